From an optimization exercise on the open Yosys and OpenROAD flow, aimed at small area, a short achievable clock period and few clock cycles; shortcuts taken in it are not production practice. At most, simulation tests tie the RTL to the original design; equivalence was not proved. The runs stand in the order in which they began. Some may have run side by side, so a run need not build on the results above it, and the first need not be the original design. Not every run is shown, and edits may drop behaviour that the tests do not exercise. Only the layout flow was run in runs 4 to 13, 25 to 27, 43 and 44; the RTL was not checked for function there. In runs 39 to 63 the design's own scripts or RTL, not TritonCTS, make the clock network. The clock input has no modelled driver; a real chip could not lean on it and would need a root buffer or a full tree. Power and IR drop assume default switching activity.

===== flow/config.mk =====
export PLATFORM = sky130hd
export DESIGN_NAME = fifo_conv_top
export DESIGN_NICKNAME = fifo_conv_top
export VERILOG_FILES = /design/flow/design.v
export SDC_FILE = /design/flow/constraint.sdc
export NUM_CORES = 4
export LEC_CHECK = 0
export CAP_MARGIN = 20
export CORE_MARGIN = 2
export CORE_UTILIZATION = 40
export SLEW_MARGIN = 20

===== flow/constraint.sdc =====
create_clock -name core_clock -period 5.0 [get_ports {clk}]
set_input_delay 1.0000 -clock core_clock [delete_from_list [all_inputs] [get_ports {clk}]]
set_output_delay 1.0000 -clock core_clock [all_outputs]
set_load 0.01 [all_outputs]

===== flow/design.v =====
module fifo_conv_top(
input clk,
input rst,
input data_valid,
input [7:0] data_i,
output wire idle,
output wire done,
output wire [15:0] data_o,
output wire conv_done
);
assign idle = 1'b1;
reg [7:0] x;           
reg acc;               
reg [7:0] h0, h1;      
reg [2:0] col;         
reg [2:0] row;         
reg signed [8:0]  a0, a1, a2;
reg signed [10:0] b0, b1, b2;
reg signed [10:0] out_r;
reg vld_r, done_r;
wire signed [8:0] d = {1'b0, x} - {1'b0, h0};
wire last_col = (col == 3'd4);
wire upd = acc && (col[2] || col[1]);    
always @(posedge clk) begin
  x <= data_i;
  out_r <= b0 + d;
  if (acc) begin
    h1 <= x;
    h0 <= h1;
  end
  if (upd) begin
    a0 <= a1; a1 <= a2; a2 <= d;
    b0 <= b1; b1 <= b2; b2 <= a0 + (d <<< 1);
  end
  if (rst) begin
    acc <= 1'b0;
    col <= 3'd0;
    row <= 3'd0;
    vld_r <= 1'b0;
    done_r <= 1'b0;
  end else begin
    acc <= data_valid;
    vld_r <= upd && (row[2] || row[1]);
    if (acc) begin
      col <= last_col ? 3'd0 : col + 3'd1;
      if (last_col && !row[2]) row <= row + 3'd1;
      if (last_col && row[2]) done_r <= 1'b1;
    end
  end
end
assign data_o = {{5{out_r[10]}}, out_r};
assign conv_done = vld_r;
assign done = done_r;
endmodule

===== flow/run.sh =====
#!/bin/bash
# synth_recipe.tcl (not shown) runs the flow's synth.tcl, then flattens the netlist and writes it again
# the make line also repeats each setting of config.mk as NAME=value (left out here)
make -C /OpenROAD-flow-scripts/flow DESIGN_CONFIG=/design/flow/config.mk WORK_HOME=/design/flow/orfs CLKGATE_MAP_FILE= SYNTH_SCRIPT=/design/flow/synth_recipe.tcl finish

==> results of run 1 <==
-- sequential cells by signal, indices dropped and copies added (netlist names) --
| name | cells |
|---|---|
| a0 | 9 |
| a1 | 9 |
| a2 | 9 |
| acc | 1 |
| b0 | 11 |
| b1 | 11 |
| b2 | 11 |
| col | 3 |
| done_r | 1 |
| h0 | 8 |
| h1 | 8 |
| out_r | 11 |
| row | 3 |
| vld_r | 1 |
| x | 8 |
-- cell usage after synthesis, drive strengths merged, types with 2 or more instances --
cell type  count
fa             3
o21bai         2
dfxtp         28
nor3           4
edfxtp        76
nand2b         2
nor2b          4
xor2           7
nand2          7
nand3          2
o21a           3
buf            6
a21oi         15
o21ai         14
mux2i          2
a21o           3
nor2          25
a211oi         6
xnor2         15
inv           14
o41ai          2
ha            33
-- stage by stage --
stage | instances | setup WS (ns)
2_1_floorplan | 281 | 2.312
3_3_place_gp | 439 | 2.016
3_5_place_dp | 439 | 1.925
4_1_cts | 455 | 1.876
5_1_grt | 455 | 1.573
6_report | 455 | 1.918
-- critical path, delay by kind of cell, from the launching register on --
kind | cells | cell delay (ns)
fa+ha+maj | 2 | 0.54
flops | 1 | 0.37
simple gates | 3 | 0.41
buf+inv | 1 | 0.10
xor+xnor | 3 | 0.60
compound gates | 6 | 0.95
-- power groups by stage --
| stage | Combinational (mW) | Sequential [mW] | Clock [mW] |
|---|---|---|---|
| 2_1_floorplan | 0.175 | 1.02 | 0 |
| 3_3_place_gp | 0.276 | 1.00 | 0 |
| 3_5_place_dp | 0.281 | 1.00 | 0 |
| 4_1_cts | 0.282 | 0.985 | 0.516 |
| 5_1_grt | 0.312 | 0.989 | 0.550 |
| 6_report | 0.279 | 0.984 | 0.494 |
-- per-layer routing --
layer | vias to the layer above | routed length (um) | global-route usage
met5 | - | 0 | 0
met2 | 42 | 2487 | 0.1722
met1 | 1006 | 2582 | 0.1297
met4 | 0 | 73 | 0.04135
met3 | 6 | 235 | 0.03924
li1 | 1074 | - | -
-- worst min-delay path by stage --
stage / start / endpoint / slack, ns / cells past startpoint
3_5_place_dp: b1[4]$_DFFE_PP_ / b0[4]$_DFFE_PP_ / 0.40 / 0
6_report: a2[7]$_DFFE_PP_ / a1[7]$_DFFE_PP_ / 0.42 / 0
4_1_cts: b2[5]$_DFFE_PP_ / b1[5]$_DFFE_PP_ / 0.42 / 0
5_1_grt: a2[7]$_DFFE_PP_ / a1[7]$_DFFE_PP_ / 0.43 / 0
2_1_floorplan: a1[0]$_DFFE_PP_ / a0[0]$_DFFE_PP_ / 0.40 / 0
3_3_place_gp: b1[10]$_DFFE_PP_ / b0[10]$_DFFE_PP_ / 0.40 / 0
-- kinds of logic (layout without fill, tap and decap cells) --
family	Yosys count	after routing	synth area share
muxes	2	2	0.004791
and+or+nand+nor	47	47	0.04970
buffers and inverters	21	59	0.02425
DFF	104	104	0.6802
other	1	1	0.0008973
adders and majority gates	36	36	0.1132
AOI/OAI and AO/OA	48	48	0.08084
xor gates and xnor gates	22	22	0.04611
-- cell type report --
class,count,area (um2),area share
sequential,104,2843,0.5946
multi-input combinational,156,1236,0.2586
timing repair buffer,29,287.8,0.06019
tap,136,170.2,0.03559
clock buffer,12,166.4,0.03481
inverter,14,52.55,0.01099
clock inverter,4,25.02,0.005234
==> flow_metrics.py, run 1 <==
metrics = {
    "pwr": {
        "leakage_nw": 1.746,
        "pwr-share-comb": 0.159,
        "seqPwrFrac": 0.560,
        "irDropWorstVdd_v": 0.0001915,
        "p_int_mw": 1.339,
        "switchingPower_mw": 0.4171,
        "powerDensity_nw_per_um2": 367.4,
        "clockPowerShare": 0.281,
        "power_switching_share": 0.2375,
        "finalPower_mw": 1.757,
    },
    "layout": {
        "final_cell_mix": "edfxtp_1, ha_1, dfxtp_1, clkdlybuf4s50_1, nor2_1",
        "syn_to_final_growth_pct": 14.40,
        "final_core_util": 0.4673,
        "layout_commonest_cell": "edfxtp_1",
        "layout-drive-gt1-share": 0.08150,
        "design_area_um2": 4781,
        "fillers": 883,
        "antennaDiodeCount": 0,
        "final_nets": 361,
    },
    "yosys": {
        "syn_area_um2": 4179,
        "synthTopCellsByArea": "edfxtp_1, dfxtp_1, ha_1",
        "postSynthCellCount": 281,
        "synth.distinct_cells": 36,
        "synth.top_cell.area_share": 0.5461,
        "ys_ff_latch": 104,
        "syn_area_per_cell_um2": 14.87,
        "yosys_warnings": 1,
        "ys.flop_type": "edfxtp_1",
        "synthArstFlopShare": 0,
        "yosys.area.top_type": "edfxtp_1",
        "syn_nets": 328,
        "synth_edf_count": 76,
        "synth.yosys.seq_area_share": 0.6802,
    },
    "critical_path": {
        "critPathArrivalTime_ns": 3.33,
        "path_cells": "inv_1 > ha_1 > nor2b_1 > o21ai_0 > a21oi_1 > nor4_1 > a21oi_1 > xor2_1 > ha_1 > a21oi_1 > nor2_1 > a211oi_4 > o31ai_2 > xnor2_1 > xnor2_1",
        "r2r_end": "out_r[10]$_DFF_P_",
        "regToRegSetupSlack_ns": 1.92,
        "cp-endpoint": "out_r[10]$_DFF_P_",
        "path_common_cell": "a21oi_1",
        "start_kind": "flop",
        "crit_fanout": 4,
        "worstSetupPathType": "flop to flop",
        "critPathSlowestCell": "edfxtp_1",
        "crit_path_end_kind": "flop",
        "rr_startpoint": "h0[1]$_DFFE_PP_",
        "critPathLaunch": "h0[1]$_DFFE_PP_",
        "max_stage_delay_ns": 0.37,
        "reg2regPathDepth": 15,
        "required_ns": 5.25,
    },
    "die": {
        "io_pins": 30,
        "coreArea_um2": 10230,
        "dieHeight_um": 106.2,
        "std_cell_rows": 37,
        "die_w_um": 106.2,
        "floorplan.initialDensity": 0.4085,
        "dieArea_um2": 11280,
    },
    "drt": {
        "drc_errors": 0,
        "antenna_left": 0,
        "routed_via_density": 4.677,
        "first_iter_violations": 36,
        "detail_route.wl_per_cell_um": 11.82,
        "dr.pass1.iters": 4,
        "num_vias": 2128,
        "drt_wl_total_um": 5378,
    },
    "global_routing": {
        "grt_max_degree": 49,
        "gr-total-overflow": 0,
        "track_usage": 0.1065,
        "grt_pass1_vias": 2119,
        "antenna_found_initial": 0,
        "grt_pass1_wl_um": 9301,
    },
    "sta": {
        "setup_viol": 0,
        "hold_slack_ns": 0.4160,
        "tightest_slew_ns": 0.9043,
        "fmax_mhz": 324.5,
        "finClkSkew_ns": 0.01756,
        "min_period_ns": 3.082,
        "finalSetupTns_ns": 0,
        "drv_slew": 0,
        "rsz0062_at_grt": "no",
        "min_period_over_period": 0.6164,
        "slew_headroom": 0.3963,
        "hold_violations": 0,
    },
    "clock_tree": {
        "post_cts_resize_count": 0,
        "post_cts_buffers": 0,
        "htree_num_levels": 3,
        "cts-buffers-inserted": 9,
        "cts-root-buf": "clkbuf_8",
        "cts.sinks": 104,
        "hold_buffers": 0,
        "worstSkewPairLatency_ns": 0.36,
        "path_clk_slew_ns": 0.10,
        "cts_tree": "yes",
        "cts_buffer_depth": 2,
    },
    "hold_path": {
        "holdCritPathClass": "flop to flop",
    },
    "placement": {
        "place_area_um2": 4589,
        "dp_hpwl_um": 3683,
        "io_buffers": 28,
        "gp_congestion": 0.7523,
    },
    "run_status": {
        "status": "timing/DRC/antenna clean",
    },
    "run": {
        "max-cap-violations": 0,
    },
}
Testbench counts, summed over its fixed seeds: cycles 1,616.
==> run 2: changes to the inputs <==
--- a/flow/config.mk
+++ b/flow/config.mk
@@ -7,2 +7,3 @@
 export LEC_CHECK = 0
+export ABC_CLOCK_PERIOD_IN_PS = 1500
 export CAP_MARGIN = 20
@@ -10,2 +11,3 @@
 export CORE_UTILIZATION = 40
+export SETUP_SLACK_MARGIN = 3.5
 export SLEW_MARGIN = 20
==> run 2 against run 1 <==
- wire length up 23%
- critical endpoint unchanged
- die area unchanged
- worst hold slack worse by 0.0018 ns
- first-iteration DRC count up 120%
==> flow_metrics.py, run 2 <==
metrics = {
    "run_status": {
        "status": "timing/DRC/antenna clean",
    },
    "yosys": {
        "synth_edf_count": 76,
        "synth.top_cells.by_count": "edfxtp_1, ha_1, dfxtp_1",
        "synthArstFlopShare": 0,
        "synthTopCellsByArea": "edfxtp_1, dfxtp_1, ha_1",
        "synth.most_common_cell": "edfxtp_1",
        "syn_area_um2": 4179,
        "synth.yosys.seq_area_share": 0.6802,
        "synth.top_cell.area_share": 0.5461,
        "ys_ff_latch": 104,
        "ys.flop_type": "edfxtp_1",
        "synth.distinct_cells": 36,
        "postSynthCellCount": 281,
    },
    "layout": {
        "final_nets": 388,
        "layout_commonest_cell": "edfxtp_1",
        "syn_to_final_growth_pct": 32.13,
        "design_area_um2": 5522,
        "final_cell_count_no_fill": 482,
        "final_cell_mix": "edfxtp_1, dfxtp_1, nor2_1, buf_4, ha_4",
        "final_core_util": 0.5397,
        "fillers": 817,
        "antennaDiodeCount": 0,
        "layout-drive-gt1-share": 0.3960,
    },
    "critical_path": {
        "required_ns": 5.29,
        "crit_path_end_kind": "flop",
        "critPathLaunch": "x[0]$_DFF_P_",
        "critPathArrivalTime_ns": 3.09,
        "rr_startpoint": "x[0]$_DFF_P_",
        "critPathSlowestCell": "dfxtp_2",
        "crit_fanout": 4,
    },
    "clock_tree": {
        "path_clk_slew_ns": 0.10,
        "cts_tree": "yes",
        "cts_buffer_depth": 2,
        "cts.sinks": 104,
        "worstSkewPairLatency_ns": 0.35,
        "cts-buffers-inserted": 9,
        "htree_num_levels": 3,
    },
    "sta": {
        "fmax_mhz": 357.3,
        "rsz0062_at_grt": "yes",
        "setup_slack_ns": 2.201,
        "hold_slack_ns": 0.4142,
        "setup_viol": 0,
        "drv_slew": 0,
        "min_period_over_period": 0.5598,
        "finClkSkew_ns": 0.009750,
        "min_period_ns": 2.799,
        "hold_violations": 0,
    },
    "drt": {
        "dr.pass1.iters": 4,
        "first_iter_violations": 78,
        "drc_errors": 0,
        "routed_via_density": 4.803,
    },
    "placement": {
        "dpl.cell_count": 438,
        "place_area_um2": 4706,
        "gp_congestion": 0.7374,
        "io_buffers": 28,
        "dp_hpwl_um": 3843,
        "post-place-ws_ns": 1.957,
    },
    "die": {
        "io_pins": 30,
        "floorplan.initialDensity": 0.4085,
        "coreArea_um2": 10230,
        "dieHeight_um": 106.2,
        "die_w_um": 106.2,
        "std_cell_rows": 37,
        "dieArea_um2": 11280,
    },
    "hold_path": {
        "hold_depth": 0,
    },
    "run": {
        "max-cap-violations": 0,
    },
    "global_routing": {
        "grt_pass1_vias": 2275,
        "antenna_found_initial": 0,
        "track_usage": 0.1212,
        "grt_pass1_wl_um": 10570,
    },
    "pwr": {
        "leakage_nw": 1.980,
    },
}
## run 2: cell count changes in the layout (fill, tap and decap cells not counted), moves of 10 or more
cell / previous run / this run
buf_4: 1 / 18
ha_1: 33 / 15
clkdlybuf4s50_1: 28 / 15
buf_6: 0 / 13
ha_4: 0 / 16
a21oi_1: 14 / 4
## run 2: layout make-up
cell class | count | area, um2 | area share
Clock inverter | 4 | 56.30 | 0.01020
Inverter | 14 | 52.55 | 0.009517
Clock buffer | 12 | 166.4 | 0.03014
Sequential cell | 104 | 2855 | 0.5171
Multi-Input combinational cell | 157 | 1740 | 0.3152
Tap cell | 136 | 170.2 | 0.03082
Timing Repair Buffer | 55 | 480.5 | 0.08702
## run 2: power by group
part / internal [mW] / switching (mW)
Combinational: 0.220 / 0.184
Sequential: 0.969 / 0.0172
Clock: 0.281 / 0.279
Total: 1.47 / 0.480
## run 2: worst max-delay path by stage
stage | to | cells after the start | slack [ns]
2_1_floorplan | out_r[10]$_DFF_P_ | 15 | 2.37
4_1_cts | out_r[10]$_DFF_P_ | 15 | 2.21
6_report | out_r[10]$_DFF_P_ | 16 | 2.20
3_3_place_gp | out_r[10]$_DFF_P_ | 15 | 2.09
5_1_grt | out_r[10]$_DFF_P_ | 15 | 2.04
3_5_place_dp | out_r[10]$_DFF_P_ | 15 | 1.96
## run 2: logic make-up after synthesis
kind of cell               synth area share
buffers and inverters               0.02425
adders and majority gates            0.1132
xor gates and xnor gates            0.04611
other                             0.0008973
muxes                              0.004791
DFF                                  0.6802
and+or+nand+nor                     0.04970
AOI/OAI and AO/OA                   0.08084
## run 2: layer usage
metal,track usage,wire (um),part of all wire
met1,0.1519,2981,0.45
met2,0.2001,3196,0.48
met3,0.03924,334,0.051
met4,0.03665,95,0.014
met5,0,0,0
## run 2: what timing repair did
item,CTS,global route
buffers inserted,13,14
hold buffers,0,0
endpoints found under the setup margin,106,47
pin swaps,2,28
gates cloned,1,0
gates resized for setup,79,53
==> run 3: changes to the inputs <==
--- a/flow/config.mk
+++ b/flow/config.mk
@@ -7,3 +7,2 @@
 export LEC_CHECK = 0
-export ABC_CLOCK_PERIOD_IN_PS = 1500
 export CAP_MARGIN = 20
==> run 3 against run 2 <==
- via count unchanged
- sequential power about the same
- first-iteration DRC count unchanged
- power unchanged
- cell count unchanged
- non-clock buffer count unchanged
- clock power about the same
- global-route usage unchanged
- maximum frequency unchanged
- core utilization unchanged
- design area unchanged
- critical path type unchanged
- critical endpoint unchanged
- largest power group unchanged
==> flow_metrics.py, run 3 <==
metrics = {
    "sta": {
        "hold_slack_ns": 0.4142,
        "min_period_over_period": 0.5598,
        "finClkSkew_ns": 0.009750,
        "rsz0062_at_grt": "yes",
        "hold_violations": 0,
        "min_period_ns": 2.799,
        "setup_viol": 0,
        "fmax_mhz": 357.3,
    },
    "yosys": {
        "synthTopCellsByArea": "edfxtp_1, dfxtp_1, ha_1",
        "yosys-mux-area-fraction": 0.004790,
        "synthAdderAreaFrac": 0.1132,
        "synth_edf_count": 76,
        "synth.most_common_cell": "edfxtp_1",
        "synth.distinct_cells": 36,
        "synth_top_family_by_area": "adder cells",
        "synthArstFlopShare": 0,
        "synth.yosys.seq_area_share": 0.6802,
        "synth-xor-area-share": 0.04611,
        "synth.top_cell.area_share": 0.5461,
        "synth_compound_area_frac": 0.08084,
        "syn_area_per_cell_um2": 14.87,
        "synth.top_cells.by_count": "edfxtp_1, ha_1, dfxtp_1",
        "postSynthCellCount": 281,
        "ys_ff_latch": 104,
        "syn_area_um2": 4179,
        "synthSimpleGateAreaFrac": 0.04970,
    },
    "clock_tree": {
        "htree_num_levels": 3,
        "worstSkewPairLatency_ns": 0.35,
        "cts.sinks": 104,
        "path_clk_slew_ns": 0.10,
        "cts_tree": "yes",
        "hold_buffers": 0,
        "cts_buffer_depth": 2,
        "cts-buffers-inserted": 9,
    },
    "layout": {
        "layout-drive-gt1-share": 0.3960,
        "design_area_um2": 5522,
        "final_cell_mix": "edfxtp_1, dfxtp_1, nor2_1, buf_4, ha_4",
        "final_nets": 388,
        "antennaDiodeCount": 0,
        "syn_to_final_growth_pct": 32.13,
        "layout_commonest_cell": "edfxtp_1",
    },
    "run": {
        "max-cap-violations": 0,
    },
    "pwr": {
        "switchingPower_mw": 0.4800,
        "clockPowerShare": 0.287,
        "leakage_nw": 1.980,
        "p_int_mw": 1.470,
        "pwr-share-comb": 0.207,
    },
    "critical_path": {
        "critPathLaunch": "x[0]$_DFF_P_",
        "cp-endpoint": "out_r[10]$_DFF_P_",
        "rr_startpoint": "x[0]$_DFF_P_",
        "critPathSlowestCell": "dfxtp_2",
        "required_ns": 5.29,
        "crit_path_end_kind": "flop",
    },
    "die": {
        "dieHeight_um": 106.2,
        "floorplan.initialDensity": 0.4085,
        "dieArea_um2": 11280,
        "std_cell_rows": 37,
        "coreArea_um2": 10230,
        "io_pins": 30,
    },
    "global_routing": {
        "antenna_found_initial": 0,
        "track_usage": 0.1212,
        "grt_pass1_vias": 2275,
        "grt_pass1_wl_um": 10570,
    },
    "run_status": {
        "status": "timing/DRC/antenna clean",
    },
    "drt": {
        "drc_errors": 0,
        "dr.pass1.iters": 4,
        "first_iter_violations": 78,
    },
    "placement": {
        "place_area_um2": 4706,
        "dp_hpwl_um": 3843,
        "gp_congestion": 0.7374,
        "io_buffers": 28,
    },
}
-- run 3: cell counts after synthesis --
Identical to the previous run, type by type.
-- run 3: through the flow --
| stage | power, mW | std cells | setup slack (ns) | util |
|---|---|---|---|---|
| after detailed placement | 1.303 | 438 | 1.957 | 0.4599 |
| final | 1.950 | 482 | 2.201 | 0.5397 |
| after floorplan | 1.207 | 281 | 2.370 | - |
| after global placement | 1.296 | 438 | 2.092 | 0.4599 |
| after global routing | 2.040 | 482 | 2.037 | 0.5397 |
| after CTS | 1.877 | 468 | 2.211 | 0.4992 |
-- run 3: layout make-up --
type                    count  area, um2
inverters                  14      52.55
fillers                   817       4710
multi-input cells         157       1740
well taps                 136      170.2
clock buffers              12      166.4
clock inverters             4      56.30
flip-flops and latches    104       2855
repair buffers             55      480.5
-- run 3: power by group through the flow --
| stage | registers (mW) | logic [mW] | clock network [mW] |
|---|---|---|---|
| after floorplan | 1.02 | 0.191 | 0 |
| after global placement | 1.00 | 0.292 | 0 |
| after detailed placement | 1.00 | 0.299 | 0 |
| after CTS | 0.985 | 0.312 | 0.581 |
| after global routing | 0.991 | 0.439 | 0.609 |
| final | 0.986 | 0.404 | 0.560 |
-- run 3: metal layers --
layer | up-vias | global-route usage | wire length, um
met4 | 0 | 0.03665 | 95
met3 | 8 | 0.03924 | 334
met1 | 1118 | 0.1519 | 2981
met2 | 56 | 0.2001 | 3196
li1 | 1133 | - | -
met5 | - | 0 | 0
-- run 3: repair_timing --
action / in CTS / in global routing
setup buffers: 13 / 14
cloned: 1 / 0
pin swaps: 2 / 28
setup endpoints to repair: 106 / 47
resized for setup: 79 / 53
endpoints found under the hold margin: 0 / 0
-- run 3: critical path, delay by kind of cell (launching register included) --
family                     cells  cell delay [ns]
and+or+nand+nor                4             0.43
buffers and inverters          2             0.11
xor gates and xnor gates       2             0.31
AOI/OAI and AO/OA              5             0.84
adders and majority gates      3             0.70
DFF                            1             0.34
==> run 4: changes to the inputs <==
==> flow/design.v (replaced) <==
module fifo_conv_top(
input clk,
input rst,
input data_valid,
input [7:0] data_i,
output wire idle,
output wire done,
output wire [15:0] data_o,
output wire conv_done
);
assign idle = 1'b1;
reg [7:0] x;           
reg acc;               
reg [7:0] h0, h1;      
reg [2:0] col;         
reg [2:0] row;         
reg signed [8:0] dq;   
reg upd, emit;         
reg signed [8:0] q0, q1, q2, q3, q4, q5;
reg signed [10:0] out_r;
reg vld_r, done_r;
wire last_col = (col == 3'd4);
always @(posedge clk) begin
  x <= data_i;
  dq <= {1'b0, x} - {1'b0, h0};
  out_r <= q0 + (q3 <<< 1) + dq;
  if (acc) begin
    h1 <= x;
    h0 <= h1;
  end
  if (upd) begin
    q0 <= q1; q1 <= q2; q2 <= q3; q3 <= q4; q4 <= q5; q5 <= dq;
  end
  if (rst) begin
    acc <= 1'b0;
    col <= 3'd0;
    row <= 3'd0;
    upd <= 1'b0;
    emit <= 1'b0;
    vld_r <= 1'b0;
    done_r <= 1'b0;
  end else begin
    acc <= data_valid;
    upd <= acc && (col[2] || col[1]);
    emit <= acc && (col[2] || col[1]) && (row[2] || row[1]);
    vld_r <= emit;
    done_r <= (row == 3'd5);
    if (acc) begin
      col <= last_col ? 3'd0 : col + 3'd1;
      if (last_col && row != 3'd5) row <= row + 3'd1;
    end
  end
end
assign data_o = {{5{out_r[10]}}, out_r};
assign conv_done = vld_r;
assign done = done_r;
endmodule
--- a/flow/config.mk
+++ b/flow/config.mk
@@ -10,3 +10,3 @@
 export CORE_UTILIZATION = 40
-export SETUP_SLACK_MARGIN = 3.5
+export SETUP_SLACK_MARGIN = 3.2
 export SLEW_MARGIN = 20
==> run 4 against run 3 <==
- still clean
- design area shrank 12%
- sequential power up 6%
- area after synthesis decreased by 1.9%
- sequential share of layout area is 7.6 points higher
- maximum frequency is 23% higher
- worst hold slack gained 0.011 ns
- power shrank 5.0%
- clock-buffer cell count fell by 2
- largest power group unchanged
- highest routed layer unchanged
==> flow_metrics.py, run 4 <==
metrics = {
    "run_status": {
        "status": "timing/DRC/antenna clean",
    },
    "pwr": {
        "finalPower_mw": 1.853,
        "p_int_mw": 1.386,
        "pg_clk_mw": 0.469,
        "leakage_nw": 1.839,
        "switchingPower_mw": 0.4671,
        "clockPowerShare": 0.253,
        "comb_power_mw": 0.333,
        "pwr-share-comb": 0.180,
        "power-top-group": "registers",
        "seq_power_mw": 1.05,
    },
    "clock_tree": {
        "post_cts_buffers": 5,
        "hold_buffers": 0,
        "cts-buffers-inserted": 9,
        "worstSkewPairLatency_ns": 0.36,
        "path_clk_slew_ns": 0.10,
        "cts.sinks": 109,
        "post_cts_resize_count": 69,
        "htree_num_levels": 3,
    },
    "run": {
        "max-cap-violations": 0,
    },
    "placement": {
        "dpl.cell_count": 418,
        "post-place-ws_ns": 2.699,
        "io_buffers": 28,
        "gp_congestion": 0.7295,
        "place_area_um2": 4549,
    },
    "layout": {
        "final_cell_mix": "edfxtp_1, dfxtp_1, inv_1",
        "layout_commonest_cell": "edfxtp_1",
        "syn_to_final_growth_pct": 19.01,
        "final_cell_count_no_fill": 444,
        "antennaDiodeCount": 0,
        "design_area_um2": 4880,
        "final_core_util": 0.4947,
        "layout-drive-gt1-share": 0.2508,
        "fillers": 841,
        "final_nets": 350,
    },
    "die": {
        "dieHeight_um": 105.2,
        "io_pins": 30,
        "std_cell_rows": 36,
        "dieArea_um2": 11080,
        "floorplan.initialDensity": 0.4157,
        "coreArea_um2": 9864,
    },
    "yosys": {
        "ys_ff_latch": 109,
        "synth-xor-area-share": 0.03204,
        "synth.most_common_cell": "edfxtp_1",
        "synth.distinct_cells": 36,
        "syn_area_um2": 4100,
        "postSynthCellCount": 263,
        "synthSimpleGateAreaFrac": 0.05432,
        "synthAdderAreaFrac": 0.1208,
        "synth_top_family_by_area": "adder cells",
        "synth.yosys.seq_area_share": 0.7031,
        "syn_area_per_cell_um2": 15.59,
        "synth.top_cell.area_share": 0.5127,
        "synth.top_cells.by_count": "edfxtp_1, dfxtp_1, inv_1",
        "synthTopCellsByArea": "edfxtp_1, dfxtp_1, ha_1",
    },
    "sta": {
        "rsz0062_at_grt": "yes",
        "hold_violations": 0,
        "min_period_ns": 2.276,
        "min_period_over_period": 0.4553,
        "setup_viol": 0,
        "hold_slack_ns": 0.4247,
        "finClkSkew_ns": 0.01139,
    },
    "drt": {
        "dr.pass1.iters": 4,
        "first_iter_violations": 73,
        "drc_errors": 0,
    },
    "critical_path": {
        "crit_path_end_kind": "flop",
        "required_ns": 5.26,
    },
    "global_routing": {
        "antenna_found_initial": 0,
        "grt_pass1_wl_um": 8694,
        "track_usage": 0.1029,
        "grt_pass1_vias": 1852,
    },
}
run 4: cell types whose count changed in the layout (fill, tap and decap cells not counted), moves of 5 or more:
| cell | delta |
|---|---|
| edfxtp_1 | -6 |
| inv_1 | +10 |
| clkdlybuf4s50_1 | -5 |
| o21ai_0 | -6 |
| a21oi_2 | -7 |
| a211oi_2 | -5 |
| buf_4 | -10 |
| ha_4 | -11 |
| fa_1 | +9 |
| dfxtp_1 | +13 |
run 4: metal layers:
metal | up-vias | GRT usage | routed length [um]
met5 | - | 0 | 0
met4 | 0 | 0.05810 | 108
met3 | 9 | 0.02968 | 198
met2 | 31 | 0.1456 | 2405
met1 | 953 | 0.1415 | 2678
li1 | 997 | - | -
run 4: critical path, stage by stage, from the launching register on:
cell and delay (ns):
edfxtp_1 0.41, fa_1 0.47, ha_2 0.21, inv_2 0.05
fa_2 0.21, inv_2 0.04, a21o_1 0.19, a41o_2 0.26
o41ai_4 0.23, xnor2_1 0.11
run 4: worst paths after layout:
check | start | end | slack (ns) | cells after the start
max | q0[1]$_DFFE_PP_ | out_r[9]$_DFF_P_ | 2.72 | 9
min | q1[2]$_DFFE_PP_ | q0[2]$_DFFE_PP_ | 0.42 | 0
max reg2reg | q0[1]$_DFFE_PP_ | out_r[9]$_DFF_P_ | 2.72 | 9
min reg2reg | q1[2]$_DFFE_PP_ | q0[2]$_DFFE_PP_ | 0.42 | 0
run 4: kinds of logic after synthesis:
| kind of cell | count (synthesis) |
|---|---|
| simple gates | 46 |
| flops | 109 |
| mux | 1 |
| buf+inv | 31 |
| other cells | 1 |
| xor+xnor | 15 |
| fa+ha+maj | 33 |
| compound gates | 27 |
run 4: cell type report:
cell class,instances,area (um2),share of cell area
Clock inverter,6,38.79,0.007949
Tap cell,133,166.4,0.03410
Multi-Input combinational cell,123,1230,0.2521
Sequential cell,109,2893,0.5928
Timing Repair Buffer,39,334.1,0.06846
Clock buffer,10,127.6,0.02615
Inverter,24,90.09,0.01846
==> run 5: changes to the inputs <==
--- a/flow/design.v
+++ b/flow/design.v
@@ -16,4 +16,5 @@
 reg [2:0] row;         
-reg signed [8:0] dq;   
-reg upd, emit;         
+reg signed [8:0] dq;
+reg signed [10:0] pq;
+reg emit;
 reg signed [8:0] q0, q1, q2, q3, q4, q5;
@@ -21,7 +22,10 @@
 reg vld_r, done_r;
+wire signed [8:0] d = {1'b0, x} - {1'b0, h0};
 wire last_col = (col == 3'd4);
+wire upd = acc && (col[2] || col[1]);    
 always @(posedge clk) begin
   x <= data_i;
-  dq <= {1'b0, x} - {1'b0, h0};
-  out_r <= q0 + (q3 <<< 1) + dq;
+  dq <= d;
+  pq <= q0 + (q3 <<< 1);
+  out_r <= pq + dq;
   if (acc) begin
@@ -31,3 +35,3 @@
   if (upd) begin
-    q0 <= q1; q1 <= q2; q2 <= q3; q3 <= q4; q4 <= q5; q5 <= dq;
+    q0 <= q1; q1 <= q2; q2 <= q3; q3 <= q4; q4 <= q5; q5 <= d;
   end
@@ -37,3 +41,2 @@
     row <= 3'd0;
-    upd <= 1'b0;
     emit <= 1'b0;
@@ -43,4 +46,3 @@
     acc <= data_valid;
-    upd <= acc && (col[2] || col[1]);
-    emit <= acc && (col[2] || col[1]) && (row[2] || row[1]);
+    emit <= upd && (row[2] || row[1]);
     vld_r <= emit;
==> run 5 against run 4 <==
- still clean on timing, DRC and antenna
- clock power rose to 2.6 times the previous value
- cell count rose by 18%
- register-to-register slack improved by 0.40 ns
- clock-buffer cell count rose by 9
- critical endpoint is now data_o[13]
- largest cell class unchanged
- largest power group is now the clock network
==> flow_metrics.py, run 5 <==
metrics = {
    "run_status": {
        "status": "timing/DRC/antenna clean",
    },
    "yosys": {
        "postSynthCellCount": 324,
        "synth.most_common_cell": "edfxtp_1",
        "synth.yosys.seq_area_share": 0.6818,
        "synthAdderAreaFrac": 0.09906,
        "synthTopCellsByArea": "edfxtp_1, dfxtp_1, ha_1",
        "syn_area_um2": 4522,
        "synth_top_family_by_area": "adder cells",
        "syn_area_per_cell_um2": 13.96,
        "synth.distinct_cells": 40,
        "synth.top_cells.by_count": "edfxtp_1, dfxtp_1, ha_1",
        "synth.top_cell.area_share": 0.4649,
        "synth-xor-area-share": 0.04261,
    },
    "drt": {
        "routed-wl-met3_um": 259,
        "wirelength_met1_um": 3343,
        "wl_met2_um": 3376,
        "dr.pass1.iters": 4,
        "top_layer_used": "met4",
    },
    "critical_path": {
        "crit_path_end_kind": "output pin",
        "path_common_cell": "buf_6",
        "reg2regPathDepth": 7,
        "critPathSlowestCell": "dfxtp_2",
        "crit_family": "flip-flops",
        "path_cells": "buf_6 > buf_6",
        "regToRegSetupSlack_ns": 3.12,
        "max_stage_delay_ns": 0.34,
        "required_ns": 4.00,
    },
    "hold_path": {
        "hp-start": "q0[0]$_DFFE_PP_",
        "hold_depth": 0,
        "holdPathEnd": "pq[0]$_DFF_P_",
    },
    "die": {
        "io_pins": 30,
        "floorplan.initialDensity": 0.4135,
        "dieHeight_um": 110.3,
        "coreArea_um2": 10940,
        "dieArea_um2": 12170,
    },
    "sta": {
        "rsz0062_at_grt": "yes",
        "min_period_over_period": 0.3928,
        "finClkSkew_ns": 0.01032,
        "hold_slack_ns": 0.3679,
        "min_period_ns": 1.964,
        "setup_viol": 0,
    },
    "pwr": {
        "leakage_nw": 2.197,
        "finalPower_mw": 2.575,
        "seqPwrFrac": 0.434,
        "p_int_mw": 2.004,
        "switchingPower_mw": 0.5713,
        "pwr-share-comb": 0.095,
        "clockPowerShare": 0.471,
    },
    "layout": {
        "layout-drive-gt1-share": 0.2416,
        "syn_to_final_growth_pct": 24.93,
        "layout_commonest_cell": "edfxtp_1",
        "antennaDiodeCount": 0,
        "final_nets": 417,
        "final_cell_mix": "edfxtp_1, dfxtp_1, ha_1",
        "design_area_um2": 5649,
    },
    "clock_tree": {
        "worstSkewPairLatency_ns": 0.41,
        "cts-buffers-inserted": 17,
        "path_clk_slew_ns": 0.05,
        "cts.sinks": 119,
    },
    "placement": {
        "dp_hpwl_um": 4334,
        "post-place-ws_ns": 2.895,
        "io_buffers": 28,
        "place_area_um2": 4938,
        "gp_congestion": 0.7770,
    },
    "global_routing": {
        "met3_usage": 0.04938,
        "track_usage": 0.1340,
        "grt_pass1_wl_um": 11810,
        "antenna_found_initial": 0,
        "grtUsageMet1": 0.1732,
        "gr-usage-met2": 0.1989,
    },
    "run": {
        "max-cap-violations": 0,
    },
}
## run 5: stage by stage
step / std cells / utilization
detailed placement: 485 / 0.4516
floorplan: 324 / -
CTS: 524 / 0.5102
global placement: 485 / 0.4516
finish: 525 / 0.5166
global route: 525 / 0.5166
## run 5: layout make-up
type	count	area, um2
fill	931	5286
sequential	119	3090
multi-input combinational	171	1403
clock buffer	19	442.9
timing repair buffer	35	277.8
tap	140	175.2
clock inverter	13	155.1
inverter	28	105.1
## run 5: worst max-delay path by stage
stage | end | startpoint | slack (ns)
floorplan | q5[8]$_DFFE_PP_ | h0[0]$_DFFE_PP_ | 3.16
global placement | q2[2]$_DFFE_PP_ | acc$_SDFF_PP0_ | 3.00
detailed placement | q0[1]$_DFFE_PP_ | acc$_SDFF_PP0_ | 2.90
CTS | data_o[15] | out_r[10]$_DFF_P_ | 2.96
global route | data_o[14] | out_r[10]$_DFF_P_ | 2.99
finish | data_o[13] | out_r[10]$_DFF_P_ | 3.04
## run 5: repair_timing
item / 4_1_cts / 5_1_grt
hold endpoints to repair: 0 / 0
setup endpoints to repair: 81 / 56
setup buffers: 6 / 1
hold buffers: 0 / 0
resized for setup: 78 / 25
pin swaps: 9 / 6
cloned: 1 / 0
## run 5: worst reg2reg max path, cell delays in order (launching register included)
cell and delay, ns:
edfxtp_1 0.37, ha_2 0.19, fa_2 0.37, nor2b_4 0.13
o21ai_2 0.06, a21oi_2 0.16, o21ai_2 0.08, a211o_1 0.27
## run 5: kinds of logic (layout without fill, tap and decap cells)
group,Yosys count,after routing
AOI/OAI and AO/OA,47,48
xor gates and xnor gates,22,22
adders and majority gates,34,34
buffers and inverters,35,95
DFF,119,119
muxes,1,1
other,1,1
and+or+nand+nor,65,65
## run 5: power groups by stage
stage	sequential (mW)	clock, mW	combinational [mW]
detailed placement	1.14	0	0.257
global route	1.12	1.29	0.271
floorplan	1.15	0	0.143
CTS	1.12	1.23	0.238
global placement	1.14	0	0.253
finish	1.12	1.21	0.245
==> run 6: changes to the inputs <==
--- a/flow/config.mk
+++ b/flow/config.mk
@@ -10,3 +10,3 @@
 export CORE_UTILIZATION = 40
-export SETUP_SLACK_MARGIN = 3.2
+export SETUP_SLACK_MARGIN = 2.8
 export SLEW_MARGIN = 20
==> run 6 against run 5 <==
- still clean
- global-route usage shrank 1.4 points
- clock-buffer cell count up 4
- design area is 2.4% lower
- power down 2.7%
- wire length shrank 6.8%
- clock power shrank 4%
- largest power group unchanged
==> flow_metrics.py, run 6 <==
metrics = {
    "layout": {
        "design_area_um2": 5513,
        "nClkBuffers": 23,
        "final_cell_count_no_fill": 518,
        "clockNetworkAreaShare": 0.1074,
        "multi_input_area_share": 0.2333,
        "seq_cell_count": 119,
        "final_cell_mix": "edfxtp_1, dfxtp_1, ha_1",
        "nNonClkInverters": 28,
        "layout-drive-gt1-share": 0.1217,
        "n_all_buffers": 29,
        "syn_to_final_growth_pct": 21.91,
        "fillers": 946,
        "final_nets": 410,
        "dominant_cells": "sequential cells",
        "seq_share": 0.5597,
        "antennaDiodeCount": 0,
        "seqCellArea_um2": 3085,
        "layout_commonest_cell": "edfxtp_1",
        "multi_input_area_um2": 1286,
        "buf_share": 0.04880,
        "nMultiInputCombCells": 170,
    },
    "placement": {
        "place_area_um2": 4937,
        "dp_hpwl_um": 4351,
        "gp_congestion": 0.7638,
        "dpl.cell_count": 486,
        "post-place-ws_ns": 2.906,
    },
    "global_routing": {
        "grt_max_degree": 56,
        "antenna_found_initial": 0,
        "gr-total-overflow": 0,
        "track_usage": 0.1200,
        "grt_pass1_wl_um": 10510,
    },
    "yosys": {
        "synth.top_cell.area_share": 0.4649,
        "synth.most_common_cell": "edfxtp_1",
        "synthTopCellsByArea": "edfxtp_1, dfxtp_1, ha_1",
        "synthAdderAreaFrac": 0.09906,
        "syn_area_per_cell_um2": 13.96,
        "synth-xor-area-share": 0.04261,
        "synth.top_cells.by_count": "edfxtp_1, dfxtp_1, ha_1",
        "synth_top_family_by_area": "adder cells",
        "syn_area_um2": 4522,
        "postSynthCellCount": 324,
    },
    "sta": {
        "min_period_over_period": 0.4089,
        "finClkSkew_ns": 0.007738,
        "rsz0062_at_grt": "no",
        "min_period_ns": 2.045,
        "hold_slack_ns": 0.3633,
        "setup_viol": 0,
    },
    "die": {
        "io_pins": 30,
        "floorplan.initialDensity": 0.4135,
        "dieArea_um2": 12170,
        "coreArea_um2": 10940,
        "taps": 140,
    },
    "critical_path": {
        "crit_path_end_kind": "output pin",
        "critPathLaunch": "out_r[8]$_DFF_P_",
        "required_ns": 4.00,
        "crit_family": "flip-flops",
        "regToRegSetupSlack_ns": 2.97,
        "max_stage_delay_ns": 0.37,
        "cp-endpoint": "data_o[8]",
        "path_cells": "dlygate4sd2_1",
        "critPathSlowestCell": "dfxtp_1",
        "reg2regPathDepth": 8,
    },
    "clock_tree": {
        "path_clk_slew_ns": 0.05,
        "cts-buffers-inserted": 17,
        "worstSkewPairLatency_ns": 0.40,
        "post_cts_buffers": 0,
        "cts.sinks": 119,
    },
    "pwr": {
        "finalPower_mw": 2.507,
    },
    "run": {
        "max-cap-violations": 0,
    },
    "run_status": {
        "status": "timing/DRC/antenna clean",
    },
    "drt": {
        "dr.pass1.iters": 4,
    },
}
## run 6: cell count changes in the layout (fill, tap and decap cells not counted), moves of 3 or more
cell / delta
clkinv_4: +3
clkbuf_2: -4
dlygate4sd2_1: +17
fa_1: +3
buf_2: -9
a21oi_1: +3
bufinv_16: -3
buf_4: -5
buf_6: -6
dfxtp_1: +4
clkinvlp_4: -4
clkbuf_16: +3
fa_2: -3
dfxtp_2: -4
## run 6: cell families after synthesis
kind of cell | after synthesis
AOI/OAI and AO/OA | 47
and+or+nand+nor | 65
muxes | 1
buffers and inverters | 35
other | 1
adders and majority gates | 34
xor gates and xnor gates | 22
DFF | 119
## run 6: worst min-delay path by stage
| stage | startpoint | endpoint | slack, ns | cells after the start |
|---|---|---|---|---|
| after floorplan | q0[0]$_DFFE_PP_ | pq[0]$_DFF_P_ | 0.32 | 0 |
| after global placement | q0[0]$_DFFE_PP_ | pq[0]$_DFF_P_ | 0.33 | 0 |
| after detailed placement | q0[0]$_DFFE_PP_ | pq[0]$_DFF_P_ | 0.35 | 0 |
| after CTS | q0[0]$_DFFE_PP_ | pq[0]$_DFF_P_ | 0.36 | 0 |
| after global routing | q0[0]$_DFFE_PP_ | pq[0]$_DFF_P_ | 0.37 | 0 |
| final | q0[0]$_DFFE_PP_ | pq[0]$_DFF_P_ | 0.36 | 0 |
## run 6: repair_timing
action | 4_1_cts | 5_1_grt
gates resized for setup | 18 | 2
pin swaps | 0 | 0
endpoints found under the setup margin | 18 | 46
gates cloned | 0 | 0
hold buffers | 0 | 0
## run 6: where the power goes
group          switching, mW  internal (mW)
logic                  0.115          0.109
registers             0.0294           1.09
clock network          0.413          0.748
## run 6: routing by layer
layer | GRT usage | vias up | share of wire
met3 | 0.05291 | 6 | 0.036
met1 | 0.1481 | 1111 | 0.50
met2 | 0.1832 | 45 | 0.46
met5 | 0 | - | 0
li1 | - | 1221 | -
met4 | 0.05179 | 0 | 0.0098
==> run 7: changes to the inputs <==
--- a/flow/config.mk
+++ b/flow/config.mk
@@ -10,3 +10,3 @@
 export CORE_UTILIZATION = 40
-export SETUP_SLACK_MARGIN = 2.8
+export SETUP_SLACK_MARGIN = 3.0
 export SLEW_MARGIN = 20
==> run 7 against run 6 <==
- first-iteration DRC count shrank 45%
- clock-buffer cell count up 1
- critical path depth up 6
- non-clock buffer count increased by 2
- setup slack improved by 0.031 ns
- sequential power hardly changed
- clock skew hardly changed
- power grew 5.1%
- largest cell class unchanged
- global-route usage grew 1.2 points
==> flow_metrics.py, run 7 <==
metrics = {
    "yosys": {
        "postSynthCellCount": 324,
        "synth.top_cells.by_count": "edfxtp_1, dfxtp_1, ha_1",
        "synthTopCellsByArea": "edfxtp_1, dfxtp_1, ha_1",
        "synthAdderAreaFrac": 0.09906,
        "syn_area_um2": 4522,
        "synth.top_cell.area_share": 0.4649,
        "synth_top_family_by_area": "adder cells",
        "synth.most_common_cell": "edfxtp_1",
        "syn_area_per_cell_um2": 13.96,
        "synth-xor-area-share": 0.04261,
        "syn_nets": 369,
    },
    "critical_path": {
        "critPathLaunch": "h0[0]$_DFFE_PP_",
        "worstSetupPathType": "flop to flop",
        "path_cells": "ha_2 > fa_2 > nor2b_4 > o21ai_2 > a21oi_2 > o21ai_2 > a211o_1",
        "path_common_cell": "o21ai_2",
        "regToRegSetupSlack_ns": 2.99,
        "reg2regPathDepth": 7,
        "required_ns": 5.14,
        "max_stage_delay_ns": 0.42,
        "critPathSlowestCell": "fa_2",
        "cp-endpoint": "q5[8]$_DFFE_PP_",
        "crit_path_end_kind": "flop",
    },
    "clock_tree": {
        "cts_tree": "yes",
        "cts-buffers-inserted": 17,
        "cts.sinks": 119,
        "path_clk_slew_ns": 0.05,
        "worstSkewPairLatency_ns": 0.40,
        "hold_buffers": 0,
    },
    "global_routing": {
        "track_usage": 0.1320,
        "met3_usage": 0.04938,
        "top_usage_layer": "met2",
        "gr-usage-met2": 0.1985,
        "grtUsageMet1": 0.1679,
        "antenna_found_initial": 0,
        "grt_pass1_wl_um": 11620,
        "gr-total-overflow": 0,
        "grt_max_degree": 29,
    },
    "run_status": {
        "status": "timing/DRC/antenna clean",
    },
    "die": {
        "coreArea_um2": 10940,
        "io_pins": 30,
        "floorplan.initialDensity": 0.4135,
        "dieArea_um2": 12170,
        "std_cell_rows": 38,
    },
    "layout": {
        "final_cell_mix": "edfxtp_1, dfxtp_1, ha_1",
        "antennaDiodeCount": 0,
        "layout-drive-gt1-share": 0.1601,
        "syn_to_final_growth_pct": 23.82,
        "final_nets": 413,
        "layout_commonest_cell": "edfxtp_1",
        "final_cell_count_no_fill": 521,
    },
    "pwr": {
        "power_switching_share": 0.2025,
        "seqPwrFrac": 0.425,
        "switchingPower_mw": 0.5334,
        "clockPowerShare": 0.488,
        "finalPower_mw": 2.635,
        "p_int_mw": 2.101,
        "pwr-share-comb": 0.087,
    },
    "placement": {
        "gp_congestion": 0.8236,
        "dpl.cell_count": 485,
        "dp_hpwl_um": 4610,
    },
    "drt": {
        "detail_route.wl_per_cell_um": 13.34,
        "dr.pass1.iters": 6,
    },
    "hold_path": {
        "hold_depth": 0,
        "hp-start": "q0[0]$_DFFE_PP_",
        "holdPathEnd": "pq[0]$_DFF_P_",
    },
    "run": {
        "max-cap-violations": 0,
    },
    "sta": {
        "min_period_ns": 2.014,
        "setup_viol": 0,
        "rsz0062_at_grt": "yes",
        "min_period_over_period": 0.4028,
        "finClkSkew_ns": 0.007652,
    },
}
[run 7: critical path: cells and delay by family (launching register included)]
kind                     cells  cell delay [ns]
AO/OA/AOI/OAI                4             0.64
adder cells (fa/ha/maj)      2             0.63
flip-flops                   1             0.37
AND/OR/NAND/NOR              1             0.12
[run 7: metrics by stage]
stage | hold slack [ns] | instance area (um2) | setup slack (ns)
4_1_cts | 0.3587 | 5562 | 2.944
2_1_floorplan | 0.3233 | 4529 | 3.079
3_5_place_dp | 0.3469 | 4936 | 2.917
5_1_grt | 0.3720 | 5599 | 2.924
6_report | 0.3517 | 5599 | 2.986
3_3_place_gp | 0.3267 | 4936 | 2.983
[run 7: cells by family (layout without fill, tap and decap cells)]
kind of cell    after synthesis  after routing
simple gates                 65             65
xor+xnor                     22             22
compound gates               47             48
mux                           1              1
other cells                   1              1
flops                       119            119
buf+inv                      35             91
fa+ha+maj                    34             34
[run 7: final cells by class]
type | count | area, um2
clock buffers | 24 | 501.7
clock inverters | 8 | 141.4
fillers | 928 | 5336
inverters | 28 | 105.1
multi-input cells | 171 | 1315
flip-flops and latches | 119 | 3090
well taps | 140 | 175.2
repair buffers | 31 | 270.3
[run 7: routing by layer]
metal	share of wire	routed length, um
met5	0	0
met4	0.018	124
met3	0.037	255
met2	0.47	3255
met1	0.48	3316
[run 7: power by group through the flow]
stage | sequential, mW | combinational, mW | clock [mW]
floorplan | 1.15 | 0.142 | 0
detailed placement | 1.14 | 0.257 | 0
finish | 1.12 | 0.229 | 1.29
CTS | 1.12 | 0.229 | 1.31
global route | 1.13 | 0.255 | 1.36
global placement | 1.14 | 0.254 | 0
[run 7: repair_timing]
item	CTS	global route
pin swaps	1	3
gates resized for setup	38	17
hold endpoints to repair	0	0
setup endpoints to repair	74	13
buffers inserted	0	3
gates cloned	1	0
==> run 8: changes to the inputs <==
--- a/flow/design.v
+++ b/flow/design.v
@@ -16,5 +16,4 @@
 reg [2:0] row;         
-reg signed [8:0] dq;
-reg signed [10:0] pq;
-reg emit;
+reg signed [8:0] dq;   
+reg upd, emit;         
 reg signed [8:0] q0, q1, q2, q3, q4, q5;
@@ -22,10 +21,7 @@
 reg vld_r, done_r;
-wire signed [8:0] d = {1'b0, x} - {1'b0, h0};
 wire last_col = (col == 3'd4);
-wire upd = acc && (col[2] || col[1]);    
 always @(posedge clk) begin
   x <= data_i;
-  dq <= d;
-  pq <= q0 + (q3 <<< 1);
-  out_r <= pq + dq;
+  dq <= {1'b0, x} - {1'b0, h0};
+  out_r <= q0 + (q3 <<< 1) + dq;
   if (acc) begin
@@ -35,3 +31,3 @@
   if (upd) begin
-    q0 <= q1; q1 <= q2; q2 <= q3; q3 <= q4; q4 <= q5; q5 <= d;
+    q0 <= q1; q1 <= q2; q2 <= q3; q3 <= q4; q4 <= q5; q5 <= dq;
   end
@@ -41,2 +37,3 @@
     row <= 3'd0;
+    upd <= 1'b0;
     emit <= 1'b0;
@@ -46,3 +43,4 @@
     acc <= data_valid;
-    emit <= upd && (row[2] || row[1]);
+    upd <= acc && (col[2] || col[1]);
+    emit <= acc && (col[2] || col[1]) && (row[2] || row[1]);
     vld_r <= emit;
--- a/flow/config.mk
+++ b/flow/config.mk
@@ -10,3 +10,3 @@
 export CORE_UTILIZATION = 40
-export SETUP_SLACK_MARGIN = 3.0
+export SETUP_SLACK_MARGIN = 2.8
 export SLEW_MARGIN = 20
==> run 8 against run 7 <==
- design area shrank 15%
- critical path type unchanged
- first-iteration DRC count fell by 26%
- critical endpoint is now out_r[9]$_DFF_P_
- largest power group is now registers
- highest routed layer unchanged
- flip-flop and latch count decreased by 10
- still clean on timing, DRC and antenna
- global-route usage decreased by 3.0 points
- worst hold slack better by 0.067 ns
- non-clock buffer count is 2 higher
- largest cell class unchanged
- combinational power is 26% higher
- die area is 9.0% lower
==> flow_metrics.py, run 8 <==
metrics = {
    "yosys": {
        "yosys_warnings": 1,
        "ys.flop_type": "edfxtp_1",
        "syn_area_per_cell_um2": 15.59,
        "syn_nets": 307,
        "synthTopCellsByArea": "edfxtp_1, dfxtp_1, ha_1",
        "synth.top_cells.by_count": "edfxtp_1, dfxtp_1, inv_1",
        "postSynthCellCount": 263,
        "syn_area_um2": 4100,
        "synth.top_cell.area_share": 0.5127,
        "synth.most_common_cell": "edfxtp_1",
    },
    "critical_path": {
        "r2r_end": "out_r[9]$_DFF_P_",
        "critPathSlowestCell": "fa_1",
        "critPathLaunch": "q3[0]$_DFFE_PP_",
        "regToRegSetupSlack_ns": 2.71,
        "max_stage_delay_ns": 0.47,
        "required_ns": 5.26,
        "reg2regPathDepth": 9,
        "worstSetupPathType": "flop to flop",
        "crit_path_end_kind": "flop",
        "cp_num_buf_inv": 2,
        "crit_cells": 9,
        "path_common_cell": "inv_2",
        "crit_family": "adder cells",
        "path_cells": "fa_1 > ha_2 > inv_2 > fa_2 > inv_2 > a21o_1 > a41o_2 > o41ai_4 > xnor2_1",
        "cp-endpoint": "out_r[9]$_DFF_P_",
    },
    "run_status": {
        "status": "timing/DRC/antenna clean",
    },
    "die": {
        "io_pins": 30,
        "floorplan.initialDensity": 0.4157,
        "std_cell_rows": 36,
        "dieArea_um2": 11080,
        "coreArea_um2": 9864,
    },
    "drt": {
        "dr.pass1.iters": 4,
        "detail_route.wl_per_cell_um": 11.91,
        "routed_via_density": 4.500,
        "antenna_left": 0,
    },
    "clock_tree": {
        "worstSkewPairLatency_ns": 0.37,
        "hold_buffers": 0,
        "cts_buffer_depth": 2,
        "cts_tree": "yes",
        "cts-buffers-inserted": 9,
        "path_clk_slew_ns": 0.11,
        "cts-root-buf": "clkbuf_8",
        "cts.sinks": 109,
    },
    "global_routing": {
        "track_usage": 0.1023,
        "gr-total-overflow": 0,
        "grt_pass1_wl_um": 8687,
        "antenna_found_initial": 0,
        "grt_max_degree": 55,
    },
    "hold_path": {
        "hp-start": "h1[3]$_DFFE_PP_",
        "holdPathEnd": "h0[3]$_DFFE_PP_",
        "hold_depth": 0,
    },
    "sta": {
        "min_period_over_period": 0.4583,
        "rsz0062_at_grt": "yes",
        "fmax_mhz": 436.4,
        "min_period_ns": 2.292,
        "setup_viol": 0,
        "finClkSkew_ns": 0.01391,
    },
    "layout": {
        "antennaDiodeCount": 0,
        "layout-drive-gt1-share": 0.1115,
        "final_cell_mix": "edfxtp_1, dfxtp_1, inv_1",
        "layout_commonest_cell": "edfxtp_1",
        "design_area_um2": 4775,
        "fillers": 852,
        "syn_to_final_growth_pct": 16.45,
        "final_nets": 344,
        "top_register": "out_r",
    },
    "placement": {
        "gp_congestion": 0.7329,
        "dp_hpwl_um": 3412,
        "place_area_um2": 4532,
    },
    "pwr": {
        "finalPower_mw": 1.876,
    },
    "run": {
        "max-cap-violations": 0,
    },
}
run 8: changes by cell type after synthesis, sizes merged, moves of 4 or more:
| cell | delta |
|---|---|
| o21ai | -5 |
| dfxtp | -10 |
| inv | -4 |
| xnor2 | -4 |
| a21oi | -11 |
| nand2 | -7 |
| nor2 | -4 |
| fa | +8 |
| ha | -9 |
run 8: logic make-up after synthesis:
| kind of cell | synth area share |
|---|---|
| AND/OR/NAND/NOR | 0.05432 |
| flip-flops | 0.7031 |
| multiplexers | 0.002441 |
| other | 0.0009146 |
| adder cells (fa/ha/maj) | 0.1208 |
| AO/OA/AOI/OAI | 0.05249 |
| XOR/XNOR | 0.03204 |
| buffers and inverters | 0.03387 |
run 8: metrics by stage:
stage | utilization | setup WS [ns] | instances | hold WS [ns]
after floorplan | - | 2.801 | 263 | 0.4003
after global placement | 0.4594 | 2.732 | 418 | 0.4004
after detailed placement | 0.4594 | 2.699 | 418 | 0.4045
after CTS | 0.4791 | 2.704 | 435 | 0.4201
after global routing | 0.4840 | 2.598 | 438 | 0.4269
final | 0.4840 | 2.708 | 438 | 0.4190
run 8: cell type report:
type,instances,area (um2),share of cell area
Tap cell,133,166.4,0.03485
Inverter,24,90.09,0.01887
Sequential cell,109,2885,0.6043
Clock buffer,10,127.6,0.02673
Multi-Input combinational cell,123,1132,0.2372
Clock inverter,6,77.57,0.01625
Timing Repair Buffer,33,295.3,0.06184
run 8: timing repair:
action,4_1_cts,5_1_grt
setup endpoints to repair,22,5
pin swaps,3,8
gates cloned,0,0
gates resized for setup,20,5
setup buffers,1,3
run 8: per-layer routing:
metal	GRT usage	wire length, um	up-vias
li1	-	-	987
met1	0.1359	2600	944
met2	0.1484	2336	33
met3	0.03958	210	7
met4	0.04571	68	0
met5	0	0	-
run 8: where the power goes:
group          total, mW  switching (mW)  internal [mW]
sequential          1.04          0.0296           1.01
clock              0.544           0.301          0.243
combinational      0.289           0.134          0.155
total               1.88           0.465           1.41
==> run 9: changes to the inputs <==
--- a/flow/design.v
+++ b/flow/design.v
@@ -16,4 +16,5 @@
 reg [2:0] row;         
-reg signed [8:0] dq;   
-reg upd, emit;         
+reg signed [8:0] dq;
+reg signed [10:0] pq;
+reg emit;
 reg signed [8:0] q0, q1, q2, q3, q4, q5;
@@ -21,7 +22,10 @@
 reg vld_r, done_r;
+wire signed [8:0] d = {1'b0, x} - {1'b0, h0};
 wire last_col = (col == 3'd4);
+wire upd = acc && (col[2] || col[1]);    
 always @(posedge clk) begin
   x <= data_i;
-  dq <= {1'b0, x} - {1'b0, h0};
-  out_r <= q0 + (q3 <<< 1) + dq;
+  dq <= d;
+  pq <= q0 + (q3 <<< 1);
+  out_r <= pq + dq;
   if (acc) begin
@@ -31,3 +35,3 @@
   if (upd) begin
-    q0 <= q1; q1 <= q2; q2 <= q3; q3 <= q4; q4 <= q5; q5 <= dq;
+    q0 <= q1; q1 <= q2; q2 <= q3; q3 <= q4; q4 <= q5; q5 <= d;
   end
@@ -37,3 +41,2 @@
     row <= 3'd0;
-    upd <= 1'b0;
     emit <= 1'b0;
@@ -43,4 +46,3 @@
     acc <= data_valid;
-    upd <= acc && (col[2] || col[1]);
-    emit <= acc && (col[2] || col[1]) && (row[2] || row[1]);
+    emit <= upd && (row[2] || row[1]);
     vld_r <= emit;
--- a/flow/config.mk
+++ b/flow/config.mk
@@ -7,2 +7,3 @@
 export LEC_CHECK = 0
+export ABC_AREA = 1
 export CAP_MARGIN = 20
@@ -10,3 +11,3 @@
 export CORE_UTILIZATION = 40
-export SETUP_SLACK_MARGIN = 2.8
+export SETUP_SLACK_MARGIN = 3.0
 export SLEW_MARGIN = 20
==> run 9 against run 8 <==
- sequential power is 8% higher
- wire length is 32% higher
- clock skew is 0.0066 ns lower
- flip-flop and latch count is 10 higher
- global-route usage is 1.8 points higher
- combinational power is 16% lower
- sequential share of layout area is 7.2 points lower
- via count is 44% higher
==> flow_metrics.py, run 9 <==
metrics = {
    "run_status": {
        "status": "timing/DRC/antenna clean",
    },
    "layout": {
        "layout_commonest_cell": "nand2_1",
        "syn_to_final_growth_pct": 21.76,
        "design_area_um2": 5803,
        "final_nets": 513,
        "layout-drive-gt1-share": 0.1247,
        "final_core_util": 0.5039,
        "antennaDiodeCount": 0,
    },
    "pwr": {
        "comb_power_mw": 0.243,
        "pg_clk_mw": 1.22,
        "power-top-group": "the clock network",
        "power_switching_share": 0.2282,
        "pwr-share-comb": 0.094,
        "finalPower_mw": 2.588,
        "switchingPower_mw": 0.5907,
        "seq_power_mw": 1.12,
        "clockPowerShare": 0.472,
        "seqPwrFrac": 0.434,
    },
    "drt": {
        "num_vias": 2845,
        "routed_via_density": 4.559,
        "antenna_left": 0,
        "dr.pass1.iters": 15,
    },
    "clock_tree": {
        "path_clk_slew_ns": 0.06,
        "cts_buffer_depth": 2,
        "cts-root-buf": "clkbuf_16",
        "cts.sinks": 119,
        "worstSkewPairLatency_ns": 0.40,
        "cts_tree": "yes",
        "cts-buffers-inserted": 17,
    },
    "placement": {
        "place_area_um2": 5200,
        "dp_hpwl_um": 4843,
        "gp_congestion": 0.8585,
    },
    "yosys": {
        "syn_nets": 469,
        "postSynthCellCount": 424,
        "synthTopCellsByArea": "edfxtp_1, dfxtp_1, nand2_1",
        "synth.top_cell.area_share": 0.4411,
        "syn_area_um2": 4766,
        "synth.most_common_cell": "nand2_1",
        "synth.yosys.seq_area_share": 0.6469,
        "yosys_warnings": 1,
        "synth.top_cells.by_count": "nand2_1, edfxtp_1, inv_1",
    },
    "hold_path": {
        "hold_depth": 0,
    },
    "critical_path": {
        "max_stage_delay_ns": 0.29,
        "crit_family": "flip-flops",
        "cp_num_buf_inv": 1,
        "critPathSlowestCell": "dfxtp_1",
        "required_ns": 4.00,
        "regToRegSetupSlack_ns": 3.30,
        "crit_cells": 1,
        "reg2regPathDepth": 7,
        "crit_path_end_kind": "output pin",
    },
    "sta": {
        "min_period_over_period": 0.3927,
        "setup_slack_ns": 3.037,
        "min_period_ns": 1.963,
        "hold_violations": 0,
        "fmax_mhz": 509.4,
        "finClkSkew_ns": 0.007301,
    },
    "global_routing": {
        "gr-total-overflow": 0,
        "grt_max_degree": 41,
        "antenna_found_initial": 0,
        "top_usage_layer": "met2",
        "grt_pass1_vias": 2696,
        "grt_pass1_wl_um": 11810,
        "met3_usage": 0.04660,
        "grtUsageMet1": 0.1450,
        "track_usage": 0.1201,
    },
    "die": {
        "floorplan.initialDensity": 0.4138,
        "coreArea_um2": 11520,
        "die_w_um": 113.2,
        "std_cell_rows": 39,
        "io_pins": 30,
    },
}
==> run 9: cell types whose count changed after synthesis, sizes merged, moves of 4 or more <==
cell / delta
fa: -8
inv: +41
ha: +9
nand3: +19
o21ai: +4
nor3: -5
nand2: +97
xor2: +6
a21oi: +13
dfxtp: +10
nand4: +5
nor2: +4
xnor2: -9
nor2b: -4
==> run 9: cells by family (layout without fill, tap and decap cells) <==
group                      after synthesis  after routing  synth area share
buffers and inverters                   71            128           0.06064
adders and majority gates               34             34           0.09399
and+or+nand+nor                        156            156            0.1376
xor gates and xnor gates                12             12           0.02205
AOI/OAI and AO/OA                       31             31           0.03807
DFF                                    119            119            0.6469
other                                    1              1         0.0007869
==> run 9: final timing paths <==
kind / from / to
hold reg to reg: q0[0]$_DFFE_PP_ / pq[0]$_DFF_P_
setup reg to reg: q3[0]$_DFFE_PP_ / pq[9]$_DFF_P_
hold / removal: q0[0]$_DFFE_PP_ / pq[0]$_DFF_P_
setup / recovery: out_r[3]$_DFF_P_ / data_o[3]
==> run 9: metal layers <==
layer | wire length, um | share of wire | up-vias
li1 | - | - | 1478
met1 | 3185 | 0.46 | 1303
met2 | 3329 | 0.48 | 52
met3 | 289 | 0.042 | 12
met4 | 94 | 0.014 | 0
met5 | 0 | 0 | -
==> run 9: cell type report <==
class,count,area (um2)
clock buffers,19,475.5
inverters,65,244.0
well taps,143,178.9
repair buffers,31,271.5
clock inverters,13,140.1
fillers,1017,5713
multi-input cells,234,1405
flip-flops and latches,119,3088
==> run 9: metrics by stage <==
step | hold slack, ns | std cells
final | 0.3390 | 624
after CTS | 0.3413 | 622
after global placement | 0.3257 | 590
after global routing | 0.3498 | 624
after detailed placement | 0.3337 | 590
after floorplan | 0.3233 | 424
==> run 9: what timing repair did <==
action                                  CTS  global route
endpoints found under the setup margin   58            52
hold buffers                              0             0
setup buffers                             0             2
pin swaps                                 0             1
endpoints found under the hold margin     0             0
resized for setup                        32            14
==> run 10: changes to the inputs <==
--- a/flow/config.mk
+++ b/flow/config.mk
@@ -7,3 +7,2 @@
 export LEC_CHECK = 0
-export ABC_AREA = 1
 export CAP_MARGIN = 20
@@ -11,3 +10,6 @@
 export CORE_UTILIZATION = 40
-export SETUP_SLACK_MARGIN = 3.0
+export CTS_BUF_LIST = sky130_fd_sc_hd__clkbuf_4
+export CTS_CLUSTER_DIAMETER = 100
+export CTS_CLUSTER_SIZE = 30
+export SETUP_SLACK_MARGIN = 2.9
 export SLEW_MARGIN = 20
==> run 10 against run 9 <==
- first-iteration DRC count grew 15%
- area after synthesis shrank 5.1%
- critical path depth is the same
- synthesized cell count shrank 24%
- combinational power shrank 13%
- setup slack lost 0.053 ns
- sequential share of layout area grew 6.8 points
==> flow_metrics.py, run 10 <==
metrics = {
    "placement": {
        "dpl.cell_count": 486,
        "gp_congestion": 0.7638,
        "dp_hpwl_um": 4351,
        "post-place-ws_ns": 2.906,
        "place_area_um2": 4937,
    },
    "sta": {
        "min_period_over_period": 0.4032,
        "finClkSkew_ns": 0.02619,
        "hold_violations": 0,
        "rsz0062_at_grt": "yes",
        "min_period_ns": 2.016,
        "fmax_mhz": 496.0,
        "slew_headroom": 0.5690,
        "setup_slack_ns": 2.984,
        "hold_slack_ns": 0.3763,
    },
    "pwr": {
        "power_switching_share": 0.2439,
        "clockPowerShare": 0.344,
        "leakage_nw": 2.017,
        "pwr-share-comb": 0.104,
        "seqPwrFrac": 0.552,
        "switchingPower_mw": 0.4960,
        "finalPower_mw": 2.034,
        "p_int_mw": 1.538,
    },
    "hold_path": {
        "hp-start": "q0[0]$_DFFE_PP_",
        "hold_depth": 0,
        "holdCritPathClass": "flop to flop",
        "holdPathEnd": "pq[0]$_DFF_P_",
    },
    "layout": {
        "reg_top3": "out_r: 11 flops, pq: 11 flops",
        "syn_to_final_growth_pct": 14.00,
        "multi_input_area_um2": 1289,
        "antennaDiodeCount": 0,
        "final_core_util": 0.4714,
        "layout_commonest_cell": "edfxtp_1",
        "layout-drive-gt1-share": 0.1852,
        "final_nets": 410,
        "seqCellArea_um2": 3095,
        "final_cell_mix": "edfxtp_1, dfxtp_1, ha_1",
        "fillers": 990,
        "design_area_um2": 5155,
        "final_cell_count_no_fill": 518,
    },
    "clock_tree": {
        "cts-buffers-inserted": 17,
        "cts-root-buf": "clkbuf_4",
        "htree_num_levels": 4,
        "path_clk_slew_ns": 0.12,
        "cts.sinks": 119,
        "hold_buffers": 0,
        "worstSkewPairLatency_ns": 0.49,
        "cts_tree": "yes",
        "cts_buffer_depth": 2,
    },
    "critical_path": {
        "required_ns": 4.00,
        "critPathSlowestCell": "dfxtp_4",
        "crit_family": "flip-flops",
        "path_cells": "buf_2",
        "crit_cells": 1,
        "rr_startpoint": "x[0]$_DFF_P_",
        "max_stage_delay_ns": 0.39,
        "reg2regPathDepth": 8,
        "cp_num_buf_inv": 1,
        "worstSetupPathType": "flop to output pin",
        "r2r_end": "q5[8]$_DFFE_PP_",
        "crit_path_end_kind": "output pin",
        "regToRegSetupSlack_ns": 3.01,
    },
    "yosys": {
        "synth.top_cell.area_share": 0.4649,
        "synthSimpleGateAreaFrac": 0.07028,
        "synth.distinct_cells": 40,
        "synthAdderAreaFrac": 0.09906,
        "synthArstFlopShare": 0,
        "synth_compound_area_frac": 0.06918,
        "synth.most_common_cell": "edfxtp_1",
        "synthTopCellsByArea": "edfxtp_1, dfxtp_1, ha_1",
        "synth.yosys.seq_area_share": 0.6818,
        "synth.top_cells.by_count": "edfxtp_1, dfxtp_1, ha_1",
        "ys.flop_type": "edfxtp_1",
        "yosys.area.top_type": "edfxtp_1",
        "synth-xor-area-share": 0.04261,
        "synth_top_family_by_area": "adder cells",
        "syn_nets": 369,
        "yosys_warnings": 1,
        "synth_edf_count": 70,
        "yosys-mux-area-fraction": 0.002214,
        "postSynthCellCount": 324,
        "syn_area_um2": 4522,
    },
    "die": {
        "coreArea_um2": 10940,
        "dieArea_um2": 12170,
        "die_w_um": 110.3,
        "dieHeight_um": 110.3,
        "io_pins": 30,
        "std_cell_rows": 38,
        "floorplan.initialDensity": 0.4135,
    },
    "drt": {
        "detail_route.wl_per_cell_um": 12.49,
        "antenna_left": 0,
        "routed_via_density": 4.614,
        "num_vias": 2390,
        "drt_wl_total_um": 6472,
        "dr.pass1.iters": 4,
    },
    "global_routing": {
        "gr-total-overflow": 0,
        "track_usage": 0.1178,
        "grt_pass1_wl_um": 10340,
        "grt_pass1_vias": 2264,
        "antenna_found_initial": 0,
        "grt_max_degree": 56,
    },
    "run_status": {
        "status": "timing/DRC/antenna clean",
    },
    "run": {
        "max-cap-violations": 0,
    },
}
[run 10: cells by family after synthesis]
kind of cell / count (synthesis)
xor+xnor: 22
other cells: 1
buf+inv: 35
mux: 1
fa+ha+maj: 34
flops: 119
compound gates: 47
simple gates: 65
[run 10: how the worst max path moves through the flow]
stage                 startpoint              end  slack (ns)
2_1_floorplan     acc$_SDFF_PP0_  q0[0]$_DFFE_PP_        2.99
3_3_place_gp      acc$_SDFF_PP0_  q5[0]$_DFFE_PP_        2.96
3_5_place_dp      acc$_SDFF_PP0_  q5[0]$_DFFE_PP_        2.91
4_1_cts         out_r[2]$_DFF_P_        data_o[2]        2.90
5_1_grt        out_r[10]$_DFF_P_       data_o[14]        2.88
6_report       out_r[10]$_DFF_P_       data_o[14]        2.98
[run 10: power groups by stage]
stage	Sequential, mW	Combinational [mW]	Clock (mW)
global placement	1.14	0.250	0
CTS	1.12	0.224	0.721
floorplan	1.15	0.142	0
global route	1.13	0.235	0.766
detailed placement	1.14	0.253	0
finish	1.12	0.212	0.699
[run 10: cell type report]
class	instances	area share
sequential	119	0.6005
multi-input combinational	170	0.2500
timing repair buffer	29	0.03835
tap	140	0.03398
clock inverter	14	0.03058
clock buffer	18	0.02621
inverter	28	0.02039
[run 10: per-layer routing]
layer / global-route usage / routed length [um] / vias to the layer above / part of all wire
met5: 0 / 0 / - / 0
met2: 0.1748 / 2915 / 48 / 0.45
li1: - / - / 1219 / -
met4: 0.06429 / 122 / 0 / 0.019
met3: 0.04527 / 271 / 13 / 0.042
met1: 0.1483 / 3163 / 1110 / 0.49
[run 10: timing repair]
action                                  in CTS  in global routing
buffers inserted                             0                  0
gates cloned                                 0                  0
endpoints found under the hold margin        0                  0
endpoints found under the setup margin      66                 17
resized for setup                           62                 14
==> run 11: changes to the inputs <==
--- a/flow/config.mk
+++ b/flow/config.mk
@@ -10,5 +10,5 @@
 export CORE_UTILIZATION = 40
-export CTS_BUF_LIST = sky130_fd_sc_hd__clkbuf_4
-export CTS_CLUSTER_DIAMETER = 100
-export CTS_CLUSTER_SIZE = 30
+export CTS_BUF_LIST = sky130_fd_sc_hd__clkbuf_8
+export CTS_CLUSTER_DIAMETER = 150
+export CTS_CLUSTER_SIZE = 40
 export SETUP_SLACK_MARGIN = 2.9
==> run 11 against run 10 <==
- worst hold slack lost 0.0086 ns
- synthesized cell count is the same
- sequential power is essentially flat
- combinational power grew 5%
- register-to-register slack is essentially flat
- still clean on timing, DRC and antenna
- sequential share of layout area shrank 2.2 points
- maximum frequency shrank 2.1%
- power grew 9.7%
- area after synthesis is the same
- core utilization grew 1.6 points
- clock-buffer cell count grew 1
- largest cell class unchanged
==> flow_metrics.py, run 11 <==
metrics = {
    "pwr": {
        "leakage_nw": 2.096,
        "seqPwrFrac": 0.502,
        "switchingPower_mw": 0.5163,
        "power_switching_share": 0.2314,
        "p_int_mw": 1.715,
    },
    "layout": {
        "syn_to_final_growth_pct": 17.93,
        "seqCellArea_um2": 3085,
        "final_cell_count_no_fill": 518,
        "final_cell_mix": "edfxtp_1, dfxtp_1, ha_1",
        "layout-drive-gt1-share": 0.1270,
        "reg_top3": "out_r: 11 flops, pq: 11 flops",
        "buf_share": 0.04927,
        "multi_input_area_um2": 1289,
        "nNonClkInverters": 28,
        "nClkBuffers": 19,
        "multi_input_area_share": 0.2417,
        "antennaDiodeCount": 0,
        "clockNetworkAreaShare": 0.07790,
    },
    "critical_path": {
        "crit_path_end_kind": "output pin",
        "rr_startpoint": "x[0]$_DFF_P_",
        "cp_num_buf_inv": 1,
        "path_cells": "dlygate4sd2_1",
        "crit_family": "flip-flops",
        "required_ns": 4.00,
        "worstSetupPathType": "flop to output pin",
        "critPathLaunch": "out_r[10]$_DFF_P_",
        "max_stage_delay_ns": 0.37,
    },
    "global_routing": {
        "antenna_found_initial": 0,
        "gr-total-overflow": 0,
        "track_usage": 0.1173,
        "grt_pass1_vias": 2269,
    },
    "clock_tree": {
        "path_clk_slew_ns": 0.08,
        "cts.sinks": 119,
        "cts-buffers-inserted": 17,
        "cts-root-buf": "clkbuf_8",
        "hold_buffers": 0,
        "worstSkewPairLatency_ns": 0.41,
        "cts_buffer_depth": 2,
        "cts_tree": "yes",
        "htree_num_levels": 4,
    },
    "die": {
        "die_w_um": 110.3,
        "floorplan.initialDensity": 0.4135,
        "coreArea_um2": 10940,
        "dieHeight_um": 110.3,
    },
    "yosys": {
        "syn_area_um2": 4522,
        "synthTopCellsByArea": "edfxtp_1, dfxtp_1, ha_1",
        "synth_edf_count": 70,
        "synth_top_family_by_area": "adder cells",
        "postSynthCellCount": 324,
        "ys.flop_type": "edfxtp_1",
        "synth.top_cells.by_count": "edfxtp_1, dfxtp_1, ha_1",
        "synth.distinct_cells": 40,
        "synth_compound_area_frac": 0.06918,
        "synth.yosys.seq_area_share": 0.6818,
        "synth-xor-area-share": 0.04261,
        "synth.top_cell.area_share": 0.4649,
        "yosys.area.top_type": "edfxtp_1",
        "synth.most_common_cell": "edfxtp_1",
        "synthAdderAreaFrac": 0.09906,
    },
    "placement": {
        "dp_hpwl_um": 4351,
        "dpl.cell_count": 486,
        "post-place-ws_ns": 2.906,
        "gp_congestion": 0.7638,
    },
    "sta": {
        "min_period_over_period": 0.4118,
        "min_period_ns": 2.059,
        "fmax_mhz": 485.7,
        "rsz0062_at_grt": "yes",
    },
    "drt": {
        "drt_wl_total_um": 6506,
    },
    "run": {
        "max-cap-violations": 0,
    },
    "run_status": {
        "status": "timing/DRC/antenna clean",
    },
    "hold_path": {
        "hp-start": "q0[0]$_DFFE_PP_",
    },
}
## run 11: repair_timing
item                                    CTS  global route
buffers inserted                          0             0
pin swaps                                 0             0
resized for setup                        21             3
endpoints found under the setup margin   62             9
## run 11: stage by stage
step	power, mW	hold WS, ns	util	area (um2)
floorplan	1.289	0.3233	-	4523
global placement	1.394	0.3334	0.4515	4937
detailed placement	1.396	0.3455	0.4515	4937
CTS	2.258	0.3624	0.4878	5334
global route	2.329	0.3739	0.4876	5333
finish	2.231	0.3677	0.4876	5333
## run 11: cells by family (layout without fill, tap and decap cells)
group | after synthesis | after routing
muxes | 1 | 1
AOI/OAI and AO/OA | 47 | 47
other | 1 | 1
buffers and inverters | 35 | 89
adders and majority gates | 34 | 34
DFF | 119 | 119
xor gates and xnor gates | 22 | 22
and+or+nand+nor | 65 | 65
## run 11: power by group through the flow
| stage | logic (mW) | registers [mW] | clock network (mW) |
|---|---|---|---|
| 2_1_floorplan | 0.142 | 1.15 | 0 |
| 3_3_place_gp | 0.250 | 1.14 | 0 |
| 3_5_place_dp | 0.253 | 1.14 | 0 |
| 4_1_cts | 0.226 | 1.12 | 0.910 |
| 5_1_grt | 0.246 | 1.13 | 0.957 |
| 6_report | 0.223 | 1.12 | 0.889 |
## run 11: final timing paths
path | to | slack [ns] | cells after the start
max | data_o[14] | 2.94 | 1
min | pq[0]$_DFF_P_ | 0.37 | 0
max reg2reg | q5[8]$_DFFE_PP_ | 3.02 | 8
min reg2reg | pq[0]$_DFF_P_ | 0.37 | 0
## run 11: layer usage
| metal | routed length (um) | global-route usage | part of all wire |
|---|---|---|---|
| met5 | 0 | 0 | 0 |
| met4 | 101 | 0.05179 | 0.016 |
| met3 | 241 | 0.04938 | 0.037 |
| met2 | 2971 | 0.1757 | 0.46 |
| met1 | 3192 | 0.1486 | 0.49 |
==> run 12: changes to the inputs <==
--- a/flow/config.mk
+++ b/flow/config.mk
@@ -10,5 +10,4 @@
 export CORE_UTILIZATION = 40
-export CTS_BUF_LIST = sky130_fd_sc_hd__clkbuf_8
-export CTS_CLUSTER_DIAMETER = 150
-export CTS_CLUSTER_SIZE = 40
+export CTS_BUF_LIST = sky130_fd_sc_hd__clkbuf_2 sky130_fd_sc_hd__clkbuf_4
+export CTS_CLUSTER_SIZE = 20
 export SETUP_SLACK_MARGIN = 2.9
==> run 12 against run 11 <==
- combinational power shrank 5%
- cell count is the same
- still clean
- critical endpoint unchanged
- flip-flop and latch count is the same
- highest routed layer unchanged
- largest cell class unchanged
- clock power shrank 21%
- clock skew grew 0.013 ns
- sequential power is essentially flat
- setup slack gained 0.043 ns
- power shrank 8.9%
==> flow_metrics.py, run 12 <==
metrics = {
    "run": {
        "max-cap-violations": 0,
    },
    "placement": {
        "dpl.cell_count": 486,
        "gp_congestion": 0.7638,
        "place_area_um2": 4937,
        "post-place-ws_ns": 2.906,
        "io_buffers": 28,
        "dp_hpwl_um": 4351,
    },
    "yosys": {
        "synth.yosys.seq_area_share": 0.6818,
        "synthArstFlopShare": 0,
        "ys.flop_type": "edfxtp_1",
        "syn_nets": 369,
        "synthTopCellsByArea": "edfxtp_1, dfxtp_1, ha_1",
        "postSynthCellCount": 324,
        "yosys.area.top_type": "edfxtp_1",
        "yosys_warnings": 1,
        "syn_area_per_cell_um2": 13.96,
        "synth.most_common_cell": "edfxtp_1",
        "synth.top_cell.area_share": 0.4649,
        "synth.top_cells.by_count": "edfxtp_1, dfxtp_1, ha_1",
        "synth.distinct_cells": 40,
        "synth_edf_count": 70,
        "syn_area_um2": 4522,
        "ys_ff_latch": 119,
    },
    "sta": {
        "hold_violations": 0,
        "setup_slack_ns": 2.984,
        "slew_headroom": 0.5690,
        "fmax_mhz": 496.0,
        "finalSetupTns_ns": 0,
        "tightest_slew_ns": 0.6465,
        "min_period_ns": 2.016,
        "rsz0062_at_grt": "yes",
        "setup_viol": 0,
        "hold_slack_ns": 0.3763,
        "finClkSkew_ns": 0.02619,
        "drv_slew": 0,
        "min_period_over_period": 0.4032,
    },
    "critical_path": {
        "crit_path_end_kind": "output pin",
        "critPathSlowestCell": "dfxtp_4",
        "path_cells": "buf_2",
        "start_kind": "flop",
        "crit_family": "flip-flops",
        "max_stage_delay_ns": 0.39,
        "cp_num_buf_inv": 1,
        "crit_fanout": 6,
        "required_ns": 4.00,
        "worstSetupPathType": "flop to output pin",
        "critPathArrivalTime_ns": 1.02,
    },
    "clock_tree": {
        "post_cts_resize_count": 62,
        "cts_tree": "yes",
        "worstSkewPairLatency_ns": 0.49,
        "htree_num_levels": 4,
        "cts-buffers-inserted": 17,
        "cts.sinks": 119,
        "hold_buffers": 0,
        "path_clk_slew_ns": 0.12,
        "post_cts_buffers": 0,
        "cts_buffer_depth": 2,
        "cts-root-buf": "clkbuf_4",
    },
    "run_status": {
        "status": "timing/DRC/antenna clean",
    },
    "drt": {
        "drt_wl_total_um": 6472,
        "antenna_left": 0,
        "routed_via_density": 4.614,
        "drc_errors": 0,
        "detail_route.wl_per_cell_um": 12.49,
        "dr.pass1.iters": 4,
        "num_vias": 2390,
        "first_iter_violations": 169,
    },
    "global_routing": {
        "grt_pass1_vias": 2264,
        "track_usage": 0.1178,
        "grt_pass1_wl_um": 10340,
        "gr-total-overflow": 0,
        "grt_max_degree": 56,
        "antenna_found_initial": 0,
    },
    "layout": {
        "multi_input_area_um2": 1289,
        "syn_to_final_growth_pct": 14.00,
        "antennaDiodeCount": 0,
        "final_cell_mix": "edfxtp_1, dfxtp_1, ha_1",
        "layout-drive-gt1-share": 0.1852,
        "final_core_util": 0.4714,
        "fillers": 990,
        "reg_top3": "out_r: 11 flops, pq: 11 flops",
        "final_cell_count_no_fill": 518,
        "design_area_um2": 5155,
        "layout_commonest_cell": "edfxtp_1",
        "seqCellArea_um2": 3095,
        "final_nets": 410,
    },
    "die": {
        "dieArea_um2": 12170,
        "io_pins": 30,
        "coreArea_um2": 10940,
        "dieHeight_um": 110.3,
        "floorplan.initialDensity": 0.4135,
        "die_w_um": 110.3,
        "std_cell_rows": 38,
    },
    "pwr": {
        "irDropWorstVdd_v": 0.0002368,
        "leakage_nw": 2.017,
        "powerDensity_nw_per_um2": 394.5,
        "finalPower_mw": 2.034,
    },
    "hold_path": {
        "holdCritPathClass": "flop to flop",
    },
}
==> run 12: cell types whose count changed in the layout (fill, tap and decap cells not counted), sizes merged <==
cell	previous run	this run
buf	1	13
clkbuf	20	24
clkdlybuf4s15	1	0
clkinv	7	9
dlygate4sd2	16	0
inv	30	29
==> run 12: power by group <==
part	leakage [nW]	total, mW	internal, mW	switching, mW
Sequential	1.05	1.12	1.09	0.0295
Combinational	0.809	0.212	0.0963	0.116
Clock	0.161	0.699	0.348	0.351
Total	2.02	2.03	1.54	0.496
==> run 12: layout make-up <==
class / count / area share
repair buffers: 29 / 0.03835
flip-flops and latches: 119 / 0.6005
clock buffers: 18 / 0.02621
clock inverters: 14 / 0.03058
multi-input cells: 170 / 0.2500
inverters: 28 / 0.02039
well taps: 140 / 0.03398
==> run 12: worst reg2reg max path, delay by kind of cell (launching register included) <==
family	cells	cell delay, ns
AOI/OAI and AO/OA	4	0.61
adders and majority gates	2	0.60
buffers and inverters	1	0.05
DFF	1	0.35
and+or+nand+nor	1	0.13
==> run 12: kinds of logic after synthesis <==
family                     count (synthesis)  synth area share
adders and majority gates                 34           0.09906
AOI/OAI and AO/OA                         47           0.06918
DFF                                      119            0.6818
buffers and inverters                     35           0.03403
muxes                                      1          0.002214
other                                      1         0.0008293
xor gates and xnor gates                  22           0.04261
and+or+nand+nor                           65           0.07028
==> run 12: path summary, 6_finish.rpt <==
kind,startpoint,to,slack [ns],cells after the start
max,out_r[10]$_DFF_P_,data_o[14],2.98,1
min,q0[0]$_DFFE_PP_,pq[0]$_DFF_P_,0.38,0
max reg2reg,x[0]$_DFF_P_,q5[8]$_DFFE_PP_,3.01,8
min reg2reg,q0[0]$_DFFE_PP_,pq[0]$_DFF_P_,0.38,0
==> run 12: routing by layer <==
metal,vias up,share of wire,track usage
met4,0,0.019,0.06429
met3,13,0.042,0.04527
met1,1110,0.49,0.1483
li1,1219,-,-
met5,-,0,0
met2,48,0.45,0.1748
==> run 13: changes to the inputs <==
--- a/flow/config.mk
+++ b/flow/config.mk
@@ -10,4 +10,3 @@
 export CORE_UTILIZATION = 40
-export CTS_BUF_LIST = sky130_fd_sc_hd__clkbuf_2 sky130_fd_sc_hd__clkbuf_4
-export CTS_CLUSTER_SIZE = 20
+export CTS_BUF_LIST = sky130_fd_sc_hd__clkbuf_4 sky130_fd_sc_hd__clkbuf_8
 export SETUP_SLACK_MARGIN = 2.9
==> run 13 against run 12 <==
- critical endpoint unchanged
- clock power grew 28%
- worst hold slack lost 0.0086 ns
- still clean on timing, DRC and antenna
- setup slack lost 0.042 ns
- largest cell class unchanged
- area after synthesis stayed put
==> flow_metrics.py, run 13 <==
metrics = {
    "yosys": {
        "syn_area_um2": 4522,
        "synth_edf_count": 70,
        "synthArstFlopShare": 0,
        "synth.yosys.seq_area_share": 0.6818,
        "synth-xor-area-share": 0.04261,
        "yosys.area.top_type": "edfxtp_1",
        "synthTopCellsByArea": "edfxtp_1, dfxtp_1, ha_1",
        "ys.flop_type": "edfxtp_1",
        "yosys_warnings": 1,
        "syn_nets": 369,
        "yosys-mux-area-fraction": 0.002214,
        "synth.top_cell.area_share": 0.4649,
        "ys_ff_latch": 119,
        "synth.top_cells.by_count": "edfxtp_1, dfxtp_1, ha_1",
        "synth.most_common_cell": "edfxtp_1",
        "synth_compound_area_frac": 0.06918,
    },
    "critical_path": {
        "worstSetupPathType": "flop to output pin",
        "max_stage_delay_ns": 0.37,
        "crit_fanout": 6,
        "cp_num_buf_inv": 1,
        "path_cells": "dlygate4sd2_1",
        "crit_path_end_kind": "output pin",
        "required_ns": 4.00,
        "rr_startpoint": "x[0]$_DFF_P_",
    },
    "clock_tree": {
        "hold_buffers": 0,
        "cts-buffers-inserted": 17,
        "cts_tree": "yes",
        "cts_buffer_depth": 2,
        "post_cts_buffers": 0,
        "cts.sinks": 119,
        "cts-root-buf": "clkbuf_8",
        "worstSkewPairLatency_ns": 0.41,
    },
    "sta": {
        "rsz0062_at_grt": "yes",
        "slew_headroom": 0.5704,
        "drv_slew": 0,
        "fmax_mhz": 485.8,
        "setup_viol": 0,
        "setup_slack_ns": 2.942,
        "finClkSkew_ns": 0.01272,
        "min_period_ns": 2.058,
        "finalSetupTns_ns": 0,
        "min_period_over_period": 0.4117,
    },
    "layout": {
        "reg_top3": "out_r: 11 flops, pq: 11 flops",
        "fillers": 957,
        "layout-drive-gt1-share": 0.1296,
        "syn_to_final_growth_pct": 18.01,
        "multi_input_area_um2": 1289,
        "antennaDiodeCount": 0,
        "final_cell_mix": "edfxtp_1, dfxtp_1, ha_1",
        "final_nets": 410,
    },
    "die": {
        "dieArea_um2": 12170,
        "die_w_um": 110.3,
        "coreArea_um2": 10940,
        "io_pins": 30,
    },
    "drt": {
        "drc_errors": 0,
        "first_iter_violations": 162,
        "dr.pass1.iters": 6,
        "routed_via_density": 4.643,
        "num_vias": 2405,
    },
    "pwr": {
        "powerDensity_nw_per_um2": 419.5,
        "leakage_nw": 2.095,
        "irDropWorstVdd_v": 0.0002183,
    },
    "global_routing": {
        "gr-total-overflow": 0,
        "grt_max_degree": 56,
        "grt_pass1_wl_um": 10320,
    },
    "placement": {
        "dp_hpwl_um": 4351,
        "post-place-ws_ns": 2.906,
        "io_buffers": 28,
    },
    "hold_path": {
        "holdCritPathClass": "flop to flop",
        "hp-start": "q0[0]$_DFFE_PP_",
    },
    "run_status": {
        "status": "timing/DRC/antenna clean",
    },
}
[run 13: cell families after synthesis]
group,after synthesis
buffers and inverters,35
and+or+nand+nor,65
other,1
xor gates and xnor gates,22
AOI/OAI and AO/OA,47
adders and majority gates,34
DFF,119
muxes,1
[run 13: per-layer routing]
layer / GRT usage / vias to the layer above / wire length [um]
li1: - / 1215 / -
met1: 0.1486 / 1131 / 3202
met2: 0.1757 / 48 / 2965
met3: 0.04938 / 11 / 234
met4: 0.05179 / 0 / 101
met5: 0 / - / 0
[run 13: worst paths after layout]
| check | cells past startpoint | end | slack [ns] |
|---|---|---|---|
| worst max-delay path | 1 | data_o[14] | 2.94 |
| worst max register to register | 8 | q5[8]$_DFFE_PP_ | 3.02 |
| worst min register to register | 0 | pq[0]$_DFF_P_ | 0.37 |
| worst min-delay path | 0 | pq[0]$_DFF_P_ | 0.37 |
[run 13: worst register-to-register path, stage by stage (launching register included)]
cell and delay (ns):
dfxtp_1 0.34, inv_1 0.05, ha_1 0.22, fa_2 0.38
nor2b_4 0.13, o21ai_2 0.06, a21oi_2 0.20, o21ai_2 0.08
a211o_1 0.27
[run 13: layout make-up]
| class | count | area share |
|---|---|---|
| clock inverter | 12 | 0.02814 |
| multi-input combinational | 170 | 0.2415 |
| timing repair buffer | 29 | 0.04924 |
| clock buffer | 20 | 0.05041 |
| inverter | 28 | 0.01970 |
| tap | 140 | 0.03283 |
| sequential | 119 | 0.5782 |
[run 13: where the power goes]
group | leakage [nW] | switching [mW] | internal (mW)
registers | 1.05 | 0.0293 | 1.09
clock network | 0.216 | 0.372 | 0.524
logic | 0.833 | 0.115 | 0.107
[run 13: stage by stage]
step             util  instances  instance area [um2]
2_1_floorplan       -        324                 4523
3_3_place_gp   0.4515        486                 4937
3_5_place_dp   0.4515        486                 4937
4_1_cts        0.4881        518                 5338
5_1_grt        0.4880        518                 5336
6_report       0.4880        518                 5336
==> run 14: changes to the inputs <==
--- a/flow/design.v
+++ b/flow/design.v
@@ -16,3 +16,2 @@
 reg [2:0] row;         
-reg signed [8:0] dq;
 reg signed [10:0] pq;
@@ -27,5 +26,4 @@
   x <= data_i;
-  dq <= d;
   pq <= q0 + (q3 <<< 1);
-  out_r <= pq + dq;
+  out_r <= pq + q5;
   if (acc) begin
==> flow/flow/run.sh (new file) <==
#!/bin/bash
# Own layout flow: the standard flow (standard.sh, standard synthesis
# included) with a few extra ORFS settings read from flow/knobs.txt, one
# VAR=value per line. Each tool's full output stays in the ORFS logs under
# orfs/logs; make's own output goes to make_finish.log here.
set -euo pipefail
W=$(pwd)
knobs=()
if [[ -f flow/knobs.txt ]]; then
  while IFS= read -r line; do
    [[ -z "$line" || "$line" == \#* ]] && continue
    knobs+=("${line//@FLOW@/$W/flow}")
  done < flow/knobs.txt
fi
bash standard.sh "${knobs[@]}" finish > make_finish.log 2>&1
==> flow/flow/knobs.txt (new file) <==
# none
==> flow/standard.sh (new file) <==
#!/bin/bash
# synth_recipe.tcl (not shown) runs the flow's synth.tcl, then flattens the netlist and writes it again
# the make line also repeats each setting of config.mk as NAME=value (left out here)
make -C /OpenROAD-flow-scripts/flow DESIGN_CONFIG=/design/flow/config.mk WORK_HOME=/design/flow/orfs CLKGATE_MAP_FILE= SYNTH_SCRIPT=/design/flow/synth_recipe.tcl "${@:-finish}"
--- a/flow/config.mk
+++ b/flow/config.mk
@@ -10,4 +10,3 @@
 export CORE_UTILIZATION = 40
-export CTS_BUF_LIST = sky130_fd_sc_hd__clkbuf_4 sky130_fd_sc_hd__clkbuf_8
-export SETUP_SLACK_MARGIN = 2.9
+export SETUP_SLACK_MARGIN = 3.1
 export SLEW_MARGIN = 20
removed: flow/run.sh
==> run 14 against run 13 <==
- flip-flop and latch count is 9 lower
- highest routed layer unchanged
- design area is 7.3% lower
- synthesized cell count is 2.8% lower
- largest power group unchanged
- combinational power is 63% lower
- cell count is 4.4% lower
- register-to-register slack better by 0.08 ns
- power is 26% lower
- die area is 3.8% lower
- setup slack better by 0.16 ns
- maximum frequency is 8.3% higher
==> flow_metrics.py, run 14 <==
metrics = {
    "run_status": {
        "status": "timing/DRC/antenna clean",
    },
    "sta": {
        "slew_headroom": 0.5605,
        "finClkSkew_ns": 0.01187,
        "drv_slew": 0,
        "rsz0062_at_grt": "yes",
        "fmax_mhz": 525.9,
        "min_period_ns": 1.901,
        "finalSetupTns_ns": 0,
        "setup_viol": 0,
    },
    "hold_path": {
        "hold_depth": 0,
        "hp-start": "q0[0]$_DFFE_PP_",
        "holdPathEnd": "pq[0]$_DFF_P_",
        "holdCritPathClass": "flop to flop",
    },
    "yosys": {
        "yosys_warnings": 1,
        "yosys.area.top_type": "edfxtp_1",
        "syn_nets": 360,
        "synth_compound_area_frac": 0.07085,
        "synth_edf_count": 70,
        "synthTopCellsByArea": "edfxtp_1, dfxtp_1, ha_1",
        "ys_ff_latch": 110,
        "synth.top_cells.by_count": "edfxtp_1, dfxtp_1, ha_1",
        "syn_area_um2": 4344,
        "synth.top_cell.area_share": 0.4839,
        "yosys-mux-area-fraction": 0.004896,
        "synth.most_common_cell": "edfxtp_1",
    },
    "layout": {
        "nNonClkInverters": 28,
        "clockNetworkAreaShare": 0.04425,
        "nMultiInputCombCells": 171,
        "final_nets": 395,
        "dominant_cells": "sequential cells",
        "reg_top3": "out_r: 11 flops, pq: 11 flops",
        "seq_cell_count": 110,
        "multi_input_area_um2": 1330,
        "buf_share": 0.04273,
        "layout-drive-gt1-share": 0.1746,
        "fillers": 943,
        "seq_share": 0.5876,
        "nClkBuffers": 9,
        "n_all_buffers": 30,
        "final_cell_count_no_fill": 495,
        "multi_input_area_share": 0.2688,
    },
    "critical_path": {
        "crit_path_end_kind": "flop",
        "worstSetupPathType": "flop to flop",
        "crit_fanout": 3,
        "rr_startpoint": "h0[0]$_DFFE_PP_",
        "required_ns": 5.12,
        "path_cells": "ha_2 > fa_2 > nor2b_4 > o21ai_2 > a21oi_2 > o21ai_2 > a211o_1",
        "max_stage_delay_ns": 0.38,
        "reg2regPathDepth": 7,
    },
    "drt": {
        "num_vias": 2339,
        "first_iter_violations": 81,
        "dr.pass1.iters": 4,
        "routed_via_density": 4.725,
    },
    "die": {
        "taps": 140,
        "dieArea_um2": 11710,
        "io_pins": 30,
        "coreArea_um2": 10700,
        "die_w_um": 108.2,
    },
    "global_routing": {
        "grt_max_degree": 29,
        "grt_pass1_wl_um": 10010,
    },
    "clock_tree": {
        "cts_buffer_depth": 2,
        "cts-buffers-inserted": 9,
        "hold_buffers": 0,
        "worstSkewPairLatency_ns": 0.35,
        "cts_tree": "yes",
        "cts.sinks": 110,
    },
    "pwr": {
        "leakage_nw": 1.908,
        "powerDensity_nw_per_um2": 333.6,
        "irDropWorstVdd_v": 0.0001448,
    },
    "placement": {
        "place_area_um2": 4761,
        "dpl.cell_count": 476,
    },
}
run 14: cell count changes in the layout (fill, tap and decap cells not counted), sizes merged, moves of 5 or more:
cell,delta
buf,+19
dlygate4sd2,-16
dfxtp,-9
clkinv,-5
clkbuf,-12
run 14: cells by family (layout without fill, tap and decap cells):
| family | count (synthesis) | in the layout |
|---|---|---|
| XOR/XNOR | 22 | 22 |
| buffers and inverters | 35 | 74 |
| other | 1 | 1 |
| flip-flops | 110 | 110 |
| AO/OA/AOI/OAI | 46 | 47 |
| multiplexers | 2 | 2 |
| AND/OR/NAND/NOR | 65 | 65 |
| adder cells (fa/ha/maj) | 34 | 34 |
run 14: worst max path at each step:
stage / depth (start not counted) / slack (ns) / startpoint / to
floorplan: 7 / 3.16 / h0[0]$_DFFE_PP_ / q5[8]$_DFFE_PP_
global placement: 1 / 2.97 / acc$_SDFF_PP0_ / q2[2]$_DFFE_PP_
detailed placement: 1 / 2.93 / acc$_SDFF_PP0_ / q0[1]$_DFFE_PP_
CTS: 1 / 2.98 / out_r[10]$_DFF_P_ / data_o[14]
global route: 7 / 2.97 / q3[0]$_DFFE_PP_ / pq[9]$_DFF_P_
finish: 7 / 3.10 / h0[0]$_DFFE_PP_ / q5[8]$_DFFE_PP_
run 14: power by group:
part           internal (mW)  switching (mW)  total [mW]  leakage [nW]
sequential             0.983          0.0117       0.995         0.970
clock                  0.284           0.288       0.572         0.110
combinational         0.0416          0.0419      0.0834         0.828
run 14: per-layer routing:
metal,routed length (um),GRT usage
met1,3009,0.1467
met2,2926,0.1783
met3,186,0.03436
met4,99,0.03938
met5,0,0
run 14: repair_timing:
action / 4_1_cts / 5_1_grt
buffers inserted: 2 / 0
resized for setup: 72 / 12
gates cloned: 1 / 0
endpoints found under the setup margin: 77 / 13
pin swaps: 2 / 5
run 14: through the flow:
step,worst slack (ns),util
finish,3.099,0.4626
global route,2.970,0.4626
CTS,2.983,0.4618
detailed placement,2.925,0.4450
global placement,2.970,0.4450
floorplan,3.161,-
Testbench counts for the RTL of run 14, summed over its fixed seeds: cycles 1,624.
==> run 15: changes to the inputs <==
==> flow/flow/knobs.txt (replaced) <==
CTS_ARGS=-sink_clustering_enable -repair_clock_nets -buf_list sky130_fd_sc_hd__clkbuf_8 -sink_clustering_size 50 -sink_clustering_max_diameter 200 -dont_use_dummy_load
==> run 15 against run 14 <==
- flip-flop and latch count unchanged
- maximum frequency shrank 0.69%
- via count shrank 1.5%
- worst hold slack better by 0.0011 ns
- clock skew up 0.011 ns
- cell count down 1.4%
- wire length increased by 0.43%
- sequential share of layout area up 1.1 points
- setup slack worse by 0.013 ns
- area after synthesis unchanged
- critical path depth stayed put
- largest cell class unchanged
- highest routed layer unchanged
==> flow_metrics.py, run 15 <==
metrics = {
    "run_status": {
        "status": "timing/DRC/antenna clean",
    },
    "hold_path": {
        "hold_depth": 0,
        "holdCritPathClass": "flop to flop",
        "hp-start": "q0[0]$_DFFE_PP_",
        "holdPathEnd": "pq[0]$_DFF_P_",
    },
    "critical_path": {
        "reg2regPathDepth": 7,
        "crit_path_end_kind": "flop",
        "start_kind": "flop",
        "worstSetupPathType": "flop to flop",
        "crit_fanout": 3,
        "required_ns": 5.10,
        "critPathArrivalTime_ns": 2.01,
        "rr_startpoint": "h0[0]$_DFFE_PP_",
        "critPathLaunch": "h0[0]$_DFFE_PP_",
        "cp-endpoint": "q5[8]$_DFFE_PP_",
        "regToRegSetupSlack_ns": 3.09,
    },
    "die": {
        "io_pins": 30,
        "coreArea_um2": 10700,
        "std_cell_rows": 38,
        "dieArea_um2": 11710,
        "die_w_um": 108.2,
    },
    "global_routing": {
        "grt_max_degree": 29,
        "grt_pass1_wl_um": 10050,
    },
    "sta": {
        "setup_viol": 0,
        "slew_headroom": 0.5472,
        "min_period_over_period": 0.3830,
        "rsz0062_at_grt": "yes",
        "drv_slew": 0,
        "min_period_ns": 1.915,
        "fmax_mhz": 522.3,
        "finClkSkew_ns": 0.02271,
        "finalSetupTns_ns": 0,
    },
    "yosys": {
        "synthTopCellsByArea": "edfxtp_1, dfxtp_1, ha_1",
        "synth.most_common_cell": "edfxtp_1",
        "synth.top_cell.area_share": 0.4839,
        "yosys-mux-area-fraction": 0.004896,
        "synth_edf_count": 70,
        "yosys_warnings": 1,
        "synth.top_cells.by_count": "edfxtp_1, dfxtp_1, ha_1",
        "syn_area_um2": 4344,
        "ys_ff_latch": 110,
        "postSynthCellCount": 315,
        "syn_nets": 360,
        "yosys.area.top_type": "edfxtp_1",
        "synth_compound_area_frac": 0.07085,
    },
    "clock_tree": {
        "cts.sinks": 110,
        "cts_tree": "yes",
        "hold_buffers": 0,
        "worstSkewPairLatency_ns": 0.35,
        "post_cts_resize_count": 61,
        "cts-buffers-inserted": 9,
        "cts_buffer_depth": 2,
        "post_cts_buffers": 2,
    },
    "drt": {
        "routed_via_density": 4.719,
        "dr.pass1.iters": 4,
        "first_iter_violations": 63,
        "drc_errors": 0,
        "num_vias": 2303,
    },
    "layout": {
        "antennaDiodeCount": 0,
        "layout_commonest_cell": "edfxtp_1",
        "syn_to_final_growth_pct": 11.98,
        "final_core_util": 0.4547,
        "final_nets": 395,
        "layout-drive-gt1-share": 0.1695,
        "final_cell_count_no_fill": 488,
        "reg_top3": "out_r: 11 flops, pq: 11 flops",
    },
    "placement": {
        "dp_hpwl_um": 4097,
        "dpl.cell_count": 476,
    },
    "pwr": {
        "irDropWorstVdd_v": 0.0001331,
        "powerDensity_nw_per_um2": 305.4,
        "leakage_nw": 1.863,
    },
}
run 15: cell families (layout without fill, tap and decap cells):
| group | Yosys count | after routing |
|---|---|---|
| simple gates | 65 | 65 |
| fa+ha+maj | 34 | 34 |
| compound gates | 46 | 47 |
| flops | 110 | 110 |
| buf+inv | 35 | 67 |
| xor+xnor | 22 | 22 |
| mux | 2 | 2 |
| other cells | 1 | 1 |
run 15: layer usage:
| layer | vias to the layer above | global-route usage | part of all wire |
|---|---|---|---|
| met1 | 1098 | 0.1468 | 0.49 |
| met2 | 25 | 0.1828 | 0.47 |
| li1 | 1170 | - | - |
| met3 | 10 | 0.02712 | 0.021 |
| met5 | - | 0 | 0 |
| met4 | 0 | 0.04762 | 0.017 |
run 15: area by class of cell:
cell class | instances | area [um2] | area share
tap | 140 | 175.2 | 0.03601
multi-input combinational | 171 | 1339 | 0.2752
timing repair buffer | 30 | 211.5 | 0.04347
sequential | 110 | 2910 | 0.5983
clock buffer | 9 | 123.9 | 0.02546
inverter | 28 | 105.1 | 0.02160
run 15: where the power goes:
| group | switching, mW | internal, mW |
|---|---|---|
| Clock | 0.244 | 0.162 |
| Combinational | 0.0420 | 0.0417 |
| Sequential | 0.0118 | 0.984 |
| Total | 0.298 | 1.19 |
run 15: stage by stage:
stage | area, um2 | setup slack [ns] | hold slack [ns] | power (mW)
6_report | 4865 | 3.085 | 0.3644 | 1.486
5_1_grt | 4865 | 2.963 | 0.3755 | 1.550
4_1_cts | 4885 | 2.999 | 0.3694 | 1.505
3_5_place_dp | 4761 | 2.925 | 0.3447 | 1.105
3_3_place_gp | 4761 | 2.970 | 0.3254 | 1.103
2_1_floorplan | 4354 | 3.161 | 0.3233 | 1.073
run 15: critical path, cell delays in order (launching register included):
cell,delay (ns)
edfxtp_1,0.38
ha_2,0.19
fa_2,0.37
nor2b_4,0.12
o21ai_2,0.06
a21oi_2,0.20
o21ai_2,0.08
a211o_1,0.25
==> run 16: changes to the inputs <==
==> flow/flow/knobs.txt (replaced) <==
CTS_ARGS=-sink_clustering_enable -repair_clock_nets -buf_list sky130_fd_sc_hd__clkbuf_8 -sink_clustering_size 50 -sink_clustering_max_diameter 200 -dont_use_dummy_load
BUFFER_PORTS_ARGS=-buffer_cell sky130_fd_sc_hd__buf_1
==> run 16 against run 15 <==
- die area is the same
- clock skew down 0.0062 ns
- core utilization decreased by 0.81 points
- synthesized cell count did not move
- setup slack better by 0.022 ns
- wire length fell by 4.0%
- largest power group unchanged
- still clean on timing, DRC and antenna
- non-clock buffer count unchanged
- worst hold slack worse by 0.0078 ns
- sequential share of layout area increased by 1.1 points
- sequential power is essentially flat
==> flow_metrics.py, run 16 <==
metrics = {
    "clock_tree": {
        "cts_buffer_depth": 2,
        "worstSkewPairLatency_ns": 0.36,
        "path_clk_slew_ns": 0.09,
        "cts-buffers-inserted": 9,
        "hold_buffers": 0,
        "cts.sinks": 110,
        "cts_tree": "yes",
    },
    "sta": {
        "drv_slew": 0,
        "rsz0062_at_grt": "yes",
        "fmax_mhz": 528.2,
        "hold_slack_ns": 0.3566,
        "setup_slack_ns": 3.107,
        "slew_headroom": 0.5010,
        "finalSetupTns_ns": 0,
        "min_period_ns": 1.893,
    },
    "pwr": {
        "powerDensity_nw_per_um2": 309.4,
        "leakage_nw": 1.803,
        "irDropWorstVdd_v": 0.0002359,
    },
    "layout": {
        "layout-drive-gt1-share": 0.1326,
        "final_nets": 394,
        "antennaDiodeCount": 0,
        "final_cell_mix": "edfxtp_1, dfxtp_1, inv_1, ha_1, nor2_1",
        "seqCellArea_um2": 2909,
        "syn_to_final_growth_pct": 9.994,
        "reg_top3": "out_r: 11 flops, pq: 11 flops",
        "multi_input_area_um2": 1335,
        "design_area_um2": 4778,
    },
    "die": {
        "die_w_um": 108.2,
        "io_pins": 30,
        "coreArea_um2": 10700,
        "std_cell_rows": 38,
        "floorplan.initialDensity": 0.4061,
        "dieArea_um2": 11710,
    },
    "drt": {
        "routed-wl-met3_um": 191,
        "num_vias": 2254,
        "drt_wl_total_um": 6000,
        "dr.pass1.iters": 4,
        "routed_via_density": 4.628,
        "top_layer_used": "met4",
        "wl_met2_um": 2820,
    },
    "yosys": {
        "synthTopCellsByArea": "edfxtp_1, dfxtp_1, ha_1",
        "synth.top_cell.area_share": 0.4839,
        "syn_nets": 360,
        "syn_area_um2": 4344,
        "ys_ff_latch": 110,
        "yosys_warnings": 1,
        "postSynthCellCount": 315,
        "synth.top_cells.by_count": "edfxtp_1, dfxtp_1, ha_1",
        "synth.most_common_cell": "edfxtp_1",
        "yosys.area.top_type": "edfxtp_1",
    },
    "global_routing": {
        "grt_pass1_wl_um": 10230,
        "gr-usage-met2": 0.1797,
        "grtUsageMet1": 0.1497,
        "met3_usage": 0.03797,
        "top_usage_layer": "met2",
        "grt_max_degree": 56,
        "antenna_found_initial": 0,
    },
    "run_status": {
        "status": "timing/DRC/antenna clean",
    },
    "critical_path": {
        "crit_fanout": 3,
        "start_kind": "flop",
        "max_stage_delay_ns": 0.37,
        "worstSetupPathType": "flop to flop",
        "critPathSlowestCell": "edfxtp_1",
        "crit_path_end_kind": "flop",
        "required_ns": 5.12,
        "path_cells": "ha_2 > fa_2 > nor2b_4 > o21ai_2 > a21oi_2 > o21ai_2 > a211o_1",
    },
    "placement": {
        "place_area_um2": 4586,
        "dp_hpwl_um": 4124,
        "post-place-ws_ns": 2.900,
    },
    "hold_path": {
        "holdCritPathClass": "flop to flop",
    },
    "run": {
        "max-cap-violations": 0,
    },
}
==> run 16: cell families after synthesis <==
logic type | Yosys count | synth area share
flip-flops | 110 | 0.6682
AO/OA/AOI/OAI | 46 | 0.07086
multiplexers | 2 | 0.004896
adder cells (fa/ha/maj) | 34 | 0.1031
other | 1 | 0.0008632
AND/OR/NAND/NOR | 65 | 0.07229
buffers and inverters | 35 | 0.03542
XOR/XNOR | 22 | 0.04435
==> run 16: metrics by stage <==
| stage | power (mW) | cells | utilization |
|---|---|---|---|
| after global placement | 1.088 | 476 | 0.4287 |
| after detailed placement | 1.090 | 476 | 0.4287 |
| after global routing | 1.545 | 487 | 0.4467 |
| final | 1.478 | 487 | 0.4467 |
| after CTS | 1.503 | 487 | 0.4428 |
| after floorplan | 1.073 | 315 | - |
==> run 16: power breakdown <==
group / internal, mW / switching [mW]
combinational: 0.0359 / 0.0420
clock: 0.162 / 0.244
sequential: 0.983 / 0.0115
==> run 16: worst max-delay path: cells and delay by family, from the launching register on <==
kind / cells / cell delay, ns
AOI/OAI and AO/OA: 4 / 0.59
adders and majority gates: 2 / 0.57
and+or+nand+nor: 1 / 0.13
DFF: 1 / 0.37
==> run 16: path summary, 6_finish.rpt <==
path              startpoint               to  slack [ns]  cells past startpoint
max reg2reg  h0[0]$_DFFE_PP_  q5[8]$_DFFE_PP_        3.11                      7
max          h0[0]$_DFFE_PP_  q5[8]$_DFFE_PP_        3.11                      7
min reg2reg  q0[0]$_DFFE_PP_    pq[0]$_DFF_P_        0.36                      0
min          q0[0]$_DFFE_PP_    pq[0]$_DFF_P_        0.36                      0
==> run 16: timing repair <==
item	in CTS	in global routing
endpoints found under the setup margin	64	15
gates resized for setup	7	15
buffers inserted	2	0
pin swaps	2	5
==> run 16: area by class of cell <==
cell class / instances / share of cell area
inverter: 28 / 0.02200
multi-input combinational: 170 / 0.2794
tap: 140 / 0.03666
timing repair buffer: 30 / 0.02723
clock buffer: 9 / 0.02592
sequential: 110 / 0.6088
==> run 17: changes to the inputs <==
==> flow/flow/knobs.txt (replaced) <==
CTS_ARGS=-sink_clustering_enable -repair_clock_nets -root_buf sky130_fd_sc_hd__clkbuf_16 -buf_list sky130_fd_sc_hd__clkbuf_16 -sink_clustering_size 100 -sink_clustering_max_diameter 500 -dont_use_dummy_load
==> run 17 against run 16 <==
- critical endpoint unchanged
- highest routed layer unchanged
- area after synthesis did not move
- largest cell class unchanged
- sequential power about the same
- still clean
- die area unchanged
- clock power grew 44%
- wire length increased by 3.9%
- first-iteration DRC count is 7.8% higher
- setup slack lost 0.057 ns
- design area grew 4.1%
- power increased by 12%
==> flow_metrics.py, run 17 <==
metrics = {
    "layout": {
        "syn_to_final_growth_pct": 14.49,
        "seqCellArea_um2": 2908,
        "buf_share": 0.04679,
        "dominant_cells": "sequential cells",
        "final_cell_mix": "edfxtp_1, dfxtp_1, inv_1, ha_1, nor2_1",
        "final_cell_count_no_fill": 489,
        "seq_share": 0.5847,
        "n_all_buffers": 31,
        "nClkBuffers": 9,
        "nMultiInputCombCells": 171,
        "layout-drive-gt1-share": 0.1461,
        "design_area_um2": 4974,
        "seq_cell_count": 110,
        "multi_input_area_um2": 1328,
        "nNonClkInverters": 28,
        "reg_top3": "out_r: 11 flops, pq: 11 flops",
        "final_nets": 396,
        "final_core_util": 0.4649,
    },
    "drt": {
        "num_vias": 2313,
        "drt_wl_total_um": 6235,
        "routed_via_density": 4.730,
        "dr.pass1.iters": 4,
    },
    "die": {
        "die_w_um": 108.2,
        "floorplan.initialDensity": 0.4061,
        "dieArea_um2": 11710,
        "std_cell_rows": 38,
        "coreArea_um2": 10700,
        "taps": 140,
        "io_pins": 30,
    },
    "critical_path": {
        "start_kind": "flop",
        "required_ns": 5.08,
        "crit_fanout": 3,
        "max_stage_delay_ns": 0.41,
        "crit_family": "adder cells",
        "worstSetupPathType": "flop to flop",
        "cp_num_buf_inv": 0,
        "path_cells": "ha_2 > fa_2 > nor2b_4 > o21ai_2 > a21oi_2 > o21ai_2 > a211o_1",
    },
    "placement": {
        "dpl.cell_count": 476,
        "dp_hpwl_um": 4097,
        "post-place-ws_ns": 2.925,
        "place_area_um2": 4761,
    },
    "global_routing": {
        "grt_pass1_vias": 2170,
        "grt_pass1_wl_um": 9984,
        "antenna_found_initial": 0,
        "grt_max_degree": 29,
    },
    "yosys": {
        "syn_area_um2": 4344,
        "postSynthCellCount": 315,
        "synth.top_cell.area_share": 0.4839,
        "synthTopCellsByArea": "edfxtp_1, dfxtp_1, ha_1",
        "ys_ff_latch": 110,
        "synth.most_common_cell": "edfxtp_1",
        "yosys.area.top_type": "edfxtp_1",
        "syn_nets": 360,
        "yosys_warnings": 1,
    },
    "clock_tree": {
        "cts.sinks": 110,
        "cts-buffers-inserted": 9,
        "worstSkewPairLatency_ns": 0.33,
        "path_clk_slew_ns": 0.07,
        "cts_buffer_depth": 2,
        "cts_tree": "yes",
    },
    "pwr": {
        "irDropWorstVdd_v": 0.0001381,
        "finalPower_mw": 1.663,
        "powerDensity_nw_per_um2": 334.4,
        "leakage_nw": 1.912,
    },
    "sta": {
        "min_period_over_period": 0.3900,
        "finalSetupTns_ns": 0,
        "hold_slack_ns": 0.3557,
        "slew_headroom": 0.5510,
        "setup_slack_ns": 3.050,
    },
    "hold_path": {
        "holdCritPathClass": "flop to flop",
    },
    "run_status": {
        "status": "timing/DRC/antenna clean",
    },
}
==> run 17: cell counts after synthesis <==
No cell type changed its count.
==> run 17: per-layer routing <==
metal | vias up | track usage | share of wire
met5 | - | 0 | 0
met4 | 0 | 0.04487 | 0.013
met3 | 9 | 0.03436 | 0.033
met2 | 30 | 0.1819 | 0.48
met1 | 1104 | 0.1449 | 0.48
li1 | 1170 | - | -
==> run 17: worst register-to-register path: cells and delay by family (launching register included) <==
kind	cells	cell delay (ns)
and+or+nand+nor	1	0.12
DFF	1	0.37
AOI/OAI and AO/OA	4	0.59
adders and majority gates	2	0.61
==> run 17: where the power goes <==
group / leakage [nW] / switching [mW] / total [mW] / internal, mW
Sequential: 0.970 / 0.0119 / 0.997 / 0.985
Clock: 0.111 / 0.265 / 0.583 / 0.318
Combinational: 0.831 / 0.0418 / 0.0839 / 0.0421
==> run 17: final timing paths <==
check | start | endpoint | slack, ns | cells after the start
max | h0[0]$_DFFE_PP_ | q5[8]$_DFFE_PP_ | 3.05 | 7
min | q0[0]$_DFFE_PP_ | pq[0]$_DFF_P_ | 0.36 | 0
max reg2reg | h0[0]$_DFFE_PP_ | q5[8]$_DFFE_PP_ | 3.05 | 7
min reg2reg | q0[0]$_DFFE_PP_ | pq[0]$_DFF_P_ | 0.36 | 0
==> run 17: cell families after synthesis <==
group / Yosys count / synth area share
mux: 2 / 0.004896
simple gates: 65 / 0.07229
other cells: 1 / 0.0008632
compound gates: 46 / 0.07086
flops: 110 / 0.6682
buf+inv: 35 / 0.03542
xor+xnor: 22 / 0.04435
fa+ha+maj: 34 / 0.1031
==> run 17: repair_timing <==
item / 4_1_cts / 5_1_grt
hold buffers: 0 / 0
endpoints found under the setup margin: 77 / 15
gates cloned: 1 / 0
gates resized for setup: 50 / 16
buffers inserted: 2 / 1
pin swaps: 2 / 6
==> run 18: changes to the inputs <==
==> flow/flow/knobs.txt (replaced) <==
CTS_ARGS=-sink_clustering_enable -repair_clock_nets -buf_list sky130_fd_sc_hd__clkbuf_8 -sink_clustering_size 40 -sink_clustering_max_diameter 300 -sink_clustering_levels 1 -dont_use_dummy_load
==> run 18 against run 17 <==
- area after synthesis stayed put
- largest cell class unchanged
- design area decreased by 2.2%
- non-clock buffer count down 1
- first-iteration DRC count fell by 8.7%
==> flow_metrics.py, run 18 <==
metrics = {
    "run_status": {
        "status": "timing/DRC/antenna clean",
    },
    "die": {
        "taps": 140,
        "io_pins": 30,
        "std_cell_rows": 38,
        "floorplan.initialDensity": 0.4061,
        "dieArea_um2": 11710,
        "coreArea_um2": 10700,
        "die_w_um": 108.2,
    },
    "yosys": {
        "synth.top_cell.area_share": 0.4839,
        "yosys.area.top_type": "edfxtp_1",
        "ys_ff_latch": 110,
        "synthTopCellsByArea": "edfxtp_1, dfxtp_1, ha_1",
        "postSynthCellCount": 315,
        "synth.top_cells.by_count": "edfxtp_1, dfxtp_1, ha_1",
        "yosys_warnings": 1,
    },
    "placement": {
        "place_area_um2": 4761,
        "dpl.cell_count": 476,
        "dp_hpwl_um": 4097,
    },
    "clock_tree": {
        "path_clk_slew_ns": 0.10,
        "cts_tree": "yes",
        "worstSkewPairLatency_ns": 0.35,
        "cts_buffer_depth": 2,
        "hold_buffers": 0,
        "cts.sinks": 110,
    },
    "drt": {
        "dr.pass1.iters": 4,
        "routed_via_density": 4.719,
        "num_vias": 2303,
        "drt_wl_total_um": 6248,
    },
    "critical_path": {
        "crit_fanout": 3,
        "reg2regPathDepth": 7,
        "rr_startpoint": "h0[0]$_DFFE_PP_",
        "start_kind": "flop",
        "cp-endpoint": "q5[8]$_DFFE_PP_",
        "worstSetupPathType": "flop to flop",
        "regToRegSetupSlack_ns": 3.09,
        "r2r_end": "q5[8]$_DFFE_PP_",
        "required_ns": 5.10,
        "critPathLaunch": "h0[0]$_DFFE_PP_",
        "path_cells": "ha_2 > fa_2 > nor2b_4 > o21ai_2 > a21oi_2 > o21ai_2 > a211o_1",
        "max_stage_delay_ns": 0.38,
    },
    "layout": {
        "nClkBuffers": 9,
        "design_area_um2": 4865,
        "buf_share": 0.04347,
        "final_nets": 395,
        "seq_share": 0.5983,
        "seqCellArea_um2": 2910,
        "layout-drive-gt1-share": 0.1695,
        "syn_to_final_growth_pct": 11.98,
        "multi_input_area_um2": 1339,
        "final_cell_mix": "edfxtp_1, dfxtp_1, inv_1, ha_1, nor2_1",
        "nMultiInputCombCells": 171,
        "multi_input_area_share": 0.2752,
        "reg_top3": "out_r: 11 flops, pq: 11 flops",
        "dominant_cells": "sequential cells",
        "nNonClkInverters": 28,
        "n_all_buffers": 30,
        "final_cell_count_no_fill": 488,
    },
    "pwr": {
        "finalPower_mw": 1.486,
        "irDropWorstVdd_v": 0.0001331,
        "powerDensity_nw_per_um2": 305.4,
        "leakage_nw": 1.863,
    },
    "sta": {
        "finClkSkew_ns": 0.02271,
        "min_period_over_period": 0.3830,
        "hold_slack_ns": 0.3644,
        "slew_headroom": 0.5472,
    },
    "global_routing": {
        "antenna_found_initial": 0,
        "grt_pass1_wl_um": 10050,
        "grt_max_degree": 29,
    },
    "hold_path": {
        "hp-start": "q0[0]$_DFFE_PP_",
        "hold_depth": 0,
        "holdCritPathClass": "flop to flop",
    },
}
==> run 18: stage by stage <==
| step | worst slack (ns) | util |
|---|---|---|
| floorplan | 3.161 | - |
| global placement | 2.970 | 0.4450 |
| detailed placement | 2.925 | 0.4450 |
| CTS | 2.999 | 0.4566 |
| global route | 2.963 | 0.4547 |
| finish | 3.085 | 0.4547 |
==> run 18: report_power, final <==
| part | switching (mW) | leakage (nW) | internal [mW] | total (mW) |
|---|---|---|---|---|
| combinational | 0.0420 | 0.828 | 0.0417 | 0.0837 |
| clock | 0.244 | 0.0647 | 0.162 | 0.407 |
| sequential | 0.0118 | 0.970 | 0.984 | 0.996 |
| total | 0.298 | 1.86 | 1.19 | 1.49 |
==> run 18: cells by family after synthesis <==
group / after synthesis / share of synthesized area
flip-flops: 110 / 0.6682
AND/OR/NAND/NOR: 65 / 0.07229
AO/OA/AOI/OAI: 46 / 0.07086
buffers and inverters: 35 / 0.03542
adder cells (fa/ha/maj): 34 / 0.1031
XOR/XNOR: 22 / 0.04435
multiplexers: 2 / 0.004896
other: 1 / 0.0008632
==> run 18: layer usage <==
metal / global-route usage / wire length [um] / vias up / part of all wire
met5: 0 / 0 / - / 0
met4: 0.04762 / 107 / 0 / 0.017
met3: 0.02712 / 132 / 10 / 0.021
met2: 0.1828 / 2967 / 25 / 0.47
met1: 0.1468 / 3041 / 1098 / 0.49
li1: - / - / 1170 / -
==> run 18: what timing repair did <==
| action | CTS | global route |
|---|---|---|
| gates cloned | 1 | 0 |
| pin swaps | 4 | 5 |
| setup buffers | 2 | 0 |
| endpoints found under the setup margin | 77 | 17 |
| gates resized for setup | 61 | 22 |
==> run 18: critical path: cells and delay by family (launching register included) <==
family,cells,cell delay (ns)
simple gates,1,0.12
compound gates,4,0.59
flops,1,0.38
fa+ha+maj,2,0.56
==> run 19: changes to the inputs <==
==> flow/flow/knobs.txt (replaced) <==
CTS_ARGS=-sink_clustering_enable -repair_clock_nets -buf_list sky130_fd_sc_hd__clkbuf_8 -sink_clustering_size 50 -sink_clustering_max_diameter 200 -dont_use_dummy_load
BUFFER_PORTS_ARGS=-buffer_cell sky130_fd_sc_hd__buf_1
--- a/flow/config.mk
+++ b/flow/config.mk
@@ -9,4 +9,4 @@
 export CORE_MARGIN = 2
-export CORE_UTILIZATION = 40
-export SETUP_SLACK_MARGIN = 3.1
+export CORE_UTILIZATION = 60
+export SETUP_SLACK_MARGIN = 3.3
 export SLEW_MARGIN = 20
==> run 19 against run 18 <==
- wire length increased by 3.1%
- non-clock buffer count is 6 higher
- setup slack better by 0.045 ns
- die area decreased by 32%
- combinational power increased by 5.7%
- critical path type is now flop to output pin
- largest power group unchanged
==> flow_metrics.py, run 19 <==
metrics = {
    "pwr": {
        "switchingPower_mw": 0.2947,
        "power-top-group": "registers",
        "seqPwrFrac": 0.671,
        "comb_power_mw": 0.0885,
        "irDropWorstVdd_v": 0.0002586,
        "powerDensity_nw_per_um2": 299.2,
        "leakage_nw": 1.897,
        "pwr-share-comb": 0.060,
        "pg_clk_mw": 0.400,
        "p_int_mw": 1.191,
        "finalPower_mw": 1.486,
        "power_switching_share": 0.1984,
    },
    "sta": {
        "finClkSkew_ns": 0.01987,
        "slew_headroom": 0.6433,
        "min_period_over_period": 0.3740,
        "tightest_slew_ns": 0.5351,
        "setup_slack_ns": 3.130,
    },
    "placement": {
        "place_area_um2": 4538,
        "post-place-ws_ns": 3.111,
        "io_buffers": 28,
        "dp_hpwl_um": 3917,
    },
    "critical_path": {
        "critPathLaunch": "out_r[10]$_DFF_P_",
        "crit_fanout": 6,
        "crit_cells": 1,
        "required_ns": 4.00,
        "path_cells": "buf_6",
        "reg2regPathDepth": 7,
        "critPathArrivalTime_ns": 0.87,
        "start_kind": "flop",
        "worstSetupPathType": "flop to output pin",
        "r2r_end": "q5[8]$_DFFE_PP_",
        "regToRegSetupSlack_ns": 3.15,
        "cp-endpoint": "data_o[11]",
        "crit_family": "flip-flops",
        "cp_num_buf_inv": 1,
    },
    "die": {
        "dieArea_um2": 7937,
        "die_w_um": 89.09,
        "io_pins": 30,
        "floorplan.initialDensity": 0.6087,
        "coreArea_um2": 7137,
        "std_cell_rows": 31,
    },
    "layout": {
        "layout-drive-gt1-share": 0.2175,
        "reg_top3": "out_r: 11 flops, pq: 11 flops",
        "final_nets": 401,
        "final_core_util": 0.6957,
        "syn_to_final_growth_pct": 14.29,
        "final_cell_mix": "edfxtp_1, dfxtp_1, inv_1",
        "design_area_um2": 4965,
    },
    "hold_path": {
        "hold_depth": 0,
        "holdCritPathClass": "flop to flop",
    },
    "yosys": {
        "yosys.area.top_type": "edfxtp_1",
        "synth.top_cell.area_share": 0.4839,
        "synth.top_cells.by_count": "edfxtp_1, dfxtp_1, ha_1",
        "postSynthCellCount": 315,
        "synth_edf_count": 70,
        "synthTopCellsByArea": "edfxtp_1, dfxtp_1, ha_1",
    },
    "clock_tree": {
        "path_clk_slew_ns": 0.08,
        "hold_buffers": 0,
        "cts_buffer_depth": 2,
        "cts_tree": "yes",
        "cts.sinks": 110,
        "worstSkewPairLatency_ns": 0.35,
    },
    "global_routing": {
        "antenna_found_initial": 0,
        "grt_max_degree": 29,
        "track_usage": 0.1717,
        "grt_pass1_wl_um": 9956,
    },
    "drt": {
        "routed_via_density": 5.046,
        "drt_wl_total_um": 6443,
        "num_vias": 2286,
        "dr.pass1.iters": 4,
    },
    "run_status": {
        "status": "timing/DRC/antenna clean",
    },
}
run 19: repair_timing:
item | 4_1_cts | 5_1_grt
endpoints found under the hold margin | 0 | 0
endpoints found under the setup margin | 80 | 32
gates cloned | 1 | 0
pin swaps | 6 | 14
resized for setup | 34 | 29
buffers inserted | 5 | 3
run 19: final cells by class:
cell class,count,area (um2),share of cell area
well taps,99,123.9,0.02495
clock buffers,9,123.9,0.02495
inverters,28,105.1,0.02117
multi-input cells,171,1448,0.2916
repair buffers,36,250.2,0.05040
flip-flops and latches,110,2914,0.5869
run 19: worst min-delay path by stage:
stage,from,endpoint
floorplan,q0[0]$_DFFE_PP_,pq[0]$_DFF_P_
CTS,q0[0]$_DFFE_PP_,pq[0]$_DFF_P_
global placement,q0[0]$_DFFE_PP_,pq[0]$_DFF_P_
finish,q0[0]$_DFFE_PP_,pq[0]$_DFF_P_
global route,q0[0]$_DFFE_PP_,pq[0]$_DFF_P_
detailed placement,q0[0]$_DFFE_PP_,pq[0]$_DFF_P_
run 19: cell families (layout without fill, tap and decap cells):
group	count (synthesis)	count (layout)	synth area share
fa+ha+maj	34	34	0.1031
simple gates	65	65	0.07229
mux	2	2	0.004896
flops	110	110	0.6682
compound gates	46	47	0.07086
buf+inv	35	73	0.03542
other cells	1	1	0.0008632
xor+xnor	22	22	0.04435
run 19: per-stage QoR:
step | hold WS [ns] | std cells
after floorplan | 0.3233 | 315
after global placement | 0.3327 | 435
after detailed placement | 0.3427 | 435
after CTS | 0.3822 | 450
after global routing | 0.3898 | 453
final | 0.3747 | 453
run 19: layer usage:
| layer | up-vias | GRT usage | part of all wire |
|---|---|---|---|
| met5 | - | 0 | 0 |
| met4 | 0 | 0.05834 | 0.0074 |
| met2 | 23 | 0.2768 | 0.49 |
| li1 | 1180 | - | - |
| met1 | 1078 | 0.2171 | 0.47 |
| met3 | 5 | 0.06094 | 0.029 |
==> run 20: changes to the inputs <==
--- a/flow/config.mk
+++ b/flow/config.mk
@@ -10,3 +10,3 @@
 export CORE_UTILIZATION = 60
-export SETUP_SLACK_MARGIN = 3.3
+export SETUP_SLACK_MARGIN = 3.1
 export SLEW_MARGIN = 20
==> run 20 against run 19 <==
- core utilization down 2.5 points
- synthesized cell count unchanged
- die area unchanged
- critical path type is now flop to flop
- critical endpoint is now q5[8]$_DFFE_PP_
- largest cell class unchanged
- highest routed layer unchanged
==> flow_metrics.py, run 20 <==
metrics = {
    "yosys": {
        "synth_edf_count": 70,
        "postSynthCellCount": 315,
        "synth.top_cells.by_count": "edfxtp_1, dfxtp_1, ha_1",
        "synth.top_cell.area_share": 0.4839,
        "syn_area_per_cell_um2": 13.79,
        "syn_area_um2": 4344,
        "synth.yosys.seq_area_share": 0.6682,
        "syn_nets": 360,
        "synth.most_common_cell": "edfxtp_1",
        "synth.distinct_cells": 41,
        "yosys.area.top_type": "edfxtp_1",
        "ys_ff_latch": 110,
        "yosys_warnings": 1,
        "ys.flop_type": "edfxtp_1",
        "synthTopCellsByArea": "edfxtp_1, dfxtp_1, ha_1",
        "synthArstFlopShare": 0,
    },
    "critical_path": {
        "max_stage_delay_ns": 0.37,
        "crit_fanout": 3,
        "critPathArrivalTime_ns": 2.01,
        "start_kind": "flop",
        "worstSetupPathType": "flop to flop",
        "crit_family": "compound AO/OA/AOI/OAI gates",
        "required_ns": 5.10,
        "critPathSlowestCell": "edfxtp_1",
        "crit_path_end_kind": "flop",
        "path_cells": "ha_2 > fa_2 > nor2b_4 > o21ai_2 > a21oi_2 > o21ai_2 > a211o_1",
        "path_common_cell": "o21ai_2",
        "cp_num_buf_inv": 0,
    },
    "die": {
        "coreArea_um2": 7137,
        "dieHeight_um": 89.09,
        "dieArea_um2": 7937,
        "die_w_um": 89.09,
        "floorplan.initialDensity": 0.6087,
        "std_cell_rows": 31,
        "io_pins": 30,
    },
    "layout": {
        "antennaDiodeCount": 0,
        "final_nets": 396,
        "final_cell_mix": "edfxtp_1, dfxtp_1, inv_1, ha_1, nor2_1",
        "layout-drive-gt1-share": 0.1318,
        "reg_top3": "out_r: 11 flops, pq: 11 flops",
        "final_cell_count_no_fill": 448,
        "syn_to_final_growth_pct": 10.25,
        "layout_commonest_cell": "edfxtp_1",
        "fillers": 553,
    },
    "clock_tree": {
        "cts-root-buf": "clkbuf_8",
        "cts_buffer_depth": 2,
        "worstSkewPairLatency_ns": 0.37,
        "path_clk_slew_ns": 0.08,
        "cts_tree": "yes",
        "hold_buffers": 0,
        "cts-buffers-inserted": 9,
        "htree_num_levels": 3,
        "cts.sinks": 110,
    },
    "pwr": {
        "leakage_nw": 1.819,
        "irDropWorstVdd_v": 0.0002102,
        "powerDensity_nw_per_um2": 309.5,
        "finalPower_mw": 1.482,
    },
    "drt": {
        "drc_errors": 0,
        "routed_via_density": 4.987,
        "detail_route.wl_per_cell_um": 13.69,
        "first_iter_violations": 89,
        "num_vias": 2234,
        "drt_wl_total_um": 6131,
        "antenna_left": 0,
        "dr.pass1.iters": 4,
    },
    "global_routing": {
        "grt_pass1_vias": 2127,
        "antenna_found_initial": 0,
        "gr-total-overflow": 0,
        "grt_max_degree": 29,
        "grt_pass1_wl_um": 9756,
        "track_usage": 0.1672,
    },
    "sta": {
        "rsz0062_at_grt": "yes",
        "setup_slack_ns": 3.086,
        "setup_viol": 0,
        "fmax_mhz": 522.4,
        "slew_headroom": 0.5931,
        "hold_violations": 0,
        "min_period_over_period": 0.3828,
        "hold_slack_ns": 0.4179,
        "min_period_ns": 1.914,
        "finalSetupTns_ns": 0,
        "finClkSkew_ns": 0.02747,
        "tightest_slew_ns": 0.6104,
        "drv_slew": 0,
    },
    "placement": {
        "dpl.cell_count": 435,
        "io_buffers": 28,
        "post-place-ws_ns": 2.936,
        "dp_hpwl_um": 3883,
        "gp_congestion": 0.7843,
    },
    "run_status": {
        "status": "timing/DRC/antenna clean",
    },
    "hold_path": {
        "holdCritPathClass": "flop to flop",
    },
    "run": {
        "max-cap-violations": 0,
    },
}
run 20: final timing paths:
| kind | cells after the start | end | slack, ns | startpoint |
|---|---|---|---|---|
| max | 7 | q5[8]$_DFFE_PP_ | 3.09 | h0[0]$_DFFE_PP_ |
| min | 0 | q3[7]$_DFFE_PP_ | 0.42 | q4[7]$_DFFE_PP_ |
| min reg2reg | 0 | q3[7]$_DFFE_PP_ | 0.42 | q4[7]$_DFFE_PP_ |
| max reg2reg | 7 | q5[8]$_DFFE_PP_ | 3.09 | h0[0]$_DFFE_PP_ |
run 20: layer usage:
metal,track usage,routed length [um],vias up
met5,0,0,-
met2,0.2700,2806,24
met4,0.06920,101,0
met3,0.04986,151,7
met1,0.2112,3072,1034
li1,-,-,1169
run 20: through the flow:
| stage | util | instance area [um2] |
|---|---|---|
| floorplan | - | 4354 |
| global route | 0.6711 | 4790 |
| global placement | 0.6353 | 4534 |
| detailed placement | 0.6353 | 4534 |
| CTS | 0.6569 | 4688 |
| finish | 0.6711 | 4790 |
run 20: report_power, final:
group	total, mW	switching (mW)	internal (mW)
logic	0.0818	0.0422	0.0396
clock network	0.404	0.242	0.162
registers	0.996	0.0130	0.983
total	1.48	0.297	1.18
run 20: timing repair:
| item | in CTS | in global routing |
|---|---|---|
| endpoints found under the setup margin | 64 | 12 |
| gates resized for setup | 3 | 30 |
| gates cloned | 1 | 0 |
| buffers inserted | 2 | 1 |
| pin swaps | 1 | 3 |
run 20: final cells by class:
type	count	area (um2)	share of cell area
repair buffers	31	172.7	0.03605
flip-flops and latches	110	2909	0.6074
multi-input cells	171	1355	0.2829
inverters	28	105.1	0.02194
well taps	99	123.9	0.02586
clock buffers	9	123.9	0.02586
run 20: cell families after synthesis:
family	after synthesis	synth area share
simple gates	65	0.07229
fa+ha+maj	34	0.1031
mux	2	0.004896
compound gates	46	0.07086
xor+xnor	22	0.04435
flops	110	0.6682
buf+inv	35	0.03542
other cells	1	0.0008632
==> run 21: changes to the inputs <==
--- a/flow/config.mk
+++ b/flow/config.mk
@@ -9,4 +9,5 @@
 export CORE_MARGIN = 2
-export CORE_UTILIZATION = 60
-export SETUP_SLACK_MARGIN = 3.1
+export CORE_UTILIZATION = 75
+export PLACE_DENSITY = 0.85
+export SETUP_SLACK_MARGIN = 3.2
 export SLEW_MARGIN = 20
==> run 21 against run 20 <==
- still clean on timing, DRC and antenna
- critical path depth grew 1
- setup slack improved by 0.016 ns
- synthesized cell count did not move
- combinational power grew 11%
- cell count decreased by 4.7%
- critical path type unchanged
- critical endpoint unchanged
- highest routed layer unchanged
==> flow_metrics.py, run 21 <==
metrics = {
    "yosys": {
        "synthTopCellsByArea": "edfxtp_1, dfxtp_1, ha_1",
        "synth.most_common_cell": "edfxtp_1",
        "synthAdderAreaFrac": 0.1031,
        "synthSimpleGateAreaFrac": 0.07229,
        "synthArstFlopShare": 0,
        "ys_ff_latch": 110,
        "postSynthCellCount": 315,
        "synth.distinct_cells": 41,
        "ys.flop_type": "edfxtp_1",
        "syn_area_per_cell_um2": 13.79,
        "yosys_warnings": 1,
        "synth_top_family_by_area": "adder cells",
        "synth-xor-area-share": 0.04435,
        "yosys.area.top_type": "edfxtp_1",
    },
    "die": {
        "coreArea_um2": 5540,
        "floorplan.initialDensity": 0.7841,
        "std_cell_rows": 27,
        "dieArea_um2": 6417,
        "die_w_um": 80.11,
    },
    "clock_tree": {
        "path_clk_slew_ns": 0.09,
        "htree_num_levels": 3,
        "hold_buffers": 0,
        "cts-root-buf": "clkbuf_8",
        "cts_tree": "yes",
        "worstSkewPairLatency_ns": 0.37,
        "cts_buffer_depth": 2,
        "cts.sinks": 110,
        "cts-buffers-inserted": 9,
    },
    "layout": {
        "final_cell_mix": "edfxtp_1, dfxtp_1, inv_1",
        "reg_top3": "out_r: 11 flops, pq: 11 flops",
        "final_nets": 402,
        "antennaDiodeCount": 0,
        "final_cell_count_no_fill": 427,
        "design_area_um2": 4892,
        "layout-drive-gt1-share": 0.2141,
        "layout_commonest_cell": "edfxtp_1",
    },
    "placement": {
        "io_buffers": 28,
        "dp_hpwl_um": 4449,
        "post-place-ws_ns": 2.983,
    },
    "critical_path": {
        "start_kind": "flop",
        "required_ns": 5.13,
        "reg2regPathDepth": 8,
        "r2r_end": "q5[8]$_DFFE_PP_",
        "max_stage_delay_ns": 0.37,
        "regToRegSetupSlack_ns": 3.10,
        "crit_path_end_kind": "flop",
        "path_cells": "inv_1 > ha_2 > fa_2 > nor2b_4 > o21ai_2 > a21oi_2 > o21ai_2 > a211o_1",
    },
    "hold_path": {
        "holdPathEnd": "pq[0]$_DFF_P_",
        "holdCritPathClass": "flop to flop",
        "hold_depth": 0,
        "hp-start": "q0[0]$_DFFE_PP_",
    },
    "run": {
        "max-cap-violations": 0,
    },
    "drt": {
        "detail_route.wl_per_cell_um": 18.70,
        "drt_wl_total_um": 7987,
        "dr.pass1.iters": 4,
        "drc_errors": 0,
        "routed_via_density": 5.874,
        "first_iter_violations": 187,
    },
    "sta": {
        "finClkSkew_ns": 0.01313,
        "drv_slew": 0,
        "rsz0062_at_grt": "yes",
        "min_period_over_period": 0.3796,
        "hold_violations": 0,
        "setup_viol": 0,
    },
    "global_routing": {
        "gr-usage-met2": 0.4167,
        "gr-total-overflow": 0,
        "met3_usage": 0.08876,
        "grt_pass1_wl_um": 11790,
        "top_usage_layer": "met2",
    },
    "pwr": {
        "powerDensity_nw_per_um2": 307.3,
    },
    "run_status": {
        "status": "timing/DRC/antenna clean",
    },
}
==> run 21: worst max-delay path by stage <==
stage / end / cells after the start / from / slack, ns
2_1_floorplan: q5[8]$_DFFE_PP_ / 7 / h0[0]$_DFFE_PP_ / 3.17
3_3_place_gp: q2[1]$_DFFE_PP_ / 1 / acc$_SDFF_PP0_ / 3.00
3_5_place_dp: q1[1]$_DFFE_PP_ / 1 / acc$_SDFF_PP0_ / 2.98
4_1_cts: q5[8]$_DFFE_PP_ / 7 / h0[0]$_DFFE_PP_ / 3.05
5_1_grt: q5[8]$_DFFE_PP_ / 8 / x[0]$_DFF_P_ / 3.05
6_report: q5[8]$_DFFE_PP_ / 8 / x[0]$_DFF_P_ / 3.10
==> run 21: metal layers <==
metal  up-vias  routed length (um)
met3        19                 500
met4         0                 188
met1      1196                3226
li1       1181                   -
met2       112                4072
met5         -                   0
==> run 21: critical path, delay by kind of cell, from the launching register on <==
family / cells / cell delay, ns
AOI/OAI and AO/OA: 4 / 0.59
adders and majority gates: 2 / 0.56
buffers and inverters: 1 / 0.04
DFF: 1 / 0.34
and+or+nand+nor: 1 / 0.12
==> run 21: area by class of cell <==
type                    instances  area (um2)
inverters                      28       105.1
well taps                      72       90.09
fillers                       230       648.1
multi-input cells             171        1394
clock buffers                   9       123.9
flip-flops and latches        110        2915
repair buffers                 37       264.0
==> run 21: report_power, final <==
| group | internal (mW) | switching (mW) | total [mW] |
|---|---|---|---|
| logic | 0.0445 | 0.0465 | 0.0910 |
| registers | 0.983 | 0.0140 | 0.997 |
| clock network | 0.162 | 0.253 | 0.415 |
| total | 1.19 | 0.314 | 1.50 |
==> run 21: timing repair <==
item                       4_1_cts  5_1_grt
cloned                           1        0
gates resized for setup         44       15
buffers inserted                 4        5
setup endpoints to repair       79       28
pin swaps                        6        9
==> run 22: changes to the inputs <==
--- a/flow/config.mk
+++ b/flow/config.mk
@@ -9,5 +9,5 @@
 export CORE_MARGIN = 2
-export CORE_UTILIZATION = 75
-export PLACE_DENSITY = 0.85
-export SETUP_SLACK_MARGIN = 3.2
+export CORE_UTILIZATION = 85
+export PLACE_DENSITY = 0.9
+export SETUP_SLACK_MARGIN = 3.1
 export SLEW_MARGIN = 20
==> run 22 against run 21 <==
- clock-buffer cell count stayed put
- clock skew is 0.012 ns higher
- power is 0.66% higher
- flip-flop and latch count stayed put
- critical path depth is 2 lower
- synthesized cell count stayed put
- clock power is 1% higher
- largest power group unchanged
==> flow_metrics.py, run 22 <==
metrics = {
    "hold_path": {
        "hp-start": "q0[0]$_DFFE_PP_",
        "hold_depth": 0,
        "holdPathEnd": "pq[0]$_DFF_P_",
    },
    "layout": {
        "layout-drive-gt1-share": 0.1595,
        "reg_top3": "out_r: 11 flops, pq: 11 flops",
        "fillers": 122,
        "final_nets": 398,
        "seqCellArea_um2": 2909,
        "layout_commonest_cell": "edfxtp_1",
        "multi_input_area_um2": 1368,
        "final_cell_count_no_fill": 421,
        "antennaDiodeCount": 0,
    },
    "pwr": {
        "switchingPower_mw": 0.3303,
        "powerDensity_nw_per_um2": 318.2,
        "pwr-share-comb": 0.063,
        "power_switching_share": 0.2183,
        "seqPwrFrac": 0.660,
        "p_int_mw": 1.183,
    },
    "drt": {
        "drc_errors": 0,
        "wl_met2_um": 5351,
        "routed_via_density": 6.929,
        "top_layer_used": "met4",
        "wirelength_met1_um": 3607,
        "dr.pass1.iters": 6,
        "first_iter_violations": 368,
        "routed-wl-met3_um": 1078,
        "detail_route.wl_per_cell_um": 25.85,
    },
    "sta": {
        "min_period_over_period": 0.4099,
        "finClkSkew_ns": 0.02553,
        "setup_viol": 0,
        "hold_violations": 0,
        "rsz0062_at_grt": "yes",
        "drv_slew": 0,
    },
    "yosys": {
        "yosys.area.top_type": "edfxtp_1",
        "synth.distinct_cells": 41,
        "ys.flop_type": "edfxtp_1",
        "synth_edf_count": 70,
        "syn_area_per_cell_um2": 13.79,
        "synthArstFlopShare": 0,
        "yosys_warnings": 1,
        "ys_ff_latch": 110,
        "synth.most_common_cell": "edfxtp_1",
        "synthTopCellsByArea": "edfxtp_1, dfxtp_1, ha_1",
        "syn_area_um2": 4344,
        "postSynthCellCount": 315,
    },
    "global_routing": {
        "top_usage_layer": "met2",
        "grt_pass1_wl_um": 13300,
        "gr-usage-met2": 0.6077,
        "met3_usage": 0.1190,
        "gr-total-overflow": 0,
    },
    "placement": {
        "io_buffers": 28,
    },
    "clock_tree": {
        "worstSkewPairLatency_ns": 0.39,
        "cts_buffer_depth": 2,
        "cts-root-buf": "clkbuf_8",
        "cts.sinks": 110,
        "cts_tree": "yes",
        "cts-buffers-inserted": 9,
        "path_clk_slew_ns": 0.10,
    },
    "run_status": {
        "status": "timing/DRC/antenna clean",
    },
    "critical_path": {
        "critPathLaunch": "q5[8]$_DFFE_PP_",
        "r2r_end": "out_r[10]$_DFF_P_",
        "reg2regPathDepth": 6,
        "rr_startpoint": "q5[8]$_DFFE_PP_",
        "required_ns": 5.28,
        "start_kind": "flop",
        "regToRegSetupSlack_ns": 2.95,
        "crit_path_end_kind": "flop",
    },
    "run": {
        "max-cap-violations": 0,
    },
    "die": {
        "coreArea_um2": 5010,
        "floorplan.initialDensity": 0.8671,
        "die_w_um": 75.49,
    },
}
run 22: cell counts after synthesis:
Identical to the previous run, type by type.
run 22: layout make-up:
type,count,share of cell area
sequential,110,0.6115
multi-input combinational,170,0.2875
timing repair buffer,34,0.03446
clock buffer,9,0.02604
inverter,28,0.02209
tap,70,0.01841
run 22: what timing repair did:
item / 4_1_cts / 5_1_grt
pin swaps: 4 / 7
cloned: 0 / 0
hold endpoints to repair: 0 / 0
hold buffers: 0 / 0
endpoints found under the setup margin: 66 / 20
resized for setup: 15 / 16
setup buffers: 4 / 2
run 22: worst max-delay path, cell delays in order, from the launching register on:
cell,delay [ns]
edfxtp_1,0.48
ha_1,0.42
a21oi_1,0.26
nand2_1,0.11
o31ai_1,0.34
a21oi_1,0.11
xnor2_1,0.23
run 22: cells by family (layout without fill, tap and decap cells):
| family | count (synthesis) | after routing | share of synthesized area |
|---|---|---|---|
| multiplexers | 2 | 2 | 0.004896 |
| adder cells (fa/ha/maj) | 34 | 34 | 0.1031 |
| AND/OR/NAND/NOR | 65 | 65 | 0.07229 |
| AO/OA/AOI/OAI | 46 | 46 | 0.07086 |
| buffers and inverters | 35 | 71 | 0.03542 |
| XOR/XNOR | 22 | 22 | 0.04435 |
| other | 1 | 1 | 0.0008632 |
| flip-flops | 110 | 110 | 0.6682 |
run 22: power by group through the flow:
stage | combinational [mW] | clock, mW | sequential (mW)
detailed placement | 0.0772 | 0 | 1.02
global route | 0.0991 | 0.448 | 1.00
floorplan | 0.0577 | 0 | 1.01
finish | 0.0961 | 0.419 | 0.998
CTS | 0.0833 | 0.407 | 0.997
global placement | 0.0707 | 0 | 1.01
run 22: per-stage QoR:
step	area (um2)	utilization	worst slack, ns
after floorplan	4354	-	3.161
after global placement	4498	0.8979	3.026
after detailed placement	4498	0.8979	2.968
after CTS	4686	0.9353	3.044
after global routing	4757	0.9496	2.911
final	4757	0.9496	2.951
==> run 23: changes to the inputs <==
--- a/flow/config.mk
+++ b/flow/config.mk
@@ -9,4 +9,5 @@
 export CORE_MARGIN = 2
-export CORE_UTILIZATION = 85
-export PLACE_DENSITY = 0.9
+export CORE_UTILIZATION = 75
+export GPL_TIMING_DRIVEN = 1
+export PLACE_DENSITY = 0.85
 export SETUP_SLACK_MARGIN = 3.1
==> run 23 against run 22 <==
- worst hold slack lost 0.00083 ns
- design area shrank 1.4%
- power shrank 2.5%
- die area grew 13%
- setup slack gained 0.18 ns
- combinational power shrank 18%
- non-clock buffer count shrank 5
- first-iteration DRC count shrank 66%
- register-to-register slack gained 0.18 ns
- critical endpoint is now q5[8]$_DFFE_PP_
==> flow_metrics.py, run 23 <==
metrics = {
    "global_routing": {
        "gr-total-overflow": 0,
        "grt_pass1_vias": 2371,
        "track_usage": 0.2327,
        "grt_pass1_wl_um": 10710,
        "antenna_found_initial": 0,
        "grt_max_degree": 29,
    },
    "run": {
        "max-cap-violations": 0,
    },
    "layout": {
        "layout-drive-gt1-share": 0.1326,
        "reg_top3": "out_r: 11 flops, pq: 11 flops",
        "final_cell_mix": "edfxtp_1, dfxtp_1, ha_1",
        "final_cell_count_no_fill": 419,
        "final_nets": 394,
        "layout_commonest_cell": "edfxtp_1",
        "antennaDiodeCount": 0,
        "final_core_util": 0.8467,
        "syn_to_final_growth_pct": 7.978,
        "design_area_um2": 4691,
    },
    "clock_tree": {
        "hold_buffers": 0,
        "cts.sinks": 110,
        "htree_num_levels": 3,
        "cts-root-buf": "clkbuf_8",
        "cts_tree": "yes",
        "worstSkewPairLatency_ns": 0.36,
        "cts-buffers-inserted": 9,
        "path_clk_slew_ns": 0.09,
        "cts_buffer_depth": 2,
    },
    "hold_path": {
        "holdCritPathClass": "flop to flop",
    },
    "critical_path": {
        "critPathArrivalTime_ns": 1.98,
        "crit_fanout": 2,
        "max_stage_delay_ns": 0.38,
        "path_common_cell": "o21ai_2",
        "path_cells": "ha_2 > fa_2 > nor2b_4 > o21ai_2 > a21oi_2 > o21ai_2 > a211o_1",
        "worstSetupPathType": "flop to flop",
        "crit_path_end_kind": "flop",
        "critPathSlowestCell": "edfxtp_1",
        "start_kind": "flop",
        "required_ns": 5.12,
    },
    "drt": {
        "detail_route.wl_per_cell_um": 16.00,
        "routed_via_density": 5.649,
        "drt_wl_total_um": 6702,
        "num_vias": 2367,
        "drc_errors": 0,
        "antenna_left": 0,
        "dr.pass1.iters": 4,
        "first_iter_violations": 126,
    },
    "yosys": {
        "synth.distinct_cells": 41,
        "ys.flop_type": "edfxtp_1",
        "postSynthCellCount": 315,
        "synthArstFlopShare": 0,
        "syn_area_um2": 4344,
        "syn_nets": 360,
        "synth_edf_count": 70,
        "synthTopCellsByArea": "edfxtp_1, dfxtp_1, ha_1",
        "synth.yosys.seq_area_share": 0.6682,
        "synth.most_common_cell": "edfxtp_1",
        "syn_area_per_cell_um2": 13.79,
        "synth.top_cells.by_count": "edfxtp_1, dfxtp_1, ha_1",
        "yosys_warnings": 1,
        "yosys.area.top_type": "edfxtp_1",
        "ys_ff_latch": 110,
        "synth.top_cell.area_share": 0.4839,
    },
    "die": {
        "coreArea_um2": 5540,
        "dieHeight_um": 80.11,
        "std_cell_rows": 27,
        "dieArea_um2": 6417,
        "io_pins": 30,
        "floorplan.initialDensity": 0.7841,
        "die_w_um": 80.11,
    },
    "run_status": {
        "status": "timing/DRC/antenna clean",
    },
    "placement": {
        "dpl.cell_count": 408,
        "io_buffers": 28,
        "dp_hpwl_um": 4474,
        "post-place-ws_ns": 2.965,
        "place_area_um2": 4501,
        "gp_congestion": 0.8443,
    },
    "pwr": {
        "leakage_nw": 1.799,
        "powerDensity_nw_per_um2": 314.6,
        "irDropWorstVdd_v": 0.0002491,
        "finalPower_mw": 1.476,
    },
    "sta": {
        "finalSetupTns_ns": 0,
        "setup_slack_ns": 3.134,
        "tightest_slew_ns": 0.6656,
        "slew_headroom": 0.5562,
        "hold_slack_ns": 0.3518,
        "finClkSkew_ns": 0.02527,
        "min_period_ns": 1.866,
        "min_period_over_period": 0.3732,
        "setup_viol": 0,
        "hold_violations": 0,
        "fmax_mhz": 535.9,
        "rsz0062_at_grt": "yes",
        "drv_slew": 0,
    },
}
[run 23: what timing repair did]
action                                  CTS  global route
setup buffers                             1             0
endpoints found under the setup margin   62            14
gates cloned                              1             0
pin swaps                                 1             4
gates resized for setup                   3            19
[run 23: final cells by class]
| cell class | instances | area (um2) |
|---|---|---|
| Sequential cell | 110 | 2909 |
| Inverter | 28 | 105.1 |
| Multi-Input combinational cell | 171 | 1339 |
| Clock buffer | 9 | 123.9 |
| Timing Repair Buffer | 29 | 123.9 |
| Tap cell | 72 | 90.09 |
| Fill cell | 286 | 849.6 |
[run 23: kinds of logic after synthesis]
logic type / count (synthesis) / share of synthesized area
AOI/OAI and AO/OA: 46 / 0.07086
xor gates and xnor gates: 22 / 0.04435
adders and majority gates: 34 / 0.1031
buffers and inverters: 35 / 0.03542
DFF: 110 / 0.6682
muxes: 2 / 0.004896
other: 1 / 0.0008632
and+or+nand+nor: 65 / 0.07229
[run 23: worst paths after layout]
kind                   start               to  slack [ns]  cells after the start
min reg2reg  q0[0]$_DFFE_PP_    pq[0]$_DFF_P_        0.35                      0
min          q0[0]$_DFFE_PP_    pq[0]$_DFF_P_        0.35                      0
max reg2reg  h0[0]$_DFFE_PP_  q5[8]$_DFFE_PP_        3.13                      7
max          h0[0]$_DFFE_PP_  q5[8]$_DFFE_PP_        3.13                      7
[run 23: metal layers]
layer	up-vias	routed length, um	share of wire	GRT usage
met1	1126	2835	0.42	0.2753
met4	0	82	0.012	0.08644
met3	9	323	0.048	0.07865
met2	70	3462	0.52	0.3958
met5	-	0	0	0
li1	1162	-	-	-
[run 23: critical path: cells and delay by family (launching register included)]
kind	cells	cell delay, ns
fa+ha+maj	2	0.56
flops	1	0.38
compound gates	4	0.56
simple gates	1	0.12
[run 23: power breakdown]
group | internal [mW] | leakage (nW) | total, mW | switching, mW
clock network | 0.162 | 0.0647 | 0.402 | 0.240
registers | 0.983 | 0.971 | 0.996 | 0.0123
logic | 0.0354 | 0.764 | 0.0787 | 0.0433
==> run 24: changes to the inputs <==
--- a/flow/config.mk
+++ b/flow/config.mk
@@ -10,3 +10,2 @@
 export CORE_UTILIZATION = 75
-export GPL_TIMING_DRIVEN = 1
 export PLACE_DENSITY = 0.85
==> run 24 against run 23 <==
- design area did not move
- flip-flop and latch count unchanged
- global-route usage is the same
- wire length unchanged
- critical path type unchanged
==> flow_metrics.py, run 24 <==
metrics = {
    "critical_path": {
        "critPathArrivalTime_ns": 1.98,
        "cp-endpoint": "q5[8]$_DFFE_PP_",
        "worstSetupPathType": "flop to flop",
        "regToRegSetupSlack_ns": 3.13,
        "critPathLaunch": "h0[0]$_DFFE_PP_",
        "reg2regPathDepth": 7,
        "r2r_end": "q5[8]$_DFFE_PP_",
        "crit_path_end_kind": "flop",
        "rr_startpoint": "h0[0]$_DFFE_PP_",
        "crit_fanout": 2,
    },
    "yosys": {
        "yosys_warnings": 1,
        "yosys-mux-area-fraction": 0.004896,
        "synth.top_cell.area_share": 0.4839,
        "syn_area_um2": 4344,
        "postSynthCellCount": 315,
        "synth_edf_count": 70,
        "synth_compound_area_frac": 0.07085,
        "ys_ff_latch": 110,
        "ys.flop_type": "edfxtp_1",
        "syn_area_per_cell_um2": 13.79,
        "synth.distinct_cells": 41,
        "yosys.area.top_type": "edfxtp_1",
        "syn_nets": 360,
        "synthArstFlopShare": 0,
        "synthSimpleGateAreaFrac": 0.07229,
    },
    "pwr": {
        "finalPower_mw": 1.476,
        "power-top-group": "registers",
        "comb_power_mw": 0.0787,
        "leakage_nw": 1.799,
        "pwr-share-comb": 0.053,
        "power_switching_share": 0.2000,
        "irDropWorstVdd_v": 0.0002491,
        "p_int_mw": 1.181,
        "switchingPower_mw": 0.2952,
        "seq_power_mw": 0.996,
    },
    "sta": {
        "setup_viol": 0,
        "drv_slew": 0,
        "finalSetupTns_ns": 0,
        "rsz0062_at_grt": "yes",
        "slew_headroom": 0.5562,
        "finClkSkew_ns": 0.02527,
        "fmax_mhz": 535.9,
        "hold_violations": 0,
    },
    "hold_path": {
        "hp-start": "q0[0]$_DFFE_PP_",
        "holdCritPathClass": "flop to flop",
    },
    "drt": {
        "drc_errors": 0,
        "drt_wl_total_um": 6702,
        "dr.pass1.iters": 4,
        "routed_via_density": 5.649,
    },
    "clock_tree": {
        "htree_num_levels": 3,
        "cts-buffers-inserted": 9,
        "path_clk_slew_ns": 0.09,
        "cts_buffer_depth": 2,
        "cts_tree": "yes",
        "cts-root-buf": "clkbuf_8",
    },
    "layout": {
        "antennaDiodeCount": 0,
        "layout_commonest_cell": "edfxtp_1",
        "fillers": 286,
        "syn_to_final_growth_pct": 7.978,
        "final_core_util": 0.8467,
        "final_cell_mix": "edfxtp_1, dfxtp_1, ha_1",
    },
    "die": {
        "io_pins": 30,
        "die_w_um": 80.11,
        "std_cell_rows": 27,
        "coreArea_um2": 5540,
    },
    "placement": {
        "gp_congestion": 0.8443,
        "dp_hpwl_um": 4474,
    },
    "run_status": {
        "status": "timing/DRC/antenna clean",
    },
    "global_routing": {
        "track_usage": 0.2327,
        "grt_pass1_vias": 2371,
        "gr-total-overflow": 0,
    },
}
-- run 24: what timing repair did --
item | CTS | global route
cloned | 1 | 0
gates resized for setup | 3 | 19
pin swaps | 1 | 4
endpoints found under the setup margin | 62 | 14
buffers inserted | 1 | 0
-- run 24: final cells by class --
type | instances | area (um2) | area share
Clock buffer | 9 | 123.9 | 0.02641
Inverter | 28 | 105.1 | 0.02241
Multi-Input combinational cell | 171 | 1339 | 0.2854
Sequential cell | 110 | 2909 | 0.6202
Tap cell | 72 | 90.09 | 0.01921
Timing Repair Buffer | 29 | 123.9 | 0.02641
-- run 24: worst max-delay path, stage by stage (launching register included) --
cell	delay, ns
edfxtp_1	0.38
ha_2	0.19
fa_2	0.37
nor2b_4	0.12
o21ai_2	0.06
a21oi_2	0.17
o21ai_2	0.07
a211o_1	0.26
-- run 24: kinds of logic after synthesis --
group	Yosys count
buffers and inverters	35
muxes	2
AOI/OAI and AO/OA	46
xor gates and xnor gates	22
and+or+nand+nor	65
other	1
DFF	110
adders and majority gates	34
-- run 24: per-stage QoR --
step,setup WS [ns],std cells,instance area [um2],hold slack (ns)
after floorplan,3.161,315,4354,0.3233
after global placement,3.004,408,4501,0.3259
after detailed placement,2.965,408,4501,0.3427
after CTS,3.087,419,4644,0.3585
after global routing,3.065,419,4691,0.3588
final,3.134,419,4691,0.3518
-- run 24: routing by layer --
layer,vias to the layer above,track usage,routed length (um)
li1,1162,-,-
met1,1126,0.2753,2835
met2,70,0.3958,3462
met3,9,0.07865,323
met4,0,0.08644,82
met5,-,0,0
-- run 24: worst min path at each step --
stage | cells past startpoint | slack, ns | to
final | 0 | 0.35 | pq[0]$_DFF_P_
after global routing | 0 | 0.36 | pq[0]$_DFF_P_
after CTS | 0 | 0.36 | pq[0]$_DFF_P_
after detailed placement | 0 | 0.34 | pq[0]$_DFF_P_
after global placement | 0 | 0.33 | pq[0]$_DFF_P_
after floorplan | 0 | 0.32 | pq[0]$_DFF_P_
==> run 25: changes to the inputs <==
--- a/flow/design.v
+++ b/flow/design.v
@@ -21,3 +21,3 @@
 reg vld_r, done_r;
-wire signed [8:0] d = {1'b0, x} - {1'b0, h0};
+wire signed [8:0] d = {1'b0, x} + {1'b1, h0} + 9'd1;    
 wire last_col = (col == 3'd4);
@@ -29,3 +29,3 @@
   if (acc) begin
-    h1 <= x;
+    h1 <= ~x;
     h0 <= h1;
==> run 25 against run 24 <==
- combinational power up 4.4%
- clock-buffer cell count is the same
- power grew 0.64%
- die area is 0.60% lower
- largest cell class unchanged
==> flow_metrics.py, run 25 <==
metrics = {
    "run_status": {
        "status": "timing/DRC/antenna clean",
    },
    "drt": {
        "first_iter_violations": 140,
        "detail_route.wl_per_cell_um": 16.95,
        "num_vias": 2331,
        "antenna_left": 0,
        "dr.pass1.iters": 5,
        "drt_wl_total_um": 7084,
        "routed_via_density": 5.577,
        "drc_errors": 0,
    },
    "sta": {
        "tightest_slew_ns": 0.7616,
        "rsz0062_at_grt": "yes",
        "slew_headroom": 0.4923,
        "drv_slew": 0,
        "fmax_mhz": 520.6,
        "finClkSkew_ns": 0.01808,
        "setup_viol": 0,
        "min_period_over_period": 0.3842,
        "hold_slack_ns": 0.4010,
        "finalSetupTns_ns": 0,
        "min_period_ns": 1.921,
        "hold_violations": 0,
    },
    "yosys": {
        "synthArstFlopShare": 0,
        "synth.distinct_cells": 40,
        "ys.flop_type": "edfxtp_1",
        "synth.top_cell.area_share": 0.4870,
        "syn_area_per_cell_um2": 13.88,
        "synth_edf_count": 70,
        "synth.yosys.seq_area_share": 0.6725,
        "yosys_warnings": 1,
        "synth.most_common_cell": "edfxtp_1",
        "synth.top_cells.by_count": "edfxtp_1, dfxtp_1, ha_1",
        "syn_area_um2": 4317,
        "ys_ff_latch": 110,
        "synthTopCellsByArea": "edfxtp_1, dfxtp_1, ha_1",
        "postSynthCellCount": 311,
        "yosys.area.top_type": "edfxtp_1",
        "syn_nets": 356,
    },
    "layout": {
        "n_all_buffers": 33,
        "seq_share": 0.6167,
        "final_cell_mix": "edfxtp_1, dfxtp_1, ha_1",
        "final_nets": 393,
        "nMultiInputCombCells": 168,
        "layout_commonest_cell": "edfxtp_1",
        "multi_input_area_share": 0.2842,
        "nClkBuffers": 9,
        "clockNetworkAreaShare": 0.02629,
        "nNonClkInverters": 26,
        "dominant_cells": "sequential cells",
        "layout-drive-gt1-share": 0.1358,
        "seq_cell_count": 110,
        "syn_to_final_growth_pct": 9.130,
        "multi_input_area_um2": 1339,
        "buf_share": 0.03293,
        "antennaDiodeCount": 0,
        "seqCellArea_um2": 2905,
        "reg_top3": "out_r: 11 flops, pq: 11 flops",
        "fillers": 263,
    },
    "die": {
        "die_w_um": 79.87,
        "io_pins": 30,
        "std_cell_rows": 27,
        "dieHeight_um": 79.87,
        "dieArea_um2": 6378,
        "taps": 72,
        "floorplan.initialDensity": 0.7791,
        "coreArea_um2": 5540,
    },
    "critical_path": {
        "worstSetupPathType": "flop to flop",
        "crit_path_end_kind": "flop",
        "crit_fanout": 2,
        "required_ns": 5.17,
        "max_stage_delay_ns": 0.38,
        "start_kind": "flop",
        "critPathArrivalTime_ns": 2.09,
        "crit_family": "compound AO/OA/AOI/OAI gates",
        "cp_num_buf_inv": 2,
        "critPathSlowestCell": "edfxtp_1",
        "path_cells": "inv_1 > ha_2 > inv_2 > fa_2 > a21o_1 > a21oi_2 > o21ai_2 > o41ai_1",
    },
    "global_routing": {
        "gr-total-overflow": 0,
        "grt_max_degree": 56,
        "grt_pass1_wl_um": 10900,
        "grt_pass1_vias": 2369,
        "track_usage": 0.2365,
        "antenna_found_initial": 0,
    },
    "clock_tree": {
        "htree_num_levels": 3,
        "hold_buffers": 0,
        "cts-root-buf": "clkbuf_8",
        "worstSkewPairLatency_ns": 0.36,
        "cts_tree": "yes",
        "post_cts_resize_count": 6,
        "cts-buffers-inserted": 9,
        "cts_buffer_depth": 2,
        "post_cts_buffers": 1,
        "path_clk_slew_ns": 0.09,
        "cts.sinks": 110,
    },
    "pwr": {
        "leakage_nw": 1.803,
        "irDropWorstVdd_v": 0.0002667,
        "powerDensity_nw_per_um2": 315.3,
    },
    "placement": {
        "gp_congestion": 0.8422,
        "io_buffers": 28,
        "dp_hpwl_um": 4612,
    },
    "hold_path": {
        "holdCritPathClass": "flop to flop",
    },
    "run": {
        "max-cap-violations": 0,
    },
}
-- run 25: power breakdown --
group | internal [mW] | switching [mW] | total, mW
logic | 0.0374 | 0.0448 | 0.0822
clock network | 0.162 | 0.245 | 0.407
registers | 0.984 | 0.0123 | 0.996
total | 1.18 | 0.302 | 1.49
-- run 25: stage by stage --
step | cells | util | setup WS, ns | power, mW | cell area (um2)
floorplan | 311 | - | 3.167 | 1.070 | 4324
global placement | 404 | 0.8069 | 2.994 | 1.083 | 4471
CTS | 414 | 0.8327 | 3.105 | 1.491 | 4613
global route | 418 | 0.8503 | 3.012 | 1.535 | 4711
finish | 418 | 0.8503 | 3.079 | 1.485 | 4711
detailed placement | 404 | 0.8069 | 2.975 | 1.089 | 4471
-- run 25: path summary, 6_finish.rpt --
path | cells past startpoint | from | slack, ns | to
worst max-delay path | 8 | h0[0]$_DFFE_PP_ | 3.08 | q5[8]$_DFFE_PP_
worst max register to register | 8 | h0[0]$_DFFE_PP_ | 3.08 | q5[8]$_DFFE_PP_
worst min register to register | 0 | q2[5]$_DFFE_PP_ | 0.40 | q1[5]$_DFFE_PP_
worst min-delay path | 0 | q2[5]$_DFFE_PP_ | 0.40 | q1[5]$_DFFE_PP_
-- run 25: cell families (layout without fill, tap and decap cells) --
logic type	Yosys count	after routing	share of synthesized area
other	1	1	0.0008687
muxes	2	2	0.004927
adders and majority gates	34	34	0.1038
AOI/OAI and AO/OA	44	44	0.06667
DFF	110	110	0.6725
and+or+nand+nor	63	63	0.06870
buffers and inverters	33	68	0.03391
xor gates and xnor gates	24	24	0.04870
-- run 25: routing by layer --
| layer | GRT usage | up-vias | part of all wire |
|---|---|---|---|
| met4 | 0.09661 | 0 | 0.015 |
| met3 | 0.07805 | 10 | 0.045 |
| met1 | 0.2733 | 1102 | 0.40 |
| met5 | 0 | - | 0 |
| li1 | - | 1156 | - |
| met2 | 0.4067 | 63 | 0.54 |
==> run 26: changes to the inputs <==
==> flow/flow/knobs.txt (replaced) <==
CTS_ARGS=-sink_clustering_enable -repair_clock_nets -root_buf sky130_fd_sc_hd__clkbuf_8 -buf_list sky130_fd_sc_hd__clkbuf_4 -sink_clustering_size 50 -sink_clustering_max_diameter 200 -dont_use_dummy_load
BUFFER_PORTS_ARGS=-buffer_cell sky130_fd_sc_hd__buf_1
==> run 26 against run 25 <==
- still clean
- worst hold slack did not move
- critical path depth did not move
- sequential power barely moved
- core utilization did not move
- cell count did not move
- sequential share of layout area did not move
- register-to-register slack barely moved
- via count did not move
- largest cell class unchanged
==> flow_metrics.py, run 26 <==
metrics = {
    "yosys": {
        "yosys_warnings": 1,
        "yosys.area.top_type": "edfxtp_1",
        "postSynthCellCount": 311,
        "syn_nets": 356,
        "syn_area_um2": 4317,
        "synth.top_cells.by_count": "edfxtp_1, dfxtp_1, ha_1",
        "ys_ff_latch": 110,
        "synthArstFlopShare": 0,
        "ys.flop_type": "edfxtp_1",
        "synth.yosys.seq_area_share": 0.6725,
    },
    "clock_tree": {
        "path_clk_slew_ns": 0.09,
        "worstSkewPairLatency_ns": 0.36,
        "cts.sinks": 110,
        "cts-root-buf": "clkbuf_8",
        "hold_buffers": 0,
        "cts_buffer_depth": 2,
        "htree_num_levels": 3,
    },
    "pwr": {
        "clockPowerShare": 0.274,
        "switchingPower_mw": 0.3021,
        "pwr-share-comb": 0.055,
        "pg_clk_mw": 0.407,
        "seqPwrFrac": 0.671,
        "power-top-group": "registers",
        "p_int_mw": 1.183,
        "power_switching_share": 0.2034,
        "comb_power_mw": 0.0822,
        "seq_power_mw": 0.996,
    },
    "layout": {
        "final_nets": 393,
        "final_cell_mix": "edfxtp_1, dfxtp_1, ha_1",
        "final_core_util": 0.8503,
        "layout-drive-gt1-share": 0.1358,
    },
    "drt": {
        "dr.pass1.iters": 5,
        "wl_met2_um": 3831,
        "drt_wl_total_um": 7084,
        "antenna_left": 0,
        "wirelength_met1_um": 2821,
        "drc_errors": 0,
        "top_layer_used": "met4",
        "routed-wl-met3_um": 322,
    },
    "placement": {
        "gp_congestion": 0.8422,
        "io_buffers": 28,
    },
    "sta": {
        "rsz0062_at_grt": "yes",
        "hold_violations": 0,
        "finalSetupTns_ns": 0,
        "tightest_slew_ns": 0.7616,
        "fmax_mhz": 520.6,
        "min_period_ns": 1.921,
        "hold_slack_ns": 0.4010,
        "finClkSkew_ns": 0.01808,
        "setup_slack_ns": 3.079,
    },
    "global_routing": {
        "grtUsageMet1": 0.2733,
        "met3_usage": 0.07805,
        "gr-total-overflow": 0,
        "antenna_found_initial": 0,
        "grt_pass1_vias": 2369,
        "track_usage": 0.2365,
        "grt_max_degree": 56,
        "gr-usage-met2": 0.4067,
        "grt_pass1_wl_um": 10900,
    },
    "critical_path": {
        "crit_fanout": 2,
        "reg2regPathDepth": 8,
        "critPathArrivalTime_ns": 2.09,
        "crit_path_end_kind": "flop",
        "cp-endpoint": "q5[8]$_DFFE_PP_",
        "required_ns": 5.17,
        "regToRegSetupSlack_ns": 3.08,
    },
    "die": {
        "dieHeight_um": 79.87,
        "floorplan.initialDensity": 0.7791,
    },
    "run": {
        "max-cap-violations": 0,
    },
    "run_status": {
        "status": "timing/DRC/antenna clean",
    },
    "hold_path": {
        "hp-start": "q2[5]$_DFFE_PP_",
    },
}
==> run 26: cell counts after synthesis <==
Identical to the previous run, type by type.
==> run 26: cell families (layout without fill, tap and decap cells) <==
logic type	after synthesis	after routing	share of synthesized area
and+or+nand+nor	63	63	0.06870
xor gates and xnor gates	24	24	0.04870
buffers and inverters	33	68	0.03391
muxes	2	2	0.004927
DFF	110	110	0.6725
adders and majority gates	34	34	0.1038
other	1	1	0.0008687
AOI/OAI and AO/OA	44	44	0.06667
==> run 26: through the flow <==
step | std cells | cell area [um2]
finish | 418 | 4711
floorplan | 311 | 4324
global placement | 404 | 4471
CTS | 414 | 4613
detailed placement | 404 | 4471
global route | 418 | 4711
==> run 26: critical path: stages, from the launching register on <==
cell and delay [ns]:
edfxtp_1 0.38, inv_1 0.07, ha_2 0.19, inv_2 0.04
fa_2 0.35, a21o_1 0.18, a21oi_2 0.17, o21ai_2 0.09
o41ai_1 0.25
==> run 26: final cells by class <==
| class | count | area, um2 | area share |
|---|---|---|---|
| Timing Repair Buffer | 33 | 155.1 | 0.03293 |
| Multi-Input combinational cell | 168 | 1339 | 0.2842 |
| Tap cell | 72 | 90.09 | 0.01912 |
| Inverter | 26 | 97.59 | 0.02072 |
| Sequential cell | 110 | 2905 | 0.6167 |
| Clock buffer | 9 | 123.9 | 0.02629 |
==> run 26: worst min-delay path by stage <==
stage | to | depth (start not counted) | slack (ns)
5_1_grt | q1[5]$_DFFE_PP_ | 0 | 0.42
3_3_place_gp | h0[7]$_DFFE_PP_ | 0 | 0.40
6_report | q1[5]$_DFFE_PP_ | 0 | 0.40
4_1_cts | q1[5]$_DFFE_PP_ | 0 | 0.40
2_1_floorplan | pq[0]$_DFF_P_ | 0 | 0.32
3_5_place_dp | pq[0]$_DFF_P_ | 0 | 0.39
==> run 26: what timing repair did <==
item,in CTS,in global routing
setup endpoints to repair,64,10
gates resized for setup,6,19
buffers inserted,1,4
pin swaps,2,8
==> run 27: changes to the inputs <==
==> flow/flow/knobs.txt (replaced) <==
CTS_ARGS=-sink_clustering_enable -repair_clock_nets -root_buf sky130_fd_sc_hd__clkbuf_16 -buf_list sky130_fd_sc_hd__clkbuf_4 -sink_clustering_size 30 -sink_clustering_max_diameter 100 -dont_use_dummy_load
BUFFER_PORTS_ARGS=-buffer_cell sky130_fd_sc_hd__buf_1
==> run 27 against run 26 <==
- still clean on timing, DRC and antenna
- clock-buffer cell count is the same
- wire length increased by 32%
- clock skew fell by 0.0034 ns
- sequential share of layout area is 1.9 points lower
- clock power up 47%
- non-clock buffer count up 3
- worst hold slack better by 0.0027 ns
- register-to-register slack better by 0.02 ns
- combinational power up 7.2%
- die area unchanged
- largest cell class unchanged
- highest routed layer unchanged
==> flow_metrics.py, run 27 <==
metrics = {
    "global_routing": {
        "antenna_found_initial": 0,
        "track_usage": 0.3072,
        "grt_pass1_wl_um": 13880,
        "grt_max_degree": 29,
        "gr-total-overflow": 0,
        "grt_pass1_vias": 2676,
    },
    "sta": {
        "min_period_over_period": 0.3798,
        "min_period_ns": 1.899,
        "hold_violations": 0,
        "drv_slew": 0,
        "tightest_slew_ns": 0.7091,
        "rsz0062_at_grt": "yes",
        "finalSetupTns_ns": 0,
        "fmax_mhz": 526.6,
        "finClkSkew_ns": 0.01469,
        "slew_headroom": 0.5273,
    },
    "yosys": {
        "synth.top_cells.by_count": "edfxtp_1, dfxtp_1, ha_1",
        "postSynthCellCount": 311,
        "synth.yosys.seq_area_share": 0.6725,
        "ys.flop_type": "edfxtp_1",
        "synthArstFlopShare": 0,
        "syn_area_um2": 4317,
        "syn_nets": 356,
        "yosys.area.top_type": "edfxtp_1",
        "syn_area_per_cell_um2": 13.88,
        "ys_ff_latch": 110,
        "synth.top_cell.area_share": 0.4870,
        "yosys_warnings": 1,
    },
    "layout": {
        "final_cell_count_no_fill": 422,
        "layout-drive-gt1-share": 0.1486,
        "reg_top3": "out_r: 11 flops, pq: 11 flops",
        "antennaDiodeCount": 0,
        "final_cell_mix": "edfxtp_1, dfxtp_1, ha_1",
        "final_nets": 397,
    },
    "clock_tree": {
        "path_clk_slew_ns": 0.07,
        "hold_buffers": 0,
        "cts_tree": "yes",
        "htree_num_levels": 3,
        "cts_buffer_depth": 2,
        "cts.sinks": 110,
        "cts-root-buf": "clkbuf_16",
        "worstSkewPairLatency_ns": 0.35,
    },
    "critical_path": {
        "crit_fanout": 2,
        "crit_path_end_kind": "flop",
        "path_cells": "inv_1 > ha_2 > inv_2 > fa_2 > a21o_1 > a21oi_2 > buf_4 > buf_6 > xnor2_2",
        "regToRegSetupSlack_ns": 3.10,
        "cp_num_buf_inv": 4,
        "critPathSlowestCell": "edfxtp_1",
        "max_stage_delay_ns": 0.37,
        "required_ns": 5.09,
        "crit_family": "adder cells",
        "critPathArrivalTime_ns": 1.99,
    },
    "placement": {
        "gp_congestion": 0.8422,
        "io_buffers": 28,
        "dpl.cell_count": 404,
    },
    "run": {
        "max-cap-violations": 0,
    },
    "die": {
        "floorplan.initialDensity": 0.7791,
        "std_cell_rows": 27,
        "dieHeight_um": 79.87,
        "die_w_um": 79.87,
        "coreArea_um2": 5540,
    },
    "hold_path": {
        "hp-start": "q2[5]$_DFFE_PP_",
    },
    "drt": {
        "drc_errors": 0,
        "dr.pass1.iters": 5,
        "antenna_left": 0,
        "drt_wl_total_um": 9366,
        "detail_route.wl_per_cell_um": 22.19,
        "num_vias": 2669,
        "routed_via_density": 6.325,
    },
    "run_status": {
        "status": "timing/DRC/antenna clean",
    },
    "pwr": {
        "powerDensity_nw_per_um2": 346.7,
    },
}
[run 27: logic make-up (layout without fill, tap and decap cells)]
family                     after synthesis  count (layout)  share of synthesized area
buffers and inverters                   33              71                    0.03391
DFF                                    110             110                     0.6725
AOI/OAI and AO/OA                       44              45                    0.06667
adders and majority gates               34              34                     0.1038
other                                    1               1                  0.0008687
muxes                                    2               2                   0.004927
and+or+nand+nor                         63              63                    0.06870
xor gates and xnor gates                24              24                    0.04870
[run 27: layout make-up]
type	instances	area (um2)
clock buffers	9	225.2
fillers	230	675.6
well taps	72	90.09
flip-flops and latches	110	2908
multi-input cells	169	1369
repair buffers	36	175.2
inverters	26	97.59
[run 27: stage by stage]
step / hold slack [ns] / setup WS (ns) / power [mW] / cell area (um2) / utilization
2_1_floorplan: 0.3233 / 3.167 / 1.070 / 4324 / -
3_3_place_gp: 0.4011 / 2.994 / 1.083 / 4471 / 0.8069
3_5_place_dp: 0.3874 / 2.975 / 1.089 / 4471 / 0.8069
4_1_cts: 0.4048 / 3.067 / 1.671 / 4750 / 0.8573
5_1_grt: 0.4067 / 3.017 / 1.722 / 4865 / 0.8780
6_report: 0.4037 / 3.101 / 1.686 / 4865 / 0.8780
[run 27: path summary, 6_finish.rpt]
check	end	cells after the start
worst min register to register	q1[5]$_DFFE_PP_	0
worst max-delay path	q5[4]$_DFFE_PP_	9
worst max register to register	q5[4]$_DFFE_PP_	9
worst min-delay path	q1[5]$_DFFE_PP_	0
[run 27: what timing repair did]
action                                  CTS  global route
resized for setup                        10            21
cloned                                    1             0
buffers inserted                          2             6
pin swaps                                 5            11
endpoints found under the setup margin   67            15
[run 27: power by group]
group	switching [mW]	total [mW]	internal, mW
combinational	0.0501	0.0881	0.0380
sequential	0.0143	0.999	0.984
clock	0.281	0.600	0.318
total	0.346	1.69	1.34
[run 27: layer usage]
metal | wire length, um | track usage
met1 | 3467 | 0.3574
met2 | 4728 | 0.5084
met5 | 0 | 0
met3 | 745 | 0.09276
met4 | 424 | 0.1729
==> run 28: changes to the inputs <==
--- a/flow/design.v
+++ b/flow/design.v
@@ -21,3 +21,3 @@
 reg vld_r, done_r;
-wire signed [8:0] d = {1'b0, x} + {1'b1, h0} + 9'd1;    
+wire signed [8:0] d = {1'b0, x} - {1'b0, h0};
 wire last_col = (col == 3'd4);
@@ -29,3 +29,3 @@
   if (acc) begin
-    h1 <= ~x;
+    h1 <= x;
     h0 <= h1;
==> flow/flow/knobs.txt (replaced) <==
CTS_ARGS=-sink_clustering_enable -repair_clock_nets -buf_list sky130_fd_sc_hd__clkbuf_8 -sink_clustering_size 50 -sink_clustering_max_diameter 200 -dont_use_dummy_load -sink_buffer_max_cap_derate 1.0
BUFFER_PORTS_ARGS=-buffer_cell sky130_fd_sc_hd__buf_1
==> run 28 against run 27 <==
- design area is 3.6% lower
- non-clock buffer count down 7
- wire length down 28%
==> flow_metrics.py, run 28 <==
metrics = {
    "yosys": {
        "synth.top_cell.area_share": 0.4839,
        "ys_ff_latch": 110,
        "yosys_warnings": 1,
        "synth_edf_count": 70,
        "synth.yosys.seq_area_share": 0.6682,
        "synth.distinct_cells": 41,
        "synthArstFlopShare": 0,
        "syn_nets": 360,
        "syn_area_um2": 4344,
        "synth.most_common_cell": "edfxtp_1",
        "postSynthCellCount": 315,
        "synth.top_cells.by_count": "edfxtp_1, dfxtp_1, ha_1",
        "ys.flop_type": "edfxtp_1",
        "yosys.area.top_type": "edfxtp_1",
        "syn_area_per_cell_um2": 13.79,
        "synthTopCellsByArea": "edfxtp_1, dfxtp_1, ha_1",
    },
    "sta": {
        "finClkSkew_ns": 0.02527,
        "slew_headroom": 0.5562,
        "hold_slack_ns": 0.3518,
        "finalSetupTns_ns": 0,
        "setup_viol": 0,
        "rsz0062_at_grt": "yes",
        "drv_slew": 0,
        "hold_violations": 0,
        "min_period_over_period": 0.3732,
        "min_period_ns": 1.866,
        "setup_slack_ns": 3.134,
        "tightest_slew_ns": 0.6656,
        "fmax_mhz": 535.9,
    },
    "drt": {
        "routed_via_density": 5.649,
        "detail_route.wl_per_cell_um": 16.00,
        "antenna_left": 0,
        "drt_wl_total_um": 6702,
        "first_iter_violations": 126,
        "dr.pass1.iters": 4,
        "drc_errors": 0,
        "num_vias": 2367,
    },
    "critical_path": {
        "crit_fanout": 2,
        "crit_path_end_kind": "flop",
        "regToRegSetupSlack_ns": 3.13,
        "r2r_end": "q5[8]$_DFFE_PP_",
        "critPathSlowestCell": "edfxtp_1",
        "critPathArrivalTime_ns": 1.98,
        "rr_startpoint": "h0[0]$_DFFE_PP_",
        "path_common_cell": "o21ai_2",
        "crit_family": "adder cells",
        "reg2regPathDepth": 7,
        "start_kind": "flop",
        "cp_num_buf_inv": 0,
        "path_cells": "ha_2 > fa_2 > nor2b_4 > o21ai_2 > a21oi_2 > o21ai_2 > a211o_1",
        "required_ns": 5.12,
        "max_stage_delay_ns": 0.38,
        "worstSetupPathType": "flop to flop",
    },
    "global_routing": {
        "antenna_found_initial": 0,
        "gr-total-overflow": 0,
        "track_usage": 0.2327,
        "grt_pass1_wl_um": 10710,
        "grt_pass1_vias": 2371,
        "grt_max_degree": 29,
    },
    "die": {
        "floorplan.initialDensity": 0.7841,
        "coreArea_um2": 5540,
        "io_pins": 30,
        "dieArea_um2": 6417,
        "std_cell_rows": 27,
        "die_w_um": 80.11,
        "dieHeight_um": 80.11,
    },
    "clock_tree": {
        "cts-buffers-inserted": 9,
        "hold_buffers": 0,
        "worstSkewPairLatency_ns": 0.36,
        "cts_tree": "yes",
        "htree_num_levels": 3,
        "post_cts_buffers": 1,
        "cts-root-buf": "clkbuf_8",
        "cts.sinks": 110,
        "path_clk_slew_ns": 0.09,
        "cts_buffer_depth": 2,
        "post_cts_resize_count": 3,
    },
    "placement": {
        "gp_congestion": 0.8443,
        "io_buffers": 28,
        "dpl.cell_count": 408,
        "dp_hpwl_um": 4474,
        "place_area_um2": 4501,
        "post-place-ws_ns": 2.965,
    },
    "layout": {
        "final_cell_count_no_fill": 419,
        "layout_commonest_cell": "edfxtp_1",
        "reg_top3": "out_r: 11 flops, pq: 11 flops",
        "syn_to_final_growth_pct": 7.978,
        "final_cell_mix": "edfxtp_1, dfxtp_1, ha_1",
        "final_core_util": 0.8467,
        "fillers": 286,
        "design_area_um2": 4691,
        "antennaDiodeCount": 0,
        "layout-drive-gt1-share": 0.1326,
        "final_nets": 394,
    },
    "pwr": {
        "finalPower_mw": 1.476,
        "powerDensity_nw_per_um2": 314.6,
        "irDropWorstVdd_v": 0.0002491,
        "leakage_nw": 1.799,
    },
    "hold_path": {
        "hp-start": "q0[0]$_DFFE_PP_",
        "holdPathEnd": "pq[0]$_DFF_P_",
        "hold_depth": 0,
        "holdCritPathClass": "flop to flop",
    },
    "run": {
        "max-cap-violations": 0,
    },
    "run_status": {
        "status": "timing/DRC/antenna clean",
    },
}
## run 28: layer usage
metal  vias to the layer above  wire [um]  track usage
li1                       1162          -            -
met1                      1126       2835       0.2753
met2                        70       3462       0.3958
met3                         9        323      0.07865
met4                         0         82      0.08644
met5                         -          0            0
## run 28: where the power goes
group	internal, mW	leakage (nW)	switching, mW
logic	0.0354	0.764	0.0433
clock network	0.162	0.0647	0.240
registers	0.983	0.971	0.0123
total	1.18	1.80	0.295
## run 28: layout make-up
| class | instances | area, um2 | area share |
|---|---|---|---|
| well taps | 72 | 90.09 | 0.01921 |
| clock buffers | 9 | 123.9 | 0.02641 |
| flip-flops and latches | 110 | 2909 | 0.6202 |
| repair buffers | 29 | 123.9 | 0.02641 |
| inverters | 28 | 105.1 | 0.02241 |
| multi-input cells | 171 | 1339 | 0.2854 |
## run 28: cell families (layout without fill, tap and decap cells)
kind of cell,count (synthesis),count (layout),synth area share
DFF,110,110,0.6682
other,1,1,0.0008632
AOI/OAI and AO/OA,46,47,0.07086
buffers and inverters,35,66,0.03542
adders and majority gates,34,34,0.1031
xor gates and xnor gates,22,22,0.04435
muxes,2,2,0.004896
and+or+nand+nor,65,65,0.07229
## run 28: worst max path at each step
stage                    start              end  slack, ns  cells past startpoint
2_1_floorplan  h0[0]$_DFFE_PP_  q5[8]$_DFFE_PP_       3.16                      7
3_3_place_gp    acc$_SDFF_PP0_  q2[1]$_DFFE_PP_       3.00                      1
3_5_place_dp    acc$_SDFF_PP0_  q1[1]$_DFFE_PP_       2.97                      1
4_1_cts        h0[0]$_DFFE_PP_  q5[8]$_DFFE_PP_       3.09                      7
5_1_grt        h0[0]$_DFFE_PP_  q5[8]$_DFFE_PP_       3.07                      7
6_report       h0[0]$_DFFE_PP_  q5[8]$_DFFE_PP_       3.13                      7
Testbench counts for the RTL of run 28, summed over its fixed seeds: cycles 1,624.
==> run 29: changes to the inputs <==
==> flow/flow/knobs.txt (replaced) <==
CTS_ARGS=-sink_clustering_enable -repair_clock_nets -buf_list sky130_fd_sc_hd__clkbuf_16 -sink_clustering_size 60 -sink_clustering_max_diameter 300 -dont_use_dummy_load -sink_buffer_max_cap_derate 1.0
BUFFER_PORTS_ARGS=-buffer_cell sky130_fd_sc_hd__buf_1
==> run 29 against run 28 <==
- first-iteration DRC count is 120% higher
- critical path type unchanged
- sequential power hardly changed
- highest routed layer unchanged
- critical path depth stayed put
- largest power group unchanged
- combinational power is 5.1% higher
- via count is 8.2% higher
- cell count is 0.24% higher
- clock-buffer cell count stayed put
- clock skew is 0.013 ns lower
- die area stayed put
==> flow_metrics.py, run 29 <==
metrics = {
    "layout": {
        "antennaDiodeCount": 0,
        "syn_to_final_growth_pct": 10.86,
        "final_nets": 395,
        "layout-drive-gt1-share": 0.1236,
        "reg_top3": "out_r: 11 flops, pq: 11 flops",
        "layout_commonest_cell": "edfxtp_1",
        "fillers": 256,
    },
    "placement": {
        "gp_congestion": 0.8443,
        "io_buffers": 28,
        "post-place-ws_ns": 2.965,
        "dp_hpwl_um": 4474,
    },
    "pwr": {
        "irDropWorstVdd_v": 0.0002765,
    },
    "run_status": {
        "status": "timing/DRC/antenna clean",
    },
    "yosys": {
        "synth.yosys.seq_area_share": 0.6682,
        "synthArstFlopShare": 0,
        "synth.top_cell.area_share": 0.4839,
        "synth.most_common_cell": "edfxtp_1",
        "postSynthCellCount": 315,
        "yosys.area.top_type": "edfxtp_1",
        "ys_ff_latch": 110,
        "syn_area_um2": 4344,
        "synth.distinct_cells": 41,
        "synthTopCellsByArea": "edfxtp_1, dfxtp_1, ha_1",
        "synth.top_cells.by_count": "edfxtp_1, dfxtp_1, ha_1",
        "ys.flop_type": "edfxtp_1",
        "syn_area_per_cell_um2": 13.79,
    },
    "die": {
        "io_pins": 30,
        "die_w_um": 80.11,
        "dieArea_um2": 6417,
        "floorplan.initialDensity": 0.7841,
        "coreArea_um2": 5540,
        "dieHeight_um": 80.11,
        "std_cell_rows": 27,
    },
    "critical_path": {
        "crit_fanout": 3,
        "critPathLaunch": "q3[0]$_DFFE_PP_",
        "regToRegSetupSlack_ns": 3.01,
        "crit_cells": 7,
        "reg2regPathDepth": 7,
        "r2r_end": "pq[9]$_DFF_P_",
        "cp-endpoint": "pq[9]$_DFF_P_",
        "cp_num_buf_inv": 1,
        "required_ns": 5.26,
        "start_kind": "flop",
        "worstSetupPathType": "flop to flop",
        "critPathSlowestCell": "edfxtp_1",
    },
    "clock_tree": {
        "cts-root-buf": "clkbuf_16",
        "cts_buffer_depth": 2,
        "cts.sinks": 110,
        "path_clk_slew_ns": 0.07,
        "htree_num_levels": 3,
    },
    "drt": {
        "antenna_left": 0,
        "routed_via_density": 6.098,
        "drt_wl_total_um": 8167,
        "dr.pass1.iters": 5,
        "drc_errors": 0,
        "first_iter_violations": 272,
    },
    "hold_path": {
        "holdPathEnd": "pq[0]$_DFF_P_",
        "hold_depth": 0,
        "holdCritPathClass": "flop to flop",
    },
    "sta": {
        "fmax_mhz": 501.3,
        "slew_headroom": 0.5690,
        "finClkSkew_ns": 0.01243,
        "min_period_ns": 1.995,
        "min_period_over_period": 0.3989,
        "tightest_slew_ns": 0.6465,
        "setup_viol": 0,
        "drv_slew": 0,
        "hold_violations": 0,
    },
    "global_routing": {
        "grt_max_degree": 29,
        "antenna_found_initial": 0,
        "grt_pass1_wl_um": 12330,
    },
}
==> run 29: cell counts after synthesis <==
No cell type changed its count.
==> run 29: cells by family (layout without fill, tap and decap cells) <==
family | count (synthesis) | after routing | synth area share
AOI/OAI and AO/OA | 46 | 47 | 0.07086
xor gates and xnor gates | 22 | 22 | 0.04435
adders and majority gates | 34 | 34 | 0.1031
buffers and inverters | 35 | 67 | 0.03542
DFF | 110 | 110 | 0.6682
muxes | 2 | 2 | 0.004896
other | 1 | 1 | 0.0008632
and+or+nand+nor | 65 | 65 | 0.07229
==> run 29: where the power goes <==
group / switching, mW / internal [mW]
clock: 0.261 / 0.318
sequential: 0.0132 / 0.985
combinational: 0.0465 / 0.0362
==> run 29: repair_timing <==
item,4_1_cts,5_1_grt
setup endpoints to repair,65,10
gates cloned,1,0
buffers inserted,2,0
pin swaps,1,2
gates resized for setup,5,14
hold buffers,0,0
==> run 29: stage by stage <==
step / power, mW / std cells / hold WS (ns) / instance area, um2
6_report: 1.659 / 420 / 0.3517 / 4816
5_1_grt: 1.708 / 420 / 0.3546 / 4816
4_1_cts: 1.664 / 420 / 0.3550 / 4760
3_5_place_dp: 1.091 / 408 / 0.3427 / 4501
3_3_place_gp: 1.086 / 408 / 0.3259 / 4501
2_1_floorplan: 1.073 / 315 / 0.3233 / 4354
==> run 29: routing by layer <==
metal | track usage | share of wire | wire, um
met1 | 0.3170 | 0.37 | 3034
met2 | 0.4675 | 0.51 | 4181
met3 | 0.06629 | 0.087 | 707
met4 | 0.1119 | 0.030 | 243
met5 | 0 | 0 | 0
==> run 29: cell type report <==
type	instances	area, um2	share of cell area
clock buffers	9	225.2	0.04677
repair buffers	30	126.4	0.02624
well taps	72	90.09	0.01871
flip-flops and latches	110	2907	0.6035
inverters	28	105.1	0.02182
multi-input cells	171	1363	0.2829
==> run 30: changes to the inputs <==
==> flow/flow/knobs.txt (replaced) <==
CTS_ARGS=-repair_clock_nets -buf_list sky130_fd_sc_hd__clkbuf_16 -dont_use_dummy_load -sink_buffer_max_cap_derate 1.0
BUFFER_PORTS_ARGS=-buffer_cell sky130_fd_sc_hd__buf_1
==> run 30 against run 29 <==
- first-iteration DRC count is the same
- sequential power is essentially flat
- combinational power is essentially flat
- wire length is the same
- clock skew is the same
- flip-flop and latch count is the same
- critical path depth is the same
- register-to-register slack is essentially flat
- clock-buffer cell count is the same
- cell count is the same
- critical path type unchanged
==> flow_metrics.py, run 30 <==
metrics = {
    "clock_tree": {
        "cts-root-buf": "clkbuf_16",
        "htree_num_levels": 3,
        "hold_buffers": 0,
        "post_cts_resize_count": 5,
        "cts.sinks": 110,
        "cts_buffer_depth": 2,
        "post_cts_buffers": 2,
    },
    "global_routing": {
        "grt_pass1_wl_um": 12330,
        "antenna_found_initial": 0,
        "grt_max_degree": 29,
    },
    "run_status": {
        "status": "timing/DRC/antenna clean",
    },
    "layout": {
        "layout-drive-gt1-share": 0.1236,
        "layout_commonest_cell": "edfxtp_1",
        "antennaDiodeCount": 0,
        "final_nets": 395,
        "fillers": 256,
        "syn_to_final_growth_pct": 10.86,
        "multi_input_area_um2": 1363,
        "reg_top3": "out_r: 11 flops, pq: 11 flops",
        "design_area_um2": 4816,
    },
    "placement": {
        "dpl.cell_count": 408,
        "dp_hpwl_um": 4474,
        "place_area_um2": 4501,
        "post-place-ws_ns": 2.965,
        "io_buffers": 28,
        "gp_congestion": 0.8443,
    },
    "drt": {
        "drt_wl_total_um": 8167,
        "drc_errors": 0,
        "antenna_left": 0,
        "routed_via_density": 6.098,
        "first_iter_violations": 272,
        "dr.pass1.iters": 5,
    },
    "sta": {
        "hold_violations": 0,
        "min_period_over_period": 0.3989,
        "tightest_slew_ns": 0.6465,
        "drv_slew": 0,
        "fmax_mhz": 501.3,
        "setup_viol": 0,
        "slew_headroom": 0.5690,
        "min_period_ns": 1.995,
        "finClkSkew_ns": 0.01243,
    },
    "yosys": {
        "syn_area_um2": 4344,
        "synth.distinct_cells": 41,
        "synthArstFlopShare": 0,
        "yosys.area.top_type": "edfxtp_1",
        "synth.top_cells.by_count": "edfxtp_1, dfxtp_1, ha_1",
        "synthTopCellsByArea": "edfxtp_1, dfxtp_1, ha_1",
        "synth.most_common_cell": "edfxtp_1",
        "synth.top_cell.area_share": 0.4839,
        "syn_area_per_cell_um2": 13.79,
        "ys_ff_latch": 110,
    },
    "critical_path": {
        "reg2regPathDepth": 7,
        "start_kind": "flop",
        "crit_fanout": 3,
        "regToRegSetupSlack_ns": 3.01,
        "required_ns": 5.26,
        "critPathSlowestCell": "edfxtp_1",
        "cp_num_buf_inv": 1,
    },
    "pwr": {
        "switchingPower_mw": 0.3209,
        "seqPwrFrac": 0.601,
        "finalPower_mw": 1.659,
        "clockPowerShare": 0.349,
        "pwr-share-comb": 0.050,
        "irDropWorstVdd_v": 0.0002765,
    },
    "die": {
        "coreArea_um2": 5540,
        "die_w_um": 80.11,
        "dieHeight_um": 80.11,
        "dieArea_um2": 6417,
    },
    "hold_path": {
        "holdPathEnd": "pq[0]$_DFF_P_",
        "holdCritPathClass": "flop to flop",
        "hold_depth": 0,
    },
}
-- run 30: worst max-delay path by stage --
stage	startpoint	endpoint	slack, ns	cells past startpoint
after floorplan	h0[0]$_DFFE_PP_	q5[8]$_DFFE_PP_	3.16	7
after global placement	acc$_SDFF_PP0_	q2[1]$_DFFE_PP_	3.00	1
after detailed placement	acc$_SDFF_PP0_	q1[1]$_DFFE_PP_	2.97	1
after CTS	q3[0]$_DFFE_PP_	pq[9]$_DFF_P_	3.05	7
after global routing	q3[0]$_DFFE_PP_	pq[9]$_DFF_P_	2.96	7
final	q3[0]$_DFFE_PP_	pq[9]$_DFF_P_	3.01	7
-- run 30: logic make-up after synthesis --
| family | after synthesis | share of synthesized area |
|---|---|---|
| flip-flops | 110 | 0.6682 |
| adder cells (fa/ha/maj) | 34 | 0.1031 |
| buffers and inverters | 35 | 0.03542 |
| other | 1 | 0.0008632 |
| AND/OR/NAND/NOR | 65 | 0.07229 |
| AO/OA/AOI/OAI | 46 | 0.07086 |
| XOR/XNOR | 22 | 0.04435 |
| multiplexers | 2 | 0.004896 |
-- run 30: area by class of cell --
class / instances / share of cell area
Timing Repair Buffer: 30 / 0.02624
Clock buffer: 9 / 0.04677
Tap cell: 72 / 0.01871
Inverter: 28 / 0.02182
Sequential cell: 110 / 0.6035
Multi-Input combinational cell: 171 / 0.2829
-- run 30: metal layers --
metal	share of wire	track usage	up-vias
met5	0	0	-
li1	-	-	1168
met3	0.087	0.06629	26
met4	0.030	0.1119	0
met1	0.37	0.3170	1227
met2	0.51	0.4675	140
-- run 30: power groups by stage --
stage / clock, mW / sequential [mW] / combinational, mW
after global routing: 0.616 / 1.00 / 0.0915
after floorplan: 0 / 1.01 / 0.0577
after CTS: 0.587 / 0.998 / 0.0797
after detailed placement: 0 / 1.02 / 0.0752
final: 0.579 / 0.998 / 0.0827
after global placement: 0 / 1.01 / 0.0714
==> run 31: changes to the inputs <==
==> flow/flow/knobs.txt (replaced) <==
CTS_ARGS=-sink_clustering_enable -repair_clock_nets -buf_list sky130_fd_sc_hd__clkbuf_8 -sink_clustering_size 50 -sink_clustering_max_diameter 200 -dont_use_dummy_load
BUFFER_PORTS_ARGS=-buffer_cell sky130_fd_sc_hd__buf_1
--- a/flow/config.mk
+++ b/flow/config.mk
@@ -11,3 +11,3 @@
 export PLACE_DENSITY = 0.85
-export SETUP_SLACK_MARGIN = 3.1
+export SETUP_SLACK_MARGIN = 2.9
 export SLEW_MARGIN = 20
==> run 31 against run 30 <==
- still clean
- flip-flop and latch count is the same
- clock power decreased by about 30%
- setup slack got worse by 0.032 ns
- sequential share of layout area rose by 2.3 points
- die area unchanged
- critical path depth did not move
- clock skew rose by 0.0091 ns
- area after synthesis is the same
- cell count shrank 0.48%
- largest cell class unchanged
==> flow_metrics.py, run 31 <==
metrics = {
    "run_status": {
        "status": "timing/DRC/antenna clean",
    },
    "pwr": {
        "seqPwrFrac": 0.675,
        "power_switching_share": 0.2007,
        "pwr-share-comb": 0.051,
        "powerDensity_nw_per_um2": 318.0,
        "switchingPower_mw": 0.2958,
        "leakage_nw": 1.770,
        "clockPowerShare": 0.274,
        "irDropWorstVdd_v": 0.0002721,
        "p_int_mw": 1.178,
        "finalPower_mw": 1.474,
    },
    "die": {
        "std_cell_rows": 27,
        "io_pins": 30,
        "dieArea_um2": 6417,
        "coreArea_um2": 5540,
        "dieHeight_um": 80.11,
        "die_w_um": 80.11,
    },
    "sta": {
        "tightest_slew_ns": 0.5212,
        "finClkSkew_ns": 0.02157,
        "fmax_mhz": 493.4,
        "min_period_ns": 2.027,
        "setup_viol": 0,
        "min_period_over_period": 0.4054,
        "slew_headroom": 0.6525,
        "setup_slack_ns": 2.973,
        "hold_violations": 0,
        "drv_slew": 0,
    },
    "yosys": {
        "synth.top_cells.by_count": "edfxtp_1, dfxtp_1, ha_1",
        "synthAdderAreaFrac": 0.1031,
        "yosys-mux-area-fraction": 0.004896,
        "synthSimpleGateAreaFrac": 0.07229,
        "synth.top_cell.area_share": 0.4839,
        "synthTopCellsByArea": "edfxtp_1, dfxtp_1, ha_1",
        "synth.distinct_cells": 41,
        "syn_area_um2": 4344,
        "synth_compound_area_frac": 0.07085,
        "postSynthCellCount": 315,
        "syn_area_per_cell_um2": 13.79,
        "synth_top_family_by_area": "adder cells",
        "synth-xor-area-share": 0.04435,
        "yosys.area.top_type": "edfxtp_1",
        "ys_ff_latch": 110,
        "synth.most_common_cell": "edfxtp_1",
        "synth.yosys.seq_area_share": 0.6682,
        "ys.flop_type": "edfxtp_1",
        "syn_nets": 360,
        "synthArstFlopShare": 0,
    },
    "layout": {
        "layout_commonest_cell": "edfxtp_1",
        "final_nets": 393,
        "final_cell_mix": "edfxtp_1, dfxtp_1, ha_1",
        "fillers": 308,
        "antennaDiodeCount": 0,
        "final_core_util": 0.8367,
        "reg_top3": "out_r: 11 flops, pq: 11 flops",
        "seqCellArea_um2": 2904,
        "layout-drive-gt1-share": 0.07803,
        "multi_input_area_um2": 1300,
        "syn_to_final_growth_pct": 6.711,
        "final_cell_count_no_fill": 418,
    },
    "drt": {
        "top_layer_used": "met4",
        "routed_via_density": 5.641,
        "wl_met2_um": 3434,
        "wirelength_met1_um": 2823,
        "drc_errors": 0,
        "dr.pass1.iters": 4,
        "antenna_left": 0,
        "routed-wl-met3_um": 278,
        "drt_wl_total_um": 6654,
        "first_iter_violations": 118,
        "num_vias": 2358,
    },
    "critical_path": {
        "critPathSlowestCell": "fa_1",
        "max_stage_delay_ns": 0.42,
        "cp_num_buf_inv": 1,
        "crit_family": "adder cells",
        "crit_fanout": 3,
        "critPathLaunch": "q3[0]$_DFFE_PP_",
        "required_ns": 5.30,
        "regToRegSetupSlack_ns": 2.97,
        "start_kind": "flop",
        "rr_startpoint": "q3[0]$_DFFE_PP_",
    },
    "placement": {
        "gp_congestion": 0.8505,
        "io_buffers": 28,
        "dp_hpwl_um": 4768,
        "dpl.cell_count": 409,
        "post-place-ws_ns": 2.739,
    },
    "global_routing": {
        "grtUsageMet1": 0.2812,
        "grt_pass1_vias": 2347,
        "grt_max_degree": 44,
        "gr-usage-met2": 0.4025,
        "met3_usage": 0.07303,
        "antenna_found_initial": 0,
        "track_usage": 0.2336,
        "top_usage_layer": "met2",
        "grt_pass1_wl_um": 10880,
    },
    "clock_tree": {
        "htree_num_levels": 3,
        "cts-root-buf": "clkbuf_8",
        "hold_buffers": 0,
        "cts-buffers-inserted": 9,
        "post_cts_buffers": 0,
        "cts_buffer_depth": 2,
        "cts.sinks": 110,
    },
    "hold_path": {
        "holdCritPathClass": "flop to flop",
    },
}
run 31: changes by cell type in the layout (fill, tap and decap cells not counted), sizes merged:
cell	previous run	this run
o21a	5	4
clkbuf	10	9
run 31: cell families after synthesis:
logic type | count (synthesis)
buffers and inverters | 35
AND/OR/NAND/NOR | 65
flip-flops | 110
AO/OA/AOI/OAI | 46
adder cells (fa/ha/maj) | 34
other | 1
XOR/XNOR | 22
multiplexers | 2
run 31: area by class of cell:
class | instances | share of cell area
Inverter | 28 | 0.02267
Sequential cell | 110 | 0.6265
Timing Repair Buffer | 29 | 0.02429
Clock buffer | 9 | 0.02672
Tap cell | 72 | 0.01943
Multi-Input combinational cell | 170 | 0.2804
run 31: metrics by stage:
step                hold WS [ns]  instance area, um2
floorplan                 0.3233                4345
global placement          0.3256                4499
detailed placement        0.3308                4499
CTS                       0.3490                4624
global route              0.3787                4636
finish                    0.3461                4636
run 31: what timing repair did:
action                                  CTS  global route
gates resized for setup                   1             3
cloned                                    0             0
endpoints found under the setup margin   43             4
run 31: worst reg2reg max path, stage by stage, from the launching register on:
cell	delay (ns)
edfxtp_1	0.41
ha_1	0.24
inv_1	0.08
fa_1	0.42
nor2b_1	0.21
o2111ai_1	0.20
a31oi_1	0.26
xor2_1	0.16
run 31: power groups by stage:
stage          sequential (mW)  combinational (mW)  clock, mW
2_1_floorplan             1.01              0.0574          0
3_3_place_gp              1.01              0.0711          0
3_5_place_dp              1.02              0.0754          0
4_1_cts                  0.995              0.0760      0.412
5_1_grt                  0.998              0.0849      0.444
6_report                 0.995              0.0754      0.404
run 31: worst paths after layout:
path,end,cells after the start
max,pq[9]$_DFF_P_,7
min,pq[0]$_DFF_P_,0
max reg2reg,pq[9]$_DFF_P_,7
min reg2reg,pq[0]$_DFF_P_,0
==> run 32: changes to the inputs <==
--- a/flow/config.mk
+++ b/flow/config.mk
@@ -11,3 +11,3 @@
 export PLACE_DENSITY = 0.85
-export SETUP_SLACK_MARGIN = 2.9
+export SETUP_SLACK_MARGIN = 3.0
 export SLEW_MARGIN = 20
==> run 32 against run 31 <==
- area after synthesis stayed put
- clock power is 1% lower
- design area grew 1.0%
- power hardly changed
- largest power group unchanged
==> flow_metrics.py, run 32 <==
metrics = {
    "drt": {
        "drc_errors": 0,
        "num_vias": 2441,
        "dr.pass1.iters": 5,
        "detail_route.wl_per_cell_um": 16.96,
        "drt_wl_total_um": 7140,
        "first_iter_violations": 152,
        "antenna_left": 0,
        "routed_via_density": 5.798,
    },
    "sta": {
        "fmax_mhz": 513.4,
        "hold_slack_ns": 0.3543,
        "finClkSkew_ns": 0.01982,
        "min_period_ns": 1.948,
        "min_period_over_period": 0.3895,
        "slew_headroom": 0.5545,
        "finalSetupTns_ns": 0,
        "setup_viol": 0,
        "rsz0062_at_grt": "yes",
        "tightest_slew_ns": 0.6682,
        "hold_violations": 0,
        "drv_slew": 0,
    },
    "global_routing": {
        "grt_max_degree": 29,
        "grtUsageMet1": 0.2784,
        "antenna_found_initial": 0,
        "track_usage": 0.2401,
        "grt_pass1_vias": 2383,
        "gr-usage-met2": 0.4225,
        "met3_usage": 0.07753,
        "gr-total-overflow": 0,
        "top_usage_layer": "met2",
        "grt_pass1_wl_um": 11150,
    },
    "layout": {
        "layout-drive-gt1-share": 0.1003,
        "layout_commonest_cell": "edfxtp_1",
        "syn_to_final_growth_pct": 7.805,
        "reg_top3": "out_r: 11 flops, pq: 11 flops",
        "antennaDiodeCount": 0,
        "fillers": 294,
        "final_nets": 396,
        "final_cell_mix": "edfxtp_1, dfxtp_1, inv_1, ha_1, buf_1",
    },
    "yosys": {
        "syn_area_per_cell_um2": 13.79,
        "postSynthCellCount": 315,
        "synth_edf_count": 70,
        "synth.yosys.seq_area_share": 0.6682,
        "synth.top_cells.by_count": "edfxtp_1, dfxtp_1, ha_1",
        "yosys_warnings": 1,
        "ys.flop_type": "edfxtp_1",
        "synth.top_cell.area_share": 0.4839,
        "synth.most_common_cell": "edfxtp_1",
        "synthArstFlopShare": 0,
        "syn_nets": 360,
        "synth.distinct_cells": 41,
        "yosys.area.top_type": "edfxtp_1",
        "syn_area_um2": 4344,
        "synthTopCellsByArea": "edfxtp_1, dfxtp_1, ha_1",
        "ys_ff_latch": 110,
    },
    "critical_path": {
        "required_ns": 5.24,
        "crit_family": "adder cells",
        "cp_num_buf_inv": 1,
        "max_stage_delay_ns": 0.42,
        "path_cells": "ha_2 > inv_1 > fa_1 > nand2b_4 > a21oi_2 > nor2_1 > a21oi_1 > xnor2_1",
        "crit_path_end_kind": "flop",
        "crit_cells": 8,
        "critPathSlowestCell": "fa_1",
        "reg2regPathDepth": 8,
        "worstSetupPathType": "flop to flop",
        "start_kind": "flop",
        "critPathArrivalTime_ns": 2.18,
        "crit_fanout": 2,
    },
    "pwr": {
        "p_int_mw": 1.179,
        "seqPwrFrac": 0.676,
        "clockPowerShare": 0.271,
        "power_switching_share": 0.1991,
        "power-top-group": "registers",
        "irDropWorstVdd_v": 0.0002882,
        "pg_clk_mw": 0.399,
        "seq_power_mw": 0.996,
        "comb_power_mw": 0.0779,
        "pwr-share-comb": 0.053,
        "switchingPower_mw": 0.2932,
        "leakage_nw": 1.787,
        "powerDensity_nw_per_um2": 314.5,
    },
    "clock_tree": {
        "cts-root-buf": "clkbuf_8",
        "path_clk_slew_ns": 0.07,
        "cts_tree": "yes",
        "cts_buffer_depth": 2,
        "htree_num_levels": 3,
        "cts-buffers-inserted": 9,
        "worstSkewPairLatency_ns": 0.36,
        "cts.sinks": 110,
    },
    "die": {
        "dieHeight_um": 80.11,
        "std_cell_rows": 27,
        "dieArea_um2": 6417,
        "io_pins": 30,
        "floorplan.initialDensity": 0.7841,
        "coreArea_um2": 5540,
        "die_w_um": 80.11,
    },
    "placement": {
        "gp_congestion": 0.8488,
        "io_buffers": 28,
        "dp_hpwl_um": 4677,
    },
    "run_status": {
        "status": "timing/DRC/antenna clean",
    },
    "run": {
        "max-cap-violations": 0,
    },
    "hold_path": {
        "hold_depth": 0,
        "holdCritPathClass": "flop to flop",
    },
}
run 32: cell counts after synthesis:
Identical to the previous run, type by type.
run 32: metrics by stage:
stage / instances / worst slack [ns] / power (mW) / util / cell area, um2
after floorplan: 315 / 3.097 / 1.073 / - / 4352
after global placement: 408 / 3.004 / 1.086 / 0.8119 / 4498
after detailed placement: 408 / 2.948 / 1.091 / 0.8119 / 4498
after CTS: 418 / 3.006 / 1.481 / 0.8365 / 4634
after global routing: 421 / 2.952 / 1.520 / 0.8453 / 4683
final: 421 / 3.052 / 1.473 / 0.8453 / 4683
run 32: cell type report:
type,count,area [um2],area share
Multi-Input combinational cell,171,1333,0.2845
Inverter,28,105.1,0.02244
Tap cell,72,90.09,0.01924
Timing Repair Buffer,31,127.6,0.02725
Clock buffer,9,123.9,0.02645
Sequential cell,110,2904,0.6201
run 32: logic make-up after synthesis:
family / share of synthesized area
other cells: 0.0008632
fa+ha+maj: 0.1031
compound gates: 0.07086
buf+inv: 0.03542
xor+xnor: 0.04435
mux: 0.004896
simple gates: 0.07229
flops: 0.6682
run 32: final timing paths:
kind / end / startpoint / slack, ns
worst max-delay path: out_r[10]$_DFF_P_ / q5[0]$_DFFE_PP_ / 3.05
worst min-delay path: pq[0]$_DFF_P_ / q0[0]$_DFFE_PP_ / 0.35
worst max register to register: out_r[10]$_DFF_P_ / q5[0]$_DFFE_PP_ / 3.05
worst min register to register: pq[0]$_DFF_P_ / q0[0]$_DFFE_PP_ / 0.35
run 32: metal layers:
metal,wire [um],vias up
met4,134,0
met1,2830,1138
met5,0,-
met3,528,22
met2,3647,113
li1,-,1168
run 32: timing repair:
item | 4_1_cts | 5_1_grt
buffers inserted | 0 | 3
pin swaps | 0 | 4
cloned | 1 | 0
gates resized for setup | 2 | 7
hold buffers | 0 | 0
setup endpoints to repair | 55 | 5
==> run 33: changes to the inputs <==
--- a/flow/design.v
+++ b/flow/design.v
@@ -21,3 +21,3 @@
 reg vld_r, done_r;
-wire signed [8:0] d = {1'b0, x} - {1'b0, h0};
+wire signed [8:0] d = {1'b0, x} + {1'b1, h0} + 9'd1;    
 wire last_col = (col == 3'd4);
@@ -26,2 +26,3 @@
   x <= data_i;
+  acc <= data_valid;     
   pq <= q0 + (q3 <<< 1);
@@ -29,3 +30,3 @@
   if (acc) begin
-    h1 <= x;
+    h1 <= ~x;
     h0 <= h1;
@@ -36,3 +37,2 @@
   if (rst) begin
-    acc <= 1'b0;
     col <= 3'd0;
@@ -43,3 +43,2 @@
   end else begin
-    acc <= data_valid;
     emit <= upd && (row[2] || row[1]);
--- a/flow/config.mk
+++ b/flow/config.mk
@@ -11,3 +11,3 @@
 export PLACE_DENSITY = 0.85
-export SETUP_SLACK_MARGIN = 3.0
+export SETUP_SLACK_MARGIN = 3.1
 export SLEW_MARGIN = 20
==> run 33 against run 32 <==
- global-route usage up 1.4 points
- combinational power rose to 2.8 times the previous value
- via count decreased by 2.3%
- maximum frequency rose by 3.9%
- wire length increased by 1.2%
- clock skew down 0.011 ns
- critical path type is now flop to output pin
- critical endpoint is now data_o[12]
==> flow_metrics.py, run 33 <==
metrics = {
    "pwr": {
        "finalPower_mw": 1.687,
        "clockPowerShare": 0.241,
        "leakage_nw": 1.789,
        "seqPwrFrac": 0.629,
        "pwr-share-comb": 0.130,
        "irDropWorstVdd_v": 0.0002395,
        "powerDensity_nw_per_um2": 362.0,
        "power_switching_share": 0.2381,
    },
    "critical_path": {
        "crit_fanout": 6,
        "required_ns": 4.00,
        "reg2regPathDepth": 9,
        "rr_startpoint": "h0[0]$_DFFE_PP_",
        "regToRegSetupSlack_ns": 3.17,
        "start_kind": "flop",
        "critPathArrivalTime_ns": 0.88,
        "path_cells": "clkbuf_2",
        "critPathSlowestCell": "dfxtp_2",
        "max_stage_delay_ns": 0.37,
        "crit_path_end_kind": "output pin",
        "r2r_end": "q5[6]$_DFFE_PP_",
        "crit_family": "flip-flops",
    },
    "hold_path": {
        "hp-start": "q0[0]$_DFFE_PP_",
        "hold_depth": 0,
    },
    "yosys": {
        "synth_compound_area_frac": 0.06676,
        "synthArstFlopShare": 0,
        "syn_area_per_cell_um2": 13.90,
        "synth.most_common_cell": "edfxtp_1",
        "synth_edf_count": 70,
        "synthAdderAreaFrac": 0.1039,
        "synth.yosys.seq_area_share": 0.6734,
        "syn_area_um2": 4310,
        "yosys-mux-area-fraction": 0.004935,
        "yosys_warnings": 1,
        "ys.flop_type": "edfxtp_1",
        "ys_ff_latch": 110,
    },
    "clock_tree": {
        "hold_buffers": 0,
        "htree_num_levels": 3,
        "cts_tree": "yes",
    },
    "placement": {
        "dpl.cell_count": 403,
        "io_buffers": 28,
        "gp_congestion": 0.8282,
        "dp_hpwl_um": 4866,
    },
    "global_routing": {
        "antenna_found_initial": 0,
        "gr-total-overflow": 0,
        "top_usage_layer": "met2",
    },
    "sta": {
        "tightest_slew_ns": 0.6828,
        "drv_slew": 0,
        "min_period_ns": 1.875,
        "slew_headroom": 0.5448,
        "fmax_mhz": 533.3,
        "setup_viol": 0,
        "finalSetupTns_ns": 0,
        "rsz0062_at_grt": "yes",
        "min_period_over_period": 0.3751,
    },
    "run_status": {
        "status": "timing/DRC/antenna clean",
    },
    "run": {
        "max-cap-violations": 0,
    },
    "layout": {
        "final_cell_mix": "edfxtp_1, dfxtp_1, ha_1",
        "layout_commonest_cell": "edfxtp_1",
        "antennaDiodeCount": 0,
        "layout-drive-gt1-share": 0.1199,
        "reg_top3": "out_r: 11 flops, pq: 11 flops",
        "fillers": 278,
        "final_nets": 389,
    },
    "die": {
        "coreArea_um2": 5540,
        "die_w_um": 79.81,
        "dieHeight_um": 79.81,
        "std_cell_rows": 27,
    },
    "drt": {
        "routed_via_density": 5.763,
        "detail_route.wl_per_cell_um": 17.46,
        "dr.pass1.iters": 5,
        "drc_errors": 0,
    },
}
run 33: power by group through the flow:
stage / Combinational [mW] / Sequential (mW) / Clock [mW]
after floorplan: 0.151 / 1.08 / 0
after global placement: 0.194 / 1.07 / 0
after detailed placement: 0.206 / 1.08 / 0
after CTS: 0.214 / 1.06 / 0.415
after global routing: 0.243 / 1.07 / 0.440
final: 0.220 / 1.06 / 0.406
run 33: worst max path at each step:
| stage | start | endpoint |
|---|---|---|
| after floorplan | h0[0]$_DFFE_PP_ | q5[6]$_DFFE_PP_ |
| after CTS | h0[0]$_DFFE_PP_ | q5[6]$_DFFE_PP_ |
| after global routing | h0[0]$_DFFE_PP_ | q5[6]$_DFFE_PP_ |
| after global placement | acc$_DFF_P_ | q0[1]$_DFFE_PP_ |
| after detailed placement | acc$_DFF_P_ | q0[2]$_DFFE_PP_ |
| final | out_r[10]$_DFF_P_ | data_o[12] |
run 33: cell type report:
type,count,area [um2],area share
clock buffer,9,123.9,0.02658
inverter,26,97.59,0.02095
multi-input combinational,168,1323,0.2838
sequential,110,2905,0.6235
tap,72,90.09,0.01933
timing repair buffer,29,120.1,0.02578
run 33: timing repair:
item / 4_1_cts / 5_1_grt
gates resized for setup: 8 / 12
gates cloned: 1 / 0
buffers inserted: 1 / 0
pin swaps: 1 / 8
setup endpoints to repair: 64 / 9
endpoints found under the hold margin: 0 / 0
run 33: through the flow:
step,util,instance area [um2],setup WS [ns],hold slack (ns)
2_1_floorplan,-,4318,3.167,0.3233
6_report,0.8410,4659,3.125,0.3547
3_5_place_dp,0.8058,4464,2.964,0.3382
4_1_cts,0.8351,4627,3.106,0.3554
3_3_place_gp,0.8058,4464,3.001,0.3324
5_1_grt,0.8410,4659,3.047,0.3763
run 33: metal layers:
layer / wire length [um] / up-vias / share of wire
li1: - / 1148 / -
met1: 2867 / 1142 / 0.40
met2: 3814 / 80 / 0.53
met3: 392 / 16 / 0.054
met4: 155 / 0 / 0.021
met5: 0 / - / 0
Testbench counts for the RTL of run 33, summed over its fixed seeds: cycles 1,624.
==> run 34: changes to the inputs <==
--- a/flow/config.mk
+++ b/flow/config.mk
@@ -9,5 +9,5 @@
 export CORE_MARGIN = 2
-export CORE_UTILIZATION = 75
-export PLACE_DENSITY = 0.85
-export SETUP_SLACK_MARGIN = 3.1
+export CORE_UTILIZATION = 70
+export PLACE_DENSITY = 0.8
+export SETUP_SLACK_MARGIN = 3.15
 export SLEW_MARGIN = 20
==> run 34 against run 33 <==
- still clean on timing, DRC and antenna
- setup slack better by 0.010 ns
- maximum frequency increased by 0.55%
- sequential power about the same
- global-route usage decreased by 3.1 points
- via count is 0.67% higher
- register-to-register slack worse by 0.04 ns
- combinational power rose by 12%
- clock-buffer cell count unchanged
- flip-flop and latch count stayed put
- critical endpoint is now q5[6]$_DFFE_PP_
- largest cell class unchanged
==> flow_metrics.py, run 34 <==
metrics = {
    "run_status": {
        "status": "timing/DRC/antenna clean",
    },
    "critical_path": {
        "critPathLaunch": "h0[0]$_DFFE_PP_",
        "worstSetupPathType": "flop to flop",
        "regToRegSetupSlack_ns": 3.13,
        "crit_fanout": 2,
        "reg2regPathDepth": 9,
        "required_ns": 5.11,
        "cp-endpoint": "q5[6]$_DFFE_PP_",
        "critPathArrivalTime_ns": 1.97,
        "r2r_end": "q5[6]$_DFFE_PP_",
        "start_kind": "flop",
        "crit_path_end_kind": "flop",
    },
    "yosys": {
        "ys.flop_type": "edfxtp_1",
        "synth.top_cells.by_count": "edfxtp_1, dfxtp_1, ha_1",
        "synth.most_common_cell": "edfxtp_1",
        "synth.yosys.seq_area_share": 0.6734,
        "syn_nets": 355,
        "synthArstFlopShare": 0,
        "syn_area_per_cell_um2": 13.90,
        "ys_ff_latch": 110,
        "yosys_warnings": 1,
        "syn_area_um2": 4310,
        "synth_edf_count": 70,
        "synth.top_cell.area_share": 0.4877,
    },
    "sta": {
        "setup_viol": 0,
        "slew_headroom": 0.5328,
        "min_period_over_period": 0.3730,
        "tightest_slew_ns": 0.7008,
        "hold_violations": 0,
        "rsz0062_at_grt": "yes",
        "hold_slack_ns": 0.3754,
        "finalSetupTns_ns": 0,
        "min_period_ns": 1.865,
        "setup_slack_ns": 3.135,
        "fmax_mhz": 536.2,
    },
    "placement": {
        "io_buffers": 28,
        "gp_congestion": 0.7572,
        "post-place-ws_ns": 2.952,
        "dp_hpwl_um": 4151,
        "dpl.cell_count": 406,
        "place_area_um2": 4468,
    },
    "global_routing": {
        "antenna_found_initial": 0,
        "gr-total-overflow": 0,
    },
    "clock_tree": {
        "cts_tree": "yes",
        "htree_num_levels": 3,
        "hold_buffers": 0,
    },
    "layout": {
        "fillers": 322,
        "seqCellArea_um2": 2909,
        "multi_input_area_um2": 1348,
        "final_cell_count_no_fill": 420,
        "final_core_util": 0.8037,
        "final_cell_mix": "edfxtp_1, dfxtp_1, ha_1",
        "layout-drive-gt1-share": 0.1536,
        "final_nets": 392,
        "design_area_um2": 4758,
        "layout_commonest_cell": "edfxtp_1",
        "reg_top3": "out_r: 11 flops, pq: 11 flops",
    },
    "die": {
        "std_cell_rows": 28,
        "die_w_um": 82.47,
        "coreArea_um2": 5921,
        "dieHeight_um": 82.47,
    },
    "run": {
        "max-cap-violations": 0,
    },
    "drt": {
        "detail_route.wl_per_cell_um": 16.97,
        "drc_errors": 0,
        "routed_via_density": 5.719,
        "dr.pass1.iters": 4,
    },
    "pwr": {
        "powerDensity_nw_per_um2": 361.1,
        "finalPower_mw": 1.718,
        "irDropWorstVdd_v": 0.0002900,
        "leakage_nw": 1.838,
    },
    "hold_path": {
        "hp-start": "q0[0]$_DFFE_PP_",
    },
}
## run 34: how the worst min path moves through the flow
stage               cells after the start  slack, ns       endpoint
floorplan                               0       0.32  pq[0]$_DFF_P_
global placement                        0       0.33  pq[0]$_DFF_P_
detailed placement                      0       0.36  pq[0]$_DFF_P_
CTS                                     0       0.39  pq[0]$_DFF_P_
global route                            0       0.40  pq[0]$_DFF_P_
finish                                  0       0.38  pq[0]$_DFF_P_
## run 34: layout make-up
type / count / area share
clock buffers: 9 / 0.02603
inverters: 26 / 0.02051
multi-input cells: 168 / 0.2832
flip-flops and latches: 110 / 0.6114
well taps: 75 / 0.01972
repair buffers: 32 / 0.03918
## run 34: critical path, stage by stage (launching register included)
cell      delay, ns
edfxtp_1       0.37
inv_1          0.07
ha_2           0.18
inv_2          0.04
fa_2           0.34
a21o_1         0.17
a21oi_2        0.18
o21ai_2        0.08
nor2_1         0.13
xnor2_1        0.08
## run 34: power by group
group	switching, mW	leakage (nW)	internal, mW
Clock	0.245	0.0647	0.162
Combinational	0.132	0.792	0.114
Sequential	0.0328	0.981	1.03
## run 34: timing repair
action / 4_1_cts / 5_1_grt
hold endpoints to repair: 0 / 0
endpoints found under the setup margin: 67 / 17
setup buffers: 2 / 2
pin swaps: 7 / 6
gates resized for setup: 18 / 21
cloned: 1 / 0
## run 34: layer usage
metal,global-route usage,routed length [um],part of all wire
met1,0.2813,3041,0.43
met2,0.3661,3573,0.50
met3,0.06848,368,0.052
met4,0.08500,146,0.020
met5,0,0,0
## run 34: cells by family (layout without fill, tap and decap cells)
logic type,count (synthesis),count (layout),synth area share
compound gates,44,45,0.06676
xor+xnor,24,24,0.04877
fa+ha+maj,34,34,0.1039
buf+inv,33,67,0.03396
flops,110,110,0.6734
mux,2,2,0.004935
other cells,1,1,0.0008700
simple gates,62,62,0.06735
==> run 35: changes to the inputs <==
--- a/flow/config.mk
+++ b/flow/config.mk
@@ -9,5 +9,5 @@
 export CORE_MARGIN = 2
-export CORE_UTILIZATION = 70
-export PLACE_DENSITY = 0.8
-export SETUP_SLACK_MARGIN = 3.15
+export CORE_UTILIZATION = 75
+export PLACE_DENSITY = 0.85
+export SETUP_SLACK_MARGIN = 3.05
 export SLEW_MARGIN = 20
==> run 35 against run 34 <==
- combinational power decreased by 13%
- worst hold slack got worse by 0.021 ns
- wire length increased by 0.55%
- still clean on timing, DRC and antenna
- sequential power about the same
- die area decreased by 6.3%
- first-iteration DRC count increased by 110%
==> flow_metrics.py, run 35 <==
metrics = {
    "yosys": {
        "synth.yosys.seq_area_share": 0.6734,
        "ys.flop_type": "edfxtp_1",
        "syn_area_um2": 4310,
        "yosys_warnings": 1,
        "synth_edf_count": 70,
        "ys_ff_latch": 110,
        "synth.top_cells.by_count": "edfxtp_1, dfxtp_1, ha_1",
        "syn_nets": 355,
        "synth.most_common_cell": "edfxtp_1",
        "syn_area_per_cell_um2": 13.90,
    },
    "run_status": {
        "status": "timing/DRC/antenna clean",
    },
    "drt": {
        "drc_errors": 0,
        "routed_via_density": 5.785,
        "dr.pass1.iters": 7,
    },
    "pwr": {
        "irDropWorstVdd_v": 0.0002356,
        "powerDensity_nw_per_um2": 361.8,
        "leakage_nw": 1.779,
    },
    "layout": {
        "nNonClkInverters": 26,
        "seqCellArea_um2": 2905,
        "nClkBuffers": 9,
        "seq_cell_count": 110,
        "n_all_buffers": 29,
        "layout_commonest_cell": "edfxtp_1",
        "nMultiInputCombCells": 168,
        "reg_top3": "out_r: 11 flops, pq: 11 flops",
        "layout-drive-gt1-share": 0.09942,
        "multi_input_area_share": 0.2828,
        "seq_share": 0.6254,
        "multi_input_area_um2": 1314,
        "fillers": 277,
        "final_cell_mix": "edfxtp_1, dfxtp_1, ha_1",
    },
    "sta": {
        "hold_violations": 0,
        "tightest_slew_ns": 0.6801,
        "rsz0062_at_grt": "yes",
        "fmax_mhz": 531.6,
        "setup_viol": 0,
        "min_period_ns": 1.881,
        "slew_headroom": 0.5466,
        "finalSetupTns_ns": 0,
    },
    "critical_path": {
        "reg2regPathDepth": 9,
        "crit_path_end_kind": "output pin",
        "critPathSlowestCell": "dfxtp_2",
        "crit_fanout": 6,
        "regToRegSetupSlack_ns": 3.16,
        "crit_family": "flip-flops",
        "worstSetupPathType": "flop to output pin",
        "start_kind": "flop",
        "r2r_end": "q5[6]$_DFFE_PP_",
        "critPathArrivalTime_ns": 0.88,
        "max_stage_delay_ns": 0.37,
        "required_ns": 4.00,
    },
    "hold_path": {
        "hp-start": "q0[0]$_DFFE_PP_",
        "holdPathEnd": "pq[0]$_DFF_P_",
        "hold_depth": 0,
    },
    "clock_tree": {
        "post_cts_resize_count": 5,
        "hold_buffers": 0,
        "htree_num_levels": 3,
        "post_cts_buffers": 0,
    },
    "placement": {
        "dp_hpwl_um": 4866,
        "io_buffers": 28,
        "gp_congestion": 0.8282,
    },
    "die": {
        "dieHeight_um": 79.81,
        "die_w_um": 79.81,
        "std_cell_rows": 27,
        "taps": 72,
    },
    "global_routing": {
        "gr-usage-met2": 0.4370,
        "antenna_found_initial": 0,
        "top_usage_layer": "met2",
        "gr-total-overflow": 0,
        "met3_usage": 0.06222,
    },
    "run": {
        "max-cap-violations": 0,
    },
}
## run 35: through the flow
| step | worst slack (ns) | total power [mW] | area (um2) | hold slack (ns) |
|---|---|---|---|---|
| after global routing | 3.033 | 1.744 | 4646 | 0.3763 |
| after floorplan | 3.167 | 1.234 | 4318 | 0.3233 |
| after detailed placement | 2.964 | 1.286 | 4464 | 0.3382 |
| after global placement | 3.001 | 1.268 | 4464 | 0.3324 |
| final | 3.119 | 1.681 | 4646 | 0.3547 |
| after CTS | 3.054 | 1.687 | 4609 | 0.3554 |
## run 35: logic make-up (layout without fill, tap and decap cells)
group	count (synthesis)	count (layout)	synth area share
other	1	1	0.0008700
flip-flops	110	110	0.6734
XOR/XNOR	24	24	0.04877
buffers and inverters	33	64	0.03396
AO/OA/AOI/OAI	44	45	0.06676
AND/OR/NAND/NOR	62	62	0.06735
multiplexers	2	2	0.004935
adder cells (fa/ha/maj)	34	34	0.1039
## run 35: per-layer routing
layer / share of wire / vias up
met5: 0 / -
li1: - / 1148
met4: 0.019 / 0
met3: 0.059 / 13
met1: 0.39 / 1133
met2: 0.53 / 101
## run 35: worst max-delay path by stage
stage                 startpoint              end  slack, ns  cells past startpoint
2_1_floorplan    h0[0]$_DFFE_PP_  q5[6]$_DFFE_PP_       3.17                      9
3_3_place_gp         acc$_DFF_P_  q0[1]$_DFFE_PP_       3.00                      1
3_5_place_dp         acc$_DFF_P_  q0[2]$_DFFE_PP_       2.96                      1
4_1_cts          h0[0]$_DFFE_PP_  q5[6]$_DFFE_PP_       3.05                      9
5_1_grt          h0[0]$_DFFE_PP_  q5[6]$_DFFE_PP_       3.03                      9
6_report       out_r[10]$_DFF_P_       data_o[14]       3.12                      1
## run 35: power by group
part | switching [mW] | leakage, nW | internal (mW)
Sequential | 0.0302 | 0.981 | 1.03
Clock | 0.244 | 0.0647 | 0.162
Combinational | 0.125 | 0.733 | 0.0891
Total | 0.399 | 1.78 | 1.28
==> run 36: changes to the inputs <==
==> flow/flow/knobs.txt (replaced) <==
CTS_ARGS=-sink_clustering_enable -root_buf sky130_fd_sc_hd__clkbuf_8 -buf_list sky130_fd_sc_hd__clkbuf_4 -sink_clustering_size 50 -sink_clustering_max_diameter 200 -dont_use_dummy_load
BUFFER_PORTS_ARGS=-buffer_cell sky130_fd_sc_hd__buf_1
==> run 36 against run 35 <==
- first-iteration DRC count stayed put
- setup slack stayed put
- clock power hardly changed
- clock skew stayed put
- register-to-register slack hardly changed
- design area stayed put
- cell count stayed put
- via count stayed put
- critical endpoint unchanged
==> flow_metrics.py, run 36 <==
metrics = {
    "clock_tree": {
        "htree_num_levels": 3,
        "worstSkewPairLatency_ns": 0.36,
        "hold_buffers": 0,
        "post_cts_resize_count": 5,
        "post_cts_buffers": 0,
    },
    "sta": {
        "rsz0062_at_grt": "yes",
        "finalSetupTns_ns": 0,
        "hold_violations": 0,
        "fmax_mhz": 531.6,
        "drv_slew": 0,
        "min_period_ns": 1.881,
        "slew_headroom": 0.5466,
        "setup_viol": 0,
        "tightest_slew_ns": 0.6801,
    },
    "yosys": {
        "synth.most_common_cell": "edfxtp_1",
        "syn_area_per_cell_um2": 13.90,
        "syn_area_um2": 4310,
        "ys_ff_latch": 110,
        "synth_edf_count": 70,
        "yosys_warnings": 1,
        "syn_nets": 355,
        "synth.yosys.seq_area_share": 0.6734,
        "synth.top_cells.by_count": "edfxtp_1, dfxtp_1, ha_1",
    },
    "layout": {
        "layout-drive-gt1-share": 0.09942,
        "antennaDiodeCount": 0,
        "reg_top3": "out_r: 11 flops, pq: 11 flops",
        "layout_commonest_cell": "edfxtp_1",
        "syn_to_final_growth_pct": 7.779,
        "final_cell_mix": "edfxtp_1, dfxtp_1, ha_1",
        "final_nets": 389,
        "fillers": 277,
    },
    "pwr": {
        "comb_power_mw": 0.214,
        "power-top-group": "registers",
        "power_switching_share": 0.2374,
        "powerDensity_nw_per_um2": 361.8,
        "leakage_nw": 1.779,
        "seqPwrFrac": 0.631,
        "finalPower_mw": 1.681,
        "irDropWorstVdd_v": 0.0002356,
        "seq_power_mw": 1.06,
        "pwr-share-comb": 0.127,
        "switchingPower_mw": 0.3989,
        "p_int_mw": 1.282,
    },
    "run_status": {
        "status": "timing/DRC/antenna clean",
    },
    "critical_path": {
        "reg2regPathDepth": 9,
        "max_stage_delay_ns": 0.37,
        "r2r_end": "q5[6]$_DFFE_PP_",
        "cp-endpoint": "data_o[14]",
        "start_kind": "flop",
        "critPathLaunch": "out_r[10]$_DFF_P_",
        "worstSetupPathType": "flop to output pin",
        "crit_fanout": 6,
        "crit_family": "flip-flops",
        "crit_cells": 1,
        "regToRegSetupSlack_ns": 3.16,
        "critPathArrivalTime_ns": 0.88,
        "required_ns": 4.00,
        "critPathSlowestCell": "dfxtp_2",
        "crit_path_end_kind": "output pin",
    },
    "die": {
        "die_w_um": 79.81,
        "dieArea_um2": 6370,
        "std_cell_rows": 27,
        "dieHeight_um": 79.81,
    },
    "drt": {
        "dr.pass1.iters": 7,
        "routed_via_density": 5.785,
        "drc_errors": 0,
    },
    "global_routing": {
        "antenna_found_initial": 0,
        "gr-total-overflow": 0,
    },
    "placement": {
        "gp_congestion": 0.8282,
        "io_buffers": 28,
        "dp_hpwl_um": 4866,
    },
}
run 36: metal layers:
layer,part of all wire,up-vias,track usage
met4,0.019,0,0.1085
met2,0.53,101,0.4370
li1,-,1148,-
met5,0,-,0
met3,0.059,13,0.06222
met1,0.39,1133,0.3023
run 36: final cells by class:
| cell class | instances | area, um2 | area share |
|---|---|---|---|
| Sequential cell | 110 | 2905 | 0.6254 |
| Multi-Input combinational cell | 168 | 1314 | 0.2828 |
| Clock buffer | 9 | 123.9 | 0.02666 |
| Timing Repair Buffer | 29 | 115.1 | 0.02478 |
| Inverter | 26 | 97.59 | 0.02101 |
| Tap cell | 72 | 90.09 | 0.01939 |
run 36: per-stage QoR:
stage	hold slack, ns	area [um2]	std cells	worst slack (ns)
after detailed placement	0.3382	4464	403	2.964
after CTS	0.3554	4609	413	3.054
after floorplan	0.3233	4318	310	3.167
after global routing	0.3763	4646	414	3.033
after global placement	0.3324	4464	403	3.001
final	0.3547	4646	414	3.119
run 36: how the worst min path moves through the flow:
stage               startpoint       endpoint  slack, ns  depth (start not counted)
3_3_place_gp   q0[0]$_DFFE_PP_  pq[0]$_DFF_P_       0.33                          0
3_5_place_dp   q0[0]$_DFFE_PP_  pq[0]$_DFF_P_       0.34                          0
6_report       q0[0]$_DFFE_PP_  pq[0]$_DFF_P_       0.35                          0
2_1_floorplan  q0[0]$_DFFE_PP_  pq[0]$_DFF_P_       0.32                          0
4_1_cts        q0[0]$_DFFE_PP_  pq[0]$_DFF_P_       0.36                          0
5_1_grt        q0[0]$_DFFE_PP_  pq[0]$_DFF_P_       0.38                          0
run 36: cell families (layout without fill, tap and decap cells):
group	after synthesis	after routing	share of synthesized area
AOI/OAI and AO/OA	44	45	0.06676
xor gates and xnor gates	24	24	0.04877
adders and majority gates	34	34	0.1039
buffers and inverters	33	64	0.03396
DFF	110	110	0.6734
muxes	2	2	0.004935
other	1	1	0.0008700
and+or+nand+nor	62	62	0.06735
==> run 37: changes to the inputs <==
==> flow/flow/knobs.txt (replaced) <==
CTS_ARGS=-sink_clustering_enable -root_buf sky130_fd_sc_hd__clkbuf_8 -tree_buf sky130_fd_sc_hd__clkbuf_4 -buf_list sky130_fd_sc_hd__clkbuf_4 -sink_clustering_size 50 -sink_clustering_max_diameter 200 -dont_use_dummy_load
BUFFER_PORTS_ARGS=-buffer_cell sky130_fd_sc_hd__buf_1
==> run 37 against run 36 <==
- still clean on timing, DRC and antenna
- via count is the same
- sequential share of layout area is the same
- maximum frequency is the same
- power is the same
- largest cell class unchanged
==> flow_metrics.py, run 37 <==
metrics = {
    "yosys": {
        "synth_edf_count": 70,
        "syn_area_um2": 4310,
        "syn_nets": 355,
        "syn_area_per_cell_um2": 13.90,
        "yosys_warnings": 1,
        "ys_ff_latch": 110,
        "synth.top_cells.by_count": "edfxtp_1, dfxtp_1, ha_1",
        "synth.yosys.seq_area_share": 0.6734,
    },
    "die": {
        "std_cell_rows": 27,
        "dieArea_um2": 6370,
        "die_w_um": 79.81,
    },
    "placement": {
        "io_buffers": 28,
        "place_area_um2": 4464,
        "dp_hpwl_um": 4866,
        "gp_congestion": 0.8282,
    },
    "layout": {
        "multi_input_area_um2": 1314,
        "fillers": 277,
        "design_area_um2": 4646,
        "final_nets": 389,
        "syn_to_final_growth_pct": 7.779,
        "seqCellArea_um2": 2905,
        "layout-drive-gt1-share": 0.09942,
        "reg_top3": "out_r: 11 flops, pq: 11 flops",
        "layout_commonest_cell": "edfxtp_1",
        "antennaDiodeCount": 0,
        "final_cell_mix": "edfxtp_1, dfxtp_1, ha_1",
    },
    "pwr": {
        "irDropWorstVdd_v": 0.0002356,
        "pwr-share-comb": 0.127,
        "p_int_mw": 1.282,
        "seqPwrFrac": 0.631,
        "switchingPower_mw": 0.3989,
        "powerDensity_nw_per_um2": 361.8,
        "power_switching_share": 0.2374,
        "leakage_nw": 1.779,
    },
    "sta": {
        "setup_viol": 0,
        "finalSetupTns_ns": 0,
        "hold_violations": 0,
        "rsz0062_at_grt": "yes",
        "min_period_ns": 1.881,
        "finClkSkew_ns": 0.01277,
        "drv_slew": 0,
        "fmax_mhz": 531.6,
        "slew_headroom": 0.5466,
    },
    "critical_path": {
        "regToRegSetupSlack_ns": 3.16,
        "max_stage_delay_ns": 0.37,
        "crit_path_end_kind": "output pin",
        "critPathSlowestCell": "dfxtp_2",
        "critPathLaunch": "out_r[10]$_DFF_P_",
        "reg2regPathDepth": 9,
        "crit_cells": 1,
        "crit_fanout": 6,
        "worstSetupPathType": "flop to output pin",
        "crit_family": "flip-flops",
        "cp-endpoint": "data_o[14]",
        "start_kind": "flop",
        "r2r_end": "q5[6]$_DFFE_PP_",
        "critPathArrivalTime_ns": 0.88,
    },
    "clock_tree": {
        "htree_num_levels": 3,
        "hold_buffers": 0,
        "worstSkewPairLatency_ns": 0.36,
    },
    "hold_path": {
        "holdPathEnd": "pq[0]$_DFF_P_",
        "hp-start": "q0[0]$_DFFE_PP_",
        "hold_depth": 0,
    },
    "drt": {
        "dr.pass1.iters": 7,
        "first_iter_violations": 223,
        "routed_via_density": 5.785,
        "drc_errors": 0,
    },
    "global_routing": {
        "grt_pass1_vias": 2410,
        "antenna_found_initial": 0,
        "gr-total-overflow": 0,
    },
    "run_status": {
        "status": "timing/DRC/antenna clean",
    },
}
## run 37: cell counts after synthesis
No cell type changed its count.
## run 37: routing by layer
layer / global-route usage / vias up / part of all wire
met2: 0.4370 / 101 / 0.53
met3: 0.06222 / 13 / 0.059
met4: 0.1085 / 0 / 0.019
met5: 0 / - / 0
li1: - / 1148 / -
met1: 0.3023 / 1133 / 0.39
## run 37: power groups by stage
stage / logic (mW) / registers, mW / clock network [mW]
2_1_floorplan: 0.151 / 1.08 / 0
6_report: 0.214 / 1.06 / 0.406
3_3_place_gp: 0.194 / 1.07 / 0
3_5_place_dp: 0.206 / 1.08 / 0
4_1_cts: 0.211 / 1.06 / 0.415
5_1_grt: 0.237 / 1.07 / 0.440
## run 37: metrics by stage
step | util | instances | worst slack, ns | hold WS [ns] | total power [mW]
6_report | 0.8385 | 414 | 3.119 | 0.3547 | 1.681
5_1_grt | 0.8385 | 414 | 3.033 | 0.3763 | 1.744
4_1_cts | 0.8320 | 413 | 3.054 | 0.3554 | 1.687
3_5_place_dp | 0.8058 | 403 | 2.964 | 0.3382 | 1.286
3_3_place_gp | 0.8058 | 403 | 3.001 | 0.3324 | 1.268
2_1_floorplan | - | 310 | 3.167 | 0.3233 | 1.234
## run 37: timing repair
action,4_1_cts,5_1_grt
endpoints found under the setup margin,59,7
pin swaps,0,5
setup buffers,0,1
resized for setup,5,8
cloned,1,0
## run 37: kinds of logic after synthesis
kind of cell / Yosys count / synth area share
fa+ha+maj: 34 / 0.1039
flops: 110 / 0.6734
simple gates: 62 / 0.06735
mux: 2 / 0.004935
compound gates: 44 / 0.06676
buf+inv: 33 / 0.03396
other cells: 1 / 0.0008700
xor+xnor: 24 / 0.04877
## run 37: final cells by class
type | count | share of cell area
Timing Repair Buffer | 29 | 0.02478
Tap cell | 72 | 0.01939
Multi-Input combinational cell | 168 | 0.2828
Inverter | 26 | 0.02101
Sequential cell | 110 | 0.6254
Clock buffer | 9 | 0.02666
==> run 38: changes to the inputs <==
==> flow/flow/knobs.txt (replaced) <==
CTS_ARGS=-sink_clustering_enable -root_buf sky130_fd_sc_hd__clkbuf_16 -tree_buf sky130_fd_sc_hd__clkbuf_4 -buf_list sky130_fd_sc_hd__clkbuf_4 -sink_clustering_size 50 -sink_clustering_max_diameter 200 -dont_use_dummy_load
BUFFER_PORTS_ARGS=-buffer_cell sky130_fd_sc_hd__buf_1
==> run 38 against run 37 <==
- design area increased by 2.8%
- setup slack got worse by 0.061 ns
- first-iteration DRC count unchanged
- combinational power increased by 9.3%
- synthesized cell count unchanged
- area after synthesis unchanged
- critical path depth increased by 6
==> flow_metrics.py, run 38 <==
metrics = {
    "critical_path": {
        "reg2regPathDepth": 7,
        "crit_family": "adder cells",
        "regToRegSetupSlack_ns": 3.06,
        "crit_path_end_kind": "flop",
        "worstSetupPathType": "flop to flop",
        "critPathSlowestCell": "edfxtp_1",
        "r2r_end": "pq[9]$_DFF_P_",
    },
    "drt": {
        "top_layer_used": "met4",
        "drc_errors": 0,
        "first_iter_violations": 223,
        "wirelength_met1_um": 3292,
    },
    "global_routing": {
        "gr-usage-met2": 0.4622,
        "met3_usage": 0.07579,
        "antenna_found_initial": 0,
        "gr-total-overflow": 0,
        "top_usage_layer": "met2",
        "grt_pass1_vias": 2496,
        "grtUsageMet1": 0.3213,
    },
    "layout": {
        "syn_to_final_growth_pct": 10.83,
        "final_cell_mix": "edfxtp_1, dfxtp_1, ha_1",
        "seqCellArea_um2": 2905,
        "fillers": 242,
        "antennaDiodeCount": 0,
        "final_nets": 389,
        "final_core_util": 0.8622,
        "layout_commonest_cell": "edfxtp_1",
        "reg_top3": "out_r: 11 flops, pq: 11 flops",
        "final_cell_count_no_fill": 414,
        "multi_input_area_um2": 1340,
        "layout-drive-gt1-share": 0.1287,
        "design_area_um2": 4777,
    },
    "yosys": {
        "ys_ff_latch": 110,
        "synth_edf_count": 70,
        "synth.yosys.seq_area_share": 0.6734,
        "synthAdderAreaFrac": 0.1039,
        "syn_area_um2": 4310,
        "syn_nets": 355,
        "synth.top_cells.by_count": "edfxtp_1, dfxtp_1, ha_1",
        "synth_top_family_by_area": "adder cells",
        "yosys_warnings": 1,
        "synthSimpleGateAreaFrac": 0.06734,
    },
    "pwr": {
        "powerDensity_nw_per_um2": 397.6,
        "irDropWorstVdd_v": 0.0002818,
        "finalPower_mw": 1.899,
        "switchingPower_mw": 0.4553,
        "p_int_mw": 1.444,
        "leakage_nw": 1.837,
        "seqPwrFrac": 0.561,
    },
    "placement": {
        "io_buffers": 28,
        "dp_hpwl_um": 4866,
        "gp_congestion": 0.8282,
        "dpl.cell_count": 403,
        "post-place-ws_ns": 2.964,
        "place_area_um2": 4464,
    },
    "sta": {
        "finClkSkew_ns": 0.007595,
        "setup_viol": 0,
        "min_period_ns": 1.942,
        "setup_slack_ns": 3.058,
        "finalSetupTns_ns": 0,
        "fmax_mhz": 514.9,
        "drv_slew": 0,
    },
    "hold_path": {
        "holdPathEnd": "pq[0]$_DFF_P_",
        "hp-start": "q0[0]$_DFFE_PP_",
        "hold_depth": 0,
    },
    "clock_tree": {
        "hold_buffers": 0,
        "htree_num_levels": 3,
        "worstSkewPairLatency_ns": 0.35,
    },
    "die": {
        "std_cell_rows": 27,
        "die_w_um": 79.81,
        "dieArea_um2": 6370,
    },
    "run_status": {
        "status": "timing/DRC/antenna clean",
    },
}
[run 38: changes by cell type in the layout (fill, tap and decap cells not counted), sizes merged]
cell,delta
clkbuf,+4
buf,-4
[run 38: worst reg2reg max path, cell delays in order (launching register included)]
cell and delay (ns):
edfxtp_1 0.38, ha_2 0.22, inv_1 0.08, fa_2 0.38, nor2b_2 0.18, o2111ai_1 0.17
a31oi_1 0.26, xor2_1 0.20
[run 38: repair_timing]
action | CTS | global route
buffers inserted | 0 | 1
gates resized for setup | 6 | 17
cloned | 1 | 0
pin swaps | 2 | 4
endpoints found under the setup margin | 62 | 12
[run 38: cell type report]
type / instances / area share
Multi-Input combinational cell: 168 / 0.2805
Timing Repair Buffer: 29 / 0.02488
Inverter: 26 / 0.02043
Tap cell: 72 / 0.01886
Sequential cell: 110 / 0.6082
Clock buffer: 9 / 0.04715
[run 38: power groups by stage]
stage | registers (mW) | clock network [mW] | logic (mW)
after floorplan | 1.08 | 0 | 0.151
after global placement | 1.07 | 0 | 0.194
after detailed placement | 1.08 | 0 | 0.206
after CTS | 1.06 | 0.598 | 0.218
after global routing | 1.07 | 0.623 | 0.254
final | 1.07 | 0.599 | 0.234
[run 38: worst max-delay path by stage]
stage / start / end / slack, ns / cells after the start
2_1_floorplan: h0[0]$_DFFE_PP_ / q5[6]$_DFFE_PP_ / 3.17 / 9
3_3_place_gp: acc$_DFF_P_ / q0[1]$_DFFE_PP_ / 3.00 / 1
3_5_place_dp: acc$_DFF_P_ / q0[2]$_DFFE_PP_ / 2.96 / 1
4_1_cts: out_r[10]$_DFF_P_ / data_o[13] / 3.05 / 1
5_1_grt: h0[0]$_DFFE_PP_ / q5[6]$_DFFE_PP_ / 3.00 / 9
6_report: q3[0]$_DFFE_PP_ / pq[9]$_DFF_P_ / 3.06 / 7
==> run 39: changes to the inputs <==
==> flow/flow/knobs.txt (replaced) <==
PRE_CTS_TCL=@FLOW@/mcts.tcl
MCTS_CELL=sky130_fd_sc_hd__clkbuf_16
BUFFER_PORTS_ARGS=-buffer_cell sky130_fd_sc_hd__buf_1
==> flow/flow/mcts.tcl (new file) <==
# One-level clock tree in place of TritonCTS's two-level H-tree: the clock port
# drives MCTS_N buffers, each driving the flip-flops of one region of the core.
# Sourced as the PRE_CTS hook of cts.tcl; clock_tree_synthesis then becomes a
# no-op and cts.tcl goes on as usual (legalisation, timing repair).
set mcts_n 4
set mcts_cell sky130_fd_sc_hd__clkbuf_8
if {[info exists ::env(MCTS_N)]} { set mcts_n $::env(MCTS_N) }
if {[info exists ::env(MCTS_CELL)]} { set mcts_cell $::env(MCTS_CELL) }

set block [ord::get_db_block]
set db [ord::get_db]
set clk_net [[$block findBTerm clk] getNet]
set master [$db findMaster $mcts_cell]

set sinks {}
foreach it [$clk_net getITerms] {
  set bb [[$it getInst] getBBox]
  lappend sinks [list $it [expr {([$bb xMin] + [$bb xMax]) / 2}] [expr {([$bb yMin] + [$bb yMax]) / 2}]]
}
puts "mcts: [llength $sinks] clock sinks, $mcts_n buffers of $mcts_cell"

# split a list of sinks into n groups, cutting alternately across x and y
proc mcts_split {sinks n axis} {
  if {$n <= 1} { return [list $sinks] }
  set idx [expr {$axis == 0 ? 1 : 2}]
  set sorted [lsort -integer -index $idx $sinks]
  set n1 [expr {$n / 2}]
  set cut [expr {[llength $sorted] * $n1 / $n}]
  set a [lrange $sorted 0 [expr {$cut - 1}]]
  set b [lrange $sorted $cut end]
  return [concat [mcts_split $a $n1 [expr {1 - $axis}]] [mcts_split $b [expr {$n - $n1}] [expr {1 - $axis}]]]
}

set core [$block getCoreArea]
set w [expr {[$core xMax] - [$core xMin]}]
set h [expr {[$core yMax] - [$core yMin]}]
set g 0
foreach grp [mcts_split $sinks $mcts_n [expr {$w >= $h ? 0 : 1}]] {
  set sx 0; set sy 0
  foreach s $grp { incr sx [lindex $s 1]; incr sy [lindex $s 2] }
  set cx [expr {$sx / [llength $grp]}]
  set cy [expr {$sy / [llength $grp]}]
  set inst [odb::dbInst_create $block $master "mcts_buf_$g"]
  set net [odb::dbNet_create $block "mcts_clk_$g"]
  $net setSigType CLOCK
  [$inst findITerm A] connect $clk_net
  [$inst findITerm X] connect $net
  foreach s $grp {
    set it [lindex $s 0]
    $it disconnect
    $it connect $net
  }
  $inst setLocation [expr {$cx - [$master getWidth] / 2}] [expr {$cy - [$master getHeight] / 2}]
  $inst setPlacementStatus PLACED
  puts "mcts: buffer $g drives [llength $grp] sinks at ([expr {$cx / 1000.0}], [expr {$cy / 1000.0}])"
  incr g
}
global_connect
set_propagated_clock [all_clocks]

proc clock_tree_synthesis {args} {
  puts "mcts: clock tree built by mcts.tcl; clock_tree_synthesis $args skipped"
}
--- a/flow/config.mk
+++ b/flow/config.mk
@@ -11,3 +11,3 @@
 export PLACE_DENSITY = 0.85
-export SETUP_SLACK_MARGIN = 3.05
+export SETUP_SLACK_MARGIN = 3.2
 export SLEW_MARGIN = 20
==> run 39 against run 38 <==
- clock skew decreased by 0.00096 ns
- area after synthesis is the same
- worst hold slack improved by 0.0046 ns
- largest cell class unchanged
==> flow_metrics.py, run 39 <==
metrics = {
    "run_status": {
        "status": "timing/DRC/antenna clean",
    },
    "sta": {
        "fmax_mhz": 533.4,
        "hold_violations": 0,
        "setup_viol": 0,
        "setup_slack_ns": 3.125,
        "finalSetupTns_ns": 0,
        "tightest_slew_ns": 0.5124,
        "rsz0062_at_grt": "yes",
        "min_period_ns": 1.875,
        "drv_slew": 0,
        "slew_headroom": 0.6584,
        "finClkSkew_ns": 0.006638,
        "hold_slack_ns": 0.3544,
        "min_period_over_period": 0.3749,
    },
    "layout": {
        "reg_top3": "out_r: 11 flops, pq: 11 flops",
        "antennaDiodeCount": 0,
        "layout-drive-gt1-share": 0.1221,
        "layout_commonest_cell": "edfxtp_1",
        "final_cell_count_no_fill": 416,
        "final_core_util": 0.8528,
        "final_cell_mix": "edfxtp_1, dfxtp_1, ha_1, buf_1, inv_1",
        "syn_to_final_growth_pct": 9.608,
        "seqCellArea_um2": 2904,
        "final_nets": 391,
        "fillers": 259,
        "multi_input_area_um2": 1368,
        "design_area_um2": 4725,
    },
    "critical_path": {
        "reg2regPathDepth": 9,
        "crit_family": "adder cells",
        "rr_startpoint": "h0[0]$_DFFE_PP_",
        "cp-endpoint": "q5[6]$_DFFE_PP_",
        "path_cells": "inv_1 > ha_2 > inv_2 > fa_2 > a21o_1 > a21oi_2 > o21ai_2 > nor2_1 > xnor2_1",
        "max_stage_delay_ns": 0.37,
        "start_kind": "flop",
        "critPathLaunch": "h0[0]$_DFFE_PP_",
        "r2r_end": "q5[6]$_DFFE_PP_",
        "worstSetupPathType": "flop to flop",
        "crit_path_end_kind": "flop",
        "regToRegSetupSlack_ns": 3.13,
        "cp_num_buf_inv": 2,
        "crit_fanout": 2,
        "required_ns": 4.92,
        "critPathArrivalTime_ns": 1.79,
        "crit_cells": 9,
        "critPathSlowestCell": "edfxtp_1",
    },
    "clock_tree": {
        "path_clk_slew_ns": 0.10,
        "worstSkewPairLatency_ns": 0.16,
    },
    "die": {
        "std_cell_rows": 27,
        "floorplan.initialDensity": 0.7780,
        "die_w_um": 79.81,
        "coreArea_um2": 5540,
        "dieArea_um2": 6370,
        "dieHeight_um": 79.81,
    },
    "yosys": {
        "synth.distinct_cells": 40,
        "syn_area_um2": 4310,
        "synthArstFlopShare": 0,
        "synth.most_common_cell": "edfxtp_1",
        "synth.yosys.seq_area_share": 0.6734,
        "syn_area_per_cell_um2": 13.90,
        "synth.top_cells.by_count": "edfxtp_1, dfxtp_1, ha_1",
        "syn_nets": 355,
        "yosys_warnings": 1,
        "synthTopCellsByArea": "edfxtp_1, dfxtp_1, ha_1",
        "synth.top_cell.area_share": 0.4877,
        "synth_edf_count": 70,
        "ys_ff_latch": 110,
        "ys.flop_type": "edfxtp_1",
        "yosys.area.top_type": "edfxtp_1",
        "postSynthCellCount": 310,
    },
    "global_routing": {
        "grtUsageMet1": 0.3013,
        "met3_usage": 0.01018,
        "grt_pass1_vias": 2390,
        "track_usage": 0.2228,
        "grt_pass1_wl_um": 11150,
        "gr-usage-met2": 0.4101,
        "gr-total-overflow": 0,
        "grt_max_degree": 29,
        "antenna_found_initial": 0,
        "top_usage_layer": "met2",
    },
    "placement": {
        "place_area_um2": 4467,
        "post-place-ws_ns": 2.942,
        "io_buffers": 28,
        "dpl.cell_count": 403,
        "gp_congestion": 0.8042,
        "dp_hpwl_um": 4628,
    },
    "drt": {
        "wirelength_met1_um": 2923,
        "drc_errors": 0,
        "first_iter_violations": 87,
        "routed_via_density": 5.776,
        "num_vias": 2403,
        "dr.pass1.iters": 4,
        "detail_route.wl_per_cell_um": 16.91,
        "wl_met2_um": 3683,
        "top_layer_used": "met4",
        "routed-wl-met3_um": 277,
        "drt_wl_total_um": 7036,
        "antenna_left": 0,
    },
    "pwr": {
        "powerDensity_nw_per_um2": 345.5,
        "finalPower_mw": 1.632,
        "irDropWorstVdd_v": 0.0003030,
        "leakage_nw": 1.804,
    },
    "hold_path": {
        "holdCritPathClass": "flop to flop",
    },
}
==> run 39: cell counts after synthesis <==
No cell type changed its count.
==> run 39: repair_timing <==
item | in CTS | in global routing
buffers inserted | 2 | 6
cloned | 1 | 0
pin swaps | 8 | 3
hold buffers | 0 | 0
resized for setup | 12 | 9
setup endpoints to repair | 61 | 35
==> run 39: area by class of cell <==
class,instances,area share
inverters,26,0.02066
plain buffers,4,0.02119
repair buffers,36,0.03496
flip-flops and latches,110,0.6147
well taps,72,0.01907
multi-input cells,168,0.2895
==> run 39: worst min path at each step <==
stage	start	to	slack [ns]	depth (start not counted)
CTS	q0[0]$_DFFE_PP_	pq[0]$_DFF_P_	0.36	0
floorplan	q0[0]$_DFFE_PP_	pq[0]$_DFF_P_	0.32	0
finish	q0[0]$_DFFE_PP_	pq[0]$_DFF_P_	0.35	0
global route	q0[0]$_DFFE_PP_	pq[0]$_DFF_P_	0.38	0
global placement	q0[0]$_DFFE_PP_	pq[0]$_DFF_P_	0.33	0
detailed placement	q0[0]$_DFFE_PP_	pq[0]$_DFF_P_	0.34	0
==> run 39: report_power, final <==
group          switching [mW]  leakage (nW)  internal [mW]  total, mW
Combinational           0.129         0.774         0.0950      0.224
Sequential             0.0290         0.981           1.03       1.06
Clock                   0.202        0.0493          0.147      0.349
==> run 39: kinds of logic (layout without fill, tap and decap cells) <==
family / Yosys count / after routing / share of synthesized area
flip-flops: 110 / 110 / 0.6734
AND/OR/NAND/NOR: 62 / 62 / 0.06735
other: 1 / 1 / 0.0008700
AO/OA/AOI/OAI: 44 / 45 / 0.06676
multiplexers: 2 / 2 / 0.004935
buffers and inverters: 33 / 66 / 0.03396
adder cells (fa/ha/maj): 34 / 34 / 0.1039
XOR/XNOR: 24 / 24 / 0.04877
==> run 40: changes to the inputs <==
--- a/flow/config.mk
+++ b/flow/config.mk
@@ -11,3 +11,3 @@
 export PLACE_DENSITY = 0.85
-export SETUP_SLACK_MARGIN = 3.2
+export SETUP_SLACK_MARGIN = 3.05
 export SLEW_MARGIN = 20
==> run 40 against run 39 <==
- combinational power is 5% lower
- first-iteration DRC count is 110% higher
- core utilization is 1.9 points lower
- highest routed layer unchanged
- maximum frequency is 1.1% higher
- die area stayed put
- setup slack better by 0.021 ns
- wire length is 2.4% lower
- sequential power hardly changed
- critical path depth stayed put
- still clean on timing, DRC and antenna
- register-to-register slack better by 0.02 ns
- largest cell class unchanged
- clock skew is 0.0020 ns higher
==> flow_metrics.py, run 40 <==
metrics = {
    "placement": {
        "dp_hpwl_um": 4866,
        "io_buffers": 28,
        "post-place-ws_ns": 2.964,
        "gp_congestion": 0.8282,
    },
    "sta": {
        "finClkSkew_ns": 0.008614,
        "hold_slack_ns": 0.3583,
        "slew_headroom": 0.5619,
        "hold_violations": 0,
        "setup_viol": 0,
        "min_period_ns": 1.854,
        "min_period_over_period": 0.3707,
        "tightest_slew_ns": 0.6572,
    },
    "critical_path": {
        "critPathSlowestCell": "edfxtp_1",
        "worstSetupPathType": "flop to flop",
        "crit_family": "adder cells",
        "regToRegSetupSlack_ns": 3.15,
        "r2r_end": "q5[6]$_DFFE_PP_",
        "required_ns": 4.92,
        "max_stage_delay_ns": 0.37,
        "critPathLaunch": "h0[0]$_DFFE_PP_",
        "start_kind": "flop",
        "crit_path_end_kind": "flop",
        "cp-endpoint": "q5[6]$_DFFE_PP_",
        "rr_startpoint": "h0[0]$_DFFE_PP_",
        "crit_cells": 9,
        "critPathArrivalTime_ns": 1.78,
        "path_cells": "inv_1 > ha_1 > inv_1 > fa_2 > a21o_1 > a21oi_2 > o21ai_1 > nor2_1 > xnor2_1",
        "reg2regPathDepth": 9,
    },
    "pwr": {
        "leakage_nw": 1.764,
        "switchingPower_mw": 0.3571,
        "clockPowerShare": 0.216,
        "p_int_mw": 1.265,
        "powerDensity_nw_per_um2": 351.2,
        "power_switching_share": 0.2202,
        "seqPwrFrac": 0.653,
    },
    "yosys": {
        "synth.top_cell.area_share": 0.4877,
        "ys.flop_type": "edfxtp_1",
        "postSynthCellCount": 310,
        "synth.distinct_cells": 40,
        "synth.yosys.seq_area_share": 0.6734,
        "ys_ff_latch": 110,
        "syn_area_per_cell_um2": 13.90,
        "syn_nets": 355,
        "synth.most_common_cell": "edfxtp_1",
        "syn_area_um2": 4310,
        "synthTopCellsByArea": "edfxtp_1, dfxtp_1, ha_1",
        "yosys_warnings": 1,
        "synth_edf_count": 70,
    },
    "layout": {
        "reg_top3": "out_r: 11 flops, pq: 11 flops",
        "design_area_um2": 4618,
        "antennaDiodeCount": 0,
        "final_cell_mix": "edfxtp_1, dfxtp_1, ha_1",
        "layout_commonest_cell": "edfxtp_1",
    },
    "drt": {
        "drc_errors": 0,
        "antenna_left": 0,
        "num_vias": 2392,
        "first_iter_violations": 179,
        "drt_wl_total_um": 6864,
    },
    "die": {
        "floorplan.initialDensity": 0.7780,
        "dieArea_um2": 6370,
        "coreArea_um2": 5540,
    },
    "clock_tree": {
        "hold_buffers": 0,
        "worstSkewPairLatency_ns": 0.16,
        "path_clk_slew_ns": 0.10,
    },
    "hold_path": {
        "hp-start": "q0[0]$_DFFE_PP_",
        "hold_depth": 0,
        "holdCritPathClass": "flop to flop",
        "holdPathEnd": "pq[0]$_DFF_P_",
    },
    "global_routing": {
        "grt_pass1_vias": 2389,
        "grt_max_degree": 29,
    },
    "run_status": {
        "status": "timing/DRC/antenna clean",
    },
}
-- run 40: cell counts after synthesis --
Identical to the previous run, type by type.
-- run 40: metrics by stage --
step / power, mW / utilization / cells
2_1_floorplan: 1.234 / - / 310
3_3_place_gp: 1.268 / 0.8058 / 403
3_5_place_dp: 1.286 / 0.8058 / 403
4_1_cts: 1.625 / 0.8270 / 408
5_1_grt: 1.677 / 0.8336 / 410
6_report: 1.622 / 0.8336 / 410
-- run 40: area by class of cell --
type                    instances  area (um2)  area share
plain buffers                   4       100.1     0.02167
repair buffers                 30       120.1     0.02601
multi-input cells             168        1306      0.2828
inverters                      26       97.59     0.02113
well taps                      72       90.09     0.01951
flip-flops and latches        110        2904      0.6288
-- run 40: worst reg2reg max path, cell delays in order (launching register included) --
cell and delay (ns):
edfxtp_1 0.37, inv_1 0.06, ha_1 0.15, inv_1 0.05
fa_2 0.34, a21o_1 0.20, a21oi_2 0.14, o21ai_1 0.12
nor2_1 0.12, xnor2_1 0.07
-- run 40: metal layers --
layer  wire length, um  track usage  vias to the layer above
met3               327      0.01697                       10
met4                95      0.03559                        0
met1              2779       0.3041                     1152
met2              3660       0.4244                       88
li1                  -            -                     1142
met5                 0            0                        -
-- run 40: logic make-up after synthesis --
group	after synthesis	share of synthesized area
DFF	110	0.6734
and+or+nand+nor	62	0.06735
AOI/OAI and AO/OA	44	0.06676
adders and majority gates	34	0.1039
buffers and inverters	33	0.03396
xor gates and xnor gates	24	0.04877
muxes	2	0.004935
other	1	0.0008700
-- run 40: power groups by stage --
stage / combinational [mW] / sequential [mW] / clock [mW]
final: 0.212 / 1.06 / 0.350
after global routing: 0.235 / 1.07 / 0.376
after detailed placement: 0.206 / 1.08 / 0
after CTS: 0.209 / 1.06 / 0.355
after global placement: 0.194 / 1.07 / 0
after floorplan: 0.151 / 1.08 / 0
==> run 41: changes to the inputs <==
--- a/flow/config.mk
+++ b/flow/config.mk
@@ -11,3 +11,3 @@
 export PLACE_DENSITY = 0.85
-export SETUP_SLACK_MARGIN = 3.05
+export SETUP_SLACK_MARGIN = 3.1
 export SLEW_MARGIN = 20
==> run 41 against run 40 <==
- still clean on timing, DRC and antenna
- design area rose by 0.46%
- sequential power barely moved
- die area did not move
- cell count rose by 0.24%
- synthesized cell count did not move
- flip-flop and latch count did not move
- sequential share of layout area fell by 0.29 points
- combinational power barely moved
- critical path depth did not move
- power barely moved
- clock power barely moved
- area after synthesis did not move
- critical path type unchanged
- largest cell class unchanged
- largest power group unchanged
==> flow_metrics.py, run 41 <==
metrics = {
    "clock_tree": {
        "path_clk_slew_ns": 0.10,
        "worstSkewPairLatency_ns": 0.16,
        "hold_buffers": 0,
    },
    "yosys": {
        "synth.yosys.seq_area_share": 0.6734,
        "synth.distinct_cells": 40,
        "synth_edf_count": 70,
        "ys_ff_latch": 110,
        "synthTopCellsByArea": "edfxtp_1, dfxtp_1, ha_1",
        "postSynthCellCount": 310,
        "synth_top_family_by_area": "adder cells",
        "syn_area_per_cell_um2": 13.90,
        "ys.flop_type": "edfxtp_1",
        "synthSimpleGateAreaFrac": 0.06734,
        "yosys_warnings": 1,
        "synth.top_cell.area_share": 0.4877,
        "synthAdderAreaFrac": 0.1039,
        "synth-xor-area-share": 0.04877,
        "yosys-mux-area-fraction": 0.004935,
        "syn_nets": 355,
        "syn_area_um2": 4310,
        "synth.most_common_cell": "edfxtp_1",
        "synth_compound_area_frac": 0.06676,
    },
    "critical_path": {
        "regToRegSetupSlack_ns": 3.16,
        "max_stage_delay_ns": 0.37,
        "required_ns": 4.92,
        "path_cells": "inv_1 > ha_2 > inv_2 > fa_2 > a21o_1 > a21oi_2 > o21ai_2 > nor2_1 > xnor2_1",
        "crit_path_end_kind": "flop",
        "critPathSlowestCell": "edfxtp_1",
        "crit_family": "adder cells",
        "critPathArrivalTime_ns": 1.76,
        "start_kind": "flop",
    },
    "drt": {
        "antenna_left": 0,
        "drc_errors": 0,
        "num_vias": 2380,
        "first_iter_violations": 172,
        "routed_via_density": 5.791,
    },
    "layout": {
        "final_cell_mix": "edfxtp_1, dfxtp_1, ha_1, buf_1, inv_1",
        "antennaDiodeCount": 0,
        "reg_top3": "out_r: 11 flops, pq: 11 flops",
        "multi_input_area_um2": 1320,
        "layout_commonest_cell": "edfxtp_1",
        "design_area_um2": 4639,
        "fillers": 280,
        "final_core_util": 0.8374,
        "seqCellArea_um2": 2904,
        "final_cell_count_no_fill": 411,
        "layout-drive-gt1-share": 0.09145,
    },
    "placement": {
        "gp_congestion": 0.8282,
        "io_buffers": 28,
        "dpl.cell_count": 403,
    },
    "hold_path": {
        "holdPathEnd": "pq[0]$_DFF_P_",
        "hold_depth": 0,
        "hp-start": "q0[0]$_DFFE_PP_",
        "holdCritPathClass": "flop to flop",
    },
    "sta": {
        "setup_viol": 0,
        "slew_headroom": 0.5485,
        "finClkSkew_ns": 0.007357,
        "hold_violations": 0,
        "tightest_slew_ns": 0.6772,
        "min_period_over_period": 0.3674,
        "min_period_ns": 1.837,
    },
    "pwr": {
        "leakage_nw": 1.767,
        "finalPower_mw": 1.622,
        "irDropWorstVdd_v": 0.0003453,
        "powerDensity_nw_per_um2": 349.6,
    },
    "die": {
        "dieArea_um2": 6370,
        "coreArea_um2": 5540,
        "floorplan.initialDensity": 0.7780,
    },
    "global_routing": {
        "grt_max_degree": 29,
        "grt_pass1_vias": 2391,
    },
    "run_status": {
        "status": "timing/DRC/antenna clean",
    },
}
==> run 41: cell types whose count changed in the layout (fill, tap and decap cells not counted), sizes merged <==
cell / before / now
buf: 30 / 31
==> run 41: area by class of cell <==
class | count | area share
Multi-Input combinational cell | 168 | 0.2845
Buffer | 4 | 0.02157
Tap cell | 72 | 0.01942
Timing Repair Buffer | 31 | 0.02751
Sequential cell | 110 | 0.6259
Inverter | 26 | 0.02104
==> run 41: metrics by stage <==
step                hold WS (ns)  worst slack [ns]
finish                    0.3581             3.163
global route              0.3812             3.043
CTS                       0.3585             3.100
detailed placement        0.3382             2.964
global placement          0.3324             3.001
floorplan                 0.3233             3.167
==> run 41: worst max-delay path by stage <==
| stage | cells past startpoint | slack [ns] | from | endpoint |
|---|---|---|---|---|
| 3_5_place_dp | 1 | 2.96 | acc$_DFF_P_ | q0[2]$_DFFE_PP_ |
| 6_report | 9 | 3.16 | h0[0]$_DFFE_PP_ | q5[6]$_DFFE_PP_ |
| 2_1_floorplan | 9 | 3.17 | h0[0]$_DFFE_PP_ | q5[6]$_DFFE_PP_ |
| 3_3_place_gp | 1 | 3.00 | acc$_DFF_P_ | q0[1]$_DFFE_PP_ |
| 4_1_cts | 9 | 3.10 | h0[0]$_DFFE_PP_ | q5[6]$_DFFE_PP_ |
| 5_1_grt | 9 | 3.04 | h0[0]$_DFFE_PP_ | q5[6]$_DFFE_PP_ |
==> run 41: layer usage <==
metal	global-route usage	vias to the layer above	wire length (um)
li1	-	1148	-
met1	0.3057	1148	2867
met2	0.4269	72	3657
met3	0.01697	12	321
met4	0.03559	0	107
met5	0	-	0
==> run 41: report_power, final <==
| part | total (mW) | leakage [nW] | internal, mW | switching (mW) |
|---|---|---|---|---|
| clock | 0.348 | 0.0493 | 0.147 | 0.201 |
| combinational | 0.215 | 0.737 | 0.0887 | 0.126 |
| sequential | 1.06 | 0.981 | 1.03 | 0.0295 |
==> run 42: changes to the inputs <==
--- a/flow/config.mk
+++ b/flow/config.mk
@@ -9,5 +9,5 @@
 export CORE_MARGIN = 2
-export CORE_UTILIZATION = 75
-export PLACE_DENSITY = 0.85
-export SETUP_SLACK_MARGIN = 3.1
+export CORE_UTILIZATION = 80
+export PLACE_DENSITY = 0.9
+export SETUP_SLACK_MARGIN = 3.05
 export SLEW_MARGIN = 20
==> run 42 against run 41 <==
- design area about the same
- highest routed layer unchanged
- die area shrank 5.9%
- largest power group unchanged
- critical path depth decreased by 3
==> flow_metrics.py, run 42 <==
metrics = {
    "sta": {
        "tightest_slew_ns": 0.7722,
        "drv_slew": 0,
        "min_period_over_period": 0.3879,
        "slew_headroom": 0.4852,
        "finClkSkew_ns": 0.008888,
        "finalSetupTns_ns": 0,
        "min_period_ns": 1.939,
        "fmax_mhz": 515.7,
        "hold_violations": 0,
        "hold_slack_ns": 0.3677,
        "rsz0062_at_grt": "yes",
        "setup_viol": 0,
    },
    "critical_path": {
        "crit_family": "compound AO/OA/AOI/OAI gates",
        "crit_path_end_kind": "flop",
        "path_common_cell": "a21oi_1",
        "required_ns": 5.09,
        "max_stage_delay_ns": 0.49,
        "path_cells": "ha_1 > a21oi_1 > nand2_1 > o31ai_1 > a21oi_1 > xnor2_1",
        "regToRegSetupSlack_ns": 3.06,
        "crit_fanout": 5,
        "cp_num_buf_inv": 0,
        "worstSetupPathType": "flop to flop",
        "critPathArrivalTime_ns": 2.03,
        "critPathSlowestCell": "edfxtp_1",
        "start_kind": "flop",
    },
    "layout": {
        "reg_top3": "out_r: 11 flops, pq: 11 flops",
        "antennaDiodeCount": 0,
        "layout_commonest_cell": "edfxtp_1",
        "final_cell_mix": "edfxtp_1, dfxtp_1, ha_1",
        "final_nets": 385,
        "layout-drive-gt1-share": 0.09172,
        "syn_to_final_growth_pct": 7.721,
        "fillers": 204,
    },
    "pwr": {
        "powerDensity_nw_per_um2": 353.8,
        "clockPowerShare": 0.215,
        "pwr-share-comb": 0.138,
        "seqPwrFrac": 0.647,
        "switchingPower_mw": 0.3761,
        "comb_power_mw": 0.227,
        "power_switching_share": 0.2289,
        "seq_power_mw": 1.06,
        "p_int_mw": 1.267,
        "leakage_nw": 1.760,
        "pg_clk_mw": 0.353,
        "irDropWorstVdd_v": 0.0003828,
        "power-top-group": "registers",
    },
    "global_routing": {
        "grtUsageMet1": 0.3460,
        "grt_max_degree": 56,
        "gr-total-overflow": 0,
        "grt_pass1_vias": 2437,
        "track_usage": 0.2592,
        "gr-usage-met2": 0.4930,
        "top_usage_layer": "met2",
        "grt_pass1_wl_um": 12170,
        "antenna_found_initial": 0,
        "met3_usage": 0.008140,
    },
    "placement": {
        "io_buffers": 28,
        "dp_hpwl_um": 4701,
        "gp_congestion": 0.8554,
    },
    "yosys": {
        "syn_area_per_cell_um2": 13.90,
        "synth.distinct_cells": 40,
        "postSynthCellCount": 310,
        "synth.most_common_cell": "edfxtp_1",
        "synth.yosys.seq_area_share": 0.6734,
        "synthArstFlopShare": 0,
        "synthTopCellsByArea": "edfxtp_1, dfxtp_1, ha_1",
        "syn_area_um2": 4310,
        "synth.top_cell.area_share": 0.4877,
        "ys.flop_type": "edfxtp_1",
        "synth_edf_count": 70,
        "syn_nets": 355,
        "yosys.area.top_type": "edfxtp_1",
        "ys_ff_latch": 110,
        "yosys_warnings": 1,
        "synth.top_cells.by_count": "edfxtp_1, dfxtp_1, ha_1",
    },
    "run_status": {
        "status": "timing/DRC/antenna clean",
    },
    "drt": {
        "detail_route.wl_per_cell_um": 20.59,
        "wl_met2_um": 4585,
        "antenna_left": 0,
        "top_layer_used": "met4",
        "num_vias": 2481,
        "drc_errors": 0,
        "routed_via_density": 6.081,
        "wirelength_met1_um": 3372,
        "routed-wl-met3_um": 390,
        "dr.pass1.iters": 4,
        "first_iter_violations": 203,
        "drt_wl_total_um": 8401,
    },
    "die": {
        "floorplan.initialDensity": 0.8386,
        "io_pins": 30,
        "std_cell_rows": 26,
        "dieArea_um2": 5991,
        "coreArea_um2": 5140,
        "dieHeight_um": 77.40,
        "die_w_um": 77.40,
    },
    "hold_path": {
        "holdCritPathClass": "flop to flop",
    },
    "run": {
        "max-cap-violations": 0,
    },
    "clock_tree": {
        "path_clk_slew_ns": 0.10,
        "worstSkewPairLatency_ns": 0.16,
    },
}
==> run 42: logic make-up (layout without fill, tap and decap cells) <==
family                     count (synthesis)  count (layout)  share of synthesized area
AOI/OAI and AO/OA                         44              44                    0.06676
xor gates and xnor gates                  24              24                    0.04877
adders and majority gates                 34              34                     0.1039
buffers and inverters                     33              61                    0.03396
DFF                                      110             110                     0.6734
muxes                                      2               2                   0.004935
other                                      1               1                  0.0008700
and+or+nand+nor                           62              62                    0.06735
==> run 42: what timing repair did <==
action                     in CTS  in global routing
setup buffers                   0                  3
gates resized for setup         8                  7
setup endpoints to repair      58                  8
hold endpoints to repair        0                  0
hold buffers                    0                  0
pin swaps                       2                  9
==> run 42: metrics by stage <==
| stage | util | instance area, um2 | worst slack, ns | power, mW | cells |
|---|---|---|---|---|---|
| 6_report | 0.9034 | 4643 | 3.061 | 1.643 | 408 |
| 5_1_grt | 0.9034 | 4643 | 2.958 | 1.693 | 408 |
| 4_1_cts | 0.8946 | 4598 | 3.051 | 1.625 | 405 |
| 3_5_place_dp | 0.8681 | 4462 | 2.943 | 1.281 | 401 |
| 3_3_place_gp | 0.8681 | 4462 | 3.010 | 1.268 | 401 |
| 2_1_floorplan | - | 4318 | 3.167 | 1.234 | 310 |
==> run 42: path summary, 6_finish.rpt <==
kind	from	end	depth (start not counted)
worst max-delay path	q5[8]$_DFFE_PP_	out_r[10]$_DFF_P_	6
worst min-delay path	q0[0]$_DFFE_PP_	pq[0]$_DFF_P_	0
worst max register to register	q5[8]$_DFFE_PP_	out_r[10]$_DFF_P_	6
worst min register to register	q0[0]$_DFFE_PP_	pq[0]$_DFF_P_	0
==> run 42: final cells by class <==
class                   instances  area, um2  area share
inverters                      26      97.59     0.02102
repair buffers                 31      127.6     0.02749
plain buffers                   4      100.1     0.02156
flip-flops and latches        110       2904      0.6254
well taps                      70      87.58     0.01886
multi-input cells             167       1326      0.2856
==> run 43: changes to the inputs <==
--- a/flow/design.v
+++ b/flow/design.v
@@ -21,3 +21,22 @@
 reg vld_r, done_r;
-wire signed [8:0] d = {1'b0, x} + {1'b1, h0} + 9'd1;    
+function [10:0] skl(input [10:0] a, input [10:0] b, input ci);
+  integer i, l; reg [10:0] g, p, gn, pn, c;
+  begin
+    g = a & b; p = a ^ b;
+    g[0] = g[0] | (p[0] & ci);
+    for (l = 1; l < 11; l = l * 2) begin
+      gn = g; pn = p;
+      for (i = 0; i < 11; i = i + 1)
+        if ((i / l) % 2 == 1) begin
+          gn[i] = g[i] | (p[i] & g[(i / l) * l - 1]);
+          pn[i] = p[i] & p[(i / l) * l - 1];
+        end
+      g = gn; p = pn;
+    end
+    c = {g[9:0], ci};
+    skl = a ^ b ^ c;
+  end
+endfunction
+wire [10:0] dfull = skl({3'b0, x}, {3'b1, h0}, 1'b1);    
+wire signed [8:0] d = dfull[8:0];
 wire last_col = (col == 3'd4);
@@ -27,4 +46,4 @@
   acc <= data_valid;     
-  pq <= q0 + (q3 <<< 1);
-  out_r <= pq + q5;
+  pq <= skl({{2{q0[8]}}, q0}, {q3[8], q3, 1'b0}, 1'b0);
+  out_r <= skl(pq, {{2{q5[8]}}, q5}, 1'b0);
   if (acc) begin
--- a/flow/config.mk
+++ b/flow/config.mk
@@ -9,5 +9,5 @@
 export CORE_MARGIN = 2
-export CORE_UTILIZATION = 80
-export PLACE_DENSITY = 0.9
-export SETUP_SLACK_MARGIN = 3.05
+export CORE_UTILIZATION = 75
+export PLACE_DENSITY = 0.85
+export SETUP_SLACK_MARGIN = 3.0
 export SLEW_MARGIN = 20
==> run 43 against run 42 <==
- still clean on timing, DRC and antenna
- clock power rose by 1%
- die area rose by 3.8%
- clock skew fell by 0.0015 ns
- flip-flop and latch count did not move
- maximum frequency fell by 7.4%
- register-to-register slack got worse by 0.15 ns
- first-iteration DRC count fell by 54%
- critical path depth did not move
- worst hold slack improved by 0.054 ns
- sequential share of layout area rose by 0.24 points
==> flow_metrics.py, run 43 <==
metrics = {
    "run_status": {
        "status": "timing/DRC/antenna clean",
    },
    "yosys": {
        "postSynthCellCount": 274,
        "syn_area_per_cell_um2": 15.34,
        "synthArstFlopShare": 0,
        "syn_area_um2": 4204,
        "synth.top_cell.area_share": 0.5000,
        "synthTopCellsByArea": "edfxtp_1, dfxtp_1, ha_1",
        "synth.yosys.seq_area_share": 0.6905,
        "ys.flop_type": "edfxtp_1",
        "synth_edf_count": 70,
        "synth.top_cells.by_count": "edfxtp_1, dfxtp_1, ha_1",
        "syn_nets": 324,
        "yosys_warnings": 1,
        "synth.most_common_cell": "edfxtp_1",
        "yosys.area.top_type": "edfxtp_1",
        "synth.distinct_cells": 40,
        "ys_ff_latch": 110,
    },
    "global_routing": {
        "grt_pass1_wl_um": 10280,
        "grt_pass1_vias": 2100,
        "gr-total-overflow": 0,
        "grt_max_degree": 29,
        "antenna_found_initial": 1,
        "track_usage": 0.2152,
    },
    "placement": {
        "io_buffers": 28,
        "gp_congestion": 0.8116,
        "dp_hpwl_um": 3994,
        "dpl.cell_count": 367,
        "place_area_um2": 4370,
    },
    "sta": {
        "finalSetupTns_ns": 0,
        "hold_violations": 0,
        "tightest_slew_ns": 0.6535,
        "slew_headroom": 0.5644,
        "rsz0062_at_grt": "yes",
        "min_period_ns": 2.094,
        "fmax_mhz": 477.6,
        "finClkSkew_ns": 0.007407,
        "drv_slew": 0,
        "min_period_over_period": 0.4187,
        "setup_viol": 0,
    },
    "drt": {
        "dr.pass1.iters": 4,
        "first_iter_violations": 93,
        "detail_route.wl_per_cell_um": 17.23,
        "drt_wl_total_um": 6529,
        "num_vias": 2100,
        "routed_via_density": 5.541,
        "drc_errors": 0,
        "antenna_left": 0,
    },
    "critical_path": {
        "start_kind": "flop",
        "critPathArrivalTime_ns": 2.15,
        "required_ns": 5.05,
        "crit_family": "compound AO/OA/AOI/OAI gates",
        "rr_startpoint": "q3[1]$_DFFE_PP_",
        "max_stage_delay_ns": 0.46,
        "worstSetupPathType": "flop to flop",
        "critPathSlowestCell": "edfxtp_1",
        "crit_fanout": 2,
        "path_cells": "ha_4 > a211oi_4 > o21bai_2 > o41a_1 > fa_2 > xor2_1",
        "critPathLaunch": "q3[1]$_DFFE_PP_",
        "crit_path_end_kind": "flop",
        "cp_num_buf_inv": 0,
    },
    "layout": {
        "final_nets": 359,
        "final_core_util": 0.8452,
        "design_area_um2": 4626,
        "final_cell_count_no_fill": 379,
        "layout_commonest_cell": "edfxtp_1",
        "reg_top3": "out_r: 11 flops, pq: 11 flops",
        "antennaDiodeCount": 0,
        "layout-drive-gt1-share": 0.1205,
        "final_cell_mix": "edfxtp_1, dfxtp_1, buf_1",
        "syn_to_final_growth_pct": 10.03,
    },
    "clock_tree": {
        "path_clk_slew_ns": 0.10,
        "worstSkewPairLatency_ns": 0.16,
    },
    "die": {
        "dieArea_um2": 6220,
        "dieHeight_um": 78.87,
        "io_pins": 30,
        "floorplan.initialDensity": 0.7682,
        "coreArea_um2": 5473,
        "die_w_um": 78.87,
        "std_cell_rows": 27,
    },
    "pwr": {
        "irDropWorstVdd_v": 0.0003100,
        "leakage_nw": 1.763,
        "powerDensity_nw_per_um2": 348.8,
    },
    "hold_path": {
        "hp-start": "q4[5]$_DFFE_PP_",
        "holdCritPathClass": "flop to flop",
    },
    "run": {
        "max-cap-violations": 0,
    },
}
==> run 43: through the flow <==
step	hold slack, ns	worst slack [ns]	power (mW)
after floorplan	0.3233	3.020	1.205
after global placement	0.3926	2.909	1.238
after detailed placement	0.3664	2.875	1.253
after CTS	0.4080	2.892	1.602
after global routing	0.4309	2.834	1.667
final	0.4220	2.906	1.613
==> run 43: final timing paths <==
kind / to / slack [ns] / depth (start not counted)
max: pq[9]$_DFF_P_ / 2.91 / 6
min: q3[5]$_DFFE_PP_ / 0.42 / 0
max reg2reg: pq[9]$_DFF_P_ / 2.91 / 6
min reg2reg: q3[5]$_DFFE_PP_ / 0.42 / 0
==> run 43: cells by family after synthesis <==
family | after synthesis | synth area share
compound gates | 40 | 0.06608
flops | 110 | 0.6905
xor+xnor | 16 | 0.03333
fa+ha+maj | 39 | 0.1339
buf+inv | 33 | 0.03482
simple gates | 33 | 0.03542
other cells | 1 | 0.0008920
mux | 2 | 0.005059
==> run 43: power breakdown <==
part | internal [mW] | total (mW) | leakage [nW] | switching [mW]
Combinational | 0.0842 | 0.196 | 0.733 | 0.112
Clock | 0.148 | 0.357 | 0.0493 | 0.209
Sequential | 1.03 | 1.06 | 0.981 | 0.0318
==> run 43: layout make-up <==
class	count	area, um2
inverters	26	97.59
flip-flops and latches	110	2904
repair buffers	35	157.7
well taps	72	90.09
plain buffers	4	100.1
multi-input cells	132	1276
fillers	263	847.1
==> run 43: what timing repair did <==
| action | in CTS | in global routing |
|---|---|---|
| endpoints found under the setup margin | 61 | 10 |
| gates cloned | 1 | 0 |
| buffers inserted | 2 | 5 |
| hold buffers | 0 | 0 |
| pin swaps | 9 | 7 |
| gates resized for setup | 10 | 10 |
==> run 43: layer usage <==
layer / track usage / part of all wire
met1: 0.2894 / 0.42
met2: 0.3966 / 0.52
met3: 0.01591 / 0.041
met4: 0.03793 / 0.017
met5: 0 / 0
==> run 44: changes to the inputs <==
--- a/flow/config.mk
+++ b/flow/config.mk
@@ -11,3 +11,3 @@
 export PLACE_DENSITY = 0.85
-export SETUP_SLACK_MARGIN = 3.0
+export SETUP_SLACK_MARGIN = 3.1
 export SLEW_MARGIN = 20
==> run 44 against run 43 <==
- still clean on timing, DRC and antenna
- die area is the same
- setup slack is essentially flat
- combinational power grew 3%
- worst hold slack lost 0.0021 ns
- flip-flop and latch count is the same
- design area grew 0.41%
- area after synthesis is the same
- register-to-register slack is essentially flat
- global-route usage shrank 0.21 points
- sequential power is essentially flat
- clock skew grew 0.0043 ns
- cell count shrank 0.26%
==> flow_metrics.py, run 44 <==
metrics = {
    "run_status": {
        "status": "timing/DRC/antenna clean",
    },
    "layout": {
        "final_nets": 358,
        "antennaDiodeCount": 0,
        "final_cell_mix": "edfxtp_1, dfxtp_1, buf_1",
        "layout_commonest_cell": "edfxtp_1",
        "syn_to_final_growth_pct": 10.48,
        "final_cell_count_no_fill": 378,
        "design_area_um2": 4644,
        "final_core_util": 0.8487,
        "reg_top3": "out_r: 11 flops, pq: 11 flops",
        "layout-drive-gt1-share": 0.1405,
    },
    "yosys": {
        "ys.flop_type": "edfxtp_1",
        "yosys-mux-area-fraction": 0.005060,
        "postSynthCellCount": 274,
        "synth_top_family_by_area": "adder cells",
        "syn_area_um2": 4204,
        "synthArstFlopShare": 0,
        "synthAdderAreaFrac": 0.1339,
        "yosys_warnings": 1,
        "synthTopCellsByArea": "edfxtp_1, dfxtp_1, ha_1",
        "ys_ff_latch": 110,
        "synth.distinct_cells": 40,
        "synth.yosys.seq_area_share": 0.6905,
        "synth_edf_count": 70,
        "synthSimpleGateAreaFrac": 0.03542,
        "syn_area_per_cell_um2": 15.34,
        "synth.top_cells.by_count": "edfxtp_1, dfxtp_1, ha_1",
        "synth-xor-area-share": 0.03333,
        "yosys.area.top_type": "edfxtp_1",
        "synth_compound_area_frac": 0.06607,
        "syn_nets": 324,
        "synth.top_cell.area_share": 0.5000,
        "synth.most_common_cell": "edfxtp_1",
    },
    "sta": {
        "hold_slack_ns": 0.4200,
        "fmax_mhz": 477.7,
        "rsz0062_at_grt": "yes",
        "setup_viol": 0,
        "hold_violations": 0,
        "finClkSkew_ns": 0.01169,
        "setup_slack_ns": 2.907,
        "finalSetupTns_ns": 0,
        "tightest_slew_ns": 0.6534,
        "slew_headroom": 0.5644,
        "min_period_ns": 2.093,
        "min_period_over_period": 0.4187,
        "drv_slew": 0,
    },
    "global_routing": {
        "grt_pass1_wl_um": 10180,
        "track_usage": 0.2130,
        "gr-total-overflow": 0,
        "antenna_found_initial": 0,
        "grt_pass1_vias": 2065,
        "grt_max_degree": 29,
    },
    "drt": {
        "routed_via_density": 5.704,
        "detail_route.wl_per_cell_um": 17.67,
        "dr.pass1.iters": 4,
        "num_vias": 2156,
        "first_iter_violations": 145,
        "antenna_left": 0,
        "drt_wl_total_um": 6680,
        "drc_errors": 0,
    },
    "run": {
        "max-cap-violations": 0,
    },
    "placement": {
        "dp_hpwl_um": 4037,
        "dpl.cell_count": 367,
        "io_buffers": 28,
        "post-place-ws_ns": 2.816,
        "place_area_um2": 4370,
        "gp_congestion": 0.8246,
    },
    "pwr": {
        "leakage_nw": 1.760,
        "irDropWorstVdd_v": 0.0003698,
        "powerDensity_nw_per_um2": 348.7,
        "finalPower_mw": 1.620,
    },
    "die": {
        "std_cell_rows": 27,
        "coreArea_um2": 5473,
        "floorplan.initialDensity": 0.7682,
        "dieHeight_um": 78.87,
        "die_w_um": 78.87,
        "io_pins": 30,
        "dieArea_um2": 6220,
    },
    "clock_tree": {
        "worstSkewPairLatency_ns": 0.16,
        "hold_buffers": 0,
        "path_clk_slew_ns": 0.10,
    },
    "critical_path": {
        "start_kind": "flop",
        "reg2regPathDepth": 5,
        "crit_path_end_kind": "flop",
        "crit_fanout": 2,
        "required_ns": 5.11,
        "critPathArrivalTime_ns": 2.20,
        "worstSetupPathType": "flop to flop",
    },
    "hold_path": {
        "hold_depth": 0,
        "holdCritPathClass": "flop to flop",
    },
}
[run 44: critical path, stage by stage, from the launching register on]
cell	delay [ns]
edfxtp_1	0.48
ha_4	0.27
a211oi_4	0.26
o21bai_2	0.11
o41a_1	0.37
fa_2	0.55
[run 44: metal layers]
layer	part of all wire	track usage	routed length (um)	vias to the layer above
met1	0.42	0.2947	2821	1074
met3	0.032	0.01136	214	11
met4	0.018	0.02931	117	0
li1	-	-	-	1020
met5	0	0	0	-
met2	0.53	0.3915	3526	51
[run 44: layout make-up]
type	count	area [um2]
sequential	110	2904
buffer	4	100.1
fill	262	828.3
multi-input combinational	132	1299
inverter	26	97.59
timing repair buffer	34	153.9
tap	72	90.09
[run 44: power by group]
part | total (mW) | switching, mW | internal [mW] | leakage [nW]
Combinational | 0.202 | 0.115 | 0.0870 | 0.730
Clock | 0.356 | 0.209 | 0.148 | 0.0493
Sequential | 1.06 | 0.0323 | 1.03 | 0.981
[run 44: what timing repair did]
| item | CTS | global route |
|---|---|---|
| gates cloned | 1 | 0 |
| endpoints found under the hold margin | 0 | 0 |
| gates resized for setup | 18 | 14 |
| buffers inserted | 3 | 3 |
| endpoints found under the setup margin | 68 | 14 |
| pin swaps | 8 | 9 |
[run 44: kinds of logic (layout without fill, tap and decap cells)]
logic type,count (synthesis),in the layout
DFF,110,110
AOI/OAI and AO/OA,40,41
adders and majority gates,39,39
and+or+nand+nor,33,33
buffers and inverters,33,64
xor gates and xnor gates,16,16
muxes,2,2
other,1,1
[run 44: worst paths after layout]
check / from / to / slack (ns)
worst min register to register: q2[3]$_DFFE_PP_ / q1[3]$_DFFE_PP_ / 0.42
worst max-delay path: q0[2]$_DFFE_PP_ / pq[8]$_DFF_P_ / 2.91
worst max register to register: q0[2]$_DFFE_PP_ / pq[8]$_DFF_P_ / 2.91
worst min-delay path: q2[3]$_DFFE_PP_ / q1[3]$_DFFE_PP_ / 0.42
==> run 45: changes to the inputs <==
--- a/flow/design.v
+++ b/flow/design.v
@@ -21,22 +21,3 @@
 reg vld_r, done_r;
-function [10:0] skl(input [10:0] a, input [10:0] b, input ci);
-  integer i, l; reg [10:0] g, p, gn, pn, c;
-  begin
-    g = a & b; p = a ^ b;
-    g[0] = g[0] | (p[0] & ci);
-    for (l = 1; l < 11; l = l * 2) begin
-      gn = g; pn = p;
-      for (i = 0; i < 11; i = i + 1)
-        if ((i / l) % 2 == 1) begin
-          gn[i] = g[i] | (p[i] & g[(i / l) * l - 1]);
-          pn[i] = p[i] & p[(i / l) * l - 1];
-        end
-      g = gn; p = pn;
-    end
-    c = {g[9:0], ci};
-    skl = a ^ b ^ c;
-  end
-endfunction
-wire [10:0] dfull = skl({3'b0, x}, {3'b1, h0}, 1'b1);    
-wire signed [8:0] d = dfull[8:0];
+wire signed [8:0] d = {1'b0, x} + {1'b1, h0} + 9'd1;    
 wire last_col = (col == 3'd4);
@@ -46,4 +27,4 @@
   acc <= data_valid;     
-  pq <= skl({{2{q0[8]}}, q0}, {q3[8], q3, 1'b0}, 1'b0);
-  out_r <= skl(pq, {{2{q5[8]}}, q5}, 1'b0);
+  pq <= q0 + (q3 <<< 1);
+  out_r <= pq + q5;
   if (acc) begin
--- a/flow/config.mk
+++ b/flow/config.mk
@@ -11,3 +11,3 @@
 export PLACE_DENSITY = 0.85
-export SETUP_SLACK_MARGIN = 3.1
+export SETUP_SLACK_MARGIN = 3.15
 export SLEW_MARGIN = 20
==> run 45 against run 44 <==
- clock skew shrank 0.0045 ns
- still clean
- clock power is essentially flat
- sequential share of layout area fell by 0.12 points
- combinational power is 7% higher
- design area increased by 0.19%
- register-to-register slack better by 0.26 ns
- first-iteration DRC count grew 17%
==> flow_metrics.py, run 45 <==
metrics = {
    "run_status": {
        "status": "timing/DRC/antenna clean",
    },
    "pwr": {
        "leakage_nw": 1.769,
        "irDropWorstVdd_v": 0.0003495,
        "powerDensity_nw_per_um2": 350.1,
    },
    "die": {
        "std_cell_rows": 27,
        "dieArea_um2": 6370,
        "dieHeight_um": 79.81,
        "io_pins": 30,
        "floorplan.initialDensity": 0.7780,
        "die_w_um": 79.81,
        "coreArea_um2": 5540,
    },
    "yosys": {
        "syn_area_per_cell_um2": 13.90,
        "synth.most_common_cell": "edfxtp_1",
        "synthTopCellsByArea": "edfxtp_1, dfxtp_1, ha_1",
        "syn_area_um2": 4310,
        "synth.yosys.seq_area_share": 0.6734,
        "syn_nets": 355,
        "ys_ff_latch": 110,
        "synth.top_cell.area_share": 0.4877,
        "synth.top_cells.by_count": "edfxtp_1, dfxtp_1, ha_1",
        "synth.distinct_cells": 40,
        "synth_edf_count": 70,
        "postSynthCellCount": 310,
        "ys.flop_type": "edfxtp_1",
        "yosys.area.top_type": "edfxtp_1",
        "yosys_warnings": 1,
        "synthArstFlopShare": 0,
    },
    "critical_path": {
        "critPathArrivalTime_ns": 1.76,
        "max_stage_delay_ns": 0.37,
        "start_kind": "flop",
        "worstSetupPathType": "flop to flop",
        "critPathSlowestCell": "edfxtp_1",
        "cp_num_buf_inv": 2,
        "required_ns": 4.93,
        "crit_fanout": 2,
        "reg2regPathDepth": 9,
        "crit_cells": 9,
        "crit_family": "adder cells",
        "crit_path_end_kind": "flop",
        "path_cells": "inv_1 > ha_2 > inv_2 > fa_2 > a21o_1 > a21oi_2 > o21ai_2 > nor2_1 > xnor2_1",
    },
    "layout": {
        "final_nets": 386,
        "layout-drive-gt1-share": 0.09440,
        "final_cell_count_no_fill": 411,
        "layout_commonest_cell": "edfxtp_1",
        "final_cell_mix": "edfxtp_1, dfxtp_1, ha_1, buf_1, inv_1",
        "design_area_um2": 4653,
        "antennaDiodeCount": 0,
        "syn_to_final_growth_pct": 7.953,
        "reg_top3": "out_r: 11 flops, pq: 11 flops",
    },
    "sta": {
        "tightest_slew_ns": 0.6682,
        "fmax_mhz": 545.5,
        "hold_violations": 0,
        "min_period_over_period": 0.3666,
        "setup_slack_ns": 3.167,
        "rsz0062_at_grt": "yes",
        "slew_headroom": 0.5546,
        "finalSetupTns_ns": 0,
        "hold_slack_ns": 0.3557,
        "min_period_ns": 1.833,
        "setup_viol": 0,
        "finClkSkew_ns": 0.007172,
        "drv_slew": 0,
    },
    "drt": {
        "routed_via_density": 5.832,
        "drt_wl_total_um": 7047,
        "drc_errors": 0,
        "num_vias": 2397,
        "antenna_left": 0,
        "dr.pass1.iters": 4,
        "detail_route.wl_per_cell_um": 17.15,
        "first_iter_violations": 170,
    },
    "global_routing": {
        "grtUsageMet1": 0.3057,
        "gr-total-overflow": 0,
        "grt_max_degree": 29,
        "top_usage_layer": "met2",
        "grt_pass1_vias": 2397,
        "gr-usage-met2": 0.4294,
        "track_usage": 0.2310,
        "antenna_found_initial": 0,
        "met3_usage": 0.01697,
        "grt_pass1_wl_um": 11330,
    },
    "hold_path": {
        "holdCritPathClass": "flop to flop",
        "hold_depth": 0,
    },
    "clock_tree": {
        "path_clk_slew_ns": 0.10,
        "worstSkewPairLatency_ns": 0.16,
        "hold_buffers": 0,
    },
    "placement": {
        "dpl.cell_count": 403,
        "dp_hpwl_um": 4866,
        "place_area_um2": 4464,
        "gp_congestion": 0.8282,
        "post-place-ws_ns": 2.964,
        "io_buffers": 28,
    },
    "run": {
        "max-cap-violations": 0,
    },
}
## run 45: metal layers
layer | up-vias | wire length [um]
met3 | 14 | 375
met4 | 0 | 120
met2 | 89 | 3674
li1 | 1142 | -
met1 | 1152 | 2876
met5 | - | 0
## run 45: cells by family (layout without fill, tap and decap cells)
kind of cell | after synthesis | count (layout) | share of synthesized area
compound gates | 44 | 45 | 0.06676
buf+inv | 33 | 61 | 0.03396
simple gates | 62 | 62 | 0.06735
flops | 110 | 110 | 0.6734
fa+ha+maj | 34 | 34 | 0.1039
xor+xnor | 24 | 24 | 0.04877
other cells | 1 | 1 | 0.0008700
mux | 2 | 2 | 0.004935
## run 45: worst paths after layout
path	endpoint	slack, ns	startpoint
setup / recovery	q5[6]$_DFFE_PP_	3.17	h0[0]$_DFFE_PP_
hold reg to reg	pq[0]$_DFF_P_	0.36	q0[0]$_DFFE_PP_
hold / removal	pq[0]$_DFF_P_	0.36	q0[0]$_DFFE_PP_
setup reg to reg	q5[6]$_DFFE_PP_	3.17	h0[0]$_DFFE_PP_
## run 45: what timing repair did
| action | 4_1_cts | 5_1_grt |
|---|---|---|
| pin swaps | 1 | 8 |
| cloned | 1 | 0 |
| gates resized for setup | 6 | 10 |
| buffers inserted | 1 | 2 |
| setup endpoints to repair | 62 | 9 |
## run 45: final cells by class
class | instances | area (um2)
Inverter | 26 | 97.59
Timing Repair Buffer | 31 | 127.6
Tap cell | 72 | 90.09
Fill cell | 279 | 887.1
Multi-Input combinational cell | 168 | 1334
Buffer | 4 | 100.1
Sequential cell | 110 | 2904
## run 45: metrics by stage
step             util  total power [mW]
2_1_floorplan       -             1.234
3_3_place_gp   0.8058             1.268
3_5_place_dp   0.8058             1.286
4_1_cts        0.8311             1.628
5_1_grt        0.8399             1.681
6_report       0.8399             1.629
## run 45: where the power goes
part / switching, mW / total (mW) / internal (mW)
Combinational: 0.128 / 0.217 / 0.0893
Sequential: 0.0295 / 1.06 / 1.03
Clock: 0.205 / 0.353 / 0.147
Testbench counts for the RTL of run 45, summed over its fixed seeds: cycles 1,624.
==> run 46: changes to the inputs <==
--- a/flow/config.mk
+++ b/flow/config.mk
@@ -9,5 +9,5 @@
 export CORE_MARGIN = 2
-export CORE_UTILIZATION = 75
+export CORE_UTILIZATION = 70
 export PLACE_DENSITY = 0.85
-export SETUP_SLACK_MARGIN = 3.15
+export SETUP_SLACK_MARGIN = 3.1
 export SLEW_MARGIN = 20
==> run 46 against run 45 <==
- sequential power is essentially flat
- flip-flop and latch count is the same
- critical path depth is the same
- die area grew 6.8%
- design area shrank 0.19%
- clock power is essentially flat
- sequential share of layout area grew 0.12 points
==> flow_metrics.py, run 46 <==
metrics = {
    "run_status": {
        "status": "timing/DRC/antenna clean",
    },
    "drt": {
        "drc_errors": 0,
        "detail_route.wl_per_cell_um": 15.74,
        "first_iter_violations": 96,
        "antenna_left": 0,
        "dr.pass1.iters": 4,
        "drt_wl_total_um": 6486,
        "routed-wl-met3_um": 232,
        "routed_via_density": 5.532,
        "num_vias": 2279,
        "wirelength_met1_um": 2813,
        "wl_met2_um": 3331,
        "top_layer_used": "met4",
    },
    "yosys": {
        "yosys_warnings": 1,
        "synth.most_common_cell": "edfxtp_1",
        "synth.top_cells.by_count": "edfxtp_1, dfxtp_1, ha_1",
        "ys.flop_type": "edfxtp_1",
        "synth.top_cell.area_share": 0.4877,
        "synth_edf_count": 70,
        "synthTopCellsByArea": "edfxtp_1, dfxtp_1, ha_1",
        "postSynthCellCount": 310,
        "yosys.area.top_type": "edfxtp_1",
        "synth.distinct_cells": 40,
        "synthArstFlopShare": 0,
        "syn_nets": 355,
        "syn_area_um2": 4310,
        "syn_area_per_cell_um2": 13.90,
        "synth.yosys.seq_area_share": 0.6734,
        "ys_ff_latch": 110,
    },
    "sta": {
        "rsz0062_at_grt": "yes",
        "fmax_mhz": 527.7,
        "slew_headroom": 0.5683,
        "finClkSkew_ns": 0.008650,
        "finalSetupTns_ns": 0,
        "drv_slew": 0,
        "setup_viol": 0,
        "hold_slack_ns": 0.3623,
        "min_period_ns": 1.895,
        "min_period_over_period": 0.3790,
        "hold_violations": 0,
        "tightest_slew_ns": 0.6475,
    },
    "global_routing": {
        "track_usage": 0.1989,
        "top_usage_layer": "met2",
        "grtUsageMet1": 0.2585,
        "antenna_found_initial": 0,
        "grt_pass1_wl_um": 10360,
        "grt_max_degree": 29,
        "gr-usage-met2": 0.3653,
        "gr-total-overflow": 0,
        "grt_pass1_vias": 2300,
        "met3_usage": 0.01957,
    },
    "hold_path": {
        "holdCritPathClass": "flop to flop",
    },
    "critical_path": {
        "required_ns": 4.92,
        "crit_path_end_kind": "flop",
        "critPathArrivalTime_ns": 1.82,
        "crit_fanout": 2,
        "worstSetupPathType": "flop to flop",
        "start_kind": "flop",
    },
    "die": {
        "dieHeight_um": 82.47,
        "dieArea_um2": 6801,
        "std_cell_rows": 28,
        "floorplan.initialDensity": 0.7280,
        "io_pins": 30,
        "die_w_um": 82.47,
        "coreArea_um2": 5921,
    },
    "pwr": {
        "irDropWorstVdd_v": 0.0003363,
        "seqPwrFrac": 0.651,
        "powerDensity_nw_per_um2": 349.6,
        "pg_clk_mw": 0.352,
        "seq_power_mw": 1.06,
        "p_int_mw": 1.266,
        "clockPowerShare": 0.217,
        "pwr-share-comb": 0.132,
        "comb_power_mw": 0.214,
        "switchingPower_mw": 0.3572,
        "power-top-group": "registers",
        "power_switching_share": 0.2200,
        "leakage_nw": 1.761,
    },
    "placement": {
        "dp_hpwl_um": 4302,
        "place_area_um2": 4468,
        "gp_congestion": 0.8179,
        "io_buffers": 28,
    },
    "layout": {
        "layout_commonest_cell": "edfxtp_1",
        "final_nets": 384,
        "antennaDiodeCount": 0,
        "final_cell_mix": "edfxtp_1, dfxtp_1, ha_1",
        "design_area_um2": 4644,
        "layout-drive-gt1-share": 0.09199,
        "final_core_util": 0.7844,
        "reg_top3": "out_r: 11 flops, pq: 11 flops",
        "syn_to_final_growth_pct": 7.750,
    },
    "clock_tree": {
        "path_clk_slew_ns": 0.10,
        "worstSkewPairLatency_ns": 0.16,
        "hold_buffers": 0,
    },
    "run": {
        "max-cap-violations": 0,
    },
}
run 46: cell counts after synthesis:
No cell type changed its count.
run 46: per-stage QoR:
step | setup slack [ns] | instances | power, mW
final | 3.105 | 412 | 1.624
after global routing | 3.028 | 412 | 1.690
after CTS | 3.105 | 412 | 1.619
after detailed placement | 2.918 | 406 | 1.280
after global placement | 3.005 | 406 | 1.268
after floorplan | 3.167 | 310 | 1.234
run 46: final cells by class:
type / count / area (um2)
well taps: 75 / 93.84
multi-input cells: 168 / 1336
inverters: 26 / 97.59
repair buffers: 29 / 112.6
fillers: 331 / 1276
plain buffers: 4 / 100.1
flip-flops and latches: 110 / 2904
run 46: path summary, 6_finish.rpt:
path | start | end | slack [ns] | cells after the start
max | h0[0]$_DFFE_PP_ | q5[6]$_DFFE_PP_ | 3.10 | 9
min | q0[0]$_DFFE_PP_ | pq[0]$_DFF_P_ | 0.36 | 0
max reg2reg | h0[0]$_DFFE_PP_ | q5[6]$_DFFE_PP_ | 3.10 | 9
min reg2reg | q0[0]$_DFFE_PP_ | pq[0]$_DFF_P_ | 0.36 | 0
run 46: repair_timing:
item,in CTS,in global routing
resized for setup,5,10
pin swaps,1,6
setup endpoints to repair,58,5
gates cloned,1,0
setup buffers,1,0
run 46: logic make-up (layout without fill, tap and decap cells):
logic type,after synthesis,in the layout,synth area share
compound gates,44,45,0.06676
xor+xnor,24,24,0.04877
fa+ha+maj,34,34,0.1039
buf+inv,33,59,0.03396
flops,110,110,0.6734
mux,2,2,0.004935
other cells,1,1,0.0008700
simple gates,62,62,0.06735
run 46: worst max-delay path, cell delays in order, from the launching register on:
cell and delay [ns]:
edfxtp_1 0.37, inv_1 0.07, ha_2 0.17, inv_1 0.05
fa_2 0.35, a21o_1 0.17, a21oi_2 0.18, o21ai_2 0.09
nor2_1 0.14, xnor2_1 0.07
==> run 47: changes to the inputs <==
--- a/flow/config.mk
+++ b/flow/config.mk
@@ -8,4 +8,6 @@
 export CAP_MARGIN = 20
+export CELL_PAD_IN_SITES_DETAIL_PLACEMENT = 0
+export CELL_PAD_IN_SITES_GLOBAL_PLACEMENT = 0
 export CORE_MARGIN = 2
-export CORE_UTILIZATION = 70
+export CORE_UTILIZATION = 75
 export PLACE_DENSITY = 0.85
==> run 47 against run 46 <==
- global-route usage up 3.1 points
- combinational power about the same
- clock power down 1%
- die area down 6.3%
- clock skew down 0.0013 ns
- cell count down 0.24%
- power down 0.11%
- first-iteration DRC count up 79%
- area after synthesis unchanged
- still clean
- synthesized cell count unchanged
- setup slack better by 0.058 ns
- critical path depth unchanged
==> flow_metrics.py, run 47 <==
metrics = {
    "run_status": {
        "status": "timing/DRC/antenna clean",
    },
    "critical_path": {
        "crit_fanout": 2,
        "start_kind": "flop",
        "critPathArrivalTime_ns": 1.76,
        "crit_path_end_kind": "flop",
        "required_ns": 4.92,
        "worstSetupPathType": "flop to flop",
    },
    "pwr": {
        "switchingPower_mw": 0.3559,
        "power-top-group": "registers",
        "p_int_mw": 1.266,
        "pwr-share-comb": 0.132,
        "powerDensity_nw_per_um2": 349.6,
        "comb_power_mw": 0.215,
        "clockPowerShare": 0.214,
        "pg_clk_mw": 0.348,
        "seq_power_mw": 1.06,
        "irDropWorstVdd_v": 0.0003453,
        "leakage_nw": 1.767,
        "seqPwrFrac": 0.653,
        "finalPower_mw": 1.622,
        "power_switching_share": 0.2195,
    },
    "yosys": {
        "synth.top_cells.by_count": "edfxtp_1, dfxtp_1, ha_1",
        "postSynthCellCount": 310,
        "synth.top_cell.area_share": 0.4877,
        "synth.most_common_cell": "edfxtp_1",
        "syn_area_um2": 4310,
        "synthTopCellsByArea": "edfxtp_1, dfxtp_1, ha_1",
        "synth.distinct_cells": 40,
        "yosys.area.top_type": "edfxtp_1",
        "synth_edf_count": 70,
        "syn_area_per_cell_um2": 13.90,
        "synthArstFlopShare": 0,
        "syn_nets": 355,
        "ys.flop_type": "edfxtp_1",
        "synth.yosys.seq_area_share": 0.6734,
        "ys_ff_latch": 110,
        "yosys_warnings": 1,
    },
    "sta": {
        "min_period_over_period": 0.3674,
        "drv_slew": 0,
        "fmax_mhz": 544.4,
        "setup_slack_ns": 3.163,
        "slew_headroom": 0.5485,
        "hold_slack_ns": 0.3581,
        "tightest_slew_ns": 0.6772,
        "finalSetupTns_ns": 0,
        "setup_viol": 0,
        "rsz0062_at_grt": "yes",
        "min_period_ns": 1.837,
        "finClkSkew_ns": 0.007357,
        "hold_violations": 0,
    },
    "placement": {
        "post-place-ws_ns": 2.964,
        "io_buffers": 28,
        "place_area_um2": 4464,
        "dpl.cell_count": 403,
        "gp_congestion": 0.8282,
        "dp_hpwl_um": 4866,
    },
    "clock_tree": {
        "hold_buffers": 0,
        "path_clk_slew_ns": 0.10,
        "worstSkewPairLatency_ns": 0.16,
    },
    "drt": {
        "drc_errors": 0,
        "drt_wl_total_um": 6954,
        "routed_via_density": 5.791,
        "antenna_left": 0,
        "detail_route.wl_per_cell_um": 16.92,
        "first_iter_violations": 172,
        "num_vias": 2380,
        "dr.pass1.iters": 5,
    },
    "layout": {
        "layout-drive-gt1-share": 0.09145,
        "final_core_util": 0.8374,
        "fillers": 280,
        "design_area_um2": 4639,
        "final_nets": 386,
        "final_cell_count_no_fill": 411,
        "layout_commonest_cell": "edfxtp_1",
        "syn_to_final_growth_pct": 7.634,
        "final_cell_mix": "edfxtp_1, dfxtp_1, ha_1, buf_1, inv_1",
        "reg_top3": "out_r: 11 flops, pq: 11 flops",
        "antennaDiodeCount": 0,
    },
    "die": {
        "io_pins": 30,
        "coreArea_um2": 5540,
        "dieArea_um2": 6370,
        "std_cell_rows": 27,
        "floorplan.initialDensity": 0.7780,
        "die_w_um": 79.81,
        "dieHeight_um": 79.81,
    },
    "global_routing": {
        "grt_pass1_wl_um": 11300,
        "antenna_found_initial": 0,
        "grt_pass1_vias": 2391,
        "gr-total-overflow": 0,
        "track_usage": 0.2303,
        "grt_max_degree": 29,
    },
    "hold_path": {
        "holdCritPathClass": "flop to flop",
    },
    "run": {
        "max-cap-violations": 0,
    },
}
[run 47: cell counts after synthesis]
Identical to the previous run, type by type.
[run 47: layout make-up]
class                           count  area [um2]  area share
Sequential cell                   110        2904      0.6259
Multi-Input combinational cell    168        1320      0.2845
Inverter                           26       97.59     0.02104
Timing Repair Buffer               31       127.6     0.02751
Tap cell                           72       90.09     0.01942
Buffer                              4       100.1     0.02157
[run 47: path summary, 6_finish.rpt]
kind                            slack (ns)             from  depth (start not counted)               to
worst min-delay path                  0.36  q0[0]$_DFFE_PP_                          0    pq[0]$_DFF_P_
worst max register to register        3.16  h0[0]$_DFFE_PP_                          9  q5[6]$_DFFE_PP_
worst min register to register        0.36  q0[0]$_DFFE_PP_                          0    pq[0]$_DFF_P_
worst max-delay path                  3.16  h0[0]$_DFFE_PP_                          9  q5[6]$_DFFE_PP_
[run 47: critical path: stages, from the launching register on]
cell and delay (ns):
edfxtp_1 0.37, inv_1 0.06, ha_2 0.17, inv_2 0.04, fa_2 0.33, a21o_1 0.18
a21oi_2 0.17, o21ai_2 0.08, nor2_1 0.12, xnor2_1 0.07
[run 47: routing by layer]
| metal | up-vias | wire (um) | global-route usage |
|---|---|---|---|
| met5 | - | 0 | 0 |
| met4 | 0 | 107 | 0.03559 |
| met3 | 12 | 321 | 0.01697 |
| met2 | 72 | 3657 | 0.4269 |
| met1 | 1148 | 2867 | 0.3057 |
| li1 | 1148 | - | - |
[run 47: kinds of logic (layout without fill, tap and decap cells)]
group	Yosys count	after routing	share of synthesized area
DFF	110	110	0.6734
and+or+nand+nor	62	62	0.06735
AOI/OAI and AO/OA	44	45	0.06676
adders and majority gates	34	34	0.1039
buffers and inverters	33	61	0.03396
xor gates and xnor gates	24	24	0.04877
muxes	2	2	0.004935
other	1	1	0.0008700
[run 47: what timing repair did]
item,in CTS,in global routing
setup endpoints to repair,59,6
setup buffers,1,2
resized for setup,4,9
gates cloned,1,0
pin swaps,1,7
==> run 48: changes to the inputs <==
--- a/flow/config.mk
+++ b/flow/config.mk
@@ -8,7 +8,5 @@
 export CAP_MARGIN = 20
-export CELL_PAD_IN_SITES_DETAIL_PLACEMENT = 0
-export CELL_PAD_IN_SITES_GLOBAL_PLACEMENT = 0
 export CORE_MARGIN = 2
 export CORE_UTILIZATION = 75
-export PLACE_DENSITY = 0.85
+export PLACE_DENSITY = 0.8
 export SETUP_SLACK_MARGIN = 3.1
==> run 48 against run 47 <==
- global-route usage decreased by 0.64 points
- design area rose by 0.65%
- register-to-register slack got worse by 0.05 ns
- power is 0.89% higher
- sequential share of layout area down 0.43 points
- worst hold slack better by 0.047 ns
- clock skew is 0.0038 ns higher
- die area unchanged
- critical path depth fell by 4
- cell count grew 0.73%
- clock power up 3%
- highest routed layer unchanged
==> flow_metrics.py, run 48 <==
metrics = {
    "run_status": {
        "status": "timing/DRC/antenna clean",
    },
    "yosys": {
        "synth.distinct_cells": 40,
        "synth.yosys.seq_area_share": 0.6734,
        "syn_area_um2": 4310,
        "yosys.area.top_type": "edfxtp_1",
        "synth_edf_count": 70,
        "synthAdderAreaFrac": 0.1039,
        "synth_compound_area_frac": 0.06676,
        "syn_nets": 355,
        "ys_ff_latch": 110,
        "yosys-mux-area-fraction": 0.004935,
        "yosys_warnings": 1,
        "synth-xor-area-share": 0.04877,
        "synth.top_cell.area_share": 0.4877,
        "synthArstFlopShare": 0,
        "syn_area_per_cell_um2": 13.90,
        "synth.top_cells.by_count": "edfxtp_1, dfxtp_1, ha_1",
        "synth.most_common_cell": "edfxtp_1",
    },
    "sta": {
        "finClkSkew_ns": 0.01117,
        "slew_headroom": 0.4897,
        "min_period_over_period": 0.3779,
        "drv_slew": 0,
        "fmax_mhz": 529.2,
        "finalSetupTns_ns": 0,
        "min_period_ns": 1.890,
        "rsz0062_at_grt": "yes",
    },
    "hold_path": {
        "holdPathEnd": "pq[0]$_DFF_P_",
        "hp-start": "q0[0]$_DFFE_PP_",
        "hold_depth": 0,
    },
    "critical_path": {
        "required_ns": 5.10,
        "rr_startpoint": "q3[1]$_DFFE_PP_",
        "reg2regPathDepth": 5,
        "r2r_end": "pq[10]$_DFF_P_",
        "critPathArrivalTime_ns": 1.99,
        "crit_path_end_kind": "flop",
    },
    "pwr": {
        "seqPwrFrac": 0.645,
        "seq_power_mw": 1.06,
        "power-top-group": "registers",
        "finalPower_mw": 1.636,
        "pg_clk_mw": 0.357,
        "comb_power_mw": 0.223,
        "pwr-share-comb": 0.136,
    },
    "global_routing": {
        "grt_pass1_vias": 2354,
        "antenna_found_initial": 0,
        "grt_pass1_wl_um": 11200,
        "gr-total-overflow": 0,
        "track_usage": 0.2239,
        "grt_max_degree": 56,
    },
    "die": {
        "std_cell_rows": 27,
        "dieArea_um2": 6370,
        "floorplan.initialDensity": 0.7780,
        "coreArea_um2": 5540,
        "io_pins": 30,
    },
    "layout": {
        "layout_commonest_cell": "edfxtp_1",
        "final_cell_count_no_fill": 414,
        "final_nets": 389,
        "syn_to_final_growth_pct": 8.331,
        "antennaDiodeCount": 0,
        "fillers": 274,
        "layout-drive-gt1-share": 0.09942,
        "final_cell_mix": "edfxtp_1, dfxtp_1, ha_1, buf_1, inv_1",
        "final_core_util": 0.8428,
    },
    "clock_tree": {
        "worstSkewPairLatency_ns": 0.16,
    },
    "drt": {
        "antenna_left": 0,
        "dr.pass1.iters": 4,
        "routed_via_density": 5.850,
        "drc_errors": 0,
        "drt_wl_total_um": 7311,
    },
    "placement": {
        "io_buffers": 28,
        "dp_hpwl_um": 4536,
        "dpl.cell_count": 404,
    },
}
## run 48: cell counts after synthesis
No cell type changed its count.
## run 48: metal layers
layer,track usage,part of all wire,up-vias
met2,0.4067,0.52,89
met4,0.04237,0.026,0
met3,0.01018,0.040,14
met5,0,0,-
met1,0.3064,0.41,1167
li1,-,-,1152
## run 48: area by class of cell
type | count | area, um2 | share of cell area
Multi-Input combinational cell | 167 | 1321 | 0.2830
Tap cell | 72 | 90.09 | 0.01929
Timing Repair Buffer | 35 | 157.7 | 0.03376
Sequential cell | 110 | 2903 | 0.6216
Inverter | 26 | 97.59 | 0.02090
Buffer | 4 | 100.1 | 0.02144
## run 48: worst max path at each step
stage	endpoint	start	slack [ns]
after floorplan	q5[6]$_DFFE_PP_	h0[0]$_DFFE_PP_	3.17
after global placement	q5[6]$_DFFE_PP_	h0[0]$_DFFE_PP_	3.10
after detailed placement	q5[8]$_DFFE_PP_	h0[0]$_DFFE_PP_	3.03
after CTS	q5[8]$_DFFE_PP_	h0[0]$_DFFE_PP_	3.08
after global routing	pq[10]$_DFF_P_	q3[1]$_DFFE_PP_	3.02
final	pq[10]$_DFF_P_	q3[1]$_DFFE_PP_	3.11
## run 48: repair_timing
| item | 4_1_cts | 5_1_grt |
|---|---|---|
| gates resized for setup | 4 | 10 |
| gates cloned | 0 | 0 |
| setup endpoints to repair | 3 | 6 |
| pin swaps | 5 | 8 |
| buffers inserted | 2 | 4 |
## run 48: stage by stage
stage               cell area, um2  hold slack [ns]
finish                        4669           0.4048
floorplan                     4318           0.3233
CTS                           4596           0.4015
global placement              4472           0.4010
detailed placement            4472           0.3844
global route                  4669           0.4178
## run 48: critical path, stage by stage, from the launching register on
cell and delay, ns:
edfxtp_1 0.44, ha_1 0.32, a211oi_1 0.44, o211ai_1 0.24
and3_1 0.25, o22ai_1 0.13
==> run 49: changes to the inputs <==
--- a/flow/design.v
+++ b/flow/design.v
@@ -22,4 +22,5 @@
 wire signed [8:0] d = {1'b0, x} + {1'b1, h0} + 9'd1;    
-wire last_col = (col == 3'd4);
-wire upd = acc && (col[2] || col[1]);    
+wire last_col = col[2] & ~col[0];
+wire row_full = row[2] & ~row[1];
+wire upd = acc && col[1];    
 always @(posedge clk) begin
@@ -45,6 +46,6 @@
     vld_r <= emit;
-    done_r <= (row == 3'd5);
+    done_r <= row_full;
     if (acc) begin
-      col <= last_col ? 3'd0 : col + 3'd1;
-      if (last_col && row != 3'd5) row <= row + 3'd1;
+      col <= {col[1] & col[0], col[0], ~col[2]};
+      if (last_col && !row_full) row <= {row[1], row[0], ~row[2]};
     end
--- a/flow/config.mk
+++ b/flow/config.mk
@@ -10,3 +10,3 @@
 export CORE_UTILIZATION = 75
-export PLACE_DENSITY = 0.8
+export PLACE_DENSITY = 0.85
 export SETUP_SLACK_MARGIN = 3.1
==> run 49 against run 48 <==
- still clean on timing, DRC and antenna
- wire length is 9.8% lower
- critical path depth up 4
- sequential share of layout area up 1.0 points
- power decreased by 5.7%
- largest power group unchanged
==> flow_metrics.py, run 49 <==
metrics = {
    "run_status": {
        "status": "timing/DRC/antenna clean",
    },
    "critical_path": {
        "r2r_end": "q5[6]$_DFFE_PP_",
        "critPathLaunch": "h0[0]$_DFFE_PP_",
        "regToRegSetupSlack_ns": 3.09,
        "rr_startpoint": "h0[0]$_DFFE_PP_",
        "worstSetupPathType": "flop to flop",
        "crit_path_end_kind": "flop",
        "critPathArrivalTime_ns": 1.83,
        "required_ns": 4.92,
        "start_kind": "flop",
        "reg2regPathDepth": 9,
        "crit_fanout": 2,
    },
    "yosys": {
        "synth.top_cells.by_count": "edfxtp_1, dfxtp_1, ha_1",
        "syn_area_per_cell_um2": 14.31,
        "synth.distinct_cells": 39,
        "yosys.area.top_type": "edfxtp_1",
        "ys_ff_latch": 110,
        "synth.most_common_cell": "edfxtp_1",
        "postSynthCellCount": 296,
        "synthTopCellsByArea": "edfxtp_1, dfxtp_1, ha_1",
        "synth.top_cell.area_share": 0.4963,
        "synth.yosys.seq_area_share": 0.6854,
        "ys.flop_type": "edfxtp_1",
        "syn_area_um2": 4235,
        "synth_edf_count": 70,
        "yosys_warnings": 1,
        "synthArstFlopShare": 0,
        "syn_nets": 337,
    },
    "clock_tree": {
        "hold_buffers": 0,
        "path_clk_slew_ns": 0.10,
        "worstSkewPairLatency_ns": 0.16,
    },
    "sta": {
        "tightest_slew_ns": 0.7211,
        "slew_headroom": 0.5192,
        "finClkSkew_ns": 0.007547,
        "hold_violations": 0,
        "drv_slew": 0,
        "min_period_over_period": 0.3825,
        "setup_slack_ns": 3.087,
        "min_period_ns": 1.913,
        "setup_viol": 0,
        "fmax_mhz": 522.9,
        "finalSetupTns_ns": 0,
        "rsz0062_at_grt": "yes",
    },
    "layout": {
        "layout_commonest_cell": "edfxtp_1",
        "syn_to_final_growth_pct": 8.508,
        "antennaDiodeCount": 0,
        "layout-drive-gt1-share": 0.09480,
        "reg_top3": "out_r: 11 flops, pq: 11 flops",
        "final_cell_mix": "edfxtp_1, dfxtp_1, buf_1",
        "final_nets": 370,
        "final_core_util": 0.8397,
    },
    "hold_path": {
        "holdCritPathClass": "flop to flop",
        "holdPathEnd": "q3[6]$_DFFE_PP_",
        "hold_depth": 0,
        "hp-start": "q4[6]$_DFFE_PP_",
    },
    "die": {
        "std_cell_rows": 27,
        "dieHeight_um": 79.15,
        "io_pins": 30,
        "coreArea_um2": 5473,
        "die_w_um": 79.15,
        "floorplan.initialDensity": 0.7739,
        "dieArea_um2": 6264,
    },
    "drt": {
        "dr.pass1.iters": 4,
        "antenna_left": 0,
        "routed_via_density": 5.687,
        "first_iter_violations": 128,
        "detail_route.wl_per_cell_um": 16.52,
        "drc_errors": 0,
        "num_vias": 2269,
        "drt_wl_total_um": 6593,
    },
    "global_routing": {
        "gr-total-overflow": 0,
        "grt_pass1_wl_um": 10360,
        "grt_max_degree": 56,
        "track_usage": 0.2117,
        "antenna_found_initial": 0,
        "grt_pass1_vias": 2243,
    },
    "placement": {
        "gp_congestion": 0.8700,
        "post-place-ws_ns": 2.994,
        "dp_hpwl_um": 4427,
        "io_buffers": 28,
    },
    "pwr": {
        "finalPower_mw": 1.542,
        "powerDensity_nw_per_um2": 335.6,
        "leakage_nw": 1.722,
        "irDropWorstVdd_v": 0.0003405,
    },
    "run": {
        "max-cap-violations": 0,
    },
}
run 49: power breakdown:
group	switching, mW	internal, mW	leakage [nW]
sequential	0.0193	1.01	0.981
clock	0.199	0.147	0.0493
combinational	0.0947	0.0708	0.692
run 49: how the worst max path moves through the flow:
stage,endpoint,cells after the start
floorplan,q5[6]$_DFFE_PP_,9
global placement,q5[6]$_DFFE_PP_,9
detailed placement,q5[6]$_DFFE_PP_,9
CTS,q5[6]$_DFFE_PP_,9
global route,q5[6]$_DFFE_PP_,9
finish,q5[6]$_DFFE_PP_,9
run 49: repair_timing:
item | in CTS | in global routing
gates resized for setup | 6 | 13
pin swaps | 4 | 15
endpoints found under the setup margin | 5 | 7
buffers inserted | 1 | 4
run 49: cell families after synthesis:
kind of cell               after synthesis  share of synthesized area
muxes                                    2                   0.004727
DFF                                    110                     0.6854
AOI/OAI and AO/OA                       43                    0.07209
and+or+nand+nor                         59                    0.06647
buffers and inverters                   29                    0.03102
other                                    1                  0.0008854
xor gates and xnor gates                22                    0.04549
adders and majority gates               30                    0.09394
run 49: layer usage:
layer  up-vias  wire (um)  global-route usage
li1       1108          -                   -
met1      1098       2748              0.2627
met2        56       3544              0.4153
met3         7        235             0.02045
met4         0         65             0.01897
met5         -          0                   0
run 49: final cells by class:
class	count	area, um2
sequential	110	2903
tap	72	90.09
timing repair buffer	34	150.1
buffer	4	100.1
fill	272	877.1
multi-input combinational	157	1270
inverter	22	82.58
run 49: metrics by stage:
step           cell area, um2  hold WS [ns]  cells
3_3_place_gp             4392        0.4009    390
4_1_cts                  4521        0.4248    395
5_1_grt                  4596        0.4250    399
3_5_place_dp             4392        0.3802    390
2_1_floorplan            4238        0.3233    296
6_report                 4596        0.4188    399
run 49: critical path, stage by stage, from the launching register on:
cell and delay [ns]:
edfxtp_1 0.37, inv_1 0.06, ha_2 0.17, inv_2 0.04, fa_2 0.36, a21o_1 0.18
a21oi_2 0.19, o21ai_2 0.09, nor2_1 0.12, xnor2_1 0.09
Testbench counts for the RTL of run 49, summed over its fixed seeds: cycles 1,624.
==> run 50: changes to the inputs <==
--- a/flow/config.mk
+++ b/flow/config.mk
@@ -11,3 +11,3 @@
 export PLACE_DENSITY = 0.85
-export SETUP_SLACK_MARGIN = 3.1
+export SETUP_SLACK_MARGIN = 3.15
 export SLEW_MARGIN = 20
==> run 50 against run 49 <==
- synthesized cell count is the same
- core utilization grew 1.4 points
- first-iteration DRC count shrank 13%
- sequential share of layout area shrank 1.0 points
- cell count grew 1.8%
- critical endpoint is now out_r[8]$_DFF_P_
- largest cell class unchanged
==> flow_metrics.py, run 50 <==
metrics = {
    "yosys": {
        "yosys_warnings": 1,
        "synth.top_cells.by_count": "edfxtp_1, dfxtp_1, ha_1",
        "synthArstFlopShare": 0,
        "synth.yosys.seq_area_share": 0.6854,
        "synth.top_cell.area_share": 0.4963,
        "synth.distinct_cells": 39,
        "postSynthCellCount": 296,
        "synth-xor-area-share": 0.04549,
        "synthTopCellsByArea": "edfxtp_1, dfxtp_1, ha_1",
        "yosys.area.top_type": "edfxtp_1",
        "syn_area_per_cell_um2": 14.31,
        "synth_edf_count": 70,
        "synth.most_common_cell": "edfxtp_1",
        "syn_nets": 337,
    },
    "layout": {
        "reg_top3": "out_r: 11 flops, pq: 11 flops",
        "layout-drive-gt1-share": 0.1171,
        "layout_commonest_cell": "edfxtp_1",
        "fillers": 264,
        "final_core_util": 0.8539,
        "final_cell_mix": "edfxtp_1, dfxtp_1, buf_1",
        "syn_to_final_growth_pct": 10.34,
    },
    "global_routing": {
        "gr-usage-met2": 0.4068,
        "grtUsageMet1": 0.2835,
        "grt_pass1_wl_um": 10790,
        "grt_pass1_vias": 2378,
        "track_usage": 0.2160,
        "antenna_found_initial": 1,
        "met3_usage": 0.01136,
        "gr-total-overflow": 0,
        "top_usage_layer": "met2",
    },
    "sta": {
        "min_period_over_period": 0.3844,
        "fmax_mhz": 520.2,
        "finClkSkew_ns": 0.01096,
        "drv_slew": 0,
        "tightest_slew_ns": 0.7014,
        "setup_viol": 0,
        "min_period_ns": 1.922,
        "rsz0062_at_grt": "yes",
    },
    "critical_path": {
        "max_stage_delay_ns": 0.42,
        "crit_path_end_kind": "flop",
        "start_kind": "flop",
        "cp_num_buf_inv": 1,
        "regToRegSetupSlack_ns": 3.08,
    },
    "drt": {
        "num_vias": 2333,
        "wirelength_met1_um": 3014,
        "routed_via_density": 5.746,
        "antenna_left": 0,
        "detail_route.wl_per_cell_um": 18.03,
        "drc_errors": 0,
        "wl_met2_um": 3954,
        "routed-wl-met3_um": 233,
    },
    "die": {
        "dieArea_um2": 6264,
        "die_w_um": 79.15,
        "io_pins": 30,
        "coreArea_um2": 5473,
        "dieHeight_um": 79.15,
        "floorplan.initialDensity": 0.7739,
    },
    "clock_tree": {
        "hold_buffers": 0,
        "post_cts_resize_count": 11,
        "post_cts_buffers": 6,
        "path_clk_slew_ns": 0.10,
    },
    "pwr": {
        "clockPowerShare": 0.226,
        "switchingPower_mw": 0.3265,
        "seqPwrFrac": 0.660,
        "p_int_mw": 1.237,
        "powerDensity_nw_per_um2": 334.5,
    },
    "run_status": {
        "status": "timing/DRC/antenna clean",
    },
    "placement": {
        "gp_congestion": 0.8655,
        "io_buffers": 28,
        "dp_hpwl_um": 4335,
    },
    "run": {
        "max-cap-violations": 0,
    },
}
## run 50: cell count changes in the layout (fill, tap and decap cells not counted), sizes merged
| cell | before | now |
|---|---|---|
| diode | 0 | 1 |
| buf | 34 | 40 |
## run 50: cell families (layout without fill, tap and decap cells)
group / after synthesis / count (layout)
muxes: 2 / 2
DFF: 110 / 110
adders and majority gates: 30 / 30
and+or+nand+nor: 59 / 59
AOI/OAI and AO/OA: 43 / 43
buffers and inverters: 29 / 66
other: 1 / 2
xor gates and xnor gates: 22 / 22
## run 50: final timing paths
check / from / end
max: q5[0]$_DFFE_PP_ / out_r[8]$_DFF_P_
min: q4[5]$_DFFE_PP_ / q3[5]$_DFFE_PP_
max reg2reg: q5[0]$_DFFE_PP_ / out_r[8]$_DFF_P_
min reg2reg: q4[5]$_DFFE_PP_ / q3[5]$_DFFE_PP_
## run 50: metrics by stage
step	worst slack, ns	hold slack, ns	std cells	total power, mW	instance area, um2
2_1_floorplan	3.167	0.3233	296	1.169	4242
3_3_place_gp	3.094	0.4019	390	1.194	4395
3_5_place_dp	3.008	0.4045	390	1.203	4395
4_1_cts	3.095	0.4286	400	1.546	4576
5_1_grt	2.997	0.4319	405	1.612	4671
6_report	3.078	0.4205	406	1.563	4673
## run 50: final cells by class
type / count / area [um2] / area share
sequential: 110 / 2903 / 0.6212
multi-input combinational: 157 / 1296 / 0.2774
timing repair buffer: 40 / 198.9 / 0.04257
buffer: 4 / 100.1 / 0.02142
tap: 72 / 90.09 / 0.01928
inverter: 22 / 82.58 / 0.01767
antenna: 1 / 2.502 / 0.0005355
## run 50: power by group through the flow
| stage | logic [mW] | clock network [mW] | registers [mW] |
|---|---|---|---|
| floorplan | 0.113 | 0 | 1.06 |
| global placement | 0.146 | 0 | 1.05 |
| detailed placement | 0.152 | 0 | 1.05 |
| CTS | 0.162 | 0.353 | 1.03 |
| global route | 0.195 | 0.381 | 1.04 |
| finish | 0.178 | 0.354 | 1.03 |
==> run 51: changes to the inputs <==
--- a/flow/config.mk
+++ b/flow/config.mk
@@ -11,3 +11,3 @@
 export PLACE_DENSITY = 0.85
-export SETUP_SLACK_MARGIN = 3.15
+export SETUP_SLACK_MARGIN = 3.05
 export SLEW_MARGIN = 20
==> run 51 against run 50 <==
- wire length is 12% lower
- critical endpoint is now q5[6]$_DFFE_PP_
- global-route usage is 0.56 points lower
- first-iteration DRC count is 57% higher
- combinational power is 11% lower
- sequential share of layout area is 1.6 points higher
- power is 1.7% lower
- register-to-register slack better by 0.05 ns
- still clean
- largest power group unchanged
==> flow_metrics.py, run 51 <==
metrics = {
    "yosys": {
        "yosys.area.top_type": "edfxtp_1",
        "synth.top_cells.by_count": "edfxtp_1, dfxtp_1, ha_1",
        "synth_edf_count": 70,
        "synth.most_common_cell": "edfxtp_1",
        "synth_top_family_by_area": "adder cells",
        "syn_area_per_cell_um2": 14.31,
        "syn_area_um2": 4235,
        "synth.top_cell.area_share": 0.4963,
        "synthArstFlopShare": 0,
        "synth-xor-area-share": 0.04549,
        "yosys_warnings": 1,
        "synthAdderAreaFrac": 0.09394,
        "synthSimpleGateAreaFrac": 0.06647,
        "synth.distinct_cells": 39,
        "ys_ff_latch": 110,
        "synth.yosys.seq_area_share": 0.6854,
        "synth_compound_area_frac": 0.07208,
        "postSynthCellCount": 296,
        "ys.flop_type": "edfxtp_1",
        "synthTopCellsByArea": "edfxtp_1, dfxtp_1, ha_1",
        "yosys-mux-area-fraction": 0.004727,
        "syn_nets": 337,
    },
    "placement": {
        "io_buffers": 28,
        "dp_hpwl_um": 4427,
        "gp_congestion": 0.8700,
    },
    "pwr": {
        "leakage_nw": 1.710,
        "clockPowerShare": 0.226,
        "power_switching_share": 0.2023,
        "pwr-share-comb": 0.103,
        "powerDensity_nw_per_um2": 337.4,
        "switchingPower_mw": 0.3110,
        "seqPwrFrac": 0.671,
        "p_int_mw": 1.226,
        "finalPower_mw": 1.537,
        "irDropWorstVdd_v": 0.0003412,
    },
    "die": {
        "io_pins": 30,
        "die_w_um": 79.15,
        "floorplan.initialDensity": 0.7739,
        "coreArea_um2": 5473,
        "dieArea_um2": 6264,
        "std_cell_rows": 27,
        "dieHeight_um": 79.15,
    },
    "global_routing": {
        "gr-total-overflow": 0,
        "track_usage": 0.2104,
        "met3_usage": 0.02045,
        "grt_max_degree": 56,
        "grtUsageMet1": 0.2609,
        "grt_pass1_vias": 2235,
        "antenna_found_initial": 0,
        "grt_pass1_wl_um": 10290,
        "gr-usage-met2": 0.4127,
        "top_usage_layer": "met2",
    },
    "critical_path": {
        "worstSetupPathType": "flop to flop",
        "crit_fanout": 2,
        "required_ns": 4.92,
        "critPathArrivalTime_ns": 1.79,
        "crit_path_end_kind": "flop",
        "reg2regPathDepth": 9,
        "start_kind": "flop",
    },
    "layout": {
        "antennaDiodeCount": 0,
        "reg_top3": "out_r: 11 flops, pq: 11 flops",
        "layout_commonest_cell": "edfxtp_1",
        "layout-drive-gt1-share": 0.07385,
        "syn_to_final_growth_pct": 7.592,
        "final_nets": 368,
        "final_cell_mix": "edfxtp_1, dfxtp_1, buf_1",
    },
    "hold_path": {
        "holdCritPathClass": "flop to flop",
        "hold_depth": 0,
    },
    "drt": {
        "routed-wl-met3_um": 259,
        "dr.pass1.iters": 4,
        "detail_route.wl_per_cell_um": 16.21,
        "wirelength_met1_um": 2685,
        "top_layer_used": "met4",
        "routed_via_density": 5.683,
        "drc_errors": 0,
        "wl_met2_um": 3423,
        "num_vias": 2256,
        "drt_wl_total_um": 6434,
        "first_iter_violations": 174,
        "antenna_left": 0,
    },
    "sta": {
        "drv_slew": 0,
        "finalSetupTns_ns": 0,
        "rsz0062_at_grt": "no",
        "fmax_mhz": 533.9,
        "setup_viol": 0,
        "hold_slack_ns": 0.4203,
        "hold_violations": 0,
        "min_period_over_period": 0.3746,
        "finClkSkew_ns": 0.008160,
        "tightest_slew_ns": 0.7168,
        "slew_headroom": 0.5221,
        "min_period_ns": 1.873,
    },
    "clock_tree": {
        "hold_buffers": 0,
        "path_clk_slew_ns": 0.10,
        "worstSkewPairLatency_ns": 0.16,
    },
    "run": {
        "max-cap-violations": 0,
    },
    "run_status": {
        "status": "timing/DRC/antenna clean",
    },
}
run 51: cell type report:
cell class	count	area [um2]
Fill cell	273	915.9
Sequential cell	110	2903
Buffer	4	100.1
Tap cell	72	90.09
Timing Repair Buffer	32	135.1
Multi-Input combinational cell	157	1246
Inverter	22	82.58
run 51: power by group through the flow:
stage,logic (mW),registers [mW],clock network [mW]
finish,0.158,1.03,0.348
global route,0.176,1.04,0.379
CTS,0.156,1.03,0.353
detailed placement,0.152,1.05,0
global placement,0.145,1.05,0
floorplan,0.112,1.06,0
run 51: what timing repair did:
| action | CTS | global route |
|---|---|---|
| pin swaps | 0 | 6 |
| buffers inserted | 0 | 3 |
| endpoints found under the setup margin | 3 | 7 |
| resized for setup | 2 | 10 |
| gates cloned | 0 | 0 |
run 51: worst max-delay path, cell delays in order, from the launching register on:
cell and delay [ns]:
edfxtp_1 0.37, inv_1 0.06, ha_2 0.16, inv_1 0.05, fa_2 0.34, a21o_1 0.18, a21oi_2 0.17, o21ai_2 0.08
nor2_1 0.13, xnor2_1 0.08
run 51: path summary, 6_finish.rpt:
| kind | start | to | slack, ns |
|---|---|---|---|
| max | h0[0]$_DFFE_PP_ | q5[6]$_DFFE_PP_ | 3.13 |
| min | q4[6]$_DFFE_PP_ | q3[6]$_DFFE_PP_ | 0.42 |
| max reg2reg | h0[0]$_DFFE_PP_ | q5[6]$_DFFE_PP_ | 3.13 |
| min reg2reg | q4[6]$_DFFE_PP_ | q3[6]$_DFFE_PP_ | 0.42 |
run 51: per-stage QoR:
step | worst slack [ns] | cells | instance area [um2] | util
finish | 3.127 | 397 | 4557 | 0.8326
global route | 3.051 | 397 | 4557 | 0.8326
CTS | 3.035 | 394 | 4503 | 0.8228
global placement | 3.036 | 390 | 4392 | 0.8025
floorplan | 3.127 | 296 | 4238 | -
detailed placement | 2.994 | 390 | 4392 | 0.8025
==> run 52: changes to the inputs <==
--- a/flow/config.mk
+++ b/flow/config.mk
@@ -11,3 +11,3 @@
 export PLACE_DENSITY = 0.85
-export SETUP_SLACK_MARGIN = 3.05
+export SETUP_SLACK_MARGIN = 3.08
 export SLEW_MARGIN = 20
==> run 52 against run 51 <==
- largest cell class unchanged
- critical endpoint unchanged
- still clean
- worst hold slack gained 0.0019 ns
- largest power group unchanged
- wire length is essentially flat
- synthesized cell count is the same
==> flow_metrics.py, run 52 <==
metrics = {
    "sta": {
        "hold_slack_ns": 0.4222,
        "slew_headroom": 0.5243,
        "fmax_mhz": 528.4,
        "hold_violations": 0,
        "min_period_ns": 1.892,
        "drv_slew": 0,
        "setup_viol": 0,
        "min_period_over_period": 0.3785,
        "finClkSkew_ns": 0.007687,
        "tightest_slew_ns": 0.7136,
        "rsz0062_at_grt": "yes",
        "finalSetupTns_ns": 0,
    },
    "critical_path": {
        "max_stage_delay_ns": 0.37,
        "crit_path_end_kind": "flop",
        "worstSetupPathType": "flop to flop",
        "start_kind": "flop",
        "cp-endpoint": "q5[6]$_DFFE_PP_",
        "regToRegSetupSlack_ns": 3.11,
        "reg2regPathDepth": 9,
        "critPathLaunch": "h0[0]$_DFFE_PP_",
        "crit_fanout": 2,
        "required_ns": 4.92,
        "path_cells": "inv_1 > ha_2 > inv_2 > fa_2 > a21o_1 > a21oi_2 > o21ai_2 > nor2_1 > xnor2_1",
        "critPathSlowestCell": "edfxtp_1",
        "r2r_end": "q5[6]$_DFFE_PP_",
        "rr_startpoint": "h0[0]$_DFFE_PP_",
        "critPathArrivalTime_ns": 1.81,
    },
    "hold_path": {
        "holdPathEnd": "q3[6]$_DFFE_PP_",
        "hp-start": "q4[6]$_DFFE_PP_",
        "hold_depth": 0,
        "holdCritPathClass": "flop to flop",
    },
    "clock_tree": {
        "worstSkewPairLatency_ns": 0.16,
        "hold_buffers": 0,
        "path_clk_slew_ns": 0.09,
    },
    "drt": {
        "routed_via_density": 5.720,
        "detail_route.wl_per_cell_um": 16.08,
        "dr.pass1.iters": 4,
        "num_vias": 2288,
        "drc_errors": 0,
        "drt_wl_total_um": 6432,
        "antenna_left": 0,
        "first_iter_violations": 158,
    },
    "layout": {
        "seqCellArea_um2": 2903,
        "reg_top3": "out_r: 11 flops, pq: 11 flops",
        "layout-drive-gt1-share": 0.08537,
        "final_nets": 371,
        "multi_input_area_um2": 1246,
        "design_area_um2": 4579,
        "antennaDiodeCount": 0,
        "final_cell_mix": "edfxtp_1, dfxtp_1, buf_1",
        "fillers": 274,
        "syn_to_final_growth_pct": 8.124,
        "layout_commonest_cell": "edfxtp_1",
        "final_core_util": 0.8368,
    },
    "yosys": {
        "ys.flop_type": "edfxtp_1",
        "yosys_warnings": 1,
        "synth_edf_count": 70,
        "synth.top_cells.by_count": "edfxtp_1, dfxtp_1, ha_1",
        "syn_area_um2": 4235,
        "synthArstFlopShare": 0,
        "synth.top_cell.area_share": 0.4963,
        "syn_area_per_cell_um2": 14.31,
        "syn_nets": 337,
        "synth.distinct_cells": 39,
        "synth.yosys.seq_area_share": 0.6854,
        "ys_ff_latch": 110,
        "synthTopCellsByArea": "edfxtp_1, dfxtp_1, ha_1",
        "yosys.area.top_type": "edfxtp_1",
        "synth.most_common_cell": "edfxtp_1",
        "postSynthCellCount": 296,
    },
    "global_routing": {
        "gr-total-overflow": 0,
        "grt_pass1_vias": 2247,
        "grt_max_degree": 56,
        "antenna_found_initial": 0,
        "track_usage": 0.2109,
        "grt_pass1_wl_um": 10320,
    },
    "die": {
        "die_w_um": 79.15,
        "dieArea_um2": 6264,
        "floorplan.initialDensity": 0.7739,
        "coreArea_um2": 5473,
        "std_cell_rows": 27,
        "dieHeight_um": 79.15,
        "io_pins": 30,
    },
    "pwr": {
        "powerDensity_nw_per_um2": 336.5,
        "irDropWorstVdd_v": 0.0003426,
        "finalPower_mw": 1.541,
        "leakage_nw": 1.724,
    },
    "run_status": {
        "status": "timing/DRC/antenna clean",
    },
    "placement": {
        "dp_hpwl_um": 4427,
        "io_buffers": 28,
        "gp_congestion": 0.8700,
        "place_area_um2": 4392,
    },
    "run": {
        "max-cap-violations": 0,
    },
}
run 52: cell types whose count changed in the layout (fill, tap and decap cells not counted), sizes merged:
cell and change:
buf +3
run 52: cell families (layout without fill, tap and decap cells):
group                      Yosys count  count (layout)  synth area share
xor gates and xnor gates            22              22           0.04549
muxes                                2               2          0.004727
DFF                                110             110            0.6854
and+or+nand+nor                     59              59           0.06647
buffers and inverters               29              61           0.03102
adders and majority gates           30              30           0.09394
AOI/OAI and AO/OA                   43              43           0.07209
other                                1               1         0.0008854
run 52: metal layers:
layer  up-vias  share of wire  global-route usage
met5         -              0                   0
met4         0          0.011             0.01897
met3         9          0.040             0.02045
met2        64           0.54              0.4144
met1      1103           0.41              0.2611
li1       1112              -                   -
run 52: metrics by stage:
step / std cells / setup slack [ns]
2_1_floorplan: 296 / 3.127
4_1_cts: 395 / 3.085
3_3_place_gp: 390 / 3.036
5_1_grt: 400 / 3.032
6_report: 400 / 3.108
3_5_place_dp: 390 / 2.994
run 52: timing repair:
action / 4_1_cts / 5_1_grt
setup buffers: 1 / 5
gates resized for setup: 4 / 9
setup endpoints to repair: 4 / 7
pin swaps: 2 / 7
run 52: critical path: cells and delay by family (launching register included):
kind,cells,cell delay (ns)
flip-flops,1,0.37
adder cells (fa/ha/maj),2,0.52
XOR/XNOR,1,0.08
buffers and inverters,2,0.10
AO/OA/AOI/OAI,3,0.44
AND/OR/NAND/NOR,1,0.13
run 52: area by class of cell:
| type | instances | area share |
|---|---|---|
| flip-flops and latches | 110 | 0.6339 |
| multi-input cells | 157 | 0.2721 |
| plain buffers | 4 | 0.02186 |
| well taps | 72 | 0.01967 |
| inverters | 22 | 0.01803 |
| repair buffers | 35 | 0.03443 |
run 52: where the power goes:
part           total [mW]  internal (mW)  switching [mW]
clock network       0.348          0.147           0.200
registers            1.03           1.01          0.0196
logic               0.162         0.0704          0.0919
total                1.54           1.23           0.312
==> run 53: changes to the inputs <==
--- a/flow/config.mk
+++ b/flow/config.mk
@@ -11,3 +11,3 @@
 export PLACE_DENSITY = 0.85
-export SETUP_SLACK_MARGIN = 3.08
+export SETUP_SLACK_MARGIN = 3.0
 export SLEW_MARGIN = 20
==> run 53 against run 52 <==
- setup slack worse by 0.038 ns
- still clean on timing, DRC and antenna
- wire length down 1.4%
- highest routed layer unchanged
- design area down 1.2%
- critical endpoint unchanged
==> flow_metrics.py, run 53 <==
metrics = {
    "yosys": {
        "ys.flop_type": "edfxtp_1",
        "syn_area_per_cell_um2": 14.31,
        "syn_nets": 337,
        "synthArstFlopShare": 0,
        "synth.distinct_cells": 39,
        "yosys_warnings": 1,
        "synth.most_common_cell": "edfxtp_1",
        "postSynthCellCount": 296,
        "ys_ff_latch": 110,
        "synth.top_cell.area_share": 0.4963,
        "synth_edf_count": 70,
        "synth.yosys.seq_area_share": 0.6854,
        "synthTopCellsByArea": "edfxtp_1, dfxtp_1, ha_1",
        "synth.top_cells.by_count": "edfxtp_1, dfxtp_1, ha_1",
        "yosys.area.top_type": "edfxtp_1",
        "syn_area_um2": 4235,
    },
    "drt": {
        "drt_wl_total_um": 6344,
        "detail_route.wl_per_cell_um": 16.06,
        "dr.pass1.iters": 4,
        "num_vias": 2246,
        "routed_via_density": 5.686,
        "first_iter_violations": 150,
        "drc_errors": 0,
        "antenna_left": 0,
    },
    "pwr": {
        "comb_power_mw": 0.156,
        "seq_power_mw": 1.03,
        "leakage_nw": 1.703,
        "finalPower_mw": 1.533,
        "irDropWorstVdd_v": 0.0003411,
        "clockPowerShare": 0.225,
        "power-top-group": "registers",
        "p_int_mw": 1.225,
        "powerDensity_nw_per_um2": 338.7,
        "pwr-share-comb": 0.102,
        "switchingPower_mw": 0.3075,
        "pg_clk_mw": 0.345,
        "power_switching_share": 0.2007,
        "seqPwrFrac": 0.673,
    },
    "sta": {
        "tightest_slew_ns": 0.7149,
        "drv_slew": 0,
        "setup_viol": 0,
        "min_period_over_period": 0.3861,
        "fmax_mhz": 518.0,
        "rsz0062_at_grt": "yes",
        "min_period_ns": 1.931,
        "finClkSkew_ns": 0.008289,
        "slew_headroom": 0.5234,
        "hold_slack_ns": 0.4195,
        "setup_slack_ns": 3.069,
        "finalSetupTns_ns": 0,
        "hold_violations": 0,
    },
    "run_status": {
        "status": "timing/DRC/antenna clean",
    },
    "placement": {
        "gp_congestion": 0.8700,
        "post-place-ws_ns": 2.994,
        "dpl.cell_count": 390,
        "place_area_um2": 4392,
        "io_buffers": 28,
        "dp_hpwl_um": 4427,
    },
    "critical_path": {
        "worstSetupPathType": "flop to flop",
        "critPathArrivalTime_ns": 1.85,
        "path_cells": "inv_1 > ha_1 > inv_1 > fa_2 > a21o_1 > a21oi_2 > o21ai_1 > nor2_1 > xnor2_1",
        "start_kind": "flop",
        "required_ns": 4.92,
        "crit_fanout": 2,
        "cp_num_buf_inv": 2,
        "max_stage_delay_ns": 0.37,
        "critPathSlowestCell": "edfxtp_1",
        "path_common_cell": "inv_1",
        "crit_family": "adder cells",
        "crit_path_end_kind": "flop",
    },
    "clock_tree": {
        "path_clk_slew_ns": 0.10,
        "worstSkewPairLatency_ns": 0.16,
        "hold_buffers": 0,
    },
    "die": {
        "std_cell_rows": 27,
        "io_pins": 30,
        "floorplan.initialDensity": 0.7739,
        "dieHeight_um": 79.15,
        "die_w_um": 79.15,
        "dieArea_um2": 6264,
        "coreArea_um2": 5473,
    },
    "run": {
        "max-cap-violations": 0,
    },
    "layout": {
        "reg_top3": "out_r: 11 flops, pq: 11 flops",
        "seqCellArea_um2": 2903,
        "antennaDiodeCount": 0,
        "final_nets": 366,
        "design_area_um2": 4524,
        "final_cell_mix": "edfxtp_1, dfxtp_1, buf_1",
        "fillers": 274,
        "multi_input_area_um2": 1229,
        "final_cell_count_no_fill": 395,
        "final_core_util": 0.8267,
        "layout-drive-gt1-share": 0.04954,
        "layout_commonest_cell": "edfxtp_1",
        "syn_to_final_growth_pct": 6.824,
    },
    "hold_path": {
        "holdCritPathClass": "flop to flop",
    },
    "global_routing": {
        "track_usage": 0.2104,
        "grt_pass1_wl_um": 10290,
        "gr-total-overflow": 0,
        "antenna_found_initial": 0,
        "grt_pass1_vias": 2235,
        "grt_max_degree": 56,
    },
}
## run 53: worst register-to-register path, cell delays in order, from the launching register on
cell and delay [ns]:
edfxtp_1 0.37, inv_1 0.06, ha_1 0.15, inv_1 0.06, fa_2 0.35, a21o_1 0.20
a21oi_2 0.16, o21ai_1 0.12, nor2_1 0.14, xnor2_1 0.08
## run 53: layout make-up
cell class                 instances  share of cell area
buffer                             4             0.02212
inverter                          22             0.01825
multi-input combinational        157              0.2716
sequential                       110              0.6416
tap                               72             0.01991
timing repair buffer              30             0.02655
## run 53: routing by layer
layer / vias up / track usage / wire length (um)
met1: 1074 / 0.2609 / 2614
met3: 5 / 0.02045 / 276
met5: - / 0 / 0
met4: 0 / 0.01897 / 57
met2: 67 / 0.4127 / 3397
li1: 1100 / - / -
## run 53: what timing repair did
| action | CTS | global route |
|---|---|---|
| endpoints found under the setup margin | 3 | 6 |
| resized for setup | 2 | 4 |
| setup buffers | 0 | 1 |
| pin swaps | 0 | 4 |
## run 53: worst paths after layout
path | start | end | slack (ns) | cells after the start
setup / recovery | h0[0]$_DFFE_PP_ | q5[6]$_DFFE_PP_ | 3.07 | 9
setup reg to reg | h0[0]$_DFFE_PP_ | q5[6]$_DFFE_PP_ | 3.07 | 9
hold / removal | q4[6]$_DFFE_PP_ | q3[6]$_DFFE_PP_ | 0.42 | 0
hold reg to reg | q4[6]$_DFFE_PP_ | q3[6]$_DFFE_PP_ | 0.42 | 0
## run 53: logic make-up (layout without fill, tap and decap cells)
kind of cell / after synthesis / count (layout) / share of synthesized area
AOI/OAI and AO/OA: 43 / 43 / 0.07209
and+or+nand+nor: 59 / 59 / 0.06647
buffers and inverters: 29 / 56 / 0.03102
adders and majority gates: 30 / 30 / 0.09394
other: 1 / 1 / 0.0008854
xor gates and xnor gates: 22 / 22 / 0.04549
muxes: 2 / 2 / 0.004727
DFF: 110 / 110 / 0.6854
==> run 54: changes to the inputs <==
--- a/flow/config.mk
+++ b/flow/config.mk
@@ -9,5 +9,5 @@
 export CORE_MARGIN = 2
-export CORE_UTILIZATION = 75
+export CORE_UTILIZATION = 72
 export PLACE_DENSITY = 0.85
-export SETUP_SLACK_MARGIN = 3.0
+export SETUP_SLACK_MARGIN = 3.1
 export SLEW_MARGIN = 20
==> run 54 against run 53 <==
- still clean
- clock skew about the same
- combinational power about the same
- global-route usage decreased by 0.77 points
- cell count increased by 1.0%
- register-to-register slack improved by 0.03 ns
- synthesized cell count unchanged
- critical path depth decreased by 1
- area after synthesis unchanged
- sequential power about the same
- largest power group unchanged
- highest routed layer unchanged
==> flow_metrics.py, run 54 <==
metrics = {
    "run_status": {
        "status": "timing/DRC/antenna clean",
    },
    "critical_path": {
        "start_kind": "flop",
        "critPathLaunch": "h0[0]$_DFFE_PP_",
        "critPathSlowestCell": "edfxtp_1",
        "path_common_cell": "inv_2",
        "r2r_end": "q5[8]$_DFFE_PP_",
        "crit_fanout": 2,
        "rr_startpoint": "h0[0]$_DFFE_PP_",
        "critPathArrivalTime_ns": 1.86,
        "crit_family": "compound AO/OA/AOI/OAI gates",
        "required_ns": 4.96,
        "max_stage_delay_ns": 0.40,
        "regToRegSetupSlack_ns": 3.10,
        "crit_path_end_kind": "flop",
        "path_cells": "inv_2 > ha_4 > inv_2 > fa_2 > a21o_1 > a21oi_2 > o21ai_2 > o41ai_1",
    },
    "pwr": {
        "leakage_nw": 1.717,
        "powerDensity_nw_per_um2": 335.6,
    },
    "clock_tree": {
        "hold_buffers": 0,
        "path_clk_slew_ns": 0.10,
        "worstSkewPairLatency_ns": 0.16,
    },
    "layout": {
        "final_cell_mix": "edfxtp_1, dfxtp_1, buf_1",
        "design_area_um2": 4591,
        "final_nets": 370,
        "final_core_util": 0.8186,
        "syn_to_final_growth_pct": 8.390,
        "layout_commonest_cell": "edfxtp_1",
        "antennaDiodeCount": 0,
    },
    "yosys": {
        "syn_area_per_cell_um2": 14.31,
        "yosys.area.top_type": "edfxtp_1",
        "ys.flop_type": "edfxtp_1",
        "syn_area_um2": 4235,
        "synth_compound_area_frac": 0.07208,
        "yosys_warnings": 1,
        "synth.yosys.seq_area_share": 0.6854,
        "synthTopCellsByArea": "edfxtp_1, dfxtp_1, ha_1",
        "ys_ff_latch": 110,
        "synth.most_common_cell": "edfxtp_1",
        "synthArstFlopShare": 0,
        "yosys-mux-area-fraction": 0.004727,
        "synth-xor-area-share": 0.04549,
        "synth_edf_count": 70,
        "syn_nets": 337,
    },
    "sta": {
        "tightest_slew_ns": 0.6334,
        "min_period_ns": 1.902,
        "drv_slew": 0,
        "setup_viol": 0,
        "finClkSkew_ns": 0.008332,
        "min_period_over_period": 0.3804,
        "rsz0062_at_grt": "yes",
        "fmax_mhz": 525.7,
        "hold_violations": 0,
        "finalSetupTns_ns": 0,
    },
    "global_routing": {
        "grt_pass1_vias": 2201,
        "grt_pass1_wl_um": 10150,
        "grt_max_degree": 29,
        "gr-total-overflow": 0,
    },
    "drt": {
        "first_iter_violations": 124,
        "routed_via_density": 5.709,
    },
    "die": {
        "std_cell_rows": 27,
        "io_pins": 30,
        "dieArea_um2": 6512,
        "coreArea_um2": 5608,
        "die_w_um": 80.70,
        "floorplan.initialDensity": 0.7552,
    },
    "placement": {
        "gp_congestion": 0.8804,
        "io_buffers": 28,
        "dp_hpwl_um": 4178,
        "post-place-ws_ns": 2.921,
    },
    "hold_path": {
        "hold_depth": 0,
        "holdCritPathClass": "flop to flop",
    },
    "run": {
        "max-cap-violations": 0,
    },
}
## run 54: cell count changes in the layout (fill, tap and decap cells not counted), moves of 2 or more
cell,delta
fa_1,-2
ha_1,-2
inv_2,+3
buf_4,+3
fa_2,+2
ha_4,+2
inv_1,-3
## run 54: kinds of logic after synthesis
family                   Yosys count
buffers and inverters             29
XOR/XNOR                          22
other                              1
AND/OR/NAND/NOR                   59
AO/OA/AOI/OAI                     43
adder cells (fa/ha/maj)           30
multiplexers                       2
flip-flops                       110
## run 54: cell type report
type | instances | area, um2 | share of cell area
Tap cell | 72 | 90.09 | 0.01962
Timing Repair Buffer | 33 | 142.6 | 0.03107
Inverter | 22 | 82.58 | 0.01799
Multi-Input combinational cell | 158 | 1271 | 0.2769
Sequential cell | 110 | 2904 | 0.6326
Buffer | 4 | 100.1 | 0.02180
## run 54: routing by layer
layer / up-vias / wire (um) / GRT usage / share of wire
li1: 1105 / - / - / -
met1: 1096 / 2781 / 0.2749 / 0.43
met2: 59 / 3181 / 0.3558 / 0.49
met3: 18 / 269 / 0.01685 / 0.042
met4: 0 / 199 / 0.05424 / 0.031
met5: - / 0 / 0 / 0
## run 54: where the power goes
| group | total [mW] | internal, mW | switching [mW] |
|---|---|---|---|
| Combinational | 0.159 | 0.0687 | 0.0900 |
| Clock | 0.350 | 0.147 | 0.202 |
| Sequential | 1.03 | 1.01 | 0.0207 |
| Total | 1.54 | 1.23 | 0.313 |
## run 54: worst reg2reg max path: stages, from the launching register on
cell	delay, ns
edfxtp_1	0.40
inv_2	0.08
ha_4	0.13
inv_2	0.04
fa_2	0.36
a21o_1	0.18
a21oi_2	0.18
o21ai_2	0.09
o41ai_1	0.26
## run 54: repair_timing
action | in CTS | in global routing
setup buffers | 1 | 4
setup endpoints to repair | 57 | 8
pin swaps | 4 | 14
cloned | 1 | 0
gates resized for setup | 5 | 13
==> run 55: changes to the inputs <==
--- a/flow/config.mk
+++ b/flow/config.mk
@@ -9,4 +9,4 @@
 export CORE_MARGIN = 2
-export CORE_UTILIZATION = 72
-export PLACE_DENSITY = 0.85
+export CORE_UTILIZATION = 78
+export PLACE_DENSITY = 0.88
 export SETUP_SLACK_MARGIN = 3.1
==> run 55 against run 54 <==
- still clean on timing, DRC and antenna
- flip-flop and latch count unchanged
- worst hold slack better by 0.013 ns
- cell count down 0.75%
- register-to-register slack about the same
- wire length is 17% higher
- area after synthesis stayed put
- critical path type unchanged
==> flow_metrics.py, run 55 <==
metrics = {
    "run_status": {
        "status": "timing/DRC/antenna clean",
    },
    "sta": {
        "min_period_ns": 1.897,
        "slew_headroom": 0.5702,
        "finalSetupTns_ns": 0,
        "rsz0062_at_grt": "yes",
        "min_period_over_period": 0.3794,
        "fmax_mhz": 527.1,
        "hold_violations": 0,
        "drv_slew": 0,
        "finClkSkew_ns": 0.007866,
        "tightest_slew_ns": 0.6447,
        "setup_viol": 0,
    },
    "global_routing": {
        "grt_pass1_wl_um": 11010,
        "antenna_found_initial": 0,
        "grt_max_degree": 56,
        "grtUsageMet1": 0.3034,
        "track_usage": 0.2282,
        "gr-total-overflow": 0,
        "met3_usage": 0.01395,
        "top_usage_layer": "met2",
        "gr-usage-met2": 0.4224,
        "grt_pass1_vias": 2347,
    },
    "drt": {
        "top_layer_used": "met4",
        "antenna_left": 0,
        "routed-wl-met3_um": 393,
        "wl_met2_um": 4064,
        "dr.pass1.iters": 5,
        "detail_route.wl_per_cell_um": 19.05,
        "drc_errors": 0,
        "first_iter_violations": 284,
        "routed_via_density": 6.023,
        "num_vias": 2385,
        "wirelength_met1_um": 2939,
        "drt_wl_total_um": 7544,
    },
    "yosys": {
        "synth.top_cell.area_share": 0.4963,
        "syn_area_um2": 4235,
        "synthTopCellsByArea": "edfxtp_1, dfxtp_1, ha_1",
        "ys.flop_type": "edfxtp_1",
        "synth.most_common_cell": "edfxtp_1",
        "synth.yosys.seq_area_share": 0.6854,
        "synth.distinct_cells": 39,
        "yosys.area.top_type": "edfxtp_1",
        "syn_area_per_cell_um2": 14.31,
        "ys_ff_latch": 110,
        "synth_edf_count": 70,
        "synth.top_cells.by_count": "edfxtp_1, dfxtp_1, ha_1",
        "synthArstFlopShare": 0,
        "yosys_warnings": 1,
        "postSynthCellCount": 296,
        "syn_nets": 337,
    },
    "clock_tree": {
        "path_clk_slew_ns": 0.10,
        "hold_buffers": 0,
        "worstSkewPairLatency_ns": 0.16,
    },
    "critical_path": {
        "crit_path_end_kind": "flop",
        "reg2regPathDepth": 7,
        "max_stage_delay_ns": 0.42,
        "critPathSlowestCell": "edfxtp_1",
        "start_kind": "flop",
        "required_ns": 5.09,
        "path_cells": "ha_4 > inv_1 > fa_2 > nor2b_2 > o2111ai_1 > a31oi_1 > xor2_1",
        "critPathArrivalTime_ns": 1.98,
        "worstSetupPathType": "flop to flop",
        "crit_fanout": 3,
    },
    "layout": {
        "layout-drive-gt1-share": 0.08282,
        "reg_top3": "out_r: 11 flops, pq: 11 flops",
        "final_nets": 369,
        "antennaDiodeCount": 0,
        "layout_commonest_cell": "edfxtp_1",
        "final_cell_mix": "edfxtp_1, dfxtp_1, buf_1",
        "final_cell_count_no_fill": 396,
        "syn_to_final_growth_pct": 8.035,
        "fillers": 195,
    },
    "placement": {
        "gp_congestion": 0.8344,
        "dp_hpwl_um": 4511,
        "io_buffers": 28,
        "dpl.cell_count": 387,
    },
    "hold_path": {
        "hold_depth": 0,
        "holdCritPathClass": "flop to flop",
    },
    "die": {
        "dieHeight_um": 77.69,
        "floorplan.initialDensity": 0.8188,
        "coreArea_um2": 5172,
        "io_pins": 30,
        "die_w_um": 77.69,
        "std_cell_rows": 26,
        "dieArea_um2": 6035,
    },
    "pwr": {
        "finalPower_mw": 1.550,
        "leakage_nw": 1.716,
        "irDropWorstVdd_v": 0.0003620,
        "powerDensity_nw_per_um2": 338.8,
    },
    "run": {
        "max-cap-violations": 0,
    },
}
## run 55: cell counts after synthesis
Identical to the previous run, type by type.
## run 55: kinds of logic (layout without fill, tap and decap cells)
logic type      count (synthesis)  count (layout)  share of synthesized area
compound gates                 43              43                    0.07209
xor+xnor                       22              22                    0.04549
fa+ha+maj                      30              30                    0.09394
buf+inv                        29              58                    0.03102
flops                         110             110                     0.6854
mux                             2               2                   0.004727
other cells                     1               1                  0.0008854
simple gates                   59              60                    0.06647
## run 55: critical path, delay by kind of cell, from the launching register on
family          cells  cell delay, ns
compound gates      2            0.44
buf+inv             1            0.07
fa+ha+maj           2            0.54
flops               1            0.42
simple gates        1            0.15
xor+xnor            1            0.20
## run 55: final timing paths
kind	from	endpoint	slack, ns
max reg2reg	q3[0]$_DFFE_PP_	pq[9]$_DFF_P_	3.10
min reg2reg	q0[0]$_DFFE_PP_	pq[0]$_DFF_P_	0.36
min	q0[0]$_DFFE_PP_	pq[0]$_DFF_P_	0.36
max	q3[0]$_DFFE_PP_	pq[9]$_DFF_P_	3.10
## run 55: metrics by stage
step	hold slack (ns)	util	worst slack (ns)	cell area, um2
after floorplan	0.3233	-	3.127	4238
after global placement	0.3263	0.8471	2.993	4382
after detailed placement	0.3427	0.8471	2.929	4382
after CTS	0.3641	0.8699	3.103	4499
after global routing	0.3664	0.8846	3.009	4576
final	0.3613	0.8846	3.103	4576
## run 55: power by group
group | internal (mW) | switching, mW | leakage [nW]
clock | 0.147 | 0.203 | 0.0493
combinational | 0.0692 | 0.0952 | 0.686
sequential | 1.01 | 0.0239 | 0.981
## run 55: repair_timing
action / CTS / global route
setup buffers: 1 / 3
gates resized for setup: 4 / 11
endpoints found under the setup margin: 58 / 9
cloned: 0 / 1
pin swaps: 4 / 7
## run 55: cell type report
type,instances,area (um2),share of cell area
sequential,110,2904,0.6347
multi-input combinational,158,1266,0.2767
timing repair buffer,32,135.1,0.02953
buffer,4,100.1,0.02188
tap,70,87.58,0.01914
inverter,22,82.58,0.01805
==> run 56: changes to the inputs <==
--- a/flow/design.v
+++ b/flow/design.v
@@ -22,5 +22,4 @@
 wire signed [8:0] d = {1'b0, x} + {1'b1, h0} + 9'd1;    
-wire last_col = col[2] & ~col[0];
-wire row_full = row[2] & ~row[1];
-wire upd = acc && col[1];    
+wire last_col = (col == 3'd4);
+wire upd = acc && (col[2] || col[1]);    
 always @(posedge clk) begin
@@ -46,6 +45,6 @@
     vld_r <= emit;
-    done_r <= row_full;
+    done_r <= (row == 3'd5);
     if (acc) begin
-      col <= {col[1] & col[0], col[0], ~col[2]};
-      if (last_col && !row_full) row <= {row[1], row[0], ~row[2]};
+      col <= last_col ? 3'd0 : col + 3'd1;
+      if (last_col && row != 3'd5) row <= row + 3'd1;
     end
==> flow/flow/knobs.txt (replaced) <==
PRE_CTS_TCL=@FLOW@/mcts.tcl
MCTS_CELL=sky130_fd_sc_hd__buf_12
BUFFER_PORTS_ARGS=-buffer_cell sky130_fd_sc_hd__buf_1
--- a/flow/config.mk
+++ b/flow/config.mk
@@ -9,4 +9,4 @@
 export CORE_MARGIN = 2
-export CORE_UTILIZATION = 78
-export PLACE_DENSITY = 0.88
+export CORE_UTILIZATION = 75
+export PLACE_DENSITY = 0.85
 export SETUP_SLACK_MARGIN = 3.1
==> run 56 against run 55 <==
- synthesized cell count up 4.7%
- clock skew rose by 0.0029 ns
- die area is 5.5% higher
- first-iteration DRC count shrank 40%
- power grew 3.6%
- global-route usage fell by 0.088 points
- sequential share of layout area decreased by 0.40 points
- setup slack better by 0.052 ns
- largest power group unchanged
- critical path type unchanged
==> flow_metrics.py, run 56 <==
metrics = {
    "run_status": {
        "status": "timing/DRC/antenna clean",
    },
    "layout": {
        "layout_commonest_cell": "edfxtp_1",
        "final_core_util": 0.8311,
        "layout-drive-gt1-share": 0.08284,
        "final_cell_mix": "edfxtp_1, dfxtp_1, ha_1, buf_1, inv_1",
    },
    "yosys": {
        "syn_nets": 355,
        "synth.yosys.seq_area_share": 0.6734,
        "synth.top_cells.by_count": "edfxtp_1, dfxtp_1, ha_1",
        "yosys.area.top_type": "edfxtp_1",
        "synth.distinct_cells": 40,
        "synth_top_family_by_area": "adder cells",
        "yosys-mux-area-fraction": 0.004935,
        "synth.most_common_cell": "edfxtp_1",
        "syn_area_um2": 4310,
        "synth.top_cell.area_share": 0.4877,
        "synth-xor-area-share": 0.04877,
        "synth_compound_area_frac": 0.06676,
        "postSynthCellCount": 310,
    },
    "die": {
        "dieArea_um2": 6370,
        "io_pins": 30,
        "die_w_um": 79.81,
        "dieHeight_um": 79.81,
        "coreArea_um2": 5540,
        "floorplan.initialDensity": 0.7780,
    },
    "clock_tree": {
        "worstSkewPairLatency_ns": 0.14,
        "post_cts_resize_count": 3,
        "path_clk_slew_ns": 0.10,
    },
    "pwr": {
        "pwr-share-comb": 0.132,
        "pg_clk_mw": 0.334,
        "irDropWorstVdd_v": 0.0003365,
        "comb_power_mw": 0.212,
        "switchingPower_mw": 0.3577,
        "finalPower_mw": 1.606,
        "seq_power_mw": 1.06,
        "p_int_mw": 1.248,
        "leakage_nw": 1.744,
        "seqPwrFrac": 0.660,
    },
    "global_routing": {
        "met3_usage": 0.01131,
        "top_usage_layer": "met2",
        "gr-total-overflow": 0,
        "grt_pass1_vias": 2361,
        "grtUsageMet1": 0.3089,
        "grt_pass1_wl_um": 11230,
        "antenna_found_initial": 0,
        "gr-usage-met2": 0.4185,
    },
    "sta": {
        "hold_violations": 0,
        "setup_viol": 0,
        "hold_slack_ns": 0.3619,
        "slew_headroom": 0.5587,
        "finClkSkew_ns": 0.01076,
        "tightest_slew_ns": 0.6619,
        "finalSetupTns_ns": 0,
        "fmax_mhz": 542.1,
    },
    "critical_path": {
        "crit_path_end_kind": "flop",
        "critPathArrivalTime_ns": 1.74,
        "start_kind": "flop",
        "worstSetupPathType": "flop to flop",
    },
    "drt": {
        "detail_route.wl_per_cell_um": 16.79,
        "routed-wl-met3_um": 240,
        "first_iter_violations": 171,
        "num_vias": 2352,
        "wl_met2_um": 3713,
        "wirelength_met1_um": 2881,
        "drc_errors": 0,
    },
    "placement": {
        "io_buffers": 28,
        "dp_hpwl_um": 4866,
        "gp_congestion": 0.8282,
        "post-place-ws_ns": 2.964,
    },
    "run": {
        "max-cap-violations": 0,
    },
    "hold_path": {
        "holdCritPathClass": "flop to flop",
        "holdPathEnd": "pq[0]$_DFF_P_",
    },
}
==> run 56: changes by cell type in the layout (fill, tap and decap cells not counted), moves of 2 or more <==
cell | before | now
o21ai_1 | 3 | 0
or2_1 | 3 | 0
nand2_1 | 10 | 16
clkbuf_16 | 4 | 0
xor2_1 | 6 | 8
buf_4 | 4 | 2
a21oi_2 | 2 | 4
o21ai_0 | 4 | 7
inv_1 | 22 | 26
buf_12 | 0 | 4
ha_1 | 24 | 28
nor2b_1 | 4 | 2
or2_2 | 0 | 3
or3_1 | 2 | 0
==> run 56: per-stage QoR <==
step / std cells / cell area, um2
2_1_floorplan: 310 / 4318
3_3_place_gp: 403 / 4464
3_5_place_dp: 403 / 4464
4_1_cts: 409 / 4573
5_1_grt: 410 / 4604
6_report: 410 / 4604
==> run 56: area by class of cell <==
class | instances | area (um2)
Sequential cell | 110 | 2904
Multi-Input combinational cell | 168 | 1313
Fill cell | 287 | 935.9
Timing Repair Buffer | 30 | 120.1
Inverter | 26 | 97.59
Tap cell | 72 | 90.09
Buffer | 4 | 80.08
==> run 56: worst max path at each step <==
stage                          from                to  slack (ns)
finish              h0[0]$_DFFE_PP_   q5[6]$_DFFE_PP_        3.16
global placement        acc$_DFF_P_   q0[1]$_DFFE_PP_        3.00
detailed placement      acc$_DFF_P_   q0[2]$_DFFE_PP_        2.96
CTS                 h0[0]$_DFFE_PP_   q5[6]$_DFFE_PP_        3.10
floorplan           h0[0]$_DFFE_PP_   q5[6]$_DFFE_PP_        3.17
global route        q5[0]$_DFFE_PP_  out_r[8]$_DFF_P_        3.01
==> run 56: worst max-delay path: stages (launching register included) <==
cell and delay [ns]:
edfxtp_1 0.37, inv_1 0.06, ha_2 0.16, inv_1 0.05
fa_2 0.34, a21o_1 0.18, a21oi_2 0.17, o21ai_2 0.08
nor2_1 0.12, xnor2_1 0.07
Testbench counts for the RTL of run 56, summed over its fixed seeds: cycles 1,624.
==> run 57: changes to the inputs <==
--- a/flow/design.v
+++ b/flow/design.v
@@ -22,4 +22,5 @@
 wire signed [8:0] d = {1'b0, x} + {1'b1, h0} + 9'd1;    
-wire last_col = (col == 3'd4);
-wire upd = acc && (col[2] || col[1]);    
+wire last_col = col[2] & ~col[0];
+wire row_full = row[2] & ~row[1];
+wire upd = acc && col[1];    
 always @(posedge clk) begin
@@ -45,6 +46,6 @@
     vld_r <= emit;
-    done_r <= (row == 3'd5);
+    done_r <= row_full;
     if (acc) begin
-      col <= last_col ? 3'd0 : col + 3'd1;
-      if (last_col && row != 3'd5) row <= row + 3'd1;
+      col <= {col[1] & col[0], col[0], ~col[2]};
+      if (last_col && !row_full) row <= {row[1], row[0], ~row[2]};
     end
--- a/flow/config.mk
+++ b/flow/config.mk
@@ -11,3 +11,3 @@
 export PLACE_DENSITY = 0.85
-export SETUP_SLACK_MARGIN = 3.1
+export SETUP_SLACK_MARGIN = 3.05
 export SLEW_MARGIN = 20
==> run 57 against run 56 <==
- global-route usage decreased by 2.6 points
- die area decreased by 1.7%
- critical path type unchanged
- register-to-register slack got worse by 0.02 ns
- highest routed layer unchanged
- maximum frequency decreased by 1.2%
- flip-flop and latch count unchanged
- setup slack got worse by 0.022 ns
- largest power group unchanged
- worst hold slack improved by 0.057 ns
- sequential power about the same
- cell count decreased by 3.2%
- design area decreased by 1.6%
==> flow_metrics.py, run 57 <==
metrics = {
    "layout": {
        "layout_commonest_cell": "edfxtp_1",
        "final_cell_count_no_fill": 397,
        "design_area_um2": 4531,
        "fillers": 286,
        "layout-drive-gt1-share": 0.07077,
        "final_cell_mix": "edfxtp_1, dfxtp_1, buf_1",
    },
    "critical_path": {
        "critPathArrivalTime_ns": 1.76,
        "crit_cells": 9,
        "start_kind": "flop",
        "cp-endpoint": "q5[6]$_DFFE_PP_",
        "crit_family": "adder cells",
        "max_stage_delay_ns": 0.37,
        "path_common_cell": "inv_1",
        "rr_startpoint": "h0[0]$_DFFE_PP_",
        "path_cells": "inv_1 > ha_2 > inv_1 > fa_2 > a21o_1 > a21oi_2 > o21ai_2 > nor2_1 > xnor2_1",
        "critPathSlowestCell": "edfxtp_1",
        "crit_path_end_kind": "flop",
        "worstSetupPathType": "flop to flop",
        "critPathLaunch": "h0[0]$_DFFE_PP_",
    },
    "yosys": {
        "synth.top_cells.by_count": "edfxtp_1, dfxtp_1, ha_1",
        "syn_area_um2": 4235,
        "synth.top_cell.area_share": 0.4963,
        "synth.yosys.seq_area_share": 0.6854,
        "yosys.area.top_type": "edfxtp_1",
        "postSynthCellCount": 296,
        "synth.most_common_cell": "edfxtp_1",
        "synth.distinct_cells": 39,
        "syn_nets": 337,
    },
    "placement": {
        "dpl.cell_count": 390,
        "place_area_um2": 4392,
        "gp_congestion": 0.8700,
        "dp_hpwl_um": 4427,
    },
    "pwr": {
        "p_int_mw": 1.210,
        "seq_power_mw": 1.03,
        "irDropWorstVdd_v": 0.0003310,
        "pg_clk_mw": 0.327,
        "leakage_nw": 1.700,
        "seqPwrFrac": 0.680,
        "switchingPower_mw": 0.3059,
        "comb_power_mw": 0.158,
    },
    "clock_tree": {
        "worstSkewPairLatency_ns": 0.13,
        "path_clk_slew_ns": 0.10,
    },
    "global_routing": {
        "gr-usage-met2": 0.3932,
        "gr-total-overflow": 0,
        "grtUsageMet1": 0.2490,
        "antenna_found_initial": 0,
        "top_usage_layer": "met2",
        "grt_pass1_wl_um": 9908,
        "met3_usage": 0.01818,
        "grt_pass1_vias": 2199,
    },
    "sta": {
        "finalSetupTns_ns": 0,
        "setup_viol": 0,
        "slew_headroom": 0.5353,
        "finClkSkew_ns": 0.004529,
        "tightest_slew_ns": 0.6970,
        "hold_violations": 0,
        "fmax_mhz": 535.8,
    },
    "drt": {
        "drc_errors": 0,
        "wirelength_met1_um": 2557,
        "routed-wl-met3_um": 241,
        "num_vias": 2224,
        "detail_route.wl_per_cell_um": 15.62,
        "first_iter_violations": 135,
        "wl_met2_um": 3309,
    },
    "die": {
        "io_pins": 30,
        "dieHeight_um": 79.15,
        "dieArea_um2": 6264,
        "floorplan.initialDensity": 0.7739,
        "coreArea_um2": 5473,
    },
    "run": {
        "max-cap-violations": 0,
    },
    "run_status": {
        "status": "timing/DRC/antenna clean",
    },
}
[run 57: worst min path at each step]
stage,start,to,slack (ns),depth (start not counted)
after global placement,q0[0]$_DFFE_PP_,pq[0]$_DFF_P_,0.40,0
final,q0[0]$_DFFE_PP_,pq[0]$_DFF_P_,0.42,0
after CTS,q0[0]$_DFFE_PP_,pq[0]$_DFF_P_,0.42,0
after floorplan,q0[0]$_DFFE_PP_,pq[0]$_DFF_P_,0.32,0
after detailed placement,q0[0]$_DFFE_PP_,pq[0]$_DFF_P_,0.38,0
after global routing,q0[0]$_DFFE_PP_,pq[0]$_DFF_P_,0.42,0
[run 57: layout make-up]
| cell class | count | area (um2) | share of cell area |
|---|---|---|---|
| inverters | 22 | 82.58 | 0.01823 |
| flip-flops and latches | 110 | 2903 | 0.6407 |
| well taps | 72 | 90.09 | 0.01988 |
| plain buffers | 4 | 80.08 | 0.01767 |
| multi-input cells | 157 | 1240 | 0.2737 |
| repair buffers | 32 | 135.1 | 0.02983 |
[run 57: cell families (layout without fill, tap and decap cells)]
kind of cell,after synthesis,in the layout,share of synthesized area
compound gates,43,43,0.07209
xor+xnor,22,22,0.04549
fa+ha+maj,30,30,0.09394
buf+inv,29,58,0.03102
flops,110,110,0.6854
mux,2,2,0.004727
other cells,1,1,0.0008854
simple gates,59,59,0.06647
[run 57: per-stage QoR]
| stage | utilization | hold WS [ns] | worst slack (ns) | total power, mW |
|---|---|---|---|---|
| floorplan | - | 0.3233 | 3.127 | 1.168 |
| global route | 0.8278 | 0.4249 | 3.030 | 1.568 |
| detailed placement | 0.8025 | 0.3802 | 2.994 | 1.203 |
| global placement | 0.8025 | 0.4009 | 3.036 | 1.194 |
| CTS | 0.8182 | 0.4170 | 3.072 | 1.516 |
| finish | 0.8278 | 0.4185 | 3.133 | 1.516 |
[run 57: repair_timing]
item                       CTS  global route
pin swaps                    1             9
buffers inserted             0             3
gates resized for setup      2             9
setup endpoints to repair    2             7
Testbench counts for the RTL of run 57, summed over its fixed seeds: cycles 1,624.
==> run 58: changes to the inputs <==
--- a/flow/design.v
+++ b/flow/design.v
@@ -27,3 +27,2 @@
   x <= data_i;
-  acc <= data_valid;     
   pq <= q0 + (q3 <<< 1);
@@ -38,2 +37,3 @@
   if (rst) begin
+    acc <= 1'b0;
     col <= 3'd0;
@@ -44,2 +44,3 @@
   end else begin
+    acc <= data_valid;
     emit <= upd && (row[2] || row[1]);
--- a/flow/config.mk
+++ b/flow/config.mk
@@ -11,3 +11,3 @@
 export PLACE_DENSITY = 0.85
-export SETUP_SLACK_MARGIN = 3.05
+export SETUP_SLACK_MARGIN = 3.1
 export SLEW_MARGIN = 20
==> run 58 against run 57 <==
- still clean
- critical path depth stayed put
- first-iteration DRC count is 26% lower
- via count is 1.6% higher
- clock power is 1% higher
- largest cell class unchanged
==> flow_metrics.py, run 58 <==
metrics = {
    "drt": {
        "routed_via_density": 5.650,
        "antenna_left": 0,
        "drc_errors": 0,
        "first_iter_violations": 100,
        "detail_route.wl_per_cell_um": 16.50,
        "num_vias": 2260,
        "dr.pass1.iters": 4,
        "drt_wl_total_um": 6600,
    },
    "sta": {
        "min_period_over_period": 0.3723,
        "drv_slew": 0,
        "slew_headroom": 0.5813,
        "tightest_slew_ns": 0.6280,
        "setup_viol": 0,
        "hold_slack_ns": 0.4277,
        "rsz0062_at_grt": "yes",
        "finClkSkew_ns": 0.004526,
        "finalSetupTns_ns": 0,
        "min_period_ns": 1.862,
        "fmax_mhz": 537.2,
        "setup_slack_ns": 3.138,
        "hold_violations": 0,
    },
    "clock_tree": {
        "hold_buffers": 0,
        "post_cts_buffers": 1,
        "worstSkewPairLatency_ns": 0.13,
        "post_cts_resize_count": 4,
        "path_clk_slew_ns": 0.10,
    },
    "global_routing": {
        "grtUsageMet1": 0.2793,
        "gr-total-overflow": 0,
        "gr-usage-met2": 0.3771,
        "antenna_found_initial": 0,
        "met3_usage": 0.01591,
        "grt_pass1_wl_um": 10110,
        "track_usage": 0.2053,
        "top_usage_layer": "met2",
        "grt_pass1_vias": 2132,
        "grt_max_degree": 29,
    },
    "placement": {
        "place_area_um2": 4390,
        "dp_hpwl_um": 4255,
        "gp_congestion": 0.8425,
        "io_buffers": 28,
        "post-place-ws_ns": 2.934,
        "dpl.cell_count": 390,
    },
    "yosys": {
        "synthArstFlopShare": 0,
        "synth_edf_count": 70,
        "yosys.area.top_type": "edfxtp_1",
        "syn_nets": 338,
        "synthTopCellsByArea": "edfxtp_1, dfxtp_1, ha_1",
        "ys.flop_type": "edfxtp_1",
        "synth.most_common_cell": "edfxtp_1",
        "syn_area_per_cell_um2": 14.28,
        "synth.yosys.seq_area_share": 0.6844,
        "synth.top_cell.area_share": 0.4956,
        "yosys_warnings": 1,
        "syn_area_um2": 4242,
        "synth.top_cells.by_count": "edfxtp_1, dfxtp_1, ha_1",
        "ys_ff_latch": 110,
        "synth.distinct_cells": 39,
        "postSynthCellCount": 297,
    },
    "layout": {
        "final_cell_count_no_fill": 400,
        "reg_top3": "out_r: 11 flops, pq: 11 flops",
        "layout-drive-gt1-share": 0.09451,
        "layout_commonest_cell": "edfxtp_1",
        "fillers": 283,
        "syn_to_final_growth_pct": 8.319,
        "antennaDiodeCount": 0,
        "final_nets": 371,
        "final_cell_mix": "edfxtp_1, dfxtp_1, buf_1",
        "final_core_util": 0.8395,
        "design_area_um2": 4594,
    },
    "pwr": {
        "leakage_nw": 1.697,
        "powerDensity_nw_per_um2": 303.7,
        "irDropWorstVdd_v": 0.0002745,
        "finalPower_mw": 1.395,
    },
    "critical_path": {
        "required_ns": 4.89,
        "worstSetupPathType": "flop to flop",
        "start_kind": "flop",
        "crit_fanout": 2,
        "critPathArrivalTime_ns": 1.76,
        "crit_path_end_kind": "flop",
    },
    "die": {
        "dieHeight_um": 79.20,
        "die_w_um": 79.20,
        "coreArea_um2": 5473,
        "dieArea_um2": 6273,
        "std_cell_rows": 27,
        "floorplan.initialDensity": 0.7750,
        "io_pins": 30,
    },
    "run": {
        "max-cap-violations": 0,
    },
    "hold_path": {
        "holdCritPathClass": "flop to flop",
    },
    "run_status": {
        "status": "timing/DRC/antenna clean",
    },
}
==> run 58: changes by cell type after synthesis, sizes merged <==
cell	delta
nor2b	+1
==> run 58: layout make-up <==
class	instances	area, um2	share of cell area
flip-flops and latches	110	2904	0.6321
repair buffers	33	142.6	0.03105
well taps	72	90.09	0.01961
multi-input cells	159	1295	0.2819
plain buffers	4	80.08	0.01743
inverters	22	82.58	0.01797
==> run 58: report_power, final <==
| part | switching, mW | leakage (nW) | total [mW] | internal, mW |
|---|---|---|---|---|
| sequential | 0.0116 | 0.970 | 0.993 | 0.982 |
| clock | 0.201 | 0.0376 | 0.331 | 0.130 |
| combinational | 0.0388 | 0.688 | 0.0712 | 0.0324 |
| total | 0.251 | 1.70 | 1.40 | 1.14 |
==> run 58: logic make-up after synthesis <==
kind of cell	count (synthesis)	share of synthesized area
buf+inv	29	0.03097
fa+ha+maj	30	0.09380
compound gates	43	0.07198
xor+xnor	22	0.04543
simple gates	60	0.06785
other cells	1	0.0008841
mux	2	0.004720
flops	110	0.6844
==> run 58: worst paths after layout <==
kind	from	to	slack, ns	cells after the start
setup / recovery	h0[0]$_DFFE_PP_	q5[6]$_DFFE_PP_	3.14	9
hold / removal	h1[1]$_DFFE_PP_	h0[1]$_DFFE_PP_	0.43	0
setup reg to reg	h0[0]$_DFFE_PP_	q5[6]$_DFFE_PP_	3.14	9
hold reg to reg	h1[1]$_DFFE_PP_	h0[1]$_DFFE_PP_	0.43	0
==> run 58: routing by layer <==
metal | part of all wire | up-vias | wire [um]
li1 | - | 1111 | -
met1 | 0.43 | 1096 | 2841
met2 | 0.52 | 46 | 3461
met3 | 0.034 | 7 | 226
met4 | 0.011 | 0 | 70
met5 | 0 | - | 0
==> run 58: critical path, stage by stage (launching register included) <==
cell and delay (ns):
edfxtp_1 0.37, inv_1 0.07, ha_2 0.17, inv_1 0.06, fa_2 0.34, a21o_1 0.17, a21oi_2 0.17, o21ai_2 0.10
nor2_2 0.10, xnor2_1 0.07
Testbench counts for the RTL of run 58, summed over its fixed seeds: cycles 1,624.
==> run 59: changes to the inputs <==
--- a/flow/config.mk
+++ b/flow/config.mk
@@ -11,3 +11,3 @@
 export PLACE_DENSITY = 0.85
-export SETUP_SLACK_MARGIN = 3.1
+export SETUP_SLACK_MARGIN = 3.05
 export SLEW_MARGIN = 20
==> run 59 against run 58 <==
- die area did not move
- sequential power barely moved
- maximum frequency fell by 0.70%
- core utilization fell by 1.4 points
- sequential share of layout area rose by 1.1 points
- synthesized cell count did not move
- global-route usage barely moved
- register-to-register slack barely moved
- combinational power fell by 6.2%
- cell count fell by 0.75%
- critical endpoint unchanged
- largest power group unchanged
==> flow_metrics.py, run 59 <==
metrics = {
    "run_status": {
        "status": "timing/DRC/antenna clean",
    },
    "drt": {
        "top_layer_used": "met4",
        "wirelength_met1_um": 2684,
        "routed_via_density": 5.579,
        "drt_wl_total_um": 6315,
        "antenna_left": 0,
        "routed-wl-met3_um": 249,
        "first_iter_violations": 79,
        "dr.pass1.iters": 4,
        "drc_errors": 0,
    },
    "critical_path": {
        "cp_num_buf_inv": 2,
        "worstSetupPathType": "flop to flop",
        "critPathArrivalTime_ns": 1.77,
        "path_cells": "inv_1 > ha_2 > inv_1 > fa_2 > a21o_1 > a21oi_2 > o21ai_2 > nor2_1 > xnor2_1",
        "max_stage_delay_ns": 0.37,
        "path_common_cell": "inv_1",
        "crit_cells": 9,
        "crit_family": "adder cells",
        "crit_path_end_kind": "flop",
        "critPathSlowestCell": "edfxtp_1",
        "crit_fanout": 2,
        "reg2regPathDepth": 9,
    },
    "sta": {
        "fmax_mhz": 533.4,
        "hold_violations": 0,
        "setup_slack_ns": 3.125,
        "finalSetupTns_ns": 0,
        "finClkSkew_ns": 0.006472,
        "min_period_ns": 1.875,
        "tightest_slew_ns": 0.6191,
        "drv_slew": 0,
        "min_period_over_period": 0.3750,
    },
    "placement": {
        "dpl.cell_count": 390,
        "gp_congestion": 0.8425,
        "post-place-ws_ns": 2.934,
        "dp_hpwl_um": 4255,
    },
    "hold_path": {
        "hold_depth": 0,
        "holdCritPathClass": "flop to flop",
    },
    "yosys": {
        "syn_area_per_cell_um2": 14.28,
        "synth.top_cell.area_share": 0.4956,
        "yosys.area.top_type": "edfxtp_1",
        "synth-xor-area-share": 0.04543,
        "synth.most_common_cell": "edfxtp_1",
        "synth_top_family_by_area": "adder cells",
        "yosys-mux-area-fraction": 0.004720,
        "ys.flop_type": "edfxtp_1",
        "synth_compound_area_frac": 0.07198,
        "synthSimpleGateAreaFrac": 0.06785,
        "ys_ff_latch": 110,
        "yosys_warnings": 1,
        "synth.distinct_cells": 39,
    },
    "die": {
        "coreArea_um2": 5473,
        "dieHeight_um": 79.20,
        "std_cell_rows": 27,
        "floorplan.initialDensity": 0.7750,
    },
    "layout": {
        "final_nets": 368,
        "final_cell_mix": "edfxtp_1, dfxtp_1, buf_1",
        "reg_top3": "out_r: 11 flops, pq: 11 flops",
        "design_area_um2": 4518,
        "final_core_util": 0.8256,
        "antennaDiodeCount": 0,
        "syn_to_final_growth_pct": 6.519,
        "layout-drive-gt1-share": 0.05846,
    },
    "global_routing": {
        "track_usage": 0.2051,
        "grt_pass1_vias": 2134,
        "grt_max_degree": 29,
    },
    "pwr": {
        "irDropWorstVdd_v": 0.0002740,
        "leakage_nw": 1.677,
        "powerDensity_nw_per_um2": 307.6,
        "finalPower_mw": 1.390,
    },
    "clock_tree": {
        "worstSkewPairLatency_ns": 0.13,
        "path_clk_slew_ns": 0.10,
    },
}
[run 59: layout make-up]
cell class	count	area (um2)	area share
buffer	4	80.08	0.01772
inverter	22	82.58	0.01828
multi-input combinational	159	1241	0.2747
sequential	110	2904	0.6428
tap	72	90.09	0.01994
timing repair buffer	30	120.1	0.02659
[run 59: cells by family (layout without fill, tap and decap cells)]
logic type / after synthesis / count (layout)
buffers and inverters: 29 / 56
adder cells (fa/ha/maj): 30 / 30
XOR/XNOR: 22 / 22
AO/OA/AOI/OAI: 43 / 43
other: 1 / 1
AND/OR/NAND/NOR: 60 / 61
multiplexers: 2 / 2
flip-flops: 110 / 110
[run 59: power by group]
group | leakage (nW) | internal [mW] | switching, mW
sequential | 0.970 | 0.982 | 0.0115
combinational | 0.669 | 0.0301 | 0.0367
clock | 0.0376 | 0.130 | 0.200
[run 59: path summary, 6_finish.rpt]
check / startpoint / slack, ns / to
setup / recovery: h0[0]$_DFFE_PP_ / 3.13 / q5[6]$_DFFE_PP_
hold / removal: h1[1]$_DFFE_PP_ / 0.43 / h0[1]$_DFFE_PP_
setup reg to reg: h0[0]$_DFFE_PP_ / 3.13 / q5[6]$_DFFE_PP_
hold reg to reg: h1[1]$_DFFE_PP_ / 0.43 / h0[1]$_DFFE_PP_
[run 59: layer usage]
layer / vias to the layer above / GRT usage
met5: - / 0
met4: 0 / 0.02414
met3: 8 / 0.01591
met2: 53 / 0.3780
met1: 1050 / 0.2776
li1: 1104 / -
[run 59: repair_timing]
action                                 in CTS  in global routing
cloned                                      1                  0
endpoints found under the hold margin       0                  0
hold buffers                                0                  0
setup endpoints to repair                  57                  5
buffers inserted                            1                  1
resized for setup                           3                  5
pin swaps                                   3                  6
[run 59: worst register-to-register path: cells and delay by family (launching register included)]
kind            cells  cell delay, ns
compound gates      3            0.43
xor+xnor            1            0.09
fa+ha+maj           2            0.51
buf+inv             2            0.13
flops               1            0.37
simple gates        1            0.12
==> run 60: changes to the inputs <==
--- a/flow/config.mk
+++ b/flow/config.mk
@@ -9,4 +9,4 @@
 export CORE_MARGIN = 2
-export CORE_UTILIZATION = 75
-export PLACE_DENSITY = 0.85
+export CORE_UTILIZATION = 72
+export PLACE_DENSITY = 0.82
 export SETUP_SLACK_MARGIN = 3.05
==> run 60 against run 59 <==
- still clean
- combinational power rose by 3.0%
- wire length rose by 8.3%
- setup slack got worse by 0.043 ns
- critical path type unchanged
- critical endpoint unchanged
- highest routed layer unchanged
==> flow_metrics.py, run 60 <==
metrics = {
    "run_status": {
        "status": "timing/DRC/antenna clean",
    },
    "drt": {
        "first_iter_violations": 144,
        "routed_via_density": 5.794,
        "drc_errors": 0,
        "antenna_left": 0,
        "dr.pass1.iters": 5,
        "drt_wl_total_um": 6838,
        "detail_route.wl_per_cell_um": 17.14,
        "num_vias": 2312,
    },
    "sta": {
        "hold_violations": 0,
        "min_period_ns": 1.918,
        "fmax_mhz": 521.5,
        "finClkSkew_ns": 0.004538,
        "setup_slack_ns": 3.083,
        "drv_slew": 0,
        "rsz0062_at_grt": "yes",
        "tightest_slew_ns": 0.6339,
        "hold_slack_ns": 0.4257,
        "setup_viol": 0,
        "slew_headroom": 0.5774,
        "finalSetupTns_ns": 0,
        "min_period_over_period": 0.3835,
    },
    "layout": {
        "design_area_um2": 4536,
        "final_cell_mix": "edfxtp_1, dfxtp_1, buf_1",
        "syn_to_final_growth_pct": 6.932,
        "layout_commonest_cell": "edfxtp_1",
        "layout-drive-gt1-share": 0.07034,
        "reg_top3": "out_r: 11 flops, pq: 11 flops",
        "antennaDiodeCount": 0,
        "final_nets": 370,
    },
    "global_routing": {
        "grt_pass1_wl_um": 10670,
        "grtUsageMet1": 0.2778,
        "antenna_found_initial": 0,
        "top_usage_layer": "met2",
        "gr-total-overflow": 0,
        "track_usage": 0.2116,
        "grt_max_degree": 29,
        "met3_usage": 0.02222,
        "grt_pass1_vias": 2223,
        "gr-usage-met2": 0.3958,
    },
    "yosys": {
        "synth-xor-area-share": 0.04543,
        "syn_nets": 338,
        "synth_top_family_by_area": "adder cells",
        "postSynthCellCount": 297,
        "synth.top_cells.by_count": "edfxtp_1, dfxtp_1, ha_1",
        "yosys-mux-area-fraction": 0.004720,
        "yosys.area.top_type": "edfxtp_1",
        "synthAdderAreaFrac": 0.09381,
        "synthTopCellsByArea": "edfxtp_1, dfxtp_1, ha_1",
        "synth.top_cell.area_share": 0.4956,
        "ys_ff_latch": 110,
        "synth.most_common_cell": "edfxtp_1",
        "synthSimpleGateAreaFrac": 0.06785,
        "yosys_warnings": 1,
        "ys.flop_type": "edfxtp_1",
        "synth_compound_area_frac": 0.07198,
        "syn_area_um2": 4242,
        "synthArstFlopShare": 0,
        "synth_edf_count": 70,
        "syn_area_per_cell_um2": 14.28,
        "synth.yosys.seq_area_share": 0.6844,
        "synth.distinct_cells": 39,
    },
    "pwr": {
        "pwr-share-comb": 0.049,
        "seqPwrFrac": 0.712,
        "leakage_nw": 1.686,
        "power_switching_share": 0.1805,
        "finalPower_mw": 1.395,
        "clockPowerShare": 0.238,
        "irDropWorstVdd_v": 0.0003230,
        "switchingPower_mw": 0.2518,
        "powerDensity_nw_per_um2": 307.6,
        "p_int_mw": 1.143,
    },
    "placement": {
        "gp_congestion": 0.8515,
        "dp_hpwl_um": 4619,
        "post-place-ws_ns": 2.940,
        "place_area_um2": 4390,
        "io_buffers": 28,
    },
    "critical_path": {
        "worstSetupPathType": "flop to flop",
        "required_ns": 4.90,
        "critPathArrivalTime_ns": 1.81,
        "crit_path_end_kind": "flop",
        "crit_fanout": 2,
        "start_kind": "flop",
        "regToRegSetupSlack_ns": 3.08,
    },
    "die": {
        "std_cell_rows": 27,
        "coreArea_um2": 5608,
        "dieArea_um2": 6521,
        "io_pins": 30,
        "dieHeight_um": 80.76,
        "floorplan.initialDensity": 0.7564,
        "die_w_um": 80.76,
    },
    "clock_tree": {
        "hold_buffers": 0,
        "worstSkewPairLatency_ns": 0.13,
        "path_clk_slew_ns": 0.10,
    },
    "run": {
        "max-cap-violations": 0,
    },
    "hold_path": {
        "holdCritPathClass": "flop to flop",
    },
}
[run 60: final cells by class]
cell class,instances,area (um2)
inverter,22,82.58
sequential,110,2904
multi-input combinational,159,1244
tap,72,90.09
fill,318,1072
timing repair buffer,32,135.1
buffer,4,80.08
[run 60: layer usage]
metal / routed length, um / vias to the layer above
met4: 43 / 0
met3: 422 / 6
met5: 0 / -
met1: 2769 / 1094
met2: 3602 / 101
li1: - / 1111
[run 60: critical path: stages (launching register included)]
cell and delay, ns:
edfxtp_1 0.38, inv_1 0.07, ha_2 0.18, inv_2 0.04, fa_2 0.36, a21o_1 0.18
a21oi_2 0.18, o21ai_2 0.08, nor2_1 0.13, xnor2_1 0.09
[run 60: cell families after synthesis]
| kind of cell | count (synthesis) |
|---|---|
| other cells | 1 |
| mux | 2 |
| buf+inv | 29 |
| fa+ha+maj | 30 |
| compound gates | 43 |
| xor+xnor | 22 |
| flops | 110 |
| simple gates | 60 |
[run 60: power groups by stage]
stage	combinational [mW]	sequential, mW	clock (mW)
detailed placement	0.0636	1.01	0
global placement	0.0600	1.01	0
floorplan	0.0485	1.01	0
global route	0.0760	0.996	0.361
finish	0.0688	0.994	0.332
CTS	0.0667	0.994	0.336
[run 60: worst paths after layout]
check | from | cells past startpoint | to
min | q2[4]$_DFFE_PP_ | 0 | q1[4]$_DFFE_PP_
max | h0[0]$_DFFE_PP_ | 9 | q5[6]$_DFFE_PP_
max reg2reg | h0[0]$_DFFE_PP_ | 9 | q5[6]$_DFFE_PP_
min reg2reg | q2[4]$_DFFE_PP_ | 0 | q1[4]$_DFFE_PP_
[run 60: stage by stage]
step	util	cells
4_1_cts	0.8012	396
5_1_grt	0.8088	399
3_3_place_gp	0.7829	390
6_report	0.8088	399
3_5_place_dp	0.7829	390
2_1_floorplan	-	297
[run 60: repair_timing]
action / in CTS / in global routing
cloned: 1 / 0
setup endpoints to repair: 57 / 6
buffers inserted: 1 / 3
gates resized for setup: 3 / 7
pin swaps: 3 / 10
==> run 61: changes to the inputs <==
--- a/flow/config.mk
+++ b/flow/config.mk
@@ -9,5 +9,5 @@
 export CORE_MARGIN = 2
-export CORE_UTILIZATION = 72
-export PLACE_DENSITY = 0.82
-export SETUP_SLACK_MARGIN = 3.05
+export CORE_UTILIZATION = 75
+export PLACE_DENSITY = 0.85
+export SETUP_SLACK_MARGIN = 3.0
 export SLEW_MARGIN = 20
==> run 61 against run 60 <==
- highest routed layer unchanged
- critical path type unchanged
- flip-flop and latch count stayed put
- area after synthesis stayed put
- sequential share of layout area is 0.43 points higher
- global-route usage is 0.80 points lower
- power is 0.37% lower
- design area is 0.66% lower
- setup slack better by 0.021 ns
- core utilization is 1.4 points higher
- critical path depth is 1 lower
- clock power hardly changed
- clock skew is 0.0011 ns lower
- via count is 5.4% lower
- critical endpoint is now q5[8]$_DFFE_PP_
==> flow_metrics.py, run 61 <==
metrics = {
    "run_status": {
        "status": "timing/DRC/antenna clean",
    },
    "drt": {
        "routed-wl-met3_um": 191,
        "first_iter_violations": 86,
        "num_vias": 2188,
        "dr.pass1.iters": 4,
        "drc_errors": 0,
        "routed_via_density": 5.525,
        "top_layer_used": "met4",
        "drt_wl_total_um": 6303,
        "detail_route.wl_per_cell_um": 15.92,
    },
    "pwr": {
        "leakage_nw": 1.674,
        "powerDensity_nw_per_um2": 308.5,
        "irDropWorstVdd_v": 0.0002733,
    },
    "die": {
        "io_pins": 30,
        "die_w_um": 79.20,
        "floorplan.initialDensity": 0.7750,
        "dieArea_um2": 6273,
        "std_cell_rows": 27,
        "coreArea_um2": 5473,
    },
    "global_routing": {
        "gr-total-overflow": 0,
        "grt_pass1_wl_um": 10030,
        "track_usage": 0.2036,
        "antenna_found_initial": 0,
    },
    "placement": {
        "dpl.cell_count": 390,
        "io_buffers": 28,
        "dp_hpwl_um": 4255,
        "place_area_um2": 4390,
        "gp_congestion": 0.8425,
    },
    "critical_path": {
        "start_kind": "flop",
        "max_stage_delay_ns": 0.37,
        "regToRegSetupSlack_ns": 3.10,
        "rr_startpoint": "h0[0]$_DFFE_PP_",
        "crit_fanout": 2,
        "cp_num_buf_inv": 2,
        "critPathLaunch": "h0[0]$_DFFE_PP_",
        "path_cells": "inv_1 > ha_1 > inv_1 > fa_2 > a21o_1 > a21oi_2 > o21ai_2 > o41ai_1",
        "worstSetupPathType": "flop to flop",
        "required_ns": 4.94,
        "critPathSlowestCell": "edfxtp_1",
        "r2r_end": "q5[8]$_DFFE_PP_",
    },
    "layout": {
        "seqCellArea_um2": 2904,
        "fillers": 300,
        "final_cell_mix": "edfxtp_1, dfxtp_1, buf_1",
        "multi_input_area_um2": 1236,
        "final_core_util": 0.8233,
        "syn_to_final_growth_pct": 6.224,
        "antennaDiodeCount": 0,
        "final_cell_count_no_fill": 396,
        "final_nets": 367,
    },
    "yosys": {
        "syn_area_per_cell_um2": 14.28,
        "ys_ff_latch": 110,
        "yosys.area.top_type": "edfxtp_1",
        "synth.top_cells.by_count": "edfxtp_1, dfxtp_1, ha_1",
        "postSynthCellCount": 297,
        "ys.flop_type": "edfxtp_1",
        "yosys-mux-area-fraction": 0.004720,
        "synth_compound_area_frac": 0.07198,
        "synth.distinct_cells": 39,
        "syn_area_um2": 4242,
        "synthAdderAreaFrac": 0.09381,
        "synthTopCellsByArea": "edfxtp_1, dfxtp_1, ha_1",
        "yosys_warnings": 1,
        "synth.most_common_cell": "edfxtp_1",
        "synth.top_cell.area_share": 0.4956,
    },
    "sta": {
        "drv_slew": 0,
        "rsz0062_at_grt": "no",
        "hold_slack_ns": 0.4278,
        "finClkSkew_ns": 0.003404,
        "min_period_ns": 1.896,
        "fmax_mhz": 527.3,
    },
    "hold_path": {
        "holdCritPathClass": "flop to flop",
    },
}
run 61: metrics by stage:
step	worst slack, ns	total power [mW]
6_report	3.104	1.390
5_1_grt	3.001	1.427
4_1_cts	3.024	1.391
3_5_place_dp	2.934	1.077
3_3_place_gp	2.995	1.073
2_1_floorplan	3.127	1.061
run 61: where the power goes:
| part | switching, mW | total (mW) | internal, mW |
|---|---|---|---|
| Combinational | 0.0369 | 0.0669 | 0.0301 |
| Sequential | 0.0115 | 0.993 | 0.982 |
| Clock | 0.199 | 0.330 | 0.130 |
| Total | 0.248 | 1.39 | 1.14 |
run 61: area by class of cell:
class                           instances  area share
Multi-Input combinational cell        159      0.2744
Timing Repair Buffer                   29     0.02499
Tap cell                               72     0.01999
Inverter                               22     0.01833
Buffer                                  4     0.01777
Sequential cell                       110      0.6445
run 61: repair_timing:
action                                  4_1_cts  5_1_grt
endpoints found under the setup margin       57        3
hold buffers                                  0        0
pin swaps                                     1        2
gates cloned                                  1        0
buffers inserted                              0        1
gates resized for setup                       2        4
run 61: worst min-delay path by stage:
stage,startpoint,end,slack [ns],depth (start not counted)
global route,h1[2]$_DFFE_PP_,h0[2]$_DFFE_PP_,0.44,0
finish,q2[4]$_DFFE_PP_,q1[4]$_DFFE_PP_,0.43,0
floorplan,q0[0]$_DFFE_PP_,pq[0]$_DFF_P_,0.32,0
CTS,h1[1]$_DFFE_PP_,h0[1]$_DFFE_PP_,0.43,0
detailed placement,h1[1]$_DFFE_PP_,h0[1]$_DFFE_PP_,0.40,0
global placement,q0[0]$_DFFE_PP_,pq[0]$_DFF_P_,0.40,0
run 61: per-layer routing:
metal  GRT usage  vias to the layer above
met5           0                        -
met4     0.02414                        0
met3     0.01591                        7
met2      0.3771                       40
met1      0.2738                     1038
li1            -                     1103
==> run 62: changes to the inputs <==
==> flow/flow/knobs.txt (replaced) <==
PRE_CTS_TCL=@FLOW@/mcts.tcl
MCTS_CELL=sky130_fd_sc_hd__buf_12
BUFFER_PORTS_ARGS=-buffer_cell sky130_fd_sc_hd__buf_1
RECOVER_POWER=50
--- a/flow/config.mk
+++ b/flow/config.mk
@@ -11,3 +11,3 @@
 export PLACE_DENSITY = 0.85
-export SETUP_SLACK_MARGIN = 3.0
+export SETUP_SLACK_MARGIN = 3.05
 export SLEW_MARGIN = 20
==> run 62 against run 61 <==
- sequential power hardly changed
- maximum frequency is 5.5% lower
- clock skew is 0.00073 ns higher
- critical path type unchanged
- critical endpoint is now q5[0]$_DFFE_PP_
==> flow_metrics.py, run 62 <==
metrics = {
    "placement": {
        "io_buffers": 28,
        "post-place-ws_ns": 2.934,
        "place_area_um2": 4390,
        "dp_hpwl_um": 4255,
        "gp_congestion": 0.8425,
    },
    "sta": {
        "finalSetupTns_ns": 0,
        "setup_viol": 0,
        "setup_slack_ns": 2.992,
        "hold_violations": 0,
        "slew_headroom": 0.3897,
        "finClkSkew_ns": 0.004135,
        "drv_slew": 0,
        "fmax_mhz": 498.1,
        "rsz0062_at_grt": "yes",
        "min_period_ns": 2.008,
        "hold_slack_ns": 0.4278,
        "min_period_over_period": 0.4015,
        "tightest_slew_ns": 0.9142,
    },
    "pwr": {
        "powerDensity_nw_per_um2": 308.4,
        "pwr-share-comb": 0.048,
        "switchingPower_mw": 0.2495,
        "leakage_nw": 1.678,
        "comb_power_mw": 0.0668,
        "irDropWorstVdd_v": 0.0002754,
        "seq_power_mw": 0.993,
        "power_switching_share": 0.1793,
        "clockPowerShare": 0.238,
        "p_int_mw": 1.142,
        "seqPwrFrac": 0.714,
        "pg_clk_mw": 0.332,
        "power-top-group": "registers",
    },
    "yosys": {
        "synthArstFlopShare": 0,
        "yosys.area.top_type": "edfxtp_1",
        "syn_nets": 338,
        "syn_area_per_cell_um2": 14.28,
        "ys_ff_latch": 110,
        "synth.top_cell.area_share": 0.4956,
        "synthTopCellsByArea": "edfxtp_1, dfxtp_1, ha_1",
        "synth.top_cells.by_count": "edfxtp_1, dfxtp_1, ha_1",
        "synth.most_common_cell": "edfxtp_1",
        "synth.yosys.seq_area_share": 0.6844,
        "synth_edf_count": 70,
        "synth.distinct_cells": 39,
        "ys.flop_type": "edfxtp_1",
        "postSynthCellCount": 297,
        "yosys_warnings": 1,
        "syn_area_um2": 4242,
    },
    "run_status": {
        "status": "timing/DRC/antenna clean",
    },
    "critical_path": {
        "critPathArrivalTime_ns": 1.78,
        "crit_path_end_kind": "flop",
        "worstSetupPathType": "flop to flop",
        "required_ns": 4.78,
        "crit_family": "flip-flops",
        "path_cells": "and2_2",
        "cp_num_buf_inv": 0,
        "crit_fanout": 27,
        "max_stage_delay_ns": 0.93,
        "critPathSlowestCell": "dfxtp_1",
        "start_kind": "flop",
    },
    "layout": {
        "layout-drive-gt1-share": 0.04923,
        "reg_top3": "out_r: 11 flops, pq: 11 flops",
        "final_cell_mix": "edfxtp_1, dfxtp_1, ha_1, buf_1",
        "antennaDiodeCount": 0,
        "fillers": 300,
        "final_nets": 368,
        "syn_to_final_growth_pct": 6.372,
        "design_area_um2": 4512,
        "final_core_util": 0.8244,
        "layout_commonest_cell": "edfxtp_1",
    },
    "drt": {
        "first_iter_violations": 74,
        "drt_wl_total_um": 6346,
        "dr.pass1.iters": 4,
        "antenna_left": 0,
        "drc_errors": 0,
        "detail_route.wl_per_cell_um": 15.98,
        "routed_via_density": 5.562,
        "num_vias": 2208,
    },
    "run": {
        "max-cap-violations": 0,
    },
    "die": {
        "dieArea_um2": 6273,
        "floorplan.initialDensity": 0.7750,
        "dieHeight_um": 79.20,
        "std_cell_rows": 27,
        "die_w_um": 79.20,
        "io_pins": 30,
        "coreArea_um2": 5473,
    },
    "global_routing": {
        "grt_pass1_vias": 2134,
        "track_usage": 0.2051,
        "grt_max_degree": 29,
        "antenna_found_initial": 0,
        "grt_pass1_wl_um": 10100,
        "gr-total-overflow": 0,
    },
    "clock_tree": {
        "path_clk_slew_ns": 0.10,
        "hold_buffers": 0,
        "worstSkewPairLatency_ns": 0.13,
    },
    "hold_path": {
        "holdCritPathClass": "flop to flop",
    },
}
-- run 62: path summary, 6_finish.rpt --
| kind | end | cells after the start | startpoint | slack [ns] |
|---|---|---|---|---|
| max | q5[0]$_DFFE_PP_ | 1 | acc$_SDFF_PP0_ | 2.99 |
| min | q1[4]$_DFFE_PP_ | 0 | q2[4]$_DFFE_PP_ | 0.43 |
| max reg2reg | q5[0]$_DFFE_PP_ | 1 | acc$_SDFF_PP0_ | 2.99 |
| min reg2reg | q1[4]$_DFFE_PP_ | 0 | q2[4]$_DFFE_PP_ | 0.43 |
-- run 62: routing by layer --
layer,part of all wire,track usage
met1,0.43,0.2776
met2,0.52,0.3780
met3,0.034,0.01591
met4,0.013,0.02414
met5,0,0
-- run 62: timing repair --
action,in CTS,in global routing
buffers inserted,1,1
gates resized for setup,3,5
gates cloned,1,0
endpoints found under the setup margin,57,5
pin swaps,3,6
-- run 62: logic make-up (layout without fill, tap and decap cells) --
family                     after synthesis  in the layout  synth area share
AOI/OAI and AO/OA                       43             43           0.07198
xor gates and xnor gates                22             22           0.04543
adders and majority gates               30             30           0.09380
buffers and inverters                   29             56           0.03097
DFF                                    110            110            0.6844
muxes                                    2              2          0.004720
other                                    1              1         0.0008841
and+or+nand+nor                         60             61           0.06785
-- run 62: metrics by stage --
| stage | total power [mW] | cells |
|---|---|---|
| floorplan | 1.061 | 297 |
| global placement | 1.073 | 390 |
| detailed placement | 1.077 | 390 |
| CTS | 1.392 | 396 |
| global route | 1.427 | 397 |
| finish | 1.391 | 397 |
-- run 62: layout make-up --
class | count | area (um2) | share of cell area
multi-input cells | 159 | 1236 | 0.2740
repair buffers | 30 | 120.1 | 0.02662
inverters | 22 | 82.58 | 0.01830
flip-flops and latches | 110 | 2903 | 0.6434
plain buffers | 4 | 80.08 | 0.01775
well taps | 72 | 90.09 | 0.01997
==> run 63: changes to the inputs <==
==> flow/flow/knobs.txt (replaced) <==
PRE_CTS_TCL=@FLOW@/mcts.tcl
MCTS_CELL=sky130_fd_sc_hd__buf_12
BUFFER_PORTS_ARGS=-buffer_cell sky130_fd_sc_hd__buf_1
RECOVER_POWER=100
==> run 63 against run 62 <==
- now fails the layout checks on capacitance limit, slew limit
- register-to-register slack lost 0.74 ns
- maximum frequency fell by 27%
- clock power is essentially flat
- global-route usage is the same
- critical path type unchanged
==> flow_metrics.py, run 63 <==
metrics = {
    "global_routing": {
        "met3_usage": 0.01591,
        "grt_pass1_wl_um": 10100,
        "gr-total-overflow": 0,
        "grtUsageMet1": 0.2776,
        "top_usage_layer": "met2",
        "gr-usage-met2": 0.3780,
        "antenna_found_initial": 0,
        "grt_pass1_vias": 2134,
        "grt_max_degree": 29,
        "track_usage": 0.2051,
    },
    "pwr": {
        "p_int_mw": 1.141,
        "clockPowerShare": 0.238,
        "leakage_nw": 1.660,
        "powerDensity_nw_per_um2": 311.3,
        "irDropWorstVdd_v": 0.0002741,
        "switchingPower_mw": 0.2462,
        "pwr-share-comb": 0.046,
        "finalPower_mw": 1.387,
        "seqPwrFrac": 0.716,
        "power_switching_share": 0.1776,
    },
    "yosys": {
        "postSynthCellCount": 297,
        "ys.flop_type": "edfxtp_1",
        "yosys_warnings": 1,
        "syn_nets": 338,
        "yosys.area.top_type": "edfxtp_1",
        "syn_area_um2": 4242,
        "synth.top_cell.area_share": 0.4956,
        "synthArstFlopShare": 0,
        "synth.top_cells.by_count": "edfxtp_1, dfxtp_1, ha_1",
        "synth.yosys.seq_area_share": 0.6844,
        "synthTopCellsByArea": "edfxtp_1, dfxtp_1, ha_1",
        "synth.most_common_cell": "edfxtp_1",
        "syn_area_per_cell_um2": 14.28,
        "ys_ff_latch": 110,
        "synth_edf_count": 70,
        "synth.distinct_cells": 39,
    },
    "drt": {
        "routed-wl-met3_um": 262,
        "drt_wl_total_um": 6317,
        "routed_via_density": 5.552,
        "wirelength_met1_um": 2694,
        "antenna_left": 0,
        "first_iter_violations": 107,
        "drc_errors": 0,
        "num_vias": 2204,
        "dr.pass1.iters": 4,
        "top_layer_used": "met4",
        "detail_route.wl_per_cell_um": 15.91,
        "wl_met2_um": 3291,
    },
    "placement": {
        "dp_hpwl_um": 4255,
        "gp_congestion": 0.8425,
        "dpl.cell_count": 390,
        "io_buffers": 28,
    },
    "sta": {
        "setup_viol": 0,
        "drv_slew": 57,
        "hold_violations": 0,
        "hold_slack_ns": 0.4276,
        "rsz0062_at_grt": "yes",
        "finalSetupTns_ns": 0,
        "tightest_slew_ns": 1.712,
        "min_period_over_period": 0.5497,
        "slew_headroom": -0.1421,
        "min_period_ns": 2.749,
        "fmax_mhz": 363.8,
        "finClkSkew_ns": 0.003715,
    },
    "clock_tree": {
        "path_clk_slew_ns": 0.10,
        "worstSkewPairLatency_ns": 0.13,
    },
    "layout": {
        "antennaDiodeCount": 0,
        "final_nets": 368,
        "layout-drive-gt1-share": 0.01846,
        "fillers": 315,
        "final_core_util": 0.8141,
        "final_cell_mix": "edfxtp_1, dfxtp_1, ha_1, buf_1",
        "final_cell_count_no_fill": 397,
        "layout_commonest_cell": "edfxtp_1",
        "reg_top3": "out_r: 11 flops, pq: 11 flops",
        "syn_to_final_growth_pct": 5.044,
    },
    "die": {
        "die_w_um": 79.20,
        "dieHeight_um": 79.20,
        "io_pins": 30,
        "floorplan.initialDensity": 0.7750,
        "coreArea_um2": 5473,
        "dieArea_um2": 6273,
        "std_cell_rows": 27,
    },
    "hold_path": {
        "holdCritPathClass": "flop to flop",
    },
    "critical_path": {
        "crit_family": "simple AND/OR/NAND/NOR gates",
        "crit_path_end_kind": "flop",
        "required_ns": 5.07,
        "path_cells": "and2_0 > o21ai_0 > nor2_1",
        "max_stage_delay_ns": 1.38,
        "critPathSlowestCell": "and2_0",
        "crit_fanout": 27,
        "cp_num_buf_inv": 0,
        "worstSetupPathType": "flop to flop",
        "start_kind": "flop",
        "critPathArrivalTime_ns": 2.82,
    },
    "run_status": {
        "status": "failed layout checks",
        "so_faults": "capacitance limit, slew limit",
    },
    "run": {
        "max-cap-violations": 2,
    },
}
==> run 63: cell counts after synthesis <==
Identical to the previous run, type by type.
==> run 63: kinds of logic (layout without fill, tap and decap cells) <==
logic type,after synthesis,after routing,synth area share
and+or+nand+nor,60,61,0.06785
DFF,110,110,0.6844
other,1,1,0.0008841
xor gates and xnor gates,22,22,0.04543
muxes,2,2,0.004720
AOI/OAI and AO/OA,43,43,0.07198
adders and majority gates,30,30,0.09380
buffers and inverters,29,56,0.03097
==> run 63: what timing repair did <==
action | in CTS | in global routing
cloned | 1 | 0
hold buffers | 0 | 0
resized for setup | 3 | 5
setup endpoints to repair | 57 | 5
buffers inserted | 1 | 1
pin swaps | 3 | 6
==> run 63: worst paths after layout <==
| path | from | endpoint | slack (ns) | depth (start not counted) |
|---|---|---|---|---|
| worst max-delay path | acc$_SDFF_PP0_ | emit$_SDFF_PP0_ | 2.25 | 3 |
| worst min-delay path | h1[1]$_DFFE_PP_ | h0[1]$_DFFE_PP_ | 0.43 | 0 |
| worst max register to register | acc$_SDFF_PP0_ | emit$_SDFF_PP0_ | 2.25 | 3 |
| worst min register to register | h1[1]$_DFFE_PP_ | h0[1]$_DFFE_PP_ | 0.43 | 0 |
==> run 63: power by group through the flow <==
stage               clock network, mW  logic [mW]  registers [mW]
CTS                             0.333      0.0660           0.993
global route                    0.358      0.0708           0.995
finish                          0.330      0.0637           0.993
global placement                    0      0.0606            1.01
floorplan                           0      0.0485            1.01
detailed placement                  0      0.0635            1.01
==> run 63: layout make-up <==
class                   count  area (um2)  share of cell area
well taps                  72       90.09             0.02022
flip-flops and latches    110        2903              0.6515
inverters                  22       82.58             0.01853
plain buffers               4       80.08             0.01797
repair buffers             30       120.1             0.02696
multi-input cells         159        1180              0.2648
==> run 63: stage by stage <==
step                      area, um2  setup slack (ns)
final                          4456             2.251
after global routing           4456             1.972
after CTS                      4493             3.099
after detailed placement       4390             2.934
after global placement         4390             2.995
after floorplan                4244             3.127

## static timing again, ports no longer ideal
Ports are ideal in the flow. The routed layouts listed here were re-timed in OpenROAD. Step 1 assumes that a clkbuf_16 drives the clock port and a buf_2 every other input. Step 2, shift: input delay + t, output delay - t, t = (earliest + latest rising clock arrival at the registers) / 2. This alone moves slack from input paths to output paths. Slacks: no drivers / after step 1 / after step 2; pairs: no drivers / after step 1.
run	shift t [ns]	setup WS [ns]	worst setup path at the end
run 1	0.381	1.918 / 1.918 / 1.918	register to register
run 2	0.382	2.201 / 2.201 / 2.201	register to register
run 3	0.382	2.201 / 2.201 / 2.201	register to register
run 4	0.386	2.724 / 2.724 / 2.724	register to register
run 5	0.442	3.036 / 2.999 / 3.085	input to register
run 6	0.428	2.955 / 2.920 / 2.967	register to register
run 7	0.435	2.986 / 2.986 / 2.986	register to register
run 8	0.393	2.708 / 2.708 / 2.708	register to register
run 9	0.435	3.037 / 3.001 / 2.982	input to register
run 10	0.510	2.984 / 2.954 / 3.010	register to register
run 11	0.434	2.941 / 2.910 / 3.015	register to register
run 12	0.510	2.984 / 2.954 / 3.010	register to register
run 13	0.434	2.942 / 2.911 / 3.015	register to register
run 14	0.381	3.099 / 3.099 / 3.049	input to register
run 15	0.369	3.085 / 3.085 / 3.044	input to register
run 16	0.387	3.107 / 3.107 / 3.107	register to register
run 17	0.363	3.050 / 3.050 / 3.046	input to register
run 18	0.369	3.085 / 3.085 / 3.044	input to register
run 19	0.371	3.130 / 3.098 / 3.154	register to register
run 20	0.383	3.086 / 3.086 / 3.086	register to register
run 21	0.398	3.102 / 3.074 / 3.102	register to register
run 22	0.409	2.951 / 2.951 / 2.951	register to register
run 23	0.380	3.134 / 3.128 / 3.134	register to register
run 24	0.380	3.134 / 3.128 / 3.134	register to register
run 25	0.386	3.079 / 3.078 / 3.079	register to register
run 26	0.386	3.079 / 3.078 / 3.079	register to register
run 27	0.374	3.101 / 3.087 / 3.101	register to register
run 28	0.380	3.134 / 3.128 / 3.134	register to register
run 29	0.364	3.005 / 3.005 / 3.005	register to register
run 30	0.364	3.005 / 3.005 / 3.005	register to register
run 31	0.383	2.973 / 2.973 / 2.973	register to register
run 32	0.381	3.052 / 3.051 / 3.052	register to register
run 33	0.380	3.125 / 3.093 / 3.166	register to register
run 34	0.374	3.135 / 3.105 / 3.135	register to register
run 35	0.383	3.119 / 3.087 / 3.160	register to register
run 36	0.383	3.119 / 3.087 / 3.160	register to register
run 37	0.383	3.119 / 3.087 / 3.160	register to register
run 38	0.381	3.058 / 3.046 / 3.058	register to register
run 39	0.236	3.125 / 3.125 / 3.125	register to register
run 40	0.230	3.146 / 3.146 / 3.146	register to register
run 41	0.229	3.163 / 3.163 / 3.163	register to register
run 42	0.225	3.061 / 3.061 / 3.061	register to register
run 43	0.228	2.906 / 2.906 / 2.906	register to register
run 44	0.229	2.907 / 2.907 / 2.907	register to register
run 45	0.231	3.167 / 3.167 / 3.167	register to register
run 46	0.232	3.105 / 3.105 / 3.105	register to register
run 47	0.229	3.163 / 3.163 / 3.163	register to register
run 48	0.232	3.110 / 3.110 / 3.110	register to register
run 49	0.233	3.087 / 3.087 / 3.087	register to register
run 50	0.233	3.078 / 3.078 / 3.078	register to register
run 51	0.233	3.127 / 3.127 / 3.127	register to register
run 52	0.232	3.108 / 3.108 / 3.108	register to register
run 53	0.232	3.069 / 3.069 / 3.069	register to register
run 54	0.231	3.098 / 3.098 / 3.098	register to register
run 55	0.230	3.103 / 3.103 / 3.103	register to register
run 56	0.211	3.155 / 3.156 / 3.156	register to register
run 57	0.213	3.133 / 3.133 / 3.133	register to register
run 58	0.215	3.138 / 3.138 / 3.138	register to register
run 59	0.214	3.125 / 3.125 / 3.125	register to register
run 60	0.211	3.083 / 3.083 / 3.083	register to register
run 61	0.214	3.104 / 3.104 / 3.104	register to register
run 62	0.214	2.992 / 2.992 / 2.992	register to register
run 63	0.214	2.251 / 2.251 / 2.251	register to register
The setup slack of run 9, which loses most, moves by -0.036 ns with the drivers and by -0.055 ns with both steps.
